This design comes from an exercise in tuning for small area, a short achievable clock period and few clock cycles per item on the open sky130 flow, not from production work.
At most, simulation tests tie the RTL to the original design; equivalence was not proved.
The runs stand in the order in which they began. Some may have run side by side, so a run need not build on the results above it, and the first need not be the original design.
Some runs may be left out. An edit can pass the tests and still lose a function that they never use.
The RTL of runs 2 to 9, 14, 16 to 18, 24, 26, 37, 38, 44, 45, 47 and 49 was laid out without a check of its function.
No activity file was given, so power comes from the tool's default toggle rates.

==> design.v <==
module bitcoin_hash(input logic        clk, reset_n, start,
                    input logic [15:0] message_addr, output_addr,
                   output logic        done, mem_we,
                   output logic [15:0] mem_addr,
                   output logic [31:0] mem_write_data,
                    input logic [31:0] mem_read_data);
enum logic [3:0] {IDLE,PREP,FIRST_SIXTEEN,PREP_KERNEL,KERNEL,POST_PHASE1,PREP_PHASE2,PHASE2,POSTPROCESS} state;
enum logic [2:0] {P2_PREP,P2_FIRST_SIXTEEN,P3_PREP,P3_FIRST_SIXTEEN,PREP_COMPUTE,COMPUTE} substate;
typedef enum logic {FALSE=1'b0,TRUE=1'b1} bool_t;
assign done = (state == IDLE);
parameter INIT_H0 = 32'h6a09e667;
parameter INIT_H1 = 32'hbb67ae85;
parameter INIT_H2 = 32'h3c6ef372;
parameter INIT_H3 = 32'ha54ff53a;
parameter INIT_H4 = 32'h510e527f;
parameter INIT_H5 = 32'h9b05688c;
wire [31:0] INIT_H6 = 32'h1f83d9ab;  
parameter INIT_H7 = 32'h5be0cd19;
parameter WORDS_TO_READ = 20;
reg [31:0] d_prev,b,c,d,m,f,g,h1;  
reg [5:0] nonce;
reg [0:7] [31:0] h;  
reg [0:7] [31:0] h_p1;  
reg [0:15] [31:0] w;  
reg [5:0] t;  
reg [5:0] rw;  
reg [0:2] [31:0] w_temp;
bool_t padding;  
logic        cur_we;
logic [15:0] cur_addr;
logic [31:0] cur_write_data;
assign mem_we = cur_we;
assign mem_addr = cur_addr + rw;
assign mem_write_data = cur_write_data;
wire [31:0] size_bits = 32'd640;
wire [31:0] delimiter = 32'h80000000;
wire [31:0] size_phase3 = 32'd256;
function [31:0] sha256_k1(input logic [5:0] i);
    case (i)
    6'd0: sha256_k1 = 32'h428a2f98;
    6'd1: sha256_k1 = 32'h71374491;
    6'd2: sha256_k1 = 32'hb5c0fbcf;
    6'd3: sha256_k1 = 32'he9b5dba5;
    6'd4: sha256_k1 = 32'h3956c25b;
    6'd5: sha256_k1 = 32'h59f111f1;
    6'd6: sha256_k1 = 32'h923f82a4;
    6'd7: sha256_k1 = 32'hab1c5ed5;
    6'd8: sha256_k1 = 32'hd807aa98;
    6'd9: sha256_k1 = 32'h12835b01;
    6'd10: sha256_k1 = 32'h243185be;
    6'd11: sha256_k1 = 32'h550c7dc3;
    6'd12: sha256_k1 = 32'h72be5d74;
    6'd13: sha256_k1 = 32'h80deb1fe;
    6'd14: sha256_k1 = 32'h9bdc06a7;
    6'd15: sha256_k1 = 32'hc19bf174;
    default: sha256_k1 = 32'd0;
    endcase
endfunction
function [31:0] sha256_k2(input logic [5:0] i);
    case (i)
    6'd16: sha256_k2 = 32'he49b69c1;
    6'd17: sha256_k2 = 32'hefbe4786;
    6'd18: sha256_k2 = 32'h0fc19dc6;
    6'd19: sha256_k2 = 32'h240ca1cc;
    6'd20: sha256_k2 = 32'h2de92c6f;
    6'd21: sha256_k2 = 32'h4a7484aa;
    6'd22: sha256_k2 = 32'h5cb0a9dc;
    6'd23: sha256_k2 = 32'h76f988da;
    6'd24: sha256_k2 = 32'h983e5152;
    6'd25: sha256_k2 = 32'ha831c66d;
    6'd26: sha256_k2 = 32'hb00327c8;
    6'd27: sha256_k2 = 32'hbf597fc7;
    6'd28: sha256_k2 = 32'hc6e00bf3;
    6'd29: sha256_k2 = 32'hd5a79147;
    6'd30: sha256_k2 = 32'h06ca6351;
    6'd31: sha256_k2 = 32'h14292967;
    6'd32: sha256_k2 = 32'h27b70a85;
    6'd33: sha256_k2 = 32'h2e1b2138;
    6'd34: sha256_k2 = 32'h4d2c6dfc;
    6'd35: sha256_k2 = 32'h53380d13;
    6'd36: sha256_k2 = 32'h650a7354;
    6'd37: sha256_k2 = 32'h766a0abb;
    6'd38: sha256_k2 = 32'h81c2c92e;
    6'd39: sha256_k2 = 32'h92722c85;
    6'd40: sha256_k2 = 32'ha2bfe8a1;
    6'd41: sha256_k2 = 32'ha81a664b;
    6'd42: sha256_k2 = 32'hc24b8b70;
    6'd43: sha256_k2 = 32'hc76c51a3;
    6'd44: sha256_k2 = 32'hd192e819;
    6'd45: sha256_k2 = 32'hd6990624;
    6'd46: sha256_k2 = 32'hf40e3585;
    6'd47: sha256_k2 = 32'h106aa070;
    6'd48: sha256_k2 = 32'h19a4c116;
    6'd49: sha256_k2 = 32'h1e376c08;
    6'd50: sha256_k2 = 32'h2748774c;
    6'd51: sha256_k2 = 32'h34b0bcb5;
    6'd52: sha256_k2 = 32'h391c0cb3;
    6'd53: sha256_k2 = 32'h4ed8aa4a;
    6'd54: sha256_k2 = 32'h5b9cca4f;
    6'd55: sha256_k2 = 32'h682e6ff3;
    6'd56: sha256_k2 = 32'h748f82ee;
    6'd57: sha256_k2 = 32'h78a5636f;
    6'd58: sha256_k2 = 32'h84c87814;
    6'd59: sha256_k2 = 32'h8cc70208;
    6'd60: sha256_k2 = 32'h90befffa;
    6'd61: sha256_k2 = 32'ha4506ceb;
    6'd62: sha256_k2 = 32'hbef9a3f7;
    6'd63: sha256_k2 = 32'hc67178f2;
    default: sha256_k2 = 32'd0;
    endcase
endfunction
function [31:0] rightrotate(input logic [31:0] in1,
                            input logic [31:0] r);
   rightrotate = (in1 >> r) | (in1 << (32-r));
endfunction
function logic [223:0] sha256_op(input logic [31:0] d_prev, b, c, d, f, g, h_compute, m);
begin
	logic [31:0] b_next,f_next;
    b_next = ((rightrotate(f,6)) ^ (rightrotate(f,11)) ^ (rightrotate(f,25))) + ((f & g) | ((~f) & h_compute)) + ((rightrotate(b,2))
               ^ (rightrotate(b,13)) ^ (rightrotate(b,22))) + ((b & c) | (b & d) | (c & d)) + m;
    f_next = ((rightrotate(f,6)) ^ (rightrotate(f,11)) ^ (rightrotate(f,25))) + d_prev + ((f & g) | ((~f) & h_compute)) + m;
    sha256_op = {d,b_next,b,c,f_next,f,g};
end
endfunction
wire [31:0] next_word;
assign next_word = w[0] + (rightrotate(w[1], 7) ^ rightrotate(w[1], 18) ^ (w[1]  >>  3)) + w[9] + (rightrotate(w[14], 17) ^ rightrotate(w[14], 19) ^ (w[14] >> 10));
always_ff @(posedge clk, negedge reset_n)
begin
    if (!reset_n) begin
        state <= IDLE;
        cur_we <= 1'b0;
        padding <= FALSE;
    end else case(state)
    IDLE:
        if (start) begin
            rw <= 0;
            h_p1[0:7] <= {INIT_H0,INIT_H1,INIT_H2,INIT_H3,INIT_H4,INIT_H5,INIT_H6,INIT_H7};
            cur_addr <= message_addr;
            cur_we <= 1'b0;
            cur_write_data <= 0;
            state <= PREP;
        end
    PREP:
    begin
        cur_we <= 1'b0;
        cur_addr <= message_addr;
        rw <= rw + 1;
        nonce <= 0;
        t <= 0;
        {b,c,d,d_prev,f,g,h1} <= {h_p1[0:5],h_p1[7]};
        state <= FIRST_SIXTEEN;
    end
    FIRST_SIXTEEN:
    begin
        t <= t + 1;
        if(t==0) begin
            h1 <= h_p1[6];  
        end else begin
            {d_prev,b,c,d,f,g,h1} <= sha256_op(d_prev,b,c,d,f,g,h1,m);
        end
        w[t] <= mem_read_data;
        m <= sha256_k1(t) + mem_read_data + h1;
        if (rw==16) begin
            state <= PREP_KERNEL;
        end else begin
            cur_we <= 1'b0;
            cur_addr <= message_addr;
            rw<=rw + 1;
            state <= FIRST_SIXTEEN;
        end
    end
    PREP_KERNEL:
    begin
        for (int n = 0; n < 15; n++) w[n] <= w[n+1];
        w[15] <= next_word;
        w_temp[0] <= mem_read_data;
        cur_we <= 1'b0;
        cur_addr <= message_addr;
        rw<=rw + 1;
        state <= KERNEL;
    end
    KERNEL:
    begin
        m <=  sha256_k2(t) + h1 + w[15];
        for (int n = 0; n < 15; n++) w[n] <= w[n+1];
        w[15] <= next_word;
        {d_prev,b,c,d,f,g,h1} <= sha256_op(d_prev,b,c,d,f,g,h1,m);
        if (t==0) begin  
            h_p1[1] <= b + h_p1[1];
            h_p1[5] <= f + h_p1[5];
            h_p1[2] <= c + h_p1[2];
            h_p1[3] <= d + h_p1[3];
            h_p1[6] <= g + h_p1[6];
            h_p1[7] <= h1 + h_p1[7];
            rw <= rw + 1;  
            state <= KERNEL;
        end
        if(t==1) begin
            w_temp[1] <= mem_read_data;
            h_p1[0] <= h_p1[0] + b;
            h_p1[4] <= h_p1[4] + f;
            state <= PREP_PHASE2;
        end else begin
            state <= KERNEL;
            t <= t + 1;
        end
    end
    PREP_PHASE2: begin
        w_temp[2] <= mem_read_data;
        state <= PHASE2;
        substate <= P2_PREP;
    end
    PHASE2: begin
        case(substate)
        P2_PREP: begin
            t <= 0;
            substate <= P2_FIRST_SIXTEEN;
            {b,c,d,d_prev,f,g,h1} <= {h_p1[0:5],h_p1[7]};
        end
        P2_FIRST_SIXTEEN:
        begin
            t <= t + 1;
            if(t==0) begin
                h1 <= h_p1[6];  
            end else begin
                {d_prev,b,c,d,f,g,h1} <= sha256_op(d_prev,b,c,d,f,g,h1,m);
            end
            unique case(padding)
            TRUE: begin
                if (t==15) begin  
                    w[t] <= size_bits;
                    m <= sha256_k1(t) + size_bits + h1;
                end else if(t==4) begin
                    w[t] <= delimiter;
                    m <= sha256_k1(t) + delimiter + h1;
                end else begin  
                    w[t] <= 32'd0;
                    m <= sha256_k1(t) + 32'd0 + h1;
                end
            end
            default: begin
                if (t==3) begin  
                    w[t] <= nonce;
                    m <= sha256_k1(t) + nonce + h1;
                    padding <= TRUE;
                end else begin  
                    w[t] <= w_temp[t];
                    m <= sha256_k1(t) + w_temp[t] + h1;
                end
            end
            endcase
            if (t==15) begin
                substate <= PREP_COMPUTE;
            end else begin
                substate <= P2_FIRST_SIXTEEN;
            end
        end
        PREP_COMPUTE:
        begin
            for (int n = 0; n < 15; n++) w[n] <= w[n+1];
            w[15] <= next_word;
            substate <= COMPUTE;
        end
        COMPUTE:
        begin
            m <=  sha256_k2(t) + h1 + w[15];
            for (int n = 0; n < 15; n++) w[n] <= w[n+1];
            w[15] <= next_word;
            {d_prev,b,c,d,f,g,h1} <= sha256_op(d_prev,b,c,d,f,g,h1,m);
            unique case(padding)
            TRUE: begin
                if (t==0) begin  
                    h[1] <= b + h_p1[1];  
                    h[5] <= f + h_p1[5];  
                    h[2] <= c + h_p1[2];
                    h[3] <= d + h_p1[3];
                    h[6] <= g + h_p1[6];
                    h[7] <= h1 + h_p1[7];
                    substate <= P3_PREP;
                end else begin
                    substate <= COMPUTE;
                    t <= t + 1;
                end
            end
            default: begin
                if (t==0) begin  
                    state <= POSTPROCESS;
                    substate <= P2_PREP;
                end else begin
                    substate <= COMPUTE;
                    t <= t + 1;
                end
            end
            endcase
        end
        P3_PREP:
        begin
            {b,c,d,d_prev,f,g,h1} <= {INIT_H0,INIT_H1,INIT_H2,INIT_H3,INIT_H4,INIT_H5,INIT_H7};
            padding <= FALSE;
            h[0] <= b + h_p1[0];
            h[4] <= f + h_p1[4];
            substate <= P3_FIRST_SIXTEEN;
        end
        P3_FIRST_SIXTEEN:
        begin
            t <= t + 1;
            if(t==0) begin
                h1 <= INIT_H6;
            end else begin
                {d_prev,b,c,d,f,g,h1} <= sha256_op(d_prev,b,c,d,f,g,h1,m);
            end
            unique casez(t)
            15: begin
                w[t] <= size_phase3;
                m <= size_phase3 + sha256_k1(t) + h1;
            end
            8: begin
                w[t] <= delimiter;
                m <= delimiter + sha256_k1(t) + h1;
            end
            6'b000???: begin
                w[t] <= h[t];
                m <= h[t] + sha256_k1(t) + h1;
            end
            default:begin
                w[t] <= 32'd0;
                m <= 32'd0 + sha256_k1(t) + h1;
            end
            endcase
            if (t==15) begin
                substate <= PREP_COMPUTE;
            end else begin
                substate <= P3_FIRST_SIXTEEN;
            end
        end
        endcase  
    end
    POSTPROCESS: begin
        if (nonce == 16) begin
            cur_we <= 1'b0;
            state <= IDLE;
        end else begin
            cur_we <= 1'b1;
            cur_addr <= output_addr;
            rw <= nonce;
            nonce <= nonce + 1;
            cur_write_data <= (b + INIT_H0);
            if (nonce == 15)
                state <= POSTPROCESS;
            else
                state <= PHASE2;
        end
    end
    endcase
end
endmodule
==> run.sh <==
#!/bin/bash
# synth_recipe.tcl (not shown) runs the flow's synth.tcl, then flattens the netlist and writes it again
# the make line also repeats each setting of config.mk as NAME=value (left out here)
make -C /OpenROAD-flow-scripts/flow DESIGN_CONFIG=/design/flow/config.mk WORK_HOME=/design/flow/orfs CLKGATE_MAP_FILE= SYNTH_SCRIPT=/design/flow/synth_recipe.tcl finish
==> config.mk <==
export PLATFORM = sky130hd
export DESIGN_NAME = bitcoin_hash
export DESIGN_NICKNAME = bitcoin_hash
export VERILOG_FILES = /design/flow/design.v
export SDC_FILE = /design/flow/constraint.sdc
export NUM_CORES = 8
export LEC_CHECK = 0
export CAP_MARGIN = 20
export CORE_MARGIN = 2
export CORE_UTILIZATION = 30
export SLEW_MARGIN = 20
==> constraint.sdc <==
create_clock -name core_clock -period 10.0 [get_ports {clk}]
set_input_delay 2.0000 -clock core_clock [delete_from_list [all_inputs] [get_ports {clk}]]
set_output_delay 2.0000 -clock core_clock [all_outputs]
set_load 0.01 [all_outputs]
==> flow_summary.yaml, run 1 <==
timing:
  max-slew-margin-rel_pct: 16.4
  clock.fmax_mhz: 136
  period_minus_slack_ns: 7.33
  grt_setup_unrepaired: "false"
  finalMaxSlewViolations: 0
  finalCritPeriodShare_pct: 73.3
  fin_setup_tns_ns: 0
  holdWs_ns: 0.508
  setup_violations: 0
  tightestPinTransition_ns: 1.24
  fin_skew_ns: 0.0918
  hold_viol: 0
route:
  drtIter0Drc: 17600
  drt-met1-wl_um: 220000
  wire_per_inst_um: 30.2
  wl_met3_um: 65900
  maxUsedRoutingLayer: "met5"
  routed_via_density: 6.11
  ant_nets: 0
  totalWireLength_um: 574000
  drtPass1Iterations: 9
  wl_met2_um: 244000
  num_vias: 116000
  drc_errors: 0
placement:
  hpwl_um: 409000
  routabilityCongestion: 1.02
  place_inst: 18600
  placed_area_um2: 132000
  io_buffers: 116
cts:
  cts_setup_buffers: 0
  htreeDepth: 4
  cts_buffers: 186
  path_clk_slew_ns: 0.06
  insertion_delay_ns: 0.95
  numClockSinks: 1515
  cts.repair.resized: 0
  cts-hold-fix-buffers: 0
  cts_tree: "done"
  ctsLongestPathBuffers: 4
  root_buffer: "clkbuf_16"
setup_path:
  critPathCaptureType: "flip-flop"
  r2r_start: "t[0]$_DFFE_PP_"
  slowest_delay_ns: 0.90
  cp-startpoint: "t[0]$_DFFE_PP_"
  arrival_ns: 7.92
  worstPathCellList: "buf_4, buf_4, mux4_2, mux2i_1, nor2_1, fa_1, ha_1, a211oi_1, o211ai_1, o2111ai_1, a21oi_1, a2111oi_0, or3_1, o31a_1, o211ai_1, and3_1, o22ai_1, o221ai_1"
  critical_path_class: "flip-flop to flip-flop"
  crit_path_start_kind: "flip-flop"
  cp_max_fo: 32
  critPathRequiredTime_ns: 10.60
  critPathSlowestCell: "a2111oi_0"
layout:
  layout.nets: 14400
  drive_above_1_share_pct: 6.95
  layout_common_cells: "1445 x edfxtp_1, 1439 x nand2_1, 1399 x a21oi_1, 1008 x o21ai_0, 997 x nor2_1"
  fin_util_pct: 33.4
  syn2layout_area_growth_pct: 10.8
  final_cell_area_um2: 138000
  fill_cells: 42200
  fin_cells: 19000
  layout_commonest_cell: "edfxtp_1"
pwr:
  ir_drop_mv: 0.132
  leakagePower_uw: 0.0509
  power_density_nw_per_um2: 145
logic_synthesis:
  synth_enable_flop_cells: 1445
  async_flop_share_pct: 0.396
  yosysSeqAreaShare_pct: 36.0
  synth_ff_type: "edfxtp_1"
  netlist_area_um2: 124000
  synth_area_per_cell_um2: 9.09
  yosys_warnings: 1
  synth_cell_type_count: 125
  synth_seq_cells: 1515
  syn_nets: 14700
  syn_inst: 13700
floorplanning:
  fp.dieH_um: 648
  core_area_um2: 413000
  rows: 236
  boundaryPins: 117
  die_w_um: 648
  fp.dieArea_um2: 420000
  initial_core_util_pct: 30.1
run_status:
  status: "complete, no violations"
global_routing:
  grt_pass1_wl_um: 807000
  grt_max_degree: 156
  grt_overflow: 0
  grt_use_total_pct: 26.3
  antenna_found_initial: 35
  grt_pass1_vias: 108000
job:
  cap_violations: 0
worst_hold_path:
  hp-start: "cur_we$_DFFE_PN0P_"
  hp-class: "flip-flop to flip-flop"
-- registers in the layout (all words and copies together) (netlist names), named ones only --
register	count
f	32
w	512
h_p1	256
d	32
w_temp	96
padding	1
h1	32
d_prev	32
cur_addr	16
nonce	6
t	6
g	32
c	32
cur_we	1
substate	3
rw	6
state	4
h	256
cur_write_data	32
m	32
b	32
-- cell type report --
type	count	area (µm²)	share of cell area (%)
clock inverter	108	943	0.684
inverter	662	2480	1.80
timing repair buffer	439	3780	2.74
sequential	1515	44800	32.5
tap	5474	6850	4.97
multi-input combinational	10600	74100	53.7
antenna	19	47.5	0.0345
clock buffer	219	4870	3.53
-- worst paths after layout --
path	end	cells after the start	slack [ns]
worst max-delay path	m[31]$_DFFE_PP_	18	2.67
worst min-delay path	cur_we$_DFFE_PN0P_	1	0.51
worst max register to register	m[31]$_DFFE_PP_	18	2.67
worst min register to register	cur_we$_DFFE_PN0P_	1	0.51
max in group asynchronous	state[0]$_DFFE_PN0P_	2	8.36
min in group asynchronous	padding$_DFFE_PN0P_	2	1.38
-- power by group --
part | leakage (µW) | internal, µW | total, µW | switching [µW]
Sequential | 0.0136 | 7180 | 7440 | 263
Clock | 0.00281 | 3840 | 6900 | 3070
Combinational | 0.0345 | 2070 | 5630 | 3560
Total | 0.0509 | 13100 | 20000 | 6900
-- Yosys cell counts (all sizes together) (88+ instances only) --
cell type / number / area (µm²)
buf: 182 / 836
nor2: 1031 / 3890
a21oi: 1413 / 7090
xor2: 211 / 1860
o22ai: 213 / 1330
o21a: 100 / 752
a21boi: 117 / 882
edfxtp: 1445 / 43400
mux2i: 206 / 2070
fa: 394 / 7890
nand2b: 202 / 1260
o21ai: 1046 / 5240
and2: 237 / 1480
ha: 584 / 7310
nand3: 212 / 1060
nand2: 1462 / 5490
clkbuf: 779 / 2940
a21o: 223 / 1680
o221ai: 259 / 2270
o21bai: 155 / 1170
a221oi: 88 / 777
a22oi: 317 / 2380
xnor2: 602 / 5270
a211oi: 125 / 948
inv: 655 / 2460
nor3: 154 / 781
a31oi: 148 / 953
-- worst max-delay path: cells and delay by family (launching register included) --
kind | cells | cell delay [ns]
AO/OA/AOI/OAI | 9 | 2.56
buffers and inverters | 2 | 1.33
AND/OR/NAND/NOR | 3 | 0.76
multiplexers | 2 | 1.08
adder cells (fa/ha/maj) | 2 | 0.88
flip-flops | 1 | 0.34
-- per-stage QoR --
stage	power, µW	setup slack, ns
floorplan	11300	-4.71
global placement	13000	2.62
detailed placement	13000	2.72
CTS	19900	2.82
global route	20700	2.38
finish	20000	2.67
-- logic make-up after synthesis --
family,Yosys count,share of synthesized area [%]
compound gates,4744,24.4
xor+xnor,814,5.75
fa+ha+maj,980,12.2
buf+inv,1623,5.03
flops,1515,36.0
mux,304,3.13
simple gates,3714,13.5
-- layer usage --
layer  vias to the layer above  global-route usage, %
met5                         -                      0
met4                        24                   17.0
met3                      1603                   6.31
met2                      7417                   39.4
met1                     57400                   33.8
li1                      49700                      -
Testbench counts, summed over its fixed seeds: cycles 89,240, hashes 640.
==> inputs of run 2 (changes only) <==
==> design.v (replaced) <==
module bitcoin_hash(input logic        clk, reset_n, start,
                    input logic [15:0] message_addr, output_addr,
                   output logic        done, mem_we,
                   output logic [15:0] mem_addr,
                   output logic [31:0] mem_write_data,
                    input logic [31:0] mem_read_data);
function automatic [31:0] rotr(input [31:0] x, input integer r);
    rotr = (x >> r) | (x << (32 - r));
endfunction
function automatic [31:0] kconst(input [5:0] i);
    case (i)
    6'd0: kconst = 32'h428a2f98; 6'd1: kconst = 32'h71374491; 6'd2: kconst = 32'hb5c0fbcf; 6'd3: kconst = 32'he9b5dba5;
    6'd4: kconst = 32'h3956c25b; 6'd5: kconst = 32'h59f111f1; 6'd6: kconst = 32'h923f82a4; 6'd7: kconst = 32'hab1c5ed5;
    6'd8: kconst = 32'hd807aa98; 6'd9: kconst = 32'h12835b01; 6'd10: kconst = 32'h243185be; 6'd11: kconst = 32'h550c7dc3;
    6'd12: kconst = 32'h72be5d74; 6'd13: kconst = 32'h80deb1fe; 6'd14: kconst = 32'h9bdc06a7; 6'd15: kconst = 32'hc19bf174;
    6'd16: kconst = 32'he49b69c1; 6'd17: kconst = 32'hefbe4786; 6'd18: kconst = 32'h0fc19dc6; 6'd19: kconst = 32'h240ca1cc;
    6'd20: kconst = 32'h2de92c6f; 6'd21: kconst = 32'h4a7484aa; 6'd22: kconst = 32'h5cb0a9dc; 6'd23: kconst = 32'h76f988da;
    6'd24: kconst = 32'h983e5152; 6'd25: kconst = 32'ha831c66d; 6'd26: kconst = 32'hb00327c8; 6'd27: kconst = 32'hbf597fc7;
    6'd28: kconst = 32'hc6e00bf3; 6'd29: kconst = 32'hd5a79147; 6'd30: kconst = 32'h06ca6351; 6'd31: kconst = 32'h14292967;
    6'd32: kconst = 32'h27b70a85; 6'd33: kconst = 32'h2e1b2138; 6'd34: kconst = 32'h4d2c6dfc; 6'd35: kconst = 32'h53380d13;
    6'd36: kconst = 32'h650a7354; 6'd37: kconst = 32'h766a0abb; 6'd38: kconst = 32'h81c2c92e; 6'd39: kconst = 32'h92722c85;
    6'd40: kconst = 32'ha2bfe8a1; 6'd41: kconst = 32'ha81a664b; 6'd42: kconst = 32'hc24b8b70; 6'd43: kconst = 32'hc76c51a3;
    6'd44: kconst = 32'hd192e819; 6'd45: kconst = 32'hd6990624; 6'd46: kconst = 32'hf40e3585; 6'd47: kconst = 32'h106aa070;
    6'd48: kconst = 32'h19a4c116; 6'd49: kconst = 32'h1e376c08; 6'd50: kconst = 32'h2748774c; 6'd51: kconst = 32'h34b0bcb5;
    6'd52: kconst = 32'h391c0cb3; 6'd53: kconst = 32'h4ed8aa4a; 6'd54: kconst = 32'h5b9cca4f; 6'd55: kconst = 32'h682e6ff3;
    6'd56: kconst = 32'h748f82ee; 6'd57: kconst = 32'h78a5636f; 6'd58: kconst = 32'h84c87814; 6'd59: kconst = 32'h8cc70208;
    6'd60: kconst = 32'h90befffa; 6'd61: kconst = 32'ha4506ceb; 6'd62: kconst = 32'hbef9a3f7; default: kconst = 32'hc67178f2;
    endcase
endfunction
function automatic [31:0] ivconst(input [2:0] i);
    case (i)
    3'd0: ivconst = 32'h6a09e667; 3'd1: ivconst = 32'hbb67ae85; 3'd2: ivconst = 32'h3c6ef372; 3'd3: ivconst = 32'ha54ff53a;
    3'd4: ivconst = 32'h510e527f; 3'd5: ivconst = 32'h9b05688c; 3'd6: ivconst = 32'h1f83d9ab; default: ivconst = 32'h5be0cd19;
    endcase
endfunction
function automatic [63:0] csa(input [31:0] x, input [31:0] y, input [31:0] z);
    csa = {x ^ y ^ z, ((x & y) | (x & z) | (y & z)) << 1};
endfunction
logic [31:0] a, b, c, d, e, f, g, h;
logic [31:0] w [0:15];
logic [31:0] ra [0:3];
logic [31:0] re [0:3];
logic [31:0] m;
logic        busy;       
logic        pro;        
logic [7:0]  tau;        
logic [3:0]  nonce;
logic        we_r;
logic [15:0] addr_r;
assign done           = ~busy;
assign mem_we         = we_r;
assign mem_addr       = addr_r;
assign mem_write_data = d;
logic        busy_n, pro_n, we_n;
logic [7:0]  tau_n;
logic [3:0]  nonce_n;
always_comb begin
    busy_n = busy; pro_n = pro; tau_n = tau + 8'd1; nonce_n = nonce;
    we_n = 1'b0;
    if (!busy) begin
        tau_n = 8'd0;
        if (start) begin
            busy_n = 1'b1; pro_n = 1'b1; tau_n = 8'd1; nonce_n = 4'd0;
        end
    end else if (pro) begin
        if (tau == 8'd85) begin pro_n = 1'b0; tau_n = 8'd0; end
    end else begin
        if (tau == 8'd138) we_n = 1'b1;
        if (tau == 8'd139) begin
            tau_n = 8'd0;
            nonce_n = nonce + 4'd1;
            if (nonce == 4'd15) busy_n = 1'b0;
        end
    end
end
localparam SEL_RND = 2'd0, SEL_ROT = 2'd1, SEL_IV = 2'd2, SEL_MID = 2'd3;
typedef struct packed {
    logic [1:0] asel;       
    logic       emit_w;     
    logic       emit_r;     
    logic       yzero;      
    logic [1:0] wsel;       
    logic [2:0] wc;         
    logic       kzero;      
    logic       kfold;      
    logic       awr;        
    logic [4:0] aoff;       
} ctrl_t;
function automatic ctrl_t decode(input logic bz, input logic pr, input logic [7:0] t, input logic [3:0] n);
    ctrl_t r;
    r = '0;
    r.asel = SEL_ROT;
    r.aoff = t[4:0] + 5'd18;               
    if (!bz) begin
        r.aoff = 5'd0;
    end else if (pr) begin
        if (t <= 8'd15) r.aoff = t[4:0];
        else r.aoff = t[4:0] + 5'd8;        
        if (t >= 8'd2 && t <= 8'd17) r.wsel = 2'd1;
        if (t >= 8'd6 && t <= 8'd9) r.asel = SEL_IV;
        if (t >= 8'd10 && t <= 8'd13) begin r.emit_r = 1'b1; r.yzero = 1'b1; end
        if (t == 8'd13 || t == 8'd85) r.kzero = 1'b1;
        if (t >= 8'd14 && t <= 8'd77) r.asel = SEL_RND;
        if (t >= 8'd78 && t <= 8'd81) r.emit_r = 1'b1;
        if (t >= 8'd82) r.asel = SEL_MID;
        if (t >= 8'd74 && t <= 8'd76) r.wsel = 2'd1;
        if (t >= 8'd77) r.wsel = 2'd2;
        if (t == 8'd78) r.wc = 3'd2;         
    end else begin
        if (t <= 8'd63) r.asel = SEL_RND;
        if (t >= 8'd64 && t <= 8'd67) r.emit_w = 1'b1;
        if (t >= 8'd68 && t <= 8'd71) r.asel = SEL_IV;
        if (t == 8'd71 || t == 8'd139) r.kzero = 1'b1;
        if (t == 8'd134) r.kfold = 1'b1;
        if (t >= 8'd72 && t <= 8'd135) r.asel = SEL_RND;
        if (t >= 8'd136) r.asel = SEL_MID;
        if (t == 8'd138) begin r.awr = 1'b1; r.aoff = {1'b0, n}; end
        if (t <= 8'd3) begin r.wsel = 2'd2; r.wc = (t == 8'd3) ? 3'd3 : 3'd0; end
        if (t >= 8'd68 && t <= 8'd75) begin
            r.wsel = 2'd2;
            r.wc = (t == 8'd68) ? 3'd2 : (t == 8'd75) ? 3'd4 : 3'd0;
        end
        if (t >= 8'd128 && t <= 8'd130) r.wsel = 2'd1;
        if (t >= 8'd131) begin
            r.wsel = 2'd2;
            r.wc = (t == 8'd131) ? 3'd1 : (t == 8'd132) ? 3'd2 : 3'd0;
        end
    end
    decode = r;
endfunction
ctrl_t ct, ct_n;
assign ct_n = decode(busy_n, pro_n, tau_n, nonce_n);
logic [5:0] kidx;       
logic [3:0] wnonce;     
always_ff @(posedge clk, negedge reset_n) begin
    if (!reset_n) begin
        busy  <= 1'b0;
        pro   <= 1'b0;
        tau   <= 8'd0;
        nonce <= 4'd0;
        we_r  <= 1'b0;
        ct    <= '0;
    end else begin
        busy  <= busy_n;
        pro   <= pro_n;
        tau   <= tau_n;
        nonce <= nonce_n;
        we_r  <= we_n;
        ct    <= ct_n;
    end
end
always_ff @(posedge clk) begin
    kidx   <= ct_n.kzero ? 6'd0 : kidx + 6'd1;
    wnonce <= pro ? 4'd0 : nonce + 4'd1;
end
wire [1:0] ph  = pro ? tau[1:0] - 2'd2 : tau[1:0];
wire [31:0] s1  = rotr(e, 6) ^ rotr(e, 11) ^ rotr(e, 25);
wire [31:0] ch  = (e & f) ^ (~e & g);
wire [31:0] s0  = rotr(a, 2) ^ rotr(a, 13) ^ rotr(a, 22);
wire [31:0] maj = (a & b) ^ (a & c) ^ (b & c);
wire [31:0] c1s, c1c, c2s, c2c, c3s, c3c, c4s, c4c;
assign {c1s, c1c} = csa(s1, ch, m);
assign {c2s, c2c} = csa(c1s, c1c, d);        
assign {c3s, c3c} = csa(s0, maj, c1s);       
assign {c4s, c4c} = csa(c3s, c3c, c1c);
wire [31:0] a_rnd = c4s + c4c;
wire [31:0] e_rnd = c2s + c2c;
wire [31:0] kk = ct.kfold ? 32'hc67178f2 + 32'h6a09e667 : kconst(kidx);
wire [31:0] m1s, m1c;
assign {m1s, m1c} = csa(w[5], g, kk);
wire [31:0] sg0 = rotr(w[1], 7) ^ rotr(w[1], 18) ^ (w[1] >> 3);
wire [31:0] sg1 = rotr(w[14], 17) ^ rotr(w[14], 19) ^ (w[14] >> 10);
wire [31:0] n1s, n1c, n2s, n2c;
assign {n1s, n1c} = csa(sg1, w[9], sg0);
assign {n2s, n2c} = csa(n1s, n1c, w[0]);
wire [31:0] w_next = n2s + n2c;
wire [31:0] xa = ph[0] ? c : a;
wire [31:0] xe = ph[0] ? g : e;
wire [31:0] sum_a = xa + (ra[3] & {32{~ct.yzero}});
wire [31:0] sum_e = xe + (re[3] & {32{~ct.yzero}});
wire [31:0] mid_a = ph[0] ? ra[2] : ra[0];
wire [31:0] mid_e = ph[0] ? re[2] : re[0];
logic [31:0] wconst, w_in, a_in, e_in;
always_comb begin
    case (ct.wc)
    3'd1:    wconst = {28'd0, wnonce};
    3'd2:    wconst = 32'h80000000;
    3'd3:    wconst = 32'd640;
    3'd4:    wconst = 32'd256;
    default: wconst = 32'd0;
    endcase
    if (ct.emit_w) w_in = sum_e;
    else case (ct.wsel)
    2'd0:    w_in = w_next;
    2'd1:    w_in = mem_read_data;
    default: w_in = wconst;
    endcase
    case (ct.asel)
    SEL_RND: begin a_in = a_rnd; e_in = e_rnd; end
    SEL_IV:  begin a_in = ivconst({1'b0, ~ph}); e_in = ivconst({1'b1, ~ph}); end
    SEL_MID: begin a_in = mid_a; e_in = mid_e; end
    default: begin a_in = d; e_in = h; end
    endcase
end
always_ff @(posedge clk) begin
    a <= a_in; b <= a; c <= b; d <= c;
    e <= e_in; f <= e; g <= f; h <= g;
    for (int i = 0; i < 15; i++) w[i] <= w[i+1];
    w[11] <= ct.emit_w ? sum_a : w[12];
    w[15] <= w_in;
    ra[0] <= ct.emit_r ? sum_a : ra[3]; ra[1] <= ra[0]; ra[2] <= ra[1]; ra[3] <= ra[2];
    re[0] <= ct.emit_r ? sum_e : re[3]; re[1] <= re[0]; re[2] <= re[1]; re[3] <= re[2];
    m <= m1s + m1c;
    addr_r <= (ct.awr ? output_addr : message_addr) + {11'd0, ct.aoff};
end
endmodule
==> flow_summary.yaml, run 2 <==
run_status:
  status: "complete, no violations"
layout:
  seq_area_um2: 23100
  largest_reg_flops: 512
  fill_cells: 16900
  top_register: "w"
  largestRegisters: "w x512, ra x128, re x128"
  multiInputGateArea_um2: 25600
  layout_commonest_cell: "dfxtp_1"
  drive_above_1_share_pct: 9.41
  syn2layout_area_growth_pct: 14.2
  layout.nets: 5522
  layout_common_cells: "1114 x dfxtp_1, 472 x inv_1, 301 x xnor2_1, 278 x a21oi_1, 254 x nor2_1"
logic_synthesis:
  syn_nets: 5478
  yosys_warnings: 4
  yosysTopAreaCellShare_pct: 43.4
  synth_seq_cells: 1146
  yosysSeqAreaShare_pct: 44.9
  synth_enable_flop_cells: 0
  synth_area_per_cell_um2: 10.3
  syn_inst: 4967
  synth_ff_type: "dfxtp_1"
  yosysTopAreaCell: "dfxtp_1"
  synth_cell_type_count: 95
  yosys-top-cells-count: "1114 x dfxtp_1, 472 x inv_1, 304 x xnor2_1"
  yosysMostFrequentCell: "dfxtp_1"
  netlist_area_um2: 51400
  async_flop_share_pct: 2.79
  synth_area_leaders: "dfxtp_1 43%, fa_1 8.6%, ha_1 5.4%"
setup_path:
  critPathRequiredTime_ns: 10.55
  critical_path_class: "primary input to flip-flop"
  crit_path_start_kind: "primary input"
  cp_max_fo: 28
  critPathCaptureType: "flip-flop"
  worst-r2r-setup-slack_ns: 4.01
  arrival_ns: 7.12
global_routing:
  grt_max_degree: 84
  grt_use_total_pct: 19.9
  grt_overflow: 0
  antenna_found_initial: 8
  grt_pass1_vias: 36000
  grt_pass1_wl_um: 254000
timing:
  grt_setup_unrepaired: "false"
  fin_setup_tns_ns: 0
  tightestPinTransition_ns: 1.13
  max-slew-margin-rel_pct: 24.6
  period_minus_slack_ns: 6.56
  finalCritPeriodShare_pct: 65.6
  hold_viol: 0
  clock.fmax_mhz: 152
  fin_skew_ns: 0.0660
  setup_violations: 0
  finalMaxSlewViolations: 0
floorplanning:
  fp.dieH_um: 418
  initial_core_util_pct: 30.3
  die_w_um: 418
  core_area_um2: 170000
  fp.dieArea_um2: 175000
  boundaryPins: 117
  rows: 151
route:
  drtIter0Drc: 3527
  drtPass1Iterations: 6
  drc_errors: 0
  wire_per_inst_um: 24.1
  num_vias: 36700
  routed_via_density: 5.01
  totalWireLength_um: 177000
  ant_nets: 0
cts:
  numClockSinks: 1146
  cts_tree: "done"
  htreeDepth: 3
  path_clk_slew_ns: 0.06
  cts-hold-fix-buffers: 0
  ctsLongestPathBuffers: 3
  root_buffer: "clkbuf_16"
  cts_buffers: 115
  cts_setup_buffers: 0
  insertion_delay_ns: 0.76
  cts.repair.resized: 0
placement:
  io_buffers: 116
  routabilityCongestion: 0.947
  hpwl_um: 137000
worst_hold_path:
  hp-class: "flip-flop to flip-flop"
job:
  cap_violations: 0
run 2: final timing paths:
kind	cells past startpoint	to	from
worst max-delay path	13	flip-flop	start
worst min-delay path	0	re[3][3]$_DFF_P_	re[2][3]$_DFF_P_
worst max register to register	14	flip-flop	tau[0]$_DFF_PN0_
worst min register to register	0	re[3][3]$_DFF_P_	re[2][3]$_DFF_P_
max in group asynchronous	1	tau[0]$_DFF_PN0_	reset_n
min in group asynchronous	1	ct[9]$_DFF_PN0_	reset_n
run 2: critical path, cell delays in order:
cell and delay, ns:
clkdlybuf4s50_1 0.48, o22ai_1 0.42, inv_1 0.23, nand2_2 0.17, a2111o_1 0.25, and2_4 0.51
nand2_1 0.44, ha_1 1.19, nand2_1 0.68, o31ai_1 0.25, a21oi_1 0.12, a211oi_1 0.27
a21oi_1 0.06
run 2: stage by stage:
step                      setup slack, ns  hold slack, ns  util [%]  cell area [µm²]  cells
after detailed placement             2.92           0.312      32.3            54800   7112
after floorplan                      4.99           0.310         -            51400   4967
final                                3.44           0.296      34.5            58700   7330
after global routing                 3.20           0.316      34.5            58700   7329
after global placement               2.93           0.310      32.3            54800   7112
after CTS                            3.68           0.296      34.5            58700   7329
run 2: cell families (layout without fill, tap and decap cells):
| family | after synthesis | after routing | synth area share (%) |
|---|---|---|---|
| mux | 283 | 283 | 6.42 |
| flops | 1146 | 1146 | 44.9 |
| other cells | 0 | 1 | 0 |
| fa+ha+maj | 472 | 472 | 14.6 |
| buf+inv | 711 | 855 | 5.33 |
| simple gates | 917 | 917 | 8.61 |
| compound gates | 985 | 985 | 12.4 |
| xor+xnor | 453 | 453 | 7.72 |
run 2: routing by layer:
metal	up-vias	share of wire, %	GRT usage (%)
met4	4	4.8	8.57
met2	1413	45	31.5
met3	308	6.2	2.89
met5	-	0.011	0
li1	16900	-	-
met1	18100	44	27.1
run 2: final cells by class:
class | count | area share [%]
multi-input cells | 3110 | 43.6
flip-flops and latches | 1146 | 39.4
clock inverters | 51 | 0.981
well taps | 2218 | 4.73
inverters | 479 | 3.07
repair buffers | 159 | 2.54
diodes | 1 | 0.00426
clock buffers | 166 | 5.64
Power of run 2 is not shown: default switching activity piles up to over one toggle a cycle in this logic, so the estimate is an artifact.
==> inputs of run 3 (changes only) <==
--- a/config.mk
+++ b/config.mk
@@ -9,3 +9,4 @@
 export CORE_MARGIN = 2
-export CORE_UTILIZATION = 30
+export CORE_UTILIZATION = 50
+export SETUP_SLACK_MARGIN = 5
 export SLEW_MARGIN = 20
==> flow_summary.yaml, run 3 <==
timing:
  max-slew-margin-rel_pct: 26.1
  setup_violations: 0
  period_minus_slack_ns: 5.02
  clock.fmax_mhz: 199
  fin_skew_ns: 0.0487
  grt_setup_unrepaired: "true"
  hold_viol: 0
  finalCritPeriodShare_pct: 50.2
  finalMaxSlewViolations: 0
  fin_setup_tns_ns: 0
  tightestPinTransition_ns: 1.10
cts:
  path_clk_slew_ns: 0.07
  cts-hold-fix-buffers: 0
  ctsLongestPathBuffers: 3
  insertion_delay_ns: 0.74
  cts_tree: "done"
  cts_buffers: 116
  numClockSinks: 1146
  htreeDepth: 3
  root_buffer: "clkbuf_16"
route:
  num_vias: 36800
  routed_via_density: 5.64
  ant_nets: 0
  totalWireLength_um: 173000
  wire_per_inst_um: 26.5
  drc_errors: 0
  drtPass1Iterations: 7
  drtIter0Drc: 3123
logic_synthesis:
  syn_nets: 5478
  yosysSeqAreaShare_pct: 44.9
  yosys-top-cells-count: "1114 x dfxtp_1, 472 x inv_1, 304 x xnor2_1"
  yosysTopAreaCellShare_pct: 43.4
  synth_seq_cells: 1146
  yosysTopAreaCell: "dfxtp_1"
  synth_ff_type: "dfxtp_1"
  netlist_area_um2: 51400
  synth_area_leaders: "dfxtp_1 43%, fa_1 8.6%, ha_1 5.4%"
  async_flop_share_pct: 2.79
  synth_enable_flop_cells: 0
  yosysMostFrequentCell: "dfxtp_1"
  syn_inst: 4967
  synth_cell_type_count: 95
  yosys_warnings: 4
  synth_area_per_cell_um2: 10.3
layout:
  largestRegisters: "w x512, ra x128, re x128"
  top_register: "w"
  largest_reg_flops: 512
  layout_commonest_cell: "dfxtp_1"
  diodes: 0
  layout_common_cells: "1080 x dfxtp_1, 462 x inv_1, 287 x xnor2_1, 274 x a21oi_1, 249 x nor2_1"
  layout.nets: 5566
  syn2layout_area_growth_pct: 14.7
  drive_above_1_share_pct: 12.9
worst_hold_path:
  hp-class: "flip-flop to flip-flop"
setup_path:
  slowest_delay_ns: 0.54
  crit_path_start_kind: "flip-flop"
  critical_path_class: "flip-flop to flip-flop"
  critPathBufInv: 4
  reg2reg_to: "a[28]$_DFF_P_"
  arrival_ns: 5.62
  critPathCaptureType: "flip-flop"
  worstPathCellList: "xor2_4, xnor2_4, fa_1, inv_1, fa_1, inv_2, fa_1, inv_2, ha_4, inv_2, fa_2, nor2b_1, o21a_1, o21ai_4, a2111o_1, nand3_4, nand2_4, o31ai_4, a21oi_2, xnor2_1, mux4_2"
  critPathCapture: "a[28]$_DFF_P_"
  critPathSlowestCell: "fa_1"
  cp_top_family: "adder cells"
  reg2reg_depth: 21
  path_depth: 21
  worst-r2r-setup-slack_ns: 4.98
  cp-startpoint: "e[8]$_DFF_P_"
  critPathRequiredTime_ns: 10.60
  cp_max_fo: 2
  r2r_start: "e[8]$_DFF_P_"
global_routing:
  grt_overflow: 0
  use_met3_pct: 4.87
  use_met2_pct: 50.5
  antenna_found_initial: 6
  grt_use_total_pct: 32.3
  top_usage_layer: "met2"
  grt_pass1_wl_um: 250000
  use_met1_pct: 44.3
  grt_max_degree: 95
  grt_pass1_vias: 35800
placement:
  io_buffers: 116
  hpwl_um: 132000
  routabilityCongestion: 0.981
run_status:
  status: "complete, no violations"
floorplanning:
  core_area_um2: 102000
  fp.dieArea_um2: 105000
  fp.dieH_um: 325
  die_w_um: 325
  rows: 117
  initial_core_util_pct: 50.4
  boundaryPins: 117
job:
  cap_violations: 0
## run 3: cell counts after synthesis
No cell type changed its count.
## run 3: metal layers
layer	part of all wire [%]	routed length (µm)
met5	0.020	34
met4	5.2	9080
met3	6.4	11000
met2	44	76900
met1	44	75900
## run 3: final cells by class
cell class	instances	area, µm²
well taps	1368	1710
clock inverters	61	836
clock buffers	155	3260
flip-flops and latches	1146	23200
fillers	8855	42900
multi-input cells	3111	26300
inverters	479	1800
repair buffers	201	1870
## run 3: worst min path at each step
| stage | start | end | slack, ns | cells past startpoint |
|---|---|---|---|---|
| after floorplan | ra[1][0]$_DFF_P_ | ra[2][0]$_DFF_P_ | 0.31 | 0 |
| after global placement | w[7][3]$_DFF_P_ | w[6][3]$_DFF_P_ | 0.31 | 0 |
| after detailed placement | ra[1][31]$_DFF_P_ | ra[2][31]$_DFF_P_ | 0.31 | 0 |
| after CTS | w[15][11]$_DFF_P_ | w[14][11]$_DFF_P_ | 0.30 | 0 |
| after global routing | w[15][3]$_DFF_P_ | w[14][3]$_DFF_P_ | 0.31 | 0 |
| final | w[15][11]$_DFF_P_ | w[14][11]$_DFF_P_ | 0.30 | 0 |
## run 3: timing repair
item / in CTS / in global routing
gates resized for setup: 116 / 84
buffers inserted: 17 / 17
gates cloned: 1 / 0
pin swaps: 32 / 31
setup endpoints to repair: 89 / 63
## run 3: cells by family (layout without fill, tap and decap cells)
kind of cell	count (synthesis)	in the layout	synth area share (%)
AOI/OAI and AO/OA	985	985	12.4
xor gates and xnor gates	453	453	7.72
adders and majority gates	472	472	14.6
buffers and inverters	711	896	5.33
DFF	1146	1146	44.9
muxes	283	283	6.42
and+or+nand+nor	917	918	8.61
## run 3: per-stage QoR
step                util, %  cells  setup slack (ns)  hold WS (ns)  cell area [µm²]
floorplan                 -   4967              5.05         0.310            51400
global placement       52.8   6270              3.35         0.310            53800
detailed placement     52.8   6270              3.32         0.312            53800
CTS                    57.4   6504              4.82         0.299            58500
global route           57.9   6521              4.84         0.308            58900
finish                 57.9   6521              4.98         0.301            58900
Power of run 3 is left out for the same reason.
==> inputs of run 4 (changes only) <==
--- a/design.v
+++ b/design.v
@@ -9,28 +9,22 @@
 endfunction
-function automatic [31:0] kconst(input [5:0] i);
-    case (i)
-    6'd0: kconst = 32'h428a2f98; 6'd1: kconst = 32'h71374491; 6'd2: kconst = 32'hb5c0fbcf; 6'd3: kconst = 32'he9b5dba5;
-    6'd4: kconst = 32'h3956c25b; 6'd5: kconst = 32'h59f111f1; 6'd6: kconst = 32'h923f82a4; 6'd7: kconst = 32'hab1c5ed5;
-    6'd8: kconst = 32'hd807aa98; 6'd9: kconst = 32'h12835b01; 6'd10: kconst = 32'h243185be; 6'd11: kconst = 32'h550c7dc3;
-    6'd12: kconst = 32'h72be5d74; 6'd13: kconst = 32'h80deb1fe; 6'd14: kconst = 32'h9bdc06a7; 6'd15: kconst = 32'hc19bf174;
-    6'd16: kconst = 32'he49b69c1; 6'd17: kconst = 32'hefbe4786; 6'd18: kconst = 32'h0fc19dc6; 6'd19: kconst = 32'h240ca1cc;
-    6'd20: kconst = 32'h2de92c6f; 6'd21: kconst = 32'h4a7484aa; 6'd22: kconst = 32'h5cb0a9dc; 6'd23: kconst = 32'h76f988da;
-    6'd24: kconst = 32'h983e5152; 6'd25: kconst = 32'ha831c66d; 6'd26: kconst = 32'hb00327c8; 6'd27: kconst = 32'hbf597fc7;
-    6'd28: kconst = 32'hc6e00bf3; 6'd29: kconst = 32'hd5a79147; 6'd30: kconst = 32'h06ca6351; 6'd31: kconst = 32'h14292967;
-    6'd32: kconst = 32'h27b70a85; 6'd33: kconst = 32'h2e1b2138; 6'd34: kconst = 32'h4d2c6dfc; 6'd35: kconst = 32'h53380d13;
-    6'd36: kconst = 32'h650a7354; 6'd37: kconst = 32'h766a0abb; 6'd38: kconst = 32'h81c2c92e; 6'd39: kconst = 32'h92722c85;
-    6'd40: kconst = 32'ha2bfe8a1; 6'd41: kconst = 32'ha81a664b; 6'd42: kconst = 32'hc24b8b70; 6'd43: kconst = 32'hc76c51a3;
-    6'd44: kconst = 32'hd192e819; 6'd45: kconst = 32'hd6990624; 6'd46: kconst = 32'hf40e3585; 6'd47: kconst = 32'h106aa070;
-    6'd48: kconst = 32'h19a4c116; 6'd49: kconst = 32'h1e376c08; 6'd50: kconst = 32'h2748774c; 6'd51: kconst = 32'h34b0bcb5;
-    6'd52: kconst = 32'h391c0cb3; 6'd53: kconst = 32'h4ed8aa4a; 6'd54: kconst = 32'h5b9cca4f; 6'd55: kconst = 32'h682e6ff3;
-    6'd56: kconst = 32'h748f82ee; 6'd57: kconst = 32'h78a5636f; 6'd58: kconst = 32'h84c87814; 6'd59: kconst = 32'h8cc70208;
-    6'd60: kconst = 32'h90befffa; 6'd61: kconst = 32'ha4506ceb; 6'd62: kconst = 32'hbef9a3f7; default: kconst = 32'hc67178f2;
-    endcase
-endfunction
-function automatic [31:0] ivconst(input [2:0] i);
-    case (i)
-    3'd0: ivconst = 32'h6a09e667; 3'd1: ivconst = 32'hbb67ae85; 3'd2: ivconst = 32'h3c6ef372; 3'd3: ivconst = 32'ha54ff53a;
-    3'd4: ivconst = 32'h510e527f; 3'd5: ivconst = 32'h9b05688c; 3'd6: ivconst = 32'h1f83d9ab; default: ivconst = 32'h5be0cd19;
-    endcase
-endfunction
+localparam logic [2047:0] KTAB = {
+    32'hc67178f2, 32'hbef9a3f7, 32'ha4506ceb, 32'h90befffa,
+    32'h8cc70208, 32'h84c87814, 32'h78a5636f, 32'h748f82ee,
+    32'h682e6ff3, 32'h5b9cca4f, 32'h4ed8aa4a, 32'h391c0cb3,
+    32'h34b0bcb5, 32'h2748774c, 32'h1e376c08, 32'h19a4c116,
+    32'h106aa070, 32'hf40e3585, 32'hd6990624, 32'hd192e819,
+    32'hc76c51a3, 32'hc24b8b70, 32'ha81a664b, 32'ha2bfe8a1,
+    32'h92722c85, 32'h81c2c92e, 32'h766a0abb, 32'h650a7354,
+    32'h53380d13, 32'h4d2c6dfc, 32'h2e1b2138, 32'h27b70a85,
+    32'h14292967, 32'h06ca6351, 32'hd5a79147, 32'hc6e00bf3,
+    32'hbf597fc7, 32'hb00327c8, 32'ha831c66d, 32'h983e5152,
+    32'h76f988da, 32'h5cb0a9dc, 32'h4a7484aa, 32'h2de92c6f,
+    32'h240ca1cc, 32'h0fc19dc6, 32'hefbe4786, 32'he49b69c1,
+    32'hc19bf174, 32'h9bdc06a7, 32'h80deb1fe, 32'h72be5d74,
+    32'h550c7dc3, 32'h243185be, 32'h12835b01, 32'hd807aa98,
+    32'hab1c5ed5, 32'h923f82a4, 32'h59f111f1, 32'h3956c25b,
+    32'he9b5dba5, 32'hb5c0fbcf, 32'h71374491, 32'h428a2f98};
+localparam logic [255:0] IVTAB = {
+    32'h5be0cd19, 32'h1f83d9ab, 32'h9b05688c, 32'h510e527f,
+    32'ha54ff53a, 32'h3c6ef372, 32'hbb67ae85, 32'h6a09e667};
 function automatic [63:0] csa(input [31:0] x, input [31:0] y, input [31:0] z);
@@ -83,3 +77,3 @@
     logic [2:0] wc;         
-    logic       kzero;      
+    logic       kz1;        
     logic       kfold;      
@@ -101,3 +95,3 @@
         if (t >= 8'd10 && t <= 8'd13) begin r.emit_r = 1'b1; r.yzero = 1'b1; end
-        if (t == 8'd13 || t == 8'd85) r.kzero = 1'b1;
+        if (t == 8'd12 || t == 8'd84) r.kz1 = 1'b1;
         if (t >= 8'd14 && t <= 8'd77) r.asel = SEL_RND;
@@ -112,3 +106,3 @@
         if (t >= 8'd68 && t <= 8'd71) r.asel = SEL_IV;
-        if (t == 8'd71 || t == 8'd139) r.kzero = 1'b1;
+        if (t == 8'd70 || t == 8'd138) r.kz1 = 1'b1;
         if (t == 8'd134) r.kfold = 1'b1;
@@ -133,2 +127,3 @@
 logic [5:0] kidx;       
+logic [31:0] kr;        
 logic [3:0] wnonce;     
@@ -152,3 +147,4 @@
 always_ff @(posedge clk) begin
-    kidx   <= ct_n.kzero ? 6'd0 : kidx + 6'd1;
+    kidx   <= ct_n.kz1 ? 6'd0 : kidx + 6'd1;
+    kr     <= ct_n.kfold ? 32'hc67178f2 + 32'h6a09e667 : KTAB[32*kidx +: 32];
     wnonce <= pro ? 4'd0 : nonce + 4'd1;
@@ -160,12 +156,13 @@
 wire [31:0] maj = (a & b) ^ (a & c) ^ (b & c);
-wire [31:0] c1s, c1c, c2s, c2c, c3s, c3c, c4s, c4c;
-assign {c1s, c1c} = csa(s1, ch, m);
-assign {c2s, c2c} = csa(c1s, c1c, d);        
-assign {c3s, c3c} = csa(s0, maj, c1s);       
-assign {c4s, c4c} = csa(c3s, c3c, c1c);
-wire [31:0] a_rnd = c4s + c4c;
-wire [31:0] e_rnd = c2s + c2c;
-wire [31:0] kk = ct.kfold ? 32'hc67178f2 + 32'h6a09e667 : kconst(kidx);
+wire [31:0] c1s, c1c, c2s, c2c, c3s, c3c, e1s, e1c, e2s, e2c;
+assign {c1s, c1c} = csa(ch, maj, m);         
+assign {c2s, c2c} = csa(s0, s1, c1s);
+assign {c3s, c3c} = csa(c2s, c2c, c1c);
+assign {e1s, e1c} = csa(ch, m, d);           
+assign {e2s, e2c} = csa(e1s, e1c, s1);
+wire        rnd   = (ct.asel == SEL_RND);
+wire [31:0] a_cy  = (c3s + c3c) ^ c3s ^ c3c;
+wire [31:0] e_cy  = (e2s + e2c) ^ e2s ^ e2c;
 wire [31:0] m1s, m1c;
-assign {m1s, m1c} = csa(w[5], g, kk);
+assign {m1s, m1c} = csa(w[5], g, kr);
 wire [31:0] sg0 = rotr(w[1], 7) ^ rotr(w[1], 18) ^ (w[1] >> 3);
@@ -182,3 +179,3 @@
 wire [31:0] mid_e = ph[0] ? re[2] : re[0];
-logic [31:0] wconst, w_in, a_in, e_in;
+logic [31:0] wconst, w_in, a_in, e_in, a_oth, e_oth;
 always_comb begin
@@ -198,7 +195,8 @@
     case (ct.asel)
-    SEL_RND: begin a_in = a_rnd; e_in = e_rnd; end
-    SEL_IV:  begin a_in = ivconst({1'b0, ~ph}); e_in = ivconst({1'b1, ~ph}); end
-    SEL_MID: begin a_in = mid_a; e_in = mid_e; end
-    default: begin a_in = d; e_in = h; end
+    SEL_IV:  begin a_oth = IVTAB[32*{1'b0, ~ph} +: 32]; e_oth = IVTAB[32*{1'b1, ~ph} +: 32]; end
+    SEL_MID: begin a_oth = mid_a; e_oth = mid_e; end
+    default: begin a_oth = d; e_oth = h; end
     endcase
+    a_in = (rnd ? c3s ^ c3c : a_oth) ^ (a_cy & {32{rnd}});
+    e_in = (rnd ? e2s ^ e2c : e_oth) ^ (e_cy & {32{rnd}});
 end
==> flow_summary.yaml, run 4 <==
floorplanning:
  rows: 117
  fp.dieH_um: 325
  initial_core_util_pct: 50.5
  fp.dieArea_um2: 106000
  core_area_um2: 102000
  boundaryPins: 117
  die_w_um: 325
cts:
  ctsLongestPathBuffers: 3
  htreeDepth: 3
  insertion_delay_ns: 0.74
  numClockSinks: 1145
  root_buffer: "clkbuf_16"
  cts_tree: "done"
  cts_buffers: 114
  path_clk_slew_ns: 0.07
  cts-hold-fix-buffers: 0
setup_path:
  worstPathCellList: "xnor2_1, xnor2_1, fa_1, fa_1, ha_1, o2111a_1, or4_4, a311oi_4, nor3_2, a2111o_1, a31oi_4, o21ai_1, xnor2_1, a221o_1"
  worst-r2r-setup-slack_ns: 5.08
  reg2reg_depth: 14
  critPathCapture: "w[15][31]$_DFF_P_"
  critPathSlowestCell: "dfxtp_1"
  slowest_delay_ns: 0.55
  critPathRequiredTime_ns: 10.63
  cp_max_fo: 4
  cpMostUsedCell: "xnor2_1"
  critPathBufInv: 0
  cp-startpoint: "w[14][25]$_DFF_P_"
  r2r_start: "w[14][25]$_DFF_P_"
  cp_top_family: "compound AO/OA/AOI/OAI gates"
  critical_path_class: "flip-flop to flip-flop"
  reg2reg_to: "w[15][31]$_DFF_P_"
  crit_path_start_kind: "flip-flop"
  arrival_ns: 5.55
  critPathCaptureType: "flip-flop"
  path_depth: 14
layout:
  drive_above_1_share_pct: 11.3
  largest_reg_flops: 512
  layout.nets: 5472
  final_cell_area_um2: 58400
  layout_commonest_cell: "dfxtp_1"
  layout_common_cells: "1063 x dfxtp_1, 406 x xnor2_1, 308 x a21oi_1, 287 x inv_1, 273 x o21ai_0"
  syn2layout_area_growth_pct: 13.5
  seq_area_um2: 23200
  fin_cells: 6398
  multiInputGateArea_um2: 26900
  fill_cells: 8889
  top_register: "w"
  largestRegisters: "w x512, ra x128, re x128"
  fin_util_pct: 57.3
job:
  cap_violations: 0
logic_synthesis:
  async_flop_share_pct: 2.71
  synth_ff_type: "dfxtp_1"
  synth_area_per_cell_um2: 10.5
  synth_cell_type_count: 86
  yosysSeqAreaShare_pct: 44.8
  synth_seq_cells: 1145
  netlist_area_um2: 51500
  yosys-top-cells-count: "1114 x dfxtp_1, 415 x xnor2_1, 311 x a21oi_1"
  yosysTopAreaCellShare_pct: 43.3
  yosys_warnings: 4
  yosysTopAreaCell: "dfxtp_1"
  synth_enable_flop_cells: 0
  syn_inst: 4886
  synth_area_leaders: "dfxtp_1 43%, fa_1 9.8%, xnor2_1 7.1%"
  yosysMostFrequentCell: "dfxtp_1"
  syn_nets: 5427
global_routing:
  grt_pass1_wl_um: 239000
  grt_pass1_vias: 34200
  antenna_found_initial: 15
  grt_overflow: 0
  grt_max_degree: 102
  grt_use_total_pct: 31.1
route:
  routed_via_density: 5.67
  num_vias: 36300
  drtIter0Drc: 3713
  totalWireLength_um: 168000
  drtPass1Iterations: 6
  ant_nets: 0
  drc_errors: 0
  wire_per_inst_um: 26.2
worst_hold_path:
  hp-class: "flip-flop to flip-flop"
  hold_depth: 0
placement:
  place_inst: 6175
  io_buffers: 116
  hpwl_um: 129000
  routabilityCongestion: 0.949
  preCtsSetupSlack_ns: 4.43
  placed_area_um2: 53800
timing:
  setup_slack_ns: 5.08
  fin_setup_tns_ns: 0
  finalCritPeriodShare_pct: 49.2
  tightestPinTransition_ns: 1.06
  period_minus_slack_ns: 4.92
  fin_skew_ns: 0.0596
  holdWs_ns: 0.322
  hold_viol: 0
  clock.fmax_mhz: 203
  grt_setup_unrepaired: "false"
  max-slew-margin-rel_pct: 29.5
  setup_violations: 0
  finalMaxSlewViolations: 0
run_status:
  status: "complete, no violations"
## run 4: changes by cell type after synthesis, sizes merged, moves of 17 or more
cell	previous run	this run
a211oi	74	54
a21o	76	114
a21oi	278	312
fa	221	252
inv	476	288
maj3	28	1
nand2	244	267
nor2	255	231
o21a	37	20
o21ai	211	284
xnor2	304	415
xor2	149	104
## run 4: final cells by class
cell class	instances	area share, %
clock buffers	149	5.48
diodes	4	0.0171
well taps	1368	2.93
flip-flops and latches	1145	39.7
inverters	294	1.89
clock inverters	62	1.36
multi-input cells	3222	46.0
repair buffers	154	2.60
## run 4: worst min-delay path by stage
stage | from | to | slack [ns]
after detailed placement | w[6][3]$_DFF_P_ | w[5][3]$_DFF_P_ | 0.31
after floorplan | ra[1][0]$_DFF_P_ | ra[2][0]$_DFF_P_ | 0.31
after global placement | ra[1][19]$_DFF_P_ | ra[2][19]$_DFF_P_ | 0.31
final | w[11][22]$_DFF_P_ | w[10][22]$_DFF_P_ | 0.32
after global routing | ra[1][29]$_DFF_P_ | ra[2][29]$_DFF_P_ | 0.32
after CTS | re[1][10]$_DFF_P_ | re[2][10]$_DFF_P_ | 0.32
## run 4: cells by family (layout without fill, tap and decap cells)
family	Yosys count	in the layout	synth area share, %
AOI/OAI and AO/OA	1053	1053	12.8
xor gates and xnor gates	519	519	8.83
adders and majority gates	475	475	15.2
buffers and inverters	519	659	3.79
DFF	1145	1145	44.8
muxes	272	272	6.12
other	0	4	0
and+or+nand+nor	903	903	8.38
## run 4: repair_timing
action                     in CTS  in global routing
cloned                          2                  0
pin swaps                       7                 18
resized for setup              42                 92
setup buffers                   1                  5
setup endpoints to repair      26                 25
## run 4: layer usage
metal / global-route usage (%) / up-vias / part of all wire [%]
met3: 4.38 / 227 / 7.1
met4: 9.34 / 0 / 3.1
met5: 0 / - / 0
met1: 45.7 / 17900 / 45
met2: 47.6 / 1375 / 44
li1: - / 16800 / -
Power of run 4 is left out for the same reason.
==> inputs of run 5 (changes only) <==
--- a/config.mk
+++ b/config.mk
@@ -7,2 +7,3 @@
 export LEC_CHECK = 0
+export ABC_AREA = 1
 export CAP_MARGIN = 20
==> flow_summary.yaml, run 5 <==
layout:
  top_register: "w"
  layout_common_cells: "1135 x nand2_1, 1114 x dfxtp_1, 795 x inv_1, 505 x nor2_1, 452 x o21ai_0"
  largestRegisters: "w x512, ra x128, re x128"
  layout_commonest_cell: "nand2_1"
  largest_reg_flops: 512
  syn2layout_area_growth_pct: 12.1
  final_cell_area_um2: 60100
  layout.nets: 6864
  drive_above_1_share_pct: 5.39
timing:
  period_minus_slack_ns: 4.74
  setup_violations: 0
  fin_setup_tns_ns: 0
  max-slew-margin-rel_pct: 24.1
  grt_setup_unrepaired: "false"
  finalCritPeriodShare_pct: 47.4
  fin_skew_ns: 0.0632
  clock.fmax_mhz: 211
  tightestPinTransition_ns: 1.13
  hold_viol: 0
  finalMaxSlewViolations: 0
  setup_slack_ns: 5.26
global_routing:
  grt_use_total_pct: 37.2
  grt_overflow: 0
  grt_max_degree: 75
  antenna_found_initial: 15
  grt_pass1_vias: 42400
  grt_pass1_wl_um: 295000
logic_synthesis:
  syn_inst: 6213
  synth_seq_cells: 1145
  synth-xor-area-share_pct: 7.20
  netlist_area_um2: 53600
  synth_enable_flop_cells: 0
  yosysMostFrequentCell: "nand2_1"
  yosys.area_share.simple_pct: 16.2
  synth_cell_type_count: 72
  synth_ff_type: "dfxtp_1"
  synth_top_family_by_area: "simple AND/OR/NAND/NOR gates"
  yosysSeqAreaShare_pct: 43.1
  async_flop_share_pct: 2.71
  syn_nets: 6754
  synth_area_per_cell_um2: 8.63
  yosysTopAreaCellShare_pct: 41.6
  yosys_warnings: 4
  synth_compound_gate_area_share_pct: 11.3
  synth_area_leaders: "dfxtp_1 42%, fa_1 9.4%, nand2_1 7.9%"
  synthAdderAreaFrac_pct: 14.6
  muxShareOfSynthArea_pct: 0.740
  yosys-top-cells-count: "1135 x nand2_1, 1114 x dfxtp_1, 796 x inv_1"
  yosysTopAreaCell: "dfxtp_1"
setup_path:
  critPathCaptureType: "flip-flop"
  cp_top_family: "buffers and inverters"
  reg2reg_depth: 14
  critPathBufInv: 4
  reg2reg_to: "w[11][18]$_DFF_P_"
  arrival_ns: 5.34
  worstPathCellList: "buf_6, buf_4, o21ai_0, ha_1, inv_1, fa_1, inv_1, nand3_1, nand3_1, a21oi_1, o21ai_0, or2_2, nand3_1, nand2_1"
  cpMostUsedCell: "nand3_1"
  r2r_start: "tau[0]$_DFF_PN0_"
  cp_max_fo: 64
  slowest_delay_ns: 0.89
  critPathSlowestCell: "dfrtp_4"
  critPathRequiredTime_ns: 10.60
  critical_path_class: "flip-flop to flip-flop"
  crit_path_start_kind: "flip-flop"
  worst-r2r-setup-slack_ns: 5.26
worst_hold_path:
  hp-class: "flip-flop to flip-flop"
  hold_path_end: "g[1]$_DFF_P_"
  hold_depth: 0
  hp-start: "f[1]$_DFF_P_"
placement:
  routabilityCongestion: 1.06
  preCtsSetupSlack_ns: 4.99
  io_buffers: 116
  hpwl_um: 170000
  placed_area_um2: 56200
cts:
  cts_tree: "done"
  root_buffer: "clkbuf_16"
  ctsLongestPathBuffers: 3
  insertion_delay_ns: 0.73
  htreeDepth: 3
  cts_buffers: 113
  numClockSinks: 1145
  path_clk_slew_ns: 0.06
  cts-hold-fix-buffers: 0
run_status:
  status: "complete, no violations"
route:
  num_vias: 43100
  drc_errors: 0
  totalWireLength_um: 207000
  wire_per_inst_um: 26.5
  routed_via_density: 5.50
  ant_nets: 0
  drtPass1Iterations: 6
  drtIter0Drc: 4280
floorplanning:
  core_area_um2: 107000
  fp.dieArea_um2: 110000
  boundaryPins: 117
  die_w_um: 331
  initial_core_util_pct: 50.2
  fp.dieH_um: 331
  rows: 120
job:
  cap_violations: 0
==> run 5: how the worst max path moves through the flow <==
stage                     slack (ns)              from           endpoint  cells after the start
after floorplan                 5.94      e[2]$_DFF_P_      a[26]$_DFF_P_                     21
after global placement          5.13             start  kr[25]$_SDFF_PP0_                      9
after detailed placement        4.99             start  kr[25]$_SDFF_PP0_                      9
after CTS                       5.12  tau[0]$_DFF_PN0_  w[11][18]$_DFF_P_                     14
after global routing            5.05      e[2]$_DFF_P_      a[28]$_DFF_P_                     22
final                           5.26  tau[0]$_DFF_PN0_  w[11][18]$_DFF_P_                     14
==> run 5: logic make-up after synthesis <==
logic type	count (synthesis)
and+or+nand+nor	2071
DFF	1145
AOI/OAI and AO/OA	1058
buffers and inverters	986
adders and majority gates	474
xor gates and xnor gates	440
muxes	39
==> run 5: what timing repair did <==
item,4_1_cts,5_1_grt
setup endpoints to repair,0,15
gates resized for setup,0,5
setup buffers,0,0
==> run 5: area by class of cell <==
cell class                 instances  area, µm²
multi-input combinational       4082      26800
timing repair buffer             159       1480
antenna                            5       12.5
tap                             1403       1760
sequential                      1145      23100
clock buffer                     155       3230
inverter                         822       3090
fill                            9870      46600
clock inverter                    53        634
==> run 5: routing by layer <==
layer / track usage, % / wire length (µm) / part of all wire [%]
met1: 47.9 / 85800 / 41
met2: 58.6 / 91800 / 44
met3: 4.41 / 12300 / 6.0
met4: 26.2 / 17200 / 8.3
met5: 0 / 12 / 0.0058
==> run 5: stage by stage <==
step           cells  utilization, %  hold WS (ns)
3_3_place_gp    7610            52.7         0.310
4_1_cts         7819            56.3         0.309
3_5_place_dp    7611            52.7         0.312
2_1_floorplan   6213               -         0.310
5_1_grt         7819            56.3         0.317
6_report        7824            56.3         0.309
Power of run 5 is left out for the same reason.
==> inputs of run 6 (changes only) <==
--- a/design.v
+++ b/design.v
@@ -31,2 +31,20 @@
     csa = {x ^ y ^ z, ((x & y) | (x & z) | (y & z)) << 1};
+endfunction
+function automatic [31:0] add_bk(input [31:0] x, input [31:0] y);
+    logic [31:0] gg, pp;
+    gg = x & y;
+    pp = x ^ y;
+    for (int l = 0; l < 5; l++)
+        for (int i = 0; i < 32; i++)
+            if (((i + 1) % (2 << l)) == 0) begin
+                gg[i] = gg[i] | (pp[i] & gg[i - (1 << l)]);
+                pp[i] = pp[i] & pp[i - (1 << l)];
+            end
+    for (int l = 3; l >= 0; l--)
+        for (int i = 0; i < 32; i++)
+            if (((i + 1) % (2 << l)) == (1 << l) && i >= (2 << l)) begin
+                gg[i] = gg[i] | (pp[i] & gg[i - (1 << l)]);
+                pp[i] = pp[i] & pp[i - (1 << l)];
+            end
+    add_bk = (x ^ y) ^ {gg[30:0], 1'b0};
 endfunction
@@ -172,7 +190,7 @@
 assign {n2s, n2c} = csa(n1s, n1c, w[0]);
-wire [31:0] w_next = n2s + n2c;
+wire [31:0] w_next = add_bk(n2s, n2c);
 wire [31:0] xa = ph[0] ? c : a;
 wire [31:0] xe = ph[0] ? g : e;
-wire [31:0] sum_a = xa + (ra[3] & {32{~ct.yzero}});
-wire [31:0] sum_e = xe + (re[3] & {32{~ct.yzero}});
+wire [31:0] sum_a = add_bk(xa, ra[3] & {32{~ct.yzero}});
+wire [31:0] sum_e = add_bk(xe, re[3] & {32{~ct.yzero}});
 wire [31:0] mid_a = ph[0] ? ra[2] : ra[0];
@@ -210,3 +228,3 @@
     re[0] <= ct.emit_r ? sum_e : re[3]; re[1] <= re[0]; re[2] <= re[1]; re[3] <= re[2];
-    m <= m1s + m1c;
+    m <= add_bk(m1s, m1c);
     addr_r <= (ct.awr ? output_addr : message_addr) + {11'd0, ct.aoff};
==> flow/run.sh (new file) <==
#!/bin/bash
set -euo pipefail
MARGIN=6.5
bash standard.sh synth > synth.log 2>&1
sed 's/"\${@:-finish}"/SETUP_SLACK_MARGIN='"$MARGIN"' "${@:-finish}"/' standard.sh > standard_margin.sh
grep -q "SETUP_SLACK_MARGIN=$MARGIN" standard_margin.sh
bash standard_margin.sh finish > layout.log 2>&1
==> standard.sh (new file) <==
#!/bin/bash
# synth_recipe.tcl (not shown) runs the flow's synth.tcl, then flattens the netlist and writes it again
# the make line also repeats each setting of config.mk as NAME=value (left out here)
make -C /OpenROAD-flow-scripts/flow DESIGN_CONFIG=/design/flow/config.mk WORK_HOME=/design/flow/orfs CLKGATE_MAP_FILE= SYNTH_SCRIPT=/design/flow/synth_recipe.tcl "${@:-finish}"
removed: run.sh
==> flow_summary.yaml, run 6 <==
logic_synthesis:
  synthAdderAreaFrac_pct: 17.5
  netlist_area_um2: 50800
  synth_top_family_by_area: "adder cells"
  syn_inst: 5457
  yosysTopAreaCellShare_pct: 43.9
  synth_cell_type_count: 65
  syn_nets: 6050
  synth_enable_flop_cells: 0
  yosysMostFrequentCell: "dfxtp_1"
  yosys-top-cells-count: "1114 x dfxtp_1, 949 x nand2_1, 697 x inv_1"
  async_flop_share_pct: 2.71
  yosysSeqAreaShare_pct: 45.4
  synth_seq_cells: 1145
  synth_area_per_cell_um2: 9.31
  yosysTopAreaCell: "dfxtp_1"
  synth-xor-area-share_pct: 7.31
  muxShareOfSynthArea_pct: 0.916
  synth_compound_gate_area_share_pct: 9.33
  yosys_warnings: 4
  synth_ff_type: "dfxtp_1"
  synth_area_leaders: "dfxtp_1 44%, fa_1 12%, nand2_1 7.0%"
  yosys.area_share.simple_pct: 13.0
floorplanning:
  rows: 116
  initial_core_util_pct: 50.6
  fp.dieArea_um2: 104000
  die_w_um: 323
  fp.dieH_um: 323
  core_area_um2: 100000
  boundaryPins: 117
layout:
  fin_cells: 7303
  drive_above_1_share_pct: 24.7
  syn2layout_area_growth_pct: 27.4
  layout_common_cells: "914 x dfxtp_1, 822 x nand2_1, 640 x inv_1, 348 x nor2_1, 261 x o21ai_0"
  layout.nets: 6440
  largest_reg_flops: 512
  top_register: "w"
  layout_commonest_cell: "dfxtp_1"
  final_cell_area_um2: 64700
  largestRegisters: "w x512, ra x128, re x128"
route:
  wire_per_inst_um: 26.5
  drtIter0Drc: 3960
  num_vias: 40100
  routed_via_density: 5.49
  drtPass1Iterations: 5
  totalWireLength_um: 193000
  drc_errors: 0
  ant_nets: 0
setup_path:
  worstPathCellList: "xnor2_2, xor2_1, inv_1, fa_1, fa_1, ha_2, a21oi_1, o21ai_0, a211oi_2, nand2_2, nand2_2, nand2_4, a31oi_4, fa_2, xnor2_2, xnor2_1, inv_1, or2_4, nand3_2, a41oi_2"
  critPathRequiredTime_ns: 10.57
  critPathBufInv: 2
  cp_top_family: "adder cells"
  slowest_delay_ns: 0.50
  critPathCaptureType: "flip-flop"
  cp_max_fo: 4
  critical_path_class: "flip-flop to flip-flop"
  arrival_ns: 5.05
  crit_path_start_kind: "flip-flop"
  critPathSlowestCell: "fa_1"
cts:
  root_buffer: "clkbuf_16"
  numClockSinks: 1145
  path_clk_slew_ns: 0.07
  insertion_delay_ns: 0.75
  htreeDepth: 3
  cts_tree: "done"
  ctsLongestPathBuffers: 3
  cts-hold-fix-buffers: 0
  cts_buffers: 112
global_routing:
  grt_overflow: 0
  antenna_found_initial: 8
  grt_max_degree: 71
  grt_use_total_pct: 36.3
  grt_pass1_wl_um: 270000
  grt_pass1_vias: 38400
timing:
  grt_setup_unrepaired: "true"
  fin_setup_tns_ns: 0
  finalMaxSlewViolations: 0
  period_minus_slack_ns: 4.48
  setup_violations: 0
  fin_skew_ns: 0.0791
  tightestPinTransition_ns: 1.08
  hold_viol: 0
  max-slew-margin-rel_pct: 28.0
  clock.fmax_mhz: 223
  finalCritPeriodShare_pct: 44.8
placement:
  place_inst: 6796
  io_buffers: 116
  placed_area_um2: 53900
  hpwl_um: 145000
  routabilityCongestion: 0.998
run_status:
  status: "complete, no violations"
job:
  cap_violations: 0
worst_hold_path:
  hp-class: "flip-flop to flip-flop"
==> run 6: cell types whose count changed in the layout (fill, tap and decap cells not counted), moves of 112 or more <==
cell,delta
a21oi_1,-193
buf_4,+209
dfxtp_1,-200
dfxtp_2,+112
inv_1,-155
nand2_1,-313
nand3_1,-130
nor2_1,-157
o21ai_0,-191
==> run 6: per-layer routing <==
metal  GRT usage, %  up-vias  part of all wire, %  routed length [µm]
li1               -    18100                    -                   -
met1           51.2    19800                   43               82600
met2           56.1     1781                   44               86000
met3           6.21      383                  8.5               16500
met4           13.7        2                  4.4                8420
met5              0        -               0.0083                  16
==> run 6: worst register-to-register path: cells and delay by family (launching register included) <==
family,cells,cell delay [ns]
fa+ha+maj,4,1.74
xor+xnor,4,0.82
compound gates,5,0.66
simple gates,5,0.55
flops,1,0.37
buf+inv,2,0.18
==> run 6: final cells by class <==
class / count / area (µm²)
tap: 1357 / 1700
inverter: 711 / 2730
clock inverter: 56 / 811
timing repair buffer: 440 / 4180
clock buffer: 153 / 3160
fill: 8269 / 35700
sequential: 1145 / 23600
antenna: 4 / 10.0
timing repair inverter: 3 / 36.3
multi-input combinational: 3434 / 28500
==> run 6: worst paths after layout <==
path,start,end,slack [ns],cells past startpoint
worst min-delay path,w[3][29]$_DFF_P_,w[2][29]$_DFF_P_,0.28,0
worst max-delay path,w[14][4]$_DFF_P_,w[15][31]$_DFF_P_,5.52,20
max in group asynchronous,reset_n,ct[14]$_DFF_PN0_,7.93,2
worst min register to register,w[3][29]$_DFF_P_,w[2][29]$_DFF_P_,0.28,0
worst max register to register,w[14][4]$_DFF_P_,w[15][31]$_DFF_P_,5.52,20
min in group asynchronous,reset_n,ct[8]$_DFF_PN0_,1.71,2
==> run 6: metrics by stage <==
stage / hold WS [ns] / setup slack, ns / util, %
6_report: 0.278 / 5.52 / 64.5
5_1_grt: 0.268 / 5.34 / 64.4
4_1_cts: 0.270 / 5.49 / 61.7
3_5_place_dp: 0.312 / 5.12 / 53.6
3_3_place_gp: 0.310 / 5.18 / 53.6
2_1_floorplan: 0.309 / 5.98 / -
==> run 6: repair_timing <==
action / in CTS / in global routing
gates cloned: 8 / 4
pin swaps: 186 / 272
resized for setup: 839 / 429
setup endpoints to repair: 238 / 170
setup buffers: 154 / 128
Power of run 6 is not shown: the default activity estimate is doubtful for this run.
==> inputs of run 7 (changes only) <==
==> run.sh (new file) <==
#!/bin/bash
# synth_recipe.tcl (not shown) runs the flow's synth.tcl, then flattens the netlist and writes it again
# the make line also repeats each setting of config.mk as NAME=value (left out here)
make -C /OpenROAD-flow-scripts/flow DESIGN_CONFIG=/design/flow/config.mk WORK_HOME=/design/flow/orfs CLKGATE_MAP_FILE= SYNTH_SCRIPT=/design/flow/synth_recipe.tcl finish
removed: flow/run.sh
removed: standard.sh
==> flow_summary.yaml, run 7 <==
job:
  cap_violations: 0
timing:
  max-slew-margin-rel_pct: 31.6
  finalCritPeriodShare_pct: 48.0
  tightestPinTransition_ns: 1.02
  fin_setup_tns_ns: 0
  period_minus_slack_ns: 4.80
  setup_violations: 0
  grt_setup_unrepaired: "true"
  hold_viol: 0
  clock.fmax_mhz: 208
  fin_skew_ns: 0.0511
  finalMaxSlewViolations: 0
cts:
  path_clk_slew_ns: 0.07
  cts-hold-fix-buffers: 0
  cts_buffers: 114
  root_buffer: "clkbuf_16"
  cts_tree: "done"
  insertion_delay_ns: 0.74
  ctsLongestPathBuffers: 3
  numClockSinks: 1145
  htreeDepth: 3
logic_synthesis:
  synth_ff_type: "dfxtp_1"
  yosysSeqAreaShare_pct: 45.4
  syn_nets: 6050
  yosys_warnings: 4
  synth_cell_type_count: 65
  yosys-top-cells-count: "1114 x dfxtp_1, 949 x nand2_1, 697 x inv_1"
  syn_inst: 5457
  yosysTopAreaCell: "dfxtp_1"
  synth_area_per_cell_um2: 9.31
  yosysTopAreaCellShare_pct: 43.9
  async_flop_share_pct: 2.71
  netlist_area_um2: 50800
  synth_seq_cells: 1145
  synth_area_leaders: "dfxtp_1 44%, fa_1 12%, nand2_1 7.0%"
  yosysMostFrequentCell: "dfxtp_1"
  synth_enable_flop_cells: 0
global_routing:
  antenna_found_initial: 10
  grt_pass1_vias: 36700
  grt_pass1_wl_um: 257000
  grt_overflow: 0
  grt_max_degree: 92
  grt_use_total_pct: 34.4
worst_hold_path:
  hp-class: "flip-flop to flip-flop"
  hp-start: "re[1][19]$_DFF_P_"
layout:
  largestRegisters: "w x512, ra x128, re x128"
  largest_reg_flops: 512
  layout_common_cells: "1083 x dfxtp_1, 947 x nand2_1, 693 x inv_1, 393 x o21ai_0, 375 x nor2_1"
  layout.nets: 6152
  top_register: "w"
  final_cell_area_um2: 57700
  syn2layout_area_growth_pct: 13.5
  fill_cells: 9065
  layout_commonest_cell: "dfxtp_1"
  drive_above_1_share_pct: 6.33
setup_path:
  critPathCaptureType: "flip-flop"
  critPathCapture: "a[30]$_DFF_P_"
  cpMostUsedCell: "nand2_1"
  critPathRequiredTime_ns: 10.64
  worstPathCellList: "inv_1, nand2_1, o21ai_0, fa_1, inv_1, fa_1, inv_1, fa_1, inv_1, ha_1, nand2_1, nor4_1, nand2_1, o21ai_0, xor2_1, nand2_1, nand2_1"
  reg2reg_to: "a[30]$_DFF_P_"
  critical_path_class: "flip-flop to flip-flop"
  arrival_ns: 5.45
  reg2reg_depth: 17
  cp_max_fo: 5
  slowest_delay_ns: 0.66
  worst-r2r-setup-slack_ns: 5.20
  cp-startpoint: "a[27]$_DFF_P_"
  crit_path_start_kind: "flip-flop"
  critPathSlowestCell: "dfxtp_1"
  r2r_start: "a[27]$_DFF_P_"
route:
  totalWireLength_um: 179000
  routed_via_density: 5.39
  ant_nets: 0
  drtIter0Drc: 4197
  num_vias: 37800
  wire_per_inst_um: 25.5
  drtPass1Iterations: 6
  drc_errors: 0
placement:
  hpwl_um: 141000
  placed_area_um2: 53300
  io_buffers: 116
  routabilityCongestion: 1.04
floorplanning:
  fp.dieArea_um2: 104000
  fp.dieH_um: 323
  initial_core_util_pct: 50.6
  boundaryPins: 117
  core_area_um2: 100000
  rows: 116
  die_w_um: 323
run_status:
  status: "complete, no violations"
run 7: changes by cell type in the layout (fill, tap and decap cells not counted), moves of 85 or more:
cell / before / now
nand2_2: 99 / 6
nand2_1: 822 / 947
dfxtp_4: 88 / 3
buf_4: 251 / 35
dfxtp_1: 914 / 1083
o21ai_0: 261 / 393
run 7: layout make-up:
type	count	area, µm²	area share, %
diodes	4	10.0	0.0174
clock buffers	146	3200	5.55
clock inverters	71	980	1.70
inverters	711	2670	4.63
multi-input cells	3434	24500	42.5
flip-flops and latches	1145	23100	40.1
well taps	1357	1700	2.94
repair buffers	153	1470	2.55
run 7: worst min path at each step:
stage / cells past startpoint / slack (ns) / end
after floorplan: 0 / 0.31 / ra[2][0]$_DFF_P_
after global placement: 0 / 0.31 / w[9][25]$_DFF_P_
after detailed placement: 0 / 0.31 / w[5][5]$_DFF_P_
after CTS: 0 / 0.28 / re[2][19]$_DFF_P_
after global routing: 0 / 0.29 / re[2][19]$_DFF_P_
final: 0 / 0.29 / re[2][19]$_DFF_P_
run 7: cell families after synthesis:
family | synth area share [%]
buffers and inverters | 6.52
multiplexers | 0.916
AO/OA/AOI/OAI | 9.33
XOR/XNOR | 7.31
adder cells (fa/ha/maj) | 17.5
flip-flops | 45.4
AND/OR/NAND/NOR | 13.0
run 7: what timing repair did:
| item | 4_1_cts | 5_1_grt |
|---|---|---|
| setup buffers | 0 | 5 |
| pin swaps | 0 | 9 |
| gates resized for setup | 2 | 50 |
| setup endpoints to repair | 10 | 48 |
| hold endpoints to repair | 0 | 0 |
run 7: critical path, delay by kind of cell (launching register included):
| kind | cells | cell delay (ns) |
|---|---|---|
| AOI/OAI and AO/OA | 2 | 0.54 |
| xor gates and xnor gates | 1 | 0.18 |
| adders and majority gates | 4 | 1.91 |
| buffers and inverters | 4 | 0.39 |
| DFF | 1 | 0.66 |
| and+or+nand+nor | 6 | 1.06 |
run 7: stage by stage:
step	setup slack (ns)	hold WS (ns)	util, %	std cells
floorplan	5.75	0.310	-	5457
global placement	4.86	0.310	53.1	6795
detailed placement	4.73	0.312	53.1	6795
CTS	4.96	0.280	57.2	7012
global route	4.97	0.286	57.4	7017
finish	5.20	0.293	57.4	7021
run 7: per-layer routing:
metal / track usage (%) / routed length, µm
met1: 48.8 / 78700
met3: 6.78 / 15200
met2: 52.3 / 77800
met5: 0 / 13
met4: 12.4 / 7570
Power of run 7 is not shown: the default activity estimate is doubtful for this run.
==> inputs of run 8 (changes only) <==
--- a/design.v
+++ b/design.v
@@ -73,5 +73,5 @@
         tau_n = 8'd0;
-        if (start) begin
-            busy_n = 1'b1; pro_n = 1'b1; tau_n = 8'd1; nonce_n = 4'd0;
-        end
+        pro_n = 1'b1;
+        nonce_n = 4'd0;
+        if (start) busy_n = 1'b1;
     end else if (pro) begin
@@ -97,4 +97,5 @@
     logic       kfold;      
+    logic       aload;      
     logic       awr;        
-    logic [4:0] aoff;       
+    logic [1:0] ainc;       
 } ctrl_t;
@@ -104,8 +105,7 @@
     r.asel = SEL_ROT;
-    r.aoff = t[4:0] + 5'd18;               
     if (!bz) begin
-        r.aoff = 5'd0;
+        r.aload = 1'b1;
     end else if (pr) begin
-        if (t <= 8'd15) r.aoff = t[4:0];
-        else r.aoff = t[4:0] + 5'd8;        
+        if (t == 8'd71) r.aload = 1'b1;
+        if (t == 8'd72) r.ainc = 2'd1;
         if (t >= 8'd2 && t <= 8'd17) r.wsel = 2'd1;
@@ -128,3 +128,6 @@
         if (t >= 8'd136) r.asel = SEL_MID;
-        if (t == 8'd138) begin r.awr = 1'b1; r.aoff = {1'b0, n}; end
+        if (t == 8'd125) r.aload = 1'b1;
+        if (t == 8'd126) r.ainc = 2'd1;
+        if (t == 8'd137) begin r.aload = 1'b1; r.awr = 1'b1; end
+        if (t == 8'd138) r.ainc = 2'd2;
         if (t <= 8'd3) begin r.wsel = 2'd2; r.wc = (t == 8'd3) ? 3'd3 : 3'd0; end
@@ -143,3 +146,3 @@
 ctrl_t ct, ct_n;
-assign ct_n = decode(busy_n, pro_n, tau_n, nonce_n);
+assign ct_n = decode(busy, pro_n, tau_n, nonce_n);
 logic [5:0] kidx;       
@@ -229,3 +232,4 @@
     m <= add_bk(m1s, m1c);
-    addr_r <= (ct.awr ? output_addr : message_addr) + {11'd0, ct.aoff};
+    addr_r <= ct.aload ? (ct.awr ? output_addr : message_addr)
+                       : addr_r + ((ct.ainc == 2'd1) ? 16'd16 : (ct.ainc == 2'd2) ? {12'd0, nonce} : 16'd1);
 end
==> flow/run.sh (new file) <==
#!/bin/bash
# Layout with the standard flow (standard.sh), except that synthesis skips
# the full-adder extraction (ADDER_MAP_FILE empty): the carry-save adders of
# the SHA-256 round then map to faster XOR/majority logic. Synthesis script,
# passes, flattening and renaming are otherwise the standard ones.
set -euo pipefail
sed 's/"\${@:-finish}"/ADDER_MAP_FILE= "${@:-finish}"/' standard.sh > standard_nofa.sh
grep -q 'ADDER_MAP_FILE= ' standard_nofa.sh
bash standard_nofa.sh synth > synth.log 2>&1
bash standard_nofa.sh finish > layout.log 2>&1
==> standard.sh (new file) <==
#!/bin/bash
# synth_recipe.tcl (not shown) runs the flow's synth.tcl, then flattens the netlist and writes it again
# the make line also repeats each setting of config.mk as NAME=value (left out here)
make -C /OpenROAD-flow-scripts/flow DESIGN_CONFIG=/design/flow/config.mk WORK_HOME=/design/flow/orfs CLKGATE_MAP_FILE= SYNTH_SCRIPT=/design/flow/synth_recipe.tcl "${@:-finish}"
removed: run.sh
==> flow_summary.yaml, run 8 <==
route:
  totalWireLength_um: 189000
  wire_per_inst_um: 21.4
  ant_nets: 0
  drc_errors: 0
  drtIter0Drc: 4400
  drtPass1Iterations: 6
  routed_via_density: 5.33
  num_vias: 47000
cts:
  root_buffer: "clkbuf_16"
  ctsLongestPathBuffers: 3
  cts-hold-fix-buffers: 0
  htreeDepth: 3
  cts_buffers: 115
  path_clk_slew_ns: 0.07
  numClockSinks: 1143
  insertion_delay_ns: 0.73
  cts_tree: "done"
timing:
  tightestPinTransition_ns: 0.973
  clock.fmax_mhz: 218
  max-slew-margin-rel_pct: 35.1
  finalCritPeriodShare_pct: 45.9
  fin_skew_ns: 0.0432
  period_minus_slack_ns: 4.59
  finalMaxSlewViolations: 0
  holdWs_ns: 0.286
  grt_setup_unrepaired: "true"
  fin_setup_tns_ns: 0
  setup_violations: 0
  hold_viol: 0
placement:
  hpwl_um: 149000
  routabilityCongestion: 0.996
  placed_area_um2: 55100
  io_buffers: 116
setup_path:
  reg2reg_to: "re[0][31]$_DFF_P_"
  critPathSlowestCell: "dfrtp_4"
  cp_max_fo: 48
  critPathRequiredTime_ns: 10.58
  arrival_ns: 5.17
  r2r_start: "tau[0]$_DFF_PN0_"
  critPathBufInv: 3
  critPathCaptureType: "flip-flop"
  critical_path_class: "flip-flop to flip-flop"
  critPathCapture: "re[0][31]$_DFF_P_"
  slowest_delay_ns: 0.64
  cp_top_family: "simple AND/OR/NAND/NOR gates"
  cpMostUsedCell: "nand2_1"
  worst-r2r-setup-slack_ns: 5.41
  cp-startpoint: "tau[0]$_DFF_PN0_"
  crit_path_start_kind: "flip-flop"
  reg2reg_depth: 30
  path_depth: 30
logic_synthesis:
  syn_nets: 7304
  netlist_area_um2: 52800
  synth_area_leaders: "dfxtp_1 42%, nand2_1 16%, inv_1 5.7%"
  yosysTopAreaCellShare_pct: 42.3
  yosysMostFrequentCell: "nand2_1"
  async_flop_share_pct: 2.54
  yosysSeqAreaShare_pct: 43.6
  synth_cell_type_count: 75
  syn_inst: 7237
  synth_area_per_cell_um2: 7.29
  yosys-top-cells-count: "2246 x nand2_1, 1114 x dfxtp_1, 798 x inv_1"
  yosysTopAreaCell: "dfxtp_1"
  yosys_warnings: 4
  synth_enable_flop_cells: 0
  synth_seq_cells: 1143
  synth_ff_type: "dfxtp_1"
layout:
  fin_util_pct: 56.3
  top_register: "w"
  final_cell_area_um2: 59100
  layout_common_cells: "2246 x nand2_1, 1114 x dfxtp_1, 795 x inv_1, 471 x o21ai_0, 445 x nor2_1"
  layout.nets: 7387
  drive_above_1_share_pct: 7.10
  largestRegisters: "w x512, ra x128, re x128"
  largest_reg_flops: 512
  syn2layout_area_growth_pct: 12.0
  layout_commonest_cell: "nand2_1"
worst_hold_path:
  hp-class: "flip-flop to flip-flop"
  hold_depth: 0
global_routing:
  grt_use_total_pct: 34.2
  grt_pass1_wl_um: 272000
  grt_max_degree: 77
  grt_overflow: 0
  antenna_found_initial: 4
  grt_pass1_vias: 42700
floorplanning:
  fp.dieArea_um2: 108000
  fp.dieH_um: 329
  initial_core_util_pct: 50.3
  core_area_um2: 105000
  rows: 119
  boundaryPins: 117
  die_w_um: 329
job:
  cap_violations: 0
run_status:
  status: "complete, no violations"
run 8: cell count changes after synthesis, sizes merged, moves of 60 or more:
| cell | delta |
|---|---|
| nand3 | +266 |
| o21ai | +115 |
| or2 | +102 |
| inv | +137 |
| ha | -216 |
| nand2 | +1354 |
| nor2 | +93 |
| buf | +60 |
| xor2 | +107 |
| fa | -310 |
run 8: final cells by class:
type,instances,area [µm²]
fillers,9952,45900
diodes,4,10.0
clock inverters,59,701
flip-flops and latches,1143,23000
well taps,1391,1740
inverters,851,3200
repair buffers,150,1420
clock buffers,157,3280
multi-input cells,5059,25700
run 8: how the worst min path moves through the flow:
| stage | start | end | slack (ns) |
|---|---|---|---|
| 4_1_cts | re[1][15]$_DFF_P_ | re[2][15]$_DFF_P_ | 0.28 |
| 6_report | re[1][15]$_DFF_P_ | re[2][15]$_DFF_P_ | 0.29 |
| 2_1_floorplan | ra[1][0]$_DFF_P_ | ra[2][0]$_DFF_P_ | 0.31 |
| 3_3_place_gp | w[4][9]$_DFF_P_ | w[3][9]$_DFF_P_ | 0.31 |
| 3_5_place_dp | w[6][27]$_DFF_P_ | w[5][27]$_DFF_P_ | 0.31 |
| 5_1_grt | re[1][15]$_DFF_P_ | re[2][15]$_DFF_P_ | 0.29 |
run 8: logic make-up (layout without fill, tap and decap cells):
kind of cell             Yosys count  in the layout  synth area share, %
AND/OR/NAND/NOR                 3457           3457                 27.3
flip-flops                      1143           1143                 43.6
AO/OA/AOI/OAI                   1055           1055                 11.7
buffers and inverters           1035           1217                 7.70
XOR/XNOR                         515            515                 9.03
adder cells (fa/ha/maj)           27             27                0.517
multiplexers                       5              5               0.0949
other                              0              4                    0
run 8: timing repair:
item	in CTS	in global routing
setup endpoints to repair	0	21
gates resized for setup	0	4
setup buffers	0	0
run 8: metal layers:
metal	share of wire (%)	GRT usage (%)	up-vias
li1	-	-	23100
met1	43	45.5	21900
met2	45	55.0	1657
met3	7.2	5.16	334
met4	4.8	14.7	2
met5	0.0053	0	-
run 8: stage by stage:
stage | instances | worst slack (ns)
2_1_floorplan | 7237 | 7.22
3_3_place_gp | 8594 | 5.26
3_5_place_dp | 8594 | 5.25
4_1_cts | 8810 | 5.23
5_1_grt | 8810 | 4.99
6_report | 8814 | 5.41
Power of run 8 is left out: the tool's default activity adds up to more than one toggle a clock period on the data nets, which glitch-free logic cannot reach.
==> inputs of run 9 (changes only) <==
==> flow/run.sh (replaced) <==
#!/bin/bash
set -euo pipefail
sed 's/"\${@:-finish}"/ADDER_MAP_FILE= "${@:-finish}"/' standard.sh > standard_nofa.sh
sed 's/"\${@:-finish}"/ADDER_MAP_FILE= SETUP_SLACK_MARGIN=6.4 "${@:-finish}"/' standard.sh > standard_margin.sh
grep -q 'ADDER_MAP_FILE= ' standard_nofa.sh
grep -q 'SETUP_SLACK_MARGIN=6.4 ' standard_margin.sh
bash standard_nofa.sh synth > synth.log 2>&1
bash standard_margin.sh finish > layout.log 2>&1
==> flow_summary.yaml, run 9 <==
setup_path:
  r2r_start: "a[7]$_DFF_P_"
  critical_path_class: "flip-flop to flip-flop"
  critPathSlowestCell: "xnor2_1"
  reg2reg_depth: 14
  slowest_delay_ns: 0.54
  cpMostUsedCell: "nand2_1"
  worst-r2r-setup-slack_ns: 6.42
  critPathRequiredTime_ns: 10.65
  arrival_ns: 4.24
  critPathBufInv: 0
  worstPathCellList: "xnor2_1, xor2_1, or2_1, nand2_1, xor2_2, maj3_1, xnor2_2, o21ai_0, a21oi_1, o21ai_0, nor2_1, nand2_1, nand2_1, xor2_1"
  reg2reg_to: "a[28]$_DFF_P_"
  cp_max_fo: 6
  critPathCaptureType: "flip-flop"
  cp_top_family: "XOR/XNOR gates"
  crit_path_start_kind: "flip-flop"
floorplanning:
  fp.dieH_um: 329
  initial_core_util_pct: 50.3
  boundaryPins: 117
  die_w_um: 329
  fp.dieArea_um2: 108000
  core_area_um2: 105000
  rows: 119
logic_synthesis:
  yosys_warnings: 4
  async_flop_share_pct: 2.54
  synth_cell_type_count: 75
  syn_nets: 7304
  synth_seq_cells: 1143
  synth_enable_flop_cells: 0
  yosysTopAreaCell: "dfxtp_1"
  synth_area_per_cell_um2: 7.29
  yosysSeqAreaShare_pct: 43.6
  yosys-top-cells-count: "2246 x nand2_1, 1114 x dfxtp_1, 798 x inv_1"
  yosysMostFrequentCell: "nand2_1"
  synth_ff_type: "dfxtp_1"
  netlist_area_um2: 52800
  syn_inst: 7237
  yosysTopAreaCellShare_pct: 42.3
  synth_area_leaders: "dfxtp_1 42%, nand2_1 16%, inv_1 5.7%"
layout:
  syn2layout_area_growth_pct: 17.7
  top_register: "w"
  fill_cells: 9696
  largestRegisters: "w x512, ra x128, re x128"
  layout_common_cells: "2175 x nand2_1, 972 x dfxtp_1, 782 x inv_1, 456 x o21ai_0, 415 x nor2_1"
  drive_above_1_share_pct: 13.8
  layout_commonest_cell: "nand2_1"
  final_cell_area_um2: 62100
  largest_reg_flops: 512
  layout.nets: 7495
worst_hold_path:
  hold_path_end: "re[2][15]$_DFF_P_"
  hp-class: "flip-flop to flip-flop"
  hold_depth: 0
  hp-start: "re[1][15]$_DFF_P_"
cts:
  ctsLongestPathBuffers: 3
  cts_buffers: 115
  htreeDepth: 3
  root_buffer: "clkbuf_16"
  insertion_delay_ns: 0.73
  path_clk_slew_ns: 0.07
  cts_tree: "done"
  numClockSinks: 1143
route:
  drc_errors: 0
  wire_per_inst_um: 21.8
  drtIter0Drc: 4240
  totalWireLength_um: 194000
  num_vias: 47800
  drtPass1Iterations: 6
  routed_via_density: 5.36
  ant_nets: 0
timing:
  clock.fmax_mhz: 279
  fin_setup_tns_ns: 0
  grt_setup_unrepaired: "true"
  finalCritPeriodShare_pct: 35.8
  setup_slack_ns: 6.42
  finalMaxSlewViolations: 0
  max-slew-margin-rel_pct: 31.0
  setup_violations: 0
  tightestPinTransition_ns: 1.03
  period_minus_slack_ns: 3.58
  fin_skew_ns: 0.0422
  hold_viol: 0
global_routing:
  grt_overflow: 0
  grt_pass1_vias: 42900
  grt_max_degree: 77
  grt_pass1_wl_um: 275000
  grt_use_total_pct: 34.6
  antenna_found_initial: 3
placement:
  preCtsSetupSlack_ns: 5.25
  routabilityCongestion: 0.996
  hpwl_um: 149000
  io_buffers: 116
  placed_area_um2: 55100
job:
  cap_violations: 0
run_status:
  status: "complete, no violations"
[run 9: worst max-delay path by stage]
stage | startpoint | to | slack [ns] | cells past startpoint
2_1_floorplan | ct[11]$_DFF_PN0_ | w[15][27]$_DFF_P_ | 7.22 | 27
3_3_place_gp | tau[0]$_DFF_PN0_ | w[15][27]$_DFF_P_ | 5.26 | 28
3_5_place_dp | tau[0]$_DFF_PN0_ | re[0][31]$_DFF_P_ | 5.25 | 30
4_1_cts | d[28]$_DFF_P_ | mem_write_data[28] | 6.27 | 1
5_1_grt | e[2]$_DFF_P_ | a[28]$_DFF_P_ | 6.24 | 21
6_report | a[7]$_DFF_P_ | a[28]$_DFF_P_ | 6.42 | 14
[run 9: layer usage]
metal	share of wire, %	wire length (µm)	vias up	track usage (%)
met3	7.6	14800	369	5.32
met5	0	0	-	0
met4	4.9	9500	0	15.1
met1	42	82000	22500	46.1
li1	-	-	23200	-
met2	45	87900	1769	55.6
[run 9: per-stage QoR]
| step | hold slack, ns | cells | util (%) |
|---|---|---|---|
| after floorplan | 0.310 | 7237 | - |
| after global placement | 0.309 | 8594 | 52.5 |
| after detailed placement | 0.312 | 8594 | 52.5 |
| after CTS | 0.276 | 8838 | 57.2 |
| after global routing | 0.284 | 8918 | 59.2 |
| final | 0.285 | 8920 | 59.2 |
[run 9: cell families (layout without fill, tap and decap cells)]
family | Yosys count | count (layout) | share of synthesized area (%)
other | 0 | 2 | 0
muxes | 5 | 5 | 0.0949
DFF | 1143 | 1143 | 43.6
adders and majority gates | 27 | 27 | 0.517
AOI/OAI and AO/OA | 1055 | 1055 | 11.7
buffers and inverters | 1035 | 1325 | 7.70
xor gates and xnor gates | 515 | 515 | 9.03
and+or+nand+nor | 3457 | 3457 | 27.3
[run 9: area by class of cell]
type,instances,area (µm²),share of cell area (%)
multi-input cells,5059,27200,43.8
flip-flops and latches,1143,23400,37.6
clock buffers,157,3280,5.27
inverters,851,3250,5.23
repair buffers,257,2570,4.13
well taps,1391,1740,2.80
clock inverters,59,701,1.13
repair inverters,1,8.76,0.0141
diodes,2,5.00,0.00806
[run 9: what timing repair did]
item | 4_1_cts | 5_1_grt
gates resized for setup | 246 | 377
hold endpoints to repair | 0 | 0
hold buffers | 0 | 0
setup buffers | 23 | 76
pin swaps | 9 | 76
gates cloned | 5 | 4
endpoints found under the setup margin | 258 | 125
Power of run 9 is left out for the same reason.
==> inputs of run 10 (changes only) <==
--- a/design.v
+++ b/design.v
@@ -96,2 +96,4 @@
     logic       kz1;        
+    logic       tp;         
+    logic [1:0] ivi;        
     logic       kfold;      
@@ -105,2 +107,4 @@
     r.asel = SEL_ROT;
+    r.tp  = t[0];
+    r.ivi = pr ? ~(t[1:0] - 2'd2) : ~t[1:0];
     if (!bz) begin
@@ -172,3 +176,2 @@
 end
-wire [1:0] ph  = pro ? tau[1:0] - 2'd2 : tau[1:0];
 wire [31:0] s1  = rotr(e, 6) ^ rotr(e, 11) ^ rotr(e, 25);
@@ -194,8 +197,8 @@
 wire [31:0] w_next = add_bk(n2s, n2c);
-wire [31:0] xa = ph[0] ? c : a;
-wire [31:0] xe = ph[0] ? g : e;
+wire [31:0] xa = ct.tp ? c : a;
+wire [31:0] xe = ct.tp ? g : e;
 wire [31:0] sum_a = add_bk(xa, ra[3] & {32{~ct.yzero}});
 wire [31:0] sum_e = add_bk(xe, re[3] & {32{~ct.yzero}});
-wire [31:0] mid_a = ph[0] ? ra[2] : ra[0];
-wire [31:0] mid_e = ph[0] ? re[2] : re[0];
+wire [31:0] mid_a = ct.tp ? ra[2] : ra[0];
+wire [31:0] mid_e = ct.tp ? re[2] : re[0];
 logic [31:0] wconst, w_in, a_in, e_in, a_oth, e_oth;
@@ -216,3 +219,3 @@
     case (ct.asel)
-    SEL_IV:  begin a_oth = IVTAB[32*{1'b0, ~ph} +: 32]; e_oth = IVTAB[32*{1'b1, ~ph} +: 32]; end
+    SEL_IV:  begin a_oth = IVTAB[32*{1'b0, ct.ivi} +: 32]; e_oth = IVTAB[32*{1'b1, ct.ivi} +: 32]; end
     SEL_MID: begin a_oth = mid_a; e_oth = mid_e; end
==> flow_summary.yaml, run 10 <==
run_status:
  status: "complete, no violations"
route:
  ant_nets: 0
  totalWireLength_um: 198000
  drtIter0Drc: 4686
  wire_per_inst_um: 22.0
  drc_errors: 0
  num_vias: 48500
  drt-met1-wl_um: 84900
  wl_met3_um: 15000
  wl_met2_um: 86700
  drtPass1Iterations: 6
  maxUsedRoutingLayer: "met5"
  routed_via_density: 5.40
cts:
  htreeDepth: 3
  numClockSinks: 1145
  ctsLongestPathBuffers: 3
  insertion_delay_ns: 0.73
  cts_tree: "done"
  cts_buffers: 114
  root_buffer: "clkbuf_16"
  cts-hold-fix-buffers: 0
  path_clk_slew_ns: 0.06
floorplanning:
  fp.dieH_um: 329
  initial_core_util_pct: 50.3
  fp.dieArea_um2: 108000
  rows: 119
  core_area_um2: 105000
  die_w_um: 329
  boundaryPins: 117
layout:
  fin_util_pct: 59.3
  syn2layout_area_growth_pct: 17.9
  diodes: 0
  layout_commonest_cell: "nand2_1"
  layout_common_cells: "2188 x nand2_1, 985 x dfxtp_1, 822 x inv_1, 497 x o21ai_0, 405 x nor2_1"
  largestRegisters: "w x512, ra x128, re x128"
  largest_reg_flops: 512
  fill_cells: 9727
  layout.nets: 7562
  top_register: "w"
  drive_above_1_share_pct: 12.8
setup_path:
  r2r_start: "ct[18]$_DFF_PN0_"
  reg2reg_to: "e[4]$_DFF_P_"
  reg2reg_depth: 12
  critPathRequiredTime_ns: 10.59
  worst-r2r-setup-slack_ns: 6.40
  critical_path_class: "flip-flop to flip-flop"
  arrival_ns: 4.19
  crit_path_start_kind: "flip-flop"
  critPathCaptureType: "flip-flop"
  cp_max_fo: 10
logic_synthesis:
  yosys-top-cells-count: "2253 x nand2_1, 1114 x dfxtp_1, 840 x inv_1"
  synth_cell_type_count: 71
  netlist_area_um2: 52900
  syn_nets: 7371
  async_flop_share_pct: 2.71
  yosysTopAreaCell: "dfxtp_1"
  yosysMostFrequentCell: "nand2_1"
  synth_enable_flop_cells: 0
  yosysTopAreaCellShare_pct: 42.2
  syn_inst: 7304
  synth_ff_type: "dfxtp_1"
  yosysSeqAreaShare_pct: 43.7
  synth_area_leaders: "dfxtp_1 42%, nand2_1 16%, inv_1 6.0%"
  yosys_warnings: 4
  synth_area_per_cell_um2: 7.24
  synth_seq_cells: 1145
placement:
  io_buffers: 116
  hpwl_um: 152000
  routabilityCongestion: 1.02
  preCtsSetupSlack_ns: 5.12
timing:
  finalCritPeriodShare_pct: 36.0
  max-slew-margin-rel_pct: 22.8
  tightestPinTransition_ns: 1.16
  period_minus_slack_ns: 3.60
  fin_skew_ns: 0.0515
  clock.fmax_mhz: 278
  finalMaxSlewViolations: 0
  hold_viol: 0
  fin_setup_tns_ns: 0
  setup_slack_ns: 6.40
  setup_violations: 0
  grt_setup_unrepaired: "true"
global_routing:
  antenna_found_initial: 8
  grt_overflow: 0
  grt_pass1_vias: 43400
  grt_pass1_wl_um: 279000
  grt_max_degree: 77
  grt_use_total_pct: 35.1
job:
  cap_violations: 0
worst_hold_path:
  hp-class: "flip-flop to flip-flop"
  hold_depth: 0
  hp-start: "w[2][6]$_DFF_P_"
  hold_path_end: "w[1][6]$_DFF_P_"
## run 10: cell families after synthesis
family	after synthesis	share of synthesized area (%)
AOI/OAI and AO/OA	1102	11.8
DFF	1145	43.7
xor gates and xnor gates	530	9.09
adders and majority gates	23	0.435
and+or+nand+nor	3447	27.2
buffers and inverters	1057	7.83
## run 10: worst max path at each step
| stage | start | endpoint | slack [ns] | depth (start not counted) |
|---|---|---|---|---|
| finish | ct[18]$_DFF_PN0_ | e[4]$_DFF_P_ | 6.40 | 12 |
| global route | ct[7]$_DFF_PN0_ | re[0][31]$_DFF_P_ | 6.22 | 31 |
| CTS | ct[7]$_DFF_PN0_ | re[0][31]$_DFF_P_ | 6.39 | 29 |
| detailed placement | ct[7]$_DFF_PN0_ | w[15][31]$_DFF_P_ | 5.12 | 29 |
| global placement | ct[7]$_DFF_PN0_ | w[15][31]$_DFF_P_ | 5.17 | 29 |
| floorplan | a[3]$_DFF_P_ | a[30]$_DFF_P_ | 7.28 | 22 |
## run 10: final cells by class
class                      count  area, µm²  area share, %
clock buffer                 160       3280           5.26
tap                         1391       1740           2.79
multi-input combinational   5102      27300           43.8
clock inverter                54        688           1.10
timing repair buffer         256       2560           4.11
timing repair inverter         2       16.3         0.0261
inverter                     874       3350           5.37
sequential                  1145      23400           37.5
## run 10: critical path: stages (launching register included)
cell and delay (ns):
dfrtp_1 0.44, inv_1 0.49, nor2_1 0.09, inv_1 0.15, nor2_2 0.13, inv_1 0.09
buf_4 0.29, nor2_1 0.15, a21oi_1 0.74, o21ai_0 0.39, a21oi_1 0.23, o21ai_0 0.13
xnor2_1 0.16
## run 10: per-layer routing
| layer | vias to the layer above | track usage, % |
|---|---|---|
| li1 | 23400 | - |
| met1 | 22700 | 47.5 |
| met2 | 1952 | 55.1 |
| met3 | 396 | 5.37 |
| met4 | 2 | 16.2 |
| met5 | - | 0 |
## run 10: metrics by stage
step | hold slack [ns] | instances | cell area [µm²]
after floorplan | 0.310 | 7304 | 52900
after global placement | 0.310 | 8663 | 55200
after detailed placement | 0.312 | 8663 | 55200
after CTS | 0.303 | 8903 | 60100
after global routing | 0.322 | 8984 | 62300
final | 0.311 | 8984 | 62300
## run 10: what timing repair did
action                                  4_1_cts  5_1_grt
cloned                                        4        5
endpoints found under the setup margin      258      140
resized for setup                           232      406
buffers inserted                             22       76
pin swaps                                     6       59
Testbench counts for the RTL of run 10, summed over its fixed seeds: cycles 93,080, hashes 640.
Power of run 10 is left out for the same reason.
==> inputs of run 11 (changes only) <==
--- a/config.mk
+++ b/config.mk
@@ -11,2 +11,4 @@
 export CORE_UTILIZATION = 50
+export CTS_CLUSTER_DIAMETER = 70
+export CTS_CLUSTER_SIZE = 25
 export SETUP_SLACK_MARGIN = 5
==> flow_summary.yaml, run 11 <==
run_status:
  status: "complete, no violations"
logic_synthesis:
  synth_area_per_cell_um2: 7.24
  synth_seq_cells: 1145
  async_flop_share_pct: 2.71
  yosysTopAreaCell: "dfxtp_1"
  synth_enable_flop_cells: 0
  yosys-top-cells-count: "2253 x nand2_1, 1114 x dfxtp_1, 840 x inv_1"
  synth_ff_type: "dfxtp_1"
  yosysSeqAreaShare_pct: 43.7
  syn_nets: 7371
  synth_area_leaders: "dfxtp_1 42%, nand2_1 16%, inv_1 6.0%"
  synth_cell_type_count: 71
  syn_inst: 7304
  yosysMostFrequentCell: "nand2_1"
  netlist_area_um2: 52900
  yosys_warnings: 4
  yosysTopAreaCellShare_pct: 42.2
layout:
  largest_reg_flops: 512
  largestRegisters: "w x512, ra x128, re x128"
  top_register: "w"
  diodes: 0
  drive_above_1_share_pct: 12.6
  fin_cells: 8909
  syn2layout_area_growth_pct: 15.7
  layout_commonest_cell: "nand2_1"
  layout_common_cells: "2183 x nand2_1, 977 x dfxtp_1, 823 x inv_1, 491 x o21ai_0, 404 x nor2_1"
  layout.nets: 7535
timing:
  grt_setup_unrepaired: "true"
  max-slew-margin-rel_pct: 21.6
  setup_violations: 0
  fin_skew_ns: 0.0290
  holdWs_ns: 0.316
  finalCritPeriodShare_pct: 36.3
  clock.fmax_mhz: 275
  fin_setup_tns_ns: 0
  setup_slack_ns: 6.37
  finalMaxSlewViolations: 0
  hold_viol: 0
  period_minus_slack_ns: 3.63
  tightestPinTransition_ns: 1.17
cts:
  htreeDepth: 3
  root_buffer: "clkbuf_16"
  cts-hold-fix-buffers: 0
  cts_buffers: 75
  ctsLongestPathBuffers: 3
  numClockSinks: 1145
  path_clk_slew_ns: 0.09
  cts_tree: "done"
  insertion_delay_ns: 0.68
floorplanning:
  boundaryPins: 117
  initial_core_util_pct: 50.3
  fp.dieArea_um2: 108000
  fp.dieH_um: 329
  core_area_um2: 105000
  rows: 119
  die_w_um: 329
setup_path:
  critPathBufInv: 1
  cp_max_fo: 6
  r2r_start: "e[13]$_DFF_P_"
  cp-startpoint: "e[13]$_DFF_P_"
  critical_path_class: "flip-flop to flip-flop"
  critPathCaptureType: "flip-flop"
  cp_top_family: "simple AND/OR/NAND/NOR gates"
  critPathSlowestCell: "dfxtp_4"
  arrival_ns: 4.20
  slowest_delay_ns: 0.41
  worstPathCellList: "xnor2_2, xor2_4, buf_12, or2_1, nand2_1, xor2_1, or2_1, nand2_1, xor2_2, nor2_2, nand2_1, nand2_2, a21oi_4, o21ai_4, nand2_1, nand2_1, nand2_1, nand2_1, nand2_1, nand2_1, nand2_1"
  cpMostUsedCell: "nand2_1"
  critPathRequiredTime_ns: 10.57
  crit_path_start_kind: "flip-flop"
placement:
  place_inst: 8663
  routabilityCongestion: 1.02
  io_buffers: 116
  hpwl_um: 152000
  preCtsSetupSlack_ns: 5.12
route:
  drtPass1Iterations: 8
  wire_per_inst_um: 22.1
  drtIter0Drc: 4637
  routed_via_density: 5.40
  drc_errors: 0
  ant_nets: 0
  totalWireLength_um: 197000
  num_vias: 48100
global_routing:
  grt_overflow: 0
  antenna_found_initial: 10
  grt_max_degree: 77
  top_usage_layer: "met2"
  use_met2_pct: 55.0
  use_met1_pct: 47.3
  grt_pass1_wl_um: 278000
  use_met3_pct: 5.67
  grt_use_total_pct: 35.0
  grt_pass1_vias: 43000
job:
  cap_violations: 0
worst_hold_path:
  hp-class: "flip-flop to flip-flop"
  hp-start: "re[1][6]$_DFF_P_"
==> run 11: cell counts after synthesis <==
Identical to the previous run, type by type.
==> run 11: area by class of cell <==
| type | instances | area [µm²] |
|---|---|---|
| Timing Repair Buffer | 269 | 2620 |
| Inverter | 874 | 3340 |
| Multi-Input combinational cell | 5102 | 27400 |
| Fill cell | 9869 | 43900 |
| Tap cell | 1391 | 1740 |
| Timing Repair inverter | 1 | 7.51 |
| Clock buffer | 81 | 1950 |
| Sequential cell | 1145 | 23400 |
| Clock inverter | 46 | 754 |
==> run 11: path summary, 6_finish.rpt <==
check                                    to  slack, ns  cells after the start
max                           a[30]$_DFF_P_       6.37                     21
min                        re[2][6]$_DFF_P_       0.32                      0
max reg2reg                   a[30]$_DFF_P_       6.37                     21
min reg2reg                re[2][6]$_DFF_P_       0.32                      0
max in group asynchronous  ct[14]$_DFF_PN0_       8.07                      1
min in group asynchronous  tau[1]$_DFF_PN0_       1.38                      1
==> run 11: stage by stage <==
stage               instance area (µm²)  util (%)
floorplan                         52900         -
global placement                  55200      52.5
detailed placement                55200      52.5
CTS                               59000      56.1
global route                      61200      58.2
finish                            61200      58.2
==> run 11: layer usage <==
metal | up-vias | share of wire (%)
li1 | 23300 | -
met5 | - | 0.023
met3 | 359 | 7.6
met4 | 6 | 5.4
met2 | 1865 | 44
met1 | 22500 | 43
==> run 11: what timing repair did <==
| item | 4_1_cts | 5_1_grt |
|---|---|---|
| buffers inserted | 31 | 82 |
| pin swaps | 11 | 74 |
| cloned | 5 | 1 |
| endpoints found under the setup margin | 257 | 147 |
| gates resized for setup | 252 | 418 |
==> run 11: cells by family (layout without fill, tap and decap cells) <==
logic type,count (synthesis),count (layout),share of synthesized area [%]
AOI/OAI and AO/OA,1102,1102,11.8
DFF,1145,1145,43.7
adders and majority gates,23,23,0.435
xor gates and xnor gates,530,530,9.09
buffers and inverters,1057,1271,7.83
and+or+nand+nor,3447,3447,27.2
Power of run 11 is left out for the same reason.
==> inputs of run 12 (changes only) <==
--- a/config.mk
+++ b/config.mk
@@ -11,4 +11,4 @@
 export CORE_UTILIZATION = 50
-export CTS_CLUSTER_DIAMETER = 70
-export CTS_CLUSTER_SIZE = 25
+export CTS_CLUSTER_DIAMETER = 100
+export CTS_CLUSTER_SIZE = 20
 export SETUP_SLACK_MARGIN = 5
==> flow_summary.yaml, run 12 <==
placement:
  io_buffers: 116
  routabilityCongestion: 1.02
  hpwl_um: 152000
  place_inst: 8663
  placed_area_um2: 55200
  preCtsSetupSlack_ns: 5.12
timing:
  setup_slack_ns: 6.37
  hold_viol: 0
  finalCritPeriodShare_pct: 36.3
  finalMaxSlewViolations: 0
  setup_violations: 0
  grt_setup_unrepaired: "true"
  holdWs_ns: 0.315
  period_minus_slack_ns: 3.63
  fin_setup_tns_ns: 0
  max-slew-margin-rel_pct: 21.1
  tightestPinTransition_ns: 1.17
  clock.fmax_mhz: 276
  fin_skew_ns: 0.0284
layout:
  drive_above_1_share_pct: 11.7
  layout.nets: 7509
  fin_util_pct: 57.2
  largest_reg_flops: 512
  top_register: "w"
  layout_commonest_cell: "nand2_1"
  layout_common_cells: "2186 x nand2_1, 979 x dfxtp_1, 823 x inv_1, 493 x o21ai_0, 404 x nor2_1"
  final_cell_area_um2: 60100
  syn2layout_area_growth_pct: 13.7
  largestRegisters: "w x512, ra x128, re x128"
  fin_cells: 8853
logic_synthesis:
  yosysSeqAreaShare_pct: 43.7
  yosysMostFrequentCell: "nand2_1"
  synth_area_per_cell_um2: 7.24
  yosys_warnings: 4
  yosysTopAreaCellShare_pct: 42.2
  synth_seq_cells: 1145
  synth_cell_type_count: 71
  syn_inst: 7304
  yosysTopAreaCell: "dfxtp_1"
  yosys-top-cells-count: "2253 x nand2_1, 1114 x dfxtp_1, 840 x inv_1"
  synth_ff_type: "dfxtp_1"
  synth_enable_flop_cells: 0
  async_flop_share_pct: 2.71
  syn_nets: 7371
  synth_area_leaders: "dfxtp_1 42%, nand2_1 16%, inv_1 6.0%"
  netlist_area_um2: 52900
cts:
  root_buffer: "clkbuf_16"
  insertion_delay_ns: 0.68
  cts-hold-fix-buffers: 0
  cts_tree: "done"
  ctsLongestPathBuffers: 3
  cts_buffers: 70
  htreeDepth: 3
  numClockSinks: 1145
  path_clk_slew_ns: 0.09
floorplanning:
  core_area_um2: 105000
  initial_core_util_pct: 50.3
  fp.dieH_um: 329
  rows: 119
  boundaryPins: 117
  fp.dieArea_um2: 108000
  die_w_um: 329
route:
  totalWireLength_um: 195000
  routed_via_density: 5.40
  wire_per_inst_um: 22.1
  num_vias: 47800
  drc_errors: 0
  drtIter0Drc: 4626
  drtPass1Iterations: 8
  ant_nets: 0
setup_path:
  critPathCaptureType: "flip-flop"
  cp_max_fo: 6
  reg2reg_to: "a[30]$_DFF_P_"
  critical_path_class: "flip-flop to flip-flop"
  crit_path_start_kind: "flip-flop"
  path_depth: 20
  worstPathCellList: "inv_1, o211ai_1, nand2_1, xor2_1, xor2_1, or2_1, nand2_1, xor2_2, nor2_2, nand2_1, nand2_2, a21oi_4, o21ai_4, nand2_1, nand2_1, nand2_1, nand2_1, nand2_1, nand2_1, nand2_1"
  critPathSlowestCell: "dfxtp_2"
  worst-r2r-setup-slack_ns: 6.37
  critPathBufInv: 1
  cpMostUsedCell: "nand2_1"
  slowest_delay_ns: 0.45
  arrival_ns: 4.21
  reg2reg_depth: 20
  critPathRequiredTime_ns: 10.58
  cp_top_family: "simple AND/OR/NAND/NOR gates"
  r2r_start: "g[2]$_DFF_P_"
global_routing:
  top_usage_layer: "met2"
  grt_overflow: 0
  grt_use_total_pct: 34.9
  grt_pass1_vias: 42900
  use_met1_pct: 47.1
  use_met2_pct: 54.5
  grt_max_degree: 77
  use_met3_pct: 5.22
  grt_pass1_wl_um: 277000
  antenna_found_initial: 9
run_status:
  status: "complete, no violations"
job:
  cap_violations: 0
worst_hold_path:
  hold_depth: 0
  hp-start: "re[1][15]$_DFF_P_"
  hp-class: "flip-flop to flip-flop"
  hold_path_end: "re[2][15]$_DFF_P_"
## run 12: cell counts after synthesis
Identical to the previous run, type by type.
## run 12: cell type report
class,count,area [µm²]
Fill cell,10100,45000
Multi-Input combinational cell,5102,27200
Sequential cell,1145,23400
Inverter,874,3340
Timing Repair Buffer,247,2400
Clock buffer,77,1820
Tap cell,1391,1740
Clock inverter,14,189
Timing Repair inverter,2,16.3
Antenna cell,1,2.50
## run 12: what timing repair did
item / CTS / global route
gates resized for setup: 241 / 403
endpoints found under the setup margin: 253 / 154
gates cloned: 4 / 2
pin swaps: 12 / 61
setup buffers: 26 / 66
## run 12: how the worst max path moves through the flow
stage                          start                end  slack (ns)
floorplan               a[3]$_DFF_P_      a[30]$_DFF_P_        7.28
global placement     ct[7]$_DFF_PN0_  w[15][31]$_DFF_P_        5.17
detailed placement   ct[7]$_DFF_PN0_  w[15][31]$_DFF_P_        5.12
CTS                  ct[7]$_DFF_PN0_  ra[0][19]$_DFF_P_        6.40
global route        w[14][9]$_DFF_P_  w[15][29]$_DFF_P_        6.18
finish                  g[2]$_DFF_P_      a[30]$_DFF_P_        6.37
## run 12: logic make-up (layout without fill, tap and decap cells)
| logic type | Yosys count | after routing | share of synthesized area, % |
|---|---|---|---|
| and+or+nand+nor | 3447 | 3447 | 27.2 |
| adders and majority gates | 23 | 23 | 0.435 |
| buffers and inverters | 1057 | 1214 | 7.83 |
| AOI/OAI and AO/OA | 1102 | 1102 | 11.8 |
| DFF | 1145 | 1145 | 43.7 |
| xor gates and xnor gates | 530 | 530 | 9.09 |
| other | 0 | 1 | 0 |
## run 12: worst register-to-register path, stage by stage (launching register included)
cell and delay [ns]:
dfxtp_2 0.45, inv_1 0.09, o211ai_1 0.27, nand2_1 0.17, xor2_1 0.29, xor2_1 0.22, or2_1 0.15, nand2_1 0.08
xor2_2 0.17, nor2_2 0.21, nand2_1 0.16, nand2_2 0.20, a21oi_4 0.10, o21ai_4 0.23, nand2_1 0.08, nand2_1 0.13
nand2_1 0.10, nand2_1 0.21, nand2_1 0.09, nand2_1 0.08, nand2_1 0.05
## run 12: layer usage
layer  vias up  share of wire (%)
li1      23300                  -
met5         -              0.021
met4         6                5.9
met2      1758                 44
met1     22400                 43
met3       373                7.4
Power of run 12 is left out for the same reason.
==> inputs of run 13 (changes only) <==
==> flow/run.sh (replaced) <==
#!/bin/bash
# Layout with the standard flow (standard.sh), with these changes:
#  - synthesis skips the full-adder extraction (ADDER_MAP_FILE empty), so the
#    carry-save adders of the SHA-256 round map to faster XOR/majority logic;
#    synthesis script, passes, flattening and renaming are otherwise standard;
#  - ports are buffered with buf_2 cells.
set -euo pipefail
EXTRA="ADDER_MAP_FILE= SETUP_SLACK_MARGIN=6.6 'BUFFER_PORTS_ARGS=-buffer_cell sky130_fd_sc_hd__buf_2'"
sed "s|\"\${@:-finish}\"|$EXTRA \"\${@:-finish}\"|" standard.sh > standard_own.sh
grep -q 'SETUP_SLACK_MARGIN=6.6' standard_own.sh
bash standard_own.sh synth > synth.log 2>&1
bash standard_own.sh finish > layout.log 2>&1
==> flow_summary.yaml, run 13 <==
logic_synthesis:
  synth_ff_type: "dfxtp_1"
  synth_cell_type_count: 71
  yosys_warnings: 4
  synth_area_leaders: "dfxtp_1 42%, nand2_1 16%, inv_1 6.0%"
  synth_seq_cells: 1145
  netlist_area_um2: 52900
  yosysMostFrequentCell: "nand2_1"
  yosysTopAreaCellShare_pct: 42.2
  yosysSeqAreaShare_pct: 43.7
  syn_inst: 7304
  yosys-top-cells-count: "2253 x nand2_1, 1114 x dfxtp_1, 840 x inv_1"
  syn_nets: 7371
  synth_area_per_cell_um2: 7.24
  synth_enable_flop_cells: 0
  yosysTopAreaCell: "dfxtp_1"
  async_flop_share_pct: 2.71
route:
  drtIter0Drc: 4701
  drtPass1Iterations: 8
  totalWireLength_um: 203000
  ant_nets: 0
  num_vias: 49100
  wire_per_inst_um: 22.5
  routed_via_density: 5.45
  drc_errors: 0
layout:
  fill_cells: 9734
  seq_area_um2: 23500
  largest_reg_flops: 512
  largestRegisters: "w x512, ra x128, re x128"
  layout_commonest_cell: "nand2_1"
  layout_common_cells: "2040 x nand2_1, 976 x dfxtp_1, 800 x inv_1, 458 x o21ai_0, 373 x nor2_1"
  syn2layout_area_growth_pct: 19.6
  drive_above_1_share_pct: 19.7
  top_register: "w"
  multiInputGateArea_um2: 29500
  layout.nets: 7656
floorplanning:
  fp.dieArea_um2: 108000
  rows: 119
  initial_core_util_pct: 50.3
  die_w_um: 329
  fp.dieH_um: 329
  boundaryPins: 117
  core_area_um2: 105000
cts:
  cts_setup_buffers: 58
  path_clk_slew_ns: 0.09
  cts-hold-fix-buffers: 0
  insertion_delay_ns: 0.67
  numClockSinks: 1145
  ctsLongestPathBuffers: 3
  htreeDepth: 3
  cts_tree: "done"
  root_buffer: "clkbuf_16"
  cts.repair.resized: 369
  cts_buffers: 69
timing:
  hold_viol: 0
  fin_skew_ns: 0.0269
  fin_setup_tns_ns: 0
  finalCritPeriodShare_pct: 35.4
  setup_violations: 0
  max-slew-margin-rel_pct: 19.9
  tightestPinTransition_ns: 1.20
  grt_setup_unrepaired: "true"
  clock.fmax_mhz: 282
  finalMaxSlewViolations: 0
  period_minus_slack_ns: 3.54
  setup_slack_ns: 6.46
setup_path:
  critPathSlowestCell: "dfxtp_4"
  r2r_start: "e[31]$_DFF_P_"
  crit_path_start_kind: "flip-flop"
  cpMostUsedCell: "nand2_1"
  critPathCaptureType: "flip-flop"
  slowest_delay_ns: 0.46
  critical_path_class: "flip-flop to flip-flop"
  cp-startpoint: "e[31]$_DFF_P_"
  critPathRequiredTime_ns: 10.56
  worstPathCellList: "buf_4, xor2_2, xor2_2, or2_4, nand2_1, xnor2_2, or2_1, nand2_2, xor2_1, nand2_1, nand2_4, nor2_4, nand2_4, nor2_4, nand4_1, nand2_1, nand2_1, xor2_1"
  arrival_ns: 4.11
  cp_max_fo: 4
  cp_top_family: "simple AND/OR/NAND/NOR gates"
  path_depth: 18
  reg2reg_depth: 18
  critPathBufInv: 1
job:
  cap_violations: 0
worst_hold_path:
  hold_depth: 0
  hp-start: "w[15][21]$_DFF_P_"
  hp-class: "flip-flop to flip-flop"
run_status:
  status: "complete, no violations"
global_routing:
  grt_max_degree: 77
  grt_use_total_pct: 35.5
  grt_pass1_vias: 43500
  antenna_found_initial: 10
  grt_overflow: 0
  grt_pass1_wl_um: 282000
placement:
  hpwl_um: 154000
  io_buffers: 116
  preCtsSetupSlack_ns: 5.18
  routabilityCongestion: 1.04
## run 13: cell types whose count changed in the layout (fill, tap and decap cells not counted), sizes merged
cell | before | now
buf | 128 | 385
bufbuf | 4 | 3
dlymetal6s2s | 6 | 0
clkinvlp | 8 | 11
clkdlybuf4s50 | 65 | 0
clkinv | 14 | 11
inv | 868 | 866
clkbuf | 77 | 83
diode | 1 | 3
clkdlybuf4s15 | 1 | 0
dlygate4sd2 | 43 | 0
## run 13: path summary, 6_finish.rpt
| path | to | slack [ns] |
|---|---|---|
| setup / recovery | a[23]$_DFF_P_ | 6.46 |
| hold / removal | w[14][21]$_DFF_P_ | 0.32 |
| setup reg to reg | a[23]$_DFF_P_ | 6.46 |
| hold reg to reg | w[14][21]$_DFF_P_ | 0.32 |
| max in group asynchronous | ct[7]$_DFF_PN0_ | 7.97 |
| min in group asynchronous | ct[16]$_DFF_PN0_ | 1.42 |
## run 13: per-stage QoR
step | instances | utilization, % | area, µm² | hold WS (ns)
floorplan | 7304 | - | 52900 | 0.310
global placement | 8659 | 51.9 | 54600 | 0.309
detailed placement | 8659 | 51.9 | 54600 | 0.312
CTS | 8810 | 55.6 | 58400 | 0.321
global route | 8997 | 60.2 | 63200 | 0.323
finish | 9000 | 60.2 | 63200 | 0.319
## run 13: cells by family (layout without fill, tap and decap cells)
logic type               after synthesis  in the layout  synth area share, %
other                                  0              3                    0
buffers and inverters               1057           1359                 7.83
adder cells (fa/ha/maj)               23             23                0.435
XOR/XNOR                             530            530                 9.09
AND/OR/NAND/NOR                     3447           3447                 27.2
AO/OA/AOI/OAI                       1102           1102                 11.8
flip-flops                          1145           1145                 43.7
## run 13: layout make-up
class | instances | share of cell area (%)
Timing Repair inverter | 3 | 0.0396
Sequential cell | 1145 | 37.1
Multi-Input combinational cell | 5102 | 46.6
Clock buffer | 77 | 2.84
Clock inverter | 11 | 0.192
Tap cell | 1391 | 2.75
Inverter | 874 | 5.34
Antenna cell | 3 | 0.0119
Timing Repair Buffer | 394 | 5.11
## run 13: layer usage
layer	vias up	part of all wire (%)	track usage (%)
met1	23100	42	48.1
met5	-	0.022	0
met2	2027	44	55.9
met3	393	8.3	6.21
li1	23600	-	-
met4	6	5.1	15.0
Power of run 13 is left out for the same reason.
==> inputs of run 14 (changes only) <==
--- a/design.v
+++ b/design.v
@@ -92,2 +92,3 @@
     logic       emit_r;     
+    logic       em;         
     logic       yzero;      
@@ -115,4 +116,4 @@
         if (t >= 8'd2 && t <= 8'd17) r.wsel = 2'd1;
-        if (t >= 8'd6 && t <= 8'd9) r.asel = SEL_IV;
-        if (t >= 8'd10 && t <= 8'd13) begin r.emit_r = 1'b1; r.yzero = 1'b1; end
+        if (t >= 8'd2 && t <= 8'd5) r.asel = SEL_IV;
+        if (t >= 8'd6 && t <= 8'd9) begin r.emit_r = 1'b1; r.yzero = 1'b1; end
         if (t == 8'd12 || t == 8'd84) r.kz1 = 1'b1;
@@ -147,2 +148,3 @@
     end
+    r.em = r.emit_r | r.emit_w;
     decode = r;
@@ -173,3 +175,3 @@
     kidx   <= ct_n.kz1 ? 6'd0 : kidx + 6'd1;
-    kr     <= ct_n.kfold ? 32'hc67178f2 + 32'h6a09e667 : KTAB[32*kidx +: 32];
+    kr     <= ct_n.em ? 32'd0 : ct_n.kfold ? 32'hc67178f2 + 32'h6a09e667 : KTAB[32*kidx +: 32];
     wnonce <= pro ? 4'd0 : nonce + 4'd1;
@@ -189,4 +191,9 @@
 wire [31:0] e_cy  = (e2s + e2c) ^ e2s ^ e2c;
+wire [31:0] xa = ct.tp ? c : a;
+wire [31:0] xe = ct.tp ? g : e;
+wire [31:0] ya = ra[3] & {32{~ct.yzero}};
+wire [31:0] ye = re[3] & {32{~ct.yzero}};
 wire [31:0] m1s, m1c;
-assign {m1s, m1c} = csa(w[5], g, kr);
+assign {m1s, m1c} = csa(ct.em ? xa : w[5], ct.em ? ya : g, kr);
+wire [31:0] m_next = add_bk(m1s, m1c);
 wire [31:0] sg0 = rotr(w[1], 7) ^ rotr(w[1], 18) ^ (w[1] >> 3);
@@ -195,8 +202,4 @@
 assign {n1s, n1c} = csa(sg1, w[9], sg0);
-assign {n2s, n2c} = csa(n1s, n1c, w[0]);
+assign {n2s, n2c} = csa(ct.em ? 32'd0 : n1s, ct.em ? xe : n1c, ct.em ? ye : w[0]);
 wire [31:0] w_next = add_bk(n2s, n2c);
-wire [31:0] xa = ct.tp ? c : a;
-wire [31:0] xe = ct.tp ? g : e;
-wire [31:0] sum_a = add_bk(xa, ra[3] & {32{~ct.yzero}});
-wire [31:0] sum_e = add_bk(xe, re[3] & {32{~ct.yzero}});
 wire [31:0] mid_a = ct.tp ? ra[2] : ra[0];
@@ -212,4 +215,3 @@
     endcase
-    if (ct.emit_w) w_in = sum_e;
-    else case (ct.wsel)
+    case (ct.wsel)
     2'd0:    w_in = w_next;
@@ -230,7 +232,7 @@
     for (int i = 0; i < 15; i++) w[i] <= w[i+1];
-    w[11] <= ct.emit_w ? sum_a : w[12];
+    w[11] <= ct.emit_w ? m_next : w[12];
     w[15] <= w_in;
-    ra[0] <= ct.emit_r ? sum_a : ra[3]; ra[1] <= ra[0]; ra[2] <= ra[1]; ra[3] <= ra[2];
-    re[0] <= ct.emit_r ? sum_e : re[3]; re[1] <= re[0]; re[2] <= re[1]; re[3] <= re[2];
-    m <= add_bk(m1s, m1c);
+    ra[0] <= ct.emit_r ? m_next : ra[3]; ra[1] <= ra[0]; ra[2] <= ra[1]; ra[3] <= ra[2];
+    re[0] <= ct.emit_r ? w_next : re[3]; re[1] <= re[0]; re[2] <= re[1]; re[3] <= re[2];
+    m <= m_next;
     addr_r <= ct.aload ? (ct.awr ? output_addr : message_addr)
--- a/flow/run.sh
+++ b/flow/run.sh
@@ -7,5 +7,5 @@
 set -euo pipefail
-EXTRA="ADDER_MAP_FILE= SETUP_SLACK_MARGIN=6.6 'BUFFER_PORTS_ARGS=-buffer_cell sky130_fd_sc_hd__buf_2'"
+EXTRA="ADDER_MAP_FILE= SETUP_SLACK_MARGIN=6.3 'BUFFER_PORTS_ARGS=-buffer_cell sky130_fd_sc_hd__buf_2'"
 sed "s|\"\${@:-finish}\"|$EXTRA \"\${@:-finish}\"|" standard.sh > standard_own.sh
-grep -q 'SETUP_SLACK_MARGIN=6.6' standard_own.sh
+grep -q 'SETUP_SLACK_MARGIN=6.3' standard_own.sh
 bash standard_own.sh synth > synth.log 2>&1
--- a/config.mk
+++ b/config.mk
@@ -10,3 +10,3 @@
 export CORE_MARGIN = 2
-export CORE_UTILIZATION = 50
+export CORE_UTILIZATION = 65
 export CTS_CLUSTER_DIAMETER = 100
==> flow_summary.yaml, run 14 <==
placement:
  hpwl_um: 148000
  io_buffers: 116
  placed_area_um2: 53400
  place_inst: 8069
  routabilityCongestion: 1.12
route:
  wl_met2_um: 88300
  drtPass1Iterations: 7
  drtIter0Drc: 6458
  drt-met1-wl_um: 71300
  wl_met3_um: 25900
  totalWireLength_um: 207000
  drc_errors: 0
  maxUsedRoutingLayer: "met5"
  routed_via_density: 6.09
  num_vias: 50400
  wire_per_inst_um: 25.1
  ant_nets: 0
setup_path:
  arrival_ns: 4.43
  crit_path_start_kind: "flip-flop"
  cp_max_fo: 9
  critical_path_class: "flip-flop to flip-flop"
  critPathCaptureType: "flip-flop"
  critPathRequiredTime_ns: 10.55
logic_synthesis:
  synth_seq_cells: 1146
  yosysSeqAreaShare_pct: 44.0
  synth_area_leaders: "dfxtp_1 42%, nand2_1 16%, inv_1 5.4%"
  syn_inst: 7083
  synth_enable_flop_cells: 0
  netlist_area_um2: 52500
  yosys-top-cells-count: "2190 x nand2_1, 1114 x dfxtp_1, 762 x inv_1"
  synth-xor-area-share_pct: 8.83
  synthAdderAreaFrac_pct: 0.400
  async_flop_share_pct: 2.79
  synth_ff_type: "dfxtp_1"
  synth_area_per_cell_um2: 7.41
  synth_top_family_by_area: "simple AND/OR/NAND/NOR gates"
  yosys.area_share.simple_pct: 27.2
  yosysTopAreaCellShare_pct: 42.5
  yosysTopAreaCell: "dfxtp_1"
  yosysMostFrequentCell: "nand2_1"
  muxShareOfSynthArea_pct: 0.0191
  syn_nets: 7150
  synth_cell_type_count: 83
  synth_compound_gate_area_share_pct: 11.5
  yosys_warnings: 4
cts:
  htreeDepth: 3
  cts_tree: "done"
  root_buffer: "clkbuf_16"
  path_clk_slew_ns: 0.09
  ctsLongestPathBuffers: 3
  cts_buffers: 70
  numClockSinks: 1146
  cts-hold-fix-buffers: 0
  insertion_delay_ns: 0.68
layout:
  final_cell_area_um2: 58200
  layout_commonest_cell: "nand2_1"
  largestRegisters: "w x512, ra x128, re x128"
  largest_reg_flops: 512
  syn2layout_area_growth_pct: 10.9
  layout_common_cells: "2172 x nand2_1, 1011 x dfxtp_1, 756 x inv_1, 425 x nand3_1, 362 x nor2_1"
  top_register: "w"
  fill_cells: 6045
  drive_above_1_share_pct: 12.3
  fin_cells: 8271
  layout.nets: 7253
global_routing:
  grt_max_degree: 84
  grt_overflow: 0
  grt_pass1_wl_um: 282000
  grt_pass1_vias: 46000
  grt_use_total_pct: 46.3
  antenna_found_initial: 13
timing:
  finalCritPeriodShare_pct: 38.8
  grt_setup_unrepaired: "true"
  fin_skew_ns: 0.0390
  holdWs_ns: 0.317
  setup_violations: 0
  finalMaxSlewViolations: 0
  tightestPinTransition_ns: 1.18
  fin_setup_tns_ns: 0
  clock.fmax_mhz: 258
  hold_viol: 0
  period_minus_slack_ns: 3.88
  max-slew-margin-rel_pct: 20.9
floorplanning:
  fp.dieH_um: 288
  initial_core_util_pct: 65.4
  die_w_um: 288
  fp.dieArea_um2: 83100
  rows: 104
  boundaryPins: 117
  core_area_um2: 80300
job:
  cap_violations: 0
run_status:
  status: "complete, no violations"
worst_hold_path:
  hp-class: "flip-flop to flip-flop"
-- run 14: cell type report --
cell class	count	area, µm²	share of cell area, %
inverter	803	3090	5.31
clock inverter	15	228	0.391
clock buffer	77	1800	3.09
timing repair inverter	4	45.0	0.0774
sequential	1146	23300	40.1
timing repair buffer	247	2060	3.54
tap	1060	1330	2.28
multi-input combinational	4914	26300	45.2
antenna	5	12.5	0.0215
-- run 14: cells by family after synthesis --
family | after synthesis
simple gates | 3377
flops | 1146
mux | 1
buf+inv | 1024
compound gates | 1018
xor+xnor | 496
fa+ha+maj | 21
-- run 14: repair_timing --
item / CTS / global route
endpoints found under the setup margin: 199 / 154
buffers inserted: 8 / 76
gates resized for setup: 78 / 349
cloned: 5 / 15
pin swaps: 1 / 50
-- run 14: worst paths after layout --
| path | to | cells after the start | slack (ns) | start |
|---|---|---|---|---|
| min in group asynchronous | nonce[3]$_DFFE_PN0P_ | 1 | 1.38 | reset_n |
| worst max register to register | a[28]$_DFF_P_ | 13 | 6.12 | ct[19]$_DFF_PN0_ |
| worst min-delay path | w[14][5]$_DFF_P_ | 0 | 0.32 | w[15][5]$_DFF_P_ |
| worst min register to register | w[14][5]$_DFF_P_ | 0 | 0.32 | w[15][5]$_DFF_P_ |
| worst max-delay path | a[28]$_DFF_P_ | 13 | 6.12 | ct[19]$_DFF_PN0_ |
| max in group asynchronous | ct[15]$_DFF_PN0_ | 1 | 8.06 | reset_n |
-- run 14: layer usage --
layer	GRT usage, %	up-vias
li1	-	22600
met1	54.4	23100
met2	71.9	3552
met3	11.7	1127
met4	37.9	4
met5	0	-
-- run 14: per-stage QoR --
step	worst slack [ns]	util, %
after global placement	5.34	66.6
after detailed placement	5.20	66.6
after CTS	6.22	69.8
final	6.12	72.5
after global routing	6.02	72.5
after floorplan	7.20	-
-- run 14: critical path, cell delays in order (launching register included) --
cell and delay, ns:
dfrtp_1 0.75, inv_1 0.14, nor2_1 0.12, inv_1 0.09
nor2_1 0.58, inv_1 0.56, nor2_1 0.21, buf_4 0.23
nor2_1 0.22, o211ai_1 0.30, o31ai_1 0.19, a21oi_1 0.18
nand3b_1 0.13, nand2_1 0.06
Power of run 14 is left out for the same reason.
==> inputs of run 15 (changes only) <==
==> design.v: back to that of run 10 <==
--- a/flow/run.sh
+++ b/flow/run.sh
@@ -5,7 +5,7 @@
 #    synthesis script, passes, flattening and renaming are otherwise standard;
-#  - ports are buffered with buf_2 cells.
+#  - optionally, ports are buffered with buf_2 cells.
 set -euo pipefail
-EXTRA="ADDER_MAP_FILE= SETUP_SLACK_MARGIN=6.3 'BUFFER_PORTS_ARGS=-buffer_cell sky130_fd_sc_hd__buf_2'"
+EXTRA="ADDER_MAP_FILE= SETUP_SLACK_MARGIN=6.4 'BUFFER_PORTS_ARGS=-buffer_cell sky130_fd_sc_hd__buf_2'"
 sed "s|\"\${@:-finish}\"|$EXTRA \"\${@:-finish}\"|" standard.sh > standard_own.sh
-grep -q 'SETUP_SLACK_MARGIN=6.3' standard_own.sh
+grep -q 'SETUP_SLACK_MARGIN=6.4' standard_own.sh
 bash standard_own.sh synth > synth.log 2>&1
--- a/config.mk
+++ b/config.mk
@@ -10,3 +10,3 @@
 export CORE_MARGIN = 2
-export CORE_UTILIZATION = 65
+export CORE_UTILIZATION = 50
 export CTS_CLUSTER_DIAMETER = 100
==> flow_summary.yaml, run 15 <==
run_status:
  status: "complete, no violations"
setup_path:
  critPathSlowestCell: "dfxtp_4"
  critPathCapture: "a[23]$_DFF_P_"
  cpMostUsedCell: "nand2_1"
  critical_path_class: "flip-flop to flip-flop"
  slowest_delay_ns: 0.43
  critPathCaptureType: "flip-flop"
  cp_top_family: "simple AND/OR/NAND/NOR gates"
  critPathRequiredTime_ns: 10.57
  reg2reg_depth: 19
  cp-startpoint: "e[21]$_DFF_P_"
  worst-r2r-setup-slack_ns: 6.32
  path_depth: 19
  worstPathCellList: "inv_2, nand2_1, nand2_1, or2_1, nand2_2, xor2_2, xnor2_1, or2_1, nand2_1, nand2_1, nand4_1, nand2_1, nor2_1, nand2_1, nor2_4, nand4_1, nand2_1, nand2_1, xor2_1"
  critPathBufInv: 1
  crit_path_start_kind: "flip-flop"
  reg2reg_to: "a[23]$_DFF_P_"
  arrival_ns: 4.25
  cp_max_fo: 5
  r2r_start: "e[21]$_DFF_P_"
cts:
  ctsLongestPathBuffers: 3
  path_clk_slew_ns: 0.10
  cts_tree: "done"
  numClockSinks: 1145
  htreeDepth: 3
  cts_buffers: 69
  insertion_delay_ns: 0.67
  root_buffer: "clkbuf_16"
  cts-hold-fix-buffers: 0
timing:
  max-slew-margin-rel_pct: 22.8
  period_minus_slack_ns: 3.68
  tightestPinTransition_ns: 1.16
  hold_viol: 0
  finalCritPeriodShare_pct: 36.8
  fin_skew_ns: 0.0304
  setup_violations: 0
  finalMaxSlewViolations: 0
  fin_setup_tns_ns: 0
  clock.fmax_mhz: 272
  setup_slack_ns: 6.32
  grt_setup_unrepaired: "true"
global_routing:
  grt_overflow: 0
  grt_use_total_pct: 35.3
  antenna_found_initial: 7
  grt_pass1_wl_um: 280000
  grt_max_degree: 77
  grt_pass1_vias: 43000
placement:
  preCtsSetupSlack_ns: 5.18
  io_buffers: 116
  routabilityCongestion: 1.04
  place_inst: 8659
  hpwl_um: 154000
route:
  drc_errors: 0
  routed_via_density: 5.40
  drtIter0Drc: 4641
  drtPass1Iterations: 6
  num_vias: 47800
  wire_per_inst_um: 22.4
  ant_nets: 0
  totalWireLength_um: 198000
logic_synthesis:
  synth_area_per_cell_um2: 7.24
  syn_inst: 7304
  synth_area_leaders: "dfxtp_1 42%, nand2_1 16%, inv_1 6.0%"
  yosys-top-cells-count: "2253 x nand2_1, 1114 x dfxtp_1, 840 x inv_1"
  synth_ff_type: "dfxtp_1"
  synth_cell_type_count: 71
  netlist_area_um2: 52900
  yosysSeqAreaShare_pct: 43.7
  synth_seq_cells: 1145
  synth_enable_flop_cells: 0
  yosysTopAreaCell: "dfxtp_1"
  yosys_warnings: 4
  yosysTopAreaCellShare_pct: 42.2
  async_flop_share_pct: 2.71
  syn_nets: 7371
  yosysMostFrequentCell: "nand2_1"
floorplanning:
  fp.dieArea_um2: 108000
  rows: 119
  fp.dieH_um: 329
  core_area_um2: 105000
  initial_core_util_pct: 50.3
  boundaryPins: 117
  die_w_um: 329
worst_hold_path:
  hp-start: "w[13][19]$_DFF_P_"
  hp-class: "flip-flop to flip-flop"
layout:
  syn2layout_area_growth_pct: 12.5
  layout_common_cells: "2185 x nand2_1, 994 x dfxtp_1, 822 x inv_1, 491 x o21ai_0, 409 x nor2_1"
  fin_util_pct: 56.6
  largest_reg_flops: 512
  largestRegisters: "w x512, ra x128, re x128"
  fin_cells: 8854
  drive_above_1_share_pct: 12.6
  top_register: "w"
  layout_commonest_cell: "nand2_1"
  layout.nets: 7508
job:
  cap_violations: 0
[run 15: changes by cell type in the layout (fill, tap and decap cells not counted), moves of 33 or more]
| cell | before | now |
|---|---|---|
| nand2_2 | 66 | 99 |
| nor2_1 | 362 | 409 |
| a21oi_1 | 198 | 239 |
| o22ai_1 | 53 | 18 |
| o21ai_0 | 357 | 491 |
| inv_1 | 756 | 822 |
[run 15: cells by family (layout without fill, tap and decap cells)]
group | count (synthesis) | after routing | synth area share (%)
compound gates | 1102 | 1102 | 11.8
xor+xnor | 530 | 530 | 9.09
fa+ha+maj | 23 | 23 | 0.435
buf+inv | 1057 | 1211 | 7.83
flops | 1145 | 1145 | 43.7
other cells | 0 | 5 | 0
simple gates | 3447 | 3447 | 27.2
[run 15: timing repair]
item / CTS / global route
buffers inserted: 18 / 74
gates cloned: 4 / 5
gates resized for setup: 177 / 395
endpoints found under the setup margin: 218 / 142
pin swaps: 7 / 56
[run 15: worst register-to-register path: cells and delay by family (launching register included)]
kind | cells | cell delay [ns]
flip-flops | 1 | 0.43
AND/OR/NAND/NOR | 15 | 2.55
buffers and inverters | 1 | 0.15
XOR/XNOR | 3 | 0.46
[run 15: stage by stage]
| step | hold slack (ns) | area (µm²) |
|---|---|---|
| floorplan | 0.310 | 52900 |
| global placement | 0.309 | 54600 |
| detailed placement | 0.312 | 54600 |
| CTS | 0.321 | 57400 |
| global route | 0.325 | 59500 |
| finish | 0.320 | 59500 |
[run 15: worst min path at each step]
stage | endpoint | cells past startpoint
3_5_place_dp | w[12][1]$_DFF_P_ | 0
4_1_cts | ra[2][17]$_DFF_P_ | 0
5_1_grt | w[10][0]$_DFF_P_ | 0
6_report | w[12][19]$_DFF_P_ | 0
3_3_place_gp | w[3][3]$_DFF_P_ | 0
2_1_floorplan | ra[2][0]$_DFF_P_ | 0
[run 15: routing by layer]
metal  vias to the layer above  global-route usage [%]  routed length [µm]
li1                      23300                       -                   -
met5                         -                       0                  13
met2                      1773                    55.4               86700
met1                     22400                    48.3               86500
met3                       354                    5.71               15000
met4                         2                    14.7                9800
[run 15: cell type report]
class | count | area (µm²)
clock inverters | 11 | 121
flip-flops and latches | 1145 | 23400
clock buffers | 77 | 1800
repair buffers | 246 | 1870
diodes | 5 | 12.5
multi-input cells | 5102 | 27200
repair inverters | 3 | 22.5
fillers | 10200 | 45600
inverters | 874 | 3370
well taps | 1391 | 1740
Testbench counts for the RTL of run 15, summed over its fixed seeds: cycles 93,080, hashes 640.
Power of run 15 is left out for the same reason.
==> inputs of run 16 (changes only) <==
==> design.v: back to that of run 14 <==
--- a/flow/run.sh
+++ b/flow/run.sh
@@ -7,3 +7,3 @@
 set -euo pipefail
-EXTRA="ADDER_MAP_FILE= SETUP_SLACK_MARGIN=6.4 'BUFFER_PORTS_ARGS=-buffer_cell sky130_fd_sc_hd__buf_2'"
+EXTRA="ADDER_MAP_FILE= SETUP_SLACK_MARGIN=6.4"
 sed "s|\"\${@:-finish}\"|$EXTRA \"\${@:-finish}\"|" standard.sh > standard_own.sh
==> flow_summary.yaml, run 16 <==
route:
  maxUsedRoutingLayer: "met5"
  wl_met2_um: 91800
  routed_via_density: 5.50
  num_vias: 47400
  drtIter0Drc: 4926
  ant_nets: 0
  totalWireLength_um: 205000
  drt-met1-wl_um: 83100
  wl_met3_um: 16200
  drtPass1Iterations: 7
  drc_errors: 0
  wire_per_inst_um: 23.7
cts:
  ctsLongestPathBuffers: 3
  htreeDepth: 3
  path_clk_slew_ns: 0.09
  insertion_delay_ns: 0.70
  cts-hold-fix-buffers: 0
  cts_buffers: 71
  root_buffer: "clkbuf_16"
  numClockSinks: 1146
  cts_tree: "done"
logic_synthesis:
  synth_cell_type_count: 83
  yosysTopAreaCell: "dfxtp_1"
  yosysTopAreaCellShare_pct: 42.5
  synth_area_leaders: "dfxtp_1 42%, nand2_1 16%, inv_1 5.4%"
  syn_inst: 7083
  syn_nets: 7150
  netlist_area_um2: 52500
  yosys_warnings: 4
  synth_area_per_cell_um2: 7.41
  synth_seq_cells: 1146
  synth_enable_flop_cells: 0
  yosysMostFrequentCell: "nand2_1"
  async_flop_share_pct: 2.79
  yosysSeqAreaShare_pct: 44.0
  synth_ff_type: "dfxtp_1"
  yosys-top-cells-count: "2190 x nand2_1, 1114 x dfxtp_1, 762 x inv_1"
placement:
  io_buffers: 116
  hpwl_um: 155000
  routabilityCongestion: 1.05
timing:
  max-slew-margin-rel_pct: 31.5
  fin_skew_ns: 0.0368
  grt_setup_unrepaired: "true"
  finalMaxSlewViolations: 0
  finalCritPeriodShare_pct: 36.8
  period_minus_slack_ns: 3.68
  fin_setup_tns_ns: 0
  hold_viol: 0
  setup_violations: 0
  clock.fmax_mhz: 272
  tightestPinTransition_ns: 1.03
setup_path:
  critPathBufInv: 3
  critPathCapture: "a[28]$_DFF_P_"
  cpMostUsedCell: "nor2_1"
  slowest_delay_ns: 0.79
  critPathSlowestCell: "dfrtp_1"
  cp-startpoint: "ct[5]$_DFF_PN0_"
  critPathCaptureType: "flip-flop"
  arrival_ns: 4.26
  cp_max_fo: 9
  worstPathCellList: "inv_1, nor2_1, inv_1, nor2_1, buf_4, nor2_1, o211ai_1, o31ai_1, a21oi_1, nand3b_1, nand2_1"
  critical_path_class: "flip-flop to flip-flop"
  path_depth: 11
  r2r_start: "ct[5]$_DFF_PN0_"
  cp_top_family: "simple AND/OR/NAND/NOR gates"
  reg2reg_depth: 11
  reg2reg_to: "a[28]$_DFF_P_"
  crit_path_start_kind: "flip-flop"
  worst-r2r-setup-slack_ns: 6.32
  critPathRequiredTime_ns: 10.58
layout:
  fill_cells: 9759
  seq_area_um2: 23300
  multiInputGateArea_um2: 26700
  layout_common_cells: "2147 x nand2_1, 995 x dfxtp_1, 752 x inv_1, 421 x nand3_1, 359 x o21ai_0"
  largestRegisters: "w x512, ra x128, re x128"
  largest_reg_flops: 512
  syn2layout_area_growth_pct: 14.0
  top_register: "w"
  layout_commonest_cell: "nand2_1"
  drive_above_1_share_pct: 12.2
  layout.nets: 7278
global_routing:
  grt_use_total_pct: 36.5
  use_met1_pct: 46.5
  grt_overflow: 0
  grt_max_degree: 62
  use_met2_pct: 58.9
  use_met3_pct: 6.44
  grt_pass1_vias: 43100
  antenna_found_initial: 5
  top_usage_layer: "met2"
  grt_pass1_wl_um: 284000
floorplanning:
  rows: 118
  initial_core_util_pct: 50.6
  core_area_um2: 104000
  fp.dieArea_um2: 108000
  fp.dieH_um: 328
  die_w_um: 328
  boundaryPins: 117
run_status:
  status: "complete, no violations"
worst_hold_path:
  hp-class: "flip-flop to flip-flop"
job:
  cap_violations: 0
-- run 16: changes by cell type after synthesis, sizes merged, moves of 16 or more --
| cell | change |
|---|---|
| o21ai | -114 |
| inv | -68 |
| nor2 | -55 |
| o22ai | +51 |
| buf | +50 |
| nand2 | -50 |
| a21oi | -43 |
| nand3 | +26 |
| nor3 | -24 |
| nand4 | +23 |
| o211ai | +19 |
| xnor2 | -18 |
| xor2 | -16 |
-- run 16: worst min-delay path by stage --
stage | startpoint | end | cells after the start | slack, ns
floorplan | ra[1][0]$_DFF_P_ | ra[2][0]$_DFF_P_ | 0 | 0.31
global placement | w[15][3]$_DFF_P_ | w[14][3]$_DFF_P_ | 0 | 0.31
detailed placement | w[2][30]$_DFF_P_ | w[1][30]$_DFF_P_ | 0 | 0.31
CTS | w[3][19]$_DFF_P_ | w[2][19]$_DFF_P_ | 0 | 0.31
global route | w[15][17]$_DFF_P_ | w[14][17]$_DFF_P_ | 0 | 0.32
finish | w[3][19]$_DFF_P_ | w[2][19]$_DFF_P_ | 0 | 0.31
-- run 16: cell type report --
type / instances / share of cell area (%)
Sequential cell: 1146 / 39.0
Inverter: 803 / 5.14
Tap cell: 1380 / 2.89
Timing Repair Buffer: 272 / 4.94
Clock buffer: 75 / 2.99
Timing Repair inverter: 3 / 0.0481
Multi-Input combinational cell: 4914 / 44.6
Antenna cell: 3 / 0.0125
Clock inverter: 17 / 0.429
-- run 16: cells by family (layout without fill, tap and decap cells) --
logic type	after synthesis	count (layout)	synth area share (%)
xor gates and xnor gates	496	496	8.83
AOI/OAI and AO/OA	1018	1018	11.5
adders and majority gates	21	21	0.400
muxes	1	1	0.0191
DFF	1146	1146	44.0
other	0	3	0
and+or+nand+nor	3377	3378	27.2
buffers and inverters	1024	1170	8.07
-- run 16: per-stage QoR --
step	setup WS, ns	util [%]	instance area [µm²]	cells	hold WS, ns
2_1_floorplan	7.20	-	52500	7083	0.310
3_3_place_gp	5.12	52.5	54500	8395	0.310
3_5_place_dp	5.04	52.5	54500	8395	0.312
4_1_cts	6.38	55.6	57700	8527	0.308
5_1_grt	6.25	57.6	59800	8610	0.317
6_report	6.32	57.7	59800	8613	0.311
-- run 16: timing repair --
item / CTS / global route
endpoints found under the setup margin: 251 / 186
cloned: 11 / 10
pin swaps: 13 / 88
buffers inserted: 29 / 73
resized for setup: 226 / 352
Power of run 16 is left out for the same reason.
==> inputs of run 17 (changes only) <==
--- a/design.v
+++ b/design.v
@@ -92,3 +92,2 @@
     logic       emit_r;     
-    logic       em;         
     logic       yzero;      
@@ -116,4 +115,4 @@
         if (t >= 8'd2 && t <= 8'd17) r.wsel = 2'd1;
-        if (t >= 8'd2 && t <= 8'd5) r.asel = SEL_IV;
-        if (t >= 8'd6 && t <= 8'd9) begin r.emit_r = 1'b1; r.yzero = 1'b1; end
+        if (t >= 8'd6 && t <= 8'd9) r.asel = SEL_IV;
+        if (t >= 8'd10 && t <= 8'd13) begin r.emit_r = 1'b1; r.yzero = 1'b1; end
         if (t == 8'd12 || t == 8'd84) r.kz1 = 1'b1;
@@ -148,3 +147,2 @@
     end
-    r.em = r.emit_r | r.emit_w;
     decode = r;
@@ -154,3 +152,2 @@
 logic [5:0] kidx;       
-logic [31:0] kr;        
 logic [3:0] wnonce;     
@@ -174,4 +171,3 @@
 always_ff @(posedge clk) begin
-    kidx   <= ct_n.kz1 ? 6'd0 : kidx + 6'd1;
-    kr     <= ct_n.em ? 32'd0 : ct_n.kfold ? 32'hc67178f2 + 32'h6a09e667 : KTAB[32*kidx +: 32];
+    kidx   <= ct.kz1 ? 6'd0 : kidx + 6'd1;
     wnonce <= pro ? 4'd0 : nonce + 4'd1;
@@ -191,9 +187,5 @@
 wire [31:0] e_cy  = (e2s + e2c) ^ e2s ^ e2c;
-wire [31:0] xa = ct.tp ? c : a;
-wire [31:0] xe = ct.tp ? g : e;
-wire [31:0] ya = ra[3] & {32{~ct.yzero}};
-wire [31:0] ye = re[3] & {32{~ct.yzero}};
 wire [31:0] m1s, m1c;
-assign {m1s, m1c} = csa(ct.em ? xa : w[5], ct.em ? ya : g, kr);
-wire [31:0] m_next = add_bk(m1s, m1c);
+wire [31:0] kk = ct.kfold ? 32'hc67178f2 + 32'h6a09e667 : KTAB[32*kidx +: 32];
+assign {m1s, m1c} = csa(w[5], g, kk);
 wire [31:0] sg0 = rotr(w[1], 7) ^ rotr(w[1], 18) ^ (w[1] >> 3);
@@ -202,4 +194,8 @@
 assign {n1s, n1c} = csa(sg1, w[9], sg0);
-assign {n2s, n2c} = csa(ct.em ? 32'd0 : n1s, ct.em ? xe : n1c, ct.em ? ye : w[0]);
+assign {n2s, n2c} = csa(n1s, n1c, w[0]);
 wire [31:0] w_next = add_bk(n2s, n2c);
+wire [31:0] xa = ct.tp ? c : a;
+wire [31:0] xe = ct.tp ? g : e;
+wire [31:0] sum_a = add_bk(xa, ra[3] & {32{~ct.yzero}});
+wire [31:0] sum_e = add_bk(xe, re[3] & {32{~ct.yzero}});
 wire [31:0] mid_a = ct.tp ? ra[2] : ra[0];
@@ -215,3 +211,4 @@
     endcase
-    case (ct.wsel)
+    if (ct.emit_w) w_in = sum_e;
+    else case (ct.wsel)
     2'd0:    w_in = w_next;
@@ -232,7 +229,7 @@
     for (int i = 0; i < 15; i++) w[i] <= w[i+1];
-    w[11] <= ct.emit_w ? m_next : w[12];
+    w[11] <= ct.emit_w ? sum_a : w[12];
     w[15] <= w_in;
-    ra[0] <= ct.emit_r ? m_next : ra[3]; ra[1] <= ra[0]; ra[2] <= ra[1]; ra[3] <= ra[2];
-    re[0] <= ct.emit_r ? w_next : re[3]; re[1] <= re[0]; re[2] <= re[1]; re[3] <= re[2];
-    m <= m_next;
+    ra[0] <= ct.emit_r ? sum_a : ra[3]; ra[1] <= ra[0]; ra[2] <= ra[1]; ra[3] <= ra[2];
+    re[0] <= ct.emit_r ? sum_e : re[3]; re[1] <= re[0]; re[2] <= re[1]; re[3] <= re[2];
+    m <= add_bk(m1s, m1c);
     addr_r <= ct.aload ? (ct.awr ? output_addr : message_addr)
==> flow_summary.yaml, run 17 <==
run_status:
  status: "complete, no violations"
route:
  ant_nets: 0
  drc_errors: 0
  drtPass1Iterations: 6
  totalWireLength_um: 197000
  wire_per_inst_um: 22.2
  routed_via_density: 5.42
  num_vias: 48100
  drtIter0Drc: 5071
global_routing:
  grt_use_total_pct: 35.2
  grt_pass1_wl_um: 278000
  grt_overflow: 0
  antenna_found_initial: 8
  grt_max_degree: 96
  grt_pass1_vias: 43200
timing:
  grt_setup_unrepaired: "true"
  clock.fmax_mhz: 281
  finalCritPeriodShare_pct: 35.5
  fin_setup_tns_ns: 0
  period_minus_slack_ns: 3.55
  tightestPinTransition_ns: 1.11
  max-slew-margin-rel_pct: 25.2
  setup_violations: 0
  fin_skew_ns: 0.0458
  finalMaxSlewViolations: 0
  hold_viol: 0
layout:
  top_register: "w"
  layout.nets: 7531
  syn2layout_area_growth_pct: 15.6
  layout_commonest_cell: "nand2_1"
  drive_above_1_share_pct: 12.1
  largestRegisters: "w x512, ra x128, re x128"
  layout_common_cells: "2293 x nand2_1, 947 x dfxtp_1, 768 x inv_1, 425 x o21ai_0, 413 x nand3_1"
  largest_reg_flops: 512
logic_synthesis:
  synth_enable_flop_cells: 0
  synth_cell_type_count: 76
  netlist_area_um2: 52100
  synth_ff_type: "dfxtp_1"
  async_flop_share_pct: 2.96
  yosys-top-cells-count: "2354 x nand2_1, 1082 x dfxtp_1, 792 x inv_1"
  synth_seq_cells: 1115
  yosysTopAreaCellShare_pct: 41.5
  yosysMostFrequentCell: "nand2_1"
  yosysSeqAreaShare_pct: 43.1
  synth_area_leaders: "dfxtp_1 42%, nand2_1 17%, xor2_1 5.8%"
  yosys_warnings: 4
  synth_area_per_cell_um2: 7.15
  syn_inst: 7289
  syn_nets: 7356
  yosysTopAreaCell: "dfxtp_1"
cts:
  root_buffer: "clkbuf_16"
  htreeDepth: 3
  ctsLongestPathBuffers: 3
  cts_tree: "done"
  cts-hold-fix-buffers: 0
  cts_buffers: 69
  path_clk_slew_ns: 0.09
  numClockSinks: 1115
  insertion_delay_ns: 0.69
floorplanning:
  boundaryPins: 117
  rows: 118
  fp.dieArea_um2: 107000
  core_area_um2: 103000
  die_w_um: 327
  fp.dieH_um: 327
  initial_core_util_pct: 50.4
setup_path:
  cp_max_fo: 39
  critPathRequiredTime_ns: 10.58
  arrival_ns: 4.14
  critPathCaptureType: "flip-flop"
  critical_path_class: "flip-flop to flip-flop"
  cp-startpoint: "ct[7]$_DFF_PN0_"
  r2r_start: "ct[7]$_DFF_PN0_"
  crit_path_start_kind: "flip-flop"
job:
  cap_violations: 0
worst_hold_path:
  hp-start: "w[15][15]$_DFF_P_"
  hp-class: "flip-flop to flip-flop"
placement:
  hpwl_um: 151000
  io_buffers: 116
  routabilityCongestion: 1.03
==> run 17: kinds of logic (layout without fill, tap and decap cells) <==
logic type	Yosys count	count (layout)	synth area share, %
xor+xnor	529	529	8.98
fa+ha+maj	23	23	0.441
other cells	0	2	0
simple gates	3602	3602	28.8
buf+inv	1000	1196	7.51
compound gates	1019	1019	11.1
flops	1115	1115	43.1
mux	1	1	0.0216
==> run 17: critical path, cell delays in order, from the launching register on <==
cell	delay, ns
dfrtp_4	0.57
buf_12	0.19
buf_8	0.17
buf_12	0.19
o21ai_0	0.90
nand3_1	0.25
nand2_1	0.19
nor2_1	0.08
a21oi_1	0.25
nand2_1	0.11
nand2_1	0.08
nand2_1	0.05
nand2_1	0.11
nand3_1	0.10
nand3_1	0.09
nand2_1	0.06
==> run 17: final timing paths <==
kind                                endpoint  slack, ns  cells past startpoint
setup reg to reg           ra[0][31]$_DFF_P_       6.45                     15
hold / removal             w[14][15]$_DFF_P_       0.32                      0
setup / recovery           ra[0][31]$_DFF_P_       6.45                     15
max in group asynchronous   ct[14]$_DFF_PN0_       8.07                      1
min in group asynchronous    ct[7]$_DFF_PN0_       1.38                      1
hold reg to reg            w[14][15]$_DFF_P_       0.32                      0
==> run 17: stage by stage <==
step                util, %  worst slack, ns  hold slack [ns]  instance area (µm²)  instances
finish                 58.2             6.45            0.317                60300       8867
global route           58.2             6.33            0.327                60300       8865
CTS                    55.6             6.39            0.317                57600       8749
detailed placement     52.6             5.06            0.312                54500       8632
global placement       52.6             5.10            0.309                54500       8632
floorplan                 -             7.17            0.310                52100       7289
==> run 17: routing by layer <==
layer | share of wire [%] | vias up | wire, µm | track usage, %
li1 | - | 23300 | - | -
met3 | 8.5 | 387 | 16800 | 4.96
met2 | 43 | 1992 | 84800 | 54.2
met5 | 0 | - | 0 | 0
met4 | 5.0 | 0 | 9790 | 15.4
met1 | 43 | 22400 | 85300 | 49.4
==> run 17: layout make-up <==
class                      count  area, µm²
antenna                        2       5.00
clock buffer                  77       1790
clock inverter                15        284
fill                        9704      43200
inverter                     816       3180
multi-input combinational   5174      27600
sequential                  1115      22800
tap                         1380       1730
timing repair buffer         286       2910
timing repair inverter         2       17.5
==> run 17: timing repair <==
item,4_1_cts,5_1_grt
endpoints found under the setup margin,230,126
gates resized for setup,288,442
setup buffers,19,106
gates cloned,6,10
pin swaps,10,83
Power of run 17 is left out for the same reason.
==> inputs of run 18 (changes only) <==
--- a/flow/run.sh
+++ b/flow/run.sh
@@ -7,3 +7,3 @@
 set -euo pipefail
-EXTRA="ADDER_MAP_FILE= SETUP_SLACK_MARGIN=6.4"
+EXTRA="ADDER_MAP_FILE= SETUP_SLACK_MARGIN=6.4 'BUFFER_PORTS_ARGS=-buffer_cell sky130_fd_sc_hd__buf_2'"
 sed "s|\"\${@:-finish}\"|$EXTRA \"\${@:-finish}\"|" standard.sh > standard_own.sh
==> flow_summary.yaml, run 18 <==
run_status:
  status: "complete, no violations"
timing:
  finalCritPeriodShare_pct: 35.1
  tightestPinTransition_ns: 1.16
  grt_setup_unrepaired: "true"
  max-slew-margin-rel_pct: 22.4
  setup_violations: 0
  hold_viol: 0
  period_minus_slack_ns: 3.51
  clock.fmax_mhz: 285
  fin_skew_ns: 0.0374
  fin_setup_tns_ns: 0
  finalMaxSlewViolations: 0
worst_hold_path:
  hold_path_end: "w[9][14]$_DFF_P_"
  hp-start: "w[10][14]$_DFF_P_"
  hp-class: "flip-flop to flip-flop"
  hold_depth: 0
logic_synthesis:
  synth_cell_type_count: 76
  syn_nets: 7356
  synth_enable_flop_cells: 0
  yosys-top-cells-count: "2354 x nand2_1, 1082 x dfxtp_1, 792 x inv_1"
  yosysSeqAreaShare_pct: 43.1
  synth_area_per_cell_um2: 7.15
  synth_ff_type: "dfxtp_1"
  async_flop_share_pct: 2.96
  yosysTopAreaCellShare_pct: 41.5
  synth_seq_cells: 1115
  netlist_area_um2: 52100
  syn_inst: 7289
  yosysMostFrequentCell: "nand2_1"
  yosysTopAreaCell: "dfxtp_1"
  yosys_warnings: 4
  synth_area_leaders: "dfxtp_1 42%, nand2_1 17%, xor2_1 5.8%"
layout:
  layout_common_cells: "2260 x nand2_1, 963 x dfxtp_1, 769 x inv_1, 417 x o21ai_0, 403 x nor2_1"
  drive_above_1_share_pct: 14.3
  top_register: "w"
  layout.nets: 7540
  final_cell_area_um2: 59900
  fin_util_pct: 57.9
  largest_reg_flops: 512
  layout_commonest_cell: "nand2_1"
  syn2layout_area_growth_pct: 14.9
  largestRegisters: "w x512, ra x128, re x128"
setup_path:
  critPathRequiredTime_ns: 10.53
  critical_path_class: "flip-flop to flip-flop"
  arrival_ns: 4.04
  cp_max_fo: 13
  reg2reg_depth: 16
  reg2reg_to: "w[11][29]$_DFF_P_"
  critPathSlowestCell: "nor4_1"
  crit_path_start_kind: "flip-flop"
  worstPathCellList: "inv_12, buf_4, nand2_1, nand2_1, inv_1, o21ai_0, nand2_1, nor4_1, nand3_4, nand2_2, nand3_2, nand2_2, nand3_2, nand2_2, xor2_1, o21ai_0"
  slowest_delay_ns: 0.80
  worst-r2r-setup-slack_ns: 6.49
  r2r_start: "ct[7]$_DFF_PN0_"
  critPathCaptureType: "flip-flop"
cts:
  htreeDepth: 3
  root_buffer: "clkbuf_16"
  insertion_delay_ns: 0.69
  ctsLongestPathBuffers: 3
  cts_buffers: 67
  numClockSinks: 1115
  cts-hold-fix-buffers: 0
  cts_tree: "done"
  path_clk_slew_ns: 0.09
route:
  drtIter0Drc: 4909
  ant_nets: 0
  wire_per_inst_um: 21.9
  drtPass1Iterations: 6
  drc_errors: 0
  num_vias: 47800
  totalWireLength_um: 194000
  routed_via_density: 5.38
placement:
  placed_area_um2: 53900
  routabilityCongestion: 1.02
  io_buffers: 116
  hpwl_um: 150000
floorplanning:
  boundaryPins: 117
  fp.dieH_um: 327
  core_area_um2: 103000
  rows: 118
  fp.dieArea_um2: 107000
  die_w_um: 327
  initial_core_util_pct: 50.4
global_routing:
  antenna_found_initial: 9
  grt_use_total_pct: 34.7
  grt_overflow: 0
  grt_pass1_wl_um: 273000
  grt_max_degree: 80
  grt_pass1_vias: 41900
job:
  cap_violations: 0
==> run 18: cells by family after synthesis <==
| family | Yosys count | share of synthesized area (%) |
|---|---|---|
| xor+xnor | 529 | 8.98 |
| buf+inv | 1000 | 7.51 |
| fa+ha+maj | 23 | 0.441 |
| mux | 1 | 0.0216 |
| simple gates | 3602 | 28.8 |
| compound gates | 1019 | 11.1 |
| flops | 1115 | 43.1 |
==> run 18: cell type report <==
| cell class | count | area (µm²) |
|---|---|---|
| fill | 9909 | 43600 |
| multi-input combinational | 5174 | 27800 |
| sequential | 1115 | 22800 |
| inverter | 816 | 3170 |
| timing repair buffer | 297 | 2450 |
| tap | 1380 | 1730 |
| clock buffer | 73 | 1710 |
| clock inverter | 12 | 243 |
| timing repair inverter | 2 | 17.5 |
| antenna | 3 | 7.51 |
==> run 18: timing repair <==
action,4_1_cts,5_1_grt
setup endpoints to repair,176,137
gates cloned,5,8
resized for setup,223,526
pin swaps,17,110
buffers inserted,31,107
==> run 18: stage by stage <==
step	hold WS, ns	cells	setup WS [ns]
after floorplan	0.310	7289	7.17
final	0.306	8872	6.49
after global placement	0.309	8633	5.05
after global routing	0.320	8869	6.29
after CTS	0.305	8754	6.38
after detailed placement	0.312	8633	5.03
==> run 18: metal layers <==
layer	global-route usage, %	part of all wire (%)	wire length, µm	vias up
li1	-	-	-	23300
met2	53.1	43	82900	1910
met4	14.0	4.9	9440	0
met3	5.60	8.4	16300	352
met1	48.9	44	85400	22200
met5	0	0	0	-
==> run 18: worst max-delay path by stage <==
stage               cells after the start                end  slack (ns)            start
CTS                                    19      a[20]$_DFF_P_        6.38    e[11]$_DFF_P_
global placement                       24  ra[0][27]$_DFF_P_        5.05  ct[7]$_DFF_PN0_
global route                           19  ra[0][15]$_DFF_P_        6.29  ct[7]$_DFF_PN0_
finish                                 16  w[11][29]$_DFF_P_        6.49  ct[7]$_DFF_PN0_
detailed placement                     25  ra[0][27]$_DFF_P_        5.03  ct[7]$_DFF_PN0_
floorplan                              20      m[31]$_DFF_P_        7.17  ct[4]$_DFF_PN0_
==> run 18: worst max-delay path, delay by kind of cell (launching register included) <==
family	cells	cell delay [ns]
AND/OR/NAND/NOR	10	1.88
flip-flops	1	0.58
buffers and inverters	3	0.51
AO/OA/AOI/OAI	2	0.20
XOR/XNOR	1	0.17
Power of run 18 is left out for the same reason.
==> inputs of run 19 (changes only) <==
--- a/design.v
+++ b/design.v
@@ -26,5 +26,4 @@
     32'he9b5dba5, 32'hb5c0fbcf, 32'h71374491, 32'h428a2f98};
-localparam logic [255:0] IVTAB = {
-    32'h5be0cd19, 32'h1f83d9ab, 32'h9b05688c, 32'h510e527f,
-    32'ha54ff53a, 32'h3c6ef372, 32'hbb67ae85, 32'h6a09e667};
+localparam logic [31:0] IV0 = 32'h6a09e667, IV1 = 32'hbb67ae85, IV2 = 32'h3c6ef372, IV3 = 32'ha54ff53a,
+                        IV4 = 32'h510e527f, IV5 = 32'h9b05688c, IV6 = 32'h1f83d9ab, IV7 = 32'h5be0cd19;
 function automatic [63:0] csa(input [31:0] x, input [31:0] y, input [31:0] z);
@@ -77,6 +76,6 @@
     end else if (pro) begin
-        if (tau == 8'd85) begin pro_n = 1'b0; tau_n = 8'd0; end
+        if (tau == 8'd81) begin pro_n = 1'b0; tau_n = 8'd0; end
     end else begin
-        if (tau == 8'd138) we_n = 1'b1;
-        if (tau == 8'd139) begin
+        if (tau == 8'd134) we_n = 1'b1;
+        if (tau == 8'd135) begin
             tau_n = 8'd0;
@@ -96,5 +95,5 @@
     logic       kz1;        
+    logic       kfold;      
+    logic       kiv;        
     logic       tp;         
-    logic [1:0] ivi;        
-    logic       kfold;      
     logic       aload;      
@@ -103,3 +102,3 @@
 } ctrl_t;
-function automatic ctrl_t decode(input logic bz, input logic pr, input logic [7:0] t, input logic [3:0] n);
+function automatic ctrl_t decode(input logic bz, input logic pr, input logic [7:0] t);
     ctrl_t r;
@@ -107,4 +106,3 @@
     r.asel = SEL_ROT;
-    r.tp  = t[0];
-    r.ivi = pr ? ~(t[1:0] - 2'd2) : ~t[1:0];
+    r.tp = t[0];            
     if (!bz) begin
@@ -115,8 +113,9 @@
         if (t >= 8'd2 && t <= 8'd17) r.wsel = 2'd1;
-        if (t >= 8'd6 && t <= 8'd9) r.asel = SEL_IV;
-        if (t >= 8'd10 && t <= 8'd13) begin r.emit_r = 1'b1; r.yzero = 1'b1; end
-        if (t == 8'd12 || t == 8'd84) r.kz1 = 1'b1;
-        if (t >= 8'd14 && t <= 8'd77) r.asel = SEL_RND;
-        if (t >= 8'd78 && t <= 8'd81) r.emit_r = 1'b1;
-        if (t >= 8'd82) r.asel = SEL_MID;
+        if (t == 8'd1 || t == 8'd9) r.asel = SEL_IV;
+        if (t >= 8'd2 && t <= 8'd5) begin r.emit_r = 1'b1; r.yzero = 1'b1; end
+        if (t == 8'd8 || t == 8'd80) r.kz1 = 1'b1;
+        if (t == 8'd9) r.kiv = 1'b1;
+        if (t >= 8'd10 && t <= 8'd73) r.asel = SEL_RND;
+        if (t >= 8'd74 && t <= 8'd77) r.emit_r = 1'b1;
+        if (t >= 8'd78) r.asel = SEL_MID;
         if (t >= 8'd74 && t <= 8'd76) r.wsel = 2'd1;
@@ -127,12 +126,12 @@
         if (t >= 8'd64 && t <= 8'd67) r.emit_w = 1'b1;
-        if (t >= 8'd68 && t <= 8'd71) r.asel = SEL_IV;
-        if (t == 8'd70 || t == 8'd138) r.kz1 = 1'b1;
-        if (t == 8'd134) r.kfold = 1'b1;
-        if (t >= 8'd72 && t <= 8'd135) r.asel = SEL_RND;
-        if (t >= 8'd136) r.asel = SEL_MID;
+        if (t == 8'd67) begin r.asel = SEL_IV; r.kiv = 1'b1; end
+        if (t == 8'd66 || t == 8'd134) r.kz1 = 1'b1;
+        if (t == 8'd130) r.kfold = 1'b1;
+        if (t >= 8'd68 && t <= 8'd131) r.asel = SEL_RND;
+        if (t >= 8'd132) r.asel = SEL_MID;
         if (t == 8'd125) r.aload = 1'b1;
         if (t == 8'd126) r.ainc = 2'd1;
-        if (t == 8'd137) begin r.aload = 1'b1; r.awr = 1'b1; end
-        if (t == 8'd138) r.ainc = 2'd2;
-        if (t <= 8'd3) begin r.wsel = 2'd2; r.wc = (t == 8'd3) ? 3'd3 : 3'd0; end
+        if (t == 8'd133) begin r.aload = 1'b1; r.awr = 1'b1; end
+        if (t == 8'd134) r.ainc = 2'd2;
+        if (t <= 8'd7) begin r.wsel = 2'd2; r.wc = (t == 8'd7) ? 3'd3 : 3'd0; end
         if (t >= 8'd68 && t <= 8'd75) begin
@@ -150,5 +149,3 @@
 ctrl_t ct, ct_n;
-assign ct_n = decode(busy, pro_n, tau_n, nonce_n);
-logic [5:0] kidx;       
-logic [3:0] wnonce;     
+assign ct_n = decode(busy, pro_n, tau_n);
 always_ff @(posedge clk, negedge reset_n) begin
@@ -170,2 +167,4 @@
 end
+logic [5:0] kidx;       
+logic [3:0] wnonce;     
 always_ff @(posedge clk) begin
@@ -187,5 +186,5 @@
 wire [31:0] e_cy  = (e2s + e2c) ^ e2s ^ e2c;
+wire [31:0] kk = ct.kfold ? 32'hc67178f2 + IV0 : ct.kiv ? 32'h428a2f98 + IV7 : KTAB[32*kidx +: 32];
 wire [31:0] m1s, m1c;
-wire [31:0] kk = ct.kfold ? 32'hc67178f2 + 32'h6a09e667 : KTAB[32*kidx +: 32];
-assign {m1s, m1c} = csa(w[5], g, kk);
+assign {m1s, m1c} = csa(w[9], g & {32{~ct.kiv}}, kk);
 wire [31:0] sg0 = rotr(w[1], 7) ^ rotr(w[1], 18) ^ (w[1] >> 3);
@@ -218,3 +217,3 @@
     case (ct.asel)
-    SEL_IV:  begin a_oth = IVTAB[32*{1'b0, ct.ivi} +: 32]; e_oth = IVTAB[32*{1'b1, ct.ivi} +: 32]; end
+    SEL_IV:  begin a_oth = IV0; e_oth = IV4; end
     SEL_MID: begin a_oth = mid_a; e_oth = mid_e; end
@@ -225,5 +224,6 @@
 end
+wire ivl = (ct.asel == SEL_IV);
 always_ff @(posedge clk) begin
-    a <= a_in; b <= a; c <= b; d <= c;
-    e <= e_in; f <= e; g <= f; h <= g;
+    a <= a_in; b <= ivl ? IV1 : a; c <= ivl ? IV2 : b; d <= ivl ? IV3 : c;
+    e <= e_in; f <= ivl ? IV5 : e; g <= ivl ? IV6 : f; h <= ivl ? IV7 : g;
     for (int i = 0; i < 15; i++) w[i] <= w[i+1];
==> flow_summary.yaml, run 19 <==
run_status:
  status: "complete, no violations"
timing:
  clock.fmax_mhz: 274
  fin_skew_ns: 0.0468
  fin_setup_tns_ns: 0
  period_minus_slack_ns: 3.65
  finalMaxSlewViolations: 0
  grt_setup_unrepaired: "true"
  tightestPinTransition_ns: 1.17
  hold_viol: 0
  max-slew-margin-rel_pct: 21.9
  finalCritPeriodShare_pct: 36.5
  setup_violations: 0
floorplanning:
  fp.dieArea_um2: 110000
  initial_core_util_pct: 50.6
  rows: 119
  die_w_um: 331
  nWellTaps: 1391
  boundaryPins: 117
  core_area_um2: 106000
  fp.dieH_um: 331
layout:
  seq_area_um2: 22700
  num-multi-input-gates: 5307
  syn2layout_area_growth_pct: 12.7
  layout_commonest_cell: "nand2_1"
  inv_count: 966
  largest_reg_flops: 512
  diodes: 5
  largestRegisters: "w x512, ra x128, re x128"
  sh_seq_area_pct: 37.7
  clkCellAreaFrac_pct: 3.19
  dominant_cells: "multi-input gates"
  layout_common_cells: "2358 x nand2_1, 961 x dfxtp_1, 926 x inv_1, 456 x nand3_1, 456 x o21ai_0"
  drive_above_1_share_pct: 13.0
  design.seq.count: 1114
  clockBufferCount: 73
  buffer_area_share_pct: 3.43
  multiInputGateArea_um2: 28100
  multi_input_area_share_pct: 46.6
  layout.nets: 7778
  non_clock_buffer_count: 255
  top_register: "w"
  fill_cells: 10200
global_routing:
  grt_overflow: 0
  top_usage_layer: "met2"
  use_met2_pct: 53.8
  grt_pass1_vias: 43900
  use_met1_pct: 45.8
  grt_max_degree: 95
  antenna_found_initial: 11
  grt_pass1_wl_um: 274000
  grt_use_total_pct: 33.8
  use_met3_pct: 5.53
setup_path:
  critPathCaptureType: "flip-flop"
  crit_path_start_kind: "flip-flop"
  arrival_ns: 4.29
  cp_max_fo: 6
  critical_path_class: "flip-flop to flip-flop"
  critPathRequiredTime_ns: 10.63
placement:
  routabilityCongestion: 0.974
  io_buffers: 116
  hpwl_um: 148000
cts:
  htreeDepth: 3
  cts-hold-fix-buffers: 0
  cts_buffers: 67
  cts_tree: "done"
  ctsLongestPathBuffers: 3
  path_clk_slew_ns: 0.09
  insertion_delay_ns: 0.69
  root_buffer: "clkbuf_16"
  numClockSinks: 1114
logic_synthesis:
  synth_area_per_cell_um2: 7.04
  yosys_warnings: 4
  synth_ff_type: "dfxtp_1"
  syn_nets: 7661
  synth_cell_type_count: 75
  yosysMostFrequentCell: "nand2_1"
  yosysTopAreaCellShare_pct: 40.5
  netlist_area_um2: 53400
  synth_seq_cells: 1114
  yosysSeqAreaShare_pct: 42.0
  async_flop_share_pct: 2.87
  syn_inst: 7594
  yosysTopAreaCell: "dfxtp_1"
  yosys-top-cells-count: "2418 x nand2_1, 1082 x dfxtp_1, 944 x inv_1"
  synth_area_leaders: "dfxtp_1 41%, nand2_1 17%, inv_1 6.6%"
  synth_enable_flop_cells: 0
worst_hold_path:
  hp-class: "flip-flop to flip-flop"
route:
  maxUsedRoutingLayer: "met5"
  drtPass1Iterations: 9
  drc_errors: 0
  routed_via_density: 5.37
  totalWireLength_um: 193000
  ant_nets: 0
  drtIter0Drc: 4527
  num_vias: 49000
  wl_met3_um: 16600
  drt-met1-wl_um: 83100
  wire_per_inst_um: 21.2
  wl_met2_um: 85000
job:
  cap_violations: 0
-- run 19: changes by cell type in the layout (fill, tap and decap cells not counted), sizes merged, moves of 10 or more --
cell / previous run / this run
xor2: 352 / 334
nand4: 53 / 37
a21boi: 30 / 44
nand2: 2389 / 2462
nor3: 62 / 43
a21oi: 235 / 198
nand3b: 37 / 27
inv: 818 / 965
nor2: 473 / 512
xnor2: 177 / 194
o21ai: 528 / 576
maj3: 23 / 1
nand3: 441 / 488
buf: 286 / 243
-- run 19: cells by family after synthesis --
family / share of synthesized area [%]
compound gates: 11.4
xor+xnor: 8.78
fa+ha+maj: 0.0187
buf+inv: 8.67
flops: 42.0
simple gates: 29.1
-- run 19: timing repair --
action	in CTS	in global routing
gates resized for setup	167	446
setup buffers	15	82
endpoints found under the setup margin	176	119
pin swaps	8	46
gates cloned	2	10
-- run 19: through the flow --
stage | setup WS (ns) | area (µm²) | utilization (%) | hold WS, ns | instances
2_1_floorplan | 7.23 | 53400 | - | 0.310 | 7594
3_3_place_gp | 5.31 | 55000 | 52.1 | 0.310 | 8924
3_5_place_dp | 5.45 | 55000 | 52.1 | 0.312 | 8924
4_1_cts | 6.35 | 57800 | 54.7 | 0.303 | 9027
5_1_grt | 6.23 | 60200 | 56.9 | 0.304 | 9119
6_report | 6.35 | 60200 | 57.0 | 0.301 | 9124
-- run 19: worst max-delay path: stages, from the launching register on --
cell     delay (ns)
dfxtp_2        0.51
xnor2_1        0.21
xor2_2         0.55
nand2_1        0.15
a21oi_1        0.24
nand2_1        0.12
a21oi_1        0.38
nor2_2         0.08
buf_4          0.16
a21oi_4        0.29
o21ai_4        0.14
nand2_1        0.08
nand3_1        0.16
nand2_1        0.12
nand2_1        0.16
nand2_1        0.11
nand2_1        0.06
nand2_1        0.05
-- run 19: worst paths after layout --
kind,depth (start not counted),from,to,slack [ns]
hold / removal,0,w[10][1]$_DFF_P_,w[9][1]$_DFF_P_,0.30
setup / recovery,17,e[6]$_DFF_P_,a[31]$_DFF_P_,6.35
max in group asynchronous,1,reset_n,ct[14]$_DFF_PN0_,8.05
setup reg to reg,17,e[6]$_DFF_P_,a[31]$_DFF_P_,6.35
min in group asynchronous,1,reset_n,tau[4]$_DFF_PN0_,1.38
hold reg to reg,0,w[10][1]$_DFF_P_,w[9][1]$_DFF_P_,0.30
Testbench counts for the RTL of run 19, summed over its fixed seeds: cycles 90,360, hashes 640.
Power of run 19 is left out for the same reason.
==> inputs of run 20 (changes only) <==
==> flow/run.sh (replaced) <==
#!/bin/bash
# Layout with the standard flow (standard.sh), with these changes:
#  - synthesis skips the full-adder extraction (ADDER_MAP_FILE empty) and maps
#    with the ABC script flow/abc_map.script (through a copy of the ORFS
#    scripts folder); synthesis passes, flattening and renaming are otherwise
#    the standard ones;
#  - ports are buffered with buf_2 cells.
set -euo pipefail
rm -rf orfs_scripts
cp -r "$FLOW_HOME/scripts" orfs_scripts
cp flow/abc_map.script orfs_scripts/abc_area.script
EXTRA="ADDER_MAP_FILE= SETUP_SLACK_MARGIN=6.4 'BUFFER_PORTS_ARGS=-buffer_cell sky130_fd_sc_hd__buf_2'"
sed "s|\"\${@:-finish}\"|$EXTRA \"\${@:-finish}\"|" standard.sh > standard_own.sh
sed "s|\"\${@:-finish}\"|SCRIPTS_DIR=$PWD/orfs_scripts $EXTRA \"\${@:-finish}\"|" standard.sh > standard_synth.sh
grep -q 'SETUP_SLACK_MARGIN=6.4' standard_own.sh
grep -q 'SCRIPTS_DIR=' standard_synth.sh
bash standard_synth.sh synth > synth.log 2>&1
bash standard_own.sh finish > layout.log 2>&1
==> flow/abc_map.script (new file) <==
strash; dch; amap; topo; stime -c; buffer -c; upsize -c; dnsize -c
==> flow_summary.yaml, run 20 <==
cts:
  cts-hold-fix-buffers: 0
  htreeDepth: 3
  numClockSinks: 1114
  path_clk_slew_ns: 0.09
  cts_buffers: 67
  cts_tree: "done"
  insertion_delay_ns: 0.70
  ctsLongestPathBuffers: 3
  root_buffer: "clkbuf_16"
setup_path:
  critPathSlowestCell: "dfxtp_4"
  cp_max_fo: 4
  critPathBufInv: 4
  critPathRequiredTime_ns: 10.64
  cpMostUsedCell: "nor3_2"
  crit_path_start_kind: "flip-flop"
  critPathCaptureType: "flip-flop"
  arrival_ns: 6.16
  critical_path_class: "flip-flop to flip-flop"
  slowest_delay_ns: 0.44
  cp_top_family: "simple AND/OR/NAND/NOR gates"
layout:
  largestRegisters: "w x512, ra x128, re x128"
  layout_common_cells: "998 x dfxtp_1, 938 x nor2_1, 596 x nand2_1, 550 x o21ai_0, 381 x inv_1"
  top_register: "w"
  syn2layout_area_growth_pct: 28.2
  layout.nets: 6768
  largest_reg_flops: 512
  layout_commonest_cell: "dfxtp_1"
  drive_above_1_share_pct: 26.0
floorplanning:
  boundaryPins: 117
  die_w_um: 312
  core_area_um2: 94600
  initial_core_util_pct: 50.3
  fp.dieArea_um2: 97600
  fp.dieH_um: 312
  rows: 113
timing:
  clock.fmax_mhz: 181
  hold_viol: 0
  grt_setup_unrepaired: "true"
  period_minus_slack_ns: 5.53
  setup_slack_ns: 4.47
  tightestPinTransition_ns: 1.21
  fin_skew_ns: 0.0548
  finalMaxSlewViolations: 0
  max-slew-margin-rel_pct: 18.4
  finalCritPeriodShare_pct: 55.3
  fin_setup_tns_ns: 0
  setup_violations: 0
run_status:
  status: "complete, no violations"
logic_synthesis:
  synth_cell_type_count: 70
  yosysTopAreaCellShare_pct: 45.5
  synth_ff_type: "dfxtp_1"
  syn_nets: 6215
  yosysSeqAreaShare_pct: 47.2
  synth_area_leaders: "dfxtp_1 46%, nor2_1 8.6%, o21ai_0 8.0%"
  yosysTopAreaCell: "dfxtp_1"
  synth_seq_cells: 1114
  synth_area_per_cell_um2: 7.74
  async_flop_share_pct: 2.87
  netlist_area_um2: 47600
  yosys_warnings: 4
  synth_enable_flop_cells: 0
  yosys-top-cells-count: "1084 x nor2_1, 1082 x dfxtp_1, 757 x o21ai_0"
  syn_inst: 6148
  yosysMostFrequentCell: "nor2_1"
global_routing:
  grt_pass1_wl_um: 271000
  grt_overflow: 0
  grt_pass1_vias: 42700
  antenna_found_initial: 6
  grt_use_total_pct: 37.2
  grt_max_degree: 74
route:
  drc_errors: 0
  routed_via_density: 5.97
  drtPass1Iterations: 6
  num_vias: 47700
  wire_per_inst_um: 24.1
  drtIter0Drc: 4664
  ant_nets: 0
  totalWireLength_um: 193000
placement:
  routabilityCongestion: 1.01
  io_buffers: 116
  preCtsSetupSlack_ns: 3.32
  hpwl_um: 134000
worst_hold_path:
  hp-class: "flip-flop to flip-flop"
job:
  cap_violations: 0
-- run 20: changes by cell type after synthesis, sizes merged, moves of 60 or more --
cell | before | now
nand2 | 2462 | 653
nor2 | 511 | 1092
inv | 964 | 466
nand3 | 488 | 20
o22ai | 22 | 382
xor2 | 334 | 3
a21oi | 198 | 494
o21ai | 576 | 780
xnor2 | 194 | 6
nor2b | 0 | 161
o22a | 0 | 96
o21a | 5 | 70
or2 | 135 | 74
buf | 83 | 23
-- run 20: final timing paths --
kind                                  start                to  slack (ns)  cells after the start
max                           e[14]$_DFF_P_     a[30]$_DFF_P_        4.47                     38
min                        w[2][31]$_DFF_P_  w[1][31]$_DFF_P_        0.28                      0
max reg2reg                   e[14]$_DFF_P_     a[30]$_DFF_P_        4.47                     38
min reg2reg                w[2][31]$_DFF_P_  w[1][31]$_DFF_P_        0.28                      0
max in group asynchronous           reset_n  ct[13]$_DFF_PN0_        8.08                      1
min in group asynchronous           reset_n  tau[6]$_DFF_PN0_        1.36                      1
-- run 20: what timing repair did --
item                       in CTS  in global routing
pin swaps                     211                191
gates cloned                    8                  1
setup endpoints to repair     198                190
buffers inserted              322                161
resized for setup             798                561
-- run 20: cell type report --
cell class                 count  area, µm²
fill                        7910      33600
multi-input combinational   4391      27100
sequential                  1114      22700
timing repair buffer         654       5690
inverter                     473       1960
clock buffer                  73       1740
tap                         1265       1580
clock inverter                14        235
antenna                        1       2.50
-- run 20: metal layers --
metal	wire length, µm	global-route usage, %	up-vias
met5	45	0	-
met4	12200	20.4	6
met3	19300	8.53	478
li1	-	-	22600
met1	79700	50.4	22400
met2	81600	55.0	2170
-- run 20: worst register-to-register path: cells and delay by family, from the launching register on --
kind	cells	cell delay, ns
buffers and inverters	4	0.50
AOI/OAI and AO/OA	13	2.11
DFF	1	0.44
and+or+nand+nor	21	2.41
-- run 20: logic make-up after synthesis --
| family | Yosys count | synth area share [%] |
|---|---|---|
| buf+inv | 643 | 5.10 |
| compound gates | 2182 | 27.8 |
| xor+xnor | 9 | 0.166 |
| simple gates | 2200 | 19.7 |
| flops | 1114 | 47.2 |
-- run 20: metrics by stage --
step	util (%)	area, µm²	hold WS, ns	instances
floorplan	-	48300	0.310	6148
global placement	53.0	50100	0.310	7404
detailed placement	53.0	50200	0.312	7405
CTS	61.0	57700	0.284	7822
global route	64.5	61000	0.295	7984
finish	64.5	61000	0.283	7985
Power of run 20 is left out for the same reason.
==> inputs of run 21 (changes only) <==
==> flow/abc_map.script (replaced) <==
strash; dch; map -a; topo; stime -c; buffer -c; upsize -c; dnsize -c
==> flow_summary.yaml, run 21 <==
floorplanning:
  fp.dieH_um: 321
  rows: 116
  core_area_um2: 99900
  die_w_um: 321
  fp.dieArea_um2: 103000
  boundaryPins: 117
  initial_core_util_pct: 50.4
global_routing:
  use_met3_pct: 4.53
  grt_max_degree: 69
  grt_overflow: 0
  use_met1_pct: 44.6
  grt_pass1_vias: 41800
  grt_pass1_wl_um: 262000
  use_met2_pct: 55.0
  grt_use_total_pct: 34.3
  top_usage_layer: "met2"
  antenna_found_initial: 12
timing:
  clock.fmax_mhz: 216
  tightestPinTransition_ns: 0.988
  hold_viol: 0
  fin_skew_ns: 0.0386
  finalCritPeriodShare_pct: 46.4
  max-slew-margin-rel_pct: 34.0
  period_minus_slack_ns: 4.64
  setup_slack_ns: 5.36
  fin_setup_tns_ns: 0
  setup_violations: 0
  grt_setup_unrepaired: "true"
  holdWs_ns: 0.318
  finalMaxSlewViolations: 0
logic_synthesis:
  synth_seq_cells: 1114
  synth_cell_type_count: 76
  synth_enable_flop_cells: 0
  synth_ff_type: "dfxtp_1"
  synth_area_per_cell_um2: 7.38
  synth_area_leaders: "dfxtp_1 43%, nand2_1 8.4%, nor2_1 7.9%"
  syn_inst: 6821
  yosysTopAreaCell: "dfxtp_1"
  async_flop_share_pct: 2.87
  yosys_warnings: 4
  netlist_area_um2: 50300
  yosysTopAreaCellShare_pct: 43.1
  yosys-top-cells-count: "1131 x nand2_1, 1082 x dfxtp_1, 1055 x nor2_1"
  yosysSeqAreaShare_pct: 44.6
  yosysMostFrequentCell: "nand2_1"
  syn_nets: 6888
setup_path:
  r2r_start: "kidx[1]$_SDFF_PP0_"
  cp_max_fo: 7
  critPathSlowestCell: "dfxtp_4"
  critPathBufInv: 4
  reg2reg_to: "m[31]$_DFF_P_"
  critPathRequiredTime_ns: 10.57
  critPathCaptureType: "flip-flop"
  slowest_delay_ns: 0.44
  reg2reg_depth: 30
  worst-r2r-setup-slack_ns: 5.36
  arrival_ns: 5.21
  crit_path_start_kind: "flip-flop"
  cp_top_family: "simple AND/OR/NAND/NOR gates"
  critical_path_class: "flip-flop to flip-flop"
cts:
  path_clk_slew_ns: 0.09
  htreeDepth: 3
  cts-hold-fix-buffers: 0
  cts_buffers: 68
  ctsLongestPathBuffers: 3
  insertion_delay_ns: 0.69
  numClockSinks: 1114
  root_buffer: "clkbuf_16"
  cts_tree: "done"
layout:
  layout_commonest_cell: "nand2_1"
  fin_util_pct: 61.5
  syn2layout_area_growth_pct: 22.0
  final_cell_area_um2: 61400
  layout_common_cells: "1057 x nand2_1, 998 x dfxtp_1, 922 x nor2_1, 913 x inv_1, 470 x a21oi_1"
  drive_above_1_share_pct: 20.1
  largestRegisters: "w x512, ra x128, re x128"
  top_register: "w"
  largest_reg_flops: 512
  layout.nets: 7279
  fin_cells: 8529
worst_hold_path:
  hp-class: "flip-flop to flip-flop"
  hp-start: "w[15][21]$_DFF_P_"
  hold_depth: 0
  hold_path_end: "w[14][21]$_DFF_P_"
route:
  num_vias: 45700
  ant_nets: 0
  totalWireLength_um: 186000
  wire_per_inst_um: 21.8
  drtIter0Drc: 3709
  drc_errors: 0
  routed_via_density: 5.36
  drtPass1Iterations: 6
job:
  cap_violations: 0
placement:
  hpwl_um: 134000
  routabilityCongestion: 0.995
  preCtsSetupSlack_ns: 4.16
  placed_area_um2: 52400
  io_buffers: 116
  place_inst: 8077
run_status:
  status: "complete, no violations"
[run 21: changes by cell type in the layout (fill, tap and decap cells not counted), moves of 86 or more]
cell | before | now
o22a_1 | 96 | 0
a21oi_1 | 356 | 470
o22ai_1 | 316 | 27
nor2b_1 | 147 | 0
xnor2_1 | 6 | 212
o21ai_0 | 550 | 321
buf_6 | 158 | 72
nand3_1 | 18 | 105
nand2_1 | 596 | 1057
inv_1 | 381 | 913
xor2_1 | 3 | 295
[run 21: how the worst max path moves through the flow]
stage                             startpoint  cells after the start                end
after floorplan           kidx[0]$_SDFF_PP0_                     35      m[31]$_DFF_P_
after detailed placement     ct[4]$_DFF_PN0_                     29  w[15][31]$_DFF_P_
final                     kidx[1]$_SDFF_PP0_                     30      m[31]$_DFF_P_
after global placement       ct[4]$_DFF_PN0_                     29  re[0][31]$_DFF_P_
after global routing           e[28]$_DFF_P_                     31      a[30]$_DFF_P_
after CTS                 kidx[0]$_SDFF_PP0_                     34      m[31]$_DFF_P_
[run 21: cells by family (layout without fill, tap and decap cells)]
| kind of cell | Yosys count | count (layout) | share of synthesized area, % |
|---|---|---|---|
| AND/OR/NAND/NOR | 2560 | 2560 | 20.6 |
| buffers and inverters | 1209 | 1616 | 9.19 |
| adder cells (fa/ha/maj) | 4 | 4 | 0.0846 |
| XOR/XNOR | 637 | 637 | 11.1 |
| flip-flops | 1114 | 1114 | 44.6 |
| multiplexers | 13 | 13 | 0.261 |
| other | 0 | 3 | 0 |
| AO/OA/AOI/OAI | 1284 | 1284 | 14.2 |
[run 21: per-layer routing]
layer	part of all wire, %	routed length, µm	vias up
li1	-	-	22100
met1	41	76800	21700
met2	45	84200	1540
met3	7.2	13300	395
met4	6.2	11600	10
met5	0.037	68	-
[run 21: what timing repair did]
action | in CTS | in global routing
setup endpoints to repair | 194 | 155
gates resized for setup | 459 | 621
setup buffers | 176 | 178
pin swaps | 134 | 231
gates cloned | 7 | 2
[run 21: cell type report]
type                    count  area (µm²)
diodes                      3        7.51
clock buffers              73        1740
clock inverters            13         279
fillers                  8890       38500
inverters                1008        3880
multi-input cells        4498       26800
flip-flops and latches   1114       22700
well taps                1298        1620
repair buffers            521        4310
repair inverters            1        8.76
Power of run 21 is left out for the same reason.
==> inputs of run 22 (changes only) <==
==> flow/run.sh (replaced) <==
#!/bin/bash
# Layout with the standard flow (standard.sh), with these changes:
#  - synthesis skips the full-adder extraction (ADDER_MAP_FILE empty), so the
#    carry-save adders of the SHA-256 round map to faster XOR/majority logic;
#    synthesis script, passes, flattening and renaming are otherwise standard;
#  - optionally, ports are buffered with buf_2 cells.
set -euo pipefail
EXTRA="ADDER_MAP_FILE= SETUP_SLACK_MARGIN=6.5 'BUFFER_PORTS_ARGS=-buffer_cell sky130_fd_sc_hd__buf_2'"
sed "s|\"\${@:-finish}\"|$EXTRA \"\${@:-finish}\"|" standard.sh > standard_own.sh
grep -q 'SETUP_SLACK_MARGIN=6.5' standard_own.sh
bash standard_own.sh synth > synth.log 2>&1
bash standard_own.sh finish > layout.log 2>&1
removed: flow/abc_map.script
==> flow_summary.yaml, run 22 <==
floorplanning:
  boundaryPins: 117
  initial_core_util_pct: 50.6
  rows: 119
  die_w_um: 331
  core_area_um2: 106000
  fp.dieArea_um2: 110000
  fp.dieH_um: 331
logic_synthesis:
  synth_cell_type_count: 75
  yosysSeqAreaShare_pct: 42.0
  synth_area_per_cell_um2: 7.04
  synth_ff_type: "dfxtp_1"
  yosys_warnings: 4
  netlist_area_um2: 53400
  syn_inst: 7594
  synthAdderAreaFrac_pct: 0.0187
  synth_top_family_by_area: "simple AND/OR/NAND/NOR gates"
  async_flop_share_pct: 2.87
  yosys.area_share.simple_pct: 29.1
  yosysTopAreaCellShare_pct: 40.5
  muxShareOfSynthArea_pct: 0
  synth_seq_cells: 1114
  yosysMostFrequentCell: "nand2_1"
  syn_nets: 7661
  yosys-top-cells-count: "2418 x nand2_1, 1082 x dfxtp_1, 944 x inv_1"
  synth_area_leaders: "dfxtp_1 41%, nand2_1 17%, inv_1 6.6%"
  yosysTopAreaCell: "dfxtp_1"
  synth_enable_flop_cells: 0
  synth_compound_gate_area_share_pct: 11.4
  synth-xor-area-share_pct: 8.78
setup_path:
  cp_top_family: "simple AND/OR/NAND/NOR gates"
  reg2reg_depth: 17
  critPathBufInv: 0
  slowest_delay_ns: 0.42
  critPathRequiredTime_ns: 10.58
  cpMostUsedCell: "nand2_1"
  crit_path_start_kind: "flip-flop"
  cp_max_fo: 6
  critPathCaptureType: "flip-flop"
  path_depth: 17
  arrival_ns: 4.12
  worstPathCellList: "xnor2_2, xor2_2, or2_2, nand2_1, xor2_2, or2_2, nand2_1, xor2_1, or2_2, nand2_1, o21ai_0, a21oi_1, o21ai_0, a21oi_1, nand2_2, nand3b_1, nand2_1"
  critical_path_class: "flip-flop to flip-flop"
  critPathSlowestCell: "dfxtp_4"
route:
  drt-met1-wl_um: 83400
  drc_errors: 0
  drtPass1Iterations: 6
  maxUsedRoutingLayer: "met5"
  num_vias: 49200
  ant_nets: 0
  routed_via_density: 5.37
  totalWireLength_um: 195000
  wire_per_inst_um: 21.3
  wl_met2_um: 85400
  drtIter0Drc: 4478
  wl_met3_um: 17100
timing:
  fin_setup_tns_ns: 0
  finalMaxSlewViolations: 0
  finalCritPeriodShare_pct: 35.4
  grt_setup_unrepaired: "true"
  fin_skew_ns: 0.0431
  clock.fmax_mhz: 283
  hold_viol: 0
  max-slew-margin-rel_pct: 20.3
  setup_violations: 0
  period_minus_slack_ns: 3.54
  tightestPinTransition_ns: 1.19
placement:
  hpwl_um: 148000
  io_buffers: 116
  routabilityCongestion: 0.974
  placed_area_um2: 55000
global_routing:
  grt_max_degree: 77
  antenna_found_initial: 12
  grt_pass1_wl_um: 276000
  grt_overflow: 0
  grt_use_total_pct: 34.1
  grt_pass1_vias: 44200
layout:
  final_cell_area_um2: 61500
  syn2layout_area_growth_pct: 15.0
  fill_cells: 9999
  layout_commonest_cell: "nand2_1"
  top_register: "w"
  largestRegisters: "w x512, ra x128, re x128"
  drive_above_1_share_pct: 15.4
  layout_common_cells: "2321 x nand2_1, 949 x dfxtp_1, 916 x inv_1, 448 x nand3_1, 437 x o21ai_0"
  largest_reg_flops: 512
  layout.nets: 7813
worst_hold_path:
  hold_depth: 0
  hp-class: "flip-flop to flip-flop"
cts:
  cts_buffers: 67
  root_buffer: "clkbuf_16"
  path_clk_slew_ns: 0.09
  cts_tree: "done"
  numClockSinks: 1114
  insertion_delay_ns: 0.69
  ctsLongestPathBuffers: 3
  htreeDepth: 3
job:
  cap_violations: 0
run_status:
  status: "complete, no violations"
## run 22: changes by cell type in the layout (fill, tap and decap cells not counted), sizes merged, moves of 79 or more
cell   delta
nand2  +1329
o21ai    +94
xnor2    -79
buf     -241
nand3   +357
nor2    -567
a21oi   -359
## run 22: cell families after synthesis
group / count (synthesis)
and+or+nand+nor: 3723
buffers and inverters: 1174
DFF: 1114
AOI/OAI and AO/OA: 1054
xor gates and xnor gates: 528
adders and majority gates: 1
## run 22: cell type report
type,instances,area (µm²),area share (%)
inverters,966,3710,6.04
clock inverters,13,189,0.307
flip-flops and latches,1114,22800,37.0
clock buffers,73,1730,2.82
well taps,1391,1740,2.83
diodes,5,12.5,0.0204
multi-input cells,5307,28800,46.8
repair buffers,290,2520,4.10
## run 22: path summary, 6_finish.rpt
kind / start / end / slack, ns
worst min-delay path: re[1][9]$_DFF_P_ / re[2][9]$_DFF_P_ / 0.30
min in group asynchronous: reset_n / tau[4]$_DFF_PN0_ / 1.37
worst min register to register: re[1][9]$_DFF_P_ / re[2][9]$_DFF_P_ / 0.30
max in group asynchronous: reset_n / busy$_DFF_PN0_ / 8.05
worst max-delay path: e[8]$_DFF_P_ / a[30]$_DFF_P_ / 6.46
worst max register to register: e[8]$_DFF_P_ / a[30]$_DFF_P_ / 6.46
## run 22: what timing repair did
item                       CTS  global route
gates cloned                 4            11
resized for setup          260           586
pin swaps                   16            78
setup buffers               37            91
setup endpoints to repair  191           124
hold buffers                 0             0
## run 22: metrics by stage
step	hold slack [ns]	std cells	utilization, %	setup WS, ns
3_3_place_gp	0.310	8924	52.1	5.31
5_1_grt	0.303	9155	58.1	6.31
4_1_cts	0.303	9051	55.2	6.46
2_1_floorplan	0.310	7594	-	7.23
6_report	0.304	9159	58.1	6.46
3_5_place_dp	0.312	8924	52.1	5.45
## run 22: layer usage
metal,GRT usage [%],vias to the layer above
li1,-,24000
met1,46.0,22900
met2,54.7,1871
met3,5.65,435
met4,12.5,12
met5,0,-
Power of run 22 is left out for the same reason.
==> inputs of run 23 (changes only) <==
--- a/flow/run.sh
+++ b/flow/run.sh
@@ -7,5 +7,5 @@
 set -euo pipefail
-EXTRA="ADDER_MAP_FILE= SETUP_SLACK_MARGIN=6.5 'BUFFER_PORTS_ARGS=-buffer_cell sky130_fd_sc_hd__buf_2'"
+EXTRA="ADDER_MAP_FILE= SETUP_SLACK_MARGIN=6.6 'BUFFER_PORTS_ARGS=-buffer_cell sky130_fd_sc_hd__buf_2'"
 sed "s|\"\${@:-finish}\"|$EXTRA \"\${@:-finish}\"|" standard.sh > standard_own.sh
-grep -q 'SETUP_SLACK_MARGIN=6.5' standard_own.sh
+grep -q 'SETUP_SLACK_MARGIN=6.6' standard_own.sh
 bash standard_own.sh synth > synth.log 2>&1
==> flow_summary.yaml, run 23 <==
run_status:
  status: "complete, no violations"
floorplanning:
  fp.dieH_um: 331
  core_area_um2: 106000
  initial_core_util_pct: 50.6
  rows: 119
  boundaryPins: 117
  fp.dieArea_um2: 110000
  die_w_um: 331
timing:
  fin_setup_tns_ns: 0
  hold_viol: 0
  setup_slack_ns: 6.52
  period_minus_slack_ns: 3.48
  max-slew-margin-rel_pct: 19.6
  setup_violations: 0
  fin_skew_ns: 0.0418
  clock.fmax_mhz: 288
  finalMaxSlewViolations: 0
  holdWs_ns: 0.307
  grt_setup_unrepaired: "true"
  finalCritPeriodShare_pct: 34.8
  tightestPinTransition_ns: 1.20
logic_synthesis:
  synth_area_leaders: "dfxtp_1 41%, nand2_1 17%, inv_1 6.6%"
  yosysTopAreaCell: "dfxtp_1"
  netlist_area_um2: 53400
  synth_ff_type: "dfxtp_1"
  syn_inst: 7594
  yosysTopAreaCellShare_pct: 40.5
  yosys_warnings: 4
  synth_cell_type_count: 75
  synth_seq_cells: 1114
  synth_area_per_cell_um2: 7.04
  yosysSeqAreaShare_pct: 42.0
  syn_nets: 7661
  yosys-top-cells-count: "2418 x nand2_1, 1082 x dfxtp_1, 944 x inv_1"
  synth_enable_flop_cells: 0
  yosysMostFrequentCell: "nand2_1"
  async_flop_share_pct: 2.87
global_routing:
  grt_pass1_vias: 44400
  grt_pass1_wl_um: 277000
  top_usage_layer: "met2"
  use_met1_pct: 46.3
  antenna_found_initial: 10
  use_met2_pct: 55.0
  grt_use_total_pct: 34.2
  use_met3_pct: 5.48
  grt_overflow: 0
  grt_max_degree: 77
layout:
  final_cell_area_um2: 63400
  fin_cells: 9209
  syn2layout_area_growth_pct: 18.6
  seq_area_um2: 22800
  fin_util_pct: 59.9
  layout_commonest_cell: "nand2_1"
  largestRegisters: "w x512, ra x128, re x128"
  layout.nets: 7864
  fill_cells: 9741
  layout_common_cells: "2225 x nand2_1, 932 x dfxtp_1, 904 x inv_1, 421 x nand3_1, 419 x o21ai_0"
  top_register: "w"
  multiInputGateArea_um2: 30200
  drive_above_1_share_pct: 19.1
  largest_reg_flops: 512
route:
  drc_errors: 0
  totalWireLength_um: 198000
  ant_nets: 0
  drtPass1Iterations: 6
  num_vias: 49900
  drtIter0Drc: 4711
  wire_per_inst_um: 21.5
  routed_via_density: 5.42
setup_path:
  critPathCaptureType: "flip-flop"
  arrival_ns: 4.06
  reg2reg_to: "m[31]$_DFF_P_"
  crit_path_start_kind: "flip-flop"
  worst-r2r-setup-slack_ns: 6.52
  reg2reg_depth: 21
  r2r_start: "kidx[0]$_SDFF_PP0_"
  critical_path_class: "flip-flop to flip-flop"
  cp_max_fo: 8
  critPathRequiredTime_ns: 10.58
worst_hold_path:
  hp-class: "flip-flop to flip-flop"
  hold_path_end: "re[2][9]$_DFF_P_"
  hold_depth: 0
  hp-start: "re[1][9]$_DFF_P_"
cts:
  insertion_delay_ns: 0.69
  ctsLongestPathBuffers: 3
  cts-hold-fix-buffers: 0
  cts_buffers: 67
  root_buffer: "clkbuf_16"
  htreeDepth: 3
  cts_tree: "done"
  numClockSinks: 1114
  path_clk_slew_ns: 0.09
placement:
  place_inst: 8924
  io_buffers: 116
  routabilityCongestion: 0.974
  preCtsSetupSlack_ns: 5.45
  hpwl_um: 148000
  placed_area_um2: 55000
job:
  cap_violations: 0
-- run 23: area by class of cell --
class | count | share of cell area (%)
antenna | 4 | 0.0158
clock buffer | 73 | 2.73
clock inverter | 13 | 0.298
inverter | 966 | 5.90
multi-input combinational | 5306 | 47.6
sequential | 1114 | 36.0
tap | 1391 | 2.75
timing repair buffer | 342 | 4.69
-- run 23: worst max-delay path by stage --
stage / from / to / slack (ns) / cells after the start
global placement: kidx[2]$_SDFF_PP0_ / m[31]$_DFF_P_ / 5.31 / 24
finish: kidx[0]$_SDFF_PP0_ / m[31]$_DFF_P_ / 6.52 / 21
floorplan: ct[13]$_DFF_PN0_ / ra[0][27]$_DFF_P_ / 7.23 / 21
detailed placement: kidx[2]$_SDFF_PP0_ / m[31]$_DFF_P_ / 5.45 / 24
global route: kidx[1]$_SDFF_PP0_ / m[31]$_DFF_P_ / 6.38 / 28
CTS: kidx[1]$_SDFF_PP0_ / m[31]$_DFF_P_ / 6.53 / 28
-- run 23: what timing repair did --
item	CTS	global route
buffers inserted	56	122
endpoints found under the setup margin	205	139
resized for setup	381	838
pin swaps	32	155
gates cloned	4	12
-- run 23: cells by family after synthesis --
kind of cell,share of synthesized area (%)
buffers and inverters,8.67
and+or+nand+nor,29.1
DFF,42.0
adders and majority gates,0.0187
AOI/OAI and AO/OA,11.4
xor gates and xnor gates,8.78
-- run 23: worst max-delay path, cell delays in order, from the launching register on --
cell and delay [ns]:
dfxtp_4 0.42, nor2_4 0.31, nor2_2 0.12, nor2_1 0.20, nor2_1 0.11, nand3b_1 0.12, nand3_1 0.14, nand3_1 0.31
nand2_1 0.16, o21ai_0 0.19, inv_1 0.07, or2_2 0.31, nand2_1 0.16, o21ai_0 0.13, a21oi_1 0.24, nand2_4 0.10
nand2_2 0.07, nand2_2 0.06, nand2_2 0.06, nand2_1 0.05, nand2_1 0.05, nand2_1 0.05
-- run 23: routing by layer --
metal | vias to the layer above | routed length, µm
met5 | - | 84
met4 | 12 | 8850
met3 | 448 | 17700
met2 | 1982 | 87700
met1 | 23300 | 83300
li1 | 24200 | -
Power of run 23 is left out for the same reason.
==> inputs of run 24 (changes only) <==
--- a/design.v
+++ b/design.v
@@ -49,3 +49,4 @@
 endfunction
-logic [31:0] a, b, c, d, e, f, g, h;
+logic [31:0] a, bn, c, dn, e, fn, g, hn;
+wire  [31:0] b = ~bn, d = ~dn, f = ~fn, h = ~hn;
 logic [31:0] w [0:15];
@@ -226,4 +227,4 @@
 always_ff @(posedge clk) begin
-    a <= a_in; b <= ivl ? IV1 : a; c <= ivl ? IV2 : b; d <= ivl ? IV3 : c;
-    e <= e_in; f <= ivl ? IV5 : e; g <= ivl ? IV6 : f; h <= ivl ? IV7 : g;
+    a <= a_in; bn <= ~(ivl ? IV1 : a); c <= ivl ? IV2 : b; dn <= ~(ivl ? IV3 : c);
+    e <= e_in; fn <= ~(ivl ? IV5 : e); g <= ivl ? IV6 : f; hn <= ~(ivl ? IV7 : g);
     for (int i = 0; i < 15; i++) w[i] <= w[i+1];
--- a/flow/run.sh
+++ b/flow/run.sh
@@ -7,5 +7,5 @@
 set -euo pipefail
-EXTRA="ADDER_MAP_FILE= SETUP_SLACK_MARGIN=6.6 'BUFFER_PORTS_ARGS=-buffer_cell sky130_fd_sc_hd__buf_2'"
+EXTRA="ADDER_MAP_FILE= SETUP_SLACK_MARGIN=6.5 'BUFFER_PORTS_ARGS=-buffer_cell sky130_fd_sc_hd__buf_2'"
 sed "s|\"\${@:-finish}\"|$EXTRA \"\${@:-finish}\"|" standard.sh > standard_own.sh
-grep -q 'SETUP_SLACK_MARGIN=6.6' standard_own.sh
+grep -q 'SETUP_SLACK_MARGIN=6.5' standard_own.sh
 bash standard_own.sh synth > synth.log 2>&1
==> flow_summary.yaml, run 24 <==
timing:
  setup_slack_ns: 6.52
  fin_setup_tns_ns: 0
  max-slew-margin-rel_pct: 21.8
  grt_setup_unrepaired: "true"
  period_minus_slack_ns: 3.48
  finalMaxSlewViolations: 0
  setup_violations: 0
  hold_viol: 0
  clock.fmax_mhz: 287
  tightestPinTransition_ns: 1.17
  finalCritPeriodShare_pct: 34.8
  fin_skew_ns: 0.0373
cts:
  path_clk_slew_ns: 0.09
  root_buffer: "clkbuf_16"
  cts-hold-fix-buffers: 0
  cts_tree: "done"
  cts_buffers: 67
  ctsLongestPathBuffers: 3
  numClockSinks: 1114
  insertion_delay_ns: 0.70
  htreeDepth: 3
global_routing:
  grt_pass1_wl_um: 277000
  grt_overflow: 0
  antenna_found_initial: 8
  grt_max_degree: 106
  grt_use_total_pct: 34.8
  grt_pass1_vias: 43500
logic_synthesis:
  yosys_warnings: 4
  synth_area_per_cell_um2: 7.04
  yosysTopAreaCellShare_pct: 41.3
  synth_cell_type_count: 72
  synth_area_leaders: "dfxtp_1 41%, nand2_1 18%, xor2_1 5.8%"
  syn_inst: 7453
  async_flop_share_pct: 2.87
  synth_ff_type: "dfxtp_1"
  yosys-top-cells-count: "2454 x nand2_1, 1082 x dfxtp_1, 794 x inv_1"
  netlist_area_um2: 52500
  synth_seq_cells: 1114
  syn_nets: 7520
  yosysMostFrequentCell: "nand2_1"
  yosysTopAreaCell: "dfxtp_1"
  synth_enable_flop_cells: 0
  yosysSeqAreaShare_pct: 42.8
route:
  totalWireLength_um: 198000
  routed_via_density: 5.40
  num_vias: 49300
  drc_errors: 0
  ant_nets: 0
  drtIter0Drc: 4377
  wire_per_inst_um: 21.7
  drtPass1Iterations: 6
layout:
  layout_common_cells: "2249 x nand2_1, 954 x dfxtp_1, 758 x inv_1, 439 x nor2_1, 408 x nand3_1"
  multiInputGateArea_um2: 30000
  largest_reg_flops: 512
  syn2layout_area_growth_pct: 20.7
  layout_commonest_cell: "nand2_1"
  layout.nets: 7792
  seq_area_um2: 22800
  fill_cells: 9434
  drive_above_1_share_pct: 19.9
  largestRegisters: "w x512, ra x128, re x128"
  top_register: "w"
worst_hold_path:
  hp-start: "w[8][18]$_DFF_P_"
  hp-class: "flip-flop to flip-flop"
setup_path:
  critical_path_class: "flip-flop to flip-flop"
  critPathSlowestCell: "dfxtp_4"
  cp_top_family: "simple AND/OR/NAND/NOR gates"
  cp-startpoint: "kidx[0]$_SDFF_PP0_"
  worst-r2r-setup-slack_ns: 6.52
  critPathRequiredTime_ns: 10.59
  cpMostUsedCell: "nand2_4"
  arrival_ns: 4.07
  critPathCapture: "m[29]$_DFF_P_"
  path_depth: 24
  critPathCaptureType: "flip-flop"
  crit_path_start_kind: "flip-flop"
  r2r_start: "kidx[0]$_SDFF_PP0_"
  reg2reg_depth: 24
  cp_max_fo: 8
  slowest_delay_ns: 0.44
  reg2reg_to: "m[29]$_DFF_P_"
  worstPathCellList: "buf_12, nand2_4, nand2_8, nand2_8, nand3_4, nand4_1, a21oi_2, o21ai_4, o21ai_4, xnor2_4, buf_6, nor2_4, nand2_2, nand2_2, a21oi_4, nand2_4, nand2_4, nand2_4, nand2_4, nand2_4, buf_6, nand2_2, nand2_2, xnor2_1"
  critPathBufInv: 3
placement:
  routabilityCongestion: 0.988
  io_buffers: 116
  hpwl_um: 147000
  preCtsSetupSlack_ns: 4.92
floorplanning:
  rows: 118
  fp.dieH_um: 328
  core_area_um2: 104000
  die_w_um: 328
  initial_core_util_pct: 50.6
  boundaryPins: 117
  fp.dieArea_um2: 108000
job:
  cap_violations: 0
run_status:
  status: "complete, no violations"
run 24: cell types whose count changed in the layout (fill, tap and decap cells not counted), moves of 24 or more:
cell / before / now
inv_1: 904 / 758
o21ai_0: 419 / 337
buf_4: 171 / 249
nor2_1: 391 / 439
a21oi_1: 155 / 189
nand2_1: 2225 / 2249
run 24: layout make-up:
class	count	area share, %
Clock inverter	12	0.324
Antenna cell	9	0.0356
Sequential cell	1114	36.0
Timing Repair inverter	2	0.0395
Tap cell	1380	2.73
Multi-Input combinational cell	5293	47.3
Inverter	827	5.16
Timing Repair Buffer	420	5.62
Clock buffer	74	2.75
run 24: routing by layer:
metal	track usage, %	part of all wire, %	up-vias
met5	0	0.028	-
met4	15.2	5.2	8
met3	5.94	7.9	441
met2	55.1	45	1866
met1	46.7	42	23200
li1	-	-	23900
run 24: worst min-delay path by stage:
stage | to | slack (ns) | cells past startpoint
finish | w[7][18]$_DFF_P_ | 0.30 | 0
global route | w[14][9]$_DFF_P_ | 0.31 | 0
CTS | w[14][9]$_DFF_P_ | 0.30 | 0
detailed placement | w[12][11]$_DFF_P_ | 0.31 | 0
global placement | re[2][1]$_DFF_P_ | 0.31 | 0
floorplan | ra[2][0]$_DFF_P_ | 0.31 | 0
run 24: cells by family (layout without fill, tap and decap cells):
| family | after synthesis | in the layout | synth area share (%) |
|---|---|---|---|
| buf+inv | 1046 | 1335 | 7.77 |
| compound gates | 975 | 975 | 10.7 |
| fa+ha+maj | 1 | 1 | 0.0191 |
| xor+xnor | 533 | 533 | 8.97 |
| other cells | 0 | 9 | 0 |
| flops | 1114 | 1114 | 42.8 |
| simple gates | 3784 | 3784 | 29.8 |
run 24: repair_timing:
action,CTS,global route
buffers inserted,75,186
pin swaps,46,241
resized for setup,396,864
cloned,10,5
endpoints found under the setup margin,208,131
endpoints found under the hold margin,0,0
run 24: metrics by stage:
step | hold WS (ns) | instances | instance area, µm² | utilization, %
floorplan | 0.310 | 7453 | 52500 | -
global placement | 0.310 | 8759 | 54100 | 52.1
detailed placement | 0.312 | 8759 | 54100 | 52.1
CTS | 0.303 | 8930 | 58400 | 56.2
global route | 0.313 | 9122 | 63300 | 61.0
finish | 0.303 | 9131 | 63300 | 61.0
Power of run 24 is left out for the same reason.
==> inputs of run 25 (changes only) <==
--- a/design.v
+++ b/design.v
@@ -49,4 +49,3 @@
 endfunction
-logic [31:0] a, bn, c, dn, e, fn, g, hn;
-wire  [31:0] b = ~bn, d = ~dn, f = ~fn, h = ~hn;
+logic [31:0] a, b, c, d, e, f, g, h;
 logic [31:0] w [0:15];
@@ -227,4 +226,4 @@
 always_ff @(posedge clk) begin
-    a <= a_in; bn <= ~(ivl ? IV1 : a); c <= ivl ? IV2 : b; dn <= ~(ivl ? IV3 : c);
-    e <= e_in; fn <= ~(ivl ? IV5 : e); g <= ivl ? IV6 : f; hn <= ~(ivl ? IV7 : g);
+    a <= a_in; b <= ivl ? IV1 : a; c <= ivl ? IV2 : b; d <= ivl ? IV3 : c;
+    e <= e_in; f <= ivl ? IV5 : e; g <= ivl ? IV6 : f; h <= ivl ? IV7 : g;
     for (int i = 0; i < 15; i++) w[i] <= w[i+1];
--- a/config.mk
+++ b/config.mk
@@ -8,3 +8,3 @@
 export ABC_AREA = 1
-export CAP_MARGIN = 20
+export CAP_MARGIN = 10
 export CORE_MARGIN = 2
@@ -14,2 +14,2 @@
 export SETUP_SLACK_MARGIN = 5
-export SLEW_MARGIN = 20
+export SLEW_MARGIN = 10
==> flow_summary.yaml, run 25 <==
layout:
  layout_commonest_cell: "nand2_1"
  layout.nets: 7810
  syn2layout_area_growth_pct: 15.0
  top_register: "w"
  final_cell_area_um2: 61400
  seq_area_um2: 22800
  fin_util_pct: 58.1
  drive_above_1_share_pct: 15.4
  largest_reg_flops: 512
  multiInputGateArea_um2: 28800
  layout_common_cells: "2322 x nand2_1, 949 x dfxtp_1, 917 x inv_1, 447 x nand3_1, 436 x o21ai_0"
  largestRegisters: "w x512, ra x128, re x128"
  fill_cells: 10000
timing:
  hold_viol: 0
  finalMaxSlewViolations: 0
  tightestPinTransition_ns: 1.20
  setup_violations: 0
  fin_skew_ns: 0.0431
  period_minus_slack_ns: 3.52
  max-slew-margin-rel_pct: 19.6
  clock.fmax_mhz: 284
  grt_setup_unrepaired: "true"
  fin_setup_tns_ns: 0
  finalCritPeriodShare_pct: 35.2
setup_path:
  worst-r2r-setup-slack_ns: 6.48
  crit_path_start_kind: "flip-flop"
  cpMostUsedCell: "nand2_1"
  worstPathCellList: "xnor2_2, xor2_2, or2_2, nand2_1, xor2_2, or2_2, nand2_1, xor2_1, or2_2, nand2_1, o21ai_0, a21oi_1, o21ai_0, a21oi_1, nand2_2, nand3b_1, nand2_1"
  critPathBufInv: 0
  r2r_start: "e[8]$_DFF_P_"
  cp_top_family: "simple AND/OR/NAND/NOR gates"
  critPathCaptureType: "flip-flop"
  critPathSlowestCell: "dfxtp_4"
  reg2reg_to: "a[30]$_DFF_P_"
  critical_path_class: "flip-flop to flip-flop"
  cp_max_fo: 6
  reg2reg_depth: 17
  critPathRequiredTime_ns: 10.58
  slowest_delay_ns: 0.42
  arrival_ns: 4.10
job:
  cap_violations: 0
global_routing:
  antenna_found_initial: 12
  grt_pass1_wl_um: 276000
  grt_pass1_vias: 44200
  grt_use_total_pct: 34.1
  grt_overflow: 0
  grt_max_degree: 77
cts:
  cts_buffers: 67
  ctsLongestPathBuffers: 3
  insertion_delay_ns: 0.69
  numClockSinks: 1114
  cts_tree: "done"
  path_clk_slew_ns: 0.09
  htreeDepth: 3
  root_buffer: "clkbuf_16"
route:
  drtPass1Iterations: 9
  wire_per_inst_um: 21.3
  routed_via_density: 5.38
  totalWireLength_um: 195000
  ant_nets: 0
  drc_errors: 0
  num_vias: 49300
  drtIter0Drc: 4555
placement:
  io_buffers: 116
  hpwl_um: 148000
  placed_area_um2: 55000
  routabilityCongestion: 0.974
logic_synthesis:
  synth_top_family_by_area: "simple AND/OR/NAND/NOR gates"
  synth_compound_gate_area_share_pct: 11.4
  yosysTopAreaCellShare_pct: 40.5
  synth_area_leaders: "dfxtp_1 41%, nand2_1 17%, inv_1 6.6%"
  yosysTopAreaCell: "dfxtp_1"
  yosysMostFrequentCell: "nand2_1"
  syn_nets: 7661
  synth_seq_cells: 1114
  yosys_warnings: 4
  yosys.area_share.simple_pct: 29.1
  synth_area_per_cell_um2: 7.04
  syn_inst: 7594
  muxShareOfSynthArea_pct: 0
  synth_enable_flop_cells: 0
  synthAdderAreaFrac_pct: 0.0187
  synth-xor-area-share_pct: 8.78
  async_flop_share_pct: 2.87
  netlist_area_um2: 53400
  yosysSeqAreaShare_pct: 42.0
  synth_ff_type: "dfxtp_1"
  yosys-top-cells-count: "2418 x nand2_1, 1082 x dfxtp_1, 944 x inv_1"
  synth_cell_type_count: 75
floorplanning:
  die_w_um: 331
  fp.dieArea_um2: 110000
  boundaryPins: 117
  initial_core_util_pct: 50.6
  fp.dieH_um: 331
  rows: 119
  core_area_um2: 106000
worst_hold_path:
  hold_depth: 0
  hp-start: "w[11][7]$_DFF_P_"
  hp-class: "flip-flop to flip-flop"
  hold_path_end: "w[10][7]$_DFF_P_"
run_status:
  status: "complete, no violations"
## run 25: metrics by stage
stage,instances,setup slack (ns),hold slack (ns)
CTS,9051,6.46,0.303
floorplan,7594,7.23,0.310
finish,9158,6.48,0.307
global placement,8924,5.31,0.310
detailed placement,8924,5.45,0.312
global route,9152,6.31,0.303
## run 25: cells by family after synthesis
| kind of cell | Yosys count |
|---|---|
| AO/OA/AOI/OAI | 1054 |
| XOR/XNOR | 528 |
| adder cells (fa/ha/maj) | 1 |
| buffers and inverters | 1174 |
| flip-flops | 1114 |
| AND/OR/NAND/NOR | 3723 |
## run 25: worst max path at each step
stage	startpoint	end	slack, ns	depth (start not counted)
after floorplan	ct[13]$_DFF_PN0_	ra[0][27]$_DFF_P_	7.23	21
after global placement	kidx[2]$_SDFF_PP0_	m[31]$_DFF_P_	5.31	24
after detailed placement	kidx[2]$_SDFF_PP0_	m[31]$_DFF_P_	5.45	24
after CTS	ct[4]$_DFF_PN0_	w[11][31]$_DFF_P_	6.46	25
after global routing	e[20]$_DFF_P_	a[30]$_DFF_P_	6.31	21
final	e[8]$_DFF_P_	a[30]$_DFF_P_	6.48	17
## run 25: layer usage
layer | part of all wire (%) | vias to the layer above | global-route usage, %
met1 | 42 | 22800 | 46.0
met3 | 9.3 | 439 | 5.65
met5 | 0.040 | - | 0
met4 | 4.5 | 12 | 12.5
met2 | 44 | 1953 | 54.7
li1 | - | 24000 | -
## run 25: final cells by class
class / instances / share of cell area (%)
Clock buffer: 73 / 2.82
Clock inverter: 13 / 0.308
Multi-Input combinational cell: 5307 / 46.9
Timing Repair Buffer: 287 / 4.01
Inverter: 966 / 6.05
Tap cell: 1391 / 2.83
Antenna cell: 7 / 0.0285
Sequential cell: 1114 / 37.1
## run 25: timing repair
item | CTS | global route
endpoints found under the setup margin | 191 | 124
hold buffers | 0 | 0
gates resized for setup | 260 | 593
pin swaps | 16 | 83
cloned | 4 | 11
buffers inserted | 37 | 89
## run 25: worst register-to-register path: stages, from the launching register on
cell      delay [ns]
dfxtp_4         0.42
xnor2_2         0.27
xor2_2          0.31
or2_2           0.18
nand2_1         0.08
xor2_2          0.20
or2_2           0.30
nand2_1         0.08
xor2_1          0.08
or2_2           0.31
nand2_1         0.14
o21ai_0         0.16
a21oi_1         0.27
o21ai_0         0.17
a21oi_1         0.17
nand2_2         0.13
nand3b_1        0.10
nand2_1         0.05
Testbench counts for the RTL of run 25, summed over its fixed seeds: cycles 90,360, hashes 640.
Power of run 25 is left out for the same reason.
==> inputs of run 26 (changes only) <==
--- a/design.v
+++ b/design.v
@@ -178,3 +178,6 @@
 wire [31:0] c1s, c1c, c2s, c2c, c3s, c3c, e1s, e1c, e2s, e2c;
-assign {c1s, c1c} = csa(ch, maj, m);         
+wire [31:0] chm = (e & (f ^ m)) | (~e & (g ^ m));           
+wire [31:0] mj  = (a & (b | c)) | (~a & (b & c));           
+assign c1s = chm ^ mj;
+assign c1c = ((m & (ch | mj)) | (~m & (ch & mj))) << 1;     
 assign {c2s, c2c} = csa(s0, s1, c1s);
--- a/config.mk
+++ b/config.mk
@@ -8,3 +8,3 @@
 export ABC_AREA = 1
-export CAP_MARGIN = 10
+export CAP_MARGIN = 20
 export CORE_MARGIN = 2
@@ -14,2 +14,2 @@
 export SETUP_SLACK_MARGIN = 5
-export SLEW_MARGIN = 10
+export SLEW_MARGIN = 20
==> flow_summary.yaml, run 26 <==
logic_synthesis:
  yosysMostFrequentCell: "nand2_1"
  syn_nets: 7571
  synth_enable_flop_cells: 0
  synth_area_leaders: "dfxtp_1 41%, nand2_1 16%, inv_1 6.7%"
  yosysTopAreaCellShare_pct: 40.7
  async_flop_share_pct: 2.87
  synth_ff_type: "dfxtp_1"
  yosysSeqAreaShare_pct: 42.2
  syn_inst: 7504
  synth_seq_cells: 1114
  yosysTopAreaCell: "dfxtp_1"
  netlist_area_um2: 53200
  yosys_warnings: 4
  synth_cell_type_count: 85
  yosys-top-cells-count: "2277 x nand2_1, 1082 x dfxtp_1, 945 x inv_1"
  synth_area_per_cell_um2: 7.09
timing:
  fin_setup_tns_ns: 0
  finalMaxSlewViolations: 0
  tightestPinTransition_ns: 0.906
  fin_skew_ns: 0.0481
  setup_violations: 0
  period_minus_slack_ns: 3.49
  finalCritPeriodShare_pct: 34.9
  max-slew-margin-rel_pct: 39.2
  clock.fmax_mhz: 287
  hold_viol: 0
  grt_setup_unrepaired: "true"
  holdWs_ns: 0.306
setup_path:
  critPathSlowestCell: "dfxtp_4"
  arrival_ns: 4.07
  cpMostUsedCell: "nand2_2"
  slowest_delay_ns: 0.42
  critical_path_class: "flip-flop to flip-flop"
  crit_path_start_kind: "flip-flop"
  critPathCaptureType: "flip-flop"
  critPathRequiredTime_ns: 10.58
  cp_max_fo: 6
  critPathBufInv: 2
  cp_top_family: "simple AND/OR/NAND/NOR gates"
  worst-r2r-setup-slack_ns: 6.51
  worstPathCellList: "xnor2_4, xor2_4, buf_12, or2_4, nand2_2, nand4_1, nand2_2, xor2_2, xnor2_2, nor2_1, a21oi_2, o21bai_1, buf_4, nand2_1, nand2_2, nand3_2, nand4_1, nand3b_1, nand2_1"
floorplanning:
  core_area_um2: 105000
  die_w_um: 330
  initial_core_util_pct: 50.5
  rows: 119
  fp.dieArea_um2: 109000
  boundaryPins: 117
  fp.dieH_um: 330
layout:
  top_register: "w"
  largestRegisters: "w x512, ra x128, re x128"
  fill_cells: 9870
  layout.nets: 7784
  fin_util_pct: 59.4
  fin_cells: 9124
  drive_above_1_share_pct: 18.9
  layout_commonest_cell: "nand2_1"
  syn2layout_area_growth_pct: 17.7
  layout_common_cells: "2106 x nand2_1, 939 x dfxtp_1, 907 x inv_1, 450 x o21ai_0, 420 x nor2_1"
  largest_reg_flops: 512
route:
  totalWireLength_um: 192000
  drtIter0Drc: 4353
  routed_via_density: 5.34
  wire_per_inst_um: 21.0
  drc_errors: 0
  drtPass1Iterations: 18
  ant_nets: 0
  num_vias: 48700
cts:
  htreeDepth: 3
  insertion_delay_ns: 0.70
  cts_buffers: 68
  root_buffer: "clkbuf_16"
  numClockSinks: 1114
  cts_tree: "done"
  cts_setup_buffers: 39
  cts.repair.resized: 290
  ctsLongestPathBuffers: 3
  cts-hold-fix-buffers: 0
  path_clk_slew_ns: 0.09
placement:
  place_inst: 8848
  routabilityCongestion: 0.982
  hpwl_um: 146000
  io_buffers: 116
global_routing:
  grt_max_degree: 91
  grt_overflow: 0
  grt_use_total_pct: 33.6
  grt_pass1_vias: 43300
  antenna_found_initial: 4
  grt_pass1_wl_um: 272000
worst_hold_path:
  hp-class: "flip-flop to flip-flop"
job:
  cap_violations: 0
run_status:
  status: "complete, no violations"
==> run 26: changes by cell type after synthesis, sizes merged, moves of 15 or more <==
cell | before | now
a21boi | 44 | 29
a21oi | 198 | 223
clkbuf | 125 | 107
o21ai | 576 | 619
nand3 | 488 | 444
nand2 | 2462 | 2325
inv | 964 | 984
nor2 | 511 | 527
xor2 | 334 | 351
==> run 26: worst reg2reg max path, delay by kind of cell (launching register included) <==
family	cells	cell delay, ns
AOI/OAI and AO/OA	2	0.44
xor gates and xnor gates	4	0.80
buffers and inverters	2	0.33
DFF	1	0.42
and+or+nand+nor	11	1.41
==> run 26: metal layers <==
metal	vias to the layer above	share of wire (%)	GRT usage (%)
met5	-	0	0
met4	0	3.9	10.9
met3	339	7.4	4.84
met2	1662	45	54.2
met1	22900	44	46.3
li1	23800	-	-
==> run 26: area by class of cell <==
class / instances / area (µm²) / area share [%]
multi-input combinational: 5211 / 29600 / 47.3
clock buffer: 72 / 1740 / 2.77
timing repair buffer: 333 / 2740 / 4.37
tap: 1391 / 1740 / 2.78
inverter: 988 / 3800 / 6.07
clock inverter: 12 / 188 / 0.300
timing repair inverter: 1 / 8.76 / 0.0140
sequential: 1114 / 22800 / 36.4
antenna: 2 / 5.00 / 0.00799
==> run 26: worst paths after layout <==
check                      cells past startpoint              from                to
max in group asynchronous                      1           reset_n   ct[4]$_DFF_PN0_
hold reg to reg                                0  w[10][9]$_DFF_P_   w[9][9]$_DFF_P_
setup reg to reg                              19      e[8]$_DFF_P_     a[31]$_DFF_P_
min in group asynchronous                      1           reset_n  tau[4]$_DFF_PN0_
setup / recovery                              19      e[8]$_DFF_P_     a[31]$_DFF_P_
hold / removal                                 0  w[10][9]$_DFF_P_   w[9][9]$_DFF_P_
==> run 26: kinds of logic after synthesis <==
kind of cell / after synthesis / share of synthesized area (%)
XOR/XNOR: 552 / 9.20
AO/OA/AOI/OAI: 1102 / 12.0
flip-flops: 1114 / 42.2
AND/OR/NAND/NOR: 3556 / 27.8
buffers and inverters: 1180 / 8.81
==> run 26: through the flow <==
step                cell area [µm²]  setup WS (ns)
floorplan                     53200           7.16
global placement              54800           5.45
detailed placement            54800           5.53
CTS                           58200           6.41
global route                  62700           6.37
finish                        62700           6.51
Power of run 26 is left out for the same reason.
==> inputs of run 27 (changes only) <==
--- a/design.v
+++ b/design.v
@@ -178,6 +178,3 @@
 wire [31:0] c1s, c1c, c2s, c2c, c3s, c3c, e1s, e1c, e2s, e2c;
-wire [31:0] chm = (e & (f ^ m)) | (~e & (g ^ m));           
-wire [31:0] mj  = (a & (b | c)) | (~a & (b & c));           
-assign c1s = chm ^ mj;
-assign c1c = ((m & (ch | mj)) | (~m & (ch & mj))) << 1;     
+assign {c1s, c1c} = csa(ch, maj, m);         
 assign {c2s, c2c} = csa(s0, s1, c1s);
--- a/config.mk
+++ b/config.mk
@@ -10,3 +10,3 @@
 export CORE_MARGIN = 2
-export CORE_UTILIZATION = 50
+export CORE_UTILIZATION = 40
 export CTS_CLUSTER_DIAMETER = 100
==> flow_summary.yaml, run 27 <==
cts:
  root_buffer: "clkbuf_16"
  insertion_delay_ns: 0.73
  numClockSinks: 1114
  cts_buffers: 68
  ctsLongestPathBuffers: 3
  htreeDepth: 3
  cts_tree: "done"
  cts-hold-fix-buffers: 0
  path_clk_slew_ns: 0.09
layout:
  layout.nets: 7821
  layout_commonest_cell: "nand2_1"
  final_cell_area_um2: 62000
  largestRegisters: "w x512, ra x128, re x128"
  drive_above_1_share_pct: 15.7
  fill_cells: 13400
  syn2layout_area_growth_pct: 16.1
  fin_util_pct: 46.7
  largest_reg_flops: 512
  top_register: "w"
  layout_common_cells: "2301 x nand2_1, 941 x dfxtp_1, 922 x inv_1, 455 x nand3_1, 438 x o21ai_0"
setup_path:
  critPathRequiredTime_ns: 8.00
  slowest_delay_ns: 0.56
  cp_top_family: "flip-flops"
  worst-r2r-setup-slack_ns: 6.56
  reg2reg_to: "a[30]$_DFF_P_"
  critPathCaptureType: "output port"
  critical_path_class: "flip-flop to output port"
  cp-startpoint: "d[20]$_SDFF_PP0_"
  r2r_start: "e[3]$_DFF_P_"
  crit_path_start_kind: "flip-flop"
  arrival_ns: 1.48
  critPathBufInv: 1
  critPathSlowestCell: "dfxtp_1"
  cp_max_fo: 4
  reg2reg_depth: 18
  worstPathCellList: "buf_2"
floorplanning:
  fp.dieH_um: 370
  initial_core_util_pct: 40.2
  fp.dieArea_um2: 137000
  rows: 134
  die_w_um: 370
  boundaryPins: 117
  core_area_um2: 133000
worst_hold_path:
  hold_path_end: "w[7][16]$_DFF_P_"
  hold_depth: 0
  hp-start: "w[8][16]$_DFF_P_"
  hp-class: "flip-flop to flip-flop"
timing:
  period_minus_slack_ns: 3.48
  finalMaxSlewViolations: 0
  grt_setup_unrepaired: "true"
  fin_setup_tns_ns: 0
  clock.fmax_mhz: 287
  fin_skew_ns: 0.0482
  setup_violations: 0
  max-slew-margin-rel_pct: 25.3
  holdWs_ns: 0.317
  tightestPinTransition_ns: 1.12
  hold_viol: 0
  finalCritPeriodShare_pct: 34.8
route:
  drc_errors: 0
  ant_nets: 0
  totalWireLength_um: 195000
  wire_per_inst_um: 20.5
  num_vias: 49100
  drtIter0Drc: 4708
  routed_via_density: 5.15
  drtPass1Iterations: 6
placement:
  hpwl_um: 150000
  placed_area_um2: 55500
  routabilityCongestion: 0.977
  io_buffers: 116
logic_synthesis:
  syn_inst: 7594
  synth_area_per_cell_um2: 7.04
  synth_area_leaders: "dfxtp_1 41%, nand2_1 17%, inv_1 6.6%"
  syn_nets: 7661
  yosysTopAreaCell: "dfxtp_1"
  synth_seq_cells: 1114
  async_flop_share_pct: 2.87
  yosysSeqAreaShare_pct: 42.0
  yosysMostFrequentCell: "nand2_1"
  synth_cell_type_count: 75
  yosysTopAreaCellShare_pct: 40.5
  yosys-top-cells-count: "2418 x nand2_1, 1082 x dfxtp_1, 944 x inv_1"
  synth_enable_flop_cells: 0
  synth_ff_type: "dfxtp_1"
  netlist_area_um2: 53400
  yosys_warnings: 4
run_status:
  status: "complete, no violations"
global_routing:
  grt_pass1_vias: 44500
  grt_use_total_pct: 27.5
  grt_pass1_wl_um: 280000
  antenna_found_initial: 8
  grt_max_degree: 83
  grt_overflow: 0
job:
  cap_violations: 0
## run 27: how the worst max path moves through the flow
| stage | end | slack (ns) | cells after the start |
|---|---|---|---|
| after floorplan | ra[0][27]$_DFF_P_ | 7.23 | 21 |
| after global placement | ct[17]$_DFF_PN0_ | 5.32 | 17 |
| after detailed placement | ct[17]$_DFF_PN0_ | 5.22 | 17 |
| after CTS | a[29]$_DFF_P_ | 6.45 | 20 |
| after global routing | a[30]$_DFF_P_ | 6.26 | 19 |
| final | mem_write_data[20] | 6.52 | 1 |
## run 27: logic make-up after synthesis
group	after synthesis	synth area share, %
buffers and inverters	1174	8.67
flip-flops	1114	42.0
adder cells (fa/ha/maj)	1	0.0187
AO/OA/AOI/OAI	1054	11.4
AND/OR/NAND/NOR	3723	29.1
XOR/XNOR	528	8.78
## run 27: through the flow
step / worst slack, ns / instances
after floorplan: 7.23 / 7594
after global placement: 5.32 / 9301
after CTS: 6.45 / 9428
final: 6.52 / 9547
after detailed placement: 5.22 / 9301
after global routing: 6.26 / 9542
## run 27: per-layer routing
layer | share of wire, % | track usage [%]
met1 | 44 | 37.5
met2 | 44 | 44.3
met3 | 7.8 | 4.70
met4 | 3.9 | 7.86
met5 | 0.014 | 0
## run 27: timing repair
item	CTS	global route
pin swaps	15	105
setup endpoints to repair	203	144
cloned	5	8
gates resized for setup	247	642
buffers inserted	32	106
## run 27: layout make-up
cell class | count | area [µm²] | area share (%)
Antenna cell | 5 | 12.5 | 0.0202
Multi-Input combinational cell | 5306 | 28900 | 46.6
Timing Repair Buffer | 296 | 2380 | 3.84
Clock buffer | 76 | 1760 | 2.84
Tap cell | 1768 | 2210 | 3.57
Clock inverter | 14 | 210 | 0.339
Timing Repair inverter | 2 | 16.3 | 0.0262
Inverter | 966 | 3710 | 5.99
Sequential cell | 1114 | 22800 | 36.7
Testbench counts for the RTL of run 27, summed over its fixed seeds: cycles 90,360, hashes 640.
Power of run 27 is left out for the same reason.
==> inputs of run 28 (changes only) <==
--- a/config.mk
+++ b/config.mk
@@ -10,3 +10,3 @@
 export CORE_MARGIN = 2
-export CORE_UTILIZATION = 40
+export CORE_UTILIZATION = 60
 export CTS_CLUSTER_DIAMETER = 100
==> flow_summary.yaml, run 28 <==
setup_path:
  critPathSlowestCell: "dfxtp_4"
  critPathRequiredTime_ns: 10.53
  worst-r2r-setup-slack_ns: 6.46
  worstPathCellList: "nand2_1, o21ai_2, nand2_1, nand2_2, xor2_1, or2_2, nand2_1, nand2_1, nand4_1, nand2_2, nor2_2, inv_1, nor2_2, nor2_2, o21ai_2, nand2_1, nand3_2, nand2_1, nand3_1, nand2_1, nand2_1, nand2_1, nand2_1, nand2_1"
  slowest_delay_ns: 0.48
  r2r_start: "e[7]$_DFF_P_"
  critical_path_class: "flip-flop to flip-flop"
  reg2reg_depth: 24
  reg2reg_to: "e[27]$_DFF_P_"
  cpMostUsedCell: "nand2_1"
  cp_max_fo: 6
  arrival_ns: 4.07
  critPathCaptureType: "flip-flop"
  crit_path_start_kind: "flip-flop"
timing:
  finalCritPeriodShare_pct: 35.4
  period_minus_slack_ns: 3.54
  fin_skew_ns: 0.0284
  fin_setup_tns_ns: 0
  max-slew-margin-rel_pct: 20.4
  tightestPinTransition_ns: 1.19
  hold_viol: 0
  grt_setup_unrepaired: "true"
  clock.fmax_mhz: 283
  setup_violations: 0
  setup_slack_ns: 6.46
  finalMaxSlewViolations: 0
logic_synthesis:
  yosysTopAreaCellShare_pct: 40.5
  yosysTopAreaCell: "dfxtp_1"
  syn_inst: 7594
  synth_ff_type: "dfxtp_1"
  yosysMostFrequentCell: "nand2_1"
  yosys-top-cells-count: "2418 x nand2_1, 1082 x dfxtp_1, 944 x inv_1"
  netlist_area_um2: 53400
  synth_enable_flop_cells: 0
  synth_area_leaders: "dfxtp_1 41%, nand2_1 17%, inv_1 6.6%"
  synth_cell_type_count: 75
  synth_area_per_cell_um2: 7.04
  yosys_warnings: 4
  yosysSeqAreaShare_pct: 42.0
  async_flop_share_pct: 2.87
  syn_nets: 7661
  synth_seq_cells: 1114
route:
  totalWireLength_um: 192000
  ant_nets: 0
  drc_errors: 0
  routed_via_density: 5.69
  num_vias: 50800
  wire_per_inst_um: 21.4
  drtIter0Drc: 5671
  drtPass1Iterations: 8
layout:
  layout_commonest_cell: "nand2_1"
  drive_above_1_share_pct: 15.7
  fill_cells: 7451
  final_cell_area_um2: 61300
  largestRegisters: "w x512, ra x128, re x128"
  largest_reg_flops: 512
  syn2layout_area_growth_pct: 14.7
  layout.nets: 7815
  fin_util_pct: 69.3
  top_register: "w"
  layout_common_cells: "2293 x nand2_1, 955 x dfxtp_1, 921 x inv_1, 446 x nand3_1, 443 x o21ai_0"
placement:
  placed_area_um2: 54700
  preCtsSetupSlack_ns: 5.62
  io_buffers: 116
  hpwl_um: 143000
  routabilityCongestion: 1.03
floorplanning:
  initial_core_util_pct: 60.5
  core_area_um2: 88400
  fp.dieArea_um2: 91500
  die_w_um: 302
  rows: 109
  boundaryPins: 117
  fp.dieH_um: 302
global_routing:
  grt_pass1_wl_um: 274000
  grt_max_degree: 80
  antenna_found_initial: 6
  grt_use_total_pct: 39.9
  grt_overflow: 0
  grt_pass1_vias: 46300
cts:
  cts_tree: "done"
  cts_buffers: 66
  numClockSinks: 1114
  ctsLongestPathBuffers: 3
  root_buffer: "clkbuf_16"
  path_clk_slew_ns: 0.09
  insertion_delay_ns: 0.67
  cts-hold-fix-buffers: 0
  htreeDepth: 3
worst_hold_path:
  hold_depth: 0
  hp-start: "w[15][16]$_DFF_P_"
  hp-class: "flip-flop to flip-flop"
  hold_path_end: "w[14][16]$_DFF_P_"
job:
  cap_violations: 0
run_status:
  status: "complete, no violations"
[run 28: critical path: cells and delay by family (launching register included)]
| family | cells | cell delay, ns |
|---|---|---|
| AOI/OAI and AO/OA | 2 | 0.32 |
| xor gates and xnor gates | 1 | 0.08 |
| buffers and inverters | 1 | 0.13 |
| DFF | 1 | 0.48 |
| and+or+nand+nor | 20 | 2.37 |
[run 28: stage by stage]
stage | instances | hold slack (ns)
after floorplan | 7594 | 0.310
after global placement | 8697 | 0.310
after detailed placement | 8697 | 0.312
after CTS | 8809 | 0.317
after global routing | 8928 | 0.319
final | 8929 | 0.309
[run 28: worst max-delay path by stage]
stage / startpoint / endpoint / slack (ns) / cells past startpoint
global placement: ct[13]$_DFF_PN0_ / ra[0][26]$_DFF_P_ / 5.72 / 24
detailed placement: ct[13]$_DFF_PN0_ / w[11][26]$_DFF_P_ / 5.62 / 24
CTS: g[18]$_SDFF_PP0_ / e[27]$_DFF_P_ / 6.50 / 23
finish: e[7]$_DFF_P_ / e[27]$_DFF_P_ / 6.46 / 24
global route: e[3]$_DFF_P_ / a[30]$_DFF_P_ / 6.37 / 22
floorplan: ct[13]$_DFF_PN0_ / ra[0][27]$_DFF_P_ / 7.23 / 21
[run 28: routing by layer]
layer	track usage (%)	part of all wire, %	vias to the layer above
li1	-	-	24000
met1	52.0	39	23700
met2	63.1	44	2492
met3	8.87	11	568
met4	18.7	5.6	2
met5	0	0.0057	-
[run 28: logic make-up after synthesis]
group | synth area share [%]
AND/OR/NAND/NOR | 29.1
XOR/XNOR | 8.78
flip-flops | 42.0
buffers and inverters | 8.67
AO/OA/AOI/OAI | 11.4
adder cells (fa/ha/maj) | 0.0187
[run 28: repair_timing]
| item | CTS | global route |
|---|---|---|
| buffers inserted | 25 | 113 |
| setup endpoints to repair | 183 | 135 |
| gates resized for setup | 248 | 636 |
| pin swaps | 13 | 104 |
| gates cloned | 4 | 6 |
[run 28: area by class of cell]
class	count	area, µm²	area share (%)
Antenna cell	1	2.50	0.00408
Clock buffer	73	1700	2.77
Clock inverter	10	180	0.294
Inverter	966	3700	6.03
Multi-Input combinational cell	5306	29100	47.5
Sequential cell	1114	22700	37.1
Tap cell	1165	1460	2.38
Timing Repair Buffer	294	2410	3.94
Power of run 28 is left out for the same reason.
==> inputs of run 29 (changes only) <==
--- a/config.mk
+++ b/config.mk
@@ -10,3 +10,3 @@
 export CORE_MARGIN = 2
-export CORE_UTILIZATION = 60
+export CORE_UTILIZATION = 30
 export CTS_CLUSTER_DIAMETER = 100
==> flow_summary.yaml, run 29 <==
route:
  wire_per_inst_um: 19.9
  routed_via_density: 4.87
  drtIter0Drc: 4392
  num_vias: 49600
  drtPass1Iterations: 6
  totalWireLength_um: 202000
  drc_errors: 0
  ant_nets: 0
setup_path:
  crit_path_start_kind: "flip-flop"
  critical_path_class: "flip-flop to flip-flop"
  cp_max_fo: 6
  cpMostUsedCell: "nand2_1"
  critPathCaptureType: "flip-flop"
  critPathBufInv: 2
  worstPathCellList: "xnor2_2, xor2_2, buf_4, or2_2, nand2_1, xor2_1, buf_4, or2_2, nand2_1, xor2_1, or2_2, nand2_1, o21ai_0, a21oi_1, o21ai_0, a21oi_1, nand2_1, nand3b_1, nand2_1"
  critPathSlowestCell: "dfxtp_4"
  critPathRequiredTime_ns: 10.60
  cp_top_family: "simple AND/OR/NAND/NOR gates"
  arrival_ns: 4.13
  slowest_delay_ns: 0.41
timing:
  hold_viol: 0
  setup_slack_ns: 6.47
  clock.fmax_mhz: 283
  period_minus_slack_ns: 3.53
  setup_violations: 0
  max-slew-margin-rel_pct: 17.1
  finalCritPeriodShare_pct: 35.3
  finalMaxSlewViolations: 0
  fin_skew_ns: 0.0403
  grt_setup_unrepaired: "true"
  tightestPinTransition_ns: 1.24
  fin_setup_tns_ns: 0
logic_synthesis:
  synthAdderAreaFrac_pct: 0.0187
  muxShareOfSynthArea_pct: 0
  yosys-top-cells-count: "2418 x nand2_1, 1082 x dfxtp_1, 944 x inv_1"
  synth-xor-area-share_pct: 8.78
  synth_compound_gate_area_share_pct: 11.4
  yosysSeqAreaShare_pct: 42.0
  synth_top_family_by_area: "simple AND/OR/NAND/NOR gates"
  synth_area_per_cell_um2: 7.04
  synth_ff_type: "dfxtp_1"
  yosysTopAreaCellShare_pct: 40.5
  synth_area_leaders: "dfxtp_1 41%, nand2_1 17%, inv_1 6.6%"
  async_flop_share_pct: 2.87
  netlist_area_um2: 53400
  synth_cell_type_count: 75
  synth_enable_flop_cells: 0
  syn_inst: 7594
  yosys_warnings: 4
  syn_nets: 7661
  yosys.area_share.simple_pct: 29.1
  synth_seq_cells: 1114
  yosysMostFrequentCell: "nand2_1"
  yosysTopAreaCell: "dfxtp_1"
layout:
  multiInputGateArea_um2: 29400
  fill_cells: 18500
  largest_reg_flops: 512
  top_register: "w"
  layout.nets: 7877
  layout_commonest_cell: "nand2_1"
  layout_common_cells: "2276 x nand2_1, 945 x dfxtp_1, 919 x inv_1, 440 x nand3_1, 427 x o21ai_0"
  fin_util_pct: 36.2
  seq_area_um2: 22800
  largestRegisters: "w x512, ra x128, re x128"
  drive_above_1_share_pct: 17.2
  syn2layout_area_growth_pct: 19.4
  fin_cells: 10200
global_routing:
  top_usage_layer: "met2"
  grt_max_degree: 81
  grt_pass1_vias: 45700
  grt_use_total_pct: 21.2
  use_met3_pct: 2.75
  grt_overflow: 0
  antenna_found_initial: 12
  use_met2_pct: 33.9
  grt_pass1_wl_um: 288000
  use_met1_pct: 28.3
cts:
  cts_tree: "done"
  insertion_delay_ns: 0.69
  ctsLongestPathBuffers: 3
  cts-hold-fix-buffers: 0
  root_buffer: "clkbuf_16"
  htreeDepth: 3
  cts_buffers: 69
  path_clk_slew_ns: 0.10
  numClockSinks: 1114
worst_hold_path:
  hp-class: "flip-flop to flip-flop"
placement:
  preCtsSetupSlack_ns: 5.34
  routabilityCongestion: 0.970
  io_buffers: 116
  place_inst: 9873
  hpwl_um: 154000
job:
  cap_violations: 0
floorplanning:
  initial_core_util_pct: 30.3
  boundaryPins: 117
  fp.dieH_um: 426
  fp.dieArea_um2: 182000
  rows: 154
  die_w_um: 426
  core_area_um2: 176000
run_status:
  status: "complete, no violations"
-- run 29: cell counts after synthesis --
Identical to the previous run, type by type.
-- run 29: path summary, 6_finish.rpt --
kind / cells after the start / to / from / slack (ns)
worst max-delay path: 19 / a[30]$_DFF_P_ / e[3]$_DFF_P_ / 6.47
worst min-delay path: 0 / w[2][15]$_DFF_P_ / w[3][15]$_DFF_P_ / 0.30
worst max register to register: 19 / a[30]$_DFF_P_ / e[3]$_DFF_P_ / 6.47
worst min register to register: 0 / w[2][15]$_DFF_P_ / w[3][15]$_DFF_P_ / 0.30
max in group asynchronous: 1 / ct[4]$_DFF_PN0_ / reset_n / 8.02
min in group asynchronous: 1 / tau[7]$_DFF_PN0_ / reset_n / 1.38
-- run 29: cells by family after synthesis --
kind of cell / Yosys count
XOR/XNOR: 528
adder cells (fa/ha/maj): 1
AO/OA/AOI/OAI: 1054
flip-flops: 1114
buffers and inverters: 1174
AND/OR/NAND/NOR: 3723
-- run 29: routing by layer --
layer | part of all wire (%) | vias to the layer above
met5 | 0.022 | -
met2 | 45 | 1764
li1 | - | 24100
met1 | 43 | 23300
met3 | 6.8 | 365
met4 | 5.2 | 6
-- run 29: layout make-up --
class / instances / share of cell area [%]
timing repair inverter: 1 / 0.0137
clock buffer: 75 / 2.79
sequential: 1114 / 35.7
clock inverter: 16 / 0.318
antenna: 3 / 0.0118
tap: 2340 / 4.59
timing repair buffer: 351 / 4.57
multi-input combinational: 5307 / 46.1
inverter: 966 / 5.85
-- run 29: stage by stage --
step / area (µm²) / hold WS (ns)
3_3_place_gp: 56200 / 0.310
6_report: 63800 / 0.301
5_1_grt: 63800 / 0.304
3_5_place_dp: 56200 / 0.312
2_1_floorplan: 53400 / 0.310
4_1_cts: 59800 / 0.303
-- run 29: repair_timing --
action,in CTS,in global routing
gates cloned,4,11
endpoints found under the setup margin,201,146
buffers inserted,42,149
pin swaps,21,136
resized for setup,301,715
Power of run 29 is left out for the same reason.
==> inputs of run 30 (changes only) <==
--- a/design.v
+++ b/design.v
@@ -153,15 +153,13 @@
         busy  <= 1'b0;
-        pro   <= 1'b0;
-        tau   <= 8'd0;
-        nonce <= 4'd0;
         we_r  <= 1'b0;
-        ct    <= '0;
     end else begin
         busy  <= busy_n;
-        pro   <= pro_n;
-        tau   <= tau_n;
-        nonce <= nonce_n;
         we_r  <= we_n;
-        ct    <= ct_n;
     end
+end
+always_ff @(posedge clk) begin
+    pro   <= pro_n;
+    tau   <= tau_n;
+    nonce <= nonce_n;
+    ct    <= ct_n;
 end
--- a/config.mk
+++ b/config.mk
@@ -10,3 +10,3 @@
 export CORE_MARGIN = 2
-export CORE_UTILIZATION = 30
+export CORE_UTILIZATION = 40
 export CTS_CLUSTER_DIAMETER = 100
==> flow_summary.yaml, run 30 <==
timing:
  holdWs_ns: 0.309
  setup_violations: 0
  hold_viol: 0
  finalCritPeriodShare_pct: 34.7
  period_minus_slack_ns: 3.47
  grt_setup_unrepaired: "true"
  finalMaxSlewViolations: 0
  clock.fmax_mhz: 289
  fin_skew_ns: 0.0354
  max-slew-margin-rel_pct: 18.9
  fin_setup_tns_ns: 0
  tightestPinTransition_ns: 1.21
cts:
  htreeDepth: 3
  root_buffer: "clkbuf_16"
  cts_tree: "done"
  cts_buffers: 70
  numClockSinks: 1114
  cts-hold-fix-buffers: 0
  insertion_delay_ns: 0.73
  path_clk_slew_ns: 0.09
  ctsLongestPathBuffers: 3
run_status:
  status: "complete, no violations"
setup_path:
  r2r_start: "e[9]$_DFF_P_"
  critPathBufInv: 1
  worst-r2r-setup-slack_ns: 6.56
  cp_top_family: "flip-flops"
  cp_max_fo: 4
  critical_path_class: "flip-flop to output port"
  critPathRequiredTime_ns: 8.00
  worstPathCellList: "buf_2"
  reg2reg_depth: 19
  reg2reg_to: "a[31]$_DFF_P_"
  critPathSlowestCell: "dfxtp_1"
  crit_path_start_kind: "flip-flop"
  slowest_delay_ns: 0.51
  critPathCaptureType: "output port"
  arrival_ns: 1.47
logic_synthesis:
  synth_top_family_by_area: "simple AND/OR/NAND/NOR gates"
  yosysSeqAreaShare_pct: 42.3
  muxShareOfSynthArea_pct: 0
  yosysTopAreaCell: "dfxtp_1"
  synth_area_per_cell_um2: 6.98
  syn_nets: 7625
  synth_area_leaders: "dfxtp_1 42%, nand2_1 17%, inv_1 6.4%"
  synth_cell_type_count: 68
  yosys_warnings: 4
  synth-xor-area-share_pct: 8.88
  synth_ff_type: "dfxtp_1"
  synthAdderAreaFrac_pct: 0
  netlist_area_um2: 52700
  synth_enable_flop_cells: 0
  synth_seq_cells: 1114
  yosys.area_share.simple_pct: 29.3
  async_flop_share_pct: 0.180
  syn_inst: 7558
  yosysMostFrequentCell: "nand2_1"
  yosys-top-cells-count: "2426 x nand2_1, 1112 x dfxtp_1, 895 x inv_1"
  synth_compound_gate_area_share_pct: 11.4
  yosysTopAreaCellShare_pct: 42.2
global_routing:
  use_met3_pct: 4.48
  grt_overflow: 0
  use_met2_pct: 45.0
  antenna_found_initial: 14
  use_met1_pct: 38.6
  grt_pass1_vias: 44300
  grt_pass1_wl_um: 285000
  grt_use_total_pct: 28.3
  top_usage_layer: "met2"
  grt_max_degree: 84
floorplanning:
  core_area_um2: 131000
  fp.dieH_um: 367
  fp.dieArea_um2: 135000
  boundaryPins: 117
  rows: 133
  die_w_um: 367
  initial_core_util_pct: 40.2
layout:
  multiInputGateArea_um2: 28900
  top_register: "w"
  layout.nets: 7805
  layout_common_cells: "2298 x nand2_1, 983 x dfxtp_1, 874 x inv_1, 446 x o21ai_0, 433 x nor2_1"
  largest_reg_flops: 512
  largestRegisters: "w x512, ra x128, re x128"
  seq_area_um2: 22600
  drive_above_1_share_pct: 15.8
  layout_commonest_cell: "nand2_1"
  syn2layout_area_growth_pct: 17.2
  fill_cells: 13300
route:
  wl_met3_um: 13900
  routed_via_density: 5.15
  drtIter0Drc: 4220
  drt-met1-wl_um: 88700
  maxUsedRoutingLayer: "met5"
  drtPass1Iterations: 6
  ant_nets: 0
  wl_met2_um: 88900
  drc_errors: 0
  totalWireLength_um: 200000
  num_vias: 49000
  wire_per_inst_um: 21.0
placement:
  routabilityCongestion: 0.970
  io_buffers: 116
  hpwl_um: 155000
worst_hold_path:
  hold_path_end: "w[10][0]$_DFF_P_"
  hold_depth: 0
  hp-class: "flip-flop to flip-flop"
  hp-start: "w[11][0]$_DFF_P_"
job:
  cap_violations: 0
-- run 30: changes by cell type after synthesis, moves of 26 or more --
cell / change
inv_1: -49
a21oi_1: +40
o21ai_0: +36
dfrtp_1: -30
dfxtp_1: +30
nor2_1: +26
-- run 30: cell type report --
class                           instances  share of cell area (%)
Antenna cell                            5                  0.0202
Clock buffer                           74                    2.88
Clock inverter                         19                   0.555
Inverter                              911                    5.71
Multi-Input combinational cell       5335                    46.8
Sequential cell                      1114                    36.6
Tap cell                             1755                    3.55
Timing Repair Buffer                  304                    3.79
Timing Repair inverter                  2                  0.0445
-- run 30: logic make-up (layout without fill, tap and decap cells) --
family                    after synthesis  count (layout)
DFF                                  1114            1114
buffers and inverters                1109            1310
xor gates and xnor gates              532             532
and+or+nand+nor                      3732            3732
other                                   0               5
AOI/OAI and AO/OA                    1071            1071
-- run 30: what timing repair did --
| item | in CTS | in global routing |
|---|---|---|
| gates resized for setup | 318 | 637 |
| cloned | 2 | 5 |
| setup buffers | 38 | 113 |
| setup endpoints to repair | 187 | 141 |
| hold endpoints to repair | 0 | 0 |
| pin swaps | 25 | 123 |
-- run 30: how the worst max path moves through the flow --
stage,startpoint,end,slack (ns),cells past startpoint
CTS,a[6]$_DFF_P_,a[31]$_DFF_P_,6.48,21
finish,d[13]$_SDFF_PP1_,mem_write_data[13],6.53,1
floorplan,e[12]$_DFF_P_,e[18]$_DFF_P_,7.17,21
global placement,tau[0]$_DFF_P_,ra[0][31]$_DFF_P_,5.35,25
detailed placement,tau[0]$_DFF_P_,ra[0][31]$_DFF_P_,5.37,25
global route,tau[0]$_DFF_P_,ct[11]$_SDFF_PN0_,6.34,20
-- run 30: per-stage QoR --
step / cell area [µm²] / utilization [%] / cells / worst slack, ns
2_1_floorplan: 52700 / - / 7558 / 7.17
3_3_place_gp: 54900 / 41.9 / 9263 / 5.35
3_5_place_dp: 54900 / 41.9 / 9263 / 5.37
4_1_cts: 58500 / 44.6 / 9396 / 6.48
5_1_grt: 61800 / 47.1 / 9514 / 6.34
6_report: 61800 / 47.1 / 9519 / 6.53
Testbench counts for the RTL of run 30, summed over its fixed seeds: cycles 90,360, hashes 640.
Power of run 30 is left out for the same reason.
==> inputs of run 31 (changes only) <==
--- a/config.mk
+++ b/config.mk
@@ -10,3 +10,3 @@
 export CORE_MARGIN = 2
-export CORE_UTILIZATION = 40
+export CORE_UTILIZATION = 45
 export CTS_CLUSTER_DIAMETER = 100
==> flow_summary.yaml, run 31 <==
placement:
  hpwl_um: 153000
  routabilityCongestion: 0.974
  place_inst: 9032
  io_buffers: 116
setup_path:
  cp_top_family: "flip-flops"
  reg2reg_depth: 19
  r2r_start: "e[3]$_DFF_P_"
  cp-startpoint: "d[5]$_SDFF_PP1_"
  critical_path_class: "flip-flop to output port"
  worstPathCellList: "buf_2"
  critPathRequiredTime_ns: 8.00
  critPathCaptureType: "output port"
  arrival_ns: 1.44
  crit_path_start_kind: "flip-flop"
  slowest_delay_ns: 0.56
  critPathSlowestCell: "dfxtp_1"
  reg2reg_to: "a[28]$_DFF_P_"
  critPathBufInv: 1
  worst-r2r-setup-slack_ns: 6.56
  cp_max_fo: 4
route:
  drtPass1Iterations: 8
  routed_via_density: 5.31
  totalWireLength_um: 201000
  wire_per_inst_um: 21.6
  ant_nets: 0
  drc_errors: 0
  num_vias: 49300
  drtIter0Drc: 4387
logic_synthesis:
  yosysTopAreaCell: "dfxtp_1"
  syn_inst: 7558
  yosys-top-cells-count: "2426 x nand2_1, 1112 x dfxtp_1, 895 x inv_1"
  async_flop_share_pct: 0.180
  synth_enable_flop_cells: 0
  synth_cell_type_count: 68
  yosysSeqAreaShare_pct: 42.3
  yosys.area_share.simple_pct: 29.3
  yosysMostFrequentCell: "nand2_1"
  yosysTopAreaCellShare_pct: 42.2
  netlist_area_um2: 52700
  synth_compound_gate_area_share_pct: 11.4
  synth_seq_cells: 1114
  muxShareOfSynthArea_pct: 0
  synth-xor-area-share_pct: 8.88
  synth_top_family_by_area: "simple AND/OR/NAND/NOR gates"
  yosys_warnings: 4
  synth_area_leaders: "dfxtp_1 42%, nand2_1 17%, inv_1 6.4%"
  synthAdderAreaFrac_pct: 0
  synth_ff_type: "dfxtp_1"
  syn_nets: 7625
  synth_area_per_cell_um2: 6.98
job:
  cap_violations: 0
worst_hold_path:
  hold_depth: 0
  hold_path_end: "w[5][24]$_DFF_P_"
  hp-class: "flip-flop to flip-flop"
  hp-start: "w[6][24]$_DFF_P_"
timing:
  setup_violations: 0
  hold_viol: 0
  fin_setup_tns_ns: 0
  fin_skew_ns: 0.0257
  finalMaxSlewViolations: 0
  clock.fmax_mhz: 290
  grt_setup_unrepaired: "true"
  max-slew-margin-rel_pct: 26.9
  tightestPinTransition_ns: 1.09
  period_minus_slack_ns: 3.44
  finalCritPeriodShare_pct: 34.4
layout:
  fin_cells: 9271
  layout_common_cells: "2303 x nand2_1, 975 x dfxtp_1, 873 x inv_1, 458 x o21ai_0, 433 x nor2_1"
  largest_reg_flops: 512
  syn2layout_area_growth_pct: 16.0
  fill_cells: 11500
  drive_above_1_share_pct: 15.5
  layout.nets: 7795
  largestRegisters: "w x512, ra x128, re x128"
  top_register: "w"
  layout_commonest_cell: "nand2_1"
  fin_util_pct: 52.7
cts:
  htreeDepth: 3
  ctsLongestPathBuffers: 3
  cts-hold-fix-buffers: 0
  numClockSinks: 1114
  cts_tree: "done"
  path_clk_slew_ns: 0.09
  root_buffer: "clkbuf_16"
  cts_buffers: 69
  insertion_delay_ns: 0.69
floorplanning:
  core_area_um2: 116000
  fp.dieH_um: 346
  boundaryPins: 117
  die_w_um: 346
  fp.dieArea_um2: 120000
  initial_core_util_pct: 45.4
  rows: 125
global_routing:
  grt_use_total_pct: 31.8
  grt_pass1_vias: 43900
  grt_pass1_wl_um: 283000
  antenna_found_initial: 13
  grt_overflow: 0
  grt_max_degree: 85
run_status:
  status: "complete, no violations"
==> run 31: worst max path at each step <==
stage                     slack (ns)  depth (start not counted)                 to
final                           6.56                          1  mem_write_data[5]
after global routing            6.42                         29  w[15][27]$_DFF_P_
after floorplan                 7.17                         21      e[18]$_DFF_P_
after detailed placement        5.46                         29  w[15][31]$_DFF_P_
after global placement          5.49                         24      m[31]$_DFF_P_
after CTS                       6.44                         21      e[18]$_DFF_P_
==> run 31: area by class of cell <==
cell class	instances	area (µm²)	share of cell area [%]
multi-input cells	5335	28800	47.1
flip-flops and latches	1114	22600	37.0
inverters	911	3500	5.72
repair buffers	295	2360	3.86
well taps	1524	1910	3.12
clock buffers	72	1780	2.91
clock inverters	14	189	0.309
repair inverters	2	13.8	0.0225
diodes	4	10.0	0.0164
==> run 31: cells by family (layout without fill, tap and decap cells) <==
group                  count (synthesis)  after routing
AO/OA/AOI/OAI                       1071           1071
XOR/XNOR                             532            532
buffers and inverters               1109           1294
flip-flops                          1114           1114
other                                  0              4
AND/OR/NAND/NOR                     3732           3732
==> run 31: worst reg2reg max path: stages (launching register included) <==
cell and delay (ns):
dfxtp_4 0.46, xor2_1 0.29, xor2_2 0.16, buf_4 0.17, inv_1 0.09, nand2_1 0.09, nand2_1 0.09, xnor2_1 0.23
nand2_1 0.08, nand2_1 0.11, xnor2_2 0.10, or2_2 0.31, nand2_2 0.14, nor2_4 0.06, a21oi_1 0.30, o211ai_1 0.24
nand2_1 0.13, nand2_1 0.13, nand3b_1 0.11, nand2_1 0.06
==> run 31: through the flow <==
stage | hold WS (ns) | instance area, µm² | setup slack [ns]
after floorplan | 0.310 | 52700 | 7.17
after global placement | 0.310 | 54600 | 5.49
after detailed placement | 0.312 | 54600 | 5.46
after CTS | 0.316 | 58200 | 6.44
after global routing | 0.323 | 61200 | 6.42
final | 0.315 | 61200 | 6.56
==> run 31: timing repair <==
action | 4_1_cts | 5_1_grt
resized for setup | 290 | 620
pin swaps | 32 | 104
setup endpoints to repair | 173 | 145
buffers inserted | 49 | 86
cloned | 6 | 7
==> run 31: per-layer routing <==
metal	track usage [%]	share of wire (%)
met1	44.5	44
met2	50.0	44
met3	4.01	7.6
met4	11.7	4.4
met5	0	0.023
Power of run 31 is left out for the same reason.
==> inputs of run 32 (changes only) <==
--- a/design.v
+++ b/design.v
@@ -182,4 +182,4 @@
 wire        rnd   = (ct.asel == SEL_RND);
-wire [31:0] a_cy  = (c3s + c3c) ^ c3s ^ c3c;
-wire [31:0] e_cy  = (e2s + e2c) ^ e2s ^ e2c;
+wire [31:0] a_cy  = add_bk(c3s, c3c) ^ c3s ^ c3c;
+wire [31:0] e_cy  = add_bk(e2s, e2c) ^ e2s ^ e2c;
 wire [31:0] kk = ct.kfold ? 32'hc67178f2 + IV0 : ct.kiv ? 32'h428a2f98 + IV7 : KTAB[32*kidx +: 32];
--- a/config.mk
+++ b/config.mk
@@ -10,3 +10,3 @@
 export CORE_MARGIN = 2
-export CORE_UTILIZATION = 45
+export CORE_UTILIZATION = 40
 export CTS_CLUSTER_DIAMETER = 100
==> flow_summary.yaml, run 32 <==
logic_synthesis:
  synth_top_family_by_area: "simple AND/OR/NAND/NOR gates"
  synth_area_per_cell_um2: 6.93
  synth_ff_type: "dfxtp_1"
  muxShareOfSynthArea_pct: 0
  synth_enable_flop_cells: 0
  synth_seq_cells: 1114
  async_flop_share_pct: 0.180
  synthAdderAreaFrac_pct: 0
  synth_area_leaders: "dfxtp_1 43%, nand2_1 18%, inv_1 6.9%"
  yosysSeqAreaShare_pct: 42.9
  synth_compound_gate_area_share_pct: 11.1
  yosys_warnings: 4
  yosys.area_share.simple_pct: 29.2
  synth-xor-area-share_pct: 8.07
  syn_inst: 7515
  yosys-top-cells-count: "2473 x nand2_1, 1112 x dfxtp_1, 954 x inv_1"
  syn_nets: 7582
  yosysMostFrequentCell: "nand2_1"
  yosysTopAreaCellShare_pct: 42.8
  synth_cell_type_count: 59
  netlist_area_um2: 52100
  yosysTopAreaCell: "dfxtp_1"
worst_hold_path:
  hp-class: "flip-flop to flip-flop"
route:
  wire_per_inst_um: 19.7
  wl_met3_um: 13600
  maxUsedRoutingLayer: "met5"
  num_vias: 48600
  drc_errors: 0
  routed_via_density: 5.14
  drt-met1-wl_um: 79900
  drtIter0Drc: 4181
  drtPass1Iterations: 6
  wl_met2_um: 83600
  ant_nets: 0
  totalWireLength_um: 187000
placement:
  io_buffers: 116
  hpwl_um: 140000
  preCtsSetupSlack_ns: 5.21
  routabilityCongestion: 0.974
  placed_area_um2: 54200
  place_inst: 9205
setup_path:
  critPathSlowestCell: "dfxtp_4"
  crit_path_start_kind: "flip-flop"
  cp_top_family: "simple AND/OR/NAND/NOR gates"
  worstPathCellList: "buf_4, nand2_8, nor2_4, inv_2, nand2_1, o21ai_1, o21ai_2, nand2_4, xor2_2, or2_0, nand2_1, nor2_2, nand4_1, nor2_2, nand2_4, nand2_4, nand2_2, nand2_2, nand2_2, nand2_2, nand2_2, nand3b_1, nand2_1"
  critPathRequiredTime_ns: 10.61
  arrival_ns: 4.10
  cp_max_fo: 6
  slowest_delay_ns: 0.45
  critPathCaptureType: "flip-flop"
  worst-r2r-setup-slack_ns: 6.51
  cpMostUsedCell: "nand2_2"
  critPathBufInv: 2
  critical_path_class: "flip-flop to flip-flop"
layout:
  layout.nets: 7762
  largestRegisters: "w x512, ra x128, re x128"
  seq_area_um2: 22600
  largest_reg_flops: 512
  layout_commonest_cell: "nand2_1"
  multiInputGateArea_um2: 27600
  final_cell_area_um2: 60600
  top_register: "w"
  drive_above_1_share_pct: 14.7
  fin_cells: 9457
  fill_cells: 12900
  layout_common_cells: "2334 x nand2_1, 977 x dfxtp_1, 912 x inv_1, 485 x nand3_1, 453 x o21ai_0"
  syn2layout_area_growth_pct: 16.5
  fin_util_pct: 46.9
timing:
  hold_viol: 0
  fin_skew_ns: 0.0363
  max-slew-margin-rel_pct: 27.6
  setup_slack_ns: 6.51
  fin_setup_tns_ns: 0
  grt_setup_unrepaired: "true"
  tightestPinTransition_ns: 1.09
  period_minus_slack_ns: 3.49
  holdWs_ns: 0.302
  finalCritPeriodShare_pct: 34.9
  clock.fmax_mhz: 287
  finalMaxSlewViolations: 0
  setup_violations: 0
floorplanning:
  fp.dieH_um: 365
  boundaryPins: 117
  fp.dieArea_um2: 133000
  initial_core_util_pct: 40.3
  die_w_um: 365
  rows: 132
  core_area_um2: 129000
cts:
  path_clk_slew_ns: 0.08
  numClockSinks: 1114
  htreeDepth: 3
  ctsLongestPathBuffers: 3
  cts_buffers: 69
  cts_tree: "done"
  root_buffer: "clkbuf_16"
  insertion_delay_ns: 0.71
job:
  cap_violations: 0
global_routing:
  grt_pass1_vias: 43900
  grt_max_degree: 71
  grt_overflow: 0
  antenna_found_initial: 6
  grt_use_total_pct: 26.9
  grt_pass1_wl_um: 267000
run_status:
  status: "complete, no violations"
==> run 32: cell types whose count changed in the layout (fill, tap and decap cells not counted), moves of 20 or more <==
cell	before	now
nand2_1	2303	2334
nor2_4	38	17
inv_2	21	42
nand3_1	429	485
or2_2	115	85
xnor2_1	160	129
o21ai_1	77	57
inv_1	873	912
xnor2_2	43	17
==> run 32: worst reg2reg max path, cell delays in order, from the launching register on <==
cell	delay, ns
dfxtp_4	0.45
buf_4	0.18
nand2_8	0.08
nor2_4	0.12
inv_2	0.08
nand2_1	0.16
o21ai_1	0.14
o21ai_2	0.31
nand2_4	0.15
xor2_2	0.20
or2_0	0.18
nand2_1	0.12
nor2_2	0.12
nand4_1	0.25
nor2_2	0.23
nand2_4	0.07
nand2_4	0.09
nand2_2	0.05
nand2_2	0.09
nand2_2	0.06
nand2_2	0.08
nand2_2	0.05
nand3b_1	0.07
nand2_1	0.05
==> run 32: final timing paths <==
kind	startpoint	endpoint	cells past startpoint
worst max-delay path	kidx[2]$_SDFF_PP0_	m[31]$_DFF_P_	23
worst min-delay path	w[4][0]$_DFF_P_	w[3][0]$_DFF_P_	0
worst max register to register	kidx[2]$_SDFF_PP0_	m[31]$_DFF_P_	23
worst min register to register	w[4][0]$_DFF_P_	w[3][0]$_DFF_P_	0
max in group asynchronous	reset_n	busy$_DFF_PN0_	1
min in group asynchronous	reset_n	busy$_DFF_PN0_	1
==> run 32: final cells by class <==
cell class | instances | area share (%)
Tap cell | 1742 | 3.59
Multi-Input combinational cell | 5227 | 45.5
Clock buffer | 75 | 2.95
Sequential cell | 1114 | 37.3
Antenna cell | 3 | 0.0124
Timing Repair inverter | 2 | 0.0268
Inverter | 980 | 6.28
Timing Repair Buffer | 301 | 3.98
Clock inverter | 13 | 0.338
==> run 32: layer usage <==
layer  vias to the layer above  GRT usage, %
met3                       389          4.25
met4                         4          12.1
met2                      1631          43.6
met1                     22700          35.2
met5                         -             0
li1                      23800             -
==> run 32: timing repair <==
action	in CTS	in global routing
endpoints found under the setup margin	174	125
pin swaps	32	120
hold buffers	0	0
gates resized for setup	307	553
gates cloned	4	6
setup buffers	50	101
Testbench counts for the RTL of run 32, summed over its fixed seeds: cycles 90,360, hashes 640.
Power of run 32 is left out for the same reason.
==> inputs of run 33 (changes only) <==
--- a/design.v
+++ b/design.v
@@ -182,4 +182,4 @@
 wire        rnd   = (ct.asel == SEL_RND);
-wire [31:0] a_cy  = add_bk(c3s, c3c) ^ c3s ^ c3c;
-wire [31:0] e_cy  = add_bk(e2s, e2c) ^ e2s ^ e2c;
+wire [31:0] a_cy  = (c3s + c3c) ^ c3s ^ c3c;
+wire [31:0] e_cy  = (e2s + e2c) ^ e2s ^ e2c;
 wire [31:0] kk = ct.kfold ? 32'hc67178f2 + IV0 : ct.kiv ? 32'h428a2f98 + IV7 : KTAB[32*kidx +: 32];
--- a/config.mk
+++ b/config.mk
@@ -10,3 +10,3 @@
 export CORE_MARGIN = 2
-export CORE_UTILIZATION = 40
+export CORE_UTILIZATION = 35
 export CTS_CLUSTER_DIAMETER = 100
==> flow_summary.yaml, run 33 <==
timing:
  finalMaxSlewViolations: 0
  clock.fmax_mhz: 288
  grt_setup_unrepaired: "true"
  fin_setup_tns_ns: 0
  finalCritPeriodShare_pct: 34.7
  period_minus_slack_ns: 3.47
  tightestPinTransition_ns: 1.38
  max-slew-margin-rel_pct: 7.96
  setup_violations: 0
  fin_skew_ns: 0.0478
  hold_viol: 0
floorplanning:
  fp.dieArea_um2: 154000
  boundaryPins: 117
  initial_core_util_pct: 35.2
  fp.dieH_um: 392
  core_area_um2: 150000
  die_w_um: 392
  rows: 142
cts:
  cts_buffers: 71
  path_clk_slew_ns: 0.09
  insertion_delay_ns: 0.73
  htreeDepth: 3
  root_buffer: "clkbuf_16"
  cts-hold-fix-buffers: 0
  numClockSinks: 1114
  cts_tree: "done"
  ctsLongestPathBuffers: 3
logic_synthesis:
  yosysSeqAreaShare_pct: 42.3
  async_flop_share_pct: 0.180
  synth_enable_flop_cells: 0
  yosysTopAreaCell: "dfxtp_1"
  yosys_warnings: 4
  synth_top_family_by_area: "simple AND/OR/NAND/NOR gates"
  yosysMostFrequentCell: "nand2_1"
  synth_area_per_cell_um2: 6.98
  synth_ff_type: "dfxtp_1"
  netlist_area_um2: 52700
  synth_compound_gate_area_share_pct: 11.4
  syn_nets: 7625
  synthAdderAreaFrac_pct: 0
  synth_seq_cells: 1114
  yosysTopAreaCellShare_pct: 42.2
  synth-xor-area-share_pct: 8.88
  muxShareOfSynthArea_pct: 0
  yosys-top-cells-count: "2426 x nand2_1, 1112 x dfxtp_1, 895 x inv_1"
  synth_area_leaders: "dfxtp_1 42%, nand2_1 17%, inv_1 6.4%"
  synth_cell_type_count: 68
  yosys.area_share.simple_pct: 29.3
  syn_inst: 7558
setup_path:
  worstPathCellList: "a21oi_1, a21oi_1, xor2_1, xor2_1, nand3_1, nand2_1, xor2_2, or2_2, nand2_1, o21ai_0, a21oi_1, nand2_1, a21oi_1, nand2_1, nand2_1, nand2_1, nand2_1"
  cp_top_family: "simple AND/OR/NAND/NOR gates"
  critPathCaptureType: "flip-flop"
  reg2reg_depth: 17
  arrival_ns: 4.09
  critPathSlowestCell: "dfxtp_1"
  r2r_start: "a[30]$_DFF_P_"
  reg2reg_to: "a[31]$_DFF_P_"
  critPathRequiredTime_ns: 10.62
  cpMostUsedCell: "nand2_1"
  cp-startpoint: "a[30]$_DFF_P_"
  crit_path_start_kind: "flip-flop"
  cp_max_fo: 5
  slowest_delay_ns: 0.66
  worst-r2r-setup-slack_ns: 6.53
  critical_path_class: "flip-flop to flip-flop"
  critPathBufInv: 0
global_routing:
  use_met1_pct: 33.8
  top_usage_layer: "met2"
  grt_max_degree: 93
  grt_pass1_wl_um: 285000
  use_met2_pct: 40.4
  use_met3_pct: 3.77
  grt_pass1_vias: 44100
  antenna_found_initial: 8
  grt_overflow: 0
  grt_use_total_pct: 25.0
placement:
  io_buffers: 116
  routabilityCongestion: 0.971
  hpwl_um: 155000
route:
  routed_via_density: 5.00
  wire_per_inst_um: 20.4
  drtIter0Drc: 4404
  drtPass1Iterations: 6
  num_vias: 48800
  ant_nets: 0
  totalWireLength_um: 200000
  drc_errors: 0
job:
  cap_violations: 0
worst_hold_path:
  hp-class: "flip-flop to flip-flop"
  hp-start: "w[10][22]$_DFF_P_"
  hold_depth: 0
  hold_path_end: "w[9][22]$_DFF_P_"
layout:
  fill_cells: 15300
  layout_commonest_cell: "nand2_1"
  top_register: "w"
  syn2layout_area_growth_pct: 17.2
  largest_reg_flops: 512
  layout.nets: 7793
  largestRegisters: "w x512, ra x128, re x128"
  drive_above_1_share_pct: 15.2
  layout_common_cells: "2313 x nand2_1, 973 x dfxtp_1, 877 x inv_1, 453 x o21ai_0, 437 x nor2_1"
run_status:
  status: "complete, no violations"
-- run 33: cell count changes after synthesis, moves of 32 or more --
cell	change
o21ai_0	+33
nor2_1	+32
nand2_1	-47
inv_1	-59
nand3_1	-66
xnor2_1	+57
-- run 33: repair_timing --
item | CTS | global route
resized for setup | 284 | 594
setup endpoints to repair | 178 | 146
pin swaps | 19 | 114
gates cloned | 5 | 6
setup buffers | 34 | 95
-- run 33: kinds of logic after synthesis --
logic type,count (synthesis)
simple gates,3732
xor+xnor,532
buf+inv,1109
compound gates,1071
flops,1114
-- run 33: final cells by class --
class	count	area [µm²]	share of cell area [%]
clock inverters	19	314	0.508
flip-flops and latches	1114	22600	36.6
clock buffers	75	1810	2.93
inverters	911	3480	5.64
well taps	2016	2520	4.08
repair buffers	292	2380	3.85
multi-input cells	5335	28700	46.4
repair inverters	1	7.51	0.0121
diodes	2	5.00	0.00810
-- run 33: worst register-to-register path, cell delays in order, from the launching register on --
cell and delay [ns]:
dfxtp_1 0.66, a21oi_1 0.10, a21oi_1 0.30, xor2_1 0.31, xor2_1 0.25, nand3_1 0.13, nand2_1 0.13, xor2_2 0.31
or2_2 0.20, nand2_1 0.10, o21ai_0 0.33, a21oi_1 0.09, nand2_1 0.10, a21oi_1 0.04, nand2_1 0.15, nand2_1 0.07
nand2_1 0.08, nand2_1 0.04
-- run 33: how the worst max path moves through the flow --
| stage | end | slack (ns) | cells after the start |
|---|---|---|---|
| detailed placement | w[15][31]$_DFF_P_ | 5.30 | 20 |
| CTS | a[31]$_DFF_P_ | 6.44 | 21 |
| global route | w[15][31]$_DFF_P_ | 6.36 | 23 |
| floorplan | e[18]$_DFF_P_ | 7.17 | 21 |
| finish | a[31]$_DFF_P_ | 6.53 | 17 |
| global placement | w[15][31]$_DFF_P_ | 5.28 | 21 |
-- run 33: per-layer routing --
layer	up-vias	part of all wire (%)
met5	-	0
met2	1645	45
met1	22900	44
met3	351	7.2
li1	24000	-
met4	0	4.2
-- run 33: per-stage QoR --
stage               cell area, µm²  hold WS, ns  worst slack (ns)  utilization (%)  cells
finish                       61800        0.298              6.53             41.3   9765
global route                 61800        0.306              6.36             41.3   9763
CTS                          58800        0.295              6.44             39.2   9661
detailed placement           55300        0.312              5.30             36.9   9528
global placement             55300        0.310              5.28             36.9   9528
floorplan                    52700        0.310              7.17                -   7558
Testbench counts for the RTL of run 33, summed over its fixed seeds: cycles 90,360, hashes 640.
Power of run 33 is left out for the same reason.
==> inputs of run 34 (changes only) <==
--- a/design.v
+++ b/design.v
@@ -182,4 +182,4 @@
 wire        rnd   = (ct.asel == SEL_RND);
-wire [31:0] a_cy  = (c3s + c3c) ^ c3s ^ c3c;
-wire [31:0] e_cy  = (e2s + e2c) ^ e2s ^ e2c;
+wire [31:0] a_cy  = add_bk(c3s, c3c) ^ c3s ^ c3c;
+wire [31:0] e_cy  = add_bk(e2s, e2c) ^ e2s ^ e2c;
 wire [31:0] kk = ct.kfold ? 32'hc67178f2 + IV0 : ct.kiv ? 32'h428a2f98 + IV7 : KTAB[32*kidx +: 32];
--- a/config.mk
+++ b/config.mk
@@ -10,3 +10,3 @@
 export CORE_MARGIN = 2
-export CORE_UTILIZATION = 35
+export CORE_UTILIZATION = 45
 export CTS_CLUSTER_DIAMETER = 100
==> flow_summary.yaml, run 34 <==
timing:
  finalMaxSlewViolations: 0
  max-slew-margin-rel_pct: 36.4
  fin_setup_tns_ns: 0
  finalCritPeriodShare_pct: 34.6
  tightestPinTransition_ns: 0.953
  setup_violations: 0
  hold_viol: 0
  grt_setup_unrepaired: "true"
  setup_slack_ns: 6.54
  period_minus_slack_ns: 3.46
  fin_skew_ns: 0.0337
  clock.fmax_mhz: 289
global_routing:
  grt_pass1_vias: 43700
  grt_pass1_wl_um: 270000
  antenna_found_initial: 4
  grt_max_degree: 68
  grt_use_total_pct: 30.8
  grt_overflow: 0
placement:
  preCtsSetupSlack_ns: 5.43
  hpwl_um: 144000
  placed_area_um2: 53900
  routabilityCongestion: 1.01
  io_buffers: 116
layout:
  layout.nets: 7808
  syn2layout_area_growth_pct: 18.2
  top_register: "w"
  layout_commonest_cell: "nand2_1"
  final_cell_area_um2: 61500
  drive_above_1_share_pct: 17.0
  fin_util_pct: 53.7
  largestRegisters: "w x512, ra x128, re x128"
  largest_reg_flops: 512
  layout_common_cells: "2289 x nand2_1, 966 x dfxtp_1, 894 x inv_1, 467 x nand3_1, 452 x o21ai_0"
worst_hold_path:
  hold_depth: 0
  hp-class: "flip-flop to flip-flop"
logic_synthesis:
  yosys-top-cells-count: "2473 x nand2_1, 1112 x dfxtp_1, 954 x inv_1"
  synth_area_per_cell_um2: 6.93
  synth_cell_type_count: 59
  synth_compound_gate_area_share_pct: 11.1
  yosysTopAreaCellShare_pct: 42.8
  synthAdderAreaFrac_pct: 0
  synth_ff_type: "dfxtp_1"
  yosys.area_share.simple_pct: 29.2
  muxShareOfSynthArea_pct: 0
  netlist_area_um2: 52100
  yosysMostFrequentCell: "nand2_1"
  synth_enable_flop_cells: 0
  yosysTopAreaCell: "dfxtp_1"
  synth_seq_cells: 1114
  yosysSeqAreaShare_pct: 42.9
  synth_area_leaders: "dfxtp_1 43%, nand2_1 18%, inv_1 6.9%"
  synth_top_family_by_area: "simple AND/OR/NAND/NOR gates"
  syn_nets: 7582
  yosys_warnings: 4
  async_flop_share_pct: 0.180
  syn_inst: 7515
  synth-xor-area-share_pct: 8.07
setup_path:
  critPathSlowestCell: "o211ai_1"
  reg2reg_depth: 26
  path_depth: 26
  cp_top_family: "simple AND/OR/NAND/NOR gates"
  crit_path_start_kind: "flip-flop"
  cp_max_fo: 7
  critPathBufInv: 4
  slowest_delay_ns: 0.49
  critPathCaptureType: "flip-flop"
  arrival_ns: 4.03
  critPathRequiredTime_ns: 10.57
  critical_path_class: "flip-flop to flip-flop"
  cpMostUsedCell: "nand2_1"
floorplanning:
  fp.dieH_um: 344
  rows: 124
  initial_core_util_pct: 45.5
  die_w_um: 344
  core_area_um2: 115000
  fp.dieArea_um2: 118000
  boundaryPins: 117
cts:
  ctsLongestPathBuffers: 3
  cts_tree: "done"
  root_buffer: "clkbuf_16"
  insertion_delay_ns: 0.70
  cts_buffers: 67
  path_clk_slew_ns: 0.08
  numClockSinks: 1114
  htreeDepth: 3
route:
  routed_via_density: 5.26
  num_vias: 48700
  wire_per_inst_um: 20.7
  ant_nets: 0
  totalWireLength_um: 192000
  drtIter0Drc: 4032
  drtPass1Iterations: 6
  drc_errors: 0
run_status:
  status: "complete, no violations"
job:
  cap_violations: 0
-- run 34: path summary, 6_finish.rpt --
path,endpoint,startpoint,slack [ns]
worst max-delay path,m[31]$_DFF_P_,kidx[2]$_SDFF_PP0_,6.54
worst min-delay path,w[2][11]$_DFF_P_,w[3][11]$_DFF_P_,0.31
worst max register to register,m[31]$_DFF_P_,kidx[2]$_SDFF_PP0_,6.54
worst min register to register,w[2][11]$_DFF_P_,w[3][11]$_DFF_P_,0.31
max in group asynchronous,busy$_DFF_PN0_,reset_n,8.77
min in group asynchronous,we_r$_DFF_PN0_,reset_n,1.10
-- run 34: area by class of cell --
class                      instances  area, µm²
multi-input combinational       5226      28300
timing repair buffer             349       2980
sequential                      1114      22700
clock inverter                    14        174
timing repair inverter             3       22.5
antenna                            1       2.50
inverter                         980       3830
tap                             1512       1890
fill                           11100      53000
clock buffer                      71       1690
-- run 34: worst reg2reg max path: stages (launching register included) --
cell and delay, ns:
dfxtp_4 0.41, nand2_4 0.17, inv_2 0.13, nor2_4 0.18, inv_4 0.07, nor2_4 0.13
a21oi_1 0.06, o211ai_1 0.49, nand3_2 0.28, xor2_2 0.29, nand2_1 0.09, inv_2 0.07
nor2_4 0.04, nand2_1 0.07, inv_2 0.04, nand2_1 0.06, nand2_1 0.06, a21oi_2 0.12
nand2_2 0.11, nand2_2 0.11, nand2_4 0.06, nand2_2 0.06, nand2_2 0.06, nand2_2 0.06
nand2_1 0.05, nand2_1 0.05, nand2_1 0.04
-- run 34: repair_timing --
action / in CTS / in global routing
endpoints found under the hold margin: 0 / 0
setup endpoints to repair: 180 / 139
hold buffers: 0 / 0
buffers inserted: 48 / 144
gates cloned: 5 / 8
gates resized for setup: 284 / 772
pin swaps: 18 / 168
-- run 34: through the flow --
stage / hold WS [ns] / std cells
2_1_floorplan: 0.310 / 7515
3_5_place_dp: 0.312 / 8979
5_1_grt: 0.309 / 9269
3_3_place_gp: 0.310 / 8979
6_report: 0.313 / 9270
4_1_cts: 0.302 / 9117
-- run 34: per-layer routing --
metal	vias to the layer above	track usage, %	share of wire (%)
met5	-	0	0
met4	0	11.1	4.1
met3	304	3.60	6.9
met2	1627	51.0	46
met1	22900	41.2	43
li1	23900	-	-
Testbench counts for the RTL of run 34, summed over its fixed seeds: cycles 90,360, hashes 640.
Power of run 34 is left out for the same reason.
==> inputs of run 35 (changes only) <==
--- a/config.mk
+++ b/config.mk
@@ -10,5 +10,6 @@
 export CORE_MARGIN = 2
-export CORE_UTILIZATION = 45
+export CORE_UTILIZATION = 40
 export CTS_CLUSTER_DIAMETER = 100
 export CTS_CLUSTER_SIZE = 20
+export PLACE_DENSITY = 0.7
 export SETUP_SLACK_MARGIN = 5
==> flow_summary.yaml, run 35 <==
logic_synthesis:
  synth_enable_flop_cells: 0
  async_flop_share_pct: 0.180
  yosysMostFrequentCell: "nand2_1"
  syn_nets: 7582
  yosysSeqAreaShare_pct: 42.9
  synth_cell_type_count: 59
  yosysTopAreaCell: "dfxtp_1"
  syn_inst: 7515
  yosys_warnings: 4
  synth_area_leaders: "dfxtp_1 43%, nand2_1 18%, inv_1 6.9%"
  yosysTopAreaCellShare_pct: 42.8
  synth_ff_type: "dfxtp_1"
  synth_seq_cells: 1114
  synth_area_per_cell_um2: 6.93
  netlist_area_um2: 52100
  yosys-top-cells-count: "2473 x nand2_1, 1112 x dfxtp_1, 954 x inv_1"
setup_path:
  reg2reg_to: "m[27]$_DFF_P_"
  critPathRequiredTime_ns: 8.00
  critical_path_class: "flip-flop to output port"
  cp_top_family: "flip-flops"
  worst-r2r-setup-slack_ns: 6.55
  cp_max_fo: 4
  crit_path_start_kind: "flip-flop"
  r2r_start: "kidx[1]$_SDFF_PP0_"
  slowest_delay_ns: 0.52
  worstPathCellList: "buf_2"
  arrival_ns: 1.46
  critPathCaptureType: "output port"
  critPathBufInv: 1
  critPathSlowestCell: "dfxtp_1"
  reg2reg_depth: 22
route:
  totalWireLength_um: 186000
  routed_via_density: 5.25
  drc_errors: 0
  drtPass1Iterations: 6
  num_vias: 49600
  ant_nets: 0
  wire_per_inst_um: 19.7
  drtIter0Drc: 5013
placement:
  routabilityCongestion: 0.988
  io_buffers: 116
  hpwl_um: 139000
  placed_area_um2: 54200
layout:
  layout_commonest_cell: "nand2_1"
  syn2layout_area_growth_pct: 16.3
  fill_cells: 12700
  layout_common_cells: "2349 x nand2_1, 971 x dfxtp_1, 915 x inv_1, 479 x nand3_1, 452 x o21ai_0"
  largestRegisters: "w x512, ra x128, re x128"
  layout.nets: 7755
  top_register: "w"
  final_cell_area_um2: 60500
  drive_above_1_share_pct: 14.4
  largest_reg_flops: 512
timing:
  period_minus_slack_ns: 3.46
  clock.fmax_mhz: 289
  grt_setup_unrepaired: "true"
  tightestPinTransition_ns: 1.22
  finalCritPeriodShare_pct: 34.6
  hold_viol: 0
  setup_violations: 0
  finalMaxSlewViolations: 0
  fin_skew_ns: 0.0568
  max-slew-margin-rel_pct: 18.4
  fin_setup_tns_ns: 0
cts:
  htreeDepth: 3
  root_buffer: "clkbuf_16"
  cts_tree: "done"
  insertion_delay_ns: 0.74
  ctsLongestPathBuffers: 3
  cts_buffers: 68
  numClockSinks: 1114
  path_clk_slew_ns: 0.10
global_routing:
  grt_overflow: 0
  grt_use_total_pct: 26.5
  grt_pass1_vias: 44000
  antenna_found_initial: 10
  grt_max_degree: 89
  grt_pass1_wl_um: 265000
floorplanning:
  core_area_um2: 129000
  fp.dieArea_um2: 133000
  die_w_um: 365
  initial_core_util_pct: 40.3
  rows: 132
  boundaryPins: 117
  fp.dieH_um: 365
worst_hold_path:
  hold_path_end: "w[14][19]$_DFF_P_"
  hp-class: "flip-flop to flip-flop"
  hold_depth: 0
  hp-start: "w[15][19]$_DFF_P_"
job:
  cap_violations: 0
run_status:
  status: "complete, no violations"
run 35: cell counts after synthesis:
Identical to the previous run, type by type.
run 35: worst max path at each step:
stage | start | endpoint | cells after the start
2_1_floorplan | e[12]$_DFF_P_ | e[31]$_DFF_P_ | 22
3_3_place_gp | kidx[3]$_SDFF_PP0_ | m[31]$_DFF_P_ | 22
3_5_place_dp | ct[13]$_SDFF_PN0_ | ra[0][31]$_DFF_P_ | 22
4_1_cts | w[14][23]$_DFF_P_ | w[15][19]$_DFF_P_ | 24
5_1_grt | e[28]$_DFF_P_ | a[31]$_DFF_P_ | 27
6_report | d[15]$_SDFF_PP1_ | mem_write_data[15] | 1
run 35: final cells by class:
class	count	area, µm²	share of cell area [%]
multi-input cells	5226	27500	45.4
flip-flops and latches	1114	22700	37.4
inverters	980	3800	6.29
repair buffers	297	2410	3.98
well taps	1742	2180	3.60
clock buffers	72	1760	2.91
clock inverters	12	206	0.341
diodes	5	12.5	0.0207
repair inverters	1	8.76	0.0145
run 35: metal layers:
metal  up-vias  track usage (%)  routed length (µm)
li1      23800                -                   -
met1     23200             33.8               75000
met2      2163             42.7               82600
met3       514             4.97               17100
met4        12             13.1               11300
met5         -                0                  79
run 35: kinds of logic after synthesis:
family,synth area share [%]
flip-flops,42.9
AND/OR/NAND/NOR,29.2
XOR/XNOR,8.07
buffers and inverters,8.73
AO/OA/AOI/OAI,11.1
run 35: repair_timing:
item	CTS	global route
hold buffers	0	0
setup buffers	42	96
hold endpoints to repair	0	0
endpoints found under the setup margin	155	129
resized for setup	295	558
pin swaps	22	111
gates cloned	3	11
run 35: stage by stage:
step | setup WS (ns) | std cells | util [%] | hold WS, ns
3_5_place_dp | 5.58 | 9208 | 41.9 | 0.312
4_1_cts | 6.46 | 9337 | 44.5 | 0.285
3_3_place_gp | 5.59 | 9208 | 41.9 | 0.310
2_1_floorplan | 7.12 | 7515 | - | 0.310
5_1_grt | 6.38 | 9444 | 46.8 | 0.294
6_report | 6.54 | 9449 | 46.8 | 0.289
Power of run 35 is left out for the same reason.
==> inputs of run 36 (changes only) <==
--- a/flow/run.sh
+++ b/flow/run.sh
@@ -7,3 +7,3 @@
 set -euo pipefail
-EXTRA="ADDER_MAP_FILE= SETUP_SLACK_MARGIN=6.5 'BUFFER_PORTS_ARGS=-buffer_cell sky130_fd_sc_hd__buf_2'"
+EXTRA="ADDER_MAP_FILE= SETUP_SLACK_MARGIN=6.5 SETUP_MOVE_SEQUENCE=unbuffer,sizeup,swap 'BUFFER_PORTS_ARGS=-buffer_cell sky130_fd_sc_hd__buf_2'"
 sed "s|\"\${@:-finish}\"|$EXTRA \"\${@:-finish}\"|" standard.sh > standard_own.sh
==> flow_summary.yaml, run 36 <==
logic_synthesis:
  synth_top_family_by_area: "simple AND/OR/NAND/NOR gates"
  syn_inst: 7515
  syn_nets: 7582
  yosys.area_share.simple_pct: 29.2
  async_flop_share_pct: 0.180
  synth-xor-area-share_pct: 8.07
  synth_compound_gate_area_share_pct: 11.1
  synth_enable_flop_cells: 0
  synth_area_per_cell_um2: 6.93
  synth_seq_cells: 1114
  yosysMostFrequentCell: "nand2_1"
  netlist_area_um2: 52100
  synth_area_leaders: "dfxtp_1 43%, nand2_1 18%, inv_1 6.9%"
  yosysSeqAreaShare_pct: 42.9
  yosysTopAreaCellShare_pct: 42.8
  synth_cell_type_count: 59
  synthAdderAreaFrac_pct: 0
  muxShareOfSynthArea_pct: 0
  synth_ff_type: "dfxtp_1"
  yosys_warnings: 4
  yosysTopAreaCell: "dfxtp_1"
  yosys-top-cells-count: "2473 x nand2_1, 1112 x dfxtp_1, 954 x inv_1"
global_routing:
  grt_use_total_pct: 26.2
  grt_pass1_wl_um: 262000
  grt_overflow: 0
  grt_pass1_vias: 43700
  grt_max_degree: 89
  antenna_found_initial: 10
worst_hold_path:
  hold_depth: 0
  hp-start: "w[15][19]$_DFF_P_"
  hp-class: "flip-flop to flip-flop"
  hold_path_end: "w[14][19]$_DFF_P_"
setup_path:
  cp-startpoint: "busy$_DFF_PN0_"
  worst-r2r-setup-slack_ns: 6.39
  arrival_ns: 1.63
  r2r_start: "kidx[1]$_SDFF_PP0_"
  reg2reg_depth: 27
  critPathRequiredTime_ns: 8.00
  critical_path_class: "flip-flop to output port"
  reg2reg_to: "m[31]$_DFF_P_"
  crit_path_start_kind: "flip-flop"
  cp_max_fo: 9
  critPathCaptureType: "output port"
layout:
  largestRegisters: "w x512, ra x128, re x128"
  syn2layout_area_growth_pct: 13.4
  drive_above_1_share_pct: 12.5
  layout_common_cells: "2341 x nand2_1, 980 x dfxtp_1, 932 x inv_1, 472 x nand3_1, 452 x o21ai_0"
  fill_cells: 12900
  largest_reg_flops: 512
  top_register: "w"
  layout_commonest_cell: "nand2_1"
  layout.nets: 7603
cts:
  cts_buffers: 68
  cts_setup_buffers: 0
  cts-hold-fix-buffers: 0
  path_clk_slew_ns: 0.08
  insertion_delay_ns: 0.75
  htreeDepth: 3
  root_buffer: "clkbuf_16"
  cts_tree: "done"
  ctsLongestPathBuffers: 3
  numClockSinks: 1114
floorplanning:
  fp.dieH_um: 365
  initial_core_util_pct: 40.3
  die_w_um: 365
  boundaryPins: 117
  rows: 132
  fp.dieArea_um2: 133000
  core_area_um2: 129000
route:
  drtIter0Drc: 4604
  routed_via_density: 5.22
  totalWireLength_um: 180000
  drc_errors: 0
  num_vias: 48500
  wire_per_inst_um: 19.4
  drtPass1Iterations: 6
  ant_nets: 0
placement:
  io_buffers: 116
  hpwl_um: 139000
  routabilityCongestion: 0.988
timing:
  clock.fmax_mhz: 276
  fin_skew_ns: 0.0521
  max-slew-margin-rel_pct: 13.7
  tightestPinTransition_ns: 1.29
  hold_viol: 0
  finalCritPeriodShare_pct: 36.3
  grt_setup_unrepaired: "true"
  period_minus_slack_ns: 3.63
  fin_setup_tns_ns: 0
  setup_violations: 0
  finalMaxSlewViolations: 0
job:
  cap_violations: 0
run_status:
  status: "complete, no violations"
-- run 36: area by class of cell --
type                    count  area, µm²  share of cell area [%]
well taps                1742       2180                    3.69
inverters                 980       3770                    6.39
diodes                      4       10.0                  0.0170
multi-input cells        5226      27600                    46.8
repair buffers            146        933                    1.58
flip-flops and latches   1114      22600                    38.2
clock buffers              72       1760                    2.98
clock inverters            12        206                   0.350
-- run 36: stage by stage --
step / worst slack (ns) / util (%) / cell area [µm²] / cells / hold slack (ns)
2_1_floorplan: 7.12 / - / 52100 / 7515 / 0.310
3_3_place_gp: 5.59 / 41.9 / 54200 / 9208 / 0.310
3_5_place_dp: 5.58 / 41.9 / 54200 / 9208 / 0.312
4_1_cts: 6.28 / 44.3 / 57300 / 9292 / 0.285
5_1_grt: 6.16 / 45.7 / 59000 / 9292 / 0.299
6_report: 6.37 / 45.7 / 59100 / 9296 / 0.289
-- run 36: cells by family after synthesis --
group / Yosys count
flip-flops: 1114
AO/OA/AOI/OAI: 1023
buffers and inverters: 1175
XOR/XNOR: 479
AND/OR/NAND/NOR: 3724
-- run 36: how the worst max path moves through the flow --
stage | to
after global routing | ra[0][31]$_DFF_P_
after detailed placement | ra[0][31]$_DFF_P_
after floorplan | e[31]$_DFF_P_
final | done
after CTS | done
after global placement | m[31]$_DFF_P_
-- run 36: worst max-delay path, stage by stage (launching register included) --
cell and delay, ns:
dfrtp_2 0.48, clkinvlp_4 0.25, buf_6 0.18
-- run 36: metal layers --
layer	up-vias	routed length, µm	GRT usage [%]
met5	-	54	0
met4	8	10100	12.8
met3	423	14600	4.54
met2	1918	81200	42.5
met1	22600	74400	33.6
li1	23500	-	-
-- run 36: repair_timing --
action | 4_1_cts | 5_1_grt
gates cloned | 0 | 0
pin swaps | 58 | 133
resized for setup | 333 | 476
endpoints found under the setup margin | 155 | 134
Power of run 36 is left out for the same reason.
==> inputs of run 37 (changes only) <==
--- a/design.v
+++ b/design.v
@@ -48,2 +48,20 @@
     add_bk = (x ^ y) ^ {gg[30:0], 1'b0};
+endfunction
+function automatic [15:0] add_bk16(input [15:0] x, input [15:0] y);
+    logic [15:0] gg, pp;
+    gg = x & y;
+    pp = x ^ y;
+    for (int l = 0; l < 4; l++)
+        for (int i = 0; i < 16; i++)
+            if (((i + 1) % (2 << l)) == 0) begin
+                gg[i] = gg[i] | (pp[i] & gg[i - (1 << l)]);
+                pp[i] = pp[i] & pp[i - (1 << l)];
+            end
+    for (int l = 2; l >= 0; l--)
+        for (int i = 0; i < 16; i++)
+            if (((i + 1) % (2 << l)) == (1 << l) && i >= (2 << l)) begin
+                gg[i] = gg[i] | (pp[i] & gg[i - (1 << l)]);
+                pp[i] = pp[i] & pp[i - (1 << l)];
+            end
+    add_bk16 = (x ^ y) ^ {gg[14:0], 1'b0};
 endfunction
@@ -233,3 +251,3 @@
     addr_r <= ct.aload ? (ct.awr ? output_addr : message_addr)
-                       : addr_r + ((ct.ainc == 2'd1) ? 16'd16 : (ct.ainc == 2'd2) ? {12'd0, nonce} : 16'd1);
+                       : add_bk16(addr_r, (ct.ainc == 2'd1) ? 16'd16 : (ct.ainc == 2'd2) ? {12'd0, nonce} : 16'd1);
 end
--- a/flow/run.sh
+++ b/flow/run.sh
@@ -7,3 +7,3 @@
 set -euo pipefail
-EXTRA="ADDER_MAP_FILE= SETUP_SLACK_MARGIN=6.5 SETUP_MOVE_SEQUENCE=unbuffer,sizeup,swap 'BUFFER_PORTS_ARGS=-buffer_cell sky130_fd_sc_hd__buf_2'"
+EXTRA="ADDER_MAP_FILE= SETUP_SLACK_MARGIN=6.5 'BUFFER_PORTS_ARGS=-buffer_cell sky130_fd_sc_hd__buf_2'"
 sed "s|\"\${@:-finish}\"|$EXTRA \"\${@:-finish}\"|" standard.sh > standard_own.sh
--- a/config.mk
+++ b/config.mk
@@ -13,3 +13,3 @@
 export CTS_CLUSTER_SIZE = 20
-export PLACE_DENSITY = 0.7
+export PLACE_DENSITY = 0.85
 export SETUP_SLACK_MARGIN = 5
==> flow_summary.yaml, run 37 <==
run_status:
  status: "complete, no violations"
floorplanning:
  fp.dieArea_um2: 133000
  boundaryPins: 117
  die_w_um: 364
  rows: 132
  initial_core_util_pct: 40.2
  core_area_um2: 129000
  fp.dieH_um: 364
setup_path:
  critical_path_class: "flip-flop to flip-flop"
  cp_max_fo: 42
  arrival_ns: 4.38
  critPathCaptureType: "flip-flop"
  crit_path_start_kind: "flip-flop"
  reg2reg_depth: 9
  worst-r2r-setup-slack_ns: 6.19
  reg2reg_to: "e[8]$_DFF_P_"
  critPathRequiredTime_ns: 10.56
  r2r_start: "ct[17]$_SDFF_PN0_"
worst_hold_path:
  hold_depth: 0
  hp-start: "w[2][3]$_DFF_P_"
  hp-class: "flip-flop to flip-flop"
  hold_path_end: "w[1][3]$_DFF_P_"
logic_synthesis:
  yosys-top-cells-count: "2363 x nand2_1, 1112 x dfxtp_1, 918 x inv_1"
  async_flop_share_pct: 0.180
  yosys_warnings: 4
  synth_seq_cells: 1114
  syn_nets: 7462
  yosysSeqAreaShare_pct: 43.0
  syn_inst: 7395
  netlist_area_um2: 51900
  yosysTopAreaCell: "dfxtp_1"
  synth_cell_type_count: 67
  synth_ff_type: "dfxtp_1"
  synth_area_per_cell_um2: 7.02
  synth_enable_flop_cells: 0
  synth_area_leaders: "dfxtp_1 43%, nand2_1 17%, inv_1 6.6%"
  yosysMostFrequentCell: "nand2_1"
  yosysTopAreaCellShare_pct: 42.9
route:
  maxUsedRoutingLayer: "met5"
  drt-met1-wl_um: 70300
  wl_met2_um: 80700
  routed_via_density: 5.32
  drc_errors: 0
  drtPass1Iterations: 8
  drtIter0Drc: 5185
  ant_nets: 0
  totalWireLength_um: 185000
  num_vias: 49600
  wl_met3_um: 20100
  wire_per_inst_um: 19.8
cts:
  cts-hold-fix-buffers: 0
  path_clk_slew_ns: 0.08
  cts_tree: "done"
  ctsLongestPathBuffers: 3
  htreeDepth: 3
  numClockSinks: 1114
  cts_buffers: 68
  insertion_delay_ns: 0.70
  root_buffer: "clkbuf_16"
global_routing:
  grt_use_total_pct: 26.0
  grt_max_degree: 84
  grt_overflow: 0
  grt_pass1_wl_um: 263000
  antenna_found_initial: 10
  grt_pass1_vias: 45000
layout:
  drive_above_1_share_pct: 16.1
  top_register: "w"
  largestRegisters: "w x512, ra x128, re x128"
  layout_commonest_cell: "nand2_1"
  final_cell_area_um2: 60800
  layout_common_cells: "2211 x nand2_1, 976 x dfxtp_1, 888 x inv_1, 458 x o21ai_0, 450 x nand3_1"
  layout.nets: 7643
  largest_reg_flops: 512
  syn2layout_area_growth_pct: 17.1
placement:
  routabilityCongestion: 1.03
  io_buffers: 116
  hpwl_um: 135000
  placed_area_um2: 54000
timing:
  tightestPinTransition_ns: 1.14
  hold_viol: 0
  grt_setup_unrepaired: "true"
  period_minus_slack_ns: 3.81
  setup_violations: 0
  fin_setup_tns_ns: 0
  finalCritPeriodShare_pct: 38.1
  holdWs_ns: 0.314
  clock.fmax_mhz: 262
  max-slew-margin-rel_pct: 24.0
  finalMaxSlewViolations: 0
  fin_skew_ns: 0.0443
job:
  cap_violations: 0
run 37: through the flow:
stage / worst slack, ns / std cells / util, %
final: 6.19 / 9336 / 47.0
after global routing: 6.22 / 9335 / 47.0
after CTS: 6.44 / 9207 / 44.3
after detailed placement: 5.18 / 9078 / 41.8
after global placement: 5.17 / 9078 / 41.8
after floorplan: 7.13 / 7395 / -
run 37: cell families after synthesis:
family,synth area share (%)
XOR/XNOR,8.68
buffers and inverters,8.61
flip-flops,43.0
AO/OA/AOI/OAI,11.0
AND/OR/NAND/NOR,28.7
run 37: final cells by class:
class / count / area (µm²)
multi-input cells: 5134 / 27800
well taps: 1742 / 2180
fillers: 12300 / 68400
repair buffers: 307 / 2500
repair inverters: 2 / 13.8
inverters: 949 / 3690
clock buffers: 71 / 1720
diodes: 2 / 5.00
flip-flops and latches: 1114 / 22700
clock inverters: 15 / 234
run 37: worst max path at each step:
stage | from | endpoint | slack [ns] | cells after the start
floorplan | kidx[3]$_SDFF_PP0_ | m[31]$_DFF_P_ | 7.13 | 26
global placement | tau[0]$_DFF_P_ | re[0][31]$_DFF_P_ | 5.17 | 22
detailed placement | tau[0]$_DFF_P_ | re[0][31]$_DFF_P_ | 5.18 | 22
CTS | w[14][31]$_DFF_P_ | w[15][31]$_DFF_P_ | 6.44 | 31
global route | ct[17]$_SDFF_PN0_ | e[8]$_DFF_P_ | 6.22 | 9
finish | ct[17]$_SDFF_PN0_ | e[8]$_DFF_P_ | 6.19 | 9
run 37: layer usage:
metal	up-vias	global-route usage (%)
met1	23000	32.4
met5	-	0
met4	6	16.9
li1	23400	-
met2	2536	41.0
met3	655	5.33
run 37: critical path, cell delays in order (launching register included):
cell and delay (ns):
dfxtp_2 0.32, buf_4 0.59, nand2_1 0.10, buf_4 0.26, clkinv_2 0.40, buf_4 0.49
o21ai_0 0.14, o21ai_0 0.81, o21ai_0 0.25, xor2_1 0.22
run 37: what timing repair did:
action | 4_1_cts | 5_1_grt
buffers inserted | 35 | 122
hold endpoints to repair | 0 | 0
pin swaps | 20 | 161
cloned | 8 | 5
resized for setup | 244 | 662
endpoints found under the setup margin | 228 | 129
Power of run 37 is left out for the same reason.
==> inputs of run 38 (changes only) <==
--- a/config.mk
+++ b/config.mk
@@ -11,5 +11,5 @@
 export CORE_UTILIZATION = 40
-export CTS_CLUSTER_DIAMETER = 100
-export CTS_CLUSTER_SIZE = 20
-export PLACE_DENSITY = 0.85
+export CTS_CLUSTER_DIAMETER = 60
+export CTS_CLUSTER_SIZE = 28
+export PLACE_DENSITY = 0.8
 export SETUP_SLACK_MARGIN = 5
==> flow_summary.yaml, run 38 <==
layout:
  fin_util_pct: 47.7
  layout_commonest_cell: "nand2_1"
  largest_reg_flops: 512
  layout.nets: 7657
  fin_cells: 9401
  drive_above_1_share_pct: 16.6
  syn2layout_area_growth_pct: 18.8
  fill_cells: 12200
  layout_common_cells: "2214 x nand2_1, 970 x dfxtp_1, 885 x inv_1, 442 x o21ai_0, 439 x nand3_1"
  top_register: "w"
  largestRegisters: "w x512, ra x128, re x128"
cts:
  cts_tree: "done"
  path_clk_slew_ns: 0.10
  htreeDepth: 3
  cts-hold-fix-buffers: 0
  numClockSinks: 1114
  insertion_delay_ns: 0.71
  root_buffer: "clkbuf_16"
  ctsLongestPathBuffers: 3
  cts_buffers: 78
placement:
  routabilityCongestion: 1.01
  hpwl_um: 137000
  place_inst: 9083
  io_buffers: 116
route:
  maxUsedRoutingLayer: "met5"
  wl_met3_um: 20300
  drtPass1Iterations: 8
  ant_nets: 0
  wl_met2_um: 83100
  routed_via_density: 5.32
  drt-met1-wl_um: 71200
  wire_per_inst_um: 20.0
  drc_errors: 0
  num_vias: 50000
  drtIter0Drc: 5259
  totalWireLength_um: 188000
setup_path:
  arrival_ns: 4.22
  cp_max_fo: 6
  critical_path_class: "flip-flop to flip-flop"
  critPathRequiredTime_ns: 10.60
  critPathCaptureType: "flip-flop"
  crit_path_start_kind: "flip-flop"
global_routing:
  grt_use_total_pct: 26.5
  grt_max_degree: 92
  use_met1_pct: 33.3
  use_met2_pct: 42.4
  grt_pass1_wl_um: 266000
  top_usage_layer: "met2"
  grt_pass1_vias: 44300
  use_met3_pct: 4.87
  antenna_found_initial: 14
  grt_overflow: 0
logic_synthesis:
  synth_area_per_cell_um2: 7.02
  yosysTopAreaCellShare_pct: 42.9
  yosys_warnings: 4
  netlist_area_um2: 51900
  yosysMostFrequentCell: "nand2_1"
  async_flop_share_pct: 0.180
  synth_compound_gate_area_share_pct: 11.0
  synth-xor-area-share_pct: 8.68
  syn_inst: 7395
  yosys-top-cells-count: "2363 x nand2_1, 1112 x dfxtp_1, 918 x inv_1"
  syn_nets: 7462
  yosys.area_share.simple_pct: 28.7
  synth_ff_type: "dfxtp_1"
  muxShareOfSynthArea_pct: 0
  synth_area_leaders: "dfxtp_1 43%, nand2_1 17%, inv_1 6.6%"
  yosysSeqAreaShare_pct: 43.0
  synth_top_family_by_area: "simple AND/OR/NAND/NOR gates"
  synth_seq_cells: 1114
  synth_enable_flop_cells: 0
  yosysTopAreaCell: "dfxtp_1"
  synth_cell_type_count: 67
  synthAdderAreaFrac_pct: 0
floorplanning:
  fp.dieArea_um2: 133000
  fp.dieH_um: 364
  boundaryPins: 117
  initial_core_util_pct: 40.2
  core_area_um2: 129000
  die_w_um: 364
  rows: 132
timing:
  hold_viol: 0
  setup_violations: 0
  finalMaxSlewViolations: 0
  tightestPinTransition_ns: 1.11
  grt_setup_unrepaired: "true"
  clock.fmax_mhz: 276
  fin_setup_tns_ns: 0
  finalCritPeriodShare_pct: 36.2
  max-slew-margin-rel_pct: 25.9
  fin_skew_ns: 0.0437
  period_minus_slack_ns: 3.62
worst_hold_path:
  hp-class: "flip-flop to flip-flop"
job:
  cap_violations: 0
run_status:
  status: "complete, no violations"
run 38: cell counts after synthesis:
Identical to the previous run, type by type.
run 38: repair_timing:
item | 4_1_cts | 5_1_grt
gates cloned | 6 | 5
pin swaps | 25 | 129
setup endpoints to repair | 181 | 139
buffers inserted | 47 | 111
hold endpoints to repair | 0 | 0
gates resized for setup | 236 | 656
run 38: logic make-up (layout without fill, tap and decap cells):
family                    Yosys count  in the layout
and+or+nand+nor                  3602           3602
xor gates and xnor gates          510            510
AOI/OAI and AO/OA                1020           1020
other                               0              4
buffers and inverters            1149           1409
DFF                              1114           1114
run 38: worst paths after layout:
kind                            slack (ns)  cells after the start              end             from
worst max-delay path                  6.38                     27    e[31]$_DFF_P_    e[14]$_DFF_P_
worst min-delay path                  0.28                      0  w[4][0]$_DFF_P_  w[5][0]$_DFF_P_
worst max register to register        6.38                     27    e[31]$_DFF_P_    e[14]$_DFF_P_
min in group asynchronous             1.11                      1   busy$_DFF_PN0_          reset_n
worst min register to register        0.28                      0  w[4][0]$_DFF_P_  w[5][0]$_DFF_P_
max in group asynchronous             8.78                      1   busy$_DFF_PN0_          reset_n
run 38: area by class of cell:
type,instances,area (µm²),share of cell area (%)
timing repair inverter,2,20.0,0.0325
tap,1742,2180,3.54
sequential,1114,22700,36.8
multi-input combinational,5132,27600,44.7
inverter,949,3660,5.94
clock inverter,61,1010,1.64
timing repair buffer,313,2480,4.02
antenna,4,10.0,0.0162
clock buffer,84,2020,3.28
run 38: stage by stage:
step	instance area, µm²	hold slack (ns)	worst slack, ns
6_report	61600	0.282	6.38
3_3_place_gp	54000	0.310	5.43
2_1_floorplan	51900	0.310	7.13
3_5_place_dp	54000	0.312	5.25
4_1_cts	58400	0.277	6.47
5_1_grt	61600	0.282	6.18
run 38: critical path, stage by stage (launching register included):
cell and delay [ns]:
dfxtp_4 0.49, nand2_2 0.11, o21ai_4 0.11, inv_1 0.08
nand2_2 0.10, nand2_4 0.09, xnor2_1 0.14, or2_1 0.23
nand2_1 0.12, xor2_2 0.33, or2_4 0.21, nand2_1 0.08
nor2_2 0.17, nand2_2 0.09, nor2_2 0.09, nand2_2 0.07
nand2_4 0.11, nand2_1 0.08, nand2_2 0.10, nand2_1 0.07
nand2_2 0.09, nand2_1 0.08, nand2_1 0.06, nand2_1 0.06
nand2_1 0.10, nand2_1 0.08, nand2_1 0.11, nand2_1 0.06
Power of run 38 is left out for the same reason.
==> inputs of run 39 (changes only) <==
--- a/design.v
+++ b/design.v
@@ -48,20 +48,2 @@
     add_bk = (x ^ y) ^ {gg[30:0], 1'b0};
-endfunction
-function automatic [15:0] add_bk16(input [15:0] x, input [15:0] y);
-    logic [15:0] gg, pp;
-    gg = x & y;
-    pp = x ^ y;
-    for (int l = 0; l < 4; l++)
-        for (int i = 0; i < 16; i++)
-            if (((i + 1) % (2 << l)) == 0) begin
-                gg[i] = gg[i] | (pp[i] & gg[i - (1 << l)]);
-                pp[i] = pp[i] & pp[i - (1 << l)];
-            end
-    for (int l = 2; l >= 0; l--)
-        for (int i = 0; i < 16; i++)
-            if (((i + 1) % (2 << l)) == (1 << l) && i >= (2 << l)) begin
-                gg[i] = gg[i] | (pp[i] & gg[i - (1 << l)]);
-                pp[i] = pp[i] & pp[i - (1 << l)];
-            end
-    add_bk16 = (x ^ y) ^ {gg[14:0], 1'b0};
 endfunction
@@ -251,3 +233,3 @@
     addr_r <= ct.aload ? (ct.awr ? output_addr : message_addr)
-                       : add_bk16(addr_r, (ct.ainc == 2'd1) ? 16'd16 : (ct.ainc == 2'd2) ? {12'd0, nonce} : 16'd1);
+                       : addr_r + ((ct.ainc == 2'd1) ? 16'd16 : (ct.ainc == 2'd2) ? {12'd0, nonce} : 16'd1);
 end
--- a/config.mk
+++ b/config.mk
@@ -11,4 +11,4 @@
 export CORE_UTILIZATION = 40
-export CTS_CLUSTER_DIAMETER = 60
-export CTS_CLUSTER_SIZE = 28
+export CTS_CLUSTER_DIAMETER = 100
+export CTS_CLUSTER_SIZE = 20
 export PLACE_DENSITY = 0.8
==> flow_summary.yaml, run 39 <==
layout:
  seq_area_um2: 22700
  top_register: "w"
  largestRegisters: "w x512, ra x128, re x128"
  drive_above_1_share_pct: 14.4
  syn2layout_area_growth_pct: 15.7
  largest_reg_flops: 512
  final_cell_area_um2: 60200
  layout_commonest_cell: "nand2_1"
  layout.nets: 7742
  layout_common_cells: "2348 x nand2_1, 967 x dfxtp_1, 917 x inv_1, 479 x nand3_1, 450 x o21ai_0"
  fill_cells: 12500
  multiInputGateArea_um2: 27400
  fin_util_pct: 46.6
cts:
  htreeDepth: 3
  path_clk_slew_ns: 0.10
  cts-hold-fix-buffers: 0
  root_buffer: "clkbuf_16"
  cts_buffers: 68
  insertion_delay_ns: 0.70
  numClockSinks: 1114
  cts_tree: "done"
  ctsLongestPathBuffers: 3
route:
  wire_per_inst_um: 19.8
  drt-met1-wl_um: 73600
  routed_via_density: 5.32
  maxUsedRoutingLayer: "met5"
  drtIter0Drc: 5559
  totalWireLength_um: 187000
  drc_errors: 0
  drtPass1Iterations: 6
  ant_nets: 0
  wl_met3_um: 18400
  wl_met2_um: 81700
  num_vias: 50200
logic_synthesis:
  async_flop_share_pct: 0.180
  synth_cell_type_count: 59
  synth_compound_gate_area_share_pct: 11.1
  yosys_warnings: 4
  synth_area_per_cell_um2: 6.93
  yosysTopAreaCell: "dfxtp_1"
  yosys.area_share.simple_pct: 29.2
  synth_top_family_by_area: "simple AND/OR/NAND/NOR gates"
  synth_enable_flop_cells: 0
  synth_ff_type: "dfxtp_1"
  synthAdderAreaFrac_pct: 0
  netlist_area_um2: 52100
  yosys-top-cells-count: "2473 x nand2_1, 1112 x dfxtp_1, 954 x inv_1"
  synth_area_leaders: "dfxtp_1 43%, nand2_1 18%, inv_1 6.9%"
  yosysTopAreaCellShare_pct: 42.8
  yosysMostFrequentCell: "nand2_1"
  synth_seq_cells: 1114
  syn_nets: 7582
  syn_inst: 7515
  synth-xor-area-share_pct: 8.07
  muxShareOfSynthArea_pct: 0
  yosysSeqAreaShare_pct: 42.9
setup_path:
  critPathCaptureType: "flip-flop"
  critical_path_class: "flip-flop to flip-flop"
  reg2reg_depth: 24
  cp_max_fo: 6
  critPathRequiredTime_ns: 10.59
  r2r_start: "e[11]$_DFF_P_"
  arrival_ns: 4.02
  reg2reg_to: "e[29]$_DFF_P_"
  crit_path_start_kind: "flip-flop"
  worst-r2r-setup-slack_ns: 6.57
timing:
  max-slew-margin-rel_pct: 22.4
  tightestPinTransition_ns: 1.16
  grt_setup_unrepaired: "true"
  period_minus_slack_ns: 3.43
  finalCritPeriodShare_pct: 34.3
  setup_violations: 0
  fin_skew_ns: 0.0388
  clock.fmax_mhz: 292
  finalMaxSlewViolations: 0
  hold_viol: 0
  fin_setup_tns_ns: 0
floorplanning:
  die_w_um: 365
  rows: 132
  core_area_um2: 129000
  fp.dieArea_um2: 133000
  fp.dieH_um: 365
  initial_core_util_pct: 40.3
  boundaryPins: 117
worst_hold_path:
  hold_depth: 0
  hold_path_end: "w[1][1]$_DFF_P_"
  hp-class: "flip-flop to flip-flop"
  hp-start: "w[2][1]$_DFF_P_"
global_routing:
  grt_use_total_pct: 26.6
  grt_pass1_vias: 45500
  use_met2_pct: 42.4
  grt_max_degree: 79
  top_usage_layer: "met2"
  use_met1_pct: 33.7
  grt_pass1_wl_um: 269000
  antenna_found_initial: 9
  grt_overflow: 0
  use_met3_pct: 5.00
job:
  cap_violations: 0
run_status:
  status: "complete, no violations"
placement:
  hpwl_um: 139000
  placed_area_um2: 54200
  routabilityCongestion: 1.01
  io_buffers: 116
==> run 39: worst max-delay path: stages (launching register included) <==
cell and delay, ns:
dfxtp_4 0.45, nand2_1 0.12, o21ai_4 0.11, inv_1 0.07, nand2_1 0.11, nand2_1 0.09
xor2_1 0.17, or2_2 0.29, nand2_1 0.11, xor2_2 0.25, xnor2_2 0.12, nor2_1 0.15
nand2_1 0.11, nor2_1 0.14, nand2_2 0.09, nand2_2 0.12, nand2_1 0.07, nand2_2 0.11
nand2_1 0.10, nand2_1 0.09, nand3_1 0.09, nand2_1 0.11, nand2_1 0.07, nand2_1 0.09
nand2_1 0.05
==> run 39: logic make-up after synthesis <==
logic type / count (synthesis)
and+or+nand+nor: 3724
buffers and inverters: 1175
DFF: 1114
AOI/OAI and AO/OA: 1023
xor gates and xnor gates: 479
==> run 39: cell type report <==
cell class                      instances  share of cell area [%]
Tap cell                             1742                    3.62
Clock inverter                         13                   0.374
Inverter                              980                    6.25
Clock buffer                           72                    2.88
Sequential cell                      1114                    37.7
Antenna cell                            1                 0.00415
Timing Repair Buffer                  285                    3.76
Multi-Input combinational cell       5226                    45.5
==> run 39: how the worst max path moves through the flow <==
stage,from,to,slack [ns],cells after the start
after global routing,e[8]$_DFF_P_,a[31]$_DFF_P_,6.28,29
after global placement,kidx[1]$_SDFF_PP0_,m[31]$_DFF_P_,5.59,24
after detailed placement,kidx[3]$_SDFF_PP0_,m[31]$_DFF_P_,5.69,26
after CTS,kidx[2]$_SDFF_PP0_,m[31]$_DFF_P_,6.46,27
final,e[11]$_DFF_P_,e[29]$_DFF_P_,6.57,24
after floorplan,e[12]$_DFF_P_,e[31]$_DFF_P_,7.12,22
==> run 39: through the flow <==
| step | setup WS (ns) | hold slack (ns) | std cells |
|---|---|---|---|
| floorplan | 7.12 | 0.310 | 7515 |
| global placement | 5.59 | 0.310 | 9207 |
| detailed placement | 5.69 | 0.312 | 9207 |
| CTS | 6.46 | 0.309 | 9327 |
| global route | 6.28 | 0.310 | 9432 |
| finish | 6.57 | 0.308 | 9433 |
==> run 39: repair_timing <==
item                       4_1_cts  5_1_grt
setup buffers                   31       99
gates resized for setup        247      596
pin swaps                       12       99
setup endpoints to repair      164      156
gates cloned                     4        6
Testbench counts for the RTL of run 39, summed over its fixed seeds: cycles 90,360, hashes 640.
Power of run 39 is left out for the same reason.
==> inputs of run 40 (changes only) <==
--- a/flow/run.sh
+++ b/flow/run.sh
@@ -7,5 +7,5 @@
 set -euo pipefail
-EXTRA="ADDER_MAP_FILE= SETUP_SLACK_MARGIN=6.5 'BUFFER_PORTS_ARGS=-buffer_cell sky130_fd_sc_hd__buf_2'"
+EXTRA="ADDER_MAP_FILE= SETUP_SLACK_MARGIN=6.6 'BUFFER_PORTS_ARGS=-buffer_cell sky130_fd_sc_hd__buf_2'"
 sed "s|\"\${@:-finish}\"|$EXTRA \"\${@:-finish}\"|" standard.sh > standard_own.sh
-grep -q 'SETUP_SLACK_MARGIN=6.5' standard_own.sh
+grep -q 'SETUP_SLACK_MARGIN=6.6' standard_own.sh
 bash standard_own.sh synth > synth.log 2>&1
==> flow_summary.yaml, run 40 <==
route:
  drtPass1Iterations: 8
  num_vias: 50700
  maxUsedRoutingLayer: "met5"
  totalWireLength_um: 190000
  drt-met1-wl_um: 73000
  ant_nets: 0
  drtIter0Drc: 5516
  wl_met3_um: 19500
  drc_errors: 0
  wl_met2_um: 83700
  routed_via_density: 5.35
  wire_per_inst_um: 20.0
timing:
  finalMaxSlewViolations: 0
  setup_violations: 0
  fin_setup_tns_ns: 0
  setup_slack_ns: 6.62
  period_minus_slack_ns: 3.38
  hold_viol: 0
  finalCritPeriodShare_pct: 33.8
  max-slew-margin-rel_pct: 23.6
  tightestPinTransition_ns: 1.14
  fin_skew_ns: 0.0454
  clock.fmax_mhz: 296
  grt_setup_unrepaired: "true"
layout:
  fin_util_pct: 48.0
  largest_reg_flops: 512
  top_register: "w"
  fin_cells: 9480
  layout.nets: 7788
  layout_commonest_cell: "nand2_1"
  layout_common_cells: "2240 x nand2_1, 951 x dfxtp_1, 892 x inv_1, 451 x nand3_1, 441 x o21ai_0"
  drive_above_1_share_pct: 18.1
  largestRegisters: "w x512, ra x128, re x128"
  syn2layout_area_growth_pct: 19.1
global_routing:
  grt_max_degree: 79
  antenna_found_initial: 12
  grt_pass1_vias: 45700
  grt_overflow: 0
  use_met1_pct: 34.0
  top_usage_layer: "met2"
  use_met3_pct: 4.91
  use_met2_pct: 42.8
  grt_use_total_pct: 26.8
  grt_pass1_wl_um: 271000
setup_path:
  critPathCaptureType: "flip-flop"
  arrival_ns: 3.97
  cp_max_fo: 8
  critPathRequiredTime_ns: 10.60
  crit_path_start_kind: "flip-flop"
  critical_path_class: "flip-flop to flip-flop"
logic_synthesis:
  netlist_area_um2: 52100
  synth_enable_flop_cells: 0
  yosysSeqAreaShare_pct: 42.9
  yosysTopAreaCellShare_pct: 42.8
  yosysMostFrequentCell: "nand2_1"
  synth_cell_type_count: 59
  synth_area_per_cell_um2: 6.93
  yosys-top-cells-count: "2473 x nand2_1, 1112 x dfxtp_1, 954 x inv_1"
  yosys_warnings: 4
  synth_area_leaders: "dfxtp_1 43%, nand2_1 18%, inv_1 6.9%"
  synth_seq_cells: 1114
  syn_nets: 7582
  syn_inst: 7515
  synth_ff_type: "dfxtp_1"
  async_flop_share_pct: 0.180
  yosysTopAreaCell: "dfxtp_1"
placement:
  preCtsSetupSlack_ns: 5.69
  hpwl_um: 139000
  io_buffers: 116
  routabilityCongestion: 1.01
  place_inst: 9207
job:
  cap_violations: 0
floorplanning:
  fp.dieArea_um2: 133000
  boundaryPins: 117
  fp.dieH_um: 365
  die_w_um: 365
  core_area_um2: 129000
  rows: 132
  initial_core_util_pct: 40.3
run_status:
  status: "complete, no violations"
cts:
  ctsLongestPathBuffers: 3
  cts_tree: "done"
  insertion_delay_ns: 0.71
  numClockSinks: 1114
  cts-hold-fix-buffers: 0
  htreeDepth: 3
  path_clk_slew_ns: 0.11
  cts_buffers: 68
  root_buffer: "clkbuf_16"
worst_hold_path:
  hp-class: "flip-flop to flip-flop"
[run 40: logic make-up (layout without fill, tap and decap cells)]
kind of cell	Yosys count	in the layout	share of synthesized area (%)
DFF	1114	1114	42.9
AOI/OAI and AO/OA	1023	1023	11.1
buffers and inverters	1175	1396	8.73
xor gates and xnor gates	479	479	8.07
and+or+nand+nor	3724	3724	29.2
other	0	2	0
[run 40: timing repair]
item / 4_1_cts / 5_1_grt
endpoints found under the setup margin: 174 / 215
resized for setup: 357 / 841
pin swaps: 24 / 216
gates cloned: 7 / 3
buffers inserted: 46 / 130
[run 40: area by class of cell]
type | instances | area [µm²]
Antenna cell | 2 | 5.00
Clock buffer | 72 | 1740
Clock inverter | 13 | 225
Fill cell | 12200 | 67300
Inverter | 980 | 3790
Multi-Input combinational cell | 5226 | 28600
Sequential cell | 1114 | 22700
Tap cell | 1742 | 2180
Timing Repair Buffer | 331 | 2750
[run 40: final timing paths]
kind / from / to / slack (ns) / depth (start not counted)
max reg2reg: kidx[1]$_SDFF_PP0_ / m[31]$_DFF_P_ / 6.62 / 26
min reg2reg: w[4][5]$_DFF_P_ / w[3][5]$_DFF_P_ / 0.31 / 0
max in group asynchronous: reset_n / busy$_DFF_PN0_ / 8.78 / 1
min in group asynchronous: reset_n / busy$_DFF_PN0_ / 1.10 / 1
max: kidx[1]$_SDFF_PP0_ / m[31]$_DFF_P_ / 6.62 / 26
min: w[4][5]$_DFF_P_ / w[3][5]$_DFF_P_ / 0.31 / 0
[run 40: critical path, stage by stage, from the launching register on]
cell and delay (ns):
dfxtp_4 0.46, clkinv_8 0.14, nand2_8 0.15, nand2_8 0.09
buf_4 0.15, o22ai_2 0.25, nand2_1 0.09, o31ai_1 0.07
nand2_1 0.09, o211ai_1 0.09, buf_4 0.16, xor2_1 0.21
inv_1 0.06, nand2_1 0.07, nand2_1 0.08, nor2_1 0.20
nand2_1 0.14, nor2_2 0.14, nand2_4 0.07, nand2_4 0.10
nand2_4 0.06, nand2_4 0.07, nand2_2 0.05, nand2_2 0.07
nand2_2 0.06, nand3b_1 0.09, nand2_1 0.05
[run 40: per-stage QoR]
| stage | cell area, µm² | hold slack (ns) |
|---|---|---|
| floorplan | 52100 | 0.310 |
| detailed placement | 54200 | 0.312 |
| finish | 62000 | 0.305 |
| global placement | 54200 | 0.310 |
| global route | 62000 | 0.310 |
| CTS | 57900 | 0.309 |
Power of run 40 is left out for the same reason.
==> inputs of run 41 (changes only) <==
--- a/flow/run.sh
+++ b/flow/run.sh
@@ -7,5 +7,5 @@
 set -euo pipefail
-EXTRA="ADDER_MAP_FILE= SETUP_SLACK_MARGIN=6.6 'BUFFER_PORTS_ARGS=-buffer_cell sky130_fd_sc_hd__buf_2'"
+EXTRA="ADDER_MAP_FILE= SETUP_SLACK_MARGIN=6.5 'BUFFER_PORTS_ARGS=-buffer_cell sky130_fd_sc_hd__buf_2'"
 sed "s|\"\${@:-finish}\"|$EXTRA \"\${@:-finish}\"|" standard.sh > standard_own.sh
-grep -q 'SETUP_SLACK_MARGIN=6.6' standard_own.sh
+grep -q 'SETUP_SLACK_MARGIN=6.5' standard_own.sh
 bash standard_own.sh synth > synth.log 2>&1
--- a/config.mk
+++ b/config.mk
@@ -10,3 +10,3 @@
 export CORE_MARGIN = 2
-export CORE_UTILIZATION = 40
+export CORE_UTILIZATION = 45
 export CTS_CLUSTER_DIAMETER = 100
==> flow_summary.yaml, run 41 <==
run_status:
  status: "complete, no violations"
setup_path:
  slowest_delay_ns: 0.87
  arrival_ns: 4.02
  cpMostUsedCell: "nand2_1"
  critPathCaptureType: "flip-flop"
  cp_max_fo: 11
  critPathRequiredTime_ns: 10.58
  reg2reg_to: "m[31]$_DFF_P_"
  critical_path_class: "flip-flop to flip-flop"
  worstPathCellList: "buf_12, nand2_8, nand2_2, nand2_1, inv_1, nor2_1, o311ai_0, nand3_2, xnor2_1, a21o_1, nand2_1, inv_1, nand2_1, nand3b_1, nand2_1"
  critPathSlowestCell: "o311ai_0"
  worst-r2r-setup-slack_ns: 6.56
  reg2reg_depth: 15
  r2r_start: "kidx[2]$_SDFF_PP0_"
  crit_path_start_kind: "flip-flop"
  critPathBufInv: 3
  cp_top_family: "simple AND/OR/NAND/NOR gates"
logic_synthesis:
  yosysSeqAreaShare_pct: 42.9
  yosys-top-cells-count: "2473 x nand2_1, 1112 x dfxtp_1, 954 x inv_1"
  syn_inst: 7515
  yosysTopAreaCellShare_pct: 42.8
  syn_nets: 7582
  netlist_area_um2: 52100
  synth_enable_flop_cells: 0
  synth_cell_type_count: 59
  yosysTopAreaCell: "dfxtp_1"
  synth_ff_type: "dfxtp_1"
  synth_area_per_cell_um2: 6.93
  yosys_warnings: 4
  synth_area_leaders: "dfxtp_1 43%, nand2_1 18%, inv_1 6.9%"
  async_flop_share_pct: 0.180
  synth_seq_cells: 1114
  yosysMostFrequentCell: "nand2_1"
floorplanning:
  initial_core_util_pct: 45.5
  die_w_um: 344
  rows: 124
  fp.dieH_um: 344
  core_area_um2: 115000
  fp.dieArea_um2: 118000
  boundaryPins: 117
route:
  num_vias: 49400
  drc_errors: 0
  routed_via_density: 5.37
  drtPass1Iterations: 8
  wire_per_inst_um: 20.0
  drtIter0Drc: 5043
  ant_nets: 0
  totalWireLength_um: 184000
layout:
  syn2layout_area_growth_pct: 15.1
  top_register: "w"
  largest_reg_flops: 512
  layout_commonest_cell: "nand2_1"
  layout_common_cells: "2350 x nand2_1, 970 x dfxtp_1, 919 x inv_1, 482 x nand3_1, 447 x o21ai_0"
  largestRegisters: "w x512, ra x128, re x128"
  layout.nets: 7749
  drive_above_1_share_pct: 14.3
  fill_cells: 10800
cts:
  cts_tree: "done"
  root_buffer: "clkbuf_16"
  htreeDepth: 3
  numClockSinks: 1114
  ctsLongestPathBuffers: 3
  cts-hold-fix-buffers: 0
  insertion_delay_ns: 0.70
  cts_buffers: 67
  path_clk_slew_ns: 0.08
timing:
  fin_skew_ns: 0.0383
  fin_setup_tns_ns: 0
  finalCritPeriodShare_pct: 34.4
  clock.fmax_mhz: 290
  hold_viol: 0
  grt_setup_unrepaired: "true"
  period_minus_slack_ns: 3.44
  setup_violations: 0
  tightestPinTransition_ns: 1.23
  finalMaxSlewViolations: 0
  max-slew-margin-rel_pct: 17.5
placement:
  hpwl_um: 138000
  routabilityCongestion: 0.999
  io_buffers: 116
global_routing:
  grt_overflow: 0
  grt_max_degree: 90
  grt_pass1_vias: 44700
  antenna_found_initial: 7
  grt_use_total_pct: 29.7
  grt_pass1_wl_um: 265000
worst_hold_path:
  hp-class: "flip-flop to flip-flop"
  hp-start: "w[10][15]$_DFF_P_"
  hold_path_end: "w[9][15]$_DFF_P_"
  hold_depth: 0
job:
  cap_violations: 0
run 41: how the worst max path moves through the flow:
stage / start / to / slack, ns / cells after the start
after floorplan: e[12]$_DFF_P_ / e[31]$_DFF_P_ / 7.12 / 22
after global placement: kidx[3]$_SDFF_PP0_ / m[31]$_DFF_P_ / 5.50 / 28
after detailed placement: tau[0]$_DFF_P_ / ra[0][31]$_DFF_P_ / 5.52 / 24
after CTS: e[31]$_DFF_P_ / a[31]$_DFF_P_ / 6.50 / 26
after global routing: e[4]$_DFF_P_ / a[31]$_DFF_P_ / 6.32 / 29
final: kidx[2]$_SDFF_PP0_ / m[31]$_DFF_P_ / 6.56 / 15
run 41: repair_timing:
item | 4_1_cts | 5_1_grt
setup buffers | 34 | 105
gates cloned | 4 | 5
endpoints found under the setup margin | 166 | 133
resized for setup | 259 | 582
endpoints found under the hold margin | 0 | 0
pin swaps | 15 | 106
run 41: per-stage QoR:
step / cell area, µm² / worst slack, ns / hold WS (ns) / util, % / cells
final: 59900 / 6.56 / 0.307 / 52.3 / 9211
after global routing: 59900 / 6.32 / 0.309 / 52.3 / 9210
after CTS: 57000 / 6.50 / 0.314 / 49.8 / 9100
after detailed placement: 53900 / 5.52 / 0.312 / 47.1 / 8977
after global placement: 53900 / 5.50 / 0.309 / 47.1 / 8977
after floorplan: 52100 / 7.12 / 0.310 / - / 7515
run 41: area by class of cell:
type	instances	area [µm²]	area share, %
inverter	980	3780	6.31
timing repair buffer	291	2220	3.70
clock inverter	13	190	0.317
sequential	1114	22700	37.8
clock buffer	72	1720	2.87
antenna	1	2.50	0.00418
timing repair inverter	1	5.00	0.00835
multi-input combinational	5227	27500	45.8
tap	1512	1890	3.16
run 41: metal layers:
layer	global-route usage (%)	vias up	routed length [µm]
met5	0	-	80
met2	48.6	2194	83700
met4	15.0	8	10800
li1	-	23800	-
met3	5.46	539	16900
met1	37.4	22900	72700
run 41: kinds of logic (layout without fill, tap and decap cells):
kind of cell           count (synthesis)  count (layout)  synth area share (%)
XOR/XNOR                             479             479                  8.07
AO/OA/AOI/OAI                       1023            1023                  11.1
AND/OR/NAND/NOR                     3724            3725                  29.2
buffers and inverters               1175            1357                  8.73
other                                  0               1                     0
flip-flops                          1114            1114                  42.9
Power of run 41 is left out for the same reason.
==> inputs of run 42 (changes only) <==
--- a/config.mk
+++ b/config.mk
@@ -10,5 +10,6 @@
 export CORE_MARGIN = 2
-export CORE_UTILIZATION = 45
-export CTS_CLUSTER_DIAMETER = 100
-export CTS_CLUSTER_SIZE = 20
+export CORE_UTILIZATION = 40
+export CTS_BUF_LIST = sky130_fd_sc_hd__clkbuf_8
+export CTS_CLUSTER_DIAMETER = 60
+export CTS_CLUSTER_SIZE = 14
 export PLACE_DENSITY = 0.8
==> flow_summary.yaml, run 42 <==
run_status:
  status: "complete, no violations"
global_routing:
  grt_max_degree: 79
  top_usage_layer: "met2"
  antenna_found_initial: 7
  use_met3_pct: 5.08
  use_met2_pct: 42.3
  grt_use_total_pct: 26.6
  use_met1_pct: 33.7
  grt_overflow: 0
  grt_pass1_vias: 45700
  grt_pass1_wl_um: 268000
route:
  ant_nets: 0
  drc_errors: 0
  wire_per_inst_um: 19.6
  drtPass1Iterations: 10
  drtIter0Drc: 5394
  routed_via_density: 5.27
  totalWireLength_um: 186000
  num_vias: 50000
worst_hold_path:
  hp-class: "flip-flop to flip-flop"
  hold_depth: 0
setup_path:
  critPathBufInv: 1
  critPathSlowestCell: "dfxtp_2"
  critical_path_class: "flip-flop to output port"
  crit_path_start_kind: "flip-flop"
  critPathCaptureType: "output port"
  cp_top_family: "flip-flops"
  slowest_delay_ns: 0.44
  reg2reg_depth: 7
  cp_max_fo: 4
  path_depth: 1
  worstPathCellList: "buf_2"
  arrival_ns: 1.45
  critPathRequiredTime_ns: 8.00
placement:
  routabilityCongestion: 1.01
  preCtsSetupSlack_ns: 5.69
  io_buffers: 116
  hpwl_um: 139000
floorplanning:
  core_area_um2: 129000
  rows: 132
  boundaryPins: 117
  initial_core_util_pct: 40.3
  die_w_um: 365
  fp.dieArea_um2: 133000
  fp.dieH_um: 365
logic_synthesis:
  async_flop_share_pct: 0.180
  synth_seq_cells: 1114
  yosysTopAreaCellShare_pct: 42.8
  yosysTopAreaCell: "dfxtp_1"
  syn_inst: 7515
  yosysMostFrequentCell: "nand2_1"
  yosys_warnings: 4
  yosysSeqAreaShare_pct: 42.9
  synth_area_per_cell_um2: 6.93
  synth_ff_type: "dfxtp_1"
  netlist_area_um2: 52100
  syn_nets: 7582
  synth_cell_type_count: 59
  yosys-top-cells-count: "2473 x nand2_1, 1112 x dfxtp_1, 954 x inv_1"
  synth_area_leaders: "dfxtp_1 43%, nand2_1 18%, inv_1 6.9%"
  synth_enable_flop_cells: 0
layout:
  drive_above_1_share_pct: 15.2
  fill_cells: 12500
  layout_commonest_cell: "nand2_1"
  layout.nets: 7777
  largest_reg_flops: 512
  layout_common_cells: "2346 x nand2_1, 945 x dfxtp_1, 917 x inv_1, 491 x nand3_1, 453 x o21ai_0"
  syn2layout_area_growth_pct: 15.8
  largestRegisters: "w x512, ra x128, re x128"
  top_register: "w"
timing:
  period_minus_slack_ns: 3.45
  grt_setup_unrepaired: "true"
  fin_setup_tns_ns: 0
  hold_viol: 0
  finalMaxSlewViolations: 0
  setup_slack_ns: 6.55
  max-slew-margin-rel_pct: 28.5
  finalCritPeriodShare_pct: 34.5
  fin_skew_ns: 0.117
  setup_violations: 0
  tightestPinTransition_ns: 1.07
  clock.fmax_mhz: 290
cts:
  root_buffer: "clkbuf_8"
  cts_tree: "done"
  cts_buffers: 100
  ctsLongestPathBuffers: 3
  htreeDepth: 3
  cts-hold-fix-buffers: 0
  path_clk_slew_ns: 0.09
  insertion_delay_ns: 0.90
  numClockSinks: 1114
job:
  cap_violations: 0
run 42: cell counts after synthesis:
No cell type changed its count.
run 42: worst paths after layout:
path	start	endpoint	slack, ns
max	d[16]$_SDFF_PP1_	mem_write_data[16]	6.55
min	re[1][19]$_DFF_P_	re[2][19]$_DFF_P_	0.28
max reg2reg	ct[17]$_SDFF_PN0_	h[26]$_SDFF_PP0_	6.56
min reg2reg	re[1][19]$_DFF_P_	re[2][19]$_DFF_P_	0.28
max in group asynchronous	reset_n	busy$_DFF_PN0_	8.90
min in group asynchronous	reset_n	busy$_DFF_PN0_	0.98
run 42: cell families (layout without fill, tap and decap cells):
family                 count (synthesis)  count (layout)  synth area share, %
AND/OR/NAND/NOR                     3724            3724                 29.2
AO/OA/AOI/OAI                       1023            1023                 11.1
buffers and inverters               1175            1405                 8.73
XOR/XNOR                             479             479                 8.07
other                                  0               3                    0
flip-flops                          1114            1114                 42.9
run 42: metrics by stage:
stage / cell area, µm² / cells / hold WS (ns) / util, %
finish: 60300 / 9490 / 0.282 / 46.6
global route: 60300 / 9488 / 0.281 / 46.6
CTS: 57100 / 9373 / 0.272 / 44.2
detailed placement: 54200 / 9207 / 0.312 / 41.9
global placement: 54200 / 9207 / 0.310 / 41.9
floorplan: 52100 / 7515 / 0.310 / -
run 42: cell type report:
type	count	area (µm²)	area share, %
clock buffers	105	1450	2.40
diodes	3	7.51	0.0125
inverters	980	3760	6.24
multi-input cells	5226	27500	45.6
flip-flops and latches	1114	22700	37.7
clock inverters	32	383	0.635
repair buffers	288	2300	3.81
well taps	1742	2180	3.62
run 42: layer usage:
layer	wire (µm)	share of wire, %
met1	73500	39
met2	81800	44
met3	18300	9.8
met4	12500	6.7
met5	77	0.041
run 42: what timing repair did:
| item | in CTS | in global routing |
|---|---|---|
| pin swaps | 13 | 110 |
| cloned | 3 | 6 |
| endpoints found under the setup margin | 185 | 146 |
| setup buffers | 26 | 108 |
| gates resized for setup | 255 | 621 |
Power of run 42 is left out for the same reason.
==> inputs of run 43 (changes only) <==
--- a/design.v
+++ b/design.v
@@ -166,5 +166,7 @@
 logic [5:0] kidx;       
+logic [31:0] kr;        
 logic [3:0] wnonce;     
 always_ff @(posedge clk) begin
-    kidx   <= ct.kz1 ? 6'd0 : kidx + 6'd1;
+    kidx   <= ct_n.kz1 ? 6'd0 : kidx + 6'd1;
+    kr     <= ct_n.kfold ? 32'hc67178f2 + IV0 : ct_n.kiv ? 32'h428a2f98 + IV7 : KTAB[32*kidx +: 32];
     wnonce <= pro ? 4'd0 : nonce + 4'd1;
@@ -176,6 +178,12 @@
 wire [31:0] c1s, c1c, c2s, c2c, c3s, c3c, e1s, e1c, e2s, e2c;
-assign {c1s, c1c} = csa(ch, maj, m);         
+wire [31:0] chm = (e & (f ^ m)) | (~e & (g ^ m));           
+wire [31:0] mj  = (a & (b | c)) | (~a & (b & c));           
+assign c1s = chm ^ mj;
+assign c1c = ((m & (ch | mj)) | (~m & (ch & mj))) << 1;     
 assign {c2s, c2c} = csa(s0, s1, c1s);
 assign {c3s, c3c} = csa(c2s, c2c, c1c);
-assign {e1s, e1c} = csa(ch, m, d);           
+wire [31:0] fmd = f ^ m ^ d, gmd = g ^ m ^ d;
+wire [31:0] fmc = (f & m) | (f & d) | (m & d), gmc = (g & m) | (g & d) | (m & d);
+assign e1s = (e & fmd) | (~e & gmd);         
+assign e1c = ((e & fmc) | (~e & gmc)) << 1;
 assign {e2s, e2c} = csa(e1s, e1c, s1);
@@ -184,5 +192,4 @@
 wire [31:0] e_cy  = add_bk(e2s, e2c) ^ e2s ^ e2c;
-wire [31:0] kk = ct.kfold ? 32'hc67178f2 + IV0 : ct.kiv ? 32'h428a2f98 + IV7 : KTAB[32*kidx +: 32];
 wire [31:0] m1s, m1c;
-assign {m1s, m1c} = csa(w[9], g & {32{~ct.kiv}}, kk);
+assign {m1s, m1c} = csa(w[9], g & {32{~ct.kiv}}, kr);
 wire [31:0] sg0 = rotr(w[1], 7) ^ rotr(w[1], 18) ^ (w[1] >> 3);
--- a/flow/run.sh
+++ b/flow/run.sh
@@ -7,5 +7,5 @@
 set -euo pipefail
-EXTRA="ADDER_MAP_FILE= SETUP_SLACK_MARGIN=6.5 'BUFFER_PORTS_ARGS=-buffer_cell sky130_fd_sc_hd__buf_2'"
+EXTRA="ADDER_MAP_FILE= SETUP_SLACK_MARGIN=6.6 'BUFFER_PORTS_ARGS=-buffer_cell sky130_fd_sc_hd__buf_2'"
 sed "s|\"\${@:-finish}\"|$EXTRA \"\${@:-finish}\"|" standard.sh > standard_own.sh
-grep -q 'SETUP_SLACK_MARGIN=6.5' standard_own.sh
+grep -q 'SETUP_SLACK_MARGIN=6.6' standard_own.sh
 bash standard_own.sh synth > synth.log 2>&1
--- a/config.mk
+++ b/config.mk
@@ -11,5 +11,4 @@
 export CORE_UTILIZATION = 40
-export CTS_BUF_LIST = sky130_fd_sc_hd__clkbuf_8
-export CTS_CLUSTER_DIAMETER = 60
-export CTS_CLUSTER_SIZE = 14
+export CTS_CLUSTER_DIAMETER = 100
+export CTS_CLUSTER_SIZE = 20
 export PLACE_DENSITY = 0.8
==> flow_summary.yaml, run 43 <==
run_status:
  status: "complete, no violations"
global_routing:
  grt_pass1_vias: 44400
  grt_max_degree: 86
  grt_overflow: 0
  antenna_found_initial: 11
  grt_pass1_wl_um: 255000
  grt_use_total_pct: 24.6
timing:
  hold_viol: 0
  fin_skew_ns: 0.0413
  setup_violations: 0
  period_minus_slack_ns: 3.38
  fin_setup_tns_ns: 0
  tightestPinTransition_ns: 1.13
  grt_setup_unrepaired: "true"
  finalMaxSlewViolations: 0
  finalCritPeriodShare_pct: 33.8
  clock.fmax_mhz: 296
  max-slew-margin-rel_pct: 24.8
cts:
  root_buffer: "clkbuf_16"
  ctsLongestPathBuffers: 3
  path_clk_slew_ns: 0.09
  cts_tree: "done"
  insertion_delay_ns: 0.70
  cts-hold-fix-buffers: 0
  numClockSinks: 1144
  cts_buffers: 67
  htreeDepth: 3
setup_path:
  cp_top_family: "flip-flops"
  r2r_start: "e[19]$_DFF_P_"
  critPathSlowestCell: "dfxtp_1"
  critical_path_class: "flip-flop to output port"
  reg2reg_depth: 24
  crit_path_start_kind: "flip-flop"
  worst-r2r-setup-slack_ns: 6.63
  slowest_delay_ns: 0.50
  reg2reg_to: "e[31]$_DFF_P_"
  worstPathCellList: "buf_2"
  critPathBufInv: 1
  critPathRequiredTime_ns: 8.00
  arrival_ns: 1.38
  critPathCaptureType: "output port"
  cp_max_fo: 5
layout:
  layout_common_cells: "2135 x nand2_1, 994 x dfxtp_1, 907 x inv_1, 481 x nor2_1, 467 x o21ai_0"
  largest_reg_flops: 512
  layout.nets: 7579
  syn2layout_area_growth_pct: 14.6
  layout_commonest_cell: "nand2_1"
  largestRegisters: "w x512, ra x128, re x128"
  drive_above_1_share_pct: 14.8
  top_register: "w"
logic_synthesis:
  synth_area_leaders: "dfxtp_1 43%, nand2_1 16%, inv_1 6.7%"
  yosysTopAreaCell: "dfxtp_1"
  syn_nets: 7439
  synth-xor-area-share_pct: 9.11
  synthAdderAreaFrac_pct: 0
  yosysTopAreaCellShare_pct: 43.3
  synth_top_family_by_area: "simple AND/OR/NAND/NOR gates"
  yosysSeqAreaShare_pct: 43.4
  async_flop_share_pct: 0.175
  syn_inst: 7372
  muxShareOfSynthArea_pct: 0
  synth_cell_type_count: 79
  synth_ff_type: "dfxtp_1"
  yosysMostFrequentCell: "nand2_1"
  synth_compound_gate_area_share_pct: 11.6
  yosys.area_share.simple_pct: 27.3
  yosys-top-cells-count: "2268 x nand2_1, 1142 x dfxtp_1, 940 x inv_1"
  synth_area_per_cell_um2: 7.16
  yosys_warnings: 4
  synth_enable_flop_cells: 0
  netlist_area_um2: 52700
  synth_seq_cells: 1144
placement:
  hpwl_um: 133000
  routabilityCongestion: 0.984
  io_buffers: 116
route:
  ant_nets: 0
  totalWireLength_um: 179000
  num_vias: 48800
  drtPass1Iterations: 6
  drtIter0Drc: 5239
  drc_errors: 0
  wire_per_inst_um: 19.3
  routed_via_density: 5.26
floorplanning:
  initial_core_util_pct: 40.2
  boundaryPins: 117
  fp.dieH_um: 367
  core_area_um2: 131000
  fp.dieArea_um2: 135000
  die_w_um: 367
  rows: 133
worst_hold_path:
  hold_depth: 0
  hp-start: "w[2][14]$_DFF_P_"
  hp-class: "flip-flop to flip-flop"
  hold_path_end: "w[1][14]$_DFF_P_"
job:
  cap_violations: 0
## run 43: cell types whose count changed after synthesis, moves of 14 or more
cell,previous run,this run
dfxtp_1,1112,1142
inv_1,954,940
nand2_1,2473,2268
nand2_2,18,41
nand3_1,532,406
nor2_1,481,516
o211ai_1,49,32
or2_1,13,29
xor2_1,332,350
xor2_2,1,16
## run 43: cell type report
cell class	instances	area, µm²
timing repair buffer	255	1910
clock buffer	74	1750
inverter	965	3700
tap	1755	2200
clock inverter	7	100
multi-input combinational	5076	27500
timing repair inverter	3	28.8
fill	12700	70700
antenna	4	10.0
sequential	1144	23300
## run 43: worst max-delay path by stage
stage,from,cells past startpoint,to,slack (ns)
after floorplan,e[10]$_DFF_P_,25,e[27]$_DFF_P_,7.28
after global placement,ct[13]$_SDFF_PN0_,25,ra[0][31]$_DFF_P_,5.73
after detailed placement,ct[13]$_SDFF_PN0_,25,w[11][31]$_DFF_P_,5.70
after CTS,ct[13]$_SDFF_PN0_,26,w[15][31]$_DFF_P_,6.60
after global routing,e[14]$_DFF_P_,27,e[31]$_DFF_P_,6.39
final,d[13]$_SDFF_PP1_,1,mem_write_data[13],6.62
## run 43: metrics by stage
| step | instance area (µm²) | util, % | hold WS, ns | worst slack (ns) | cells |
|---|---|---|---|---|---|
| after global routing | 60400 | 46.1 | 0.320 | 6.39 | 9281 |
| final | 60400 | 46.1 | 0.312 | 6.62 | 9283 |
| after floorplan | 52700 | - | 0.310 | 7.28 | 7372 |
| after global placement | 54900 | 41.9 | 0.310 | 5.73 | 9083 |
| after CTS | 57500 | 43.9 | 0.312 | 6.60 | 9191 |
| after detailed placement | 54900 | 41.9 | 0.312 | 5.70 | 9084 |
## run 43: repair_timing
| action | 4_1_cts | 5_1_grt |
|---|---|---|
| setup endpoints to repair | 188 | 127 |
| setup buffers | 23 | 81 |
| pin swaps | 6 | 108 |
| gates cloned | 3 | 7 |
| resized for setup | 141 | 604 |
## run 43: metal layers
metal | GRT usage [%] | vias to the layer above | wire length (µm)
met1 | 30.6 | 22800 | 69200
met3 | 4.13 | 563 | 16600
met4 | 13.1 | 4 | 11800
met2 | 40.8 | 2215 | 81700
li1 | - | 23200 | -
met5 | 0 | - | 22
Testbench counts for the RTL of run 43, summed over its fixed seeds: cycles 90,360, hashes 640.
Power of run 43 is left out for the same reason.
==> inputs of run 44 (changes only) <==
--- a/design.v
+++ b/design.v
@@ -59,7 +59,8 @@
 logic        we_r;
+logic        done_r;     
 logic [15:0] addr_r;
-assign done           = ~busy;
+assign done           = done_r;
 assign mem_we         = we_r;
 assign mem_addr       = addr_r;
-assign mem_write_data = d;
+assign mem_write_data = c;
 logic        busy_n, pro_n, we_n;
@@ -78,3 +79,4 @@
     end else begin
-        if (tau == 8'd134) we_n = 1'b1;
+        if (tau == 8'd133) we_n = 1'b1;
+        if (tau == 8'd134 && nonce == 4'd15) busy_n = 1'b0;
         if (tau == 8'd135) begin
@@ -82,3 +84,2 @@
             nonce_n = nonce + 4'd1;
-            if (nonce == 4'd15) busy_n = 1'b0;
         end
@@ -133,4 +134,4 @@
         if (t == 8'd126) r.ainc = 2'd1;
-        if (t == 8'd133) begin r.aload = 1'b1; r.awr = 1'b1; end
-        if (t == 8'd134) r.ainc = 2'd2;
+        if (t == 8'd132) begin r.aload = 1'b1; r.awr = 1'b1; end
+        if (t == 8'd133) r.ainc = 2'd2;
         if (t <= 8'd7) begin r.wsel = 2'd2; r.wc = (t == 8'd7) ? 3'd3 : 3'd0; end
@@ -152,7 +153,9 @@
     if (!reset_n) begin
-        busy  <= 1'b0;
-        we_r  <= 1'b0;
+        busy   <= 1'b0;
+        done_r <= 1'b1;
+        we_r   <= 1'b0;
     end else begin
-        busy  <= busy_n;
-        we_r  <= we_n;
+        busy   <= busy_n;
+        done_r <= ~busy_n;
+        we_r   <= we_n;
     end
--- a/flow/run.sh
+++ b/flow/run.sh
@@ -7,5 +7,5 @@
 set -euo pipefail
-EXTRA="ADDER_MAP_FILE= SETUP_SLACK_MARGIN=6.6 'BUFFER_PORTS_ARGS=-buffer_cell sky130_fd_sc_hd__buf_2'"
+EXTRA="ADDER_MAP_FILE= SETUP_SLACK_MARGIN=6.5 'BUFFER_PORTS_ARGS=-buffer_cell sky130_fd_sc_hd__buf_2'"
 sed "s|\"\${@:-finish}\"|$EXTRA \"\${@:-finish}\"|" standard.sh > standard_own.sh
-grep -q 'SETUP_SLACK_MARGIN=6.6' standard_own.sh
+grep -q 'SETUP_SLACK_MARGIN=6.5' standard_own.sh
 bash standard_own.sh synth > synth.log 2>&1
==> flow_summary.yaml, run 44 <==
run_status:
  status: "complete, no violations"
cts:
  cts-hold-fix-buffers: 0
  root_buffer: "clkbuf_16"
  insertion_delay_ns: 0.72
  cts_buffers: 68
  ctsLongestPathBuffers: 3
  numClockSinks: 1145
  path_clk_slew_ns: 0.10
  htreeDepth: 3
  cts_tree: "done"
timing:
  clock.fmax_mhz: 275
  finalMaxSlewViolations: 0
  hold_viol: 0
  tightestPinTransition_ns: 1.20
  period_minus_slack_ns: 3.64
  max-slew-margin-rel_pct: 20.2
  fin_skew_ns: 0.0400
  finalCritPeriodShare_pct: 36.4
  setup_violations: 0
  grt_setup_unrepaired: "true"
  fin_setup_tns_ns: 0
setup_path:
  critPathSlowestCell: "dfxtp_4"
  cp_max_fo: 6
  arrival_ns: 4.21
  cpMostUsedCell: "nand2_1"
  critPathCaptureType: "flip-flop"
  critPathBufInv: 1
  critical_path_class: "flip-flop to flip-flop"
  slowest_delay_ns: 0.41
  reg2reg_depth: 21
  critPathRequiredTime_ns: 10.57
  path_depth: 21
  cp_top_family: "simple AND/OR/NAND/NOR gates"
  worstPathCellList: "inv_4, nand2_1, nand3b_1, nand2_2, xor2_2, or2_1, nand2_1, nand2_1, nand4_1, nand2_1, nor2_2, nand4_1, nor2_2, nand2_4, nand2_4, nand2_1, nand2_1, a21oi_1, o21ai_0, nand2_1, xnor2_1"
  crit_path_start_kind: "flip-flop"
route:
  ant_nets: 0
  wire_per_inst_um: 20.0
  totalWireLength_um: 185000
  drtPass1Iterations: 7
  num_vias: 48600
  routed_via_density: 5.26
  drc_errors: 0
  drtIter0Drc: 5352
floorplanning:
  die_w_um: 368
  fp.dieArea_um2: 135000
  rows: 133
  core_area_um2: 131000
  fp.dieH_um: 368
  boundaryPins: 117
  initial_core_util_pct: 40.3
layout:
  largest_reg_flops: 512
  syn2layout_area_growth_pct: 13.4
  largestRegisters: "w x512, ra x128, re x128"
  multiInputGateArea_um2: 27100
  fill_cells: 12800
  layout_common_cells: "2099 x nand2_1, 1008 x dfxtp_1, 877 x inv_1, 480 x nor2_1, 469 x o21ai_0"
  drive_above_1_share_pct: 13.9
  top_register: "w"
  layout.nets: 7548
  diodes: 0
  seq_area_um2: 23200
  layout_commonest_cell: "nand2_1"
global_routing:
  grt_use_total_pct: 25.7
  antenna_found_initial: 7
  grt_pass1_wl_um: 264000
  grt_max_degree: 93
  grt_overflow: 0
  grt_pass1_vias: 44400
worst_hold_path:
  hp-class: "flip-flop to flip-flop"
  hold_depth: 0
logic_synthesis:
  netlist_area_um2: 52900
  syn_inst: 7349
  syn_nets: 7416
  async_flop_share_pct: 0.262
  synth_seq_cells: 1145
  yosysTopAreaCell: "dfxtp_1"
  synth_ff_type: "dfxtp_1"
  yosysMostFrequentCell: "nand2_1"
  synth_area_leaders: "dfxtp_1 43%, nand2_1 15%, inv_1 6.4%"
  synth_cell_type_count: 74
  synth_area_per_cell_um2: 7.20
  synth_enable_flop_cells: 0
  yosysTopAreaCellShare_pct: 43.2
  yosys-top-cells-count: "2164 x nand2_1, 1142 x dfxtp_1, 897 x inv_1"
  yosys_warnings: 4
  yosysSeqAreaShare_pct: 43.3
placement:
  io_buffers: 116
  routabilityCongestion: 1.01
  hpwl_um: 138000
job:
  cap_violations: 0
run 44: cell count changes after synthesis, moves of 9 or more:
cell / change
nor2_2: +10
xor2_1: -33
o21ai_2: +9
nand3_2: +10
o22ai_1: -14
inv_2: +21
nand4_1: -14
xnor2_1: +13
inv_1: -43
nand2_2: +38
buf_2: -9
o21ai_1: +26
nand2_1: -104
nand3_1: +57
run 44: logic make-up (layout without fill, tap and decap cells):
kind of cell               count (synthesis)  after routing  share of synthesized area (%)
muxes                                      1              1                         0.0189
DFF                                     1145           1145                           43.3
and+or+nand+nor                         3471           3471                           27.5
adders and majority gates                  2              2                         0.0378
buffers and inverters                   1132           1278                           8.43
xor gates and xnor gates                 513            513                           8.89
AOI/OAI and AO/OA                       1085           1085                           11.8
run 44: metal layers:
layer	up-vias	routed length (µm)	track usage, %
met5	-	29	0
met4	4	10700	12.8
met3	489	16700	4.20
met2	2091	84400	42.2
met1	22800	72900	32.6
li1	23300	-	-
run 44: metrics by stage:
step	instance area [µm²]	instances	setup WS, ns	utilization, %	hold slack, ns
after floorplan	52900	7349	7.23	-	0.310
after global placement	55000	9060	5.47	41.9	0.310
after detailed placement	55000	9060	5.40	41.9	0.312
after CTS	57600	9159	6.50	43.8	0.319
after global routing	60000	9250	6.20	45.7	0.321
final	60000	9250	6.36	45.7	0.317
run 44: path summary, 6_finish.rpt:
check	startpoint	to	slack (ns)
min in group asynchronous	reset_n	we_r$_DFF_PN0_	1.08
hold / removal	ra[1][12]$_DFF_P_	ra[2][12]$_DFF_P_	0.32
setup / recovery	e[14]$_DFF_P_	e[23]$_DFF_P_	6.36
hold reg to reg	ra[1][12]$_DFF_P_	ra[2][12]$_DFF_P_	0.32
setup reg to reg	e[14]$_DFF_P_	e[23]$_DFF_P_	6.36
max in group asynchronous	reset_n	done_r$_DFF_PN1_	8.73
run 44: final cells by class:
class / count / share of cell area, %
repair buffers: 250 / 3.29
multi-input cells: 5072 / 45.1
well taps: 1755 / 3.66
flip-flops and latches: 1145 / 38.7
clock inverters: 13 / 0.327
clock buffers: 71 / 2.85
repair inverters: 1 / 0.0146
inverters: 943 / 6.00
run 44: repair_timing:
action | in CTS | in global routing
setup buffers | 11 | 85
resized for setup | 123 | 432
cloned | 4 | 6
endpoints found under the setup margin | 185 | 131
pin swaps | 3 | 91
Power of run 44 is left out for the same reason.
==> inputs of run 45 (changes only) <==
--- a/flow/run.sh
+++ b/flow/run.sh
@@ -7,5 +7,5 @@
 set -euo pipefail
-EXTRA="ADDER_MAP_FILE= SETUP_SLACK_MARGIN=6.5 'BUFFER_PORTS_ARGS=-buffer_cell sky130_fd_sc_hd__buf_2'"
+EXTRA="ADDER_MAP_FILE= SETUP_SLACK_MARGIN=6.55 'BUFFER_PORTS_ARGS=-buffer_cell sky130_fd_sc_hd__buf_2'"
 sed "s|\"\${@:-finish}\"|$EXTRA \"\${@:-finish}\"|" standard.sh > standard_own.sh
-grep -q 'SETUP_SLACK_MARGIN=6.5' standard_own.sh
+grep -q 'SETUP_SLACK_MARGIN=6.55' standard_own.sh
 bash standard_own.sh synth > synth.log 2>&1
==> flow_summary.yaml, run 45 <==
cts:
  path_clk_slew_ns: 0.10
  cts_tree: "done"
  htreeDepth: 3
  ctsLongestPathBuffers: 3
  cts_buffers: 68
  cts-hold-fix-buffers: 0
  insertion_delay_ns: 0.72
  root_buffer: "clkbuf_16"
  numClockSinks: 1145
logic_synthesis:
  syn_nets: 7416
  yosysMostFrequentCell: "nand2_1"
  yosys_warnings: 4
  synth_seq_cells: 1145
  synth_cell_type_count: 74
  synth_enable_flop_cells: 0
  yosysTopAreaCellShare_pct: 43.2
  async_flop_share_pct: 0.262
  synth_ff_type: "dfxtp_1"
  netlist_area_um2: 52900
  yosysTopAreaCell: "dfxtp_1"
  synth_area_per_cell_um2: 7.20
  syn_inst: 7349
  synth_area_leaders: "dfxtp_1 43%, nand2_1 15%, inv_1 6.4%"
  yosys-top-cells-count: "2164 x nand2_1, 1142 x dfxtp_1, 897 x inv_1"
  yosysSeqAreaShare_pct: 43.3
layout:
  layout_common_cells: "2063 x nand2_1, 997 x dfxtp_1, 863 x inv_1, 474 x nor2_1, 465 x o21ai_0"
  multiInputGateArea_um2: 27600
  drive_above_1_share_pct: 15.6
  clkCellAreaFrac_pct: 3.14
  layout_commonest_cell: "nand2_1"
  num-multi-input-gates: 5072
  diodes: 4
  sh_seq_area_pct: 38.3
  largestRegisters: "w x512, ra x128, re x128"
  non_clock_buffer_count: 279
  inv_count: 944
  largest_reg_flops: 512
  clockBufferCount: 71
  syn2layout_area_growth_pct: 14.8
  dominant_cells: "multi-input gates"
  multi_input_area_share_pct: 45.4
  layout.nets: 7577
  fill_cells: 12600
  buffer_area_share_pct: 3.59
  top_register: "w"
  design.seq.count: 1145
  seq_area_um2: 23300
setup_path:
  reg2reg_to: "e[31]$_DFF_P_"
  arrival_ns: 4.11
  worst-r2r-setup-slack_ns: 6.51
  reg2reg_depth: 26
  cpMostUsedCell: "nand2_4"
  critPathCaptureType: "flip-flop"
  cp_top_family: "simple AND/OR/NAND/NOR gates"
  cp_max_fo: 6
  critPathBufInv: 1
  critical_path_class: "flip-flop to flip-flop"
  slowest_delay_ns: 0.39
  crit_path_start_kind: "flip-flop"
  critPathSlowestCell: "dfxtp_4"
  r2r_start: "e[14]$_DFF_P_"
  critPathRequiredTime_ns: 10.62
timing:
  grt_setup_unrepaired: "true"
  hold_viol: 0
  tightestPinTransition_ns: 1.18
  clock.fmax_mhz: 286
  max-slew-margin-rel_pct: 21.1
  finalCritPeriodShare_pct: 34.9
  setup_violations: 0
  fin_skew_ns: 0.0383
  finalMaxSlewViolations: 0
  period_minus_slack_ns: 3.49
  fin_setup_tns_ns: 0
global_routing:
  grt_max_degree: 93
  grt_pass1_vias: 44500
  top_usage_layer: "met2"
  antenna_found_initial: 6
  grt_pass1_wl_um: 265000
  grt_use_total_pct: 25.7
  use_met2_pct: 42.1
  use_met1_pct: 32.5
  use_met3_pct: 4.43
  grt_overflow: 0
floorplanning:
  initial_core_util_pct: 40.3
  fp.dieH_um: 368
  boundaryPins: 117
  fp.dieArea_um2: 135000
  rows: 133
  core_area_um2: 131000
  nWellTaps: 1755
  die_w_um: 368
route:
  drc_errors: 0
  num_vias: 48900
  wl_met2_um: 84800
  drtPass1Iterations: 14
  maxUsedRoutingLayer: "met5"
  ant_nets: 0
  wl_met3_um: 17200
  wire_per_inst_um: 20.0
  totalWireLength_um: 186000
  routed_via_density: 5.27
  drt-met1-wl_um: 72500
  drtIter0Drc: 5101
worst_hold_path:
  hp-class: "flip-flop to flip-flop"
  hp-start: "w[8][12]$_DFF_P_"
  hold_depth: 0
  hold_path_end: "w[7][12]$_DFF_P_"
job:
  cap_violations: 0
placement:
  routabilityCongestion: 1.01
  io_buffers: 116
  hpwl_um: 138000
run_status:
  status: "complete, no violations"
==> run 45: cell counts after synthesis <==
No cell type changed its count.
==> run 45: how the worst max path moves through the flow <==
stage	from	to	slack (ns)	cells after the start
2_1_floorplan	e[12]$_DFF_P_	a[31]$_DFF_P_	7.23	26
3_3_place_gp	tau[0]$_DFF_P_	re[0][31]$_DFF_P_	5.47	25
3_5_place_dp	tau[0]$_DFF_P_	re[0][31]$_DFF_P_	5.40	25
4_1_cts	ct[13]$_SDFF_PN0_	re[0][31]$_DFF_P_	6.54	28
5_1_grt	tau[0]$_DFF_P_	re[0][31]$_DFF_P_	6.37	21
6_report	e[14]$_DFF_P_	e[31]$_DFF_P_	6.51	26
==> run 45: metrics by stage <==
stage | cells | setup WS (ns) | hold slack [ns] | instance area (µm²) | utilization [%]
final | 9283 | 6.51 | 0.320 | 60800 | 46.2
after global routing | 9279 | 6.37 | 0.321 | 60800 | 46.2
after CTS | 9164 | 6.54 | 0.319 | 57800 | 43.9
after detailed placement | 9060 | 5.40 | 0.312 | 55000 | 41.9
after global placement | 9060 | 5.47 | 0.310 | 55000 | 41.9
after floorplan | 7349 | 7.23 | 0.310 | 52900 | -
==> run 45: what timing repair did <==
item                                    CTS  global route
endpoints found under the setup margin  189           140
resized for setup                       153           542
pin swaps                                 5           122
buffers inserted                         15           111
cloned                                    5             4
==> run 45: cells by family after synthesis <==
group | share of synthesized area, %
compound gates | 11.8
xor+xnor | 8.89
fa+ha+maj | 0.0378
buf+inv | 8.43
flops | 43.3
mux | 0.0189
simple gates | 27.5
==> run 45: worst reg2reg max path, stage by stage, from the launching register on <==
cell and delay, ns:
dfxtp_4 0.39, inv_4 0.07, nand2_2 0.04, nand3b_1 0.25, nand2_2 0.15, xor2_2 0.20, or2_1 0.26, nand2_1 0.08
nand2_1 0.06, nand4_1 0.22, nand2_1 0.15, nor2_2 0.13, nand4_1 0.20, nor2_2 0.20, nand2_4 0.11, nand2_4 0.10
nand2_4 0.06, nand2_4 0.08, nand2_4 0.07, nand2_4 0.09, nand2_4 0.05, nand2_2 0.06, nand2_2 0.06, nand2_2 0.08
nand2_1 0.06, nand2_1 0.10, nand2_1 0.05
Power of run 45 is left out for the same reason.
==> inputs of run 46 (changes only) <==
--- a/design.v
+++ b/design.v
@@ -59,8 +59,7 @@
 logic        we_r;
-logic        done_r;     
 logic [15:0] addr_r;
-assign done           = done_r;
+assign done           = ~busy;
 assign mem_we         = we_r;
 assign mem_addr       = addr_r;
-assign mem_write_data = c;
+assign mem_write_data = d;
 logic        busy_n, pro_n, we_n;
@@ -79,4 +78,3 @@
     end else begin
-        if (tau == 8'd133) we_n = 1'b1;
-        if (tau == 8'd134 && nonce == 4'd15) busy_n = 1'b0;
+        if (tau == 8'd134) we_n = 1'b1;
         if (tau == 8'd135) begin
@@ -84,2 +82,3 @@
             nonce_n = nonce + 4'd1;
+            if (nonce == 4'd15) busy_n = 1'b0;
         end
@@ -134,4 +133,4 @@
         if (t == 8'd126) r.ainc = 2'd1;
-        if (t == 8'd132) begin r.aload = 1'b1; r.awr = 1'b1; end
-        if (t == 8'd133) r.ainc = 2'd2;
+        if (t == 8'd133) begin r.aload = 1'b1; r.awr = 1'b1; end
+        if (t == 8'd134) r.ainc = 2'd2;
         if (t <= 8'd7) begin r.wsel = 2'd2; r.wc = (t == 8'd7) ? 3'd3 : 3'd0; end
@@ -153,9 +152,7 @@
     if (!reset_n) begin
-        busy   <= 1'b0;
-        done_r <= 1'b1;
-        we_r   <= 1'b0;
+        busy  <= 1'b0;
+        we_r  <= 1'b0;
     end else begin
-        busy   <= busy_n;
-        done_r <= ~busy_n;
-        we_r   <= we_n;
+        busy  <= busy_n;
+        we_r  <= we_n;
     end
--- a/flow/run.sh
+++ b/flow/run.sh
@@ -7,5 +7,5 @@
 set -euo pipefail
-EXTRA="ADDER_MAP_FILE= SETUP_SLACK_MARGIN=6.55 'BUFFER_PORTS_ARGS=-buffer_cell sky130_fd_sc_hd__buf_2'"
+EXTRA="ADDER_MAP_FILE= SETUP_SLACK_MARGIN=6.5 'BUFFER_PORTS_ARGS=-buffer_cell sky130_fd_sc_hd__buf_2'"
 sed "s|\"\${@:-finish}\"|$EXTRA \"\${@:-finish}\"|" standard.sh > standard_own.sh
-grep -q 'SETUP_SLACK_MARGIN=6.55' standard_own.sh
+grep -q 'SETUP_SLACK_MARGIN=6.5' standard_own.sh
 bash standard_own.sh synth > synth.log 2>&1
==> flow_summary.yaml, run 46 <==
worst_hold_path:
  hp-class: "flip-flop to flip-flop"
  hold_path_end: "w[7][12]$_DFF_P_"
  hp-start: "w[8][12]$_DFF_P_"
  hold_depth: 0
floorplanning:
  fp.dieArea_um2: 135000
  fp.dieH_um: 367
  die_w_um: 367
  boundaryPins: 117
  core_area_um2: 131000
  initial_core_util_pct: 40.2
  rows: 133
setup_path:
  worst-r2r-setup-slack_ns: 6.62
  cp_max_fo: 6
  reg2reg_to: "a[29]$_DFF_P_"
  critPathRequiredTime_ns: 8.00
  cp-startpoint: "busy$_DFF_PN0_"
  critical_path_class: "flip-flop to output port"
  crit_path_start_kind: "flip-flop"
  critPathCaptureType: "output port"
  r2r_start: "a[27]$_DFF_P_"
  reg2reg_depth: 24
  arrival_ns: 1.42
placement:
  routabilityCongestion: 0.984
  preCtsSetupSlack_ns: 5.70
  hpwl_um: 133000
  io_buffers: 116
logic_synthesis:
  synth_cell_type_count: 79
  synth_seq_cells: 1144
  yosys-top-cells-count: "2268 x nand2_1, 1142 x dfxtp_1, 940 x inv_1"
  synth_ff_type: "dfxtp_1"
  syn_nets: 7439
  synth_area_per_cell_um2: 7.16
  yosysTopAreaCell: "dfxtp_1"
  yosysSeqAreaShare_pct: 43.4
  yosysMostFrequentCell: "nand2_1"
  async_flop_share_pct: 0.175
  synth_area_leaders: "dfxtp_1 43%, nand2_1 16%, inv_1 6.7%"
  syn_inst: 7372
  netlist_area_um2: 52700
  yosys_warnings: 4
  synth_enable_flop_cells: 0
  yosysTopAreaCellShare_pct: 43.3
timing:
  setup_violations: 0
  grt_setup_unrepaired: "true"
  setup_slack_ns: 6.58
  finalMaxSlewViolations: 0
  clock.fmax_mhz: 292
  max-slew-margin-rel_pct: 26.9
  fin_skew_ns: 0.0354
  tightestPinTransition_ns: 1.10
  finalCritPeriodShare_pct: 34.2
  period_minus_slack_ns: 3.42
  hold_viol: 0
  fin_setup_tns_ns: 0
route:
  drc_errors: 0
  wire_per_inst_um: 19.1
  drtPass1Iterations: 8
  ant_nets: 0
  drtIter0Drc: 5151
  totalWireLength_um: 177000
  num_vias: 48200
  routed_via_density: 5.21
layout:
  largestRegisters: "w x512, ra x128, re x128"
  layout_commonest_cell: "nand2_1"
  largest_reg_flops: 512
  layout_common_cells: "2210 x nand2_1, 1010 x dfxtp_1, 921 x inv_1, 493 x nor2_1, 481 x o21ai_0"
  top_register: "w"
  layout.nets: 7550
  drive_above_1_share_pct: 12.2
  syn2layout_area_growth_pct: 12.5
  fill_cells: 12900
job:
  cap_violations: 0
global_routing:
  grt_max_degree: 86
  grt_overflow: 0
  antenna_found_initial: 11
  grt_pass1_vias: 44300
  grt_pass1_wl_um: 253000
  grt_use_total_pct: 24.5
cts:
  insertion_delay_ns: 0.69
  cts_tree: "done"
  cts_buffers: 67
  numClockSinks: 1144
  cts-hold-fix-buffers: 0
  root_buffer: "clkbuf_16"
  htreeDepth: 3
  path_clk_slew_ns: 0.09
  ctsLongestPathBuffers: 3
run_status:
  status: "complete, no violations"
run 46: worst max-delay path by stage:
stage / endpoint / slack (ns)
after floorplan: e[27]$_DFF_P_ / 7.28
after global placement: ra[0][31]$_DFF_P_ / 5.73
after detailed placement: w[11][31]$_DFF_P_ / 5.70
after CTS: w[15][31]$_DFF_P_ / 6.47
after global routing: e[31]$_DFF_P_ / 6.37
final: done / 6.58
run 46: kinds of logic after synthesis:
family / after synthesis / share of synthesized area [%]
xor gates and xnor gates: 530 / 9.11
and+or+nand+nor: 3485 / 27.3
DFF: 1144 / 43.4
AOI/OAI and AO/OA: 1061 / 11.6
buffers and inverters: 1152 / 8.52
run 46: worst max-delay path, cell delays in order (launching register included):
cell	delay, ns
dfrtp_2	0.46
inv_2	0.14
buf_2	0.15
run 46: routing by layer:
| metal | vias up | part of all wire (%) | GRT usage [%] |
|---|---|---|---|
| met5 | - | 0.011 | 0 |
| met4 | 4 | 6.6 | 13.2 |
| met3 | 533 | 9.0 | 3.98 |
| met2 | 2094 | 45 | 40.5 |
| met1 | 22400 | 39 | 30.4 |
| li1 | 23200 | - | - |
run 46: per-stage QoR:
stage               cells  hold WS [ns]  util (%)  instance area (µm²)
CTS                  9170         0.312      43.5                57100
global route         9251         0.320      45.2                59300
floorplan            7372         0.310         -                52700
global placement     9083         0.310      41.9                54900
finish               9252         0.310      45.2                59300
detailed placement   9084         0.312      41.9                54900
run 46: cell type report:
cell class                 instances  area (µm²)  area share, %
multi-input combinational       5076       26700           45.0
sequential                      1144       23200           39.2
inverter                         965        3670           6.18
tap                             1755        2200           3.70
clock buffer                      74        1750           2.96
timing repair buffer             227        1650           2.77
clock inverter                     7         100          0.169
timing repair inverter             2        17.5         0.0295
antenna                            2        5.00        0.00844
run 46: repair_timing:
item | in CTS | in global routing
gates cloned | 1 | 7
resized for setup | 86 | 418
endpoints found under the setup margin | 176 | 132
setup buffers | 4 | 73
pin swaps | 1 | 65
Testbench counts for the RTL of run 46, summed over its fixed seeds: cycles 90,360, hashes 640.
Power of run 46 is left out for the same reason.
==> inputs of run 47 (changes only) <==
--- a/design.v
+++ b/design.v
@@ -59,7 +59,8 @@
 logic        we_r;
+logic        done_r;     
 logic [15:0] addr_r;
-assign done           = ~busy;
+assign done           = done_r;
 assign mem_we         = we_r;
 assign mem_addr       = addr_r;
-assign mem_write_data = d;
+assign mem_write_data = c;
 logic        busy_n, pro_n, we_n;
@@ -78,3 +79,4 @@
     end else begin
-        if (tau == 8'd134) we_n = 1'b1;
+        if (tau == 8'd133) we_n = 1'b1;
+        if (tau == 8'd134 && nonce == 4'd15) busy_n = 1'b0;
         if (tau == 8'd135) begin
@@ -82,3 +84,2 @@
             nonce_n = nonce + 4'd1;
-            if (nonce == 4'd15) busy_n = 1'b0;
         end
@@ -133,4 +134,4 @@
         if (t == 8'd126) r.ainc = 2'd1;
-        if (t == 8'd133) begin r.aload = 1'b1; r.awr = 1'b1; end
-        if (t == 8'd134) r.ainc = 2'd2;
+        if (t == 8'd132) begin r.aload = 1'b1; r.awr = 1'b1; end
+        if (t == 8'd133) r.ainc = 2'd2;
         if (t <= 8'd7) begin r.wsel = 2'd2; r.wc = (t == 8'd7) ? 3'd3 : 3'd0; end
@@ -152,7 +153,9 @@
     if (!reset_n) begin
-        busy  <= 1'b0;
-        we_r  <= 1'b0;
+        busy   <= 1'b0;
+        done_r <= 1'b1;
+        we_r   <= 1'b0;
     end else begin
-        busy  <= busy_n;
-        we_r  <= we_n;
+        busy   <= busy_n;
+        done_r <= ~busy_n;
+        we_r   <= we_n;
     end
@@ -182,4 +185,4 @@
 assign c1c = ((m & (ch | mj)) | (~m & (ch & mj))) << 1;     
-assign {c2s, c2c} = csa(s0, s1, c1s);
-assign {c3s, c3c} = csa(c2s, c2c, c1c);
+assign {c2s, c2c} = csa(c1s, c1c, s0);
+assign {c3s, c3c} = csa(c2s, c2c, s1);
 wire [31:0] fmd = f ^ m ^ d, gmd = g ^ m ^ d;
==> flow_summary.yaml, run 47 <==
global_routing:
  grt_use_total_pct: 25.4
  use_met2_pct: 42.0
  use_met1_pct: 31.7
  top_usage_layer: "met2"
  use_met3_pct: 3.76
  grt_pass1_vias: 45900
  grt_overflow: 0
  grt_max_degree: 90
  antenna_found_initial: 6
  grt_pass1_wl_um: 263000
placement:
  io_buffers: 116
  placed_area_um2: 54900
  hpwl_um: 137000
  routabilityCongestion: 0.975
setup_path:
  cp_max_fo: 24
  worstPathCellList: "buf_4, inv_4, nor2_1, nand3_1, nor4_2, nand2_1, nand2_1, nor2_1, nand3_1, inv_1, nor2_2, nand2_1, nor2_4, o21ai_4, nand2_4, a211oi_2"
  critPathCaptureType: "flip-flop"
  crit_path_start_kind: "flip-flop"
  arrival_ns: 4.01
  cpMostUsedCell: "nand2_1"
  slowest_delay_ns: 0.46
  critPathRequiredTime_ns: 10.53
  critPathSlowestCell: "a211oi_2"
  reg2reg_depth: 16
  critical_path_class: "flip-flop to flip-flop"
timing:
  finalCritPeriodShare_pct: 34.7
  setup_violations: 0
  max-slew-margin-rel_pct: 24.1
  hold_viol: 0
  clock.fmax_mhz: 288
  period_minus_slack_ns: 3.47
  fin_skew_ns: 0.0495
  tightestPinTransition_ns: 1.14
  fin_setup_tns_ns: 0
  grt_setup_unrepaired: "true"
  finalMaxSlewViolations: 0
run_status:
  status: "complete, no violations"
layout:
  seq_area_um2: 23300
  layout_commonest_cell: "nand2_1"
  largest_reg_flops: 512
  largestRegisters: "w x512, ra x128, re x128"
  syn2layout_area_growth_pct: 13.5
  layout.nets: 7722
  fill_cells: 12900
  layout_common_cells: "2290 x nand2_1, 1004 x dfxtp_1, 905 x inv_1, 487 x nor2_1, 466 x o21ai_0"
  top_register: "w"
  multiInputGateArea_um2: 26800
  fin_util_pct: 45.7
  final_cell_area_um2: 59900
  drive_above_1_share_pct: 12.4
logic_synthesis:
  synth_seq_cells: 1145
  yosysSeqAreaShare_pct: 43.5
  yosysMostFrequentCell: "nand2_1"
  synth_cell_type_count: 70
  yosysTopAreaCell: "dfxtp_1"
  synth_area_per_cell_um2: 7.02
  async_flop_share_pct: 0.262
  synth_area_leaders: "dfxtp_1 43%, nand2_1 17%, inv_1 6.6%"
  synth_enable_flop_cells: 0
  netlist_area_um2: 52800
  syn_nets: 7588
  yosys_warnings: 4
  yosys-top-cells-count: "2402 x nand2_1, 1142 x dfxtp_1, 934 x inv_1"
  syn_inst: 7521
  yosysTopAreaCellShare_pct: 43.3
  synth_ff_type: "dfxtp_1"
cts:
  cts-hold-fix-buffers: 0
  insertion_delay_ns: 0.72
  htreeDepth: 3
  root_buffer: "clkbuf_16"
  cts_tree: "done"
  path_clk_slew_ns: 0.09
  numClockSinks: 1145
  ctsLongestPathBuffers: 3
  cts_buffers: 70
route:
  wl_met3_um: 15200
  routed_via_density: 5.25
  totalWireLength_um: 182000
  drt-met1-wl_um: 72400
  num_vias: 49500
  ant_nets: 0
  drtIter0Drc: 5236
  wl_met2_um: 82100
  drtPass1Iterations: 6
  wire_per_inst_um: 19.3
  maxUsedRoutingLayer: "met4"
  drc_errors: 0
floorplanning:
  rows: 133
  fp.dieH_um: 367
  initial_core_util_pct: 40.2
  boundaryPins: 117
  fp.dieArea_um2: 135000
  die_w_um: 367
  core_area_um2: 131000
job:
  cap_violations: 0
worst_hold_path:
  hold_depth: 0
  hp-class: "flip-flop to flip-flop"
==> run 47: cell count changes in the layout (fill, tap and decap cells not counted), moves of 15 or more <==
cell     delta
inv_1      -16
a21oi_1    +21
nand2_1    +80
o21ai_0    -15
nand2_2    +22
or2_1      -16
o21ai_1    +17
xor2_2     -31
buf_4      +23
nand3_1    +90
nand3_2    +17
a31oi_1    -17
==> run 47: per-stage QoR <==
step | instances | hold slack, ns | setup WS, ns
after floorplan | 7521 | 0.310 | 7.25
after global placement | 9228 | 0.310 | 5.63
after detailed placement | 9228 | 0.312 | 5.59
after CTS | 9334 | 0.313 | 6.49
after global routing | 9428 | 0.317 | 6.40
final | 9428 | 0.306 | 6.53
==> run 47: worst max-delay path, delay by kind of cell, from the launching register on <==
kind / cells / cell delay (ns)
buffers and inverters: 3 / 0.75
and+or+nand+nor: 11 / 1.46
AOI/OAI and AO/OA: 2 / 0.69
DFF: 1 / 0.41
==> run 47: timing repair <==
item,CTS,global route
cloned,2,8
gates resized for setup,123,508
pin swaps,3,81
setup buffers,15,85
endpoints found under the setup margin,193,147
==> run 47: path summary, 6_finish.rpt <==
check / startpoint / to / slack [ns]
setup / recovery: tau[0]$_DFF_P_ / kr[23]$_SDFF_PP0_ / 6.53
hold / removal: w[7][3]$_DFF_P_ / w[6][3]$_DFF_P_ / 0.31
setup reg to reg: tau[0]$_DFF_P_ / kr[23]$_SDFF_PP0_ / 6.53
hold reg to reg: w[7][3]$_DFF_P_ / w[6][3]$_DFF_P_ / 0.31
max in group asynchronous: reset_n / done_r$_DFF_PN1_ / 8.73
min in group asynchronous: reset_n / busy$_DFF_PN0_ / 1.06
==> run 47: cell type report <==
cell class | count | area share (%)
clock inverters | 14 | 0.311
clock buffers | 75 | 2.99
diodes | 1 | 0.00418
repair inverters | 3 | 0.0418
inverters | 951 | 6.06
repair buffers | 257 | 3.27
multi-input cells | 5227 | 44.8
well taps | 1755 | 3.67
flip-flops and latches | 1145 | 38.9
==> run 47: cells by family (layout without fill, tap and decap cells) <==
logic type	after synthesis	after routing	synth area share, %
and+or+nand+nor	3670	3670	28.5
buffers and inverters	1149	1300	8.45
DFF	1145	1145	43.5
AOI/OAI and AO/OA	1075	1075	11.5
xor gates and xnor gates	479	479	7.98
adders and majority gates	2	2	0.0403
muxes	1	1	0.0190
other	0	1	0
Power of run 47 is left out for the same reason.
==> inputs of run 48 (changes only) <==
--- a/design.v
+++ b/design.v
@@ -30,2 +30,17 @@
     csa = {x ^ y ^ z, ((x & y) | (x & z) | (y & z)) << 1};
+endfunction
+function automatic [31:0] add_sk(input [31:0] x, input [31:0] y);
+    logic [31:0] gg, pp, g2, p2;
+    gg = x & y;
+    pp = x | y;
+    for (int l = 0; l < 5; l++) begin
+        g2 = gg; p2 = pp;
+        for (int i = 0; i < 32; i++)
+            if ((i >> l) & 1) begin
+                g2[i] = gg[i] | (pp[i] & gg[((i >> l) << l) - 1]);
+                p2[i] = pp[i] & pp[((i >> l) << l) - 1];
+            end
+        gg = g2; pp = p2;
+    end
+    add_sk = (x ^ y) ^ {gg[30:0], 1'b0};
 endfunction
@@ -193,4 +208,4 @@
 wire        rnd   = (ct.asel == SEL_RND);
-wire [31:0] a_cy  = add_bk(c3s, c3c) ^ c3s ^ c3c;
-wire [31:0] e_cy  = add_bk(e2s, e2c) ^ e2s ^ e2c;
+wire [31:0] a_cy  = add_sk(c3s, c3c) ^ c3s ^ c3c;
+wire [31:0] e_cy  = add_sk(e2s, e2c) ^ e2s ^ e2c;
 wire [31:0] m1s, m1c;
==> flow_summary.yaml, run 48 <==
run_status:
  status: "complete, no violations"
route:
  drc_errors: 0
  drtIter0Drc: 4673
  wire_per_inst_um: 18.8
  routed_via_density: 5.21
  totalWireLength_um: 174000
  ant_nets: 0
  drtPass1Iterations: 6
  num_vias: 48200
floorplanning:
  initial_core_util_pct: 40.2
  die_w_um: 367
  fp.dieH_um: 367
  rows: 133
  core_area_um2: 131000
  fp.dieArea_um2: 135000
  boundaryPins: 117
setup_path:
  cp_top_family: "compound AO/OA/AOI/OAI gates"
  critPathCaptureType: "flip-flop"
  crit_path_start_kind: "flip-flop"
  critPathSlowestCell: "xor2_1"
  cp_max_fo: 8
  cpMostUsedCell: "nand2_1"
  slowest_delay_ns: 0.60
  critPathRequiredTime_ns: 10.59
  worstPathCellList: "xor2_1, xor2_1, inv_1, o21ai_0, nor2_1, inv_1, a21oi_1, a31oi_1, inv_2, a21oi_4, buf_4, nand2_8, nand2_1, nand2_1, nand3b_1, nand2_1"
  critical_path_class: "flip-flop to flip-flop"
  critPathBufInv: 4
  arrival_ns: 4.07
timing:
  clock.fmax_mhz: 287
  fin_skew_ns: 0.0458
  hold_viol: 0
  period_minus_slack_ns: 3.49
  finalCritPeriodShare_pct: 34.9
  max-slew-margin-rel_pct: 32.4
  grt_setup_unrepaired: "true"
  tightestPinTransition_ns: 1.01
  fin_setup_tns_ns: 0
  setup_violations: 0
  setup_slack_ns: 6.51
  finalMaxSlewViolations: 0
logic_synthesis:
  yosysTopAreaCell: "dfxtp_1"
  yosysMostFrequentCell: "nand2_1"
  synth_area_per_cell_um2: 7.11
  async_flop_share_pct: 0.262
  synth_area_leaders: "dfxtp_1 43%, nand2_1 16%, inv_1 6.7%"
  synth_cell_type_count: 75
  syn_nets: 7493
  netlist_area_um2: 52800
  yosys-top-cells-count: "2214 x nand2_1, 1142 x dfxtp_1, 940 x inv_1"
  yosys_warnings: 4
  synth_enable_flop_cells: 0
  syn_inst: 7426
  synth_ff_type: "dfxtp_1"
  synth_seq_cells: 1145
  yosysSeqAreaShare_pct: 43.4
  yosysTopAreaCellShare_pct: 43.3
worst_hold_path:
  hp-class: "flip-flop to flip-flop"
global_routing:
  antenna_found_initial: 4
  grt_overflow: 0
  grt_pass1_vias: 43800
  grt_max_degree: 85
  grt_use_total_pct: 24.3
  use_met1_pct: 30.5
  grt_pass1_wl_um: 252000
  use_met3_pct: 4.72
  use_met2_pct: 39.5
  top_usage_layer: "met2"
cts:
  insertion_delay_ns: 0.70
  path_clk_slew_ns: 0.09
  cts-hold-fix-buffers: 0
  cts_buffers: 68
  htreeDepth: 3
  cts_tree: "done"
  ctsLongestPathBuffers: 3
  root_buffer: "clkbuf_16"
  numClockSinks: 1145
layout:
  layout_commonest_cell: "nand2_1"
  layout.nets: 7555
  top_register: "w"
  largest_reg_flops: 512
  diodes: 0
  layout_common_cells: "2170 x nand2_1, 1038 x dfxtp_1, 929 x inv_1, 548 x nor2_1, 439 x o21ai_0"
  syn2layout_area_growth_pct: 10.4
  drive_above_1_share_pct: 9.88
  fin_util_pct: 44.4
  largestRegisters: "w x512, ra x128, re x128"
  fin_cells: 9255
placement:
  preCtsSetupSlack_ns: 5.13
  routabilityCongestion: 0.998
  hpwl_um: 132000
  io_buffers: 116
  place_inst: 9129
job:
  cap_violations: 0
-- run 48: final timing paths --
kind                             startpoint                to  slack (ns)  cells after the start
min reg2reg                w[3][20]$_DFF_P_  w[2][20]$_DFF_P_        0.31                      0
min                        w[3][20]$_DFF_P_  w[2][20]$_DFF_P_        0.31                      0
max reg2reg                    e[2]$_DFF_P_     e[19]$_DFF_P_        6.51                     16
max in group asynchronous           reset_n  done_r$_DFF_PN1_        8.72                      1
min in group asynchronous           reset_n    we_r$_DFF_PN0_        1.08                      1
max                            e[2]$_DFF_P_     e[19]$_DFF_P_        6.51                     16
-- run 48: routing by layer --
layer	vias to the layer above	wire (µm)
li1	23300	-
met1	22500	70100
met2	1977	78100
met3	441	16100
met4	6	9820
met5	-	43
-- run 48: cells by family after synthesis --
kind of cell,count (synthesis),share of synthesized area [%]
buf+inv,1184,8.69
fa+ha+maj,1,0.0190
compound gates,1063,11.5
xor+xnor,524,8.75
simple gates,3509,27.6
flops,1145,43.4
-- run 48: what timing repair did --
action	4_1_cts	5_1_grt
buffers inserted	5	31
gates cloned	1	6
pin swaps	0	25
gates resized for setup	51	287
setup endpoints to repair	174	140
-- run 48: stage by stage --
stage / hold WS (ns) / instance area (µm²)
detailed placement: 0.312 / 54900
floorplan: 0.310 / 52800
finish: 0.309 / 58300
CTS: 0.317 / 57100
global placement: 0.310 / 54900
global route: 0.323 / 58300
-- run 48: area by class of cell --
| cell class | count | area [µm²] |
|---|---|---|
| clock buffer | 72 | 1750 |
| tap | 1755 | 2200 |
| timing repair buffer | 187 | 1330 |
| multi-input combinational | 5098 | 26000 |
| timing repair inverter | 1 | 8.76 |
| inverter | 987 | 3730 |
| clock inverter | 10 | 106 |
| fill | 12800 | 73000 |
| sequential | 1145 | 23100 |
Testbench counts for the RTL of run 48, summed over its fixed seeds: cycles 90,320, hashes 640.
Power of run 48 is left out for the same reason.
==> inputs of run 49 (changes only) <==
--- a/design.v
+++ b/design.v
@@ -64,3 +64,4 @@
 endfunction
-logic [31:0] a, b, c, d, e, f, g, h;
+logic [31:0] a, bn, c, dn, e, fn, g, hn;
+wire  [31:0] b = ~bn, d = ~dn, f = ~fn, h = ~hn;
 logic [31:0] w [0:15];
@@ -249,4 +250,4 @@
 always_ff @(posedge clk) begin
-    a <= a_in; b <= ivl ? IV1 : a; c <= ivl ? IV2 : b; d <= ivl ? IV3 : c;
-    e <= e_in; f <= ivl ? IV5 : e; g <= ivl ? IV6 : f; h <= ivl ? IV7 : g;
+    a <= a_in; bn <= ~(ivl ? IV1 : a); c <= ivl ? IV2 : b; dn <= ~(ivl ? IV3 : c);
+    e <= e_in; fn <= ~(ivl ? IV5 : e); g <= ivl ? IV6 : f; hn <= ~(ivl ? IV7 : g);
     for (int i = 0; i < 15; i++) w[i] <= w[i+1];
==> flow_summary.yaml, run 49 <==
layout:
  syn2layout_area_growth_pct: 12.1
  largestRegisters: "w x512, ra x128, re x128"
  seq_area_um2: 23200
  final_cell_area_um2: 58900
  drive_above_1_share_pct: 11.4
  clockBufferCount: 75
  fill_cells: 12800
  buffer_area_share_pct: 2.90
  diodes: 0
  inv_count: 911
  layout.nets: 7490
  multiInputGateArea_um2: 26400
  non_clock_buffer_count: 228
  largest_reg_flops: 512
  layout_commonest_cell: "nand2_1"
  top_register: "w"
  multi_input_area_share_pct: 44.7
  design.seq.count: 1145
  dominant_cells: "multi-input gates"
  layout_common_cells: "2152 x nand2_1, 1020 x dfxtp_1, 862 x inv_1, 556 x nor2_1, 446 x o21ai_0"
  sh_seq_area_pct: 39.4
  num-multi-input-gates: 5067
  clkCellAreaFrac_pct: 3.31
setup_path:
  crit_path_start_kind: "flip-flop"
  critical_path_class: "flip-flop to flip-flop"
  arrival_ns: 4.06
  worst-r2r-setup-slack_ns: 6.51
  reg2reg_to: "e[31]$_DFF_P_"
  worstPathCellList: "xnor2_1, xor2_2, inv_1, xor2_1, inv_1, nand2_2, nand2_2, nand2_2, nand2_1, nand2_2, o21ai_2, nand2_2, nand3_4, nand2_4, o21ai_4, a21oi_4, buf_6, o21ai_4, nand2_2, nand2_2, nand2_2"
  r2r_start: "e[13]$_DFF_P_"
  critPathSlowestCell: "dfxtp_4"
  reg2reg_depth: 21
  cp_max_fo: 8
  cp-startpoint: "e[13]$_DFF_P_"
  critPathRequiredTime_ns: 10.57
  critPathCapture: "e[31]$_DFF_P_"
  critPathCaptureType: "flip-flop"
  slowest_delay_ns: 0.40
  cpMostUsedCell: "nand2_2"
route:
  wire_per_inst_um: 19.2
  drtPass1Iterations: 10
  drtIter0Drc: 5405
  drc_errors: 0
  ant_nets: 0
  routed_via_density: 5.28
  num_vias: 48500
  totalWireLength_um: 176000
floorplanning:
  rows: 133
  boundaryPins: 117
  fp.dieH_um: 367
  nWellTaps: 1755
  die_w_um: 367
  core_area_um2: 131000
  initial_core_util_pct: 40.1
  fp.dieArea_um2: 134000
logic_synthesis:
  yosysTopAreaCellShare_pct: 43.5
  yosysTopAreaCell: "dfxtp_1"
  synth_seq_cells: 1145
  syn_nets: 7421
  async_flop_share_pct: 0.262
  yosysMostFrequentCell: "nand2_1"
  yosys_warnings: 4
  syn_inst: 7354
  synth_area_leaders: "dfxtp_1 43%, nand2_1 16%, inv_1 6.2%"
  synth_area_per_cell_um2: 7.15
  synth_ff_type: "dfxtp_1"
  synth_enable_flop_cells: 0
  netlist_area_um2: 52600
  synth_cell_type_count: 74
  yosys-top-cells-count: "2226 x nand2_1, 1142 x dfxtp_1, 872 x inv_1"
  yosysSeqAreaShare_pct: 43.6
global_routing:
  antenna_found_initial: 5
  top_usage_layer: "met2"
  grt_pass1_wl_um: 256000
  grt_pass1_vias: 44300
  grt_max_degree: 81
  use_met2_pct: 39.5
  grt_overflow: 0
  use_met1_pct: 30.8
  use_met3_pct: 4.31
  grt_use_total_pct: 24.7
cts:
  cts_buffers: 70
  insertion_delay_ns: 0.68
  root_buffer: "clkbuf_16"
  htreeDepth: 3
  cts-hold-fix-buffers: 0
  cts_tree: "done"
  numClockSinks: 1145
  ctsLongestPathBuffers: 3
  path_clk_slew_ns: 0.10
timing:
  max-slew-margin-rel_pct: 33.5
  fin_skew_ns: 0.0394
  period_minus_slack_ns: 3.49
  setup_slack_ns: 6.51
  tightestPinTransition_ns: 0.996
  holdWs_ns: 0.317
  finalCritPeriodShare_pct: 34.9
  grt_setup_unrepaired: "true"
  setup_violations: 0
  fin_setup_tns_ns: 0
  clock.fmax_mhz: 287
  hold_viol: 0
  finalMaxSlewViolations: 0
placement:
  preCtsSetupSlack_ns: 5.36
  routabilityCongestion: 0.993
  io_buffers: 116
  placed_area_um2: 54500
  hpwl_um: 132000
worst_hold_path:
  hp-class: "flip-flop to flip-flop"
job:
  cap_violations: 0
run_status:
  status: "complete, no violations"
-- run 49: cell types whose count changed after synthesis, sizes merged, moves of 17 or more --
| cell | previous run | this run |
|---|---|---|
| xor2 | 360 | 343 |
| nor2 | 574 | 605 |
| inv | 981 | 905 |
| or2 | 138 | 80 |
| nand3 | 427 | 401 |
| buf | 64 | 91 |
| o22ai | 29 | 49 |
| xnor2 | 164 | 187 |
-- run 49: worst min path at each step --
stage | to | slack (ns) | start | cells past startpoint
floorplan | ra[2][0]$_DFF_P_ | 0.31 | ra[1][0]$_DFF_P_ | 0
global placement | w[3][5]$_DFF_P_ | 0.31 | w[4][5]$_DFF_P_ | 0
global route | w[14][12]$_DFF_P_ | 0.32 | w[15][12]$_DFF_P_ | 0
CTS | w[14][20]$_DFF_P_ | 0.31 | w[15][20]$_DFF_P_ | 0
detailed placement | re[2][20]$_DFF_P_ | 0.31 | re[1][20]$_DFF_P_ | 0
finish | w[14][20]$_DFF_P_ | 0.32 | w[15][20]$_DFF_P_ | 0
-- run 49: per-stage QoR --
step | util, % | cells
after floorplan | - | 7354
after global placement | 41.6 | 9023
after detailed placement | 41.6 | 9023
after CTS | 43.5 | 9128
after global routing | 45.0 | 9191
final | 45.0 | 9191
-- run 49: kinds of logic after synthesis --
group / after synthesis / share of synthesized area (%)
xor gates and xnor gates: 530 / 8.93
and+or+nand+nor: 3470 / 27.1
buffers and inverters: 1144 / 8.55
DFF: 1145 / 43.6
AOI/OAI and AO/OA: 1065 / 11.8
-- run 49: worst max-delay path: cells and delay by family, from the launching register on --
family                 cells  cell delay (ns)
XOR/XNOR                   3             0.86
buffers and inverters      3             0.43
AND/OR/NAND/NOR           11             0.86
flip-flops                 1             0.40
AO/OA/AOI/OAI              4             0.82
-- run 49: metal layers --
| layer | vias up | part of all wire [%] |
|---|---|---|
| met1 | 22600 | 39 |
| met5 | - | 0 |
| li1 | 23200 | - |
| met3 | 556 | 9.7 |
| met2 | 2256 | 44 |
| met4 | 0 | 7.3 |
-- run 49: timing repair --
action,CTS,global route
hold endpoints to repair,0,0
resized for setup,93,406
pin swaps,8,70
setup endpoints to repair,242,152
buffers inserted,17,57
gates cloned,3,6
Power of run 49 is left out for the same reason.
==> inputs of run 50 (changes only) <==
--- a/design.v
+++ b/design.v
@@ -64,4 +64,3 @@
 endfunction
-logic [31:0] a, bn, c, dn, e, fn, g, hn;
-wire  [31:0] b = ~bn, d = ~dn, f = ~fn, h = ~hn;
+logic [31:0] a, b, c, d, e, f, g, h;
 logic [31:0] w [0:15];
@@ -250,4 +249,4 @@
 always_ff @(posedge clk) begin
-    a <= a_in; bn <= ~(ivl ? IV1 : a); c <= ivl ? IV2 : b; dn <= ~(ivl ? IV3 : c);
-    e <= e_in; fn <= ~(ivl ? IV5 : e); g <= ivl ? IV6 : f; hn <= ~(ivl ? IV7 : g);
+    a <= a_in; b <= ivl ? IV1 : a; c <= ivl ? IV2 : b; d <= ivl ? IV3 : c;
+    e <= e_in; f <= ivl ? IV5 : e; g <= ivl ? IV6 : f; h <= ivl ? IV7 : g;
     for (int i = 0; i < 15; i++) w[i] <= w[i+1];
--- a/flow/run.sh
+++ b/flow/run.sh
@@ -7,5 +7,5 @@
 set -euo pipefail
-EXTRA="ADDER_MAP_FILE= SETUP_SLACK_MARGIN=6.5 'BUFFER_PORTS_ARGS=-buffer_cell sky130_fd_sc_hd__buf_2'"
+EXTRA="ADDER_MAP_FILE= SETUP_SLACK_MARGIN=6.45 'BUFFER_PORTS_ARGS=-buffer_cell sky130_fd_sc_hd__buf_2'"
 sed "s|\"\${@:-finish}\"|$EXTRA \"\${@:-finish}\"|" standard.sh > standard_own.sh
-grep -q 'SETUP_SLACK_MARGIN=6.5' standard_own.sh
+grep -q 'SETUP_SLACK_MARGIN=6.45' standard_own.sh
 bash standard_own.sh synth > synth.log 2>&1
==> flow_summary.yaml, run 50 <==
run_status:
  status: "complete, no violations"
cts:
  cts_tree: "done"
  insertion_delay_ns: 0.70
  htreeDepth: 3
  cts_buffers: 68
  ctsLongestPathBuffers: 3
  numClockSinks: 1145
  root_buffer: "clkbuf_16"
  path_clk_slew_ns: 0.09
layout:
  multiInputGateArea_um2: 25900
  top_register: "w"
  inv_count: 988
  seq_area_um2: 23100
  clockBufferCount: 72
  layout.nets: 7541
  fill_cells: 12900
  multi_input_area_share_pct: 44.6
  design.seq.count: 1145
  num-multi-input-gates: 5098
  final_cell_area_um2: 58000
  drive_above_1_share_pct: 9.12
  largestRegisters: "w x512, ra x128, re x128"
  syn2layout_area_growth_pct: 9.79
  diodes: 1
  clkCellAreaFrac_pct: 3.20
  buffer_area_share_pct: 2.07
  dominant_cells: "multi-input gates"
  layout_common_cells: "2182 x nand2_1, 1051 x dfxtp_1, 931 x inv_1, 550 x nor2_1, 443 x o21ai_0"
  non_clock_buffer_count: 173
  layout_commonest_cell: "nand2_1"
  sh_seq_area_pct: 39.9
  largest_reg_flops: 512
worst_hold_path:
  hp-class: "flip-flop to flip-flop"
floorplanning:
  nWellTaps: 1755
  fp.dieH_um: 367
  boundaryPins: 117
  core_area_um2: 131000
  fp.dieArea_um2: 135000
  rows: 133
  initial_core_util_pct: 40.2
  die_w_um: 367
logic_synthesis:
  yosysMostFrequentCell: "nand2_1"
  synth_compound_gate_area_share_pct: 11.5
  yosys-top-cells-count: "2214 x nand2_1, 1142 x dfxtp_1, 940 x inv_1"
  syn_inst: 7426
  synth_ff_type: "dfxtp_1"
  muxShareOfSynthArea_pct: 0
  yosysTopAreaCellShare_pct: 43.3
  synth_enable_flop_cells: 0
  yosysSeqAreaShare_pct: 43.4
  syn_nets: 7493
  synth_area_leaders: "dfxtp_1 43%, nand2_1 16%, inv_1 6.7%"
  async_flop_share_pct: 0.262
  synthAdderAreaFrac_pct: 0.0190
  netlist_area_um2: 52800
  yosysTopAreaCell: "dfxtp_1"
  synth-xor-area-share_pct: 8.75
  synth_top_family_by_area: "simple AND/OR/NAND/NOR gates"
  synth_cell_type_count: 75
  synth_seq_cells: 1145
  synth_area_per_cell_um2: 7.11
  yosys_warnings: 4
  yosys.area_share.simple_pct: 27.6
timing:
  clock.fmax_mhz: 285
  finalCritPeriodShare_pct: 35.1
  finalMaxSlewViolations: 0
  grt_setup_unrepaired: "true"
  fin_setup_tns_ns: 0
  tightestPinTransition_ns: 1.01
  period_minus_slack_ns: 3.51
  max-slew-margin-rel_pct: 32.5
  fin_skew_ns: 0.0372
  setup_violations: 0
  hold_viol: 0
route:
  totalWireLength_um: 174000
  drtIter0Drc: 4939
  routed_via_density: 5.19
  drc_errors: 0
  wire_per_inst_um: 18.8
  ant_nets: 0
  num_vias: 48000
  drtPass1Iterations: 6
global_routing:
  grt_use_total_pct: 24.3
  grt_overflow: 0
  antenna_found_initial: 3
  grt_pass1_vias: 43800
  grt_max_degree: 85
  grt_pass1_wl_um: 252000
setup_path:
  critPathCaptureType: "flip-flop"
  cp_max_fo: 8
  worstPathCellList: "xor2_1, xor2_1, inv_1, o21ai_0, nor2_1, inv_1, a21oi_1, a31oi_1, inv_1, a21oi_4, buf_4, nand2_8, nand2_1, nand2_1, nand3b_1, nand2_1"
  arrival_ns: 4.10
  crit_path_start_kind: "flip-flop"
  slowest_delay_ns: 0.64
  critPathSlowestCell: "xor2_1"
  critical_path_class: "flip-flop to flip-flop"
  critPathRequiredTime_ns: 10.59
placement:
  routabilityCongestion: 0.998
  hpwl_um: 132000
  io_buffers: 116
  placed_area_um2: 54900
job:
  cap_violations: 0
-- run 50: layer usage --
| layer | track usage, % | part of all wire [%] |
|---|---|---|
| met1 | 30.4 | 40 |
| met2 | 39.6 | 45 |
| met3 | 4.79 | 9.1 |
| met4 | 12.5 | 5.4 |
| met5 | 0 | 0.016 |
-- run 50: timing repair --
item                                    CTS  global route
resized for setup                        38           235
setup buffers                             5            17
cloned                                    1             6
hold buffers                              0             0
pin swaps                                 0            20
endpoints found under the setup margin  166           134
-- run 50: critical path: cells and delay by family, from the launching register on --
| family | cells | cell delay (ns) |
|---|---|---|
| AO/OA/AOI/OAI | 4 | 0.90 |
| XOR/XNOR | 2 | 0.87 |
| flip-flops | 1 | 0.47 |
| buffers and inverters | 4 | 0.62 |
| AND/OR/NAND/NOR | 6 | 0.57 |
-- run 50: cells by family (layout without fill, tap and decap cells) --
| group | count (synthesis) | in the layout |
|---|---|---|
| other | 0 | 1 |
| XOR/XNOR | 524 | 524 |
| AND/OR/NAND/NOR | 3509 | 3510 |
| flip-flops | 1145 | 1145 |
| AO/OA/AOI/OAI | 1063 | 1063 |
| buffers and inverters | 1184 | 1243 |
| adder cells (fa/ha/maj) | 1 | 1 |
-- run 50: per-stage QoR --
stage | setup slack (ns) | hold WS, ns | util, % | instances
floorplan | 7.17 | 0.310 | - | 7426
global placement | 5.21 | 0.310 | 41.8 | 9129
detailed placement | 5.13 | 0.312 | 41.8 | 9129
CTS | 6.42 | 0.317 | 43.4 | 9217
global route | 6.35 | 0.323 | 44.1 | 9241
finish | 6.49 | 0.312 | 44.1 | 9242
-- run 50: worst paths after layout --
path	from	end	slack, ns	cells past startpoint
max in group asynchronous	reset_n	done_r$_DFF_PN1_	8.72	1
hold reg to reg	w[15][5]$_DFF_P_	w[14][5]$_DFF_P_	0.31	0
hold / removal	w[15][5]$_DFF_P_	w[14][5]$_DFF_P_	0.31	0
min in group asynchronous	reset_n	we_r$_DFF_PN0_	1.09	1
setup / recovery	e[2]$_DFF_P_	e[19]$_DFF_P_	6.49	16
setup reg to reg	e[2]$_DFF_P_	e[19]$_DFF_P_	6.49	16
Testbench counts for the RTL of run 50, summed over its fixed seeds: cycles 90,320, hashes 640.
Power of run 50 is left out for the same reason.
==> inputs of run 51 (changes only) <==
--- a/flow/run.sh
+++ b/flow/run.sh
@@ -7,5 +7,5 @@
 set -euo pipefail
-EXTRA="ADDER_MAP_FILE= SETUP_SLACK_MARGIN=6.45 'BUFFER_PORTS_ARGS=-buffer_cell sky130_fd_sc_hd__buf_2'"
+EXTRA="ADDER_MAP_FILE= SETUP_SLACK_MARGIN=6.55 'BUFFER_PORTS_ARGS=-buffer_cell sky130_fd_sc_hd__buf_2'"
 sed "s|\"\${@:-finish}\"|$EXTRA \"\${@:-finish}\"|" standard.sh > standard_own.sh
-grep -q 'SETUP_SLACK_MARGIN=6.45' standard_own.sh
+grep -q 'SETUP_SLACK_MARGIN=6.55' standard_own.sh
 bash standard_own.sh synth > synth.log 2>&1
==> flow_summary.yaml, run 51 <==
run_status:
  status: "complete, no violations"
global_routing:
  top_usage_layer: "met2"
  grt_max_degree: 85
  grt_pass1_wl_um: 252000
  use_met3_pct: 5.04
  grt_overflow: 0
  grt_pass1_vias: 43900
  antenna_found_initial: 3
  grt_use_total_pct: 24.4
  use_met1_pct: 30.4
  use_met2_pct: 39.7
setup_path:
  reg2reg_to: "kr[3]$_SDFF_PP1_"
  arrival_ns: 3.96
  reg2reg_depth: 10
  r2r_start: "kidx[2]$_SDFF_PP0_"
  worst-r2r-setup-slack_ns: 6.61
  cpMostUsedCell: "inv_1"
  slowest_delay_ns: 0.58
  crit_path_start_kind: "flip-flop"
  cp_top_family: "simple AND/OR/NAND/NOR gates"
  cp_max_fo: 19
  critPathRequiredTime_ns: 10.58
  critPathSlowestCell: "dfxtp_2"
  critical_path_class: "flip-flop to flip-flop"
  worstPathCellList: "inv_1, nor2_2, inv_1, nor2_1, inv_1, nand2_1, nand2_1, o32ai_1, nor2_1, o31ai_1"
  critPathBufInv: 3
  critPathCaptureType: "flip-flop"
layout:
  final_cell_area_um2: 58800
  top_register: "w"
  syn2layout_area_growth_pct: 11.3
  layout.nets: 7575
  largestRegisters: "w x512, ra x128, re x128"
  largest_reg_flops: 512
  layout_commonest_cell: "nand2_1"
  drive_above_1_share_pct: 10.8
  layout_common_cells: "2157 x nand2_1, 1027 x dfxtp_1, 928 x inv_1, 545 x nor2_1, 436 x o21ai_0"
route:
  num_vias: 48200
  totalWireLength_um: 175000
  ant_nets: 0
  wire_per_inst_um: 18.9
  drc_errors: 0
  routed_via_density: 5.19
  drtPass1Iterations: 8
  drtIter0Drc: 5063
worst_hold_path:
  hold_path_end: "w[2][20]$_DFF_P_"
  hp-start: "w[3][20]$_DFF_P_"
  hold_depth: 0
  hp-class: "flip-flop to flip-flop"
timing:
  fin_setup_tns_ns: 0
  finalMaxSlewViolations: 0
  holdWs_ns: 0.308
  fin_skew_ns: 0.0469
  max-slew-margin-rel_pct: 28.1
  tightestPinTransition_ns: 1.08
  hold_viol: 0
  clock.fmax_mhz: 295
  period_minus_slack_ns: 3.39
  finalCritPeriodShare_pct: 33.9
  setup_slack_ns: 6.61
  grt_setup_unrepaired: "true"
  setup_violations: 0
floorplanning:
  boundaryPins: 117
  core_area_um2: 131000
  rows: 133
  fp.dieH_um: 367
  initial_core_util_pct: 40.2
  fp.dieArea_um2: 135000
  die_w_um: 367
logic_synthesis:
  synth_ff_type: "dfxtp_1"
  yosys_warnings: 4
  yosys-top-cells-count: "2214 x nand2_1, 1142 x dfxtp_1, 940 x inv_1"
  synth_area_per_cell_um2: 7.11
  synth_seq_cells: 1145
  netlist_area_um2: 52800
  async_flop_share_pct: 0.262
  synth_enable_flop_cells: 0
  yosysSeqAreaShare_pct: 43.4
  syn_inst: 7426
  synth_area_leaders: "dfxtp_1 43%, nand2_1 16%, inv_1 6.7%"
  yosysMostFrequentCell: "nand2_1"
  yosysTopAreaCell: "dfxtp_1"
  synth_cell_type_count: 75
  yosysTopAreaCellShare_pct: 43.3
  syn_nets: 7493
placement:
  preCtsSetupSlack_ns: 5.13
  io_buffers: 116
  hpwl_um: 132000
  routabilityCongestion: 0.998
  placed_area_um2: 54900
cts:
  root_buffer: "clkbuf_16"
  insertion_delay_ns: 0.71
  numClockSinks: 1145
  cts_tree: "done"
  htreeDepth: 3
  ctsLongestPathBuffers: 3
  path_clk_slew_ns: 0.08
  cts_buffers: 68
job:
  cap_violations: 0
-- run 51: cell counts after synthesis --
Identical to the previous run, type by type.
-- run 51: metal layers --
layer / share of wire (%) / vias to the layer above
li1: - / 23300
met1: 40 / 22400
met2: 45 / 2012
met3: 9.7 / 417
met4: 5.3 / 4
met5: 0.015 / -
-- run 51: worst max path at each step --
stage	cells past startpoint	endpoint	slack, ns	start
final	10	kr[3]$_SDFF_PP1_	6.61	kidx[2]$_SDFF_PP0_
after detailed placement	28	w[15][31]$_DFF_P_	5.13	tau[0]$_DFF_P_
after global placement	27	w[15][31]$_DFF_P_	5.21	tau[0]$_DFF_P_
after floorplan	24	a[21]$_DFF_P_	7.17	e[3]$_DFF_P_
after global routing	28	w[15][29]$_DFF_P_	6.43	w[14][25]$_DFF_P_
after CTS	27	w[15][31]$_DFF_P_	6.50	tau[0]$_DFF_P_
-- run 51: what timing repair did --
| action | CTS | global route |
|---|---|---|
| hold buffers | 0 | 0 |
| setup endpoints to repair | 187 | 135 |
| pin swaps | 1 | 34 |
| gates cloned | 2 | 8 |
| endpoints found under the hold margin | 0 | 0 |
| gates resized for setup | 77 | 334 |
| setup buffers | 6 | 48 |
-- run 51: metrics by stage --
stage | instances | utilization [%]
after global placement | 9129 | 41.8
after detailed placement | 9129 | 41.8
after CTS | 9219 | 43.5
final | 9276 | 44.8
after global routing | 9275 | 44.7
after floorplan | 7426 | -
-- run 51: cell type report --
| type | instances | area [µm²] |
|---|---|---|
| Sequential cell | 1145 | 23200 |
| Fill cell | 12800 | 72500 |
| Tap cell | 1755 | 2200 |
| Clock inverter | 10 | 106 |
| Timing Repair inverter | 1 | 8.76 |
| Timing Repair Buffer | 206 | 1510 |
| Multi-Input combinational cell | 5099 | 26300 |
| Clock buffer | 72 | 1750 |
| Inverter | 987 | 3730 |
| Antenna cell | 1 | 2.50 |
-- run 51: cells by family (layout without fill, tap and decap cells) --
family / count (synthesis) / in the layout / synth area share, %
adder cells (fa/ha/maj): 1 / 1 / 0.0190
buffers and inverters: 1184 / 1276 / 8.69
XOR/XNOR: 524 / 524 / 8.75
AO/OA/AOI/OAI: 1063 / 1063 / 11.5
AND/OR/NAND/NOR: 3509 / 3511 / 27.6
flip-flops: 1145 / 1145 / 43.4
other: 0 / 1 / 0
Power of run 51 is left out for the same reason.
==> inputs of run 52 (changes only) <==
--- a/flow/run.sh
+++ b/flow/run.sh
@@ -7,5 +7,5 @@
 set -euo pipefail
-EXTRA="ADDER_MAP_FILE= SETUP_SLACK_MARGIN=6.55 'BUFFER_PORTS_ARGS=-buffer_cell sky130_fd_sc_hd__buf_2'"
+EXTRA="ADDER_MAP_FILE= SETUP_SLACK_MARGIN=6.5 'BUFFER_PORTS_ARGS=-buffer_cell sky130_fd_sc_hd__buf_2'"
 sed "s|\"\${@:-finish}\"|$EXTRA \"\${@:-finish}\"|" standard.sh > standard_own.sh
-grep -q 'SETUP_SLACK_MARGIN=6.55' standard_own.sh
+grep -q 'SETUP_SLACK_MARGIN=6.5' standard_own.sh
 bash standard_own.sh synth > synth.log 2>&1
--- a/config.mk
+++ b/config.mk
@@ -10,3 +10,3 @@
 export CORE_MARGIN = 2
-export CORE_UTILIZATION = 40
+export CORE_UTILIZATION = 50
 export CTS_CLUSTER_DIAMETER = 100
==> flow_summary.yaml, run 52 <==
run_status:
  status: "complete, no violations"
timing:
  fin_setup_tns_ns: 0
  setup_violations: 0
  clock.fmax_mhz: 287
  tightestPinTransition_ns: 1.30
  hold_viol: 0
  setup_slack_ns: 6.51
  finalMaxSlewViolations: 0
  grt_setup_unrepaired: "true"
  max-slew-margin-rel_pct: 13.5
  finalCritPeriodShare_pct: 34.9
  fin_skew_ns: 0.0423
  period_minus_slack_ns: 3.49
logic_synthesis:
  synth_seq_cells: 1145
  async_flop_share_pct: 0.262
  yosysMostFrequentCell: "nand2_1"
  syn_nets: 7493
  synth_area_per_cell_um2: 7.11
  synth_area_leaders: "dfxtp_1 43%, nand2_1 16%, inv_1 6.7%"
  yosys-top-cells-count: "2214 x nand2_1, 1142 x dfxtp_1, 940 x inv_1"
  yosysSeqAreaShare_pct: 43.4
  yosysTopAreaCell: "dfxtp_1"
  yosys_warnings: 4
  synth_enable_flop_cells: 0
  synth_ff_type: "dfxtp_1"
  synth_cell_type_count: 75
  syn_inst: 7426
  yosysTopAreaCellShare_pct: 43.3
  netlist_area_um2: 52800
setup_path:
  cp_max_fo: 11
  arrival_ns: 4.09
  critical_path_class: "flip-flop to flip-flop"
  reg2reg_depth: 10
  critPathSlowestCell: "nor2_1"
  critPathCaptureType: "flip-flop"
  worstPathCellList: "inv_1, nor2_1, inv_1, nor2_1, nor2_1, nand2_1, nand2_1, a32oi_1, o21ai_0, inv_1"
  critPathRequiredTime_ns: 10.60
  crit_path_start_kind: "flip-flop"
  slowest_delay_ns: 0.79
global_routing:
  grt_max_degree: 88
  grt_pass1_vias: 44100
  grt_pass1_wl_um: 252000
  grt_use_total_pct: 30.6
  antenna_found_initial: 3
  grt_overflow: 0
layout:
  largestRegisters: "w x512, ra x128, re x128"
  fill_cells: 9702
  drive_above_1_share_pct: 10.3
  layout_common_cells: "2180 x nand2_1, 1032 x dfxtp_1, 931 x inv_1, 546 x nor2_1, 438 x o21ai_0"
  syn2layout_area_growth_pct: 10.3
  fin_cells: 8920
  final_cell_area_um2: 58300
  layout_commonest_cell: "nand2_1"
  layout.nets: 7578
  top_register: "w"
  largest_reg_flops: 512
floorplanning:
  initial_core_util_pct: 50.3
  boundaryPins: 117
  die_w_um: 329
  rows: 119
  core_area_um2: 105000
  fp.dieArea_um2: 108000
  fp.dieH_um: 329
placement:
  io_buffers: 116
  preCtsSetupSlack_ns: 5.53
  place_inst: 8768
  routabilityCongestion: 1.01
  placed_area_um2: 54500
  hpwl_um: 130000
route:
  totalWireLength_um: 173000
  wire_per_inst_um: 19.4
  num_vias: 48500
  drtIter0Drc: 4664
  drc_errors: 0
  routed_via_density: 5.43
  drtPass1Iterations: 8
  ant_nets: 0
cts:
  numClockSinks: 1145
  cts_tree: "done"
  path_clk_slew_ns: 0.08
  cts-hold-fix-buffers: 0
  insertion_delay_ns: 0.67
  cts_buffers: 70
  htreeDepth: 3
  ctsLongestPathBuffers: 3
  root_buffer: "clkbuf_16"
  cts_setup_buffers: 2
  cts.repair.resized: 55
worst_hold_path:
  hold_depth: 0
  hp-class: "flip-flop to flip-flop"
job:
  cap_violations: 0
-- run 52: changes by cell type in the layout (fill, tap and decap cells not counted), moves of 4 or more --
| cell | delta |
|---|---|
| a21oi_2 | +4 |
| nand3_2 | -12 |
| nand3_1 | +12 |
| nand2_1 | +23 |
| nand2_2 | -21 |
| dfxtp_1 | +5 |
| xor2_2 | -4 |
| buf_6 | +4 |
-- run 52: final cells by class --
cell class	count	area (µm²)	area share, %
timing repair buffer	207	1480	2.54
antenna	3	7.51	0.0129
inverter	987	3740	6.42
timing repair inverter	1	8.76	0.0150
sequential	1145	23200	39.8
clock buffer	77	1850	3.18
clock inverter	10	151	0.260
multi-input combinational	5099	26100	44.8
tap	1391	1740	2.99
-- run 52: metrics by stage --
step                      util [%]  hold slack, ns
final                         55.5           0.314
after global routing          55.5           0.313
after CTS                     54.1           0.313
after detailed placement      51.9           0.312
after global placement        51.9           0.310
after floorplan                  -           0.310
-- run 52: worst paths after layout --
| kind | start | to | slack (ns) |
|---|---|---|---|
| worst max-delay path | kidx[1]$_SDFF_PP0_ | kr[13]$_SDFF_PP0_ | 6.51 |
| worst min register to register | w[4][11]$_DFF_P_ | w[3][11]$_DFF_P_ | 0.31 |
| min in group asynchronous | reset_n | busy$_DFF_PN0_ | 1.13 |
| worst min-delay path | w[4][11]$_DFF_P_ | w[3][11]$_DFF_P_ | 0.31 |
| max in group asynchronous | reset_n | done_r$_DFF_PN1_ | 8.68 |
| worst max register to register | kidx[1]$_SDFF_PP0_ | kr[13]$_SDFF_PP0_ | 6.51 |
-- run 52: per-layer routing --
metal  GRT usage [%]  part of all wire, %
met1            37.9                   38
met2            49.7                   45
met3            5.61                  9.5
met4            18.2                  6.8
met5               0               0.0075
-- run 52: cells by family after synthesis --
family | count (synthesis) | synth area share (%)
buffers and inverters | 1184 | 8.69
adder cells (fa/ha/maj) | 1 | 0.0190
AO/OA/AOI/OAI | 1063 | 11.5
AND/OR/NAND/NOR | 3509 | 27.6
flip-flops | 1145 | 43.4
XOR/XNOR | 524 | 8.75
-- run 52: critical path, delay by kind of cell, from the launching register on --
family                 cells  cell delay, ns
AND/OR/NAND/NOR            5            1.75
flip-flops                 1            0.64
AO/OA/AOI/OAI              2            0.56
buffers and inverters      3            0.50
Power of run 52 is left out for the same reason.
==> inputs of run 53 (changes only) <==
--- a/config.mk
+++ b/config.mk
@@ -10,5 +10,5 @@
 export CORE_MARGIN = 2
-export CORE_UTILIZATION = 50
-export CTS_CLUSTER_DIAMETER = 100
-export CTS_CLUSTER_SIZE = 20
+export CORE_UTILIZATION = 40
+export CTS_CLUSTER_DIAMETER = 80
+export CTS_CLUSTER_SIZE = 24
 export PLACE_DENSITY = 0.8
==> flow_summary.yaml, run 53 <==
global_routing:
  grt_use_total_pct: 24.1
  grt_max_degree: 85
  antenna_found_initial: 4
  grt_overflow: 0
  grt_pass1_vias: 43800
  grt_pass1_wl_um: 251000
setup_path:
  critPathCaptureType: "output port"
  reg2reg_to: "w[15][31]$_DFF_P_"
  critPathSlowestCell: "dfxtp_1"
  arrival_ns: 1.41
  reg2reg_depth: 28
  cp_max_fo: 5
  r2r_start: "tau[0]$_DFF_P_"
  cp_top_family: "flip-flops"
  critical_path_class: "flip-flop to output port"
  crit_path_start_kind: "flip-flop"
  worstPathCellList: "buf_2"
  slowest_delay_ns: 0.49
  worst-r2r-setup-slack_ns: 6.62
  cp-startpoint: "c[22]$_SDFF_PP1_"
  critPathRequiredTime_ns: 8.00
  critPathBufInv: 1
floorplanning:
  rows: 133
  core_area_um2: 131000
  initial_core_util_pct: 40.2
  die_w_um: 367
  fp.dieH_um: 367
  fp.dieArea_um2: 135000
  boundaryPins: 117
worst_hold_path:
  hold_depth: 0
  hp-start: "w[15][5]$_DFF_P_"
  hp-class: "flip-flop to flip-flop"
  hold_path_end: "w[14][5]$_DFF_P_"
timing:
  max-slew-margin-rel_pct: 29.9
  finalMaxSlewViolations: 0
  fin_skew_ns: 0.0519
  tightestPinTransition_ns: 1.05
  grt_setup_unrepaired: "true"
  finalCritPeriodShare_pct: 34.1
  period_minus_slack_ns: 3.41
  setup_violations: 0
  hold_viol: 0
  fin_setup_tns_ns: 0
  clock.fmax_mhz: 294
placement:
  io_buffers: 116
  hpwl_um: 132000
  routabilityCongestion: 0.998
job:
  cap_violations: 0
layout:
  largestRegisters: "w x512, ra x128, re x128"
  layout.nets: 7549
  largest_reg_flops: 512
  syn2layout_area_growth_pct: 10.3
  drive_above_1_share_pct: 10.1
  top_register: "w"
  layout_commonest_cell: "nand2_1"
  layout_common_cells: "2170 x nand2_1, 1033 x dfxtp_1, 927 x inv_1, 545 x nor2_1, 439 x o21ai_0"
route:
  ant_nets: 0
  totalWireLength_um: 173000
  drtIter0Drc: 4564
  wire_per_inst_um: 18.7
  num_vias: 47900
  routed_via_density: 5.17
  drtPass1Iterations: 9
  drc_errors: 0
logic_synthesis:
  yosys-top-cells-count: "2214 x nand2_1, 1142 x dfxtp_1, 940 x inv_1"
  synth_enable_flop_cells: 0
  syn_inst: 7426
  muxShareOfSynthArea_pct: 0
  yosysMostFrequentCell: "nand2_1"
  synthAdderAreaFrac_pct: 0.0190
  synth_top_family_by_area: "simple AND/OR/NAND/NOR gates"
  synth_area_leaders: "dfxtp_1 43%, nand2_1 16%, inv_1 6.7%"
  synth-xor-area-share_pct: 8.75
  yosysSeqAreaShare_pct: 43.4
  yosysTopAreaCellShare_pct: 43.3
  synth_seq_cells: 1145
  netlist_area_um2: 52800
  async_flop_share_pct: 0.262
  synth_compound_gate_area_share_pct: 11.5
  syn_nets: 7493
  synth_ff_type: "dfxtp_1"
  yosys.area_share.simple_pct: 27.6
  synth_area_per_cell_um2: 7.11
  yosysTopAreaCell: "dfxtp_1"
  yosys_warnings: 4
  synth_cell_type_count: 75
run_status:
  status: "complete, no violations"
cts:
  root_buffer: "clkbuf_16"
  cts_buffers: 59
  path_clk_slew_ns: 0.10
  numClockSinks: 1145
  insertion_delay_ns: 0.72
  ctsLongestPathBuffers: 3
  htreeDepth: 2
  cts_tree: "done"
## run 53: cell families (layout without fill, tap and decap cells)
group / count (synthesis) / in the layout
compound gates: 1063 / 1063
flops: 1145 / 1145
fa+ha+maj: 1 / 1
xor+xnor: 524 / 524
other cells: 0 / 1
simple gates: 3509 / 3510
buf+inv: 1184 / 1259
## run 53: timing repair
action	CTS	global route
cloned	1	6
pin swaps	0	30
setup endpoints to repair	173	136
resized for setup	52	301
setup buffers	6	33
hold buffers	0	0
## run 53: cell type report
type / instances / area, µm²
timing repair buffer: 190 / 1340
inverter: 987 / 3740
multi-input combinational: 5098 / 26000
tap: 1755 / 2200
clock inverter: 18 / 270
clock buffer: 63 / 1500
sequential: 1145 / 23200
fill: 12800 / 73100
antenna: 1 / 2.50
timing repair inverter: 1 / 8.76
## run 53: worst max-delay path by stage
stage,depth (start not counted),end
2_1_floorplan,24,a[21]$_DFF_P_
3_5_place_dp,28,w[15][31]$_DFF_P_
3_3_place_gp,27,w[15][31]$_DFF_P_
4_1_cts,26,w[15][31]$_DFF_P_
6_report,1,mem_write_data[22]
5_1_grt,28,w[15][31]$_DFF_P_
## run 53: per-stage QoR
step | worst slack [ns] | utilization [%] | hold slack, ns | instance area [µm²] | cells
after CTS | 6.45 | 43.4 | 0.306 | 57000 | 9217
final | 6.59 | 44.4 | 0.297 | 58200 | 9258
after global placement | 5.21 | 41.8 | 0.310 | 54900 | 9129
after detailed placement | 5.13 | 41.8 | 0.312 | 54900 | 9129
after floorplan | 7.17 | - | 0.310 | 52800 | 7426
after global routing | 6.37 | 44.4 | 0.307 | 58200 | 9257
## run 53: per-layer routing
metal  global-route usage [%]  up-vias  share of wire [%]
met5                        0        -              0.013
met4                     11.9        4                5.5
met3                     4.25      412                9.4
met2                     39.5     1931                 45
met1                     30.4    22200                 40
li1                         -    23300                  -
Power of run 53 is left out for the same reason.
==> inputs of run 54 (changes only) <==
--- a/config.mk
+++ b/config.mk
@@ -12,3 +12,3 @@
 export CTS_CLUSTER_DIAMETER = 80
-export CTS_CLUSTER_SIZE = 24
+export CTS_CLUSTER_SIZE = 28
 export PLACE_DENSITY = 0.8
==> flow_summary.yaml, run 54 <==
run_status:
  status: "complete, no violations"
logic_synthesis:
  yosysMostFrequentCell: "nand2_1"
  synth_enable_flop_cells: 0
  netlist_area_um2: 52800
  syn_inst: 7426
  yosys_warnings: 4
  synth_area_per_cell_um2: 7.11
  async_flop_share_pct: 0.262
  synth_ff_type: "dfxtp_1"
  synth_seq_cells: 1145
  synth_cell_type_count: 75
  synth_area_leaders: "dfxtp_1 43%, nand2_1 16%, inv_1 6.7%"
  yosysTopAreaCellShare_pct: 43.3
  yosysSeqAreaShare_pct: 43.4
  yosysTopAreaCell: "dfxtp_1"
  yosys-top-cells-count: "2214 x nand2_1, 1142 x dfxtp_1, 940 x inv_1"
  syn_nets: 7493
floorplanning:
  boundaryPins: 117
  fp.dieArea_um2: 135000
  die_w_um: 367
  rows: 133
  core_area_um2: 131000
  initial_core_util_pct: 40.2
  fp.dieH_um: 367
cts:
  numClockSinks: 1145
  cts_tree: "done"
  root_buffer: "clkbuf_16"
  insertion_delay_ns: 0.72
  cts-hold-fix-buffers: 0
  ctsLongestPathBuffers: 3
  cts_setup_buffers: 6
  htreeDepth: 2
  cts_buffers: 54
  cts.repair.resized: 53
  path_clk_slew_ns: 0.11
layout:
  multiInputGateArea_um2: 26000
  largest_reg_flops: 512
  drive_above_1_share_pct: 10.1
  layout.nets: 7543
  layout_common_cells: "2170 x nand2_1, 1030 x dfxtp_1, 925 x inv_1, 545 x nor2_1, 438 x o21ai_0"
  largestRegisters: "w x512, ra x128, re x128"
  seq_area_um2: 23200
  fill_cells: 12800
  layout_commonest_cell: "nand2_1"
  syn2layout_area_growth_pct: 10.1
  top_register: "w"
timing:
  grt_setup_unrepaired: "true"
  setup_violations: 0
  fin_skew_ns: 0.0553
  clock.fmax_mhz: 291
  finalMaxSlewViolations: 0
  tightestPinTransition_ns: 1.26
  max-slew-margin-rel_pct: 16.0
  setup_slack_ns: 6.56
  hold_viol: 0
  fin_setup_tns_ns: 0
  period_minus_slack_ns: 3.44
  finalCritPeriodShare_pct: 34.4
worst_hold_path:
  hp-class: "flip-flop to flip-flop"
global_routing:
  antenna_found_initial: 2
  grt_overflow: 0
  grt_pass1_vias: 43700
  grt_pass1_wl_um: 251000
  grt_max_degree: 85
  grt_use_total_pct: 24.1
setup_path:
  critical_path_class: "flip-flop to flip-flop"
  critPathRequiredTime_ns: 10.57
  arrival_ns: 4.00
  critPathCaptureType: "flip-flop"
  crit_path_start_kind: "flip-flop"
  cp_max_fo: 43
route:
  ant_nets: 0
  totalWireLength_um: 174000
  drc_errors: 0
  num_vias: 48000
  drtPass1Iterations: 6
  wire_per_inst_um: 18.8
  drtIter0Drc: 4752
  routed_via_density: 5.18
placement:
  hpwl_um: 132000
  io_buffers: 116
  routabilityCongestion: 0.998
  preCtsSetupSlack_ns: 5.13
job:
  cap_violations: 0
-- run 54: cell counts after synthesis --
Identical to the previous run, type by type.
-- run 54: stage by stage --
| stage | hold slack, ns | instance area (µm²) | utilization [%] | instances |
|---|---|---|---|---|
| after detailed placement | 0.312 | 54900 | 41.8 | 9129 |
| after global routing | 0.317 | 58200 | 44.3 | 9253 |
| after CTS | 0.312 | 56900 | 43.3 | 9214 |
| after floorplan | 0.310 | 52800 | - | 7426 |
| final | 0.306 | 58200 | 44.3 | 9254 |
| after global placement | 0.310 | 54900 | 41.8 | 9129 |
-- run 54: critical path, stage by stage (launching register included) --
cell and delay (ns):
dfxtp_4 0.42, buf_8 0.16, buf_12 0.20, buf_12 0.24, nand2_1 0.08, o21ai_0 0.16, a21o_1 0.15, nand2_1 0.10
nor4_1 0.62, nand2_1 0.15, nand2_1 0.09, nand2_1 0.09, nand2_1 0.08, xor2_1 0.55, o21ai_0 0.15
-- run 54: routing by layer --
metal  track usage [%]  routed length, µm  up-vias
met2              39.4              78100     1986
met1              30.6              69900    22300
met4              11.9               9570        0
met5                 0                  0        -
met3              4.16              16000      402
li1                  -                  -    23300
-- run 54: worst paths after layout --
path	depth (start not counted)	slack, ns	to	from
setup reg to reg	14	6.56	w[11][21]$_DFF_P_	tau[0]$_DFF_P_
max in group asynchronous	1	8.72	done_r$_DFF_PN1_	reset_n
setup / recovery	14	6.56	w[11][21]$_DFF_P_	tau[0]$_DFF_P_
hold / removal	0	0.31	w[14][5]$_DFF_P_	w[15][5]$_DFF_P_
min in group asynchronous	1	1.09	we_r$_DFF_PN0_	reset_n
hold reg to reg	0	0.31	w[14][5]$_DFF_P_	w[15][5]$_DFF_P_
-- run 54: cell families after synthesis --
logic type	after synthesis	share of synthesized area (%)
simple gates	3509	27.6
buf+inv	1184	8.69
flops	1145	43.4
compound gates	1063	11.5
xor+xnor	524	8.75
fa+ha+maj	1	0.0190
-- run 54: layout make-up --
cell class | instances | share of cell area (%)
Clock buffer | 56 | 2.39
Inverter | 987 | 6.42
Clock inverter | 22 | 0.564
Antenna cell | 1 | 0.00430
Sequential cell | 1145 | 39.8
Multi-Input combinational cell | 5098 | 44.7
Timing Repair Buffer | 189 | 2.27
Tap cell | 1755 | 3.78
Timing Repair inverter | 1 | 0.0151
Power of run 54 is left out for the same reason.

-- re-timing with driven ports --
The flow's constraints put no driver on any port. The routed layouts listed below were extracted and timed again, unchanged, in two steps. Step 1: set_driving_cell puts a clkbuf_16 on clk and a buf_2 on each other input, an assumption about the parent block. Step 2 adds t to the input delays and takes it off the output delays; t is the mean of the earliest and latest rising clock arrival at the registers after step 1. Input paths then give back, and output paths get back, about the clock's delay inside the block. a / b / c = ideal / step 1 / step 2; a / b = the first two.
run	t (ns)	setup slack, ns	hold WS [ns]	clock arrival spread, ns	worst slew at a driven data input, ns
run 1	1.016	2.674 / 2.674 / 2.537	0.508 / 0.508 / 0.508	0.093 / 0.092	0.12
run 2	0.812	3.435 / 3.467 / 2.655	0.296 / 0.296 / 0.296	0.066 / 0.066	0.07
run 3	0.785	4.978 / 4.978 / 4.565	0.301 / 0.301 / 0.301	0.048 / 0.048	0.09
run 4	0.788	5.078 / 5.078 / 4.956	0.322 / 0.322 / 0.322	0.063 / 0.063	0.07
run 5	0.774	5.260 / 5.260 / 4.877	0.309 / 0.309 / 0.309	0.067 / 0.067	0.05
run 6	0.792	5.523 / 5.523 / 5.523	0.278 / 0.278 / 0.278	0.080 / 0.080	0.05
run 7	0.786	5.196 / 5.196 / 5.196	0.293 / 0.293 / 0.293	0.051 / 0.051	0.04
run 8	0.782	5.413 / 5.413 / 5.413	0.286 / 0.286 / 0.286	0.044 / 0.044	0.05
run 9	0.780	6.418 / 6.393 / 6.418	0.285 / 0.285 / 0.285	0.043 / 0.043	0.05
run 10	0.789	6.399 / 6.394 / 6.181	0.311 / 0.311 / 0.311	0.056 / 0.056	0.06
run 11	0.737	6.367 / 6.367 / 6.180	0.316 / 0.316 / 0.316	0.032 / 0.032	0.06
run 12	0.730	6.371 / 6.371 / 6.130	0.315 / 0.315 / 0.315	0.035 / 0.035	0.06
run 13	0.732	6.459 / 6.459 / 6.459	0.319 / 0.319 / 0.319	0.028 / 0.028	0.06
run 14	0.736	6.124 / 6.124 / 6.124	0.317 / 0.317 / 0.317	0.040 / 0.039	0.13
run 15	0.732	6.318 / 6.318 / 6.318	0.320 / 0.320 / 0.320	0.032 / 0.031	0.06
run 16	0.754	6.321 / 6.321 / 6.321	0.311 / 0.311 / 0.311	0.044 / 0.043	0.10
run 17	0.740	6.445 / 6.379 / 6.398	0.317 / 0.317 / 0.317	0.048 / 0.047	0.08
run 18	0.744	6.490 / 6.432 / 6.490	0.306 / 0.306 / 0.306	0.041 / 0.041	0.08
run 19	0.746	6.346 / 6.346 / 6.346	0.301 / 0.301 / 0.301	0.047 / 0.047	0.06
run 20	0.742	4.473 / 4.473 / 4.473	0.283 / 0.283 / 0.283	0.061 / 0.061	0.05
run 21	0.750	5.363 / 5.363 / 5.363	0.318 / 0.318 / 0.318	0.041 / 0.040	0.07
run 22	0.748	6.464 / 6.464 / 6.464	0.304 / 0.304 / 0.304	0.045 / 0.045	0.06
run 23	0.747	6.522 / 6.522 / 6.522	0.307 / 0.307 / 0.307	0.045 / 0.044	0.06
run 24	0.756	6.521 / 6.463 / 6.521	0.303 / 0.303 / 0.303	0.042 / 0.042	0.04
run 25	0.746	6.480 / 6.480 / 6.480	0.307 / 0.307 / 0.307	0.046 / 0.045	0.06
run 26	0.748	6.511 / 6.444 / 6.511	0.306 / 0.306 / 0.306	0.049 / 0.049	0.05
run 27	0.784	6.520 / 6.440 / 6.556	0.317 / 0.317 / 0.317	0.050 / 0.051	0.04
run 28	0.731	6.461 / 6.461 / 6.461	0.309 / 0.309 / 0.309	0.034 / 0.034	0.05
run 29	0.743	6.471 / 6.471 / 6.471	0.301 / 0.301 / 0.301	0.045 / 0.044	0.08
run 30	0.791	6.535 / 6.453 / 6.562	0.309 / 0.309 / 0.309	0.038 / 0.038	0.06
run 31	0.756	6.556 / 6.477 / 6.558	0.315 / 0.315 / 0.315	0.028 / 0.028	0.05
run 32	0.768	6.510 / 6.487 / 6.510	0.302 / 0.302 / 0.302	0.037 / 0.037	0.05
run 33	0.780	6.527 / 6.491 / 6.527	0.298 / 0.298 / 0.298	0.048 / 0.048	0.08
run 34	0.763	6.542 / 6.463 / 6.542	0.313 / 0.313 / 0.313	0.042 / 0.042	0.09
run 35	0.793	6.544 / 6.467 / 6.551	0.289 / 0.289 / 0.289	0.058 / 0.058	0.05
run 36	0.801	6.375 / 6.293 / 6.386	0.289 / 0.289 / 0.289	0.053 / 0.053	0.04
run 37	0.747	6.187 / 6.187 / 6.187	0.314 / 0.314 / 0.314	0.044 / 0.044	0.07
run 38	0.756	6.380 / 6.380 / 6.380	0.282 / 0.282 / 0.282	0.056 / 0.057	0.08
run 39	0.763	6.570 / 6.494 / 6.570	0.308 / 0.308 / 0.308	0.039 / 0.038	0.06
run 40	0.760	6.624 / 6.548 / 6.624	0.305 / 0.305 / 0.305	0.045 / 0.045	0.06
run 41	0.760	6.556 / 6.499 / 6.556	0.307 / 0.307 / 0.307	0.041 / 0.041	0.04
run 42	0.919	6.550 / 6.478 / 6.562	0.282 / 0.282 / 0.282	0.123 / 0.122	0.07
run 43	0.745	6.620 / 6.550 / 6.626	0.312 / 0.312 / 0.312	0.044 / 0.044	0.13
run 44	0.770	6.363 / 6.363 / 6.363	0.317 / 0.317 / 0.317	0.042 / 0.041	0.07
run 45	0.772	6.509 / 6.502 / 6.509	0.320 / 0.320 / 0.320	0.040 / 0.041	0.08
run 46	0.740	6.578 / 6.508 / 6.622	0.310 / 0.310 / 0.310	0.039 / 0.040	0.13
run 47	0.759	6.527 / 6.527 / 6.527	0.306 / 0.306 / 0.306	0.050 / 0.050	0.06
run 48	0.752	6.512 / 6.512 / 6.512	0.309 / 0.309 / 0.309	0.047 / 0.047	0.08
run 49	0.736	6.514 / 6.514 / 6.514	0.317 / 0.317 / 0.317	0.048 / 0.048	0.08
run 50	0.752	6.491 / 6.491 / 6.491	0.312 / 0.312 / 0.312	0.040 / 0.041	0.08
run 51	0.755	6.615 / 6.558 / 6.615	0.308 / 0.308 / 0.308	0.048 / 0.048	0.07
run 52	0.732	6.511 / 6.511 / 6.456	0.314 / 0.314 / 0.314	0.043 / 0.043	0.08
run 53	0.766	6.593 / 6.521 / 6.617	0.297 / 0.297 / 0.297	0.055 / 0.055	0.07
run 54	0.758	6.561 / 6.540 / 6.473	0.306 / 0.306 / 0.306	0.058 / 0.058	0.07
After both steps setup and hold are still met in every run listed. For run 2, which loses most, drivers alone change the setup slack by +0.032 ns; drivers and shift together by -0.780 ns.
